This is an optimization exercise on Yosys and OpenROAD, whose aim is small area, a short achievable clock period and few clock cycles, not a production implementation. Where RTL was checked, it was by simulation tests only, not by an equivalence proof against the original. Order is by start time. A run may have started before the one above it ended, and the first run may already hold edits. The series may have gaps, and a smaller design here may also do less where the tests do not look. Function not checked in runs 5 to 10, 13 to 19, 21 to 23, 26, 27, 31, 34, 35 and 38: the RTL went through the layout flow alone. Power is estimated from default activity; no workload was simulated.

==> flow/constraint.sdc <==
create_clock -name core_clock -period 3.6 [get_ports {clk}]
set_input_delay 0.7200 -clock core_clock [delete_from_list [all_inputs] [get_ports {clk}]]
set_output_delay 0.7200 -clock core_clock [all_outputs]
set_load 0.01 [all_outputs]
==> flow/config.mk <==
export PLATFORM = sky130hd
export DESIGN_NAME = powlib_xbar_top
export DESIGN_NICKNAME = powlib_xbar_top
export VERILOG_FILES = /design/flow/design.v
export SDC_FILE = /design/flow/constraint.sdc
export NUM_CORES = 4
export LEC_CHECK = 0
export CAP_MARGIN = 20
export CORE_MARGIN = 2
export CORE_UTILIZATION = 40
export SLEW_MARGIN = 20
==> flow/design.v <==
function integer powlib_clogb2;
  input reg [32-1:0] value;
  begin
    value = value - 1;
    for (powlib_clogb2=0; value>0; powlib_clogb2=powlib_clogb2+1) begin
      value = value >> 1;
    end
  end
endfunction
function integer powlib_grayencode;
  input reg [32-1:0] value;
  begin
    powlib_grayencode = value^(value>>1);
  end
endfunction
function integer powlib_graydecode;
  input reg     [32-1:0] encoded;
        reg     [32-1:0] value;
        integer                  i;
  begin
    value[32-1] = encoded[32-1];
    for (i=32-2; i>=0; i=i-1) begin
      value[i] = encoded[i]^value[i+1];
    end
    powlib_graydecode = value;
  end 
endfunction
function integer powlib_digits;
  input reg     [32-1:0] value;
  input reg     [32-1:0] base;
        integer                  i;
  begin
    i = 0;
    while (value!=0) begin
      value = value/base;
      i     = i+1;
    end
    if (i==0) begin
      powlib_digits = 1;
    end else begin
      powlib_digits = i;
    end    
  end
endfunction
function integer powlib_itoaw;
  parameter                      BASE = 10;          
  parameter                      CW   = 8;  
  input     reg [32-1:0] value;
  begin
    powlib_itoaw = (powlib_digits(value,BASE)+1)*CW;
  end
endfunction    
function [32*8-1:0] powlib_itoa;
  parameter                      BASE = 10;          
  parameter                      CW   = 8;  
  input     reg [32-1:0] value;  
            reg [CW-1:0]         digit;
            integer              i;
  begin
    powlib_itoa = 0;
    i           = 1;
    while (value!=0) begin
      digit                 = value%BASE;
      value                 = value/BASE;
      powlib_itoa[i*CW+:CW] = digit + "0";
      i                     = i+1;
    end
    if (i==1) begin
      powlib_itoa[1*CW+:CW] = "0";
    end
  end
endfunction
`timescale 1ns / 1ps
module powlib_flipflop(d,q,clk,rst,vld);
  parameter              W    = 1;     
  parameter      [W-1:0] INIT = 0;     
  parameter              EAR  = 0;     
  parameter              EVLD = 0;     
  input     wire [W-1:0] d;            
  input     wire         vld;          
  input     wire         clk;          
  input     wire         rst;          
  output    reg  [W-1:0] q;            
            reg          vld0;
  always @(*) begin
    vld0 <= vld==1 || EVLD==0;
  end            
  if (EAR==0) begin
    always @(posedge clk) begin
      if (rst==1) begin
        q <= INIT;
      end else if (vld0==1) begin
        q <= d;
      end
    end
  end else begin
    always @(posedge clk or posedge rst) begin
      if (rst==1) begin
        q <= INIT;
      end else if (vld0==1) begin
        q <= d;
      end    
    end  
  end
endmodule
module powlib_ffsync(d,q,aclk,bclk,arst,brst,vld);
  parameter                W    = 1;     
  parameter        [W-1:0] INIT = 0;     
  parameter                EAR  = 0;     
  parameter                EVLD = 0;     
  parameter                S    = 2;     
  input     wire   [W-1:0] d;            
  input     wire           vld;          
  input     wire           aclk, bclk;   
  input     wire           arst, brst;   
  output    wire   [W-1:0] q;            
            genvar         i;
            wire   [W-1:0] ds [0:S];
            wire   [W-1:0] aq;
  powlib_flipflop #(.W(W),.INIT(INIT),.EAR(EAR),.EVLD(EVLD))  aff (.d(d),.q(aq),.clk(aclk),.rst(arst),.vld(vld));
  for (i=0; i<S; i=i+1) begin
    powlib_flipflop #(.W(W),.INIT(INIT),.EAR(EAR))  bffs (.d(ds[i]),.q(ds[i+1]),.clk(bclk),.rst(brst));
  end
  if (S<1) begin
    assign q     = aq;
  end else begin
    assign ds[0] = aq;
    assign q     = ds[S];
  end 
endmodule
module powlib_edge(d,q,clk,rst,vld);
  parameter              W    = 1;       
  parameter      [W-1:0] INIT = 0;       
  parameter              EAR  = 0;       
  parameter              EHP  = 1;       
  parameter              EHN  = 0;       
  parameter              EVLD = 0;       
  input     wire [W-1:0] d;              
  output    wire [W-1:0] q;              
  input     wire         vld;            
  input     wire         clk;            
  input     wire         rst;            
            wire [W-1:0] q_0;
  assign                 q = ( (EHP!=0) ? (d & ~q_0) : {W{1'd0}} ) |
                             ( (EHN!=0) ? (~d & q_0) : {W{1'd0}} );             
  powlib_flipflop #(.W(W),.INIT(INIT),.EAR(EAR),.EVLD(EVLD))  ff (.d(d),.q(q_0),.clk(clk),.rst(rst),.vld(vld));
endmodule
module powlib_pipe(d,q,clk,rst,vld);
  parameter              W    = 1;     
  parameter      [W-1:0] INIT = 0;     
  parameter              EAR  = 0;     
  parameter              EVLD = 0;     
  parameter              S    = 4;     
  input     wire [W-1:0] d;            
  output    wire [W-1:0] q;            
  input     wire         clk;          
  input     wire         rst;          
  input     wire         vld;          
  if (S<1) begin
    assign q = d;
  end else begin
    powlib_ffsync #(.W(W),.INIT(INIT),.EAR(EAR),.EVLD(EVLD),.S(S-1)) ffs (.d(d),.q(q),.aclk(clk),.bclk(clk),.arst(rst),.brst(rst),.vld(vld));
  end
endmodule
module powlib_flag(q,set,clr,clk,rst);
  parameter      INIT = 0;     
  parameter      EAR  = 0;     
  output    wire q;            
  input     wire set;          
  input     wire clr;          
  input     wire clk;          
  input     wire rst;          
  powlib_flipflop #(.W(1),.INIT(INIT),.EAR(EAR),.EVLD(1)) flag_inst (
    .d((clr) ? 1'd0 :
       (set) ? 1'd1 : q),
    .q(q),
    .clk(clk),
    .rst(rst),
    .vld(clr||set));
endmodule
module powlib_cntr(cntr,nval,adv,ld,dx,clr,clk,rst);
  parameter              W     = 32;  
  parameter      [W-1:0] X     = 1;   
  parameter      [W-1:0] INIT  = 0;   
  parameter              ELD   = 1;   
  parameter              EDX   = 0;   
  parameter              EAR   = 0;   
  output    wire [W-1:0] cntr;        
  input     wire [W-1:0] nval;        
  input     wire         adv;         
  input     wire         ld;          
  input     wire [W-1:0] dx;          
  input     wire         clr;         
  input     wire         clk;         
  input     wire         rst;         
            wire         ld0   = ld && (ELD!=0);
            wire [W-1:0] x0    = (EDX!=0) ? dx : X;        
  powlib_flipflop #(.W(W),.INIT(INIT),.EAR(EAR),.EVLD(1)) cntr_inst (
    .d((clr) ? INIT    : 
       (ld0) ? nval    :
       (adv) ? cntr+x0 : cntr),
    .q(cntr),
    .clk(clk),
    .rst(rst),
    .vld(clr||ld0||adv));
endmodule
module powlib_grayencodeff(d,q,clk,rst,vld);
function integer powlib_clogb2;
  input reg [32-1:0] value;
  begin
    value = value - 1;
    for (powlib_clogb2=0; value>0; powlib_clogb2=powlib_clogb2+1) begin
      value = value >> 1;
    end
  end
endfunction
function integer powlib_grayencode;
  input reg [32-1:0] value;
  begin
    powlib_grayencode = value^(value>>1);
  end
endfunction
function integer powlib_graydecode;
  input reg     [32-1:0] encoded;
        reg     [32-1:0] value;
        integer                  i;
  begin
    value[32-1] = encoded[32-1];
    for (i=32-2; i>=0; i=i-1) begin
      value[i] = encoded[i]^value[i+1];
    end
    powlib_graydecode = value;
  end 
endfunction
function integer powlib_digits;
  input reg     [32-1:0] value;
  input reg     [32-1:0] base;
        integer                  i;
  begin
    i = 0;
    while (value!=0) begin
      value = value/base;
      i     = i+1;
    end
    if (i==0) begin
      powlib_digits = 1;
    end else begin
      powlib_digits = i;
    end    
  end
endfunction
function integer powlib_itoaw;
  parameter                      BASE = 10;          
  parameter                      CW   = 8;  
  input     reg [32-1:0] value;
  begin
    powlib_itoaw = (powlib_digits(value,BASE)+1)*CW;
  end
endfunction    
function [32*8-1:0] powlib_itoa;
  parameter                      BASE = 10;          
  parameter                      CW   = 8;  
  input     reg [32-1:0] value;  
            reg [CW-1:0]         digit;
            integer              i;
  begin
    powlib_itoa = 0;
    i           = 1;
    while (value!=0) begin
      digit                 = value%BASE;
      value                 = value/BASE;
      powlib_itoa[i*CW+:CW] = digit + "0";
      i                     = i+1;
    end
    if (i==1) begin
      powlib_itoa[1*CW+:CW] = "0";
    end
  end
endfunction
  parameter                       W    = 1;            
  parameter      [W-1:0]          INIT = 0;            
  parameter                       EAR  = 0;            
  parameter                       EVLD = 0;            
  input     wire [W-1:0]          d;                   
  input     wire                  vld;                 
  input     wire                  clk;                 
  input     wire                  rst;                 
  output    wire [W-1:0]          q;                   
            wire [32-1:0] d0 = powlib_grayencode(d); 
            wire [W-1:0]          d1 = d0[W-1:0];
  powlib_flipflop #(.W(W),.INIT(powlib_grayencode(INIT)),.EAR(EAR),.EVLD(EVLD)) ff_inst (
    .d(d1),.q(q),.vld(vld),.clk(clk),.rst(rst));
endmodule
module powlib_graydecodeff(d,q,clk,rst,vld);
function integer powlib_clogb2;
  input reg [32-1:0] value;
  begin
    value = value - 1;
    for (powlib_clogb2=0; value>0; powlib_clogb2=powlib_clogb2+1) begin
      value = value >> 1;
    end
  end
endfunction
function integer powlib_grayencode;
  input reg [32-1:0] value;
  begin
    powlib_grayencode = value^(value>>1);
  end
endfunction
function integer powlib_graydecode;
  input reg     [32-1:0] encoded;
        reg     [32-1:0] value;
        integer                  i;
  begin
    value[32-1] = encoded[32-1];
    for (i=32-2; i>=0; i=i-1) begin
      value[i] = encoded[i]^value[i+1];
    end
    powlib_graydecode = value;
  end 
endfunction
function integer powlib_digits;
  input reg     [32-1:0] value;
  input reg     [32-1:0] base;
        integer                  i;
  begin
    i = 0;
    while (value!=0) begin
      value = value/base;
      i     = i+1;
    end
    if (i==0) begin
      powlib_digits = 1;
    end else begin
      powlib_digits = i;
    end    
  end
endfunction
function integer powlib_itoaw;
  parameter                      BASE = 10;          
  parameter                      CW   = 8;  
  input     reg [32-1:0] value;
  begin
    powlib_itoaw = (powlib_digits(value,BASE)+1)*CW;
  end
endfunction    
function [32*8-1:0] powlib_itoa;
  parameter                      BASE = 10;          
  parameter                      CW   = 8;  
  input     reg [32-1:0] value;  
            reg [CW-1:0]         digit;
            integer              i;
  begin
    powlib_itoa = 0;
    i           = 1;
    while (value!=0) begin
      digit                 = value%BASE;
      value                 = value/BASE;
      powlib_itoa[i*CW+:CW] = digit + "0";
      i                     = i+1;
    end
    if (i==1) begin
      powlib_itoa[1*CW+:CW] = "0";
    end
  end
endfunction
  parameter                       W    = 1;          
  parameter      [W-1:0]          INIT = 0;          
  parameter                       EAR  = 0;          
  parameter                       EVLD = 0;          
  input     wire [W-1:0]          d;                 
  input     wire                  vld;               
  input     wire                  clk;               
  input     wire                  rst;               
  output    wire [W-1:0]          q;                 
            wire [32-1:0] d0 = powlib_graydecode(d); 
            wire [W-1:0]          d1 = d0[W-1:0];
  powlib_flipflop #(.W(W),.INIT(powlib_graydecode(INIT)),.EAR(EAR),.EVLD(EVLD)) ff_inst (
    .d(d1),.q(q),.vld(vld),.clk(clk),.rst(rst));
endmodule
module powlib_dpram(wridx,wrdata,wrvld,wrbe,rdidx,rddata,rdrdy,clk,wrclk,rdclk);
function integer powlib_clogb2;
  input reg [32-1:0] value;
  begin
    value = value - 1;
    for (powlib_clogb2=0; value>0; powlib_clogb2=powlib_clogb2+1) begin
      value = value >> 1;
    end
  end
endfunction
function integer powlib_grayencode;
  input reg [32-1:0] value;
  begin
    powlib_grayencode = value^(value>>1);
  end
endfunction
function integer powlib_graydecode;
  input reg     [32-1:0] encoded;
        reg     [32-1:0] value;
        integer                  i;
  begin
    value[32-1] = encoded[32-1];
    for (i=32-2; i>=0; i=i-1) begin
      value[i] = encoded[i]^value[i+1];
    end
    powlib_graydecode = value;
  end 
endfunction
function integer powlib_digits;
  input reg     [32-1:0] value;
  input reg     [32-1:0] base;
        integer                  i;
  begin
    i = 0;
    while (value!=0) begin
      value = value/base;
      i     = i+1;
    end
    if (i==0) begin
      powlib_digits = 1;
    end else begin
      powlib_digits = i;
    end    
  end
endfunction
function integer powlib_itoaw;
  parameter                      BASE = 10;          
  parameter                      CW   = 8;  
  input     reg [32-1:0] value;
  begin
    powlib_itoaw = (powlib_digits(value,BASE)+1)*CW;
  end
endfunction    
function [32*8-1:0] powlib_itoa;
  parameter                      BASE = 10;          
  parameter                      CW   = 8;  
  input     reg [32-1:0] value;  
            reg [CW-1:0]         digit;
            integer              i;
  begin
    powlib_itoa = 0;
    i           = 1;
    while (value!=0) begin
      digit                 = value%BASE;
      value                 = value/BASE;
      powlib_itoa[i*CW+:CW] = digit + "0";
      i                     = i+1;
    end
    if (i==1) begin
      powlib_itoa[1*CW+:CW] = "0";
    end
  end
endfunction
  parameter                    W      = 32;                
  parameter                    D      = 128;               
  parameter         [W*D-1:0]  INIT   = 0;                 
  parameter                    WIDX   = powlib_clogb2(D);  
  parameter                    EWBE   = 0;                 
  parameter                    ERDRDY = 0;                 
  parameter                    ERRD   = 0;                 
  parameter                    EASYNC = 0;                 
  parameter                    EDBG   = 0;                 
  parameter                    ID     = "DPRAM";           
  input     wire    [WIDX-1:0] wridx;                      
  input     wire    [W-1:0]    wrdata;                     
  input     wire               wrvld;                      
  input     wire    [W-1:0]    wrbe;                       
  input     wire    [WIDX-1:0] rdidx;                      
  output    reg     [W-1:0]    rddata;                     
  input     wire               rdrdy;                      
  input     wire               clk;                        
  input     wire               wrclk;                      
  input     wire               rdclk;                      
            wire               wrclk0, rdclk0;
            reg     [W-1:0]    mem[D-1:0];                 
            reg                rdrdy0;
            integer            i; 
  assign wrclk0 = (EASYNC!=0) ? wrclk : clk; 
  assign rdclk0 = (EASYNC!=0) ? rdclk : clk;
  always @(*) begin
    rdrdy0 <= rdrdy==1 || ERDRDY==0;
  end    
  if (ERRD!=0) begin
    always @(posedge rdclk0) begin
      if (rdrdy0==1) begin
        rddata <= mem[rdidx];
      end
    end
  end else begin
    always @(*) begin
      rddata <= mem[rdidx];
    end
  end
  always @(posedge wrclk0) begin               
    if (EWBE==0) begin
      if (wrvld==1) begin
        mem[wridx] <= wrdata;
      end
    end else begin
      for (i=0; i<W; i=i+1) begin
        if (wrbe[i]==1) begin
          mem[wridx][i] <= wrdata[i];
        end
      end
    end    
  end
  if (EDBG!=0) begin
    always @(posedge wrclk0) begin      
      for (i=0; i<D; i=i+1) begin
        $display("ID: %s, i: %d, mem[i]: %h", ID, i, mem[i]);        
      end     
    end
  end
endmodule
`timescale 1ns / 1ps
module powlib_downfifo(wrdata,wrvld,wrrdy,wrnf,rddata,rdvld,rdrdy,wrclk,wrrst,rdclk,rdrst);
function integer powlib_clogb2;
  input reg [32-1:0] value;
  begin
    value = value - 1;
    for (powlib_clogb2=0; value>0; powlib_clogb2=powlib_clogb2+1) begin
      value = value >> 1;
    end
  end
endfunction
function integer powlib_grayencode;
  input reg [32-1:0] value;
  begin
    powlib_grayencode = value^(value>>1);
  end
endfunction
function integer powlib_graydecode;
  input reg     [32-1:0] encoded;
        reg     [32-1:0] value;
        integer                  i;
  begin
    value[32-1] = encoded[32-1];
    for (i=32-2; i>=0; i=i-1) begin
      value[i] = encoded[i]^value[i+1];
    end
    powlib_graydecode = value;
  end 
endfunction
function integer powlib_digits;
  input reg     [32-1:0] value;
  input reg     [32-1:0] base;
        integer                  i;
  begin
    i = 0;
    while (value!=0) begin
      value = value/base;
      i     = i+1;
    end
    if (i==0) begin
      powlib_digits = 1;
    end else begin
      powlib_digits = i;
    end    
  end
endfunction
function integer powlib_itoaw;
  parameter                      BASE = 10;          
  parameter                      CW   = 8;  
  input     reg [32-1:0] value;
  begin
    powlib_itoaw = (powlib_digits(value,BASE)+1)*CW;
  end
endfunction    
function [32*8-1:0] powlib_itoa;
  parameter                      BASE = 10;          
  parameter                      CW   = 8;  
  input     reg [32-1:0] value;  
            reg [CW-1:0]         digit;
            integer              i;
  begin
    powlib_itoa = 0;
    i           = 1;
    while (value!=0) begin
      digit                 = value%BASE;
      value                 = value/BASE;
      powlib_itoa[i*CW+:CW] = digit + "0";
      i                     = i+1;
    end
    if (i==1) begin
      powlib_itoa[1*CW+:CW] = "0";
    end
  end
endfunction
  parameter                  W      = 16;          
  parameter                  MULT   = 2;           
  parameter                  NFS    = 0;           
  parameter                  D      = 12;          
  parameter                  S      = 0;           
  parameter                  EASYNC = 0;           
  parameter                  DD     = 8;           
  parameter                  EAR    = 0;           
  parameter                  ID     = "DOWNFIFO";  
  parameter                  EDBG   = 0;           
  localparam                 WR_W   = W*MULT;      
  localparam                 PTR_W  = powlib_clogb2(WR_W);
  input      wire             wrclk;                
  input      wire             wrrst;                
  input      wire             rdclk;                
  input      wire             rdrst;                
  input      wire [WR_W-1:0]  wrdata;               
  input      wire             wrvld;                
  output     wire             wrrdy;                
  output     wire             wrnf;                 
  output     wire [W-1:0]     rddata;               
  output     wire             rdvld;                
  input      wire             rdrdy;                
             wire [WR_W-1:0]  data_s0_0, data_s1_0;
             wire [W-1:0]     data_s1_1 [0:MULT-1];
             reg  [W-1:0]     data_s2_0;
             wire [W-1:0]     data_s3_0;
             wire             vld_s0_0, vld_s0_1, vld_s1_0, 
                              vld_s1_1, vld_s2_0, vld_s3_0;
             wire             rdy_s0_0, rdy_s3_0;
             wire             nf_s3_0;             
             wire [PTR_W-1:0] ptr_s1_0;
             wire             adv_s0_0;
             wire             clr_s0_0;
             genvar           i;
  powlib_swissfifo #(.W(WR_W),.NFS(NFS),.D(D),.S(S),
    .EASYNC(EASYNC),.DD(DD),.EAR(EAR),
    .ID({ID,"_WR_FIFO"}),.EDBG(EDBG))
  fifo_wr_s0_inst (
    .wrdata(wrdata),.wrvld(wrvld),.wrrdy(wrrdy),.wrnf(wrnf),.wrclk(wrclk),.wrrst(wrrst),
    .rddata(data_s0_0),.rdvld(vld_s0_0),.rdrdy(rdy_s0_0),.rdclk(rdclk),.rdrst(rdrst));
  assign rdy_s0_0 = !nf_s3_0 && (!adv_s0_0 || clr_s0_0);
  assign vld_s0_1 = vld_s0_0 && rdy_s0_0;
  assign adv_s0_0 = vld_s1_0 || (ptr_s1_0!=0);
  assign clr_s0_0 = ptr_s1_0 == (MULT-1);
  powlib_flipflop #(.W(WR_W), .EAR(EAR),.EVLD(1)) data_s0_s1_0_inst (.d(data_s0_0),.q(data_s1_0),.vld(vld_s0_1),   .clk(rdclk),.rst(1'd0));
  powlib_flipflop #(.W(1),    .EAR(EAR))           vld_s0_s1_0_inst (.d(vld_s0_1), .q(vld_s1_0),                   .clk(rdclk),.rst(rdrst));  
  powlib_cntr     #(.W(PTR_W),.EAR(EAR),.ELD(0))  cntr_s0_s1_0_inst (.cntr(ptr_s1_0),.adv(adv_s0_0),.clr(clr_s0_0),.clk(rdclk),.rst(rdrst));
  for (i=0; i<MULT; i=i+1) assign data_s1_1[i] = data_s1_0[i*W+:W];
  assign vld_s1_1 = adv_s0_0;
  always @(posedge rdclk) data_s2_0 <= data_s1_1[ptr_s1_0];
  powlib_flipflop #(.W(1),    .EAR(EAR))           vld_s1_s2_0_inst (.d(vld_s1_1), .q(vld_s2_0),                   .clk(rdclk),.rst(rdrst));
  powlib_flipflop #(.W(W),    .EAR(EAR))          data_s2_s3_0_inst (.d(data_s2_0),.q(data_s3_0),                  .clk(rdclk),.rst(1'd0));
  powlib_flipflop #(.W(1),    .EAR(EAR))           vld_s2_s3_0_inst (.d(vld_s2_0), .q(vld_s3_0),                   .clk(rdclk),.rst(rdrst));   
  powlib_swissfifo #(.W(W),.NFS(3+(MULT-1)),.D(10+(MULT-1)),
    .EASYNC(0),.EAR(EAR),.ID({ID,"_RD_FIFO"}),.EDBG(EDBG))
  fifo_s3_rd_inst (
    .wrdata(data_s3_0),.wrvld(vld_s3_0),.wrrdy(rdy_s3_0),.wrnf(nf_s3_0),.wrclk(rdclk),.wrrst(rdrst),
    .rddata(rddata),.rdvld(rdvld),.rdrdy(rdrdy),.rdclk(rdclk),.rdrst(rdrst));   
endmodule
module powlib_upfifo(wrdata,wrvld,wrrdy,wrnf,rddata,rdvld,rdrdy,wrclk,wrrst,rdclk,rdrst);
function integer powlib_clogb2;
  input reg [32-1:0] value;
  begin
    value = value - 1;
    for (powlib_clogb2=0; value>0; powlib_clogb2=powlib_clogb2+1) begin
      value = value >> 1;
    end
  end
endfunction
function integer powlib_grayencode;
  input reg [32-1:0] value;
  begin
    powlib_grayencode = value^(value>>1);
  end
endfunction
function integer powlib_graydecode;
  input reg     [32-1:0] encoded;
        reg     [32-1:0] value;
        integer                  i;
  begin
    value[32-1] = encoded[32-1];
    for (i=32-2; i>=0; i=i-1) begin
      value[i] = encoded[i]^value[i+1];
    end
    powlib_graydecode = value;
  end 
endfunction
function integer powlib_digits;
  input reg     [32-1:0] value;
  input reg     [32-1:0] base;
        integer                  i;
  begin
    i = 0;
    while (value!=0) begin
      value = value/base;
      i     = i+1;
    end
    if (i==0) begin
      powlib_digits = 1;
    end else begin
      powlib_digits = i;
    end    
  end
endfunction
function integer powlib_itoaw;
  parameter                      BASE = 10;          
  parameter                      CW   = 8;  
  input     reg [32-1:0] value;
  begin
    powlib_itoaw = (powlib_digits(value,BASE)+1)*CW;
  end
endfunction    
function [32*8-1:0] powlib_itoa;
  parameter                      BASE = 10;          
  parameter                      CW   = 8;  
  input     reg [32-1:0] value;  
            reg [CW-1:0]         digit;
            integer              i;
  begin
    powlib_itoa = 0;
    i           = 1;
    while (value!=0) begin
      digit                 = value%BASE;
      value                 = value/BASE;
      powlib_itoa[i*CW+:CW] = digit + "0";
      i                     = i+1;
    end
    if (i==1) begin
      powlib_itoa[1*CW+:CW] = "0";
    end
  end
endfunction
  parameter                  W      = 16;          
  parameter                  MULT   = 2;           
  parameter                  NFS    = 0;           
  parameter                  D      = 8;           
  parameter                  S      = 0;           
  parameter                  EASYNC = 0;           
  parameter                  DD     = 4;           
  parameter                  EAR    = 0;           
  parameter                  ID     = "UPFIFO";    
  parameter                  EDBG   = 0;           
  localparam                 RD_W   = W*MULT;      
  localparam                 PTR_W  = powlib_clogb2(RD_W);
  input      wire             wrclk;                
  input      wire             wrrst;                
  input      wire             rdclk;                
  input      wire             rdrst;                
  input      wire [W-1:0]     wrdata;               
  input      wire             wrvld;                
  output     wire             wrrdy;                
  output     wire             wrnf;                 
  output     wire [RD_W-1:0]  rddata;               
  output     wire             rdvld;                
  input      wire             rdrdy;                
             wire [W-1:0]     data_s0_0, data_s1_0;
             reg  [W-1:0]     datas_s2_0 [0:MULT-1];
             wire [RD_W-1:0]  datas_s2_1, datas_s3_0;
             wire             vld_s0_0, vld_s0_1, 
                              vld_s1_0, vld_s1_1,
                              vld_s2_0, vld_s3_0;
             wire             rdy_s0_0, rdy_s3_0, nf_s3_0;
             wire [PTR_W-1:0] ptr_s2_0;
             wire             adv_s1_0, clr_s1_0;
             genvar           i;
  powlib_swissfifo #(.W(W),.NFS(NFS),.D(D),.S(S),
    .EASYNC(0),.DD(DD),.EAR(EAR),
    .ID({ID,"_WR_FIFO"}),.EDBG(EDBG))
  fifo_wr_s0_inst (
    .wrdata(wrdata),.wrvld(wrvld),.wrrdy(wrrdy),.wrnf(wrnf),.wrclk(wrclk),.wrrst(wrrst),
    .rddata(data_s0_0),.rdvld(vld_s0_0),.rdrdy(rdy_s0_0),.rdclk(wrclk),.rdrst(wrrst));
  assign rdy_s0_0 = !nf_s3_0;
  assign vld_s0_1 = vld_s0_0 && rdy_s0_0;
  powlib_flipflop #(.W(W),    .EAR(EAR))         data_s0_s1_inst  (.d(data_s0_0), .q(data_s1_0),                .clk(wrclk),.rst(1'd0));
  powlib_flipflop #(.W(1),    .EAR(EAR))          vld_s0_s1_inst  (.d(vld_s0_1),  .q(vld_s1_0),                 .clk(wrclk),.rst(wrrst));
  assign vld_s1_1 = (ptr_s2_0==(MULT-1)) && vld_s1_0;
  assign adv_s1_0 = vld_s1_0;
  assign clr_s1_0 = vld_s1_1;
  always @(posedge wrclk) datas_s2_0[ptr_s2_0] <= data_s1_0;  
  powlib_flipflop #(.W(1),    .EAR(EAR))          vld_s1_s2_inst  (.d(vld_s1_1),  .q(vld_s2_0),                 .clk(wrclk),.rst(wrrst));
  powlib_cntr     #(.W(PTR_W),.EAR(EAR),.ELD(0)) cntr_s1_s2_inst (.cntr(ptr_s2_0),.adv(adv_s1_0),.clr(clr_s1_0),.clk(wrclk),.rst(wrrst));
  for (i=0; i<MULT; i=i+1) assign datas_s2_1[i*W+:W] = datas_s2_0[i];
  powlib_flipflop #(.W(RD_W),.EAR(EAR))          data_s2_s3_inst  (.d(datas_s2_1),.q(datas_s3_0),               .clk(wrclk),.rst(1'd0));
  powlib_flipflop #(.W(1),   .EAR(EAR))          vld_s2_s3_inst   (.d(vld_s2_0),  .q(vld_s3_0),                 .clk(wrclk),.rst(wrrst));
  powlib_swissfifo #(.W(RD_W),.NFS(3),.D(10),
    .EASYNC(EASYNC),.EAR(EAR),
    .ID({ID,"_RD_FIFO"}),.EDBG(EDBG))
  fifo_s3_rd_inst (
    .wrdata(datas_s3_0),.wrvld(vld_s3_0),.wrrdy(rdy_s3_0),.wrnf(nf_s3_0),.wrclk(wrclk),.wrrst(wrrst),
    .rddata(rddata),.rdvld(rdvld),.rdrdy(rdrdy),.rdclk(rdclk),.rdrst(rdrst));  
endmodule
module powlib_swissfifo(wrdata,wrvld,wrrdy,wrnf,rddata,rdvld,rdrdy,wrclk,wrrst,rdclk,rdrst);
  parameter               W      = 16;          
  parameter               NFS    = 0;           
  parameter               D      = 8;           
  parameter               S      = 0;           
  parameter               EASYNC = 0;           
  parameter               DD     = 4;           
  parameter               EAR    = 0;           
  parameter               ID     = "SWISSFIFO"; 
  parameter               EDBG   = 0;           
  input      wire         wrclk;                
  input      wire         wrrst;                
  input      wire         rdclk;                
  input      wire         rdrst;                
  input      wire [W-1:0] wrdata;               
  input      wire         wrvld;                
  output     wire         wrrdy;                
  output     wire         wrnf;                 
  output     wire [W-1:0] rddata;               
  output     wire         rdvld;                
  input      wire         rdrdy;                
             wire [W-1:0] data_s0_0, data_s1_0, 
                          data_s2_0, data_s3_0,
                          data_s4_0;
             wire         vld_s0_0, vld_s1_0, vld_s1_1,
                          vld_s2_0, vld_s3_0, vld_s4_0,
                          rdy_s0_0, rdy_s1_0, rdy_s2_0,
                          rdy_s3_0, rdy_s4_0,
                          nf_s0_0, nf_s2_0;
  if (S!=0 && EASYNC!=0) begin
    localparam LD        = D-( 2*(S+1)+DD );
    assign     data_s0_0 = wrdata;
    assign     vld_s0_0  = wrvld;
    assign     wrrdy     = rdy_s0_0;
    assign     wrnf      = nf_s0_0;
    assign     rdy_s1_0  = ~nf_s2_0;
    assign     vld_s1_1  = vld_s1_0 & rdy_s1_0; 
    assign     rddata    = data_s4_0;
    assign     rdvld     = vld_s4_0;
    assign     rdy_s4_0  = rdrdy;
    powlib_sfifo #(.W(W),.D(S+1),.NFS(NFS),.EAR(EAR),.EDBG(EDBG),.ID({ID,"_SFIFO_0"})) sfifo_0_inst (
      .wrdata(data_s0_0),.wrvld(vld_s0_0),.wrrdy(rdy_s0_0),.wrnf(nf_s0_0),
      .rddata(data_s1_0),.rdvld(vld_s1_0),.rdrdy(rdy_s1_0), 
      .clk(wrclk),.rst(wrrst));
    powlib_pipe #(.W(W),.EAR(EAR),.S(S)) datapipe_inst (
      .d(data_s1_0),.q(data_s2_0),.clk(wrclk),.rst(0));
    powlib_pipe #(.W(1),.EAR(EAR),.S(S)) vldpipe_inst (
      .d(vld_s1_1),.q(vld_s2_0),.clk(wrclk),.rst(wrrst));  
    powlib_sfifo #(.W(W),.D(LD+S+1),.NFS(S),.EAR(EAR),.EDBG(EDBG),.ID({ID,"_SFIFO_1"})) sfifo_1_inst (
      .wrdata(data_s2_0),.wrvld(vld_s2_0),.wrrdy(rdy_s2_0),.wrnf(nf_s2_0),
      .rddata(data_s3_0),.rdvld(vld_s3_0),.rdrdy(rdy_s3_0), 
      .clk(wrclk),.rst(wrrst));  
    powlib_afifo #(.W(W),.D(DD),.EAR(EAR),.EDBG(EDBG),.ID({ID,"_AFIFO"})) afifo_inst (
      .wrdata(data_s3_0),.wrvld(vld_s3_0),.wrrdy(rdy_s3_0),.wrclk(wrclk),.wrrst(wrrst),
      .rddata(data_s4_0),.rdvld(vld_s4_0),.rdrdy(rdy_s4_0),.rdclk(rdclk),.rdrst(rdrst));
    initial begin
      if ( ( 2*(S+1)+DD )>=D ) begin
        $display("ID: %s, D: %d, S: %d, DD: %d, EASYNC: %d, D should be greater than ( 2*(S+1)+DD ).", ID, D, S, DD, EASYNC);
        $finish;
      end
    end
  end
  if (S!=0 && EASYNC==0) begin
    localparam LD        = D-( 2*(S+1) );
    assign     data_s0_0 = wrdata;
    assign     vld_s0_0  = wrvld;
    assign     wrrdy     = rdy_s0_0;
    assign     wrnf      = nf_s0_0;
    assign     rdy_s1_0  = ~nf_s2_0;
    assign     vld_s1_1  = vld_s1_0 & rdy_s1_0; 
    assign     rddata    = data_s3_0;
    assign     rdvld     = vld_s3_0;
    assign     rdy_s3_0  = rdrdy;
    powlib_sfifo #(.W(W),.D(S+1),.NFS(NFS),.EAR(EAR),.EDBG(EDBG),.ID({ID,"_SFIFO_0"})) sfifo_0_inst (
      .wrdata(data_s0_0),.wrvld(vld_s0_0),.wrrdy(rdy_s0_0),.wrnf(nf_s0_0),
      .rddata(data_s1_0),.rdvld(vld_s1_0),.rdrdy(rdy_s1_0), 
      .clk(wrclk),.rst(wrrst));
    powlib_pipe #(.W(W),.EAR(EAR),.S(S)) datapipe_inst (
      .d(data_s1_0),.q(data_s2_0),.clk(wrclk),.rst(0));
    powlib_pipe #(.W(1),.EAR(EAR),.S(S)) vldpipe_inst (
      .d(vld_s1_1),.q(vld_s2_0),.clk(wrclk),.rst(wrrst));  
    powlib_sfifo #(.W(W),.D(LD+S+1),.NFS(S),.EAR(EAR),.EDBG(EDBG),.ID({ID,"_SFIFO_1"})) sfifo_1_inst (
      .wrdata(data_s2_0),.wrvld(vld_s2_0),.wrrdy(rdy_s2_0),.wrnf(nf_s2_0),
      .rddata(data_s3_0),.rdvld(vld_s3_0),.rdrdy(rdy_s3_0), 
      .clk(wrclk),.rst(wrrst));  
    initial begin
      if ( ( 2*(S+1) )>=D ) begin
        $display("ID: %s, D: %d, S: %d, DD: %d, EASYNC: %d, D should be greater than ( 2*(S+1) ).", ID, D, S, DD, EASYNC);
        $finish;
      end    
    end
  end
  if (S==0 && EASYNC!=0) begin
    localparam LD        = D-( DD );
    assign     data_s0_0 = wrdata;
    assign     vld_s0_0  = wrvld;
    assign     wrrdy     = rdy_s0_0;
    assign     wrnf      = nf_s0_0;
    assign     rddata    = data_s2_0;
    assign     rdvld     = vld_s2_0;
    assign     rdy_s2_0  = rdrdy;
    powlib_sfifo #(.W(W),.D(LD),.NFS(NFS),.EAR(EAR),.EDBG(EDBG),.ID({ID,"_SFIFO"})) sfifo_inst (
      .wrdata(data_s0_0),.wrvld(vld_s0_0),.wrrdy(rdy_s0_0),.wrnf(nf_s0_0),
      .rddata(data_s1_0),.rdvld(vld_s1_0),.rdrdy(rdy_s1_0), 
      .clk(wrclk),.rst(wrrst));
    powlib_afifo #(.W(W),.D(DD),.EAR(EAR),.EDBG(EDBG),.ID({ID,"_AFIFO"})) afifo_inst (
      .wrdata(data_s1_0),.wrvld(vld_s1_0),.wrrdy(rdy_s1_0),.wrclk(wrclk),.wrrst(wrrst),
      .rddata(data_s2_0),.rdvld(vld_s2_0),.rdrdy(rdy_s2_0),.rdclk(rdclk),.rdrst(rdrst));
    initial begin
      if ( ( DD )>=D ) begin
        $display("ID: %s, D: %d, S: %d, DD: %d, EASYNC: %d, D should be greater than ( DD ).", ID, D, S, DD, EASYNC);
        $finish;
      end    
    end    
  end
  if (S==0 && EASYNC==0) begin
    assign data_s0_0 = wrdata;
    assign vld_s0_0  = wrvld;
    assign wrrdy     = rdy_s0_0;
    assign wrnf      = nf_s0_0;
    assign rddata    = data_s1_0;
    assign rdvld     = vld_s1_0;
    assign rdy_s1_0  = rdrdy;
    powlib_sfifo #(.W(W),.D(D),.NFS(NFS),.EAR(EAR),.EDBG(EDBG),.ID({ID,"_SFIFO"})) sfifo_inst (
      .wrdata(data_s0_0),.wrvld(vld_s0_0),.wrrdy(rdy_s0_0),.wrnf(nf_s0_0),
      .rddata(data_s1_0),.rdvld(vld_s1_0),.rdrdy(rdy_s1_0), 
      .clk(wrclk),.rst(wrrst));
  end
endmodule
module powlib_sfifo(wrdata,wrvld,wrrdy,wrnf,rddata,rdvld,rdrdy,clk,rst);
function integer powlib_clogb2;
  input reg [32-1:0] value;
  begin
    value = value - 1;
    for (powlib_clogb2=0; value>0; powlib_clogb2=powlib_clogb2+1) begin
      value = value >> 1;
    end
  end
endfunction
function integer powlib_grayencode;
  input reg [32-1:0] value;
  begin
    powlib_grayencode = value^(value>>1);
  end
endfunction
function integer powlib_graydecode;
  input reg     [32-1:0] encoded;
        reg     [32-1:0] value;
        integer                  i;
  begin
    value[32-1] = encoded[32-1];
    for (i=32-2; i>=0; i=i-1) begin
      value[i] = encoded[i]^value[i+1];
    end
    powlib_graydecode = value;
  end 
endfunction
function integer powlib_digits;
  input reg     [32-1:0] value;
  input reg     [32-1:0] base;
        integer                  i;
  begin
    i = 0;
    while (value!=0) begin
      value = value/base;
      i     = i+1;
    end
    if (i==0) begin
      powlib_digits = 1;
    end else begin
      powlib_digits = i;
    end    
  end
endfunction
function integer powlib_itoaw;
  parameter                      BASE = 10;          
  parameter                      CW   = 8;  
  input     reg [32-1:0] value;
  begin
    powlib_itoaw = (powlib_digits(value,BASE)+1)*CW;
  end
endfunction    
function [32*8-1:0] powlib_itoa;
  parameter                      BASE = 10;          
  parameter                      CW   = 8;  
  input     reg [32-1:0] value;  
            reg [CW-1:0]         digit;
            integer              i;
  begin
    powlib_itoa = 0;
    i           = 1;
    while (value!=0) begin
      digit                 = value%BASE;
      value                 = value/BASE;
      powlib_itoa[i*CW+:CW] = digit + "0";
      i                     = i+1;
    end
    if (i==1) begin
      powlib_itoa[1*CW+:CW] = "0";
    end
  end
endfunction
  parameter                     W     = 16;       
  parameter                     D     = 8;        
  parameter                     NFS   = 0;        
  parameter                     EAR   = 0;        
  parameter                     EDBG  = 0;        
  parameter                     ID    = "SFIFO";  
  localparam                    WPTR  = powlib_clogb2(D);
  localparam         [WPTR-1:0] NFT   = D-NFS-1;  
  input      wire               clk;              
  input      wire               rst;              
  input      wire    [W-1:0]    wrdata;           
  input      wire               wrvld;            
  output     wire               wrrdy;            
  output     wire               wrnf;             
  output     wire    [W-1:0]    rddata;           
  output     wire               rdvld;            
  input      wire               rdrdy;            
             wire    [WPTR-1:0] wrptr, rdptr0, rdptrm1;     
  assign                        wrrdy  = (wrptr!=rdptrm1) && !rst;
             wire               wrinc  =  wrvld && wrrdy; 
             wire               wrclr  = (wrptr==(D-1))   && wrinc;    
  assign                        rdvld  = rdvld1;
             wire               rdvld0 = (rdptr0!=wrptr)  && !rst;
             wire               rdinc  = rdvld0 && (rdrdy||!rdvld1);    
             wire               rdrdy0 = rdinc || (rdvld1 && rdrdy);             
             wire               rdclr0 = (rdptr0==(D-1))  && rdinc;   
             wire    [WPTR-1:0] amtcurr;
             wire               amtop  =  wrinc || rdinc;      
             wire    [WPTR-1:0] amtdx  = (wrinc!=0 && rdinc==0) ?  1 : 
                                         (wrinc==0 && rdinc!=0) ? -1 : 0;
  assign                        wrnf   = (amtcurr>=NFT)   || rst;                     
  powlib_cntr     #(.W(WPTR),.ELD(0),            .EAR(EAR))  wrcntr_inst (.cntr(wrptr),  .adv(wrinc),           .clr(wrclr), .clk(clk),.rst(rst));
  powlib_cntr     #(.W(WPTR),.ELD(0),            .EAR(EAR))  rdcntr_inst (.cntr(rdptr0), .adv(rdinc),           .clr(rdclr0),.clk(clk),.rst(rst));
  powlib_cntr     #(.W(WPTR),.ELD(0), .EDX(1),   .EAR(EAR))  nfcntr_inst (.cntr(amtcurr),.adv(amtop),.dx(amtdx),.clr(1'b0),  .clk(clk),.rst(rst));  
  powlib_flipflop #(.W(WPTR),.EVLD(1),.INIT(D-1),.EAR(EAR)) rdptrm1_inst (.d(rdptr0),.q(rdptrm1),.vld(rdinc),                .clk(clk),.rst(rst));  
  powlib_flipflop #(.W(1),   .EVLD(1),           .EAR(EAR))   rdvld_inst (.d(rdvld0),.q(rdvld1), .vld(rdrdy0),               .clk(clk),.rst(rst));
  powlib_dpram    #(.W(W),.D(D),.EDBG(EDBG),.ID({ID,"_DPRAM"}),.ERRD(1),.ERDRDY(1)) ram_inst (.wridx(wrptr),.wrdata(wrdata),.wrvld(wrinc),.rdidx(rdptr0),.rddata(rddata),.rdrdy(rdrdy0),.clk(clk));
  initial begin
    if ((NFS+1)>D) begin
      $display("ID: %s, NFS: %d, D: %d, NFS+1 should not be greater than D.", ID, NFS, D);
      $finish;
    end
    if (D<2) begin
      $display("ID: %s, D: %d, D should be at least 2.", ID, D);
      $finish;
    end
  end
endmodule
module powlib_afifo(wrdata,wrvld,wrrdy,rddata,rdvld,rdrdy,wrclk,wrrst,rdclk,rdrst);
function integer powlib_clogb2;
  input reg [32-1:0] value;
  begin
    value = value - 1;
    for (powlib_clogb2=0; value>0; powlib_clogb2=powlib_clogb2+1) begin
      value = value >> 1;
    end
  end
endfunction
function integer powlib_grayencode;
  input reg [32-1:0] value;
  begin
    powlib_grayencode = value^(value>>1);
  end
endfunction
function integer powlib_graydecode;
  input reg     [32-1:0] encoded;
        reg     [32-1:0] value;
        integer                  i;
  begin
    value[32-1] = encoded[32-1];
    for (i=32-2; i>=0; i=i-1) begin
      value[i] = encoded[i]^value[i+1];
    end
    powlib_graydecode = value;
  end 
endfunction
function integer powlib_digits;
  input reg     [32-1:0] value;
  input reg     [32-1:0] base;
        integer                  i;
  begin
    i = 0;
    while (value!=0) begin
      value = value/base;
      i     = i+1;
    end
    if (i==0) begin
      powlib_digits = 1;
    end else begin
      powlib_digits = i;
    end    
  end
endfunction
function integer powlib_itoaw;
  parameter                      BASE = 10;          
  parameter                      CW   = 8;  
  input     reg [32-1:0] value;
  begin
    powlib_itoaw = (powlib_digits(value,BASE)+1)*CW;
  end
endfunction    
function [32*8-1:0] powlib_itoa;
  parameter                      BASE = 10;          
  parameter                      CW   = 8;  
  input     reg [32-1:0] value;  
            reg [CW-1:0]         digit;
            integer              i;
  begin
    powlib_itoa = 0;
    i           = 1;
    while (value!=0) begin
      digit                 = value%BASE;
      value                 = value/BASE;
      powlib_itoa[i*CW+:CW] = digit + "0";
      i                     = i+1;
    end
    if (i==1) begin
      powlib_itoa[1*CW+:CW] = "0";
    end
  end
endfunction
  parameter                  W    = 16;        
  parameter                  D    = 8;         
  parameter                  EAR  = 0;         
  parameter                  EDBG = 0;         
  parameter                  ID   = "AFIFO";   
  localparam                 WPTR =  powlib_clogb2(D);
  input      wire [W-1:0]    wrdata;           
  input      wire            wrvld;            
  output     wire            wrrdy;            
  output     wire [W-1:0]    rddata;           
  output     wire            rdvld;            
  input      wire            rdrdy;            
  input      wire            wrclk;            
  input      wire            wrrst;            
  input      wire            rdclk;            
  input      wire            rdrst;            
             wire [WPTR-1:0] wrptr, graywrptr,   graywrptr0;
             wire [WPTR-1:0] rdptr, grayrdptrm1, grayrdptrm10;
             wire            rdrdy0 = rdinc || (rdvld1 && rdrdy); 
             assign          rdvld  = rdvld1;
  powlib_afifo_wrcntrl #(.W(WPTR),.EAR(EAR)) wrcntrl_inst (
    .wrptr(wrptr),.graywrptr(graywrptr),.grayrdptrm1(grayrdptrm10),
    .wrvld(wrvld),.wrrdy(wrrdy),.wrinc(wrinc),
    .wrclk(wrclk),.wrrst(wrrst));
  powlib_afifo_rdcntrl #(.W(WPTR),.EAR(EAR)) rdcntrl_inst (
    .rdptr(rdptr), .grayrdptrm1(grayrdptrm1),.graywrptr(graywrptr0),
    .rdvld(rdvld0),.rdvld1(rdvld1),.rdrdy(rdrdy),.rdinc(rdinc),
    .rdclk(rdclk), .rdrst(rdrst));
  powlib_ffsync #(.W(WPTR),.INIT(0),.EAR(EAR)) graywrptr_sync_inst (
    .d(graywrptr),.q(graywrptr0),
    .aclk(wrclk),.bclk(rdclk),.arst(wrrst),.brst(rdrst));
  powlib_ffsync #(.W(WPTR),.INIT(powlib_grayencode({WPTR{1'd1}})),.EAR(EAR)) grayrdptrm1_sync_inst (
    .d(grayrdptrm1),.q(grayrdptrm10),
    .aclk(rdclk),.bclk(wrclk),.arst(rdrst),.brst(wrrst));
  powlib_flipflop #(.W(1),.EVLD(1),.EAR(EAR)) rdvld_inst (.d(rdvld0),.q(rdvld1),.vld(rdrdy0),.clk(rdclk),.rst(rdrst));
  powlib_dpram #(.W(W),.D(D),.EDBG(EDBG),.ERRD(1),.ERDRDY(1),.EASYNC(1),.ID({ID,"_DPRAM"})) ram_inst (
    .wridx(wrptr),.wrdata(wrdata),.wrvld(wrinc), .wrclk(wrclk),
    .rdidx(rdptr),.rddata(rddata),.rdrdy(rdrdy0),.rdclk(rdclk));
  initial begin
    if ((1<<WPTR)!=D) begin
      $display("ID: %s, D: %d, D is not a power of 2.", ID, D);
      $finish;
    end
    if (D<2) begin
      $display("ID: %s, D: %d, D should be at least 2.", ID, D);
      $finish;
    end    
  end
endmodule
module powlib_afifo_wrcntrl(wrptr,graywrptr,grayrdptrm1,wrvld,wrrdy,wrinc,wrclk,wrrst);
function integer powlib_clogb2;
  input reg [32-1:0] value;
  begin
    value = value - 1;
    for (powlib_clogb2=0; value>0; powlib_clogb2=powlib_clogb2+1) begin
      value = value >> 1;
    end
  end
endfunction
function integer powlib_grayencode;
  input reg [32-1:0] value;
  begin
    powlib_grayencode = value^(value>>1);
  end
endfunction
function integer powlib_graydecode;
  input reg     [32-1:0] encoded;
        reg     [32-1:0] value;
        integer                  i;
  begin
    value[32-1] = encoded[32-1];
    for (i=32-2; i>=0; i=i-1) begin
      value[i] = encoded[i]^value[i+1];
    end
    powlib_graydecode = value;
  end 
endfunction
function integer powlib_digits;
  input reg     [32-1:0] value;
  input reg     [32-1:0] base;
        integer                  i;
  begin
    i = 0;
    while (value!=0) begin
      value = value/base;
      i     = i+1;
    end
    if (i==0) begin
      powlib_digits = 1;
    end else begin
      powlib_digits = i;
    end    
  end
endfunction
function integer powlib_itoaw;
  parameter                      BASE = 10;          
  parameter                      CW   = 8;  
  input     reg [32-1:0] value;
  begin
    powlib_itoaw = (powlib_digits(value,BASE)+1)*CW;
  end
endfunction    
function [32*8-1:0] powlib_itoa;
  parameter                      BASE = 10;          
  parameter                      CW   = 8;  
  input     reg [32-1:0] value;  
            reg [CW-1:0]         digit;
            integer              i;
  begin
    powlib_itoa = 0;
    i           = 1;
    while (value!=0) begin
      digit                 = value%BASE;
      value                 = value/BASE;
      powlib_itoa[i*CW+:CW] = digit + "0";
      i                     = i+1;
    end
    if (i==1) begin
      powlib_itoa[1*CW+:CW] = "0";
    end
  end
endfunction
  parameter              W   = 16;        
  parameter              EAR = 0;
  output    wire [W-1:0] wrptr;
  output    wire [W-1:0] graywrptr;
  input     wire [W-1:0] grayrdptrm1;
  input     wire         wrvld;
  output    wire         wrrdy;
  output    wire         wrinc;
  input     wire         wrclk;
  input     wire         wrrst;
            wire [W-1:0] wrptr0;
            wire         wrinc0 = wrvld && wrrdy0;
            wire         wrrdy0 = (graywrptr!=grayrdptrm1) && !wrrst;
  assign                 wrinc  = wrinc0;
  assign                 wrrdy  = wrrdy0;
  powlib_flipflop #(.W(W),.INIT(0),.EAR(EAR),.EVLD(1)) wrptr0_inst (
    .d(wrptr0),.q(wrptr),.vld(wrinc0),.clk(wrclk),.rst(wrrst));
  powlib_grayencodeff #(.W(W),.INIT(0),.EAR(EAR),.EVLD(1)) encode_inst (
    .d(wrptr0),.q(graywrptr),.vld(wrinc0),.clk(wrclk),.rst(wrrst));
  powlib_cntr #(.W(W),.INIT(1),.EAR(EAR),.ELD(0)) cntr_inst (
    .cntr(wrptr0),.adv(wrinc0),.clr(1'd0),.clk(wrclk),.rst(wrrst));
endmodule
module powlib_afifo_rdcntrl(rdptr,grayrdptrm1,graywrptr,rdvld,rdvld1,rdrdy,rdclk,rdrst,rdinc);
function integer powlib_clogb2;
  input reg [32-1:0] value;
  begin
    value = value - 1;
    for (powlib_clogb2=0; value>0; powlib_clogb2=powlib_clogb2+1) begin
      value = value >> 1;
    end
  end
endfunction
function integer powlib_grayencode;
  input reg [32-1:0] value;
  begin
    powlib_grayencode = value^(value>>1);
  end
endfunction
function integer powlib_graydecode;
  input reg     [32-1:0] encoded;
        reg     [32-1:0] value;
        integer                  i;
  begin
    value[32-1] = encoded[32-1];
    for (i=32-2; i>=0; i=i-1) begin
      value[i] = encoded[i]^value[i+1];
    end
    powlib_graydecode = value;
  end 
endfunction
function integer powlib_digits;
  input reg     [32-1:0] value;
  input reg     [32-1:0] base;
        integer                  i;
  begin
    i = 0;
    while (value!=0) begin
      value = value/base;
      i     = i+1;
    end
    if (i==0) begin
      powlib_digits = 1;
    end else begin
      powlib_digits = i;
    end    
  end
endfunction
function integer powlib_itoaw;
  parameter                      BASE = 10;          
  parameter                      CW   = 8;  
  input     reg [32-1:0] value;
  begin
    powlib_itoaw = (powlib_digits(value,BASE)+1)*CW;
  end
endfunction    
function [32*8-1:0] powlib_itoa;
  parameter                      BASE = 10;          
  parameter                      CW   = 8;  
  input     reg [32-1:0] value;  
            reg [CW-1:0]         digit;
            integer              i;
  begin
    powlib_itoa = 0;
    i           = 1;
    while (value!=0) begin
      digit                 = value%BASE;
      value                 = value/BASE;
      powlib_itoa[i*CW+:CW] = digit + "0";
      i                     = i+1;
    end
    if (i==1) begin
      powlib_itoa[1*CW+:CW] = "0";
    end
  end
endfunction
  parameter              W   = 16;        
  parameter              EAR = 0;
  output    wire [W-1:0] rdptr;
  output    wire [W-1:0] grayrdptrm1;
  input     wire [W-1:0] graywrptr;
  output    wire         rdvld;
  input     wire         rdvld1;
  input     wire         rdrdy;
  output    wire         rdinc;
  input     wire         rdclk;
  input     wire         rdrst;
            wire [W-1:0] grayrdptr;
            wire         rdvld0 = (graywrptr!=grayrdptr) && !rdrst;
            wire [W-1:0] rdptr0;
            wire         rdinc0 = rdvld0 && (rdrdy||!rdvld1);
  assign                 rdvld  = rdvld0;
  assign                 rdinc  = rdinc0;
  powlib_flipflop #(.W(W),.INIT(0),.EAR(EAR),.EVLD(1)) rdptr0_inst (
    .d(rdptr0),.q(rdptr),.vld(rdinc0),.clk(rdclk),.rst(rdrst));
  powlib_flipflop #(.W(W),.INIT(powlib_grayencode({W{1'd1}})),.EAR(EAR),.EVLD(1)) encodem1_inst (
    .d(grayrdptr),.q(grayrdptrm1),.vld(rdinc0),.clk(rdclk),.rst(rdrst));
  powlib_grayencodeff #(.W(W),.INIT(0),.EAR(EAR),.EVLD(1)) encode_inst (
    .d(rdptr0),.q(grayrdptr),.vld(rdinc0),.clk(rdclk),.rst(rdrst));
  powlib_cntr #(.W(W),.INIT(1),.EAR(EAR),.ELD(0)) cntr_inst (
    .cntr(rdptr0),.adv(rdinc0),.clr(1'd0),.clk(rdclk),.rst(rdrst));
endmodule
`timescale 1ns / 1ps
module powlib_buscross(wrclks,wrrsts,wrdatas,wraddrs,wrvlds,wrrdys,wrnfs,
                       rdclks,rdrsts,rddatas,rdaddrs,rdvlds,rdrdys);
function integer powlib_clogb2;
  input reg [32-1:0] value;
  begin
    value = value - 1;
    for (powlib_clogb2=0; value>0; powlib_clogb2=powlib_clogb2+1) begin
      value = value >> 1;
    end
  end
endfunction
function integer powlib_grayencode;
  input reg [32-1:0] value;
  begin
    powlib_grayencode = value^(value>>1);
  end
endfunction
function integer powlib_graydecode;
  input reg     [32-1:0] encoded;
        reg     [32-1:0] value;
        integer                  i;
  begin
    value[32-1] = encoded[32-1];
    for (i=32-2; i>=0; i=i-1) begin
      value[i] = encoded[i]^value[i+1];
    end
    powlib_graydecode = value;
  end 
endfunction
function integer powlib_digits;
  input reg     [32-1:0] value;
  input reg     [32-1:0] base;
        integer                  i;
  begin
    i = 0;
    while (value!=0) begin
      value = value/base;
      i     = i+1;
    end
    if (i==0) begin
      powlib_digits = 1;
    end else begin
      powlib_digits = i;
    end    
  end
endfunction
function integer powlib_itoaw;
  parameter                      BASE = 10;          
  parameter                      CW   = 8;  
  input     reg [32-1:0] value;
  begin
    powlib_itoaw = (powlib_digits(value,BASE)+1)*CW;
  end
endfunction    
function [32*8-1:0] powlib_itoa;
  parameter                      BASE = 10;          
  parameter                      CW   = 8;  
  input     reg [32-1:0] value;  
            reg [CW-1:0]         digit;
            integer              i;
  begin
    powlib_itoa = 0;
    i           = 1;
    while (value!=0) begin
      digit                 = value%BASE;
      value                 = value/BASE;
      powlib_itoa[i*CW+:CW] = digit + "0";
      i                     = i+1;
    end
    if (i==1) begin
      powlib_itoa[1*CW+:CW] = "0";
    end
  end
endfunction
  parameter                        NFS       = 0;                      
  parameter                        D         = 8;                      
  parameter                        S         = 0;                      
  parameter                        EAR       = 0;                      
  parameter                        ID        = "BUSCROSS";             
  parameter                        EDBG      = 0;                      
  parameter                        B_WRS     = 4;                      
  parameter                        B_RDS     = 3;                      
  parameter                        B_AW      = 2;                      
  parameter                        B_DW      = 4;                      
  parameter                        B_D       = 8;                      
  parameter                        B_S       = 0;                      
  parameter                        B_DD      = 4;                      
  parameter      [B_WRS*B_RDS-1:0] B_EASYNCS = {1'b0,1'b0,1'b0,1'b0,
                                                1'b0,1'b0,1'b0,1'b0,
                                                1'b0,1'b0,1'b0,1'b0};  
  parameter      [B_AW*B_RDS-1:0]  B_BASES   = {2'b00,2'b10,2'b11};    
  parameter      [B_AW*B_RDS-1:0]  B_SIZES   = {2'b01,2'b00,2'b00};    
  input     wire [B_WRS-1:0]       wrclks;                             
  input     wire [B_WRS-1:0]       wrrsts;                             
  input     wire [B_WRS*B_DW-1:0]  wrdatas;                            
  input     wire [B_WRS*B_AW-1:0]  wraddrs;                            
  input     wire [B_WRS-1:0]       wrvlds;                             
  output    wire [B_WRS-1:0]       wrrdys;                             
  output    wire [B_WRS-1:0]       wrnfs;                              
  input     wire [B_RDS-1:0]       rdclks;                             
  input     wire [B_RDS-1:0]       rdrsts;                             
  output    wire [B_RDS*B_DW-1:0]  rddatas;                            
  output    wire [B_RDS*B_AW-1:0]  rdaddrs;                            
  output    wire [B_RDS-1:0]       rdvlds;                             
  input     wire [B_RDS-1:0]       rdrdys;                             
            wire [B_WRS*B_DW-1:0]  datas_s0_0;
            wire [B_WRS*B_AW-1:0]  addrs_s0_0;
            wire [B_WRS-1:0]       vlds_s0_0;
            wire [B_RDS-1:0]       rdys_s0_0 [0:B_WRS-1];
            wire [B_WRS-1:0]       rdys_s0_1 [0:B_RDS-1];
            wire [B_WRS-1:0]       nfs_s0_0;
            genvar i, j;
  for (i=0; i<B_WRS; i=i+1) begin
    wire                             vld_s0_0;
    wire                             rdy_s0_0;    
    assign                           vlds_s0_0[i] = vld_s0_0 && rdy_s0_0;
    assign                           rdy_s0_0     = &rdys_s0_0[i];    
    powlib_busfifo #(.NFS(NFS),.D(D),.S(S),.EAR(EAR),.ID({ID,"_INPUTFIFO"}),.B_AW(B_AW),.B_DW(B_DW)) fifo_in_s0_inst (
      .wrclk(wrclks[i]),.wrrst(wrrsts[i]),.rdclk(wrclks[i]),.rdrst(wrrsts[i]),
      .wrdata(   wrdatas[i*B_DW+:B_DW]),.wraddr(   wraddrs[i*B_AW+:B_AW]),.wrvld(wrvlds[i]),.wrrdy(wrrdys[i]),.wrnf(wrnfs[i]),
      .rddata(datas_s0_0[i*B_DW+:B_DW]),.rdaddr(addrs_s0_0[i*B_AW+:B_AW]),.rdvld(vld_s0_0), .rdrdy(rdy_s0_0));    
  end
  for (j=0; j<B_RDS; j=j+1) begin    
    for (i=0; i<B_WRS; i=i+1) begin
      assign rdys_s0_0[i][j] = rdys_s0_1[j][i];
    end    
    powlib_buscross_lane #(
      .NFS(0),.D(B_D),.S(B_S),.DD(B_DD),.EAR(EAR),.ID({ID,"_LANE"}),.EDBG(EDBG),
      .B_WRS(B_WRS),.B_AW(B_AW),.B_DW(B_DW),.B_EASYNCS(B_EASYNCS[j*B_WRS+:B_WRS]),
      .B_BASE(B_BASES[j*B_AW+:B_AW]),.B_SIZE(B_SIZES[j*B_AW+:B_AW]))
    lane_s0_out_inst (
      .wrclks(wrclks),.wrrsts(wrrsts),.rdclk(rdclks[j]),.rdrst(rdrsts[j]),
      .wrdatas(datas_s0_0),.wraddrs(addrs_s0_0),.wrvlds(vlds_s0_0),.wrrdys(rdys_s0_1[j]),.wrnfs(nfs_s0_0),
      .rddata(rddatas[j*B_DW+:B_DW]),.rdaddr(rdaddrs[j*B_AW+:B_AW]),.rdvld(rdvlds[j]),.rdrdy(rdrdys[j]));    
  end
endmodule
module powlib_buscross_lane(wrdatas,wraddrs,wrvlds,wrrdys,wrnfs,wrclks,wrrsts,rddata,rdaddr,rdvld,rdrdy,rdclk,rdrst);
function integer powlib_clogb2;
  input reg [32-1:0] value;
  begin
    value = value - 1;
    for (powlib_clogb2=0; value>0; powlib_clogb2=powlib_clogb2+1) begin
      value = value >> 1;
    end
  end
endfunction
function integer powlib_grayencode;
  input reg [32-1:0] value;
  begin
    powlib_grayencode = value^(value>>1);
  end
endfunction
function integer powlib_graydecode;
  input reg     [32-1:0] encoded;
        reg     [32-1:0] value;
        integer                  i;
  begin
    value[32-1] = encoded[32-1];
    for (i=32-2; i>=0; i=i-1) begin
      value[i] = encoded[i]^value[i+1];
    end
    powlib_graydecode = value;
  end 
endfunction
function integer powlib_digits;
  input reg     [32-1:0] value;
  input reg     [32-1:0] base;
        integer                  i;
  begin
    i = 0;
    while (value!=0) begin
      value = value/base;
      i     = i+1;
    end
    if (i==0) begin
      powlib_digits = 1;
    end else begin
      powlib_digits = i;
    end    
  end
endfunction
function integer powlib_itoaw;
  parameter                      BASE = 10;          
  parameter                      CW   = 8;  
  input     reg [32-1:0] value;
  begin
    powlib_itoaw = (powlib_digits(value,BASE)+1)*CW;
  end
endfunction    
function [32*8-1:0] powlib_itoa;
  parameter                      BASE = 10;          
  parameter                      CW   = 8;  
  input     reg [32-1:0] value;  
            reg [CW-1:0]         digit;
            integer              i;
  begin
    powlib_itoa = 0;
    i           = 1;
    while (value!=0) begin
      digit                 = value%BASE;
      value                 = value/BASE;
      powlib_itoa[i*CW+:CW] = digit + "0";
      i                     = i+1;
    end
    if (i==1) begin
      powlib_itoa[1*CW+:CW] = "0";
    end
  end
endfunction
  parameter                        NFS       = 0;        
  parameter                        D         = 8;        
  parameter                        S         = 0;        
  parameter                        DD        = 4;        
  parameter                        EAR       = 0;        
  parameter                        ID        = "LANE";   
  parameter                        EDBG      = 0;        
  parameter                        B_WRS     = 4;
  parameter                        B_AW      = 2;
  parameter                        B_DW      = 4;
  parameter       [B_WRS-1:0]      B_EASYNCS = {1'b0,1'b0,1'b0,1'b0};           
  parameter       [B_AW-1:0]       B_BASE    = 0;        
  parameter       [B_AW-1:0]       B_SIZE    = 2;        
  localparam      [B_AW-1:0]       B_HIGH    = B_BASE+B_SIZE;  
  input      wire [B_WRS-1:0]      wrclks;
  input      wire [B_WRS-1:0]      wrrsts;
  input      wire [B_WRS*B_DW-1:0] wrdatas;
  input      wire [B_WRS*B_AW-1:0] wraddrs;
  input      wire [B_WRS-1:0]      wrvlds;
  output     wire [B_WRS-1:0]      wrrdys; 
  output     wire [B_WRS-1:0]      wrnfs;  
  input      wire                  rdclk;
  input      wire                  rdrst;
  output     wire [B_DW-1:0]       rddata;
  output     wire [B_AW-1:0]       rdaddr;
  output     wire                  rdvld;
  input      wire                  rdrdy;  
             wire [B_WRS-1:0]      conds_s0_0;    
             wire [B_WRS-1:0]      vlds_s1_0; 
             wire                  vld_s1_0;
             wire [B_DW-1:0]       data_s1_0;
             wire [B_AW-1:0]       addr_s1_0; 
             wire [B_DW-1:0]       data_s2_0;
             wire [B_AW-1:0]       addr_s2_0;             
             wire                  vld_s2_0;
             wire                  nf_s2_0;
             wire                  rdy_s2_0;
             wire [B_DW-1:0]       datas_s1_2 [0:B_WRS];
             wire [B_AW-1:0]       addrs_s1_2 [0:B_WRS];
             genvar                i;
             assign                vld_s1_0 = |vlds_s1_0;
             assign                datas_s1_2[0] = {B_DW{1'b0}};
             assign                addrs_s1_2[0] = {B_AW{1'b0}};
             assign                data_s1_0 = datas_s1_2[B_WRS];
             assign                addr_s1_0 = addrs_s1_2[B_WRS];
  for (i=0; i<B_WRS; i=i+1) begin
    wire [B_DW-1:0] data_in_0;
    wire [B_AW-1:0] addr_in_0;
    wire [B_DW-1:0] data_s0_0;
    wire [B_AW-1:0] addr_s0_0;
    wire            vld_s0_0;
    wire            rdy_s0_0;
    wire            cond_s0_0;
    wire            cond_s0_1;   
    wire            cond_in_0;
    wire            vld_in_0;
    wire            rdy_in_0;
    wire            nf_in_0;
    wire [B_DW-1:0] data_s1_1;
    wire [B_AW-1:0] addr_s1_1;     
    assign          addr_in_0     = wraddrs[i*B_AW+:B_AW];
    assign          data_in_0     = wrdatas[i*B_DW+:B_DW];
    assign          cond_in_0     = (addr_in_0>=B_BASE) && (addr_in_0<=B_HIGH);        
    assign          vld_in_0      = cond_in_0 && wrvlds[i];                            
    assign          wrrdys[i]     = rdy_in_0;
    assign          wrnfs[i]      = nf_in_0; 
    assign          conds_s0_0[i] = ((i==0) ? 0 :  conds_s0_0[i-1]) || vld_s0_0;       
    assign          cond_s0_0     = ((i==0) ? 1 : !conds_s0_0[i-1]) && conds_s0_0[i];  
    assign          cond_s0_1     = cond_s0_0 && !nf_s2_0;
    assign          rdy_s0_0      = cond_s0_1;
    assign          addrs_s1_2[i+1] = addrs_s1_2[i] | ((vlds_s1_0[i]) ? addr_s1_1 : {B_AW{1'b0}});  
    assign          datas_s1_2[i+1] = datas_s1_2[i] | ((vlds_s1_0[i]) ? data_s1_1 : {B_DW{1'b0}});  
    powlib_busfifo #(
      .D(D),.S(S),.EASYNC(B_EASYNCS[i]),.DD(DD),.EAR(EAR),
      .ID({ID,"_INFIFO"}),.EDBG(EDBG),
      .B_AW(B_AW),.B_DW(B_DW))
    fifo_in_s0_inst (
      .wrclk(wrclks[i]),.wrrst(wrrsts[i]),
      .rdclk(rdclk),    .rdrst(rdrst),
      .wrdata(data_in_0),.wraddr(addr_in_0),.wrvld(vld_in_0),.wrrdy(rdy_in_0),.wrnf(nf_in_0),
      .rddata(data_s0_0),.rdaddr(addr_s0_0),.rdvld(vld_s0_0),.rdrdy(rdy_s0_0));
    powlib_flipflop #(         .EAR(EAR))  vld_s0_s1_0_inst (.d(cond_s0_1),.q(vlds_s1_0[i]),.clk(rdclk),.rst(rdrst));
    powlib_flipflop #(.W(B_AW),.EAR(EAR)) addr_s0_s1_0_inst (.d(addr_s0_0),.q(addr_s1_1),   .clk(rdclk),.rst(1'b0));
    powlib_flipflop #(.W(B_DW),.EAR(EAR)) data_s0_s1_0_inst (.d(data_s0_0),.q(data_s1_1),   .clk(rdclk),.rst(1'b0));
  end
  powlib_flipflop #(         .EAR(EAR))  vld_s1_s2_0_inst (.d( vld_s1_0),.q( vld_s2_0),.clk(rdclk),.rst(rdrst));
  powlib_flipflop #(.W(B_AW),.EAR(EAR)) addr_s1_s2_0_inst (.d(addr_s1_0),.q(addr_s2_0),.clk(rdclk),.rst(1'b0));
  powlib_flipflop #(.W(B_DW),.EAR(EAR)) data_s1_s2_0_inst (.d(data_s1_0),.q(data_s2_0),.clk(rdclk),.rst(1'b0));  
  powlib_busfifo #(
    .NFS(2),.D(8),.EAR(EAR),.EDBG(EDBG),.ID({ID,"_OUTFIFO"}),
    .B_AW(B_AW),.B_DW(B_DW)) 
  fifo_s2_out_inst (
    .wrclk(rdclk),.wrrst(rdrst),.rdclk(rdclk),.rdrst(rdrst),
    .wrdata(data_s2_0),.wraddr(addr_s2_0),.wrvld(vld_s2_0),.wrrdy(rdy_s2_0),.wrnf(nf_s2_0),
    .rddata(rddata),   .rdaddr(rdaddr),   .rdvld(rdvld),   .rdrdy(rdrdy));
endmodule
module powlib_busfifo(wrdata,wraddr,wrvld,wrrdy,wrnf,wrclk,wrrst,
                      rddata,rdaddr,rdvld,rdrdy,     rdclk,rdrst);
  parameter                   NFS    = 0;           
  parameter                   D      = 8;           
  parameter                   S      = 0;           
  parameter                   EASYNC = 0;           
  parameter                   DD     = 4;           
  parameter                   EAR    = 0;           
  parameter                   ID     = "BUSFIFO";   
  parameter                   EDBG   = 0;           
  parameter                   B_AW   = 2;           
  parameter                   B_DW   = 4;           
  localparam                  OFF_0  = 0;
  localparam                  OFF_1  = OFF_0+B_DW;
  localparam                  OFF_2  = OFF_1+B_AW;
  localparam                  B_WW   = OFF_2;
  input      wire             wrclk;                
  input      wire             wrrst;                
  input      wire             rdclk;                
  input      wire             rdrst;                
  input      wire [B_DW-1:0]  wrdata;               
  input      wire [B_AW-1:0]  wraddr;               
  input      wire             wrvld;                
  output     wire             wrrdy;                
  output     wire             wrnf;                 
  output     wire [B_DW-1:0]  rddata;               
  output     wire [B_AW-1:0]  rdaddr;               
  output     wire             rdvld;                
  input      wire             rdrdy;                
             wire [B_WW-1:0]  wrword;  
             wire [B_WW-1:0]  rdword;
  assign                      wrword[OFF_0 +: B_DW]  = wrdata;
  assign                      wrword[OFF_1 +: B_AW]  = wraddr;                     
  assign                      rddata                 = rdword[OFF_0 +: B_DW];
  assign                      rdaddr                 = rdword[OFF_1 +: B_AW];
  powlib_swissfifo #(
    .W(B_WW),.NFS(NFS),.D(D),.S(S),.EASYNC(EASYNC),.DD(DD),.EAR(EAR),
    .ID({ID,"_SWISS"}),.EDBG(EDBG))
  swissfifo_inst (
    .wrdata(wrword),.wrvld(wrvld),.wrrdy(wrrdy),.wrnf(wrnf),.wrclk(wrclk),.wrrst(wrrst),
    .rddata(rdword),.rdvld(rdvld),.rdrdy(rdrdy),            .rdclk(rdclk),.rdrst(rdrst));
endmodule
`timescale 1ns / 1ps
module powlib_xbar_top(clk,rst,wrdatas,wraddrs,wrvlds,wrrdys,rddatas,rdaddrs,rdvlds,rdrdys);
  localparam                       B_WRS = 4;
  localparam                       B_RDS = 3;
  localparam                       B_AW  = 2;
  localparam                       B_DW  = 8;
  input     wire                   clk;
  input     wire                   rst;
  input     wire [B_WRS*B_DW-1:0]  wrdatas;
  input     wire [B_WRS*B_AW-1:0]  wraddrs;
  input     wire [B_WRS-1:0]       wrvlds;
  output    wire [B_WRS-1:0]       wrrdys;
  output    wire [B_RDS*B_DW-1:0]  rddatas;
  output    wire [B_RDS*B_AW-1:0]  rdaddrs;
  output    wire [B_RDS-1:0]       rdvlds;
  input     wire [B_RDS-1:0]       rdrdys;
            wire [B_WRS-1:0]       wrnfs;
  powlib_buscross #(.B_WRS(B_WRS),.B_RDS(B_RDS),.B_AW(B_AW),.B_DW(B_DW)) crossbar_inst (
    .wrclks({B_WRS{clk}}),.wrrsts({B_WRS{rst}}),
    .wrdatas(wrdatas),.wraddrs(wraddrs),.wrvlds(wrvlds),.wrrdys(wrrdys),.wrnfs(wrnfs),
    .rdclks({B_RDS{clk}}),.rdrsts({B_RDS{rst}}),
    .rddatas(rddatas),.rdaddrs(rdaddrs),.rdvlds(rdvlds),.rdrdys(rdrdys));
endmodule
==> flow/run.sh <==
#!/bin/bash
# synth_recipe.tcl (not shown) runs the flow's synth.tcl, then flattens the netlist and writes it again
# the make line also repeats each setting of config.mk as NAME=value (left out here)
make -C /OpenROAD-flow-scripts/flow DESIGN_CONFIG=/design/flow/config.mk WORK_HOME=/design/flow/orfs CLKGATE_MAP_FILE= SYNTH_SCRIPT=/design/flow/synth_recipe.tcl finish
==> impl_results.md, run 1 <==
* Cell Rows at 162
* H-tree levels at 4
* TritonCTS clock tree: built
* Final period util at about nine tenths
* Area Overhead vs Synth at 15.2%
* FF+latch count, synth at ~2.1k
* Mapped Avg Cell Area at 18.7 um2
* Routed wire length at 161,000 um
* Vias/cell at about 5.1
* CTS Buffer Depth at 3
* Die width at roughly 450 um
* Critical Path RT at ~2.9 ns
* DR DRC count at 0
* Clock sink total at roughly 2.1k
* Full die area at between 0.15 and 0.2 mm2
* Mapped Cells at 4,187
* Leakage at just under 30 nW
* Final Max Tran Viols at 0
* RSZ-0062 raised after global routing: false
* Ys Warns at 19
* Clock latency at the later pin of the worst-skew pair at a little over 0.8 ns
* Global-route wire length before repair at about 240,000 um
* Final ANT Viol Nets at 0
* Post-cts hold buffer count at 0
* CP Capture Type: primary output
* Worst path max stage delay at between 0.6 and 0.7 ns
* Share of layout cells above drive strength 1 at 24.9%
* Slack of the worst reg-to-reg path at 0.77 ns
* Vias at 37.2k
* Largest net degree at the start of global routing at between 50 and 60
* CP cell instances: xnor2_1 -> a31oi_1 -> clkdlybuf4s50_1
* PwrDens at 651 mW/mm2
* Core footprint at around 0.19 mm2
* Starting Density at 40.2%
* CP arrival at 2.51 ns
* Post-synth EDFFs at ~1.7k
* Post-route setup TNS at 0 ns
* Clock skew at 0.0493 ns
* Post-CTS sizing at 0
* DPL Wire Length at 102,000 um
* First DRT Iteration DRCs at about 2.8k
* Most used DFF post-synth: edfxtp_1
* I/O pin count at 86
* DR pass1 iterations at 7
* Final setup viols at 0
* Async set-reset flop share out of synthesis at 0%
* Reg2reg path depth at 10
* Vias in the first global route at approximately 38k
* Port Buf Inserts at 85
* Status: timing/DRC/antenna clean
* CTS clk-pin slew, worst paths at roughly 0.060 ns
* Final non-filler cell total at approximately 7.3k
* CTS root buffer: clkbuf_16
* Remaining Overflow, GRT at 0
* WS Path Type: reg2out
* Setup bufs post-CTS at 0
* Worst vdd ir at 0.000424 V
* Nets at ~4.6k
* Hold WC Path Type: in2reg
* Max-capacitance violation count at 0
* Initial antenna violation count at 3
* Register area share after synthesis at about three quarters
* CP Launch Type: flop
* Final Wtd Congestion at a little under 0.8
* WL per Instance at 22.0 um
* Hold path startpoint: rst
* Mapped Area at roughly 0.078 mm2
* Dpl cells at 6,909
* Cts bufs inserted at roughly 210
* WP buf/inv at 1
* Yosys cell types at a little over 60
* Critical path's slowest cell: clkdlybuf4s50_1
* WHS Path Cells at 2
* Slew @ Worst Pin at between 1 and 1.5 ns
* Final Hold Viols at 0
* Crit path time final at 3.23 ns
* GRT Total Usage at between 15 and 20%
* CP delay by family, top: buffers and inverters
* F_max at ~0.31 GHz
* Worst Path Max Fanout at 9
* Slew HR at a little over 30%
* Chip height at about 450 um
[synthesized netlist by cell type, types with 5 or more instances]
cell | instances | area share (%)
a21oi_1 | 70 | 0.45
or4_1 | 6 | 0.057
a31oi_1 | 10 | 0.080
xnor2_1 | 40 | 0.45
nor3_1 | 69 | 0.44
nor4_1 | 19 | 0.15
or3_1 | 14 | 0.11
nor3b_1 | 33 | 0.32
and3b_1 | 6 | 0.067
nand2b_1 | 45 | 0.36
xor2_2 | 5 | 0.10
clkbuf_1 | 141 | 0.68
and4b_1 | 7 | 0.089
nand2_1 | 287 | 1.4
a31o_2 | 10 | 0.11
buf_1 | 19 | 0.091
a22oi_1 | 60 | 0.57
dfxtp_1 | 364 | 9.3
buf_2 | 61 | 0.39
and2_1 | 10 | 0.080
buf_4 | 16 | 0.15
and3_1 | 13 | 0.10
o31ai_1 | 9 | 0.086
ha_1 | 85 | 1.4
inv_1 | 51 | 0.24
nor4bb_1 | 5 | 0.064
nand3b_1 | 12 | 0.11
nand4_1 | 5 | 0.040
edfxtp_1 | 1710 | 66
or2_2 | 5 | 0.040
xor2_1 | 72 | 0.80
nor4b_1 | 19 | 0.21
o21ai_0 | 45 | 0.29
nor3b_2 | 5 | 0.080
mux2i_1 | 57 | 0.73
mux2_2 | 166 | 2.4
nand3_1 | 24 | 0.15
nor2_1 | 185 | 0.89
mux4_2 | 380 | 11
[where the power goes]
part	switching, mW	internal (mW)
Clock	8.85	12.0
Combinational	3.54	3.12
Sequential	2.21	29.1
Total	14.6	44.2
[cell families (layout without fill, tap and decap cells)]
family | count (synthesis) | in the layout | share of synthesized area (%)
AO/OA/AOI/OAI | 230 | 230 | 1.86
XOR/XNOR | 117 | 117 | 1.36
adder cells (fa/ha/maj) | 88 | 88 | 1.43
buffers and inverters | 290 | 777 | 1.58
flip-flops | 2074 | 2074 | 74.8
multiplexers | 603 | 603 | 14.0
other | 0 | 2 | 0
AND/OR/NAND/NOR | 785 | 785 | 4.93
[worst max path at each step]
stage          startpoint   endpoint  slack [ns]  cells after the start
2_1_floorplan         rst       flop        0.28                      6
3_3_place_gp    rdrdys[1]       flop        0.25                     11
3_5_place_dp    rdrdys[2]       flop        0.28                     10
4_1_cts              flop  wrrdys[1]        0.20                      3
5_1_grt              flop  wrrdys[1]        0.20                      3
6_report             flop  wrrdys[1]        0.37                      3
[cells in the final DEF, fill, tap and decap left out, types with 12 or more instances in the layout]
cell type        synthesis  routed
clkbuf_8                 0      18
dfxtp_1                364     364
ha_1                    85      85
mux2_2                 166     166
buf_4                   16     247
xnor2_1                 40      40
nand2_1                287     287
mux4_2                 380     380
nor4_2                   2      14
a21oi_1                 70      70
clkbuf_16                0     208
bufinv_16                0      13
nor3b_1                 33      33
nor3_1                  69      69
nand3b_1                12      12
nor4b_2                  0      18
a22oi_1                 60      60
edfxtp_1              1710    1710
clkdlybuf4s50_1          0      84
nor2_1                 185     185
xor2_1                  72      72
nand3_1                 24      24
nand2b_1                45      45
or3_1                   14      14
mux2i_1                 57      57
and3_1                  13      13
inv_1                   51      50
clkinv_2                 0      39
clkinv_1                 0      20
clkbuf_1               141      72
o21ai_0                 45      45
[metrics by stage]
| stage | total power, mW | setup WS, ns | area (um2) | util [%] | hold slack, ns |
|---|---|---|---|---|---|
| finish | 58.8 | 0.372 | 90300 | 46.3 | 0.257 |
| global route | 61.2 | 0.197 | 90300 | 46.3 | 0.212 |
| CTS | 59.5 | 0.196 | 90300 | 46.3 | 0.185 |
| detailed placement | 38.7 | 0.280 | 83700 | 42.9 | 0.327 |
| global placement | 38.5 | 0.251 | 83700 | 42.9 | 0.325 |
| floorplan | 35.4 | 0.283 | 78400 | - | 0.323 |
[per-layer routing]
layer / up-vias / global-route usage, % / share of wire (%)
li1: 17000 / - / -
met1: 19300 / 22.4 / 45
met2: 693 / 26.4 / 49
met3: 232 / 2.50 / 3.8
met4: 2 / 4.69 / 2.3
met5: - / 0 / 0.029
[cell type report]
| type | count | area (um2) |
|---|---|---|
| Fill cell | 16400 | 105000 |
| Sequential cell | 2074 | 58600 |
| Multi-Input combinational cell | 1823 | 18700 |
| Clock buffer | 298 | 5720 |
| Tap cell | 2624 | 3280 |
| Timing Repair Buffer | 337 | 2810 |
| Clock inverter | 91 | 887 |
| Inverter | 51 | 194 |
| Antenna cell | 2 | 5.00 |
Testbench counts, summed over its fixed seeds: cycles 5,071.
==> inputs of run 2 (changes only) <==
==> flow/design.v (replaced) <==
`timescale 1ns / 1ps
module powlib_xbar_top(clk,rst,wrdatas,wraddrs,wrvlds,wrrdys,rddatas,rdaddrs,rdvlds,rdrdys);
  localparam                       B_WRS = 4;
  localparam                       B_RDS = 3;
  localparam                       B_AW  = 2;
  localparam                       B_DW  = 8;
  input     wire                   clk;
  input     wire                   rst;
  input     wire [B_WRS*B_DW-1:0]  wrdatas;
  input     wire [B_WRS*B_AW-1:0]  wraddrs;
  input     wire [B_WRS-1:0]       wrvlds;
  output    wire [B_WRS-1:0]       wrrdys;
  output    wire [B_RDS*B_DW-1:0]  rddatas;
  output    wire [B_RDS*B_AW-1:0]  rdaddrs;
  output    wire [B_RDS-1:0]       rdvlds;
  input     wire [B_RDS-1:0]       rdrdys;
  wire [B_WRS-1:0] req [0:B_RDS-1];
  wire [B_WRS-1:0] gnt [0:B_RDS-1];
  wire [B_RDS-1:0] acc;
  wire [B_RDS-1:0] ld;
  reg  [B_RDS-1:0] vld_q;
  reg  [B_RDS*B_DW-1:0] dat_q;
  reg              a0_q;                  
  reg  [2*B_RDS-1:0]   ptr_q;     
  genvar i, j;
  for (i=0; i<B_WRS; i=i+1) begin : g_req
    wire [1:0] a = wraddrs[i*B_AW+:B_AW];
    assign req[0][i] = wrvlds[i] &  a[1] &  a[0];
    assign req[1][i] = wrvlds[i] &  a[1] & ~a[0];
    assign req[2][i] = wrvlds[i] & ~a[1];
    assign wrrdys[i] = (gnt[0][i] & acc[0]) | (gnt[1][i] & acc[1]) | (gnt[2][i] & acc[2]);
  end
  for (j=0; j<B_RDS; j=j+1) begin : g_rd
    wire [2*B_WRS-1:0] rr = {req[j],req[j]} >> ptr_q[2*j+:2];
    wire [B_WRS-1:0]   rg = rr[0] ? 4'b0001 : rr[1] ? 4'b0010 : rr[2] ? 4'b0100 : rr[3] ? 4'b1000 : 4'b0000;
    wire [2*B_WRS-1:0] gg = {rg,rg} << ptr_q[2*j+:2];
    assign gnt[j] = gg[2*B_WRS-1:B_WRS];
    assign acc[j] = ~vld_q[j] | rdrdys[j];
    assign ld[j]  = acc[j] & (|req[j]);
    wire [B_DW-1:0] d = ({B_DW{gnt[j][0]}} & wrdatas[0*B_DW+:B_DW]) |
                        ({B_DW{gnt[j][1]}} & wrdatas[1*B_DW+:B_DW]) |
                        ({B_DW{gnt[j][2]}} & wrdatas[2*B_DW+:B_DW]) |
                        ({B_DW{gnt[j][3]}} & wrdatas[3*B_DW+:B_DW]);
    always @(posedge clk) begin
      if (rst)
        vld_q[j] <= 1'b0;
      else if (acc[j])
        vld_q[j] <= |req[j];
      if (ld[j]) begin
        dat_q[j*B_DW+:B_DW] <= d;
      end
      if (rst)
        ptr_q[2*j+:2] <= 2'd0;
      else if (ld[j])
        ptr_q[2*j+:2] <= gnt[j][0] ? 2'd1 : gnt[j][1] ? 2'd2 : gnt[j][2] ? 2'd3 : 2'd0;
    end
    assign rddatas[j*B_DW+:B_DW] = dat_q[j*B_DW+:B_DW];
    assign rdvlds[j]             = vld_q[j];
  end
  always @(posedge clk) begin
    if (ld[2])
      a0_q <= (gnt[2][0] & wraddrs[0]) | (gnt[2][1] & wraddrs[2]) |
              (gnt[2][2] & wraddrs[4]) | (gnt[2][3] & wraddrs[6]);
  end
  assign rdaddrs = {1'b0, a0_q, 2'b10, 2'b11};
endmodule
==> impl_results.md, run 2 <==
* Global-route wire length before repair at approximately 11,000 um
* Fraction of power consumed by the clock network at between 20% and 30%
* Worst Path Max Fanout at 7
* Async set-reset flop share out of synthesis at 0%
* Worst path max stage delay at between 0.5 and 0.6 ns
* PwrDens at about 360 mW/mm2
* Vias/cell at 5.91
* Fin util at 59.8%
* CTS Buffer Depth at 2
* Chip height at 78.8 um
* Combinational Power Share at between 30% and 40%
* Worst vdd ir at approximately 0.00016 V
* Post-cts hold buffer count at 0
* Synth top area cells: edfxtp_1 (34%), a221o_1 (8.0%), dfxtp_1 (8.0%)
* Layout filler cell count at approximately 480
* CTS root buffer: clkbuf_8
* Post-synth top area cell: edfxtp_1
* Final period util at a little over nine tenths
* Slew @ Worst Pin at just under 0.6 ns
* Leakage at 1.27 nW
* Placed cell areas at 0.00315 mm2
* Die width at around 80 um
* Ys Warns at 1
* Vias in the first global route at 2,174
* Post-CTS sizing at 0
* Most used DFF post-synth: edfxtp_1
* DR DRC count at 0
* Final setup viols at 0
* Critical path's slowest cell: clkdlybuf4s50_1
* Initial antenna violation count at 0
* Largest regs: dat_q x24, ptr_q x6, vld_q x3
* FF+latch count, synth at 34
* Status: timing/DRC/antenna clean
* Mapped Area at roughly 0.0022 mm2
* Mapped Avg Cell Area at between 10 and 15 um2
* Clock latency at the later pin of the worst-skew pair at around 0.30 ns
* Most frequent CP cell: clkdlybuf4s50_1
* H-tree levels at 2
* List of most frequent post-synthesis cells: edfxtp_1 (25), nand2_1 (24), a221o_1 (18)
* CP Capture Type: primary output
* DPL Wire Length at 5220 um
* Core footprint at around 0.0054 mm2
* Internal power at 0.830 mW
* Register share of total power at between 40% and 50%
* Post-route setup TNS at 0 ns
* I/O pin count at between 80 and 90
* CP arrival at roughly 2.8 ns
* Port Buf Inserts at 80
* Hold WC Path Type: reg2reg
* Starting Density at 41.2%
* DR pass1 iterations at 5
* Post-synth EDFFs at 25
* Share of layout cells above drive strength 1 at 11.0%
* F_max at 0.285 GHz
* CP Launch Type: input port
* Full die area at 0.00621 mm2
* Slew HR at 60.8%
* Setup bufs post-CTS at 0
* Cell Rows at 27
* First DRT Iteration DRCs at 130
* Final Wtd Congestion at around 0.85
* Remaining Overflow, GRT at 0
* Most common cell in the netlist: edfxtp_1
* Crit path time final at approximately 3.5 ns
* WL per Instance at between 15 and 20 um
* Register area share after synthesis at between 40% and 50%
* Area Overhead vs Synth at 45.3%
* Vias at about 2.3k
* Mapped Cells at 218
* Sw Ratio at just under 30%
* Net Sw Power at between 0.3 and 0.4 mW
* Clock sink total at 34
* WP buf/inv at 2
* CP delay by family, top: buffers and inverters
* Critical Path RT at about 2.9 ns
* GRT Total Usage at 23.8%
* TritonCTS clock tree: built
* RSZ-0062 raised after global routing: false
* Area of the multi-input gates at between 0.001 and 0.0015 mm2
* CP cell instances: clkdlybuf4s50_1 -> nand3b_1 -> a22oi_2 -> o31ai_4 -> a22o_1 -> a21o_1 -> clkdlybuf4s50_1
* Final ANT Viol Nets at 0
* Clock skew at 0.0118 ns
* Final Hold Viols at 0
* ANT cells at 0
* Max reg flops at 24
* CTS clk-pin slew, worst paths at ~0.080 ns
* Fin area at approximately 0.0033 mm2
* Routed wire length at between 7000 and 8000 um
* WS Path Type: in2out
* Largest net degree at the start of global routing at 12
* Final Max Tran Viols at 0
* Biggest register: dat_q
* Cts bufs inserted at 5
* Top-area cell type share of the netlist area at roughly a third
* Register area at roughly 930 um2
* Nets at between 300 and 400
* Most common cell after layout, fill and taps aside: clkdlybuf4s50_1
* Most frequent cells in the layout: clkdlybuf4s50_1 (79), edfxtp_1 (25), nand2_1 (24)
* Max-capacitance violation count at 0
* Yosys cell types at 51
* Total power at ~1.2 mW
## run 2: cell count changes in the layout (fill, tap and decap cells not counted), sizes merged, moves of 77 or more
cell,delta
dfxtp,-355
mux4,-380
mux2,-166
ha,-85
clkbuf,-292
xor2,-77
nand2,-263
nor2,-179
edfxtp,-1685
buf,-239
## run 2: layer usage
| layer | vias to the layer above | wire length, um | track usage, % |
|---|---|---|---|
| met5 | - | 0 | 0 |
| met4 | 0 | 72 | 8.07 |
| met3 | 8 | 580 | 4.66 |
| met2 | 109 | 3560 | 39.5 |
| met1 | 1091 | 3070 | 31.1 |
| li1 | 1044 | - | - |
## run 2: path summary, 6_finish.rpt
path,start,to,slack (ns),depth (start not counted)
worst max-delay path,wrvlds[2],wrrdys[0],0.09,7
worst min-delay path,ptr_q[1],ptr_q[1],0.54,2
worst max register to register,ptr_q[5],a0_q,1.69,5
worst min register to register,ptr_q[1],ptr_q[1],0.54,2
## run 2: area by class of cell
class	instances	share of cell area, %
Multi-Input combinational cell	157	35.9
Sequential cell	34	28.6
Timing Repair Buffer	94	27.9
Tap cell	72	2.77
Clock buffer	6	2.54
Inverter	16	1.85
Clock inverter	2	0.385
## run 2: power groups by stage
stage / sequential, mW / clock [mW] / combinational (mW)
final: 0.499 / 0.304 / 0.373
after global routing: 0.504 / 0.325 / 0.399
after CTS: 0.499 / 0.309 / 0.371
after detailed placement: 0.507 / 0 / 0.369
after global placement: 0.507 / 0 / 0.369
after floorplan: 0.522 / 0 / 0.155
## run 2: worst register-to-register path, stage by stage, from the launching register on
cell,delay [ns]
dfxtp_1,0.50
nor2b_1,0.08
a21oi_1,0.13
o22ai_1,0.10
and2_1,0.37
a221o_1,0.47
## run 2: stage by stage
step	setup WS, ns	hold WS [ns]	cells
after floorplan	1.05	0.499	221
after global placement	0.0954	0.521	373
after detailed placement	0.0585	0.529	373
after CTS	0.0561	0.542	381
after global routing	0.00174	0.590	381
final	0.0885	0.544	381
## run 2: cells by family (layout without fill, tap and decap cells)
family	Yosys count	after routing	synth area share (%)
flops	34	34	41.6
other cells	2	5	0.336
buf+inv	30	118	6.93
simple gates	68	68	17.9
compound gates	84	84	33.2
Testbench counts for the RTL of run 2, summed over its fixed seeds: cycles 4,900.
==> inputs of run 3 (changes only) <==
--- a/flow/config.mk
+++ b/flow/config.mk
@@ -8,4 +8,5 @@
 export CAP_MARGIN = 20
 export CORE_MARGIN = 2
 export CORE_UTILIZATION = 40
+export SETUP_SLACK_MARGIN = 2.5
 export SLEW_MARGIN = 20
==> impl_results.md, run 3 <==
* Status: timing/DRC/antenna clean
* Final Hold Viols at 0
* Top-area cell type share of the netlist area at between 30% and 40%
* Chip height at approximately 80 um
* TritonCTS clock tree: built
* Remaining Overflow, GRT at 0
* PwrDens at 351 mW/mm2
* Mapped Avg Cell Area at between 10 and 15 um2
* Async set-reset flop share out of synthesis at 0%
* Slack of the worst reg-to-reg path at 1.01 ns
* Initial antenna violation count at 0
* F_max at about 0.36 GHz
* Core footprint at roughly 0.0054 mm2
* Max-capacitance violation count at 0
* H-tree levels at 2
* Area Overhead vs Synth at 82.6%
* First DRT Iteration DRCs at 291
* Largest family of logic cells by synthesized area: compound AO/OA/AOI/OAI gates
* Routed wire length at just over 9000 um
* Simple-Gate Fraction of Synth Area at ~18%
* Crit path time final at 2.74 ns
* I/O pin count at between 80 and 90
* Slew @ Worst Pin at about 0.53 ns
* Post-cts hold buffer count at 0
* Largest net degree at the start of global routing at 13
* Port Buf Inserts at 80
* Final Max Tran Viols at 0
* Fin area at between 0.004 and 0.005 mm2
* Register area share after synthesis at about two fifths
* Clock sink total at 34
* Register share of total power at 35.3%
* Share of layout cells above drive strength 1 at approximately half
* Mux contribution to synthesized area at 0%
* WS Path Type: in2out
* Post-route setup TNS at 0 ns
* Post-synth EDFFs at 25
* Worst Path Max Fanout at 6
* Vias in the first global route at about 2.6k
* Die width at 78.8 um
* Internal power at 1.01 mW
* Most frequent cells in the layout: buf_6 (36), clkdlybuf4s50_1 (33), buf_2 (30)
* Hold WC Path Type: reg2reg
* CP Capture Type: primary output
* Cell Rows at 27
* Clock skew at ~0.0077 ns
* Mapped Cells at between 200 and 250
* CTS root buffer: clkbuf_8
* Total power at 1.44 mW
* Fin Hold WS at 0.553 ns
* Global-route wire length before repair at between 10,000 and 15,000 um
* Vias at approximately 2.6k
* Worst vdd ir at roughly 0.00026 V
* Final period util at ~76%
* RSZ-0062 raised after global routing: true
* Mapped Area at 0.00224 mm2
* Final Wtd Congestion at around 0.93
* Post-synth top area cell: edfxtp_1
* Yosys cell types at 51
* Placed cell areas at roughly 0.0033 mm2
* Fraction of power consumed by the clock network at a little under a third
* Slew HR at 65.0%
* Cts bufs inserted at 5
* Starting Density at roughly two fifths
* Synth Area in Compound Gates at roughly a third
* CP Launch Type: input port
* Most common cell after layout, fill and taps aside: buf_6
* Biggest register: dat_q
* Nets at between 400 and 500
* Final ANT Viol Nets at 0
* Adder-cell share of the synthesized area at 0%
* Combinational Power Share at around 34%
* Sw Ratio at 29.8%
* Max reg flops at 24
* GRT Total Usage at roughly 30%
* Most common cell in the netlist: edfxtp_1
* Net Sw Power at 0.428 mW
* DR DRC count at 0
* Synth top area cells: edfxtp_1 (34%), a221o_1 (8.0%), dfxtp_1 (8.0%)
* CP arrival at 2.02 ns
* CTS Buffer Depth at 2
* Critical Path RT at between 2 and 3 ns
* Ys Warns at 1
* FF+latch count, synth at 34
* Clock latency at the later pin of the worst-skew pair at between 0.2 and 0.3 ns
* DPL Wire Length at between 5000 and 6000 um
* CTS clk-pin slew, worst paths at ~0.080 ns
* Full die area at ~0.0062 mm2
* Most used DFF post-synth: edfxtp_1
* XOR/XNOR Fraction of Synth Area at 0%
* Leakage at about 1.7 nW
* WL per Instance at approximately 22 um
* Fin util at 75.2%
* ANT cells at 0
* Vias/cell at just over 6
* Largest regs: dat_q x24, ptr_q x6, vld_q x3
* List of most frequent post-synthesis cells: edfxtp_1 (25), nand2_1 (24), a221o_1 (18)
* DR pass1 iterations at 6
* Final setup viols at 0
==> run 3: cell count changes in the layout (fill, tap and decap cells not counted), moves of 5 or more <==
| cell | change |
|---|---|
| buf_6 | +36 |
| buf_2 | +30 |
| dfxtp_1 | -5 |
| buf_4 | +15 |
| clkdlybuf4s50_1 | -46 |
| nand2_1 | -5 |
==> run 3: metal layers <==
metal,vias to the layer above,part of all wire [%],wire length [um],track usage [%]
met5,-,0,0,0
met2,177,48,4490,49.3
met1,1245,37,3490,36.6
met4,0,4.9,460,13.3
li1,1152,-,-,-
met3,40,9.4,874,6.48
==> run 3: logic make-up after synthesis <==
group,Yosys count
compound gates,84
buf+inv,30
flops,34
other cells,2
simple gates,68
==> run 3: final timing paths <==
| path | from | endpoint | depth (start not counted) |
|---|---|---|---|
| worst max-delay path | wraddrs[1] | wrrdys[1] | 8 |
| worst max register to register | ptr_q[2] | dat_q[13] | 12 |
| worst min-delay path | vld_q[0] | vld_q[0] | 2 |
| worst min register to register | vld_q[0] | vld_q[0] | 2 |
==> run 3: layout make-up <==
type                       count  area [um2]
clock buffer                   5        68.8
sequential                    34         942
multi-input combinational    158        1550
fill                         361        1350
inverter                      16        77.6
timing repair inverter         2        18.8
timing repair buffer         139        1270
tap                           72        90.1
clock inverter                 3        68.8
==> run 3: critical path, cell delays in order <==
cell and delay [ns]:
buf_6 0.10, nand2b_4 0.15, buf_6 0.14, a21oi_4 0.16
a211oi_4 0.07, a222oi_1 0.40, inv_1 0.11, buf_2 0.16
==> run 3: power by group through the flow <==
stage	Combinational, mW	Sequential [mW]	Clock (mW)
2_1_floorplan	0.172	0.524	0
3_3_place_gp	0.390	0.508	0
3_5_place_dp	0.390	0.510	0
4_1_cts	0.444	0.503	0.437
5_1_grt	0.519	0.510	0.456
6_report	0.493	0.507	0.436
==> run 3: repair_timing <==
action,4_1_cts,5_1_grt
endpoints found under the setup margin,91,91
pin swaps,33,21
setup buffers,31,8
cloned,6,1
gates resized for setup,270,35
==> run 3: metrics by stage <==
step | setup slack (ns) | cells
6_report | 0.857 | 429
5_1_grt | 0.801 | 429
3_3_place_gp | 0.0580 | 375
3_5_place_dp | 0.0280 | 375
4_1_cts | 0.925 | 420
2_1_floorplan | 1.10 | 221
==> inputs of run 4 (changes only) <==
--- a/flow/config.mk
+++ b/flow/config.mk
@@ -8,5 +8,5 @@
 export CAP_MARGIN = 20
 export CORE_MARGIN = 2
 export CORE_UTILIZATION = 40
-export SETUP_SLACK_MARGIN = 2.5
+export SETUP_SLACK_MARGIN = 1.5
 export SLEW_MARGIN = 20
==> impl_results.md, run 4 <==
* Status: timing/DRC/antenna clean
* Max reg flops at 24
* Nets at between 300 and 400
* GRT Total Usage at around a quarter
* TritonCTS clock tree: built
* Adder-cell share of the synthesized area at 0%
* Register area share after synthesis at between 40% and 50%
* Post-synth top area cell: edfxtp_1
* Fraction of power consumed by the clock network at roughly 25%
* DPL Wire Length at roughly 5000 um
* Final Wtd Congestion at about 0.96
* Clock skew at between 0.015 and 0.02 ns
* RSZ-0062 raised after global routing: true
* Yosys cell types at a little over 50
* XOR/XNOR Fraction of Synth Area at 0%
* Mapped Avg Cell Area at about 10 um2
* Most common cell in the netlist: edfxtp_1
* Final Hold Viols at 0
* Slew HR at 49.6%
* Final ANT Viol Nets at 0
* Grt met3 use at approximately 4.5%
* Leakage at ~1.4 nW
* Remaining Overflow, GRT at 0
* FF+latch count, synth at 34
* Largest net degree at the start of global routing at 13
* Mux contribution to synthesized area at 0%
* CP Capture Type: primary output
* Sw Ratio at a little under a third
* Most used DFF post-synth: edfxtp_1
* CTS Buffer Depth at 2
* Max-capacitance violation count at 0
* Most frequent cells in the layout: clkdlybuf4s50_1 (64), buf_4 (27), edfxtp_1 (25)
* Routed wire length at approximately 7600 um
* Starting Density at between 40% and 50%
* Post-synth EDFFs at 25
* Chip height at 78.8 um
* Core footprint at 0.00544 mm2
* First DRT Iteration DRCs at roughly 130
* WS Path Type: in2out
* Worst vdd ir at 0.000190 V
* Final period util at approximately 74%
* Synth Area in Compound Gates at 33.2%
* Met1 GRT Util at around a third
* PwrDens at 339 mW/mm2
* List of most frequent post-synthesis cells: edfxtp_1 (25), nand2_1 (24), a221o_1 (18)
* H-tree levels at 2
* Simple-Gate Fraction of Synth Area at between 15 and 20%
* Top-area cell type share of the netlist area at approximately a third
* CP arrival at slightly below 2 ns
* Clock latency at the later pin of the worst-skew pair at 0.30 ns
* Combinational Power Share at 33.3%
* Biggest register: dat_q
* Final setup viols at 0
* Synth top area cells: edfxtp_1 (34%), a221o_1 (8.0%), dfxtp_1 (8.0%)
* Layout filler cell count at between 400 and 500
* Slew @ Worst Pin at 0.755 ns
* CTS clk-pin slew, worst paths at roughly 0.070 ns
* Vias in the first global route at roughly 2.2k
* F_max at about 0.37 GHz
* DR DRC count at 0
* Fin Hold WS at roughly 0.57 ns
* Internal power at 0.846 mW
* I/O pin count at 86
* Post-route setup TNS at 0 ns
* Async set-reset flop share out of synthesis at 0%
* Full die area at about 0.0062 mm2
* Die width at roughly 79 um
* Initial antenna violation count at 0
* Critical Path RT at about 2.9 ns
* Clock sink total at 34
* ANT cells at 0
* M2 GR Usage at a little over two fifths
* WL per Instance at 19.0 um
* Most common cell after layout, fill and taps aside: clkdlybuf4s50_1
* Final Max Tran Viols at 0
* Cell Rows at 27
* Global-route wire length before repair at ~12,000 um
* Share of layout cells above drive strength 1 at 26.9%
* Crit path time final at 2.67 ns
* CP Launch Type: input port
* Register share of total power at 41.4%
* DR pass1 iterations at 5
* Mapped Cells at ~220
* Largest family of logic cells by synthesized area: compound AO/OA/AOI/OAI gates
* Hold WC Path Type: reg2reg
* GRT Max-Usage Layer: met2
* CTS root buffer: clkbuf_8
* Vias at roughly 2.3k
* Vias/cell at 5.71
* Cts bufs inserted at 5
* Mapped Area at 0.00224 mm2
* Ys Warns at 1
* Worst Path Max Fanout at 6
* Area Overhead vs Synth at 59.5%
* Net Sw Power at roughly 0.36 mW
* Largest regs: dat_q x24, ptr_q x6, vld_q x3
* Port Buf Inserts at 80
==> run 4: area by class of cell <==
cell class / count / area [um2] / area share [%]
clock buffer: 6 / 82.6 / 2.31
tap: 72 / 90.1 / 2.52
timing repair buffer: 112 / 1050 / 29.3
multi-input combinational: 157 / 1350 / 37.7
sequential: 34 / 931 / 26.1
clock inverter: 2 / 12.5 / 0.351
inverter: 16 / 60.1 / 1.68
==> run 4: through the flow <==
stage | power (mW) | cell area [um2] | setup WS [ns] | util, % | std cells
floorplan | 0.681 | 2290 | 1.10 | - | 221
global placement | 0.877 | 3180 | 0.107 | 58.5 | 372
detailed placement | 0.878 | 3180 | 0.0755 | 58.5 | 372
CTS | 1.20 | 3460 | 0.942 | 63.5 | 398
global route | 1.27 | 3570 | 0.864 | 65.6 | 399
finish | 1.21 | 3570 | 0.925 | 65.6 | 399
==> run 4: cells by family after synthesis <==
family | Yosys count
AO/OA/AOI/OAI | 84
buffers and inverters | 30
flip-flops | 34
other | 2
AND/OR/NAND/NOR | 68
==> run 4: per-layer routing <==
layer	up-vias	routed length [um]
li1	1089	-
met1	1075	3120
met2	100	3640
met3	15	666
met4	0	163
met5	-	0
==> run 4: path summary, 6_finish.rpt <==
check / startpoint / endpoint / slack, ns / depth (start not counted)
setup / recovery: rdrdys[1] / wrrdys[1] / 0.93 / 5
hold / removal: ptr_q[1] / ptr_q[1] / 0.57 / 2
setup reg to reg: ptr_q[2] / dat_q[10] / 1.21 / 12
hold reg to reg: ptr_q[1] / ptr_q[1] / 0.57 / 2
==> run 4: power groups by stage <==
stage	Clock [mW]	Combinational [mW]	Sequential (mW)
after global routing	0.330	0.430	0.505
after global placement	0	0.370	0.507
after detailed placement	0	0.370	0.508
after floorplan	0	0.159	0.523
after CTS	0.313	0.386	0.500
final	0.307	0.403	0.501
==> run 4: worst max-delay path: stages <==
cell and delay [ns]:
clkdlybuf4s50_1 0.38, nand2b_2 0.23, a222oi_1 0.36, inv_1 0.10, buf_2 0.15
==> run 4: what timing repair did <==
item                       CTS  global route
gates cloned                 1             0
resized for setup           97            18
pin swaps                   14             4
setup endpoints to repair   60            25
hold buffers                 0             0
buffers inserted            17             1
==> inputs of run 5 (changes only) <==
==> flow/design.v (replaced) <==
`timescale 1ns / 1ps
module powlib_xbar_top(clk,rst,wrdatas,wraddrs,wrvlds,wrrdys,rddatas,rdaddrs,rdvlds,rdrdys);
  localparam                       B_WRS = 4;
  localparam                       B_RDS = 3;
  localparam                       B_AW  = 2;
  localparam                       B_DW  = 8;
  localparam                       B_WW  = B_AW+B_DW;
  input     wire                   clk;
  input     wire                   rst;
  input     wire [B_WRS*B_DW-1:0]  wrdatas;
  input     wire [B_WRS*B_AW-1:0]  wraddrs;
  input     wire [B_WRS-1:0]       wrvlds;
  output    wire [B_WRS-1:0]       wrrdys;
  output    wire [B_RDS*B_DW-1:0]  rddatas;
  output    wire [B_RDS*B_AW-1:0]  rdaddrs;
  output    wire [B_RDS-1:0]       rdvlds;
  input     wire [B_RDS-1:0]       rdrdys;
  reg  [B_WRS-1:0]      sv_q;             
  reg  [B_WRS*B_WW-1:0] sk_q;             
  reg  [B_RDS-1:0]      vld_q;            
  reg  [B_RDS*B_DW-1:0] dat_q;
  reg                   a0_q;             
  reg  [1:0]            ptr_q;            
  wire [B_WRS*B_WW-1:0] ow;               
  wire [B_WRS-1:0]      ov;               
  wire [B_WRS-1:0]      req [0:B_RDS-1];
  wire [B_WRS-1:0]      gnt [0:B_RDS-1];
  wire [B_WRS-1:0]      tkn;              
  wire [B_RDS-1:0]      acc;
  wire [B_RDS-1:0]      ld;
  genvar i, j;
  for (i=0; i<B_WRS; i=i+1) begin : g_wr
    assign ov[i]           = sv_q[i] | wrvlds[i];
    assign ow[i*B_WW+:B_WW] = sv_q[i] ? sk_q[i*B_WW+:B_WW] : {wraddrs[i*B_AW+:B_AW], wrdatas[i*B_DW+:B_DW]};
    wire [1:0] a = ow[i*B_WW+B_DW+:B_AW];
    assign req[0][i] = ov[i] &  a[1] &  a[0];
    assign req[1][i] = ov[i] &  a[1] & ~a[0];
    assign req[2][i] = ov[i] & ~a[1];
    assign tkn[i]    = (gnt[0][i] & acc[0]) | (gnt[1][i] & acc[1]) | (gnt[2][i] & acc[2]);
    assign wrrdys[i] = ~sv_q[i];
    always @(posedge clk) begin
      if (rst)
        sv_q[i] <= 1'b0;
      else
        sv_q[i] <= ov[i] & ~tkn[i];
      if (~sv_q[i])
        sk_q[i*B_WW+:B_WW] <= {wraddrs[i*B_AW+:B_AW], wrdatas[i*B_DW+:B_DW]};
    end
  end
  for (j=0; j<B_RDS; j=j+1) begin : g_rd
    wire [2*B_WRS-1:0] rr = {req[j],req[j]} >> ptr_q;
    wire [B_WRS-1:0]   rg = rr[0] ? 4'b0001 : rr[1] ? 4'b0010 : rr[2] ? 4'b0100 : rr[3] ? 4'b1000 : 4'b0000;
    wire [2*B_WRS-1:0] gg = {rg,rg} << ptr_q;
    assign gnt[j] = gg[2*B_WRS-1:B_WRS];
    assign acc[j] = ~vld_q[j] | rdrdys[j];
    assign ld[j]  = acc[j] & (|req[j]);
    wire [B_DW-1:0] d = ({B_DW{gnt[j][0]}} & ow[0*B_WW+:B_DW]) |
                        ({B_DW{gnt[j][1]}} & ow[1*B_WW+:B_DW]) |
                        ({B_DW{gnt[j][2]}} & ow[2*B_WW+:B_DW]) |
                        ({B_DW{gnt[j][3]}} & ow[3*B_WW+:B_DW]);
    always @(posedge clk) begin
      if (rst)
        vld_q[j] <= 1'b0;
      else if (acc[j])
        vld_q[j] <= |req[j];
      if (ld[j])
        dat_q[j*B_DW+:B_DW] <= d;
    end
    assign rddatas[j*B_DW+:B_DW] = dat_q[j*B_DW+:B_DW];
    assign rdvlds[j]             = vld_q[j];
  end
  always @(posedge clk) begin
    if (ld[2])
      a0_q <= (gnt[2][0] & ow[0*B_WW+B_DW]) | (gnt[2][1] & ow[1*B_WW+B_DW]) |
              (gnt[2][2] & ow[2*B_WW+B_DW]) | (gnt[2][3] & ow[3*B_WW+B_DW]);
    if (rst)
      ptr_q <= 2'd0;
    else
      ptr_q <= ptr_q + 2'd1;
  end
  assign rdaddrs = {1'b0, a0_q, 2'b10, 2'b11};
endmodule
--- a/flow/config.mk
+++ b/flow/config.mk
@@ -8,5 +8,5 @@
 export CAP_MARGIN = 20
 export CORE_MARGIN = 2
 export CORE_UTILIZATION = 40
-export SETUP_SLACK_MARGIN = 1.5
+export SETUP_SLACK_MARGIN = 2.2
 export SLEW_MARGIN = 20
==> impl_results.md, run 5 <==
* Largest net degree at the start of global routing at 25
* RR Startpoint: sv_q[2]
* TritonCTS clock tree: built
* Cell Rows at 35
* M2 GR Usage at between 40% and 50%
* DR pass1 iterations at 8
* Starting Density at 41.0%
* PwrDens at between 500 and 600 mW/mm2
* CTS root buffer: clkbuf_8
* Hold path endpoint: sk_q[38]
* Status: timing/DRC/antenna clean
* GRT Total Usage at about a quarter
* Most used DFF post-synth: dfxtp_1
* Synth top area cells: dfxtp_1 (26%), edfxtp_1 (20%), mux2_2 (9.3%)
* Max-capacitance violation count at 0
* Post-route setup TNS at 0 ns
* Most frequent cells in the layout: buf_4 (49), dfxtp_1 (40), clkdlybuf4s50_1 (36)
* Slew HR at 65.3%
* Max reg flops at 40
* Slew @ Worst Pin at around 0.52 ns
* CTS clk-pin slew, worst paths at roughly 0.07 ns
* FF+latch count, synth at 74
* Largest regs: sk_q x40, dat_q x24, sv_q x4
* Area Overhead vs Synth at 70.0%
* Vias at 3,929
* RSZ-0062 raised after global routing: true
* Share of layout cells above drive strength 1 at between 50% and 60%
* Total power at 3.28 mW
* Async set-reset flop share out of synthesis at 0%
* Final Worst Setup Slack at roughly 1.4 ns
* Largest family of logic cells by synthesized area: compound AO/OA/AOI/OAI gates
* Final setup viols at 0
* Slack of the worst reg-to-reg path at between 1 and 1.5 ns
* Simple-Gate Fraction of Synth Area at 12.2%
* F_max at 0.457 GHz
* Adder-cell share of the synthesized area at 0%
* Ys Warns at 1
* Mux contribution to synthesized area at under 10%
* Hold WC Path Type: reg2reg
* CP cell instances: buf_8 -> or3b_4 -> buf_6 -> a41oi_4 -> o22ai_2 -> nand2_2 -> a21oi_2 -> or3_1
* Core footprint at approximately 0.0092 mm2
* Crit path time final at about 2.2 ns
* WHS Path Cells at 2
* Post-synth EDFFs at 25
* Clock skew at approximately 0.008 ns
* ANT cells at 0
* Critical path's slowest cell: or3b_4
* GRT Max-Usage Layer: met2
* XOR/XNOR Fraction of Synth Area at less than 1%
* Leakage at between 2 and 3 nW
* Die width at approximately 100 um
* Mapped Area at around 0.0037 mm2
* Post-cts hold buffer count at 0
* Critical Path RT at between 3 and 4 ns
* Vias/cell at slightly above 6
* Global-route wire length before repair at ~20,000 um
* First DRT Iteration DRCs at 424
* Nets at ~580
* CTS Buffer Depth at 2
* Mapped Cells at ~380
* CP arrival at around 2.3 ns
* Port Buf Inserts at 80
* Yosys cell types at between 50 and 60
* Vias in the first global route at approximately 3.7k
* Worst reg2reg endpoint: a0_q
* DPL Wire Length at between 8000 and 9000 um
* Post-synth top area cell: dfxtp_1
* WS Path Type: in2reg
* Full die area at ~0.010 mm2
* Biggest register: sk_q
* Clock latency at the later pin of the worst-skew pair at 0.35 ns
* Final Wtd Congestion at 0.941
* Chip height at ~100 um
* WL per Instance at roughly 22 um
* Worst Path Max Fanout at 3
* Dpl ws at ~0.42 ns
* Routed wire length at ~14,000 um
* Mapped Avg Cell Area at between 9 and 10 um2
* DR DRC count at 0
* Grt met3 use at just under 3%
* Most common cell in the netlist: dfxtp_1
* Worst path max stage delay at 0.41 ns
* Met1 GRT Util at a little under two fifths
* List of most frequent post-synthesis cells: dfxtp_1 (49), inv_1 (31), mux2_2 (31)
* Reg2reg path depth at 7
* Most common cell after layout, fill and taps aside: buf_4
* Synth Area in Compound Gates at 24.8%
* Layout filler cell count at between 600 and 700
* Worst vdd ir at 0.000314 V
* Final Hold Viols at 0
* Final Max Tran Viols at 0
* H-tree levels at 3
* Hold path startpoint: sk_q[38]
* Register area share after synthesis at 46.2%
* CP Capture Type: flop
* Cts bufs inserted at 9
* Remaining Overflow, GRT at 0
* Final period util at 60.7%
* I/O pin count at 86
* Top-area cell type share of the netlist area at 26.2%
* Final ANT Viol Nets at 0
* Initial antenna violation count at 0
* Clock sink total at 74
* CP Launch Type: input port
-- run 5: cell count changes after synthesis, sizes merged, moves of 9 or more --
cell   delta
o21ai    +14
a22o      -9
o22ai     +9
a221o    -10
mux2     +31
nor2     +14
inv      +15
a22oi    +24
dfxtp    +40
-- run 5: routing by layer --
| metal | vias to the layer above | part of all wire, % |
|---|---|---|
| li1 | 1757 | - |
| met3 | 66 | 8.6 |
| met2 | 276 | 46 |
| met4 | 0 | 4.7 |
| met1 | 1830 | 41 |
| met5 | - | 0 |
-- run 5: power breakdown --
part	internal, mW	switching [mW]
registers	1.07	0.0934
logic	0.679	0.722
clock network	0.393	0.317
total	2.15	1.13
-- run 5: timing repair --
item / in CTS / in global routing
buffers inserted: 55 / 21
gates resized for setup: 273 / 62
cloned: 5 / 2
setup endpoints to repair: 112 / 89
pin swaps: 52 / 46
-- run 5: cells by family (layout without fill, tap and decap cells) --
family                    Yosys count  count (layout)
other                               2               5
muxes                              32              32
and+or+nand+nor                    90              90
xor gates and xnor gates            1               1
AOI/OAI and AO/OA                 124             129
buffers and inverters              54             207
DFF                                74              74
-- run 5: cell type report --
| type | instances | area (um2) | share of cell area (%) |
|---|---|---|---|
| Clock buffer | 10 | 128 | 2.00 |
| Sequential cell | 74 | 1760 | 27.6 |
| Inverter | 32 | 123 | 1.92 |
| Multi-Input combinational cell | 257 | 2650 | 41.6 |
| Tap cell | 111 | 139 | 2.18 |
| Clock inverter | 6 | 91.3 | 1.43 |
| Timing Repair Buffer | 159 | 1480 | 23.3 |
-- run 5: worst max-delay path by stage --
stage | startpoint | to | slack (ns) | depth (start not counted)
3_3_place_gp | wraddrs[5] | dat_q[15] | 0.50 | 6
3_5_place_dp | wraddrs[5] | dat_q[15] | 0.42 | 6
4_1_cts | wraddrs[1] | a0_q | 1.42 | 7
2_1_floorplan | wraddrs[7] | a0_q | 1.21 | 7
5_1_grt | wraddrs[7] | dat_q[23] | 1.38 | 8
6_report | wraddrs[5] | a0_q | 1.41 | 8
-- run 5: metrics by stage --
step	std cells	area, um2	utilization (%)	hold slack, ns
after floorplan	380	4140	-	0.468
after global placement	550	4900	53.5	0.513
after detailed placement	550	4900	53.5	0.518
after CTS	626	5890	64.3	0.536
after global routing	649	6370	69.6	0.567
final	649	6370	69.6	0.533
-- run 5: critical path: cells and delay by family --
kind,cells,cell delay [ns]
AO/OA/AOI/OAI,3,0.39
buffers and inverters,2,0.25
AND/OR/NAND/NOR,3,0.90
==> inputs of run 6 (changes only) <==
==> flow/design.v (replaced) <==
`timescale 1ns / 1ps
module powlib_xbar_top(clk,rst,wrdatas,wraddrs,wrvlds,wrrdys,rddatas,rdaddrs,rdvlds,rdrdys);
  localparam                       B_WRS = 4;
  localparam                       B_RDS = 3;
  localparam                       B_AW  = 2;
  localparam                       B_DW  = 8;
  input     wire                   clk;
  input     wire                   rst;
  input     wire [B_WRS*B_DW-1:0]  wrdatas;
  input     wire [B_WRS*B_AW-1:0]  wraddrs;
  input     wire [B_WRS-1:0]       wrvlds;
  output    wire [B_WRS-1:0]       wrrdys;
  output    wire [B_RDS*B_DW-1:0]  rddatas;
  output    wire [B_RDS*B_AW-1:0]  rdaddrs;
  output    wire [B_RDS-1:0]       rdvlds;
  input     wire [B_RDS-1:0]       rdrdys;
  wire [B_WRS-1:0] req [0:B_RDS-1];
  wire [B_WRS-1:0] gnt [0:B_RDS-1];
  wire [B_RDS-1:0] acc;
  wire [B_RDS-1:0] ld;
  reg  [B_RDS-1:0] vld_q;
  reg  [B_RDS*B_DW-1:0] dat_q;
  reg              a0_q;                  
  reg  [1:0]       ptr_q;                 
  genvar i, j;
  for (i=0; i<B_WRS; i=i+1) begin : g_req
    wire [1:0] a = wraddrs[i*B_AW+:B_AW];
    assign req[0][i] = wrvlds[i] &  a[1] &  a[0];
    assign req[1][i] = wrvlds[i] &  a[1] & ~a[0];
    assign req[2][i] = wrvlds[i] & ~a[1];
    assign wrrdys[i] = (gnt[0][i] & acc[0]) | (gnt[1][i] & acc[1]) | (gnt[2][i] & acc[2]);
  end
  for (j=0; j<B_RDS; j=j+1) begin : g_rd
    wire [2*B_WRS-1:0] rr = {req[j],req[j]} >> ptr_q;
    wire [B_WRS-1:0]   rg = rr[0] ? 4'b0001 : rr[1] ? 4'b0010 : rr[2] ? 4'b0100 : rr[3] ? 4'b1000 : 4'b0000;
    wire [2*B_WRS-1:0] gg = {rg,rg} << ptr_q;
    assign gnt[j] = gg[2*B_WRS-1:B_WRS];
    assign acc[j] = ~vld_q[j] | rdrdys[j];
    assign ld[j]  = acc[j] & (|req[j]);
    wire [B_DW-1:0] d = ({B_DW{gnt[j][0]}} & wrdatas[0*B_DW+:B_DW]) |
                        ({B_DW{gnt[j][1]}} & wrdatas[1*B_DW+:B_DW]) |
                        ({B_DW{gnt[j][2]}} & wrdatas[2*B_DW+:B_DW]) |
                        ({B_DW{gnt[j][3]}} & wrdatas[3*B_DW+:B_DW]);
    always @(posedge clk) begin
      if (rst)
        vld_q[j] <= 1'b0;
      else if (acc[j])
        vld_q[j] <= |req[j];
      if (ld[j]) begin
        dat_q[j*B_DW+:B_DW] <= d;
      end
    end
    assign rddatas[j*B_DW+:B_DW] = dat_q[j*B_DW+:B_DW];
    assign rdvlds[j]             = vld_q[j];
  end
  always @(posedge clk) begin
    if (rst)
      ptr_q <= 2'd0;
    else
      ptr_q <= ptr_q + 2'd1;
    if (ld[2])
      a0_q <= (gnt[2][0] & wraddrs[0]) | (gnt[2][1] & wraddrs[2]) |
              (gnt[2][2] & wraddrs[4]) | (gnt[2][3] & wraddrs[6]);
  end
  assign rdaddrs = {1'b0, a0_q, 2'b10, 2'b11};
endmodule
--- a/flow/config.mk
+++ b/flow/config.mk
@@ -8,5 +8,5 @@
 export CAP_MARGIN = 20
 export CORE_MARGIN = 2
 export CORE_UTILIZATION = 40
-export SETUP_SLACK_MARGIN = 2.2
+export SETUP_SLACK_MARGIN = 1.5
 export SLEW_MARGIN = 20
==> impl_results.md, run 6 <==
* Internal power at slightly below 0.8 mW
* Sw Ratio at 30.5%
* Dpl ws at ~0.11 ns
* Clock sink total at 30
* Most common cell in the netlist: edfxtp_1
* H-tree levels at 2
* Mapped Avg Cell Area at 10.1 um2
* Mapped Area at 0.00211 mm2
* Most used DFF post-synth: edfxtp_1
* Crit path time final at about 2.7 ns
* Full die area at roughly 0.0059 mm2
* Reg2reg path depth at 5
* Max reg flops at 24
* Critical Path RT at ~2.9 ns
* Vias at between 2k and 2.5k
* First DRT Iteration DRCs at 109
* Post-cts hold buffer count at 0
* Clock skew at between 0.009 and 0.01 ns
* Most frequent cells in the layout: clkdlybuf4s50_1 (64), buf_4 (32), edfxtp_1 (25)
* Core footprint at about 0.0051 mm2
* TritonCTS clock tree: built
* Max-capacitance violation count at 0
* WS Path Type: in2out
* Final period util at approximately 76%
* Synth top area cells: edfxtp_1 (36%), a221o_1 (9.0%), a22oi_1 (6.0%)
* CTS Buffer Depth at 2
* GRT Total Usage at approximately a quarter
* Mapped Cells at 208
* Final setup viols at 0
* Slack of the worst reg-to-reg path at ~1.6 ns
* CTS root buffer: clkbuf_8
* Vias/cell at between 5 and 6
* ANT cells at 0
* Post-synth top area cell: edfxtp_1
* DR pass1 iterations at 4
* List of most frequent post-synthesis cells: edfxtp_1 (25), a221o_1 (19), inv_1 (19)
* Largest regs: dat_q x24, vld_q x3, ptr_q x2
* Crit. Startpoint: wraddrs[5]
* Global-route wire length before repair at around 11,000 um
* Register share of total power at 40.2%
* Final Worst Setup Slack at 0.861 ns
* CP cell instances: buf_8 -> buf_6 -> nor2b_4 -> buf_4 -> a21oi_2 -> o221a_1 -> a221o_2 -> buf_6
* Biggest register: dat_q
* Combinational Power Share at between 30% and 40%
* Largest net degree at the start of global routing at 18
* CTS clk-pin slew, worst paths at roughly 0.07 ns
* Initial antenna violation count at 0
* Share of layout cells above drive strength 1 at a little under 30%
* CP Launch Type: input port
* Vias in the first global route at 2,171
* Die width at 76.6 um
* Most frequent CP cell: buf_6
* Hold WC Path Type: reg2reg
* Clock latency at the later pin of the worst-skew pair at ~0.28 ns
* Port Buf Inserts at 80
* Final ANT Viol Nets at 0
* Top-area cell type share of the netlist area at 35.6%
* Final Hold Viols at 0
* Cts bufs inserted at 5
* RSZ-0062 raised after global routing: true
* CP delay by family, top: compound AO/OA/AOI/OAI gates
* Fin area at around 0.0034 mm2
* Leakage at between 1 and 1.5 nW
* Routed wire length at between 7000 and 8000 um
* Net Sw Power at ~0.34 mW
* Critical path's slowest cell: a221o_2
* Post-route setup TNS at 0 ns
* Worst reg2reg endpoint: dat_q[21]
* PwrDens at ~330 mW/mm2
* Worst setup path endpoint: wrrdys[1]
* Cell Rows at 26
* Final Max Tran Viols at 0
* CP Depth at 8
* Chip height at 76.6 um
* Starting Density at a little over 40%
* Nets at between 300 and 400
* Worst vdd ir at 0.000150 V
* WP buf/inv at 4
* I/O pin count at 86
* Async set-reset flop share out of synthesis at 0%
* FF+latch count, synth at 30
* Ys Warns at 1
* DPL Wire Length at between 4000 and 5000 um
* Status: timing/DRC/antenna clean
* RR Startpoint: ptr_q[1]
* Yosys cell types at 45
* Register area share after synthesis at around two fifths
* Worst path max stage delay at 0.37 ns
* Remaining Overflow, GRT at 0
* Final Wtd Congestion at around 0.93
* Most common cell after layout, fill and taps aside: clkdlybuf4s50_1
* Area Overhead vs Synth at 59.3%
* DR DRC count at 0
* Placed cell areas at roughly 0.0030 mm2
* F_max at around 0.37 GHz
* Fin Hold WS at about 0.57 ns
* Fraction of power consumed by the clock network at between 20% and 30%
* Post-synth EDFFs at 25
* WL per Instance at approximately 19 um
* WHS Path Cells at 1
* CP Capture Type: primary output
* CP arrival at between 2 and 2.5 ns
* Worst Path Max Fanout at 3
## run 6: cell types whose count changed in the layout (fill, tap and decap cells not counted), moves of 8 or more
cell / delta
dfxtp_1: -37
mux2_2: -31
clkdlybuf4s50_1: +28
buf_6: -26
a22oi_2: -22
buf_2: -18
buf_4: -17
a221o_1: +11
a22oi_1: +10
a22o_1: +9
nand3_1: -9
inv_1: -8
## run 6: metrics by stage
stage	utilization (%)	power, mW	std cells
floorplan	-	0.629	211
global placement	59.5	0.828	365
detailed placement	59.5	0.827	365
CTS	64.5	1.11	388
global route	65.8	1.17	392
finish	65.8	1.12	392
## run 6: power groups by stage
| stage | logic [mW] | clock network (mW) | registers, mW |
|---|---|---|---|
| after floorplan | 0.159 | 0 | 0.470 |
| after global placement | 0.372 | 0 | 0.456 |
| after detailed placement | 0.371 | 0 | 0.456 |
| after CTS | 0.390 | 0.275 | 0.450 |
| after global routing | 0.425 | 0.290 | 0.456 |
| final | 0.403 | 0.269 | 0.451 |
## run 6: final cells by class
class,instances,area [um2]
inverters,19,71.3
clock inverters,3,16.3
flip-flops and latches,30,856
repair buffers,116,1050
fillers,417,1750
well taps,70,87.6
clock buffers,5,68.8
multi-input cells,149,1200
## run 6: how the worst min path moves through the flow
stage | slack, ns | endpoint | startpoint
4_1_cts | 0.60 | vld_q[1] | vld_q[1]
5_1_grt | 0.60 | ptr_q[0] | ptr_q[0]
3_5_place_dp | 0.57 | vld_q[1] | vld_q[1]
6_report | 0.57 | ptr_q[0] | ptr_q[0]
3_3_place_gp | 0.56 | vld_q[1] | vld_q[1]
2_1_floorplan | 0.54 | vld_q[1] | vld_q[1]
## run 6: timing repair
action | 4_1_cts | 5_1_grt
resized for setup | 89 | 16
pin swaps | 16 | 12
endpoints found under the setup margin | 46 | 21
cloned | 0 | 0
buffers inserted | 15 | 4
## run 6: cell families after synthesis
kind of cell              Yosys count  synth area share (%)
AOI/OAI and AO/OA                  87                  34.9
other                               2                 0.356
DFF                                30                  40.3
buffers and inverters              32                  8.72
xor gates and xnor gates            1                 0.415
and+or+nand+nor                    56                  15.3
## run 6: metal layers
metal / wire, um / share of wire (%) / track usage (%) / vias up
met4: 160 / 2.2 / 9.82 / 0
met3: 574 / 7.9 / 4.86 / 18
met1: 2900 / 40 / 29.7 / 1054
met2: 3660 / 50 / 42.5 / 131
li1: - / - / - / 1044
met5: 0 / 0 / 0 / -
==> inputs of run 7 (changes only) <==
==> flow/design.v (replaced) <==
`timescale 1ns / 1ps
module powlib_xbar_top(clk,rst,wrdatas,wraddrs,wrvlds,wrrdys,rddatas,rdaddrs,rdvlds,rdrdys);
  localparam                       B_WRS = 4;
  localparam                       B_RDS = 3;
  localparam                       B_AW  = 2;
  localparam                       B_DW  = 8;
  input     wire                   clk;
  input     wire                   rst;
  input     wire [B_WRS*B_DW-1:0]  wrdatas;
  input     wire [B_WRS*B_AW-1:0]  wraddrs;
  input     wire [B_WRS-1:0]       wrvlds;
  output    wire [B_WRS-1:0]       wrrdys;
  output    wire [B_RDS*B_DW-1:0]  rddatas;
  output    wire [B_RDS*B_AW-1:0]  rdaddrs;
  output    wire [B_RDS-1:0]       rdvlds;
  input     wire [B_RDS-1:0]       rdrdys;
  reg  [B_RDS-1:0]      vld_q;            
  reg  [B_RDS*B_DW-1:0] dat_q;            
  reg                   a0_q;             
  reg  [B_WRS-1:0]      top_q;            
  wire [B_WRS-1:0]      dec [0:B_RDS-1];  
  wire [B_WRS-1:0]      req [0:B_RDS-1];  
  wire [B_WRS-1:0]      gnt [0:B_RDS-1];  
  wire [B_WRS-1:0]      blk [0:B_RDS-1];  
  wire [B_RDS-1:0]      acc;              
  wire [B_RDS-1:0]      ld;
  wire [B_WRS*B_WRS-1:0] pri;
  genvar i, j, k;
  for (k=0; k<B_WRS; k=k+1) begin : g_pk
    for (i=0; i<B_WRS; i=i+1) begin : g_pi
      if (k==i) begin : g_same
        assign pri[k*B_WRS+i] = 1'b0;
      end else begin : g_other
        wire [B_WRS-1:0] m;
        for (j=0; j<B_WRS; j=j+1) begin : g_m
          assign m[j] = (((j-i-1+2*B_WRS)%B_WRS) <= ((k-i-1+2*B_WRS)%B_WRS)) ? top_q[j] : 1'b0;
        end
        assign pri[k*B_WRS+i] = |m;
      end
    end
  end
  for (i=0; i<B_WRS; i=i+1) begin : g_wr
    wire [1:0] a = wraddrs[i*B_AW+:B_AW];
    assign dec[0][i] =  a[1] &  a[0];
    assign dec[1][i] =  a[1] & ~a[0];
    assign dec[2][i] = ~a[1];
    assign req[0][i] = wrvlds[i] & dec[0][i];
    assign req[1][i] = wrvlds[i] & dec[1][i];
    assign req[2][i] = wrvlds[i] & dec[2][i];
    assign wrrdys[i] = (dec[0][i] & acc[0] & ~blk[0][i]) |
                       (dec[1][i] & acc[1] & ~blk[1][i]) |
                       (dec[2][i] & acc[2] & ~blk[2][i]);
  end
  for (j=0; j<B_RDS; j=j+1) begin : g_rd
    for (i=0; i<B_WRS; i=i+1) begin : g_blk
      wire [B_WRS-1:0] b;
      for (k=0; k<B_WRS; k=k+1) begin : g_b
        assign b[k] = req[j][k] & pri[k*B_WRS+i];
      end
      assign blk[j][i] = |b;
      assign gnt[j][i] = req[j][i] & ~blk[j][i];
    end
    assign acc[j] = ~vld_q[j] | rdrdys[j];
    assign ld[j]  = acc[j] & (|req[j]);
    wire [B_DW-1:0] d = ({B_DW{gnt[j][0]}} & wrdatas[0*B_DW+:B_DW]) |
                        ({B_DW{gnt[j][1]}} & wrdatas[1*B_DW+:B_DW]) |
                        ({B_DW{gnt[j][2]}} & wrdatas[2*B_DW+:B_DW]) |
                        ({B_DW{gnt[j][3]}} & wrdatas[3*B_DW+:B_DW]);
    always @(posedge clk) begin
      if (rst)
        vld_q[j] <= 1'b0;
      else if (acc[j])
        vld_q[j] <= |req[j];
      if (ld[j])
        dat_q[j*B_DW+:B_DW] <= d;
    end
    assign rddatas[j*B_DW+:B_DW] = dat_q[j*B_DW+:B_DW];
    assign rdvlds[j]             = vld_q[j];
  end
  always @(posedge clk) begin
    if (rst)
      top_q <= 4'b0001;
    else
      top_q <= {top_q[B_WRS-2:0], top_q[B_WRS-1]};
    if (ld[2])
      a0_q <= (gnt[2][0] & wraddrs[0]) | (gnt[2][1] & wraddrs[2]) |
              (gnt[2][2] & wraddrs[4]) | (gnt[2][3] & wraddrs[6]);
  end
  assign rdaddrs = {1'b0, a0_q, 2'b10, 2'b11};
endmodule
--- a/flow/config.mk
+++ b/flow/config.mk
@@ -5,6 +5,7 @@
 export SDC_FILE = /design/flow/constraint.sdc
 export NUM_CORES = 4
 export LEC_CHECK = 0
+export ABC_CLOCK_PERIOD_IN_PS = 1000
 export CAP_MARGIN = 20
 export CORE_MARGIN = 2
 export CORE_UTILIZATION = 40
==> impl_results.md, run 7 <==
* Cts bufs inserted at 5
* Post-synth EDFFs at 25
* GRT Total Usage at between 20% and 30%
* Slew @ Worst Pin at 0.621 ns
* PwrDens at around 330 mW/mm2
* Ys Warns at 1
* Final period util at between 70 and 80%
* Core footprint at around 0.0054 mm2
* Post-synth top area cell: edfxtp_1
* Grt met3 use at between 4 and 5%
* WS Path Type: in2out
* Placed cell areas at around 0.0032 mm2
* Critical Path RT at 2.88 ns
* Final Worst Setup Slack at 1.03 ns
* Nets at 398
* Hold WC Path Type: reg2reg
* Fin area at roughly 0.0036 mm2
* Synth top area cells: edfxtp_1 (34%), a22oi_1 (9.1%), nand2_1 (6.9%)
* Final Wtd Congestion at 0.959
* Full die area at 0.00615 mm2
* DR pass1 iterations at 6
* Post-cts hold buffer count at 0
* Dpl ws at slightly above 0.08 ns
* Leakage at between 1 and 1.5 nW
* CP Capture Type: primary output
* Async set-reset flop share out of synthesis at 0%
* Worst vdd ir at 0.000182 V
* CP arrival at about 1.9 ns
* Largest net degree at the start of global routing at 15
* Top-area cell type share of the netlist area at between 30% and 40%
* Most used DFF post-synth: edfxtp_1
* CP delay by family, top: compound AO/OA/AOI/OAI gates
* CTS clk-pin slew, worst paths at around 0.070 ns
* Clock skew at 0.00289 ns
* List of most frequent post-synthesis cells: nand2_1 (41), a22oi_1 (27), edfxtp_1 (25)
* FF+latch count, synth at 32
* Vias in the first global route at 2,394
* Status: timing/DRC/antenna clean
* TritonCTS clock tree: built
* Final setup viols at 0
* Cell Rows at 27
* Yosys cell types at 50
* Initial antenna violation count at 0
* CTS Buffer Depth at 2
* H-tree levels at 2
* Slew HR at between 50% and 60%
* Critical path's slowest cell: o22ai_1
* WL per Instance at 19.3 um
* Vias at around 2.5k
* Most common cell in the netlist: nand2_1
* M2 GR Usage at between 40% and 50%
* RSZ-0062 raised after global routing: true
* Most common cell after layout, fill and taps aside: clkdlybuf4s50_1
* DR DRC count at 0
* Routed wire length at slightly above 8000 um
* Worst Path Max Fanout at 7
* Global-route wire length before repair at approximately 12,000 um
* Crit path time final at about 2.6 ns
* Starting Density at between 40% and 50%
* Met1 GRT Util at around 33%
* Fin Hold WS at around 0.58 ns
* Clock latency at the later pin of the worst-skew pair at 0.28 ns
* GRT Max-Usage Layer: met2
* Vias/cell at a little under 6
* F_max at 0.390 GHz
* Port Buf Inserts at 80
* Mapped Area at roughly 0.0022 mm2
* CTS root buffer: clkbuf_8
* CP cell instances: clkbuf_4 -> and4b_1 -> o22ai_1 -> a31oi_2 -> o31ai_4 -> buf_2
* Final Max Tran Viols at 0
* Final Hold Viols at 0
* Max reg flops at 24
* Area Overhead vs Synth at 61.8%
* Final ANT Viol Nets at 0
* DPL Wire Length at 5810 um
* Share of layout cells above drive strength 1 at a little under a third
* Layout filler cell count at between 400 and 500
* Worst path max stage delay at about 0.32 ns
* CP Launch Type: input port
* Area of the multi-input gates at 0.00147 mm2
* Register area at around 900 um2
* WP buf/inv at 2
* Biggest register: dat_q
* Chip height at just under 80 um
* Register area share after synthesis at 40.2%
* I/O pin count at 86
* Remaining Overflow, GRT at 0
* Clock sink total at 32
* Die width at ~80 um
* Largest regs: dat_q x24, top_q x4, vld_q x3
* Max-capacitance violation count at 0
* ANT cells at 0
* Post-route setup TNS at 0 ns
* First DRT Iteration DRCs at approximately 250
* Mapped Cells at 245
* Most frequent cells in the layout: clkdlybuf4s50_1 (62), nand2_1 (39), buf_4 (29)
* Mapped Avg Cell Area at approximately 9.0 um2
-- run 7: cell count changes after synthesis, moves of 5 or more --
cell	change
a221o_1	-18
a22o_1	-10
a22oi_1	+10
nor2_1	+8
o22ai_1	-7
nand2_1	+27
nand4b_1	+8
a222oi_1	+8
nor3_1	+10
inv_1	-17
nand3_1	+10
clkbuf_1	+5
-- run 7: metal layers --
layer	up-vias	share of wire [%]	wire length, um
li1	1152	-	-
met1	1160	39	3180
met2	168	50	4070
met3	26	7.6	623
met4	0	3.4	275
met5	-	0	0
-- run 7: worst reg2reg max path, cell delays in order (launching register included) --
cell and delay [ns]:
dfxtp_2 0.42, nor3_1 0.40, o22ai_2 0.16, nor3_1 0.40, buf_4 0.24, a222oi_1 0.09
nand2_1 0.14
-- run 7: logic make-up (layout without fill, tap and decap cells) --
logic type,after synthesis,after routing,synth area share (%)
simple gates,134,134,33.8
other cells,2,5,0.339
flops,32,32,40.2
buf+inv,17,119,4.12
compound gates,60,60,21.6
-- run 7: cell type report --
class                   count  area share [%]
well taps                  72            2.51
clock inverters             2           0.977
clock buffers               6            2.02
multi-input cells         199            40.9
inverters                   2           0.209
flip-flops and latches     32            25.0
repair buffers            109            28.4
-- run 7: timing repair --
| item | CTS | global route |
|---|---|---|
| pin swaps | 22 | 7 |
| hold endpoints to repair | 0 | 0 |
| endpoints found under the setup margin | 54 | 25 |
| resized for setup | 111 | 17 |
| buffers inserted | 12 | 1 |
-- run 7: report_power, final --
part,total (mW),internal [mW],switching (mW)
sequential,0.466,0.447,0.0191
clock,0.340,0.205,0.135
combinational,0.382,0.199,0.183
-- run 7: stage by stage --
| step | power, mW | instances | utilization, % |
|---|---|---|---|
| 2_1_floorplan | 0.630 | 248 | - |
| 3_3_place_gp | 0.826 | 401 | 59.3 |
| 3_5_place_dp | 0.825 | 401 | 59.3 |
| 4_1_cts | 1.18 | 421 | 64.5 |
| 5_1_grt | 1.24 | 422 | 65.9 |
| 6_report | 1.19 | 422 | 65.9 |
-- run 7: path summary, 6_finish.rpt --
kind	slack, ns	from	cells past startpoint	to
worst max-delay path	1.03	wraddrs[0]	6	wrrdys[2]
worst min-delay path	0.58	top_q[0]	1	top_q[1]
worst max register to register	1.61	top_q[1]	6	dat_q[7]
worst min register to register	0.58	top_q[0]	1	top_q[1]
==> inputs of run 8 (changes only) <==
--- a/flow/config.mk
+++ b/flow/config.mk
@@ -5,7 +5,6 @@
 export SDC_FILE = /design/flow/constraint.sdc
 export NUM_CORES = 4
 export LEC_CHECK = 0
-export ABC_CLOCK_PERIOD_IN_PS = 1000
 export CAP_MARGIN = 20
 export CORE_MARGIN = 2
 export CORE_UTILIZATION = 40
==> impl_results.md, run 8 <==
* Cts bufs inserted at 5
* F_max at about 0.39 GHz
* Worst vdd ir at about 0.00018 V
* Post-synth EDFFs at 25
* Most frequent cells in the layout: clkdlybuf4s50_1 (62), nand2_1 (39), buf_4 (29)
* CTS Buffer Depth at 2
* Top layer in use: met4
* WP buf/inv at 2
* Fin Hold WS at about 0.58 ns
* Worst Path Max Fanout at 7
* Final ANT Viol Nets at 0
* CP Launch Type: input port
* CP arrival at approximately 1.9 ns
* Vias at around 2.5k
* PwrDens at ~330 mW/mm2
* I/O pin count at 86
* Most used DFF post-synth: edfxtp_1
* Fin util at between 60% and 70%
* Mapped Avg Cell Area at 9.04 um2
* Vias/cell at roughly 5.9
* Crit path time final at between 2 and 3 ns
* Top-area cell type share of the netlist area at around a third
* CP delay by family, top: compound AO/OA/AOI/OAI gates
* Wire length on met3 at ~620 um
* CP Capture Type: primary output
* TritonCTS clock tree: built
* Biggest register: dat_q
* Critical Path RT at about 2.9 ns
* Max-capacitance violation count at 0
* Mapped Area at around 0.0022 mm2
* Vias in the first global route at ~2.4k
* Post-synth top area cell: edfxtp_1
* Core footprint at between 0.005 and 0.006 mm2
* Max reg flops at 24
* Hold WC Path Type: reg2reg
* GRT Total Usage at about a quarter
* Ys Warns at 1
* Routed wl met2 at ~4000 um
* Most common cell after layout, fill and taps aside: clkdlybuf4s50_1
* Async set-reset flop share out of synthesis at 0%
* Wire length on met1 at 3180 um
* DR pass1 iterations at 6
* Synth top area cells: edfxtp_1 (34%), a22oi_1 (9.1%), nand2_1 (6.9%)
* Mapped Cells at 245
* Final non-filler cell total at around 420
* Routed wire length at 8150 um
* WL per Instance at 19.3 um
* Critical path's slowest cell: o22ai_1
* Clock skew at a little under 0.003 ns
* Largest net degree at the start of global routing at 15
* CP cell instances: clkbuf_4 -> and4b_1 -> o22ai_1 -> a31oi_2 -> o31ai_4 -> buf_2
* Chip height at around 78 um
* Remaining Overflow, GRT at 0
* Full die area at between 0.006 and 0.007 mm2
* DR DRC count at 0
* Register area share after synthesis at roughly two fifths
* Final period util at between 70% and 80%
* ANT cells at 0
* Dpl cells at between 400 and 500
* Final Hold Viols at 0
* Clock latency at the later pin of the worst-skew pair at 0.28 ns
* Most common cell in the netlist: nand2_1
* CTS root buffer: clkbuf_8
* Leakage at 1.40 nW
* Starting Density at 40.7%
* Dpl ws at 0.0813 ns
* Final Worst Setup Slack at between 1 and 1.5 ns
* RSZ-0062 raised after global routing: true
* DPL Wire Length at roughly 5800 um
* Slew @ Worst Pin at a little over 0.6 ns
* First DRT Iteration DRCs at around 250
* Clock sink total at 32
* Die width at 78.4 um
* Status: timing/DRC/antenna clean
* List of most frequent post-synthesis cells: nand2_1 (41), a22oi_1 (27), edfxtp_1 (25)
* CTS clk-pin slew, worst paths at around 0.070 ns
* Nets at 398
* Slew HR at ~59%
* Layout filler cell count at between 400 and 500
* Final Wtd Congestion at around 0.96
* Initial antenna violation count at 0
* Final Max Tran Viols at 0
* Area Overhead vs Synth at 61.8%
* Final setup viols at 0
* WS Path Type: in2out
* Post-route setup TNS at 0 ns
* Largest regs: dat_q x24, top_q x4, vld_q x3
* Port Buf Inserts at 80
* H-tree levels at 2
* Worst path max stage delay at around 0.32 ns
* FF+latch count, synth at 32
* Yosys cell types at 50
* Share of layout cells above drive strength 1 at 30.9%
* Global-route wire length before repair at about 12,000 um
* Cell Rows at 27
-- run 8: cells by family (layout without fill, tap and decap cells) --
group	after synthesis	count (layout)	synth area share (%)
simple gates	134	134	33.8
flops	32	32	40.2
other cells	2	5	0.339
buf+inv	17	119	4.12
compound gates	60	60	21.6
-- run 8: final timing paths --
path | end | cells after the start | slack [ns] | from
worst min register to register | top_q[1] | 1 | 0.58 | top_q[0]
worst max-delay path | wrrdys[2] | 6 | 1.03 | wraddrs[0]
worst min-delay path | top_q[1] | 1 | 0.58 | top_q[0]
worst max register to register | dat_q[7] | 6 | 1.61 | top_q[1]
-- run 8: worst reg2reg max path, cell delays in order, from the launching register on --
cell and delay [ns]:
dfxtp_2 0.42, nor3_1 0.40, o22ai_2 0.16, nor3_1 0.40, buf_4 0.24, a222oi_1 0.09, nand2_1 0.14
-- run 8: repair_timing --
item / 4_1_cts / 5_1_grt
hold buffers: 0 / 0
endpoints found under the setup margin: 54 / 25
pin swaps: 22 / 7
endpoints found under the hold margin: 0 / 0
setup buffers: 12 / 1
gates resized for setup: 111 / 17
-- run 8: where the power goes --
part,total [mW],internal (mW),leakage (nW),switching (mW)
Clock,0.340,0.205,0.0552,0.135
Combinational,0.382,0.199,1.04,0.183
Sequential,0.466,0.447,0.309,0.0191
Total,1.19,0.852,1.40,0.337
-- run 8: final cells by class --
cell class	count	area, um2	share of cell area [%]
well taps	72	90.1	2.51
clock inverters	2	35.0	0.977
clock buffers	6	72.6	2.02
flip-flops and latches	32	896	25.0
multi-input cells	199	1470	40.9
inverters	2	7.51	0.209
repair buffers	109	1020	28.4
-- run 8: per-stage QoR --
stage,total power [mW],cell area (um2)
finish,1.19,3590
global placement,0.826,3230
detailed placement,0.825,3230
global route,1.24,3590
floorplan,0.630,2320
CTS,1.18,3510
-- run 8: per-layer routing --
metal | vias to the layer above | global-route usage, %
met5 | - | 0
met4 | 0 | 11.9
met3 | 26 | 4.94
li1 | 1152 | -
met2 | 168 | 44.7
met1 | 1160 | 32.6
==> inputs of run 9 (changes only) <==
==> flow/flow/run.sh (new file) <==
#!/bin/bash
# Standard layout, except that the port buffers are the smallest plain
# buffer (the resizer upsizes the ones on critical paths) instead of the
# delay buffer buffer_ports picks by default.
set -euo pipefail
export BUFFER_PORTS_ARGS="-buffer_cell sky130_fd_sc_hd__buf_1"
bash standard.sh > standard.log 2>&1
==> flow/standard.sh (new file) <==
#!/bin/bash
# synth_recipe.tcl (not shown) runs the flow's synth.tcl, then flattens the netlist and writes it again
# the make line also repeats each setting of config.mk as NAME=value (left out here)
make -C /OpenROAD-flow-scripts/flow DESIGN_CONFIG=/design/flow/config.mk WORK_HOME=/design/flow/orfs CLKGATE_MAP_FILE= SYNTH_SCRIPT=/design/flow/synth_recipe.tcl "${@:-finish}"
removed: flow/run.sh
==> impl_results.md, run 9 <==
* Largest net degree at the start of global routing at 15
* Final period util at a little over 70%
* Wire length on met3 at 700 um
* Post-route setup TNS at 0 ns
* Biggest register: dat_q
* Combinational Power Share at about 27%
* Cts bufs inserted at 5
* Final Worst Setup Slack at slightly above 1 ns
* Sw Ratio at 30.0%
* Share of layout cells above drive strength 1 at approximately 25%
* PwrDens at between 300 and 400 mW/mm2
* Global-route wire length before repair at roughly 12,000 um
* Max-capacitance violation count at 0
* Most used DFF post-synth: edfxtp_1
* DR DRC count at 0
* Status: timing/DRC/antenna clean
* Most common cell in the netlist: nand2_1
* Final ANT Viol Nets at 0
* Full die area at between 0.006 and 0.007 mm2
* Worst vdd ir at roughly 0.00015 V
* RR Startpoint: top_q[2]
* Largest regs: dat_q x24, top_q x4, vld_q x3
* Slack of the worst reg-to-reg path at 1.56 ns
* Hold path startpoint: top_q[0]
* Mapped Area at roughly 0.0022 mm2
* Register share of total power at between 40% and 50%
* Clock latency at the later pin of the worst-skew pair at approximately 0.28 ns
* Final Hold Viols at 0
* F_max at 0.390 GHz
* Remaining Overflow, GRT at 0
* Mapped Cells at about 250
* Nets at 393
* Final non-filler cell total at between 400 and 500
* ANT cells at 0
* CTS root buffer: clkbuf_8
* Starting Density at approximately two fifths
* First DRT Iteration DRCs at roughly 220
* Initial antenna violation count at 0
* CTS Buffer Depth at 2
* Area Overhead vs Synth at 39.8%
* Die width at a little under 80 um
* Final Wtd Congestion at 0.914
* Top layer in use: met4
* Slew HR at just under 50%
* Dpl ws at between 0.6 and 0.7 ns
* Internal power at just under 0.8 mW
* Chip height at 78.4 um
* Register area share after synthesis at approximately 40%
* Leakage at 1.19 nW
* WS Path Type: in2out
* Routed wire length at around 7800 um
* Crit path time final at ~2.6 ns
* GRT Total Usage at between 20% and 30%
* Top-area cell type share of the netlist area at around a third
* Fin util at between 50% and 60%
* Critical Path RT at approximately 2.9 ns
* Async set-reset flop share out of synthesis at 0%
* Yosys cell types at 50
* Critical path's slowest cell: a221o_1
* Worst path max stage delay at around 0.37 ns
* Slew @ Worst Pin at 0.766 ns
* DR pass1 iterations at 7
* CP cell instances: buf_6 -> and3b_2 -> a221o_1 -> nand4bb_1 -> nand3_2 -> buf_6
* RSZ-0062 raised after global routing: true
* CP Capture Type: primary output
* DPL Wire Length at between 5000 and 6000 um
* Wire length on met1 at about 3200 um
* Net Sw Power at 0.332 mW
* Post-synth top area cell: edfxtp_1
* Hold WC Path Type: reg2reg
* Vias at between 2k and 3k
* Port Buf Inserts at 80
* Post-synth EDFFs at 25
* Final setup viols at 0
* Clock sink total at 32
* FF+latch count, synth at 32
* I/O pin count at 86
* Vias in the first global route at approximately 2.2k
* Max reg flops at 24
* Worst Path Max Fanout at 5
* Most common cell after layout, fill and taps aside: buf_1
* List of most frequent post-synthesis cells: nand2_1 (41), a22oi_1 (27), edfxtp_1 (25)
* TritonCTS clock tree: built
* CTS clk-pin slew, worst paths at approximately 0.07 ns
* Most frequent CP cell: buf_6
* Fraction of power consumed by the clock network at a little over 30%
* Post-cts hold buffer count at 0
* H-tree levels at 2
* Vias/cell at between 5 and 6
* CP arrival at around 1.8 ns
* Ys Warns at 1
* Final Max Tran Viols at 0
* Clock skew at ~0.0034 ns
* Mapped Avg Cell Area at about 9 um2
* Cell Rows at 27
* Dpl cells at ~390
* WL per Instance at approximately 19 um
* Synth top area cells: edfxtp_1 (34%), a22oi_1 (9.1%), nand2_1 (6.9%)
* Routed wl met2 at approximately 3800 um
* CP Launch Type: input port
* Most frequent cells in the layout: buf_1 (64), nand2_1 (39), a22oi_1 (26), buf_4 (26), edfxtp_1 (25)
* Core footprint at around 0.0054 mm2
* Crit. Startpoint: wrvlds[1]
run 9: per-stage QoR:
step                      instance area, um2  hold slack (ns)  power (mW)
after CTS                               3000            0.576        1.09
after global placement                  2640            0.652       0.724
after floorplan                         2320            0.591       0.630
after global routing                    3100            0.599        1.16
after detailed placement                2640            0.655       0.723
final                                   3100            0.593        1.11
run 9: power groups by stage:
stage          registers, mW  clock network, mW  logic (mW)
3_5_place_dp           0.472                  0       0.251
5_1_grt                0.466              0.365       0.324
2_1_floorplan          0.484                  0       0.146
6_report               0.463              0.346       0.300
4_1_cts                0.465              0.345       0.283
3_3_place_gp           0.472                  0       0.252
run 9: per-layer routing:
metal  GRT usage (%)  up-vias
met5               0        -
met4            8.95        0
met3            5.86       15
met2            40.9      153
met1            31.2     1183
li1                -     1149
run 9: path summary, 6_finish.rpt:
path                    end  depth (start not counted)
setup / recovery  wrrdys[3]                          6
hold / removal     top_q[1]                          1
setup reg to reg  dat_q[14]                          6
hold reg to reg    top_q[1]                          1
run 9: cell families (layout without fill, tap and decap cells):
group / count (synthesis) / after routing / share of synthesized area [%]
AND/OR/NAND/NOR: 134 / 134 / 33.8
buffers and inverters: 17 / 114 / 4.12
other: 2 / 5 / 0.339
AO/OA/AOI/OAI: 60 / 60 / 21.6
flip-flops: 32 / 32 / 40.2
run 9: critical path, delay by kind of cell:
kind	cells	cell delay, ns
buf+inv	2	0.20
compound gates	1	0.37
simple gates	3	0.56
run 9: timing repair:
| item | 4_1_cts | 5_1_grt |
|---|---|---|
| endpoints found under the setup margin | 54 | 20 |
| buffers inserted | 14 | 6 |
| resized for setup | 56 | 16 |
| pin swaps | 15 | 9 |
run 9: area by class of cell:
type / count / area, um2
repair buffers: 104 / 607
multi-input cells: 199 / 1380
well taps: 72 / 90.1
clock inverters: 2 / 35.0
clock buffers: 6 / 72.6
flip-flops and latches: 32 / 903
inverters: 2 / 7.51
fillers: 531 / 2340
==> inputs of run 10 (changes only) <==
--- a/flow/flow/run.sh
+++ b/flow/flow/run.sh
@@ -4,4 +4,4 @@
 # delay buffer buffer_ports picks by default.
 set -euo pipefail
 export BUFFER_PORTS_ARGS="-buffer_cell sky130_fd_sc_hd__buf_1"
-bash standard.sh > standard.log 2>&1
+bash standard.sh MATCH_CELL_FOOTPRINT=0 finish > standard.log 2>&1
==> impl_results.md, run 10 <==
* Status: timing/DRC/antenna clean
* CP Capture Type: primary output
* Simple-Gate Fraction of Synth Area at around 34%
* First DRT Iteration DRCs at 321
* FF+latch count, synth at 32
* GRT Total Usage at roughly a quarter
* Total power at roughly 1.1 mW
* Leakage at between 1 and 1.5 nW
* Mapped Cells at approximately 250
* Mux contribution to synthesized area at 0%
* Cell Rows at 27
* M2 GR Usage at about two fifths
* Adder-cell share of the synthesized area at 0%
* Final ANT Viol Nets at 0
* List of most frequent post-synthesis cells: nand2_1 (41), a22oi_1 (27), edfxtp_1 (25)
* Post-synth top area cell: edfxtp_1
* Final Wtd Congestion at 0.962
* Fin area at 0.00332 mm2
* Met1 GRT Util at roughly 33%
* Post-synth EDFFs at 25
* Worst vdd ir at 0.000166 V
* Port Buf Inserts at 80
* Ys Warns at 1
* Slew @ Worst Pin at 0.972 ns
* RSZ-0062 raised after global routing: true
* Hold WC Path Type: reg2reg
* WL per Instance at 19.7 um
* Grt met3 use at between 5 and 6%
* Cts bufs inserted at 5
* Initial antenna violation count at 0
* Worst Path Max Fanout at 5
* Most common cell after layout, fill and taps aside: buf_1
* Post-route setup TNS at 0 ns
* Full die area at slightly above 0.006 mm2
* Die width at 78.4 um
* Dpl ws at around 0.68 ns
* Most used DFF post-synth: edfxtp_1
* Register area at 903 um2
* Vias/cell at slightly above 6
* Largest regs: dat_q x24, top_q x4, vld_q x3
* Top-area cell type share of the netlist area at around a third
* Routed wire length at approximately 8400 um
* CTS clk-pin slew, worst paths at approximately 0.060 ns
* DR DRC count at 0
* Final period util at between 70 and 80%
* Most frequent cells in the layout: buf_1 (64), nand2_1 (32), buf_4 (31)
* PwrDens at roughly 340 mW/mm2
* Mapped Area at 0.00222 mm2
* Max reg flops at 24
* Final Hold Viols at 0
* Global-route wire length before repair at between 10,000 and 15,000 um
* Final non-filler cell total at ~430
* Final setup viols at 0
* Async set-reset flop share out of synthesis at 0%
* Mapped Avg Cell Area at approximately 9.0 um2
* Fin util at between 60 and 70%
* ANT cells at 0
* Area Overhead vs Synth at 49.7%
* Placed cell areas at approximately 0.0026 mm2
* Fin Hold WS at 0.535 ns
* Clock latency at the later pin of the worst-skew pair at between 0.2 and 0.3 ns
* Vias in the first global route at approximately 2.3k
* Synth Area in Compound Gates at between 20% and 30%
* Nets at approximately 400
* H-tree levels at 2
* Starting Density at 40.7%
* DR pass1 iterations at 5
* F_max at between 0.3 and 0.4 GHz
* Largest family of logic cells by synthesized area: simple AND/OR/NAND/NOR gates
* Final Worst Setup Slack at roughly 1.0 ns
* Register area share after synthesis at roughly 40%
* CTS Buffer Depth at 2
* Most common cell in the netlist: nand2_1
* Chip height at slightly below 80 um
* Critical Path RT at roughly 2.9 ns
* Clock skew at ~0.0074 ns
* DPL Wire Length at around 5400 um
* I/O pin count at 86
* Share of layout cells above drive strength 1 at 33.1%
* Area of the multi-input gates at approximately 0.0015 mm2
* Crit path time final at ~2.6 ns
* XOR/XNOR Fraction of Synth Area at 0%
* Synth top area cells: edfxtp_1 (34%), a22oi_1 (9.1%), nand2_1 (6.9%)
* Final Max Tran Viols at 0
* Core footprint at 0.00544 mm2
* Largest net degree at the start of global routing at 15
* Yosys cell types at 50
* CP arrival at around 1.9 ns
* GRT Max-Usage Layer: met2
* Max-capacitance violation count at 0
* Clock sink total at 32
* TritonCTS clock tree: built
* Biggest register: dat_q
* Vias at around 2.6k
* CP Launch Type: input port
* Slew HR at between 30% and 40%
* CTS root buffer: clkbuf_8
* Layout filler cell count at 471
* Dpl cells at 389
* WS Path Type: in2out
* Remaining Overflow, GRT at 0
-- run 10: cell counts after synthesis --
No cell type changed its count.
-- run 10: critical path: stages --
cell     delay, ns
buf_12        0.08
buf_4         0.10
nand3_2       0.16
a21oi_2       0.23
nor3_1        0.09
a31oi_2       0.23
o31ai_4       0.10
buf_2         0.15
-- run 10: layer usage --
layer	share of wire [%]	up-vias	wire length (um)
met1	39	1229	3330
met4	4.0	0	337
met3	9.5	30	802
met2	47	207	3970
met5	0	-	0
li1	-	1174	-
-- run 10: path summary, 6_finish.rpt --
| check | startpoint | end | slack (ns) | cells after the start |
|---|---|---|---|---|
| worst max-delay path | wraddrs[7] | wrrdys[2] | 1.01 | 8 |
| worst min-delay path | top_q[1] | top_q[2] | 0.54 | 1 |
| worst max register to register | top_q[2] | dat_q[11] | 1.62 | 7 |
| worst min register to register | top_q[1] | top_q[2] | 0.54 | 1 |
-- run 10: layout make-up --
type	count	share of cell area [%]
clock buffers	6	2.19
clock inverters	2	1.06
inverters	2	0.226
multi-input cells	199	44.5
flip-flops and latches	32	27.2
well taps	72	2.72
repair buffers	115	22.1
-- run 10: cells by family (layout without fill, tap and decap cells) --
group | Yosys count | after routing
AND/OR/NAND/NOR | 134 | 134
AO/OA/AOI/OAI | 60 | 60
flip-flops | 32 | 32
buffers and inverters | 17 | 125
other | 2 | 5
-- run 10: what timing repair did --
action	4_1_cts	5_1_grt
pin swaps	20	10
hold buffers	0	0
cloned	0	1
setup endpoints to repair	54	25
resized for setup	85	39
buffers inserted	18	12
-- run 10: where the power goes --
part	switching, mW	internal, mW
Clock	0.135	0.205
Sequential	0.0160	0.446
Combinational	0.192	0.142
==> inputs of run 11 (changes only) <==
--- a/flow/design.v
+++ b/flow/design.v
@@ -17,26 +17,18 @@
   reg  [B_RDS-1:0]      vld_q;            
   reg  [B_RDS*B_DW-1:0] dat_q;            
   reg                   a0_q;             
-  reg  [B_WRS-1:0]      top_q;            
+  reg  [1:0]            top_q;            
   wire [B_WRS-1:0]      dec [0:B_RDS-1];  
   wire [B_WRS-1:0]      req [0:B_RDS-1];  
-  wire [B_WRS-1:0]      gnt [0:B_RDS-1];  
+  wire [B_WRS-1:0]      tk  [0:B_RDS-1];  
   wire [B_WRS-1:0]      blk [0:B_RDS-1];  
   wire [B_RDS-1:0]      acc;              
-  wire [B_RDS-1:0]      ld;
+  wire [B_RDS-1:0]      hold;             
   wire [B_WRS*B_WRS-1:0] pri;
   genvar i, j, k;
   for (k=0; k<B_WRS; k=k+1) begin : g_pk
     for (i=0; i<B_WRS; i=i+1) begin : g_pi
-      if (k==i) begin : g_same
-        assign pri[k*B_WRS+i] = 1'b0;
-      end else begin : g_other
-        wire [B_WRS-1:0] m;
-        for (j=0; j<B_WRS; j=j+1) begin : g_m
-          assign m[j] = (((j-i-1+2*B_WRS)%B_WRS) <= ((k-i-1+2*B_WRS)%B_WRS)) ? top_q[j] : 1'b0;
-        end
-        assign pri[k*B_WRS+i] = |m;
-      end
+      assign pri[k*B_WRS+i] = (k!=i) && (((top_q-i-1)&2'd3) <= ((k-i-1)&3));
     end
   end
   for (i=0; i<B_WRS; i=i+1) begin : g_wr
@@ -58,33 +50,32 @@
         assign b[k] = req[j][k] & pri[k*B_WRS+i];
       end
       assign blk[j][i] = |b;
-      assign gnt[j][i] = req[j][i] & ~blk[j][i];
+      assign tk[j][i]  = req[j][i] & ~blk[j][i] & acc[j];
     end
-    assign acc[j] = ~vld_q[j] | rdrdys[j];
-    assign ld[j]  = acc[j] & (|req[j]);
-    wire [B_DW-1:0] d = ({B_DW{gnt[j][0]}} & wrdatas[0*B_DW+:B_DW]) |
-                        ({B_DW{gnt[j][1]}} & wrdatas[1*B_DW+:B_DW]) |
-                        ({B_DW{gnt[j][2]}} & wrdatas[2*B_DW+:B_DW]) |
-                        ({B_DW{gnt[j][3]}} & wrdatas[3*B_DW+:B_DW]);
+    assign acc[j]  = ~vld_q[j] | rdrdys[j];
+    assign hold[j] = ~acc[j];
+    wire [B_DW-1:0] d = ({B_DW{tk[j][0]}} & wrdatas[0*B_DW+:B_DW]) |
+                        ({B_DW{tk[j][1]}} & wrdatas[1*B_DW+:B_DW]) |
+                        ({B_DW{tk[j][2]}} & wrdatas[2*B_DW+:B_DW]) |
+                        ({B_DW{tk[j][3]}} & wrdatas[3*B_DW+:B_DW]) |
+                        ({B_DW{hold[j]}}  & dat_q[j*B_DW+:B_DW]);
     always @(posedge clk) begin
       if (rst)
         vld_q[j] <= 1'b0;
-      else if (acc[j])
-        vld_q[j] <= |req[j];
-      if (ld[j])
-        dat_q[j*B_DW+:B_DW] <= d;
+      else
+        vld_q[j] <= hold[j] | (|req[j]);
+      dat_q[j*B_DW+:B_DW] <= d;
     end
     assign rddatas[j*B_DW+:B_DW] = dat_q[j*B_DW+:B_DW];
     assign rdvlds[j]             = vld_q[j];
   end
   always @(posedge clk) begin
     if (rst)
-      top_q <= 4'b0001;
+      top_q <= 2'd0;
     else
-      top_q <= {top_q[B_WRS-2:0], top_q[B_WRS-1]};
-    if (ld[2])
-      a0_q <= (gnt[2][0] & wraddrs[0]) | (gnt[2][1] & wraddrs[2]) |
-              (gnt[2][2] & wraddrs[4]) | (gnt[2][3] & wraddrs[6]);
+      top_q <= top_q + 2'd1;
+    a0_q <= (tk[2][0] & wraddrs[0]) | (tk[2][1] & wraddrs[2]) |
+            (tk[2][2] & wraddrs[4]) | (tk[2][3] & wraddrs[6]) | (hold[2] & a0_q);
   end
   assign rdaddrs = {1'b0, a0_q, 2'b10, 2'b11};
 endmodule
--- a/flow/flow/run.sh
+++ b/flow/flow/run.sh
@@ -4,4 +4,4 @@
 # delay buffer buffer_ports picks by default.
 set -euo pipefail
 export BUFFER_PORTS_ARGS="-buffer_cell sky130_fd_sc_hd__buf_1"
-bash standard.sh MATCH_CELL_FOOTPRINT=0 finish > standard.log 2>&1
+bash standard.sh > standard.log 2>&1
--- a/flow/config.mk
+++ b/flow/config.mk
@@ -8,5 +8,5 @@
 export CAP_MARGIN = 20
 export CORE_MARGIN = 2
 export CORE_UTILIZATION = 40
-export SETUP_SLACK_MARGIN = 1.5
+export SETUP_SLACK_MARGIN = 2.0
 export SLEW_MARGIN = 20
==> impl_results.md, run 11 <==
* GRT Total Usage at around 30%
* CP Depth at 7
* Largest net degree at the start of global routing at 15
* Critical path's slowest cell: o221ai_2
* Hold WC Path Type: reg2reg
* Post-synth top area cell: dfxtp_1
* Worst vdd ir at 0.000382 V
* Vias in the first global route at roughly 2.6k
* CTS clk-pin slew, worst paths at 0.07 ns
* Routed wl met2 at slightly above 4000 um
* Share of layout cells above drive strength 1 at between 30% and 40%
* Worst path max stage delay at approximately 0.3 ns
* Worst Path Max Fanout at 7
* Synth Area in Compound Gates at about 30%
* Clock skew at approximately 0.007 ns
* WHS Path Cells at 2
* Starting Density at around two fifths
* Ys Warns at 1
* Top layer in use: met4
* CTS root buffer: clkbuf_8
* Cell Rows at 26
* Post-route setup TNS at 0 ns
* Adder-cell share of the synthesized area at between 4 and 5%
* Slew HR at a little over two fifths
* Remaining Overflow, GRT at 0
* Async set-reset flop share out of synthesis at 0%
* TritonCTS clock tree: built
* Crit path time final at between 2 and 3 ns
* Area Overhead vs Synth at 63.8%
* Wire length on met3 at 1010 um
* Wire length on met1 at 3710 um
* Final Hold Viols at 0
* Vias at 2,716
* F_max at 0.382 GHz
* Status: timing/DRC/antenna clean
* Most common cell after layout, fill and taps aside: buf_1
* Post-synth EDFFs at 0
* DR pass1 iterations at 5
* Core footprint at a little over 0.005 mm2
* Chip height at around 77 um
* Nets at roughly 420
* Dpl ws at approximately 0.69 ns
* DPL Wire Length at roughly 5700 um
* Largest regs: dat_q x24, vld_q x3, top_q x2
* CP delay by family, top: compound AO/OA/AOI/OAI gates
* Register area share after synthesis at between 20% and 30%
* Mapped Cells at roughly 250
* Simple-Gate Fraction of Synth Area at 29.6%
* Max-capacitance violation count at 0
* Mapped Area at roughly 0.0021 mm2
* Slew @ Worst Pin at ~0.87 ns
* Mapped Avg Cell Area at 8.73 um2
* Die width at about 77 um
* Clock sink total at 30
* RSZ-0062 raised after global routing: true
* Most frequent cells in the layout: buf_1 (64), nand2_1 (29), buf_4 (29)
* FF+latch count, synth at 30
* Full die area at ~0.006 mm2
* Reg2reg path depth at 18
* Final Max Tran Viols at 0
* Synth top area cells: dfxtp_1 (28%), a222oi_1 (7.5%), nand2_1 (6.5%)
* Final period util at 72.8%
* CP Launch Type: input port
* Most used DFF post-synth: dfxtp_1
* Total power at approximately 1.2 mW
* Largest family of logic cells by synthesized area: compound AO/OA/AOI/OAI gates
* Global-route wire length before repair at ~14,000 um
* ANT cells at 0
* Mux contribution to synthesized area at 0%
* I/O pin count at 86
* Biggest register: dat_q
* DR DRC count at 0
* First DRT Iteration DRCs at around 400
* Final ANT Viol Nets at 0
* Vias/cell at ~6.2
* Final setup viols at 0
* List of most frequent post-synthesis cells: nand2_1 (37), dfxtp_1 (30), a222oi_1 (16)
* WL per Instance at 20.9 um
* Routed wire length at roughly 9100 um
* Critical Path RT at ~2.9 ns
* PwrDens at between 300 and 400 mW/mm2
* Fin util at roughly two thirds
* Final Worst Setup Slack at between 0.9 and 1 ns
* XOR/XNOR Fraction of Synth Area at 0%
* CTS Buffer Depth at 2
* Clock latency at the later pin of the worst-skew pair at 0.29 ns
* CP arrival at approximately 1.9 ns
* WP buf/inv at 2
* Fin Hold WS at about 0.46 ns
* Final Wtd Congestion at roughly 0.98
* Port Buf Inserts at 80
* Initial antenna violation count at 0
* Post-cts hold buffer count at 0
* CP cell instances: buf_4 -> nand3b_1 -> o221ai_2 -> a211oi_2 -> a21oi_1 -> o21ai_2 -> buf_2
* Max reg flops at 24
* H-tree levels at 2
* WS Path Type: in2out
* Yosys cell types at between 50 and 60
* Top-area cell type share of the netlist area at 28.1%
* Cts bufs inserted at 5
* Most common cell in the netlist: nand2_1
* CP Capture Type: primary output
* Leakage at between 1 and 1.5 nW
[run 11: changes by cell type in the layout (fill, tap and decap cells not counted), sizes merged, moves of 7 or more]
cell	delta
ha	+7
a32oi	+15
o211ai	+10
dfxtp	+23
buf	+12
edfxtp	-25
a222oi	+8
a22oi	-18
nand4b	-9
[run 11: cell type report]
type                       instances  area (um2)
tap                               70        87.6
multi-input combinational        194        1820
fill                             435        1640
timing repair buffer             127         846
clock inverter                     3        40.0
clock buffer                       5        68.8
sequential                        30         608
inverter                           7        33.8
[run 11: report_power, final]
group / total [mW] / switching, mW / internal [mW]
logic: 0.469 / 0.254 / 0.214
clock network: 0.339 / 0.136 / 0.203
registers: 0.399 / 0.0257 / 0.373
total: 1.21 / 0.416 / 0.791
[run 11: path summary, 6_finish.rpt]
check             start        end  slack, ns
min                a0_q       a0_q       0.46
max          wraddrs[6]  wrrdys[1]       0.98
max reg2reg    top_q[1]  dat_q[10]       1.11
min reg2reg        a0_q       a0_q       0.46
[run 11: cells by family after synthesis]
kind of cell,Yosys count
AOI/OAI and AO/OA,75
other,2
and+or+nand+nor,107
buffers and inverters,24
DFF,30
adders and majority gates,7
[run 11: repair_timing]
action,4_1_cts,5_1_grt
pin swaps,22,12
buffers inserted,40,3
endpoints found under the setup margin,29,29
gates resized for setup,91,20
cloned,1,0
[run 11: stage by stage]
step,instances,instance area [um2]
4_1_cts,433,3380
6_report,436,3500
5_1_grt,436,3500
2_1_floorplan,248,2350
3_5_place_dp,384,2610
3_3_place_gp,384,2610
[run 11: layer usage]
layer  global-route usage, %  up-vias
met5                       0        -
met1                    40.0     1259
li1                        -     1218
met3                    6.82       27
met2                    44.5      212
met4                    15.9        0
[run 11: worst register-to-register path, cell delays in order (launching register included)]
cell and delay (ns):
dfxtp_4 0.37, inv_6 0.08, ha_4 0.14, and4b_4 0.26, a211oi_4 0.05, buf_4 0.14, buf_6 0.10, buf_6 0.10
buf_6 0.10, buf_6 0.10, buf_6 0.10, buf_6 0.11, buf_6 0.10, buf_6 0.10, buf_6 0.10, nor3b_4 0.14
buf_6 0.14, nand2_2 0.05, o211ai_1 0.08
Testbench counts for the RTL of run 11, summed over its fixed seeds: cycles 4,878.
==> inputs of run 12 (changes only) <==
--- a/flow/config.mk
+++ b/flow/config.mk
@@ -8,5 +8,5 @@
 export CAP_MARGIN = 20
 export CORE_MARGIN = 2
 export CORE_UTILIZATION = 40
-export SETUP_SLACK_MARGIN = 2.0
+export SETUP_SLACK_MARGIN = 1.5
 export SLEW_MARGIN = 20
==> impl_results.md, run 12 <==
* Most common cell after layout, fill and taps aside: buf_1
* GRT Total Usage at 26.8%
* CTS Buffer Depth at 2
* DR pass1 iterations at 8
* Global-route wire length before repair at between 10,000 and 15,000 um
* Core footprint at 0.00514 mm2
* Post-cts hold buffer count at 0
* Combinational Power Share at between 30% and 40%
* Net Sw Power at about 0.39 mW
* Clock skew at around 0.012 ns
* Post-route setup TNS at 0 ns
* Vias in the first global route at ~2.5k
* Vias at 2,565
* Vias/cell at 6.21
* Max reg flops at 24
* Crit path time final at ~2.6 ns
* Async set-reset flop share out of synthesis at 0%
* H-tree levels at 2
* Initial antenna violation count at 0
* Clock sink total at 30
* Register area share after synthesis at about 28%
* Largest net degree at the start of global routing at 16
* CP delay by family, top: simple AND/OR/NAND/NOR gates
* Yosys cell types at 58
* CTS root buffer: clkbuf_8
* Worst Path Max Fanout at 3
* Max-capacitance violation count at 0
* Worst vdd ir at 0.000153 V
* Final Max Tran Viols at 0
* Remaining Overflow, GRT at 0
* Post-synth top area cell: dfxtp_1
* I/O pin count at 86
* WS Path Type: in2out
* Slew @ Worst Pin at 0.950 ns
* Largest regs: dat_q x24, vld_q x3, top_q x2
* Most frequent CP cell: buf_6
* Register share of total power at 37.2%
* Post-synth EDFFs at 0
* ANT cells at 0
* PwrDens at 363 mW/mm2
* Die width at a little under 80 um
* Ys Warns at 1
* Share of layout cells above drive strength 1 at roughly 29%
* Internal power at about 0.68 mW
* Final ANT Viol Nets at 0
* CP Launch Type: input port
* Area Overhead vs Synth at 37.8%
* Fin area at about 0.0029 mm2
* Most common cell in the netlist: nand2_1
* Biggest register: dat_q
* Clock latency at the later pin of the worst-skew pair at 0.29 ns
* TritonCTS clock tree: built
* F_max at around 0.38 GHz
* Final Wtd Congestion at 0.985
* Leakage at around 1.1 nW
* Full die area at 0.00595 mm2
* Sw Ratio at a little over a third
* Cts bufs inserted at 5
* Top-area cell type share of the netlist area at between 20% and 30%
* DR DRC count at 0
* Starting Density at 41.6%
* CTS clk-pin slew, worst paths at around 0.070 ns
* CP Capture Type: primary output
* Port Buf Inserts at 80
* Final Hold Viols at 0
* WP buf/inv at 3
* Status: timing/DRC/antenna clean
* Most used DFF post-synth: dfxtp_1
* RSZ-0062 raised after global routing: true
* Worst path max stage delay at slightly above 0.4 ns
* First DRT Iteration DRCs at between 500 and 600
* Critical path's slowest cell: or3b_4
* Mapped Area at about 0.0021 mm2
* WL per Instance at approximately 20 um
* Slew HR at between 30% and 40%
* Synth top area cells: dfxtp_1 (28%), a222oi_1 (7.5%), nand2_1 (6.5%)
* Chip height at 77.1 um
* Hold WC Path Type: reg2reg
* Critical Path RT at between 2 and 3 ns
* Placed cell areas at approximately 0.0025 mm2
* CP arrival at around 1.9 ns
* Most frequent cells in the layout: buf_1 (65), nand2_1 (36), dfxtp_1 (28)
* DPL Wire Length at 5590 um
* Mapped Cells at about 250
* Routed wire length at a little over 8000 um
* CP cell instances: buf_6 -> buf_6 -> and3b_4 -> a211oi_2 -> or3b_4 -> nand3_2 -> buf_6
* Nets at a little under 400
* Fraction of power consumed by the clock network at 28.4%
* Final period util at 72.9%
* Mapped Avg Cell Area at about 8.7 um2
* Final setup viols at 0
* Cell Rows at 26
* List of most frequent post-synthesis cells: nand2_1 (37), dfxtp_1 (30), a222oi_1 (16)
* FF+latch count, synth at 30
## run 12: cell counts after synthesis
No cell type changed its count.
## run 12: final timing paths
path,end,startpoint,slack [ns],cells after the start
hold reg to reg,dat_q[16],dat_q[16],0.45,2
setup reg to reg,dat_q[6],top_q[1],1.58,8
setup / recovery,wrrdys[0],wrvlds[2],0.98,7
hold / removal,dat_q[16],dat_q[16],0.45,2
## run 12: layer usage
metal  share of wire, %  global-route usage [%]  vias up
li1                   -                       -     1162
met4                3.3                    12.3        0
met2                 48                    44.0      192
met5                  0                       0        -
met3                9.6                    5.88       29
met1                 39                    33.3     1182
## run 12: logic make-up after synthesis
| kind of cell | synth area share (%) |
|---|---|
| AND/OR/NAND/NOR | 29.6 |
| AO/OA/AOI/OAI | 30.8 |
| flip-flops | 28.1 |
| buffers and inverters | 7.08 |
| adder cells (fa/ha/maj) | 4.09 |
| other | 0.351 |
## run 12: power groups by stage
stage / sequential (mW) / clock [mW] / combinational, mW
detailed placement: 0.403 / 0 / 0.298
CTS: 0.397 / 0.308 / 0.346
global placement: 0.403 / 0 / 0.300
floorplan: 0.418 / 0 / 0.179
global route: 0.404 / 0.324 / 0.393
finish: 0.398 / 0.304 / 0.367
## run 12: what timing repair did
action                                 4_1_cts  5_1_grt
endpoints found under the hold margin        0        0
buffers inserted                            14        5
pin swaps                                    6        5
gates resized for setup                     48       13
setup endpoints to repair                   29        9
## run 12: tightest hold or removal path, stage by stage, from the launching register on
cell     delay (ns)
dfxtp_1        0.32
nand2_1        0.05
nand3_1        0.05
## run 12: area by class of cell
| type | instances | area [um2] |
|---|---|---|
| clock buffers | 6 | 82.6 |
| clock inverters | 2 | 12.5 |
| fillers | 517 | 2190 |
| inverters | 7 | 28.8 |
| multi-input cells | 194 | 1600 |
| flip-flops and latches | 30 | 608 |
| well taps | 70 | 87.6 |
| repair buffers | 104 | 524 |
## run 12: stage by stage
step	total power, mW	std cells	hold WS (ns)	util, %	setup slack (ns)
after floorplan	0.597	248	0.427	-	1.20
after global placement	0.703	386	0.437	48.8	0.764
after detailed placement	0.702	386	0.439	48.8	0.736
after CTS	1.05	408	0.457	55.7	0.989
after global routing	1.12	413	0.492	57.4	0.883
final	1.07	413	0.453	57.4	0.976
==> inputs of run 13 (changes only) <==
--- a/flow/design.v
+++ b/flow/design.v
@@ -28,7 +28,11 @@
   genvar i, j, k;
   for (k=0; k<B_WRS; k=k+1) begin : g_pk
     for (i=0; i<B_WRS; i=i+1) begin : g_pi
-      assign pri[k*B_WRS+i] = (k!=i) && (((top_q-i-1)&2'd3) <= ((k-i-1)&3));
+      wire [B_WRS-1:0] m;
+      for (j=0; j<B_WRS; j=j+1) begin : g_pm
+        assign m[j] = (k!=i) && (((j-i-1)&3) <= ((k-i-1)&3));
+      end
+      assign pri[k*B_WRS+i] = m[top_q];
     end
   end
   for (i=0; i<B_WRS; i=i+1) begin : g_wr
@@ -73,7 +77,7 @@
     if (rst)
       top_q <= 2'd0;
     else
-      top_q <= top_q + 2'd1;
+      top_q <= {top_q[1]^top_q[0], ~top_q[0]};
     a0_q <= (tk[2][0] & wraddrs[0]) | (tk[2][1] & wraddrs[2]) |
             (tk[2][2] & wraddrs[4]) | (tk[2][3] & wraddrs[6]) | (hold[2] & a0_q);
   end
--- a/flow/config.mk
+++ b/flow/config.mk
@@ -8,5 +8,5 @@
 export CAP_MARGIN = 20
 export CORE_MARGIN = 2
 export CORE_UTILIZATION = 40
-export SETUP_SLACK_MARGIN = 1.5
+export SETUP_SLACK_MARGIN = 1.0
 export SLEW_MARGIN = 20
==> impl_results.md, run 13 <==
* Status: timing/DRC/antenna clean
* ANT cells at 0
* GRT Total Usage at between 20% and 30%
* Slack of the worst reg-to-reg path at between 1.5 and 2 ns
* Final Max Tran Viols at 0
* Max-capacitance violation count at 0
* Nets at between 400 and 500
* Register area share after synthesis at around 27%
* Clock latency at the later pin of the worst-skew pair at about 0.29 ns
* Most used DFF post-synth: dfxtp_1
* Slew @ Worst Pin at 0.678 ns
* Placed cell areas at 0.00260 mm2
* Fin area at around 0.003 mm2
* Mapped Area at 0.00222 mm2
* Post-synth EDFFs at 0
* Full die area at between 0.006 and 0.007 mm2
* Crit. Startpoint: top_q[1]
* WS Path Type: reg2out
* Mapped Avg Cell Area at roughly 8 um2
* Final setup viols at 0
* RR Startpoint: top_q[1]
* Largest regs: dat_q x24, vld_q x3, top_q x2
* PwrDens at 356 mW/mm2
* Critical path's slowest cell: or4_4
* Yosys cell types at 50
* Chip height at about 78 um
* Dpl cells at ~420
* Async set-reset flop share out of synthesis at 0%
* CTS Buffer Depth at 2
* Largest net degree at the start of global routing at 22
* Mapped Cells at between 200 and 300
* Final period util at between 70% and 80%
* Worst reg2reg endpoint: dat_q[3]
* CP Launch Type: flop
* Hold path endpoint: top_q[0]
* Final Wtd Congestion at between 1 and 1.5
* Routed wire length at between 8000 and 9000 um
* Leakage at 1.18 nW
* DR pass1 iterations at 5
* Vias at between 2k and 3k
* Hold WC Path Type: reg2reg
* Layout filler cell count at about 540
* Vias/cell at ~6.2
* RSZ-0062 raised after global routing: true
* I/O pin count at 86
* Crit path time final at roughly 2.6 ns
* WHS Path Cells at 1
* Initial antenna violation count at 0
* CTS clk-pin slew, worst paths at approximately 0.06 ns
* Critical Path RT at 2.88 ns
* Remaining Overflow, GRT at 0
* CP Capture Type: primary output
* Global-route wire length before repair at 13,500 um
* FF+latch count, synth at 30
* Most frequent cells in the layout: buf_1 (66), nand2_1 (32), dfxtp_1 (28)
* Share of layout cells above drive strength 1 at a little under a quarter
* CP arrival at between 1.5 and 2 ns
* Reg2reg path depth at 9
* Max reg flops at 24
* DPL Wire Length at 5930 um
* Area Overhead vs Synth at 34.9%
* DR DRC count at 0
* Die width at 78.5 um
* Port Buf Inserts at 80
* H-tree levels at 2
* Post-cts hold buffer count at 0
* Ys Warns at 1
* Final ANT Viol Nets at 0
* Core footprint at approximately 0.0054 mm2
* Worst Path Max Fanout at 3
* TritonCTS clock tree: built
* Final non-filler cell total at 440
* Most common cell after layout, fill and taps aside: buf_1
* Cell Rows at 27
* F_max at around 0.38 GHz
* First DRT Iteration DRCs at between 200 and 250
* Most common cell in the netlist: nand2_1
* Worst path max stage delay at about 0.5 ns
* Slew HR at between 50 and 60%
* Top-area cell type share of the netlist area at 27.1%
* Clock sink total at 30
* Hold path startpoint: top_q[0]
* Worst vdd ir at 0.000246 V
* List of most frequent post-synthesis cells: nand2_1 (33), dfxtp_1 (30), nand3_1 (27)
* Final Hold Viols at 0
* Starting Density at between 40% and 50%
* CP cell instances: inv_1 -> ha_2 -> nor3b_2 -> or4_4 -> nor2_4 -> or3_4 -> buf_6
* Biggest register: dat_q
* Clock skew at between 0.009 and 0.01 ns
* Synth top area cells: dfxtp_1 (27%), a22oi_1 (7.1%), nand3_1 (6.1%)
* WL per Instance at 20.2 um
* Post-synth top area cell: dfxtp_1
* Post-route setup TNS at 0 ns
* Area of the multi-input gates at between 0.0015 and 0.002 mm2
* Register area at slightly above 600 um2
* CTS root buffer: clkbuf_8
* Vias in the first global route at approximately 2.6k
* Cts bufs inserted at 5
run 13: what timing repair did:
action                     in CTS  in global routing
setup endpoints to repair       4                  4
buffers inserted               12                  2
gates resized for setup        42                 18
pin swaps                       7                  5
run 13: power breakdown:
group | switching (mW) | internal, mW
Clock | 0.142 | 0.154
Sequential | 0.0247 | 0.373
Combinational | 0.216 | 0.158
run 13: how the worst max path moves through the flow:
| stage | endpoint | slack [ns] |
|---|---|---|
| after floorplan | wrrdys[1] | 1.08 |
| after global placement | wrrdys[1] | 0.63 |
| after detailed placement | wrrdys[1] | 0.62 |
| after CTS | wrrdys[1] | 0.97 |
| after global routing | wrrdys[1] | 0.93 |
| final | wrrdys[1] | 0.98 |
run 13: metrics by stage:
stage	power (mW)	worst slack [ns]	util (%)	hold WS, ns
final	1.07	0.979	55.1	0.458
after global routing	1.12	0.933	55.1	0.471
after CTS	1.04	0.968	53.3	0.469
after detailed placement	0.713	0.619	47.8	0.453
after global placement	0.714	0.632	47.8	0.446
after floorplan	0.594	1.08	-	0.451
run 13: layout make-up:
cell class	instances	area share (%)
Clock buffer	6	2.76
Clock inverter	2	0.418
Inverter	6	0.752
Multi-Input combinational cell	217	53.8
Sequential cell	30	20.3
Tap cell	72	3.01
Timing Repair Buffer	107	19.0
run 13: cell families (layout without fill, tap and decap cells):
kind of cell             Yosys count  in the layout  share of synthesized area, %
buffers and inverters             28            121                          6.37
adder cells (fa/ha/maj)            7              7                          3.95
other                              2              5                         0.338
AND/OR/NAND/NOR                  132            132                          35.7
AO/OA/AOI/OAI                     73             73                          26.6
flip-flops                        30             30                          27.1
run 13: routing by layer:
metal  GRT usage (%)  share of wire [%]
met2            43.0                 46
met4            12.6                2.4
met1            37.6                 42
met5               0                  0
met3            6.09                9.5
run 13: critical path, delay by kind of cell, from the launching register on:
family / cells / cell delay [ns]
flops: 1 / 0.35
simple gates: 4 / 0.80
fa+ha+maj: 1 / 0.25
buf+inv: 2 / 0.22
==> inputs of run 14 (changes only) <==
--- a/flow/config.mk
+++ b/flow/config.mk
@@ -8,5 +8,7 @@
 export CAP_MARGIN = 20
 export CORE_MARGIN = 2
 export CORE_UTILIZATION = 40
+export CTS_BUF_LIST = sky130_fd_sc_hd__clkbuf_4
+export CTS_CLUSTER_SIZE = 30
 export SETUP_SLACK_MARGIN = 1.0
 export SLEW_MARGIN = 20
==> impl_results.md, run 14 <==
* I/O pin count at 86
* List of most frequent post-synthesis cells: nand2_1 (33), dfxtp_1 (30), nand3_1 (27)
* Yosys cell types at 50
* Chip height at between 70 and 80 um
* TritonCTS clock tree: built
* Starting Density at approximately two fifths
* H-tree levels at 2
* Worst reg2reg endpoint: dat_q[13]
* Biggest register: dat_q
* Leakage at 1.17 nW
* Register area share after synthesis at around 27%
* Internal power at between 0.6 and 0.7 mW
* ANT cells at 0
* Top-area cell type share of the netlist area at a little over a quarter
* Slew @ Worst Pin at between 0.6 and 0.7 ns
* Final Wtd Congestion at around 1
* Reg2reg path depth at 7
* Most common cell in the netlist: nand2_1
* Routed wire length at 8650 um
* Port Buf Inserts at 80
* Remaining Overflow, GRT at 0
* Core footprint at around 0.0054 mm2
* Register area at just over 600 um2
* Max-capacitance violation count at 0
* Mapped Cells at 272
* RSZ-0062 raised after global routing: true
* Critical Path RT at 2.88 ns
* Full die area at around 0.0062 mm2
* CP arrival at 1.98 ns
* Net Sw Power at 0.375 mW
* Clock latency at the later pin of the worst-skew pair at between 0.3 and 0.4 ns
* Mapped Area at 0.00222 mm2
* Critical path's slowest cell: or3_4
* Worst vdd ir at between 0.0002 and 0.00025 V
* Vias/cell at roughly 6.2
* Nets at about 430
* Sw Ratio at between 30% and 40%
* DPL Wire Length at between 5000 and 6000 um
* Initial antenna violation count at 0
* CTS root buffer: clkbuf_4
* First DRT Iteration DRCs at 248
* RR Startpoint: top_q[1]
* Max reg flops at 24
* Fraction of power consumed by the clock network at roughly a fifth
* WS Path Type: in2out
* Post-synth EDFFs at 0
* F_max at ~0.37 GHz
* Final setup viols at 0
* Register share of total power at ~41%
* Hold WC Path Type: reg2reg
* Cts bufs inserted at 5
* Status: timing/DRC/antenna clean
* Combinational Power Share at 38.6%
* Ys Warns at 1
* Total power at ~0.98 mW
* Mapped Avg Cell Area at about 8 um2
* Crit. Startpoint: wraddrs[6]
* Final ANT Viol Nets at 0
* CP Launch Type: input port
* Vias in the first global route at around 2.7k
* CP delay by family, top: simple AND/OR/NAND/NOR gates
* Die width at just under 80 um
* Synth top area cells: dfxtp_1 (27%), a22oi_1 (7.1%), nand3_1 (6.1%)
* Worst path max stage delay at ~0.35 ns
* DR DRC count at 0
* Crit path time final at approximately 2.7 ns
* CP Depth at 6
* Most common cell after layout, fill and taps aside: buf_1
* Clock sink total at 30
* Async set-reset flop share out of synthesis at 0%
* GRT Total Usage at approximately 28%
* Fin util at between 50% and 60%
* CTS clk-pin slew, worst paths at about 0.11 ns
* CP Capture Type: primary output
* Vias at around 2.7k
* Final Max Tran Viols at 0
* Largest net degree at the start of global routing at 22
* Clock skew at roughly 0.012 ns
* Slew HR at 55.8%
* Final Hold Viols at 0
* Fin Hold WS at roughly 0.47 ns
* DR pass1 iterations at 5
* CP cell instances: buf_1 -> and3_1 -> a22o_1 -> nor4_4 -> or3_4 -> buf_6
* CTS Buffer Depth at 2
* Area Overhead vs Synth at 34.5%
* Post-route setup TNS at 0 ns
* PwrDens at between 300 and 400 mW/mm2
* Global-route wire length before repair at between 10,000 and 15,000 um
* Layout filler cell count at 553
* Largest regs: dat_q x24, vld_q x3, top_q x2
* Area of the multi-input gates at between 0.0015 and 0.002 mm2
* FF+latch count, synth at 30
* WL per Instance at between 15 and 20 um
* Most used DFF post-synth: dfxtp_1
* WP buf/inv at 2
* Worst setup path endpoint: wrrdys[1]
* Share of layout cells above drive strength 1 at between 20% and 30%
* Slack of the worst reg-to-reg path at 1.66 ns
* Worst Path Max Fanout at 5
* Final period util at 74.9%
* Cell Rows at 27
* Post-synth top area cell: dfxtp_1
* Most frequent cells in the layout: buf_1 (67), nand2_1 (32), dfxtp_1 (28), buf_4 (28), nand3_1 (27)
-- run 14: cell types whose count changed in the layout (fill, tap and decap cells not counted), moves of 2 or more --
cell and change:
nor2_2 -2, nor2_1 +2, buf_4 +2, clkbuf_2 +2, clkbuf_4 +4, clkbuf_8 -6
-- run 14: worst reg2reg max path: stages, from the launching register on --
cell	delay (ns)
dfxtp_4	0.38
buf_6	0.13
buf_4	0.13
nor4bb_1	0.39
nor4_2	0.07
and3_1	0.32
a222oi_1	0.27
o211ai_1	0.14
-- run 14: power groups by stage --
stage               clock, mW  sequential (mW)  combinational, mW
finish                  0.205            0.398              0.379
floorplan                   0            0.420              0.174
global route            0.223            0.403              0.408
detailed placement          0            0.406              0.307
global placement            0            0.406              0.307
CTS                     0.205            0.397              0.351
-- run 14: worst min path at each step --
stage	endpoint	from	cells past startpoint	slack, ns
3_3_place_gp	dat_q[4]	dat_q[4]	1	0.45
4_1_cts	dat_q[1]	dat_q[1]	1	0.48
3_5_place_dp	dat_q[1]	dat_q[1]	1	0.45
5_1_grt	dat_q[1]	dat_q[1]	1	0.50
6_report	dat_q[1]	dat_q[1]	1	0.47
2_1_floorplan	a0_q	a0_q	2	0.45
-- run 14: layout make-up --
| cell class | instances | area share, % |
|---|---|---|
| flip-flops and latches | 30 | 20.4 |
| inverters | 6 | 0.838 |
| well taps | 72 | 3.02 |
| clock buffers | 5 | 1.26 |
| repair buffers | 110 | 19.4 |
| multi-input cells | 217 | 54.5 |
| clock inverters | 3 | 0.545 |
-- run 14: metrics by stage --
step / worst slack (ns) / instances / instance area [um2]
CTS: 0.947 / 440 / 2890
detailed placement: 0.619 / 418 / 2600
global route: 0.868 / 443 / 2990
floorplan: 1.08 / 275 / 2230
global placement: 0.632 / 418 / 2600
finish: 0.905 / 443 / 2990
-- run 14: logic make-up (layout without fill, tap and decap cells) --
group                      after synthesis  in the layout  share of synthesized area [%]
and+or+nand+nor                        132            132                           35.7
adders and majority gates                7              7                           3.95
AOI/OAI and AO/OA                       73             73                           26.6
DFF                                     30             30                           27.1
other                                    2              5                          0.338
buffers and inverters                   28            124                           6.37
-- run 14: per-layer routing --
| layer | routed length (um) | vias up | GRT usage (%) | part of all wire, % |
|---|---|---|---|---|
| met4 | 311 | 0 | 13.7 | 3.6 |
| met2 | 3910 | 201 | 42.6 | 45 |
| met3 | 865 | 34 | 7.01 | 10 |
| met5 | 0 | - | 0 | 0 |
| met1 | 3570 | 1267 | 36.6 | 41 |
| li1 | - | 1233 | - | - |
-- run 14: timing repair --
action / in CTS / in global routing
pin swaps: 10 / 9
cloned: 0 / 0
setup endpoints to repair: 4 / 4
hold buffers: 0 / 0
gates resized for setup: 41 / 18
setup buffers: 14 / 3
==> inputs of run 15 (changes only) <==
--- a/flow/config.mk
+++ b/flow/config.mk
@@ -8,7 +8,6 @@
 export CAP_MARGIN = 20
 export CORE_MARGIN = 2
 export CORE_UTILIZATION = 40
-export CTS_BUF_LIST = sky130_fd_sc_hd__clkbuf_4
-export CTS_CLUSTER_SIZE = 30
 export SETUP_SLACK_MARGIN = 1.0
 export SLEW_MARGIN = 20
+export TNS_END_PERCENT = 0
==> impl_results.md, run 15 <==
* Top-area cell type share of the netlist area at 27.1%
* Remaining Overflow, GRT at 0
* DPL Wire Length at approximately 6000 um
* Yosys cell types at 50
* Critical Path RT at ~2.9 ns
* Critical path's slowest cell: or3_4
* CP Launch Type: input port
* Vias in the first global route at 2,620
* Synth top area cells: dfxtp_1 (27%), a22oi_1 (7.1%), nand3_1 (6.1%)
* Die width at 78.5 um
* Cell Rows at 27
* Vias/cell at ~6.2
* Largest regs: dat_q x24, vld_q x3, top_q x2
* CP cell instances: buf_2 -> and3_1 -> a22o_4 -> nor4_4 -> or3_4 -> buf_6
* Chip height at 78.5 um
* WHS Path Cells at 1
* Final period util at a little over 70%
* Mapped Cells at between 200 and 300
* CTS root buffer: clkbuf_8
* Async set-reset flop share out of synthesis at 0%
* DR DRC count at 0
* Register area at between 600 and 700 um2
* Final Wtd Congestion at between 1 and 1.5
* Most common cell after layout, fill and taps aside: buf_1
* Vias at around 2.7k
* Worst Path Max Fanout at 5
* Full die area at a little over 0.006 mm2
* Crit path time final at about 2.6 ns
* Final Worst Setup Slack at between 0.9 and 1 ns
* DR pass1 iterations at 5
* CTS Buffer Depth at 2
* Post-cts hold buffer count at 0
* Mapped Area at 0.00222 mm2
* Layout filler cell count at approximately 540
* Final setup viols at 0
* Clock sink total at 30
* Mapped Avg Cell Area at a little over 8 um2
* Max-capacitance violation count at 0
* Clock latency at the later pin of the worst-skew pair at 0.28 ns
* List of most frequent post-synthesis cells: nand2_1 (33), dfxtp_1 (30), nand3_1 (27)
* Final ANT Viol Nets at 0
* Final Hold Viols at 0
* Global-route wire length before repair at 13,500 um
* CTS clk-pin slew, worst paths at about 0.06 ns
* Starting Density at 40.8%
* Hold WC Path Type: reg2reg
* Max reg flops at 24
* CP arrival at 1.89 ns
* H-tree levels at 2
* CP Capture Type: primary output
* ANT cells at 0
* RSZ-0062 raised after global routing: true
* First DRT Iteration DRCs at between 200 and 300
* Leakage at approximately 1.2 nW
* Dpl cells at about 420
* WS Path Type: in2out
* Final non-filler cell total at 440
* F_max at 0.383 GHz
* Nets at ~420
* FF+latch count, synth at 30
* Slew @ Worst Pin at ~0.72 ns
* Most frequent cells in the layout: buf_1 (67), nand2_1 (32), dfxtp_1 (28)
* Worst path max stage delay at 0.40 ns
* Most common cell in the netlist: nand2_1
* Slew HR at ~52%
* Post-synth top area cell: dfxtp_1
* Area Overhead vs Synth at 34.3%
* Routed wire length at roughly 8700 um
* Biggest register: dat_q
* TritonCTS clock tree: built
* Cts bufs inserted at 5
* Port Buf Inserts at 80
* Post-synth EDFFs at 0
* Share of layout cells above drive strength 1 at around 22%
* Post-route setup TNS at 0 ns
* WL per Instance at 19.8 um
* Area of the multi-input gates at between 0.0015 and 0.002 mm2
* Worst vdd ir at 0.000231 V
* GRT Total Usage at between 20 and 30%
* Ys Warns at 1
* Reg2reg path depth at 8
* I/O pin count at 86
* Status: timing/DRC/antenna clean
* Final Max Tran Viols at 0
* Initial antenna violation count at 0
* PwrDens at ~360 mW/mm2
* Core footprint at between 0.005 and 0.006 mm2
* Register area share after synthesis at 27.1%
* Largest net degree at the start of global routing at 22
* Clock skew at 0.0114 ns
* Most used DFF post-synth: dfxtp_1
* Dpl ws at 0.619 ns
## run 15: cell count changes in the layout (fill, tap and decap cells not counted), sizes merged
cell	delta
buf	-2
clkinv	-1
## run 15: metal layers
metal / track usage [%] / share of wire (%)
met5: 0 / 0
met4: 13.0 / 2.8
met3: 6.21 / 9.9
met2: 42.3 / 46
met1: 37.8 / 42
## run 15: power breakdown
group | internal (mW) | total, mW | switching [mW] | leakage, nW
clock | 0.154 | 0.293 | 0.139 | 0.0472
combinational | 0.156 | 0.370 | 0.214 | 0.882
sequential | 0.373 | 0.397 | 0.0244 | 0.251
## run 15: per-stage QoR
step,area (um2),hold WS [ns],power [mW],utilization (%)
after global routing,2980,0.470,1.11,54.8
after CTS,2880,0.469,1.04,53.0
after detailed placement,2600,0.453,0.713,47.8
after global placement,2600,0.446,0.714,47.8
final,2980,0.457,1.06,54.8
after floorplan,2230,0.451,0.594,-
## run 15: cell type report
| cell class | instances | area share, % |
|---|---|---|
| Inverter | 6 | 0.755 |
| Clock buffer | 6 | 2.77 |
| Tap cell | 72 | 3.02 |
| Sequential cell | 30 | 20.4 |
| Clock inverter | 2 | 0.420 |
| Timing Repair Buffer | 107 | 18.9 |
| Multi-Input combinational cell | 217 | 53.8 |
## run 15: kinds of logic after synthesis
logic type	count (synthesis)	share of synthesized area, %
other	2	0.338
and+or+nand+nor	132	35.7
adders and majority gates	7	3.95
AOI/OAI and AO/OA	73	26.6
DFF	30	27.1
buffers and inverters	28	6.37
## run 15: worst paths after layout
kind	start	to	slack (ns)
worst max-delay path	wraddrs[6]	wrrdys[1]	0.99
worst min-delay path	top_q[0]	top_q[0]	0.46
worst max register to register	top_q[1]	dat_q[13]	1.67
worst min register to register	top_q[0]	top_q[0]	0.46
## run 15: worst max-delay path, delay by kind of cell
kind            cells  cell delay, ns
simple gates        3            0.70
buf+inv             2            0.27
compound gates      1            0.19
## run 15: timing repair
action                                  CTS  global route
setup buffers                            10             4
endpoints found under the setup margin    4             4
gates cloned                              0             0
pin swaps                                 7             4
resized for setup                        40            15
==> inputs of run 16 (changes only) <==
--- a/flow/config.mk
+++ b/flow/config.mk
@@ -10,4 +10,4 @@
 export CORE_UTILIZATION = 40
 export SETUP_SLACK_MARGIN = 1.0
 export SLEW_MARGIN = 20
-export TNS_END_PERCENT = 0
+export TNS_END_PERCENT = 10
==> impl_results.md, run 16 <==
* H-tree levels at 2
* WS Path Type: in2out
* CP arrival at around 1.9 ns
* Vias in the first global route at 2,620
* Yosys cell types at 50
* Mapped Area at around 0.0022 mm2
* Max reg flops at 24
* Critical Path RT at between 2 and 3 ns
* WL per Instance at 19.8 um
* Final period util at between 70% and 80%
* Biggest register: dat_q
* DR pass1 iterations at 5
* Largest regs: dat_q x24, vld_q x3, top_q x2
* Initial antenna violation count at 0
* Post-route setup TNS at 0 ns
* Status: timing/DRC/antenna clean
* CP Capture Type: primary output
* Most used DFF post-synth: dfxtp_1
* Critical path's slowest cell: or3_4
* F_max at approximately 0.38 GHz
* Final Max Tran Viols at 0
* Global-route wire length before repair at 13,500 um
* Worst Path Max Fanout at 5
* FF+latch count, synth at 30
* Area Overhead vs Synth at 34.3%
* Routed wire length at between 8000 and 9000 um
* Leakage at 1.18 nW
* Async set-reset flop share out of synthesis at 0%
* Worst path max stage delay at roughly 0.40 ns
* Vias at between 2k and 3k
* Synth top area cells: dfxtp_1 (27%), a22oi_1 (7.1%), nand3_1 (6.1%)
* CTS root buffer: clkbuf_8
* Top-area cell type share of the netlist area at approximately 27%
* Vias/cell at roughly 6.2
* Clock skew at around 0.011 ns
* Slew @ Worst Pin at between 0.7 and 0.8 ns
* Remaining Overflow, GRT at 0
* Starting Density at between 40% and 50%
* Placed cell areas at approximately 0.0026 mm2
* Sw Ratio at roughly 36%
* TritonCTS clock tree: built
* GRT Total Usage at between 20 and 30%
* Crit path time final at approximately 2.6 ns
* Port Buf Inserts at 80
* Final ANT Viol Nets at 0
* CP Launch Type: input port
* CP cell instances: buf_2 -> and3_1 -> a22o_4 -> nor4_4 -> or3_4 -> buf_6
* PwrDens at between 300 and 400 mW/mm2
* Share of layout cells above drive strength 1 at roughly 22%
* Mapped Cells at 272
* Register share of total power at between 30% and 40%
* ANT cells at 0
* Largest net degree at the start of global routing at 22
* WP buf/inv at 2
* Most common cell in the netlist: nand2_1
* Clock sink total at 30
* Post-synth EDFFs at 0
* Most frequent cells in the layout: buf_1 (67), nand2_1 (32), dfxtp_1 (28)
* Final Hold Viols at 0
* RSZ-0062 raised after global routing: true
* I/O pin count at 86
* Full die area at roughly 0.0062 mm2
* Net Sw Power at between 0.3 and 0.4 mW
* CTS Buffer Depth at 2
* Slew HR at a little over half
* Internal power at 0.683 mW
* Cts bufs inserted at 5
* Final Wtd Congestion at between 1 and 1.5
* Nets at about 420
* Fraction of power consumed by the clock network at 27.6%
* Hold WC Path Type: reg2reg
* Combinational Power Share at 34.9%
* Register area share after synthesis at between 20% and 30%
* Most common cell after layout, fill and taps aside: buf_1
* Die width at around 78 um
* CP delay by family, top: simple AND/OR/NAND/NOR gates
* CTS clk-pin slew, worst paths at approximately 0.06 ns
* DR DRC count at 0
* Final setup viols at 0
* Chip height at 78.5 um
* Layout filler cell count at roughly 540
* Cell Rows at 27
* Worst vdd ir at 0.000231 V
* Clock latency at the later pin of the worst-skew pair at roughly 0.28 ns
* Ys Warns at 1
* Fin area at 0.00298 mm2
* Post-synth top area cell: dfxtp_1
* List of most frequent post-synthesis cells: nand2_1 (33), dfxtp_1 (30), nand3_1 (27)
* Max-capacitance violation count at 0
* DPL Wire Length at around 5900 um
* Mapped Avg Cell Area at about 8 um2
* Core footprint at approximately 0.0054 mm2
* First DRT Iteration DRCs at ~280
-- run 16: cell counts after synthesis --
No cell type changed its count.
-- run 16: cells by family (layout without fill, tap and decap cells) --
logic type / after synthesis / after routing / share of synthesized area (%)
other cells: 2 / 5 / 0.338
buf+inv: 28 / 121 / 6.37
simple gates: 132 / 132 / 35.7
flops: 30 / 30 / 27.1
compound gates: 73 / 73 / 26.6
fa+ha+maj: 7 / 7 / 3.95
-- run 16: final cells by class --
| type | instances | area [um2] | area share [%] |
|---|---|---|---|
| Multi-Input combinational cell | 217 | 1600 | 53.8 |
| Sequential cell | 30 | 608 | 20.4 |
| Timing Repair Buffer | 107 | 563 | 18.9 |
| Tap cell | 72 | 90.1 | 3.02 |
| Clock buffer | 6 | 82.6 | 2.77 |
| Inverter | 6 | 22.5 | 0.755 |
| Clock inverter | 2 | 12.5 | 0.420 |
-- run 16: timing repair --
action / CTS / global route
endpoints found under the hold margin: 0 / 0
hold buffers: 0 / 0
resized for setup: 40 / 15
setup endpoints to repair: 4 / 4
buffers inserted: 10 / 4
pin swaps: 7 / 4
-- run 16: power groups by stage --
stage | combinational (mW) | clock [mW] | sequential, mW
2_1_floorplan | 0.174 | 0 | 0.420
3_3_place_gp | 0.307 | 0 | 0.406
3_5_place_dp | 0.307 | 0 | 0.406
4_1_cts | 0.343 | 0.295 | 0.397
5_1_grt | 0.396 | 0.314 | 0.402
6_report | 0.370 | 0.293 | 0.397
-- run 16: per-layer routing --
| metal | vias to the layer above | part of all wire [%] | track usage (%) |
|---|---|---|---|
| met5 | - | 0 | 0 |
| met3 | 27 | 9.9 | 6.21 |
| li1 | 1232 | - | - |
| met1 | 1273 | 42 | 37.8 |
| met2 | 213 | 46 | 42.3 |
| met4 | 0 | 2.8 | 13.0 |
-- run 16: worst reg2reg max path, delay by kind of cell (launching register included) --
family,cells,cell delay (ns)
flip-flops,1,0.35
adder cells (fa/ha/maj),1,0.24
AO/OA/AOI/OAI,4,0.76
AND/OR/NAND/NOR,1,0.15
buffers and inverters,2,0.33
-- run 16: worst paths after layout --
kind	from	endpoint	slack, ns	depth (start not counted)
worst max register to register	top_q[1]	dat_q[13]	1.67	8
worst min register to register	top_q[0]	top_q[0]	0.46	1
worst min-delay path	top_q[0]	top_q[0]	0.46	1
worst max-delay path	wraddrs[6]	wrrdys[1]	0.99	6
-- run 16: per-stage QoR --
step                      hold WS, ns  util, %  power [mW]  std cells  setup WS, ns
final                           0.457     54.8        1.06        440         0.990
after global placement          0.446     47.8       0.714        418         0.632
after floorplan                 0.451        -       0.594        275          1.08
after detailed placement        0.453     47.8       0.713        418         0.619
after global routing            0.470     54.8        1.11        440         0.940
after CTS                       0.469     53.0        1.04        436         0.968
==> inputs of run 17 (changes only) <==
--- a/flow/design.v
+++ b/flow/design.v
@@ -17,7 +17,8 @@
   reg  [B_RDS-1:0]      vld_q;            
   reg  [B_RDS*B_DW-1:0] dat_q;            
   reg                   a0_q;             
-  reg  [1:0]            top_q;            
+  localparam            B_NP = B_WRS*(B_WRS-1)/2;
+  reg  [B_NP-1:0]       pri_q;            
   wire [B_WRS-1:0]      dec [0:B_RDS-1];  
   wire [B_WRS-1:0]      req [0:B_RDS-1];  
   wire [B_WRS-1:0]      tk  [0:B_RDS-1];  
@@ -28,12 +29,23 @@
   genvar i, j, k;
   for (k=0; k<B_WRS; k=k+1) begin : g_pk
     for (i=0; i<B_WRS; i=i+1) begin : g_pi
-      wire [B_WRS-1:0] m;
-      for (j=0; j<B_WRS; j=j+1) begin : g_pm
-        assign m[j] = (k!=i) && (((j-i-1)&3) <= ((k-i-1)&3));
+      if (k==i) begin : g_eq
+        assign pri[k*B_WRS+i] = 1'b0;
+      end else if (k<i) begin : g_lt
+        assign pri[k*B_WRS+i] = pri_q[(k*(2*B_WRS-1-k))/2+i-k-1];
+      end else begin : g_gt
+        assign pri[k*B_WRS+i] = ~pri_q[(i*(2*B_WRS-1-i))/2+k-i-1];
       end
-      assign pri[k*B_WRS+i] = m[top_q];
     end
+  end
+  always @(posedge clk) begin : p_pri
+    integer pk, pi;
+    for (pk=0; pk<B_WRS; pk=pk+1)
+      for (pi=pk+1; pi<B_WRS; pi=pi+1)
+        if (rst)
+          pri_q[(pk*(2*B_WRS-1-pk))/2+pi-pk-1] <= 1'b1;
+        else
+          pri_q[(pk*(2*B_WRS-1-pk))/2+pi-pk-1] <= pri[((pk+B_WRS-1)%B_WRS)*B_WRS+((pi+B_WRS-1)%B_WRS)];
   end
   for (i=0; i<B_WRS; i=i+1) begin : g_wr
     wire [1:0] a = wraddrs[i*B_AW+:B_AW];
@@ -74,10 +86,6 @@
     assign rdvlds[j]             = vld_q[j];
   end
   always @(posedge clk) begin
-    if (rst)
-      top_q <= 2'd0;
-    else
-      top_q <= {top_q[1]^top_q[0], ~top_q[0]};
     a0_q <= (tk[2][0] & wraddrs[0]) | (tk[2][1] & wraddrs[2]) |
             (tk[2][2] & wraddrs[4]) | (tk[2][3] & wraddrs[6]) | (hold[2] & a0_q);
   end
--- a/flow/config.mk
+++ b/flow/config.mk
@@ -10,4 +10,3 @@
 export CORE_UTILIZATION = 40
 export SETUP_SLACK_MARGIN = 1.0
 export SLEW_MARGIN = 20
-export TNS_END_PERCENT = 10
==> impl_results.md, run 17 <==
* Initial antenna violation count at 0
* DR pass1 iterations at 6
* CTS root buffer: clkbuf_8
* Starting Density at between 40% and 50%
* Max-capacitance violation count at 0
* Hold WC Path Type: reg2reg
* F_max at approximately 0.38 GHz
* Combinational Power Share at 31.9%
* Remaining Overflow, GRT at 0
* Leakage at 1.25 nW
* Post-route setup TNS at 0 ns
* Net Sw Power at slightly below 0.4 mW
* Post-synth EDFFs at 0
* FF+latch count, synth at 34
* Register area share after synthesis at around 28%
* Largest regs: dat_q x24, pri_q x6, vld_q x3
* Mapped Avg Cell Area at slightly above 8 um2
* Die width at between 80 and 90 um
* Top-area cell type share of the netlist area at 27.5%
* Critical Path RT at around 2.9 ns
* Async set-reset flop share out of synthesis at 0%
* Area Overhead vs Synth at 31.8%
* Mapped Area at 0.00247 mm2
* DPL Wire Length at between 6000 and 7000 um
* Post-synth top area cell: dfxtp_1
* Worst Path Max Fanout at 12
* Clock sink total at 34
* Fraction of power consumed by the clock network at roughly 28%
* Routed wire length at just over 10,000 um
* Final setup viols at 0
* Nets at about 450
* Final period util at between 70% and 80%
* Status: timing/DRC/antenna clean
* Layout filler cell count at 600
* PwrDens at about 340 mW/mm2
* Max reg flops at 24
* Biggest register: dat_q
* Cell Rows at 28
* Vias in the first global route at roughly 3.0k
* DR DRC count at 0
* Most frequent cells in the layout: nand3_1 (65), buf_1 (64), buf_4 (41)
* Sw Ratio at a little over a third
* CP Launch Type: input port
* TritonCTS clock tree: built
* Final ANT Viol Nets at 0
* Synth top area cells: dfxtp_1 (28%), nand3_1 (13%), a32oi_1 (8.5%)
* CTS Buffer Depth at 2
* GRT Total Usage at around 30%
* Mapped Cells at 301
* First DRT Iteration DRCs at 510
* Ys Warns at 1
* Fin util at between 50 and 60%
* Core footprint at 0.00596 mm2
* List of most frequent post-synthesis cells: nand3_1 (65), dfxtp_1 (34), nand4_1 (25)
* Full die area at approximately 0.0068 mm2
* Most used DFF post-synth: dfxtp_1
* Slew HR at 44.7%
* Cts bufs inserted at 5
* CP arrival at about 1.9 ns
* Yosys cell types at 42
* I/O pin count at 86
* CTS clk-pin slew, worst paths at roughly 0.07 ns
* Final Max Tran Viols at 0
* RSZ-0062 raised after global routing: true
* Final Hold Viols at 0
* Most common cell in the netlist: nand3_1
* Share of layout cells above drive strength 1 at approximately 22%
* ANT cells at 0
* Port Buf Inserts at 80
* Largest net degree at the start of global routing at 15
* Chip height at 82.6 um
* Vias/cell at about 6.5
* Vias at 3,132
* Internal power at approximately 0.71 mW
* Register share of total power at 40.3%
* Slew @ Worst Pin at 0.827 ns
* Clock latency at the later pin of the worst-skew pair at roughly 0.3 ns
* WL per Instance at 21.2 um
* CP Capture Type: primary output
* Post-cts hold buffer count at 0
* WS Path Type: in2out
* Final Worst Setup Slack at 0.971 ns
* H-tree levels at 2
* Worst vdd ir at 0.000163 V
* Crit path time final at 2.63 ns
* Global-route wire length before repair at around 15,000 um
* Final Wtd Congestion at around 1
* Clock skew at 0.0135 ns
* Dpl ws at 0.440 ns
* Most common cell after layout, fill and taps aside: nand3_1
-- run 17: changes by cell type in the layout (fill, tap and decap cells not counted), sizes merged, moves of 6 or more --
| cell | before | now |
|---|---|---|
| o2111ai | 1 | 7 |
| o211ai | 10 | 0 |
| nor2 | 15 | 5 |
| a32oi | 6 | 24 |
| buf | 105 | 118 |
| ha | 7 | 0 |
| nand4 | 9 | 25 |
| nand2 | 33 | 13 |
| a22oi | 21 | 2 |
| nand3 | 27 | 65 |
| and2 | 8 | 17 |
-- run 17: cell families (layout without fill, tap and decap cells) --
kind of cell           after synthesis  count (layout)  share of synthesized area, %
buffers and inverters               39             139                          7.75
and+or+nand+nor                    175             175                          43.3
other                                2               5                         0.304
DFF                                 34              34                          27.5
AOI/OAI and AO/OA                   51              51                          21.1
-- run 17: worst max-delay path, stage by stage --
cell      delay, ns
buf_2          0.21
nor2b_1        0.26
buf_4          0.19
a211oi_2       0.08
a22oi_1        0.19
nand2_1        0.10
buf_2          0.15
-- run 17: area by class of cell --
cell class	instances	area, um2	area share (%)
Clock buffer	6	82.6	2.53
Clock inverter	2	12.5	0.384
Inverter	11	41.3	1.27
Multi-Input combinational cell	231	1690	52.0
Sequential cell	34	681	20.9
Tap cell	75	93.8	2.88
Timing Repair Buffer	120	654	20.1
-- run 17: power groups by stage --
stage	Sequential (mW)	Combinational [mW]	Clock [mW]
2_1_floorplan	0.463	0.172	0
3_3_place_gp	0.454	0.312	0
3_5_place_dp	0.454	0.313	0
4_1_cts	0.446	0.334	0.314
5_1_grt	0.451	0.379	0.330
6_report	0.447	0.354	0.309
-- run 17: what timing repair did --
item,CTS,global route
pin swaps,9,9
resized for setup,35,9
setup buffers,7,9
endpoints found under the setup margin,4,4
-- run 17: worst paths after layout --
| path | from | end | slack [ns] | cells after the start |
|---|---|---|---|---|
| max | wrvlds[3] | wrrdys[1] | 0.97 | 7 |
| min | dat_q[7] | dat_q[7] | 0.50 | 2 |
| max reg2reg | vld_q[1] | dat_q[9] | 1.61 | 6 |
| min reg2reg | dat_q[7] | dat_q[7] | 0.50 | 2 |
-- run 17: per-layer routing --
metal	wire (um)	global-route usage (%)	up-vias
li1	-	-	1374
met1	4010	39.0	1443
met2	4490	47.8	265
met3	1240	7.17	50
met4	402	14.9	0
met5	0	0	-
-- run 17: stage by stage --
stage	instances	cell area [um2]	hold WS, ns	total power, mW
finish	479	3260	0.500	1.11
global route	479	3260	0.523	1.16
CTS	470	3170	0.503	1.09
detailed placement	455	2910	0.481	0.766
global placement	455	2910	0.477	0.766
floorplan	304	2490	0.420	0.635
==> inputs of run 18 (changes only) <==
--- a/flow/config.mk
+++ b/flow/config.mk
@@ -8,5 +8,5 @@
 export CAP_MARGIN = 20
 export CORE_MARGIN = 2
 export CORE_UTILIZATION = 40
-export SETUP_SLACK_MARGIN = 1.0
+export SETUP_SLACK_MARGIN = 1.4
 export SLEW_MARGIN = 20
==> impl_results.md, run 18 <==
* Worst vdd ir at 0.000188 V
* I/O pin count at 86
* Final Max Tran Viols at 0
* Worst path max stage delay at a little under 0.4 ns
* Total power at 1.29 mW
* RR Startpoint: pri_q[2]
* Cell Rows at 28
* Worst reg2reg endpoint: dat_q[10]
* CP Launch Type: input port
* CP Capture Type: primary output
* GRT Total Usage at 32.7%
* Largest regs: dat_q x24, pri_q x6, vld_q x3
* Critical path's slowest cell: a2111oi_4
* Clock skew at just under 0.008 ns
* Remaining Overflow, GRT at 0
* Vias at 3,210
* Hold path startpoint: pri_q[4]
* Final Worst Setup Slack at between 0.9 and 1 ns
* Slew HR at between 30% and 40%
* Most common cell in the netlist: nand3_1
* Internal power at approximately 0.86 mW
* Fin area at around 0.0035 mm2
* Net Sw Power at roughly 0.42 mW
* Mapped Cells at around 300
* Vias/cell at 6.58
* WHS Path Cells at 1
* DR DRC count at 0
* Slew @ Worst Pin at about 0.9 ns
* Worst Path Max Fanout at 5
* ANT cells at 0
* DPL Wire Length at approximately 7000 um
* Full die area at about 0.0068 mm2
* Mapped Avg Cell Area at roughly 8 um2
* Crit. Startpoint: wraddrs[3]
* List of most frequent post-synthesis cells: nand3_1 (65), dfxtp_1 (34), nand4_1 (25)
* Final Hold Viols at 0
* Port Buf Inserts at 80
* Initial antenna violation count at 0
* RSZ-0062 raised after global routing: true
* Routed wire length at ~11,000 um
* Register area share after synthesis at between 20% and 30%
* Crit path time final at 2.64 ns
* Starting Density at 41.5%
* Share of layout cells above drive strength 1 at between 20% and 30%
* CTS clk-pin slew, worst paths at approximately 0.080 ns
* Global-route wire length before repair at about 16,000 um
* Most frequent cells in the layout: nand3_1 (65), buf_1 (65), buf_4 (40)
* Clock latency at the later pin of the worst-skew pair at ~0.30 ns
* Biggest register: dat_q
* FF+latch count, synth at 34
* CTS root buffer: clkbuf_8
* Yosys cell types at 42
* Fraction of power consumed by the clock network at 34.4%
* Max reg flops at 24
* Cts bufs inserted at 5
* Final period util at 73.4%
* Largest net degree at the start of global routing at 15
* Layout filler cell count at ~550
* Sw Ratio at 32.9%
* CP arrival at about 1.9 ns
* First DRT Iteration DRCs at 589
* CP cell instances: buf_8 -> and3b_2 -> a2111oi_4 -> nand2b_1 -> a31oi_2 -> buf_2
* Reg2reg path depth at 6
* Most used DFF post-synth: dfxtp_1
* Post-synth top area cell: dfxtp_1
* Status: timing/DRC/antenna clean
* DR pass1 iterations at 6
* F_max at between 0.3 and 0.4 GHz
* WS Path Type: in2out
* Mapped Area at ~0.0025 mm2
* Synth top area cells: dfxtp_1 (28%), nand3_1 (13%), a32oi_1 (8.5%)
* TritonCTS clock tree: built
* Post-synth EDFFs at 0
* Chip height at a little over 80 um
* Final Wtd Congestion at between 0.9 and 1
* H-tree levels at 2
* WL per Instance at ~23 um
* Ys Warns at 1
* Leakage at 1.37 nW
* Top-area cell type share of the netlist area at between 20 and 30%
* Clock sink total at 34
* Max-capacitance violation count at 0
* PwrDens at ~360 mW/mm2
* Vias in the first global route at roughly 3.0k
* Async set-reset flop share out of synthesis at 0%
* Nets at 461
* Core footprint at between 0.005 and 0.006 mm2
* Hold path endpoint: pri_q[1]
* Final setup viols at 0
* CTS Buffer Depth at 2
* Post-route setup TNS at 0 ns
* Slack of the worst reg-to-reg path at around 1.5 ns
* Dpl ws at between 0.6 and 0.7 ns
* Final ANT Viol Nets at 0
* Die width at ~83 um
* Hold WC Path Type: reg2reg
* Area Overhead vs Synth at 43.5%
* Register share of total power at between 30% and 40%
* Combinational Power Share at 30.8%
* Critical Path RT at around 2.9 ns
* Placed cell areas at around 0.0029 mm2
-- run 18: worst max path at each step --
stage | end | slack [ns]
3_5_place_dp | wrrdys[2] | 0.61
3_3_place_gp | wrrdys[2] | 0.65
5_1_grt | wrrdys[0] | 0.90
2_1_floorplan | wrrdys[0] | 1.01
6_report | wrrdys[0] | 0.96
4_1_cts | wrrdys[0] | 0.99
-- run 18: power by group through the flow --
stage / registers (mW) / clock network [mW] / logic, mW
2_1_floorplan: 0.463 / 0 / 0.176
3_3_place_gp: 0.453 / 0 / 0.314
3_5_place_dp: 0.453 / 0 / 0.315
4_1_cts: 0.446 / 0.445 / 0.364
5_1_grt: 0.452 / 0.460 / 0.420
6_report: 0.449 / 0.444 / 0.396
-- run 18: kinds of logic (layout without fill, tap and decap cells) --
kind of cell	after synthesis	count (layout)	share of synthesized area (%)
AND/OR/NAND/NOR	175	175	43.3
AO/OA/AOI/OAI	51	51	21.1
buffers and inverters	39	148	7.75
flip-flops	34	34	27.5
other	2	5	0.304
-- run 18: layer usage --
layer / part of all wire [%] / global-route usage [%] / vias to the layer above / wire length [um]
met5: 0 / 0 / - / 0
met3: 11 / 6.20 / 70 / 1260
met4: 4.7 / 16.4 / 0 / 520
met1: 39 / 42.8 / 1459 / 4250
li1: - / - / 1387 / -
met2: 45 / 51.1 / 294 / 4990
-- run 18: critical path, delay by kind of cell --
kind | cells | cell delay [ns]
compound gates | 2 | 0.57
simple gates | 2 | 0.36
buf+inv | 2 | 0.26
-- run 18: stage by stage --
| stage | cells | util, % | hold WS (ns) |
|---|---|---|---|
| final | 488 | 59.6 | 0.490 |
| after global routing | 488 | 59.6 | 0.510 |
| after CTS | 478 | 57.1 | 0.469 |
| after detailed placement | 451 | 48.9 | 0.476 |
| after global placement | 451 | 48.9 | 0.472 |
| after floorplan | 304 | - | 0.420 |
-- run 18: area by class of cell --
type                       count  area [um2]  share of cell area, %
inverter                      11        41.3                   1.16
tap                           75        93.8                   2.65
sequential                    34         682                   19.2
multi-input combinational    231        1740                   49.0
timing repair buffer         129         855                   24.1
clock buffer                   5        68.8                   1.94
clock inverter                 3        68.8                   1.94
-- run 18: what timing repair did --
item	4_1_cts	5_1_grt
buffers inserted	19	9
endpoints found under the setup margin	11	4
pin swaps	16	14
gates cloned	0	1
hold buffers	0	0
resized for setup	58	17
==> inputs of run 19 (changes only) <==
--- a/flow/design.v
+++ b/flow/design.v
@@ -70,11 +70,11 @@
     end
     assign acc[j]  = ~vld_q[j] | rdrdys[j];
     assign hold[j] = ~acc[j];
-    wire [B_DW-1:0] d = ({B_DW{tk[j][0]}} & wrdatas[0*B_DW+:B_DW]) |
-                        ({B_DW{tk[j][1]}} & wrdatas[1*B_DW+:B_DW]) |
-                        ({B_DW{tk[j][2]}} & wrdatas[2*B_DW+:B_DW]) |
-                        ({B_DW{tk[j][3]}} & wrdatas[3*B_DW+:B_DW]) |
-                        ({B_DW{hold[j]}}  & dat_q[j*B_DW+:B_DW]);
+    wire [B_DW-1:0] d;
+    powlib_xbar_dmux #(.W(B_DW)) dmux_inst (
+      .sel({hold[j], tk[j]}),
+      .din({dat_q[j*B_DW+:B_DW], wrdatas}),
+      .dout(d));
     always @(posedge clk) begin
       if (rst)
         vld_q[j] <= 1'b0;
@@ -91,3 +91,18 @@
   end
   assign rdaddrs = {1'b0, a0_q, 2'b10, 2'b11};
 endmodule
+module powlib_xbar_dmux(sel,din,dout);
+  parameter                W = 8;
+  parameter                N = 5;
+  input  wire [N-1:0]      sel;
+  input  wire [N*W-1:0]    din;
+  output wire [W-1:0]      dout;
+  genvar b, n;
+  for (b=0; b<W; b=b+1) begin : g_bit
+    wire [N-1:0] t;
+    for (n=0; n<N; n=n+1) begin : g_word
+      assign t[n] = sel[n] & din[n*W+b];
+    end
+    assign dout[b] = |t;
+  end
+endmodule
--- a/flow/config.mk
+++ b/flow/config.mk
@@ -8,5 +8,7 @@
 export CAP_MARGIN = 20
 export CORE_MARGIN = 2
 export CORE_UTILIZATION = 40
-export SETUP_SLACK_MARGIN = 1.4
+export SETUP_SLACK_MARGIN = 1.0
 export SLEW_MARGIN = 20
+export SYNTH_HIERARCHICAL = 1
+export SYNTH_MINIMUM_KEEP_SIZE = 0
==> impl_results.md, run 19 <==
* Status: timing/DRC/antenna clean
* GRT Total Usage at 27.7%
* Clock skew at roughly 0.005 ns
* Global-route wire length before repair at between 10,000 and 15,000 um
* Clock latency at the later pin of the worst-skew pair at 0.28 ns
* H-tree levels at 2
* TritonCTS clock tree: built
* Worst Path Max Fanout at 11
* Max-capacitance violation count at 0
* List of most frequent post-synthesis cells: dfxtp_1 (34), nand2_1 (32), a222oi_1 (24), a22oi_1 (24)
* Most common cell after layout, fill and taps aside: buf_1
* Initial antenna violation count at 0
* Max reg flops at 24
* I/O pin count at between 80 and 90
* CP cell instances: buf_8 -> or3b_1 -> nand4_1 -> nor2_1 -> or3_1 -> buf_1
* CP Launch Type: input port
* Post-route setup TNS at 0 ns
* Starting Density at a little over two fifths
* Cell Rows at 25
* F_max at 0.380 GHz
* Crit path time final at approximately 2.6 ns
* Largest net degree at the start of global routing at 13
* Critical Path RT at roughly 2.9 ns
* CP Capture Type: primary output
* Top-area cell type share of the netlist area at between 30% and 40%
* Total power at about 1.0 mW
* Post-synth EDFFs at 0
* Area of the multi-input gates at 0.00129 mm2
* Full die area at 0.00559 mm2
* Most frequent cells in the layout: buf_1 (65), dfxtp_1 (34), nand2_1 (32)
* Critical path's slowest cell: or3b_1
* Worst vdd ir at about 0.00017 V
* Post-synth top area cell: dfxtp_1
* Synth top area cells: dfxtp_1 (34%), a222oi_1 (12%), a22oi_1 (9.0%)
* PwrDens at between 300 and 400 mW/mm2
* Mapped Avg Cell Area at about 8.5 um2
* Biggest register: dat_q
* Vias in the first global route at between 2k and 2.5k
* Port Buf Inserts at 80
* Mapped Cells at around 240
* DPL Wire Length at between 4000 and 5000 um
* Post-cts hold buffer count at 0
* Slew @ Worst Pin at 0.884 ns
* Slew HR at 40.8%
* Vias/cell at 6.23
* Final period util at 73.2%
* CTS root buffer: clkbuf_8
* ANT cells at 0
* Final Max Tran Viols at 0
* Cts bufs inserted at 5
* RSZ-0062 raised after global routing: true
* Clock sink total at 34
* Hold WC Path Type: reg2reg
* Share of layout cells above drive strength 1 at 21.3%
* First DRT Iteration DRCs at around 500
* Die width at ~75 um
* Final setup viols at 0
* Final ANT Viol Nets at 0
* FF+latch count, synth at 34
* Register area share after synthesis at 34.0%
* Yosys cell types at between 40 and 50
* Leakage at 1.09 nW
* Mapped Area at roughly 0.002 mm2
* Largest regs: dat_q x24, pri_q x6, vld_q x3
* Core footprint at roughly 0.0048 mm2
* DR pass1 iterations at 7
* Fin Hold WS at around 0.47 ns
* Most used DFF post-synth: dfxtp_1
* Ys Warns at 7
* Final Wtd Congestion at 0.929
* CP arrival at between 1.5 and 2 ns
* Fin util at between 50% and 60%
* DR DRC count at 0
* Remaining Overflow, GRT at 0
* Layout filler cell count at ~470
* Area Overhead vs Synth at 36.4%
* WL per Instance at roughly 20 um
* Nets at between 300 and 400
* CTS clk-pin slew, worst paths at about 0.060 ns
* Most common cell in the netlist: dfxtp_1
* Vias at ~2.4k
* CTS Buffer Depth at 2
* Routed wire length at 7640 um
* Register area at around 680 um2
* Chip height at between 70 and 80 um
* Worst path max stage delay at between 0.3 and 0.4 ns
* WS Path Type: in2out
* Final Hold Viols at 0
* Async set-reset flop share out of synthesis at 0%
[run 19: cell types whose count changed after synthesis, sizes merged, moves of 5 or more]
cell / previous run / this run
nand3: 65 / 3
inv: 11 / 6
nand4: 25 / 3
a22oi: 2 / 24
nor4: 5 / 0
nand2: 13 / 32
nand3b: 1 / 8
a32oi: 24 / 0
and2: 17 / 7
and4b: 7 / 0
nor2: 5 / 11
a222oi: 0 / 24
o2111ai: 7 / 2
[run 19: timing repair]
item / in CTS / in global routing
buffers inserted: 18 / 2
endpoints found under the setup margin: 4 / 7
gates resized for setup: 48 / 19
pin swaps: 7 / 7
[run 19: layer usage]
layer,up-vias,share of wire (%),GRT usage (%),routed length [um]
met1,1117,38,37.6,2900
met4,0,3.6,9.72,277
li1,1094,-,-,-
met2,192,46,43.4,3510
met3,34,12,6.43,946
met5,-,0,0,0
[run 19: cell families (layout without fill, tap and decap cells)]
family | after synthesis | after routing | synth area share [%]
DFF | 34 | 34 | 34.0
other | 2 | 5 | 0.375
and+or+nand+nor | 98 | 98 | 27.3
AOI/OAI and AO/OA | 72 | 72 | 30.3
buffers and inverters | 29 | 115 | 7.99
[run 19: final cells by class]
type / instances / share of cell area, %
Inverter: 6 / 1.37
Timing Repair Buffer: 103 / 20.6
Multi-Input combinational cell: 175 / 47.0
Sequential cell: 34 / 24.9
Clock buffer: 6 / 3.02
Tap cell: 67 / 3.07
[run 19: power by group]
group | switching (mW) | internal, mW | leakage (nW)
clock network | 0.134 | 0.148 | 0.0431
registers | 0.0321 | 0.418 | 0.283
logic | 0.158 | 0.121 | 0.761
[run 19: metrics by stage]
step	std cells	cell area, um2	setup WS, ns
after global placement	365	2280	0.633
after floorplan	238	2020	1.14
after CTS	389	2650	0.995
after global routing	391	2730	0.913
after detailed placement	365	2280	0.715
final	391	2730	0.966
[run 19: path summary, 6_finish.rpt]
check,start,end,slack [ns],depth (start not counted)
setup / recovery,wraddrs[7],wrrdys[2],0.97,6
hold / removal,dat_q[20],dat_q[20],0.47,2
hold reg to reg,dat_q[20],dat_q[20],0.47,2
setup reg to reg,vld_q[1],dat_q[13],1.28,15
[run 19: worst max-delay path: cells and delay by family]
kind,cells,cell delay (ns)
buf+inv,2,0.26
simple gates,4,0.93
==> inputs of run 20 (changes only) <==
==> flow/design.v: back to that of run 11 <==
--- a/flow/config.mk
+++ b/flow/config.mk
@@ -10,5 +10,3 @@
 export CORE_UTILIZATION = 40
 export SETUP_SLACK_MARGIN = 1.0
 export SLEW_MARGIN = 20
-export SYNTH_HIERARCHICAL = 1
-export SYNTH_MINIMUM_KEEP_SIZE = 0
==> impl_results.md, run 20 <==
* Post-synth top area cell: dfxtp_1
* Synth top area cells: dfxtp_1 (28%), a222oi_1 (7.5%), nand2_1 (6.5%)
* Async set-reset flop share out of synthesis at 0%
* TritonCTS clock tree: built
* Most common cell in the netlist: nand2_1
* Dpl ws at approximately 0.75 ns
* Die width at roughly 77 um
* RSZ-0062 raised after global routing: true
* Vias at approximately 2.5k
* Status: timing/DRC/antenna clean
* Nets at ~390
* Final Wtd Congestion at between 1 and 1.5
* Clock latency at the later pin of the worst-skew pair at just under 0.3 ns
* Post-synth EDFFs at 0
* Slew HR at 43.5%
* Worst reg2reg endpoint: dat_q[22]
* Final Worst Setup Slack at roughly 1 ns
* Reg2reg path depth at 7
* Port Buf Inserts at 80
* Cell Rows at 26
* ANT cells at 0
* Vias in the first global route at 2,512
* CP Launch Type: flop
* Most frequent cells in the layout: buf_1 (66), nand2_1 (37), dfxtp_1 (28)
* DR DRC count at 0
* Met1 GRT Util at between 30% and 40%
* Slew @ Worst Pin at around 0.84 ns
* Clock sink total at 30
* DPL Wire Length at 5560 um
* F_max at 0.381 GHz
* Critical Path RT at 2.88 ns
* Clock skew at about 0.011 ns
* Ys Warns at 1
* Mapped Cells at ~250
* Crit. Startpoint: top_q[0]
* Mapped Area at approximately 0.0021 mm2
* Most common cell after layout, fill and taps aside: buf_1
* Largest net degree at the start of global routing at 21
* Register area share after synthesis at 28.1%
* Max-capacitance violation count at 0
* Remaining Overflow, GRT at 0
* RR Startpoint: top_q[0]
* Grt met3 use at approximately 4.9%
* Fin Hold WS at roughly 0.46 ns
* Final setup viols at 0
* DR pass1 iterations at 10
* Crit path time final at about 2.6 ns
* Leakage at ~1.1 nW
* Final Max Tran Viols at 0
* WL per Instance at just over 20 um
* Routed wire length at between 8000 and 9000 um
* Chip height at roughly 77 um
* Biggest register: dat_q
* H-tree levels at 2
* Slack of the worst reg-to-reg path at about 1.5 ns
* First DRT Iteration DRCs at just over 400
* Worst Path Max Fanout at 5
* Final ANT Viol Nets at 0
* Cts bufs inserted at 5
* Placed cell areas at approximately 0.0025 mm2
* PwrDens at about 380 mW/mm2
* Most used DFF post-synth: dfxtp_1
* List of most frequent post-synthesis cells: nand2_1 (37), dfxtp_1 (30), a222oi_1 (16)
* M2 GR Usage at 43.5%
* Yosys cell types at 58
* Vias/cell at 6.25
* GRT Max-Usage Layer: met2
* GRT Total Usage at about a quarter
* Worst setup path endpoint: wrrdys[0]
* Fin area at about 0.003 mm2
* Worst vdd ir at roughly 0.00019 V
* Largest regs: dat_q x24, vld_q x3, top_q x2
* Initial antenna violation count at 0
* I/O pin count at 86
* CTS root buffer: clkbuf_8
* Post-route setup TNS at 0 ns
* CTS clk-pin slew, worst paths at 0.08 ns
* Starting Density at about two fifths
* CP arrival at ~1.9 ns
* Mapped Avg Cell Area at a little under 9 um2
* Max reg flops at 24
* Area Overhead vs Synth at 36.8%
* Core footprint at roughly 0.005 mm2
* Full die area at around 0.0059 mm2
* Hold WC Path Type: reg2reg
* Top-area cell type share of the netlist area at ~28%
* FF+latch count, synth at 30
* Final period util at roughly 73%
* WS Path Type: reg2out
* CTS Buffer Depth at 2
* CP Capture Type: primary output
* Global-route wire length before repair at 12,700 um
* Final Hold Viols at 0
* Share of layout cells above drive strength 1 at 25.7%
run 20: changes by cell type after synthesis, moves of 4 or more:
cell	previous run	this run
dfxtp_1	34	30
nand3_1	3	14
clkbuf_1	11	3
o211ai_1	2	11
a22oi_1	24	9
nor3b_1	4	0
a222oi_1	24	16
nand2_1	32	37
a32oi_1	0	15
and2_1	7	1
nand3b_1	8	3
ha_1	0	7
run 20: how the worst min path moves through the flow:
stage | to | slack [ns] | from | depth (start not counted)
6_report | dat_q[19] | 0.46 | dat_q[19] | 2
5_1_grt | dat_q[19] | 0.49 | dat_q[19] | 2
4_1_cts | dat_q[20] | 0.46 | dat_q[20] | 2
3_5_place_dp | dat_q[20] | 0.45 | dat_q[20] | 2
3_3_place_gp | dat_q[19] | 0.44 | dat_q[19] | 2
2_1_floorplan | a0_q | 0.43 | a0_q | 2
run 20: kinds of logic (layout without fill, tap and decap cells):
group	Yosys count	after routing	synth area share [%]
flip-flops	30	30	28.1
other	2	5	0.351
buffers and inverters	24	111	7.08
AO/OA/AOI/OAI	75	75	30.8
adder cells (fa/ha/maj)	7	7	4.09
AND/OR/NAND/NOR	107	107	29.6
run 20: cell type report:
cell class | instances | area (um2)
fillers | 491 | 2210
multi-input cells | 194 | 1600
flip-flops and latches | 30 | 608
repair buffers | 97 | 485
well taps | 70 | 87.6
clock buffers | 6 | 82.6
inverters | 7 | 31.3
clock inverters | 1 | 30.0
run 20: worst max-delay path: stages, from the launching register on:
cell and delay (ns):
dfxtp_4 0.36, buf_8 0.13, ha_4 0.17, and4b_4 0.19
a211oi_2 0.17, or3b_4 0.42, nand3_2 0.07, buf_6 0.10
run 20: where the power goes:
part	internal, mW	switching, mW
logic	0.151	0.217
registers	0.373	0.0238
clock network	0.221	0.140
run 20: timing repair:
action | 4_1_cts | 5_1_grt
hold buffers | 0 | 0
endpoints found under the setup margin | 4 | 4
setup buffers | 8 | 4
resized for setup | 51 | 23
pin swaps | 6 | 11
gates cloned | 0 | 0
run 20: per-layer routing:
| metal | share of wire, % | routed length [um] | vias up |
|---|---|---|---|
| li1 | - | - | 1148 |
| met1 | 42 | 3420 | 1174 |
| met2 | 46 | 3820 | 184 |
| met3 | 9.5 | 780 | 27 |
| met4 | 2.6 | 214 | 0 |
| met5 | 0 | 0 | - |
run 20: through the flow:
stage	power (mW)	cells	utilization, %
final	1.13	405	57.0
after floorplan	0.586	248	-
after CTS	1.09	401	54.2
after global placement	0.691	386	47.7
after global routing	1.17	405	57.0
after detailed placement	0.691	386	47.7
Testbench counts for the RTL of run 20, summed over its fixed seeds: cycles 4,878.
==> inputs of run 21 (changes only) <==
==> flow/design.v (replaced) <==
`timescale 1ns / 1ps
module powlib_xbar_top(clk,rst,wrdatas,wraddrs,wrvlds,wrrdys,rddatas,rdaddrs,rdvlds,rdrdys);
  localparam                       B_WRS = 4;
  localparam                       B_RDS = 3;
  localparam                       B_AW  = 2;
  localparam                       B_DW  = 8;
  localparam                       B_NP  = B_WRS*(B_WRS-1)/2;
  input     wire                   clk;
  input     wire                   rst;
  input     wire [B_WRS*B_DW-1:0]  wrdatas;
  input     wire [B_WRS*B_AW-1:0]  wraddrs;
  input     wire [B_WRS-1:0]       wrvlds;
  output    wire [B_WRS-1:0]       wrrdys;
  output    wire [B_RDS*B_DW-1:0]  rddatas;
  output    wire [B_RDS*B_AW-1:0]  rdaddrs;
  output    wire [B_RDS-1:0]       rdvlds;
  input     wire [B_RDS-1:0]       rdrdys;
  reg  [B_RDS-1:0]      vld_q;            
  reg  [B_RDS*B_DW-1:0] dat_q;            
  reg                   a0_q;             
  reg  [B_NP-1:0]       pri_q;            
  wire [B_RDS-1:0]      dec [0:B_WRS-1];  
  wire [B_RDS-1:0]      req [0:B_WRS-1];  
  wire [B_RDS-1:0]      nbk [0:B_WRS-1];  
  wire [B_RDS-1:0]      tk  [0:B_WRS-1];  
  wire [B_WRS-1:0]      tkr [0:B_RDS-1];  
  wire [B_RDS-1:0]      acc;              
  wire [B_RDS-1:0]      hold;             
  wire [B_WRS*B_WRS-1:0] pri;
  genvar i, j, k;
  for (k=0; k<B_WRS; k=k+1) begin : g_pk
    for (i=0; i<B_WRS; i=i+1) begin : g_pi
      if (k==i) begin : g_eq
        assign pri[k*B_WRS+i] = 1'b0;
      end else if (k<i) begin : g_lt
        assign pri[k*B_WRS+i] = pri_q[(k*(2*B_WRS-1-k))/2+i-k-1];
      end else begin : g_gt
        assign pri[k*B_WRS+i] = ~pri_q[(i*(2*B_WRS-1-i))/2+k-i-1];
      end
    end
  end
  always @(posedge clk) begin : p_pri
    integer pk, pi;
    for (pk=0; pk<B_WRS; pk=pk+1)
      for (pi=pk+1; pi<B_WRS; pi=pi+1)
        if (rst)
          pri_q[(pk*(2*B_WRS-1-pk))/2+pi-pk-1] <= 1'b1;
        else
          pri_q[(pk*(2*B_WRS-1-pk))/2+pi-pk-1] <= pri[((pk+B_WRS-1)%B_WRS)*B_WRS+((pi+B_WRS-1)%B_WRS)];
  end
  for (j=0; j<B_RDS; j=j+1) begin : g_acc
    assign acc[j]  = ~vld_q[j] | rdrdys[j];
    assign hold[j] = ~acc[j];
  end
  for (i=0; i<B_WRS; i=i+1) begin : g_wr
    powlib_xbar_dec dec_inst (
      .vld(wrvlds[i]),.addr(wraddrs[i*B_AW+:B_AW]),.dec(dec[i]),.req(req[i]));
    for (j=0; j<B_RDS; j=j+1) begin : g_rd
      wire [B_WRS-2:0] oreq;
      wire [B_WRS-2:0] opri;
      for (k=0; k<B_WRS-1; k=k+1) begin : g_o
        assign oreq[k] = req[(i+1+k)%B_WRS][j];
        assign opri[k] = pri[((i+1+k)%B_WRS)*B_WRS+i];
      end
      powlib_xbar_nblk nblk_inst (.req(oreq),.pri(opri),.nblk(nbk[i][j]));
      assign tk[i][j]  = req[i][j] & nbk[i][j] & acc[j];
      assign tkr[j][i] = tk[i][j];
    end
    powlib_xbar_rdy rdy_inst (.dec(dec[i]),.acc(acc),.nblk(nbk[i]),.rdy(wrrdys[i]));
  end
  for (j=0; j<B_RDS; j=j+1) begin : g_rd
    wire [B_DW-1:0] d;
    powlib_xbar_dmux #(.W(B_DW)) dmux_inst (
      .sel({hold[j], tkr[j]}),
      .din({dat_q[j*B_DW+:B_DW], wrdatas}),
      .dout(d));
    always @(posedge clk) begin
      if (rst)
        vld_q[j] <= 1'b0;
      else
        vld_q[j] <= hold[j] | req[0][j] | req[1][j] | req[2][j] | req[3][j];
      dat_q[j*B_DW+:B_DW] <= d;
    end
    assign rddatas[j*B_DW+:B_DW] = dat_q[j*B_DW+:B_DW];
    assign rdvlds[j]             = vld_q[j];
  end
  always @(posedge clk) begin
    a0_q <= (tk[0][2] & wraddrs[0]) | (tk[1][2] & wraddrs[2]) |
            (tk[2][2] & wraddrs[4]) | (tk[3][2] & wraddrs[6]) | (hold[2] & a0_q);
  end
  assign rdaddrs = {1'b0, a0_q, 2'b10, 2'b11};
endmodule
module powlib_xbar_dec(vld,addr,dec,req);
  input  wire       vld;
  input  wire [1:0] addr;
  output wire [2:0] dec;
  output wire [2:0] req;
  assign dec[0] =  addr[1] &  addr[0];
  assign dec[1] =  addr[1] & ~addr[0];
  assign dec[2] = ~addr[1];
  assign req    = {3{vld}} & dec;
endmodule
module powlib_xbar_nblk(req,pri,nblk);
  input  wire [2:0] req;
  input  wire [2:0] pri;
  output wire       nblk;
  assign nblk = ~|(req & pri);
endmodule
module powlib_xbar_rdy(dec,acc,nblk,rdy);
  input  wire [2:0] dec;
  input  wire [2:0] acc;
  input  wire [2:0] nblk;
  output wire       rdy;
  assign rdy = |(dec & acc & nblk);
endmodule
module powlib_xbar_dmux(sel,din,dout);
  parameter                W = 8;
  parameter                N = 5;
  input  wire [N-1:0]      sel;
  input  wire [N*W-1:0]    din;
  output wire [W-1:0]      dout;
  genvar b, n;
  for (b=0; b<W; b=b+1) begin : g_bit
    wire [N-1:0] t;
    for (n=0; n<N; n=n+1) begin : g_word
      assign t[n] = sel[n] & din[n*W+b];
    end
    assign dout[b] = |t;
  end
endmodule
--- a/flow/config.mk
+++ b/flow/config.mk
@@ -10,3 +10,5 @@
 export CORE_UTILIZATION = 40
 export SETUP_SLACK_MARGIN = 1.0
 export SLEW_MARGIN = 20
+export SYNTH_HIERARCHICAL = 1
+export SYNTH_MINIMUM_KEEP_SIZE = 0
==> impl_results.md, run 21 <==
* Dpl ws at between 0.9 and 1 ns
* Final setup viols at 0
* Yosys cell types at 21
* Sw Ratio at 29.1%
* Chip height at 73.3 um
* Most common cell after layout, fill and taps aside: buf_1
* WS Path Type: in2out
* Cell Rows at 25
* Adder-cell share of the synthesized area at 0%
* Worst reg2reg endpoint: dat_q[21]
* CTS root buffer: clkbuf_8
* CP Launch Type: input port
* DPL Wire Length at around 4500 um
* Global-route wire length before repair at around 9700 um
* Core footprint at 0.00466 mm2
* Reg2reg path depth at 6
* Critical Path RT at between 2 and 3 ns
* First DRT Iteration DRCs at ~420
* FF+latch count, synth at 34
* Most frequent CP cell: nand3_1
* Ys Warns at 7
* Final Hold Viols at 0
* Mapped Avg Cell Area at 8.69 um2
* DR DRC count at 0
* Post-synth EDFFs at 0
* Max reg flops at 24
* Biggest register: dat_q
* Die width at ~73 um
* Net Sw Power at about 0.3 mW
* Full die area at 0.00537 mm2
* Most frequent cells in the layout: buf_1 (65), a222oi_1 (36), dfxtp_1 (34)
* Final Wtd Congestion at about 0.95
* RR Startpoint: pri_q[0]
* WHS Path Cells at 1
* List of most frequent post-synthesis cells: a222oi_1 (36), dfxtp_1 (34), a22oi_1 (24), nand2_1 (24), and3_1 (17)
* Vias in the first global route at ~1.9k
* Fraction of power consumed by the clock network at between 30% and 40%
* Clock sink total at 34
* CP arrival at 1.90 ns
* DR pass1 iterations at 10
* Register share of total power at a little over two fifths
* Routed wire length at roughly 6700 um
* RSZ-0062 raised after global routing: true
* WL per Instance at approximately 19 um
* Final Max Tran Viols at 0
* Post-cts hold buffer count at 0
* Total power at ~1.0 mW
* F_max at between 0.3 and 0.4 GHz
* XOR/XNOR Fraction of Synth Area at 0%
* Mapped Area at 0.00192 mm2
* Top-area cell type share of the netlist area at a little over a third
* Mux contribution to synthesized area at less than 1%
* I/O pin count at 86
* Remaining Overflow, GRT at 0
* Register area share after synthesis at 35.4%
* CP cell instances: buf_1 -> nor2b_1 -> a222oi_1 -> buf_4 -> nand3_1 -> nand3_1 -> buf_2
* CP Capture Type: primary output
* Clock latency at the later pin of the worst-skew pair at between 0.2 and 0.3 ns
* Vias at approximately 2.3k
* Share of layout cells above drive strength 1 at around 14%
* Largest net degree at the start of global routing at 15
* Vias/cell at 6.42
* CTS Buffer Depth at 2
* Clock skew at around 0.009 ns
* Nets at around 350
* Synth top area cells: dfxtp_1 (35%), a222oi_1 (19%), a22oi_1 (9.4%)
* Status: timing/DRC/antenna clean
* Hold path endpoint: pri_q[2]
* PwrDens at ~430 mW/mm2
* Final ANT Viol Nets at 0
* Hold WC Path Type: reg2reg
* Area Overhead vs Synth at 27.0%
* Largest regs: dat_q x24, pri_q x6, vld_q x3
* Largest family of logic cells by synthesized area: compound AO/OA/AOI/OAI gates
* TritonCTS clock tree: built
* Starting Density at roughly two fifths
* H-tree levels at 2
* Final period util at roughly 73%
* Slack of the worst reg-to-reg path at 1.76 ns
* Most common cell in the netlist: a222oi_1
* Post-synth top area cell: dfxtp_1
* Most used DFF post-synth: dfxtp_1
* Internal power at roughly 0.74 mW
* Synth Area in Compound Gates at 28.9%
* ANT cells at 0
* Async set-reset flop share out of synthesis at 0%
* Max-capacitance violation count at 0
* Worst path max stage delay at 0.44 ns
* Cts bufs inserted at 5
* Combinational Power Share at 23.2%
* Critical path's slowest cell: nor2b_1
* Final Worst Setup Slack at ~0.98 ns
* Initial antenna violation count at 0
* CTS clk-pin slew, worst paths at roughly 0.070 ns
* Worst vdd ir at approximately 0.00036 V
* Hold path startpoint: pri_q[5]
* Simple-Gate Fraction of Synth Area at between 20 and 30%
* GRT Total Usage at a little under a quarter
* Crit path time final at approximately 2.6 ns
* Worst Path Max Fanout at 6
* Post-route setup TNS at 0 ns
* Port Buf Inserts at 80
* Leakage at approximately 1.1 nW
* Mapped Cells at ~220
==> run 21: cell types whose count changed after synthesis, sizes merged, moves of 7 or more <==
cell and change:
ha -7, nor2 -14, a222oi +20, a32oi -15
and3 +16, o211ai -11, a22oi +15, nand2 -13
==> run 21: power groups by stage <==
stage               sequential, mW  clock [mW]  combinational [mW]
global route                 0.447       0.377               0.264
finish                       0.443       0.357               0.242
detailed placement           0.451           0               0.217
floorplan                    0.464           0               0.120
global placement             0.452           0               0.217
CTS                          0.442       0.361               0.219
==> run 21: worst max-delay path by stage <==
stage / start / end / cells after the start
after floorplan: wraddrs[1] / wrrdys[3] / 4
after global placement: wraddrs[6] / wrrdys[2] / 6
after detailed placement: wraddrs[2] / wrrdys[0] / 6
after CTS: wraddrs[1] / wrrdys[3] / 6
after global routing: wrvlds[1] / wrrdys[3] / 7
final: wrvlds[1] / wrrdys[3] / 7
==> run 21: what timing repair did <==
| action | CTS | global route |
|---|---|---|
| setup endpoints to repair | 4 | 4 |
| pin swaps | 3 | 21 |
| gates resized for setup | 7 | 46 |
| setup buffers | 0 | 6 |
==> run 21: logic make-up after synthesis <==
| logic type | count (synthesis) |
|---|---|
| flops | 34 |
| simple gates | 89 |
| compound gates | 63 |
| mux | 1 |
| other cells | 2 |
| buf+inv | 32 |
==> run 21: per-module statistics from Yosys (local to each module, per instance), a selection <==
| module | times used | flops+latches | area, um2 |
|---|---|---|---|
| powlib_xbar_dec | 4 | 0 | 37.5 |
| powlib_xbar_nblk | 12 | 0 | 10.0 |
| powlib_xbar_rdy | 4 | 0 | 20.0 |
| powlib_xbar_top | 1 | 34 | 992 |
==> run 21: metrics by stage <==
| step | util (%) | instance area (um2) | hold WS [ns] | std cells |
|---|---|---|---|---|
| final | 52.3 | 2440 | 0.463 | 352 |
| after global routing | 52.3 | 2440 | 0.489 | 352 |
| after detailed placement | 46.7 | 2180 | 0.441 | 339 |
| after CTS | 49.3 | 2300 | 0.460 | 346 |
| after floorplan | - | 1930 | 0.406 | 224 |
| after global placement | 46.7 | 2180 | 0.451 | 339 |
==> run 21: layer usage <==
metal	global-route usage [%]	share of wire (%)	vias up
li1	-	-	1033
met1	34.1	41	1050
met2	36.5	47	163
met3	4.94	11	15
met4	6.46	1.3	0
met5	0	0	-
==> run 21: critical path, delay by kind of cell <==
family / cells / cell delay [ns]
AND/OR/NAND/NOR: 3 / 0.58
buffers and inverters: 3 / 0.45
AO/OA/AOI/OAI: 1 / 0.14
==> run 21: area by class of cell <==
cell class	count	area, um2
Timing Repair Buffer	86	425
Multi-Input combinational cell	158	1100
Inverter	13	48.8
Fill cell	492	2220
Sequential cell	34	681
Tap cell	54	67.6
Clock inverter	1	30.0
Clock buffer	6	82.6
==> inputs of run 22 (changes only) <==
--- a/flow/config.mk
+++ b/flow/config.mk
@@ -8,7 +8,7 @@
 export CAP_MARGIN = 20
 export CORE_MARGIN = 2
 export CORE_UTILIZATION = 40
-export SETUP_SLACK_MARGIN = 1.0
+export SETUP_SLACK_MARGIN = 1.4
 export SLEW_MARGIN = 20
 export SYNTH_HIERARCHICAL = 1
 export SYNTH_MINIMUM_KEEP_SIZE = 0
==> impl_results.md, run 22 <==
* Adder-cell share of the synthesized area at 0%
* CP Launch Type: input port
* Vias in the first global route at 1,969
* CP cell instances: buf_2 -> and3_4 -> a222oi_1 -> nand3_1 -> nand3_2 -> buf_6
* Status: timing/DRC/antenna clean
* Post-synth top area cell: dfxtp_1
* First DRT Iteration DRCs at about 370
* Port Buf Inserts at 80
* Share of layout cells above drive strength 1 at ~20%
* DPL Wire Length at ~4600 um
* Most common cell in the netlist: a222oi_1
* Max reg flops at 24
* Final setup viols at 0
* Die width at 73.3 um
* Async set-reset flop share out of synthesis at 0%
* Vias at roughly 2.3k
* Mux contribution to synthesized area at less than 1%
* Initial antenna violation count at 0
* Top-area cell type share of the netlist area at roughly 35%
* Most frequent cells in the layout: buf_1 (64), a222oi_1 (36), dfxtp_1 (34)
* Mapped Area at 0.00192 mm2
* Final Wtd Congestion at roughly 0.95
* Most used DFF post-synth: dfxtp_1
* Register area share after synthesis at a little over a third
* Cts bufs inserted at 5
* CP Capture Type: primary output
* Fraction of power consumed by the clock network at 29.4%
* Simple-Gate Fraction of Synth Area at around a quarter
* F_max at slightly below 0.4 GHz
* List of most frequent post-synthesis cells: a222oi_1 (36), dfxtp_1 (34), a22oi_1 (24), nand2_1 (24), and3_1 (17)
* DR pass1 iterations at 9
* ANT cells at 0
* Post-synth EDFFs at 0
* Global-route wire length before repair at roughly 10,000 um
* Vias/cell at ~6.2
* Post-route setup TNS at 0 ns
* Final Hold Viols at 0
* GRT Total Usage at around a quarter
* TritonCTS clock tree: built
* Clock latency at the later pin of the worst-skew pair at slightly below 0.3 ns
* RSZ-0062 raised after global routing: true
* Synth Area in Compound Gates at between 20% and 30%
* DR DRC count at 0
* Ys Warns at 7
* Worst Path Max Fanout at 5
* Total power at approximately 1 mW
* CTS root buffer: clkbuf_8
* Core footprint at between 0.004 and 0.005 mm2
* Area of the multi-input gates at approximately 0.0012 mm2
* Clock sink total at 34
* Full die area at between 0.005 and 0.006 mm2
* Starting Density at 41.2%
* CTS clk-pin slew, worst paths at 0.08 ns
* Crit path time final at 2.60 ns
* Critical Path RT at between 2 and 3 ns
* Worst path max stage delay at 0.50 ns
* Cell Rows at 25
* Yosys cell types at 21
* XOR/XNOR Fraction of Synth Area at 0%
* Nets at 360
* Combinational Power Share at roughly 27%
* Mapped Avg Cell Area at 8.69 um2
* Register area at 681 um2
* Post-cts hold buffer count at 0
* Net Sw Power at ~0.33 mW
* Hold WC Path Type: reg2reg
* Leakage at ~1.2 nW
* Most common cell after layout, fill and taps aside: buf_1
* H-tree levels at 2
* Remaining Overflow, GRT at 0
* WS Path Type: in2out
* FF+latch count, synth at 34
* Internal power at 0.700 mW
* Mapped Cells at 221
* CTS Buffer Depth at 2
* I/O pin count at 86
* Final period util at 72.2%
* Clock skew at just over 0.009 ns
* WL per Instance at 19.2 um
* Register share of total power at approximately 43%
* Sw Ratio at 31.7%
* Critical path's slowest cell: a222oi_1
* Area Overhead vs Synth at 37.3%
* Final ANT Viol Nets at 0
* PwrDens at 389 mW/mm2
* Largest regs: dat_q x24, pri_q x6, vld_q x3
* Biggest register: dat_q
* Largest net degree at the start of global routing at 15
* CP arrival at 1.88 ns
* Layout filler cell count at ~460
* Worst vdd ir at 0.000324 V
* Synth top area cells: dfxtp_1 (35%), a222oi_1 (19%), a22oi_1 (9.4%)
* Routed wire length at 7010 um
* Final Max Tran Viols at 0
* Largest family of logic cells by synthesized area: compound AO/OA/AOI/OAI gates
* Max-capacitance violation count at 0
* Chip height at approximately 73 um
[run 22: per-stage QoR]
step	cell area [um2]	util, %	setup slack [ns]	instances	hold WS [ns]
2_1_floorplan	1990	-	1.40	224	0.406
3_5_place_dp	2240	48.0	0.890	339	0.437
4_1_cts	2510	53.9	1.07	356	0.449
6_report	2640	56.6	1.00	366	0.452
3_3_place_gp	2240	48.0	0.857	339	0.438
5_1_grt	2640	56.6	0.948	366	0.461
[run 22: final cells by class]
cell class / count / area share, %
multi-input cells: 158 / 43.8
clock buffers: 6 / 3.13
repair buffers: 99 / 22.4
clock inverters: 2 / 0.475
well taps: 54 / 2.56
flip-flops and latches: 34 / 25.8
inverters: 13 / 1.85
[run 22: per-module statistics from Yosys, one instance, submodules excluded, a selection]
module	cells inside	flip-flops and latches	times used	area, um2
powlib_xbar_top	85	34	1	992
powlib_xbar_rdy	4	0	4	20.0
powlib_xbar_dec	6	0	4	37.5
powlib_xbar_nblk	1	0	12	10.0
[run 22: final timing paths]
check	slack (ns)	depth (start not counted)	start	to
worst min-delay path	0.45	1	pri_q[2]	pri_q[0]
worst max register to register	1.59	11	pri_q[2]	dat_q[22]
worst min register to register	0.45	1	pri_q[2]	pri_q[0]
worst max-delay path	1.00	6	wrvlds[1]	wrrdys[0]
[run 22: power by group through the flow]
stage | Clock (mW) | Combinational, mW | Sequential, mW
after floorplan | 0 | 0.126 | 0.464
after global placement | 0 | 0.226 | 0.451
after detailed placement | 0 | 0.226 | 0.451
after CTS | 0.302 | 0.256 | 0.443
after global routing | 0.318 | 0.305 | 0.447
final | 0.301 | 0.281 | 0.443
[run 22: cells by family (layout without fill, tap and decap cells)]
group | after synthesis | after routing
AND/OR/NAND/NOR | 89 | 89
other | 2 | 5
buffers and inverters | 32 | 120
flip-flops | 34 | 34
multiplexers | 1 | 1
AO/OA/AOI/OAI | 63 | 63
[run 22: worst max-delay path: cells and delay by family]
family                 cells  cell delay (ns)
buffers and inverters      2             0.21
AO/OA/AOI/OAI              1             0.50
AND/OR/NAND/NOR            3             0.45
[run 22: metal layers]
metal / up-vias / GRT usage, % / part of all wire [%]
li1: 1057 / - / -
met1: 1039 / 34.9 / 40
met2: 160 / 38.0 / 47
met3: 21 / 7.00 / 11
met4: 0 / 10.1 / 2.2
met5: - / 0 / 0
[run 22: timing repair]
action	4_1_cts	5_1_grt
buffers inserted	9	10
resized for setup	38	16
gates cloned	0	0
endpoints found under the hold margin	0	0
pin swaps	18	24
endpoints found under the setup margin	4	12
==> inputs of run 23 (changes only) <==
--- a/flow/config.mk
+++ b/flow/config.mk
@@ -8,7 +8,7 @@
 export CAP_MARGIN = 20
 export CORE_MARGIN = 2
 export CORE_UTILIZATION = 40
-export SETUP_SLACK_MARGIN = 1.4
+export SETUP_SLACK_MARGIN = 1.8
 export SLEW_MARGIN = 20
 export SYNTH_HIERARCHICAL = 1
 export SYNTH_MINIMUM_KEEP_SIZE = 0
==> impl_results.md, run 23 <==
* Top-area cell type share of the netlist area at 35.4%
* Post-synth top area cell: dfxtp_1
* Starting Density at 41.2%
* Fin Hold WS at 0.448 ns
* CP Capture Type: primary output
* Port Buf Inserts at 80
* Max reg flops at 24
* WL per Instance at about 19 um
* Vias in the first global route at approximately 2.1k
* Ys Warns at 7
* ANT cells at 0
* CP arrival at 1.90 ns
* Clock sink total at 34
* Yosys cell types at 21
* Hold WC Path Type: reg2reg
* Cell Rows at 25
* Initial antenna violation count at 0
* Area Overhead vs Synth at 32.9%
* RSZ-0062 raised after global routing: true
* Async set-reset flop share out of synthesis at 0%
* Crit path time final at ~2.6 ns
* Cts bufs inserted at 5
* GRT Total Usage at around a quarter
* PwrDens at slightly below 400 mW/mm2
* H-tree levels at 2
* Worst Path Max Fanout at 6
* DR pass1 iterations at 7
* Vias/cell at about 6.3
* FF+latch count, synth at 34
* Register area share after synthesis at between 30% and 40%
* Full die area at ~0.0054 mm2
* Routed wire length at ~6900 um
* Worst vdd ir at between 0.0002 and 0.00025 V
* Most common cell in the netlist: a222oi_1
* F_max at 0.382 GHz
* Status: timing/DRC/antenna clean
* Final setup viols at 0
* Mapped Area at roughly 0.0019 mm2
* Final Max Tran Viols at 0
* Slew HR at between 60% and 70%
* Final Hold Viols at 0
* First DRT Iteration DRCs at between 200 and 300
* Share of layout cells above drive strength 1 at between 20% and 30%
* Core footprint at 0.00466 mm2
* Fin util at a little over half
* Most used DFF post-synth: dfxtp_1
* Nets at between 300 and 400
* Synth top area cells: dfxtp_1 (35%), a222oi_1 (19%), a22oi_1 (9.4%)
* DPL Wire Length at about 4600 um
* CTS root buffer: clkbuf_8
* Post-route setup TNS at 0 ns
* Remaining Overflow, GRT at 0
* WS Path Type: in2out
* Biggest register: dat_q
* Critical Path RT at ~2.9 ns
* DR DRC count at 0
* Total power at ~1.0 mW
* Largest net degree at the start of global routing at 15
* Fin area at 0.00255 mm2
* Final non-filler cell total at 353
* Most frequent cells in the layout: buf_1 (65), a222oi_1 (36), dfxtp_1 (34)
* Clock skew at roughly 0.007 ns
* Mapped Cells at around 220
* CP Launch Type: input port
* List of most frequent post-synthesis cells: a222oi_1 (36), dfxtp_1 (34), a22oi_1 (24), nand2_1 (24), and3_1 (17)
* Placed cell areas at between 0.002 and 0.0025 mm2
* Largest regs: dat_q x24, pri_q x6, vld_q x3
* Final Wtd Congestion at between 0.8 and 0.9
* Final period util at slightly above 70%
* Layout filler cell count at 465
* Mapped Avg Cell Area at 8.69 um2
* TritonCTS clock tree: built
* Most common cell after layout, fill and taps aside: buf_1
* Die width at between 70 and 80 um
* I/O pin count at between 80 and 90
* Max-capacitance violation count at 0
* Leakage at approximately 1.1 nW
* Chip height at 73.3 um
* Post-cts hold buffer count at 0
* Dpl ws at slightly below 0.9 ns
* CTS clk-pin slew, worst paths at 0.06 ns
* Final ANT Viol Nets at 0
* Clock latency at the later pin of the worst-skew pair at ~0.29 ns
* CTS Buffer Depth at 2
* Global-route wire length before repair at ~10,000 um
* Dpl cells at 339
* Vias at about 2.2k
* Slew @ Worst Pin at 0.542 ns
* Post-synth EDFFs at 0
* Final Worst Setup Slack at 0.985 ns
==> run 23: cell counts after synthesis <==
No cell type changed its count.
==> run 23: kinds of logic after synthesis <==
kind of cell,synth area share (%)
compound gates,28.9
simple gates,25.7
mux,0.521
flops,35.4
buf+inv,8.99
other cells,0.391
==> run 23: area by class of cell <==
| class | instances | area (um2) | area share (%) |
|---|---|---|---|
| Multi-Input combinational cell | 158 | 1190 | 46.7 |
| Sequential cell | 34 | 681 | 26.7 |
| Timing Repair Buffer | 86 | 472 | 18.5 |
| Clock buffer | 7 | 86.3 | 3.38 |
| Tap cell | 54 | 67.6 | 2.65 |
| Inverter | 13 | 48.8 | 1.91 |
| Clock inverter | 1 | 5.00 | 0.196 |
==> run 23: worst max-delay path, cell delays in order <==
cell and delay [ns]:
buf_8 0.11, and3b_2 0.25, a222oi_1 0.47, nand3_1 0.15
nand3_2 0.10, buf_6 0.10
==> run 23: worst paths after layout <==
check             startpoint   endpoint  slack (ns)  cells after the start
setup reg to reg    pri_q[0]  dat_q[23]        1.88                      5
hold / removal      pri_q[5]   pri_q[2]        0.45                      1
hold reg to reg     pri_q[5]   pri_q[2]        0.45                      1
setup / recovery  wraddrs[7]  wrrdys[2]        0.98                      6
==> run 23: report_power, final <==
group / internal, mW / leakage, nW / switching [mW]
clock network: 0.154 / 0.0482 / 0.142
registers: 0.417 / 0.283 / 0.0246
logic: 0.115 / 0.795 / 0.149
total: 0.687 / 1.13 / 0.315
==> run 23: layer usage <==
layer	GRT usage, %	vias up	part of all wire, %
met5	0	-	0
met4	9.70	0	1.6
met3	5.49	12	11
met2	41.2	154	46
met1	33.4	1041	41
li1	-	1030	-
==> run 23: per-module statistics from Yosys, one instance, submodules excluded, excerpt <==
| module | cells inside | area, um2 |
|---|---|---|
| powlib_xbar_rdy | 4 | 20.0 |
| powlib_xbar_nblk | 1 | 10.0 |
| powlib_xbar_top | 85 | 992 |
| powlib_xbar_dec | 6 | 37.5 |
==> run 23: repair_timing <==
item | in CTS | in global routing
buffers inserted | 4 | 2
setup endpoints to repair | 28 | 28
gates resized for setup | 60 | 5
pin swaps | 21 | 16
==> inputs of run 24 (changes only) <==
--- a/flow/design.v
+++ b/flow/design.v
@@ -19,9 +19,7 @@
   reg  [B_RDS*B_DW-1:0] dat_q;            
   reg                   a0_q;             
   reg  [B_NP-1:0]       pri_q;            
-  wire [B_RDS-1:0]      dec [0:B_WRS-1];  
   wire [B_RDS-1:0]      req [0:B_WRS-1];  
-  wire [B_RDS-1:0]      nbk [0:B_WRS-1];  
   wire [B_RDS-1:0]      tk  [0:B_WRS-1];  
   wire [B_WRS-1:0]      tkr [0:B_RDS-1];  
   wire [B_RDS-1:0]      acc;              
@@ -52,21 +50,24 @@
     assign acc[j]  = ~vld_q[j] | rdrdys[j];
     assign hold[j] = ~acc[j];
   end
+  wire [B_RDS-1:0]      t   [0:B_WRS-1];
   for (i=0; i<B_WRS; i=i+1) begin : g_wr
-    powlib_xbar_dec dec_inst (
-      .vld(wrvlds[i]),.addr(wraddrs[i*B_AW+:B_AW]),.dec(dec[i]),.req(req[i]));
     for (j=0; j<B_RDS; j=j+1) begin : g_rd
-      wire [B_WRS-2:0] oreq;
-      wire [B_WRS-2:0] opri;
+      wire             x;
+      wire [B_WRS-2:0] m;
+      powlib_xbar_xterm #(.J(j)) xterm_inst (
+        .addr(wraddrs[i*B_AW+:B_AW]),.acc(acc[j]),.x(x));
       for (k=0; k<B_WRS-1; k=k+1) begin : g_o
-        assign oreq[k] = req[(i+1+k)%B_WRS][j];
-        assign opri[k] = pri[((i+1+k)%B_WRS)*B_WRS+i];
+        powlib_xbar_bterm #(.J(j)) bterm_inst (
+          .vld(wrvlds[(i+1+k)%B_WRS]),.addr(wraddrs[((i+1+k)%B_WRS)*B_AW+:B_AW]),
+          .pri(pri[((i+1+k)%B_WRS)*B_WRS+i]),.m(m[k]));
       end
-      powlib_xbar_nblk nblk_inst (.req(oreq),.pri(opri),.nblk(nbk[i][j]));
-      assign tk[i][j]  = req[i][j] & nbk[i][j] & acc[j];
+      powlib_xbar_rterm rterm_inst (.x(x),.m(m),.t(t[i][j]));
+      assign req[i][j] = wrvlds[i] & x;
+      assign tk[i][j]  = wrvlds[i] & ~t[i][j];
       assign tkr[j][i] = tk[i][j];
     end
-    powlib_xbar_rdy rdy_inst (.dec(dec[i]),.acc(acc),.nblk(nbk[i]),.rdy(wrrdys[i]));
+    assign wrrdys[i] = ~&t[i];
   end
   for (j=0; j<B_RDS; j=j+1) begin : g_rd
     wire [B_DW-1:0] d;
@@ -90,28 +91,32 @@
   end
   assign rdaddrs = {1'b0, a0_q, 2'b10, 2'b11};
 endmodule
-module powlib_xbar_dec(vld,addr,dec,req);
+module powlib_xbar_xterm(addr,acc,x);
+  parameter         J = 0;
+  input  wire [1:0] addr;
+  input  wire       acc;
+  output wire       x;
+  wire              dec = (J==0) ? ( addr[1] &  addr[0]) :
+                          (J==1) ? ( addr[1] & ~addr[0]) :
+                                   (~addr[1]);
+  assign x = dec & acc;
+endmodule
+module powlib_xbar_bterm(vld,addr,pri,m);
+  parameter         J = 0;
   input  wire       vld;
   input  wire [1:0] addr;
-  output wire [2:0] dec;
-  output wire [2:0] req;
-  assign dec[0] =  addr[1] &  addr[0];
-  assign dec[1] =  addr[1] & ~addr[0];
-  assign dec[2] = ~addr[1];
-  assign req    = {3{vld}} & dec;
+  input  wire       pri;
+  output wire       m;
+  wire              dec = (J==0) ? ( addr[1] &  addr[0]) :
+                          (J==1) ? ( addr[1] & ~addr[0]) :
+                                   (~addr[1]);
+  assign m = ~(vld & dec & pri);
 endmodule
-module powlib_xbar_nblk(req,pri,nblk);
-  input  wire [2:0] req;
-  input  wire [2:0] pri;
-  output wire       nblk;
-  assign nblk = ~|(req & pri);
-endmodule
-module powlib_xbar_rdy(dec,acc,nblk,rdy);
-  input  wire [2:0] dec;
-  input  wire [2:0] acc;
-  input  wire [2:0] nblk;
-  output wire       rdy;
-  assign rdy = |(dec & acc & nblk);
+module powlib_xbar_rterm(x,m,t);
+  input  wire       x;
+  input  wire [2:0] m;
+  output wire       t;
+  assign t = ~(x & (&m));
 endmodule
 module powlib_xbar_dmux(sel,din,dout);
   parameter                W = 8;
--- a/flow/config.mk
+++ b/flow/config.mk
@@ -8,7 +8,7 @@
 export CAP_MARGIN = 20
 export CORE_MARGIN = 2
 export CORE_UTILIZATION = 40
-export SETUP_SLACK_MARGIN = 1.8
+export SETUP_SLACK_MARGIN = 1.7
 export SLEW_MARGIN = 20
 export SYNTH_HIERARCHICAL = 1
 export SYNTH_MINIMUM_KEEP_SIZE = 0
==> impl_results.md, run 24 <==
* Slew @ Worst Pin at around 0.49 ns
* Top-area cell type share of the netlist area at 33.2%
* RSZ-0062 raised after global routing: true
* Crit. Startpoint: rdrdys[1]
* CTS Buffer Depth at 2
* Port Buf Inserts at 80
* Vias in the first global route at 2,174
* Sw Ratio at between 30% and 40%
* WL per Instance at 18.8 um
* Vias/cell at about 6.0
* Final period util at between 60% and 70%
* Max-capacitance violation count at 0
* Slew HR at 66.9%
* List of most frequent post-synthesis cells: dfxtp_1 (34), a22oi_1 (30), a222oi_1 (25), nand2_1 (25), nand4_1 (24)
* Largest regs: dat_q x24, pri_q x6, vld_q x3
* CTS clk-pin slew, worst paths at around 0.07 ns
* CP Capture Type: primary output
* TritonCTS clock tree: built
* First DRT Iteration DRCs at 263
* Cell Rows at 26
* Final Wtd Congestion at ~0.87
* GRT Total Usage at 25.3%
* WS Path Type: in2out
* Ys Warns at 7
* Max reg flops at 24
* Combinational Power Share at ~29%
* Biggest register: dat_q
* Final Worst Setup Slack at 1.34 ns
* F_max at ~0.44 GHz
* Nets at approximately 380
* Final Max Tran Viols at 0
* Final ANT Viol Nets at 0
* DR pass1 iterations at 5
* Share of layout cells above drive strength 1 at around 25%
* Die width at roughly 76 um
* Clock skew at 0.0104 ns
* Largest net degree at the start of global routing at 16
* Crit path time final at roughly 2.3 ns
* Final Hold Viols at 0
* Async set-reset flop share out of synthesis at 0%
* Dpl cells at between 300 and 400
* Synth top area cells: dfxtp_1 (33%), a222oi_1 (12%), a22oi_1 (11%)
* Post-synth top area cell: dfxtp_1
* PwrDens at 369 mW/mm2
* DR DRC count at 0
* Core footprint at about 0.005 mm2
* Critical Path RT at ~2.9 ns
* Chip height at approximately 76 um
* Vias at between 2k and 2.5k
* Clock latency at the later pin of the worst-skew pair at 0.29 ns
* Full die area at ~0.0057 mm2
* I/O pin count at 86
* CTS root buffer: clkbuf_8
* Register share of total power at between 40% and 50%
* H-tree levels at 2
* Fraction of power consumed by the clock network at approximately 29%
* Post-synth EDFFs at 0
* Mapped Area at 0.00205 mm2
* Fin util at 56.9%
* Most used DFF post-synth: dfxtp_1
* Worst Path Max Fanout at 5
* Routed wire length at 7550 um
* Status: timing/DRC/antenna clean
* Yosys cell types at 22
* Total power at 1.05 mW
* Starting Density at 40.9%
* CP arrival at around 1.5 ns
* Mapped Cells at around 230
* RR Startpoint: pri_q[3]
* Leakage at ~1.2 nW
* Most frequent cells in the layout: buf_1 (63), dfxtp_1 (34), buf_4 (30)
* Hold path startpoint: pri_q[5]
* Worst vdd ir at around 0.00018 V
* Final setup viols at 0
* Cts bufs inserted at 5
* ANT cells at 0
* Final non-filler cell total at roughly 400
* Post-cts hold buffer count at 0
* Mapped Avg Cell Area at slightly below 9 um2
* Initial antenna violation count at 0
* Dpl ws at 0.998 ns
* DPL Wire Length at ~4900 um
* Hold WC Path Type: reg2reg
* Register area share after synthesis at 33.2%
* Most common cell in the netlist: dfxtp_1
* Clock sink total at 34
* Net Sw Power at approximately 0.34 mW
* Internal power at 0.707 mW
* Post-route setup TNS at 0 ns
* FF+latch count, synth at 34
* Global-route wire length before repair at roughly 11,000 um
* Remaining Overflow, GRT at 0
* Layout filler cell count at 481
* Most common cell after layout, fill and taps aside: buf_1
* Area Overhead vs Synth at 39.1%
* CP Launch Type: input port
-- run 24: changes by cell type after synthesis, moves of 5 or more --
cell / previous run / this run
and3_1: 17 / 4
a222oi_1: 36 / 25
nor2b_4: 0 / 5
nand3_1: 16 / 4
nand4b_1: 0 / 12
a22oi_1: 24 / 30
nand3b_1: 0 / 12
nand4_1: 4 / 24
-- run 24: worst max-delay path: stages --
cell,delay [ns]
buf_1,0.07
nand2b_4,0.15
and3b_2,0.21
nand4_1,0.13
nand3_2,0.12
buf_6,0.14
-- run 24: modules after synthesis (local to each module, per instance), a selection --
| module | copies in the design | flops+latches | cell area (um2) | cells inside |
|---|---|---|---|---|
| powlib_xbar_rterm | 12 | 0 | 6.26 | 1 |
| powlib_xbar_top | 1 | 34 | 1010 | 88 |
-- run 24: power by group through the flow --
stage / registers (mW) / clock network [mW] / logic [mW]
2_1_floorplan: 0.465 / 0 / 0.126
3_3_place_gp: 0.454 / 0 / 0.240
3_5_place_dp: 0.453 / 0 / 0.241
4_1_cts: 0.445 / 0.305 / 0.274
5_1_grt: 0.450 / 0.326 / 0.329
6_report: 0.445 / 0.303 / 0.303
-- run 24: kinds of logic (layout without fill, tap and decap cells) --
kind of cell	count (synthesis)	in the layout	synth area share [%]
flip-flops	34	34	33.2
AO/OA/AOI/OAI	59	59	24.5
buffers and inverters	27	123	7.14
AND/OR/NAND/NOR	110	110	34.8
other	2	5	0.366
-- run 24: final timing paths --
path	slack (ns)	cells after the start	to
min reg2reg	0.46	1	pri_q[2]
min	0.46	1	pri_q[2]
max	1.34	6	wrrdys[2]
max reg2reg	1.87	9	dat_q[9]
-- run 24: final cells by class --
cell class	count	area, um2	share of cell area, %
timing repair buffer	106	588	20.6
tap	70	87.6	3.07
clock buffer	6	82.6	2.90
sequential	34	681	23.9
multi-input combinational	174	1370	47.9
inverter	9	33.8	1.18
clock inverter	2	12.5	0.439
-- run 24: per-layer routing --
layer / track usage (%) / vias up / part of all wire, %
li1: - / 1130 / -
met1: 36.2 / 1141 / 44
met2: 38.8 / 120 / 47
met3: 4.10 / 15 / 7.3
met4: 7.99 / 0 / 1.7
met5: 0 / - / 0
-- run 24: what timing repair did --
action	CTS	global route
gates resized for setup	41	21
pin swaps	4	13
buffers inserted	13	13
gates cloned	0	0
setup endpoints to repair	29	22
-- run 24: stage by stage --
stage	cell area (um2)	hold slack, ns
floorplan	2100	0.408
global placement	2380	0.431
detailed placement	2380	0.440
CTS	2680	0.464
global route	2850	0.493
finish	2850	0.457
Testbench counts for the RTL of run 24, summed over its fixed seeds: cycles 4,878.
==> inputs of run 25 (changes only) <==
--- a/flow/config.mk
+++ b/flow/config.mk
@@ -8,7 +8,7 @@
 export CAP_MARGIN = 20
 export CORE_MARGIN = 2
 export CORE_UTILIZATION = 40
-export SETUP_SLACK_MARGIN = 1.7
+export SETUP_SLACK_MARGIN = 2.0
 export SLEW_MARGIN = 20
 export SYNTH_HIERARCHICAL = 1
 export SYNTH_MINIMUM_KEEP_SIZE = 0
==> impl_results.md, run 25 <==
* Cts bufs inserted at 5
* Register area at just under 700 um2
* Vias at 2,528
* GRT Total Usage at between 20% and 30%
* Slew HR at ~40%
* RSZ-0062 raised after global routing: true
* Top-area cell type share of the netlist area at between 30 and 40%
* Final ANT Viol Nets at 0
* I/O pin count at 86
* CP delay by family, top: simple AND/OR/NAND/NOR gates
* Final period util at roughly 62%
* Status: timing/DRC/antenna clean
* Final setup viols at 0
* Share of layout cells above drive strength 1 at around a quarter
* Routed wire length at around 7700 um
* Largest net degree at the start of global routing at 17
* Fin Hold WS at around 0.46 ns
* Crit path time final at approximately 2.2 ns
* CTS root buffer: clkbuf_8
* Most common cell after layout, fill and taps aside: buf_1
* Post-synth EDFFs at 0
* Critical path's slowest cell: and3_1
* Async set-reset flop share out of synthesis at 0%
* Leakage at between 1 and 1.5 nW
* Fin util at 57.2%
* Post-cts hold buffer count at 0
* Core footprint at 0.00501 mm2
* Worst path max stage delay at 0.22 ns
* Biggest register: dat_q
* Critical Path RT at between 2 and 3 ns
* FF+latch count, synth at 34
* Mapped Cells at 232
* Vias/cell at approximately 6.4
* ANT cells at 0
* CP Launch Type: input port
* Full die area at approximately 0.0057 mm2
* Mapped Avg Cell Area at around 9 um2
* Cell Rows at 26
* Fin area at 0.00287 mm2
* CP cell instances: buf_2 -> and3_1 -> nand4_1 -> nand3_2 -> buf_6
* CP arrival at approximately 1.5 ns
* Dpl ws at between 1 and 1.5 ns
* Synth top area cells: dfxtp_1 (33%), a222oi_1 (12%), a22oi_1 (11%)
* Ys Warns at 7
* Vias in the first global route at 2,211
* Worst Path Max Fanout at 9
* Final Max Tran Viols at 0
* H-tree levels at 2
* Post-synth top area cell: dfxtp_1
* Placed cell areas at about 0.0024 mm2
* WP buf/inv at 2
* F_max at approximately 0.45 GHz
* Total power at ~1.0 mW
* Die width at approximately 76 um
* Dpl cells at approximately 370
* First DRT Iteration DRCs at 327
* Largest regs: dat_q x24, pri_q x6, vld_q x3
* Area of the multi-input gates at 0.00138 mm2
* WS Path Type: in2out
* CTS Buffer Depth at 2
* Worst vdd ir at 0.000184 V
* Layout filler cell count at about 500
* Final Wtd Congestion at 0.886
* TritonCTS clock tree: built
* Post-route setup TNS at 0 ns
* Port Buf Inserts at 80
* Nets at between 300 and 400
* List of most frequent post-synthesis cells: dfxtp_1 (34), a22oi_1 (30), a222oi_1 (25), nand2_1 (25), nand4_1 (24)
* Most used DFF post-synth: dfxtp_1
* Final non-filler cell total at 398
* Clock skew at 0.00694 ns
* DPL Wire Length at a little under 5000 um
* Clock latency at the later pin of the worst-skew pair at just under 0.3 ns
* Max reg flops at 24
* PwrDens at 359 mW/mm2
* Remaining Overflow, GRT at 0
* Most frequent cells in the layout: buf_1 (63), dfxtp_1 (34), a222oi_1 (25), nand2_1 (25)
* Max-capacitance violation count at 0
* CTS clk-pin slew, worst paths at 0.07 ns
* Hold WC Path Type: reg2reg
* Most common cell in the netlist: dfxtp_1
* Final Hold Viols at 0
* WL per Instance at ~19 um
* Yosys cell types at 22
* Final Worst Setup Slack at around 1.4 ns
* Register area share after synthesis at 33.2%
* Slew @ Worst Pin at a little under 0.9 ns
* Mapped Area at 0.00205 mm2
* CP Capture Type: primary output
* DR DRC count at 0
* DR pass1 iterations at 8
* Clock sink total at 34
* Area Overhead vs Synth at 39.8%
* Starting Density at about two fifths
* Global-route wire length before repair at roughly 11,000 um
* Initial antenna violation count at 0
* Chip height at 75.6 um
-- run 25: cell counts after synthesis --
Identical to the previous run, type by type.
-- run 25: repair_timing --
action	4_1_cts	5_1_grt
resized for setup	43	17
setup buffers	17	6
pin swaps	5	9
cloned	1	0
setup endpoints to repair	30	30
-- run 25: final cells by class --
type                            count  area share, %
Multi-Input combinational cell    175           48.3
Sequential cell                    34           23.8
Timing Repair Buffer              103           21.0
Tap cell                           70           3.06
Clock buffer                        5           2.40
Inverter                            9           1.18
Clock inverter                      2          0.349
-- run 25: worst register-to-register path: stages, from the launching register on --
cell and delay, ns:
dfxtp_1 0.43, inv_1 0.11, nand3b_1 0.12, nand4_1 0.16, buf_4 0.17, buf_4 0.12, buf_4 0.12, nor2b_2 0.42
a22oi_1 0.17, nand2_1 0.12
-- run 25: metal layers --
| metal | track usage, % | share of wire [%] | vias up |
|---|---|---|---|
| met2 | 41.2 | 47 | 161 |
| met4 | 9.75 | 2.2 | 0 |
| li1 | - | - | 1124 |
| met1 | 35.4 | 40 | 1217 |
| met3 | 5.82 | 10 | 26 |
| met5 | 0 | 0 | - |
-- run 25: final timing paths --
path,cells after the start,endpoint,start,slack (ns)
worst max-delay path,5,wrrdys[0],wraddrs[0],1.37
worst min-delay path,1,pri_q[0],pri_q[2],0.46
worst max register to register,9,dat_q[17],pri_q[5],1.60
worst min register to register,1,pri_q[0],pri_q[2],0.46
-- run 25: cells by family (layout without fill, tap and decap cells) --
kind of cell	count (synthesis)	in the layout	share of synthesized area (%)
buffers and inverters	27	119	7.14
and+or+nand+nor	110	111	34.8
other	2	5	0.366
DFF	34	34	33.2
AOI/OAI and AO/OA	59	59	24.5
-- run 25: report_power, final --
group	total, mW	internal, mW	switching (mW)
logic	0.313	0.140	0.173
clock network	0.271	0.130	0.141
registers	0.446	0.418	0.0279
-- run 25: Yosys stat by module (local to each module, per instance), a selection --
module,flops+latches,cell area (um2)
powlib_xbar_rterm,0,6.26
powlib_xbar_top,34,1010
==> inputs of run 26 (changes only) <==
--- a/flow/design.v
+++ b/flow/design.v
@@ -22,7 +22,6 @@
   wire [B_RDS-1:0]      req [0:B_WRS-1];  
   wire [B_RDS-1:0]      tk  [0:B_WRS-1];  
   wire [B_WRS-1:0]      tkr [0:B_RDS-1];  
-  wire [B_RDS-1:0]      acc;              
   wire [B_RDS-1:0]      hold;             
   wire [B_WRS*B_WRS-1:0] pri;
   genvar i, j, k;
@@ -46,9 +45,8 @@
         else
           pri_q[(pk*(2*B_WRS-1-pk))/2+pi-pk-1] <= pri[((pk+B_WRS-1)%B_WRS)*B_WRS+((pi+B_WRS-1)%B_WRS)];
   end
-  for (j=0; j<B_RDS; j=j+1) begin : g_acc
-    assign acc[j]  = ~vld_q[j] | rdrdys[j];
-    assign hold[j] = ~acc[j];
+  for (j=0; j<B_RDS; j=j+1) begin : g_hold
+    assign hold[j] = vld_q[j] & ~rdrdys[j];
   end
   wire [B_RDS-1:0]      t   [0:B_WRS-1];
   for (i=0; i<B_WRS; i=i+1) begin : g_wr
@@ -56,7 +54,7 @@
       wire             x;
       wire [B_WRS-2:0] m;
       powlib_xbar_xterm #(.J(j)) xterm_inst (
-        .addr(wraddrs[i*B_AW+:B_AW]),.acc(acc[j]),.x(x));
+        .addr(wraddrs[i*B_AW+:B_AW]),.vld(vld_q[j]),.rdy(rdrdys[j]),.x(x));
       for (k=0; k<B_WRS-1; k=k+1) begin : g_o
         powlib_xbar_bterm #(.J(j)) bterm_inst (
           .vld(wrvlds[(i+1+k)%B_WRS]),.addr(wraddrs[((i+1+k)%B_WRS)*B_AW+:B_AW]),
@@ -91,15 +89,16 @@
   end
   assign rdaddrs = {1'b0, a0_q, 2'b10, 2'b11};
 endmodule
-module powlib_xbar_xterm(addr,acc,x);
+module powlib_xbar_xterm(addr,vld,rdy,x);
   parameter         J = 0;
   input  wire [1:0] addr;
-  input  wire       acc;
+  input  wire       vld;    
+  input  wire       rdy;    
   output wire       x;
   wire              dec = (J==0) ? ( addr[1] &  addr[0]) :
                           (J==1) ? ( addr[1] & ~addr[0]) :
                                    (~addr[1]);
-  assign x = dec & acc;
+  assign x = dec & (~vld | rdy);
 endmodule
 module powlib_xbar_bterm(vld,addr,pri,m);
   parameter         J = 0;
--- a/flow/config.mk
+++ b/flow/config.mk
@@ -8,7 +8,7 @@
 export CAP_MARGIN = 20
 export CORE_MARGIN = 2
 export CORE_UTILIZATION = 40
-export SETUP_SLACK_MARGIN = 2.0
+export SETUP_SLACK_MARGIN = 1.4
 export SLEW_MARGIN = 20
 export SYNTH_HIERARCHICAL = 1
 export SYNTH_MINIMUM_KEEP_SIZE = 0
==> impl_results.md, run 26 <==
* Final ANT Viol Nets at 0
* Synth Area in Compound Gates at about a quarter
* Combinational Power Share at between 20% and 30%
* Mux contribution to synthesized area at 0%
* Global-route wire length before repair at between 10,000 and 15,000 um
* Critical path's slowest cell: nor3b_4
* Max reg flops at 24
* Share of layout cells above drive strength 1 at about 15%
* GRT Total Usage at 24.7%
* CTS clk-pin slew, worst paths at about 0.06 ns
* TritonCTS clock tree: built
* Cts bufs inserted at 5
* Net Sw Power at between 0.3 and 0.4 mW
* Yosys cell types at 21
* Simple-Gate Fraction of Synth Area at around a third
* Final period util at 61.3%
* CP Launch Type: input port
* F_max at 0.453 GHz
* XOR/XNOR Fraction of Synth Area at 0%
* Remaining Overflow, GRT at 0
* Post-synth top area cell: dfxtp_1
* Status: timing/DRC/antenna clean
* Most common cell after layout, fill and taps aside: buf_1
* Most used DFF post-synth: dfxtp_1
* Largest family of logic cells by synthesized area: simple AND/OR/NAND/NOR gates
* I/O pin count at 86
* Mapped Cells at between 200 and 250
* Synth top area cells: dfxtp_1 (32%), a222oi_1 (12%), a22oi_1 (9.8%)
* Ys Warns at 7
* Vias at about 2.4k
* Full die area at around 0.006 mm2
* Worst vdd ir at around 0.00017 V
* Routed wire length at ~7500 um
* Cell Rows at 26
* Biggest register: dat_q
* Final Max Tran Viols at 0
* PwrDens at roughly 400 mW/mm2
* Clock sink total at 34
* Chip height at 77.2 um
* Most common cell in the netlist: dfxtp_1
* Die width at between 70 and 80 um
* Max-capacitance violation count at 0
* DR pass1 iterations at 5
* CP cell instances: buf_4 -> nor3b_4 -> nand4_1 -> nand3_1 -> buf_2
* DPL Wire Length at just over 5000 um
* Internal power at between 0.7 and 0.8 mW
* Starting Density at between 40% and 50%
* Mapped Avg Cell Area at between 8 and 9 um2
* Post-synth EDFFs at 0
* WS Path Type: in2out
* Port Buf Inserts at 80
* DR DRC count at 0
* Leakage at 1.05 nW
* Post-route setup TNS at 0 ns
* Most frequent cells in the layout: buf_1 (61), dfxtp_1 (34), nand2_1 (29)
* Final Hold Viols at 0
* Slew @ Worst Pin at around 0.92 ns
* FF+latch count, synth at 34
* H-tree levels at 2
* Crit path time final at 2.21 ns
* First DRT Iteration DRCs at between 200 and 300
* Register share of total power at between 40% and 50%
* Adder-cell share of the synthesized area at 0%
* Mapped Area at between 0.002 and 0.0025 mm2
* Final Wtd Congestion at around 0.92
* Nets at 370
* CTS Buffer Depth at 2
* RSZ-0062 raised after global routing: true
* WL per Instance at 19.1 um
* Final setup viols at 0
* CP Capture Type: primary output
* Hold WC Path Type: reg2reg
* Vias in the first global route at 2,285
* Register area share after synthesis at between 30% and 40%
* Post-cts hold buffer count at 0
* Clock skew at between 0.007 and 0.008 ns
* Worst Path Max Fanout at 12
* Vias/cell at a little over 6
* Clock latency at the later pin of the worst-skew pair at approximately 0.29 ns
* Fin Hold WS at roughly 0.45 ns
* Core footprint at between 0.005 and 0.006 mm2
* Initial antenna violation count at 0
* Sw Ratio at about 31%
* ANT cells at 0
* Area Overhead vs Synth at 26.2%
* Async set-reset flop share out of synthesis at 0%
* Fraction of power consumed by the clock network at 33.5%
* Largest regs: dat_q x24, pri_q x6, vld_q x3
* Largest net degree at the start of global routing at 16
* CTS root buffer: clkbuf_8
* List of most frequent post-synthesis cells: dfxtp_1 (34), nand2_1 (29), a22oi_1 (28)
* Worst path max stage delay at about 0.22 ns
* CP arrival at ~1.5 ns
* Critical Path RT at approximately 2.9 ns
* Slew HR at around 39%
* Top-area cell type share of the netlist area at approximately a third
run 26: power by group through the flow:
stage | sequential, mW | clock, mW | combinational (mW)
finish | 0.450 | 0.364 | 0.273
global placement | 0.457 | 0 | 0.245
CTS | 0.449 | 0.370 | 0.258
detailed placement | 0.457 | 0 | 0.245
global route | 0.455 | 0.386 | 0.297
floorplan | 0.468 | 0 | 0.128
run 26: worst paths after layout:
check                                 from        end  slack [ns]  cells after the start
worst max-delay path            wraddrs[7]  wrrdys[3]        1.39                      5
worst min-delay path              pri_q[5]   pri_q[2]        0.45                      1
worst max register to register    vld_q[2]       a0_q        1.71                      6
worst min register to register    pri_q[5]   pri_q[2]        0.45                      1
run 26: through the flow:
stage	power (mW)	cells	setup WS (ns)	instance area, um2	util, %
floorplan	0.596	248	1.69	2150	-
global placement	0.701	380	0.941	2430	47.3
detailed placement	0.702	380	1.01	2430	47.3
CTS	1.08	389	1.39	2630	51.2
global route	1.14	391	1.32	2710	52.6
finish	1.09	391	1.39	2710	52.6
run 26: worst max-delay path, delay by kind of cell:
kind | cells | cell delay [ns]
simple gates | 3 | 0.47
buf+inv | 2 | 0.29
run 26: Yosys stat by module (local to each module, per instance), a selection:
| module | times used | area [um2] | flip-flops and latches |
|---|---|---|---|
| powlib_xbar_top | 1 | 1000 | 34 |
| powlib_xbar_rterm | 12 | 6.26 | 0 |
run 26: cells by family after synthesis:
group                  after synthesis
and+or+nand+nor                    110
buffers and inverters               32
AOI/OAI and AO/OA                   67
DFF                                 34
other                                2
run 26: final cells by class:
type | instances | area (um2)
Fill cell | 533 | 2430
Sequential cell | 34 | 681
Clock inverter | 1 | 30.0
Multi-Input combinational cell | 182 | 1340
Inverter | 14 | 52.6
Timing Repair Buffer | 84 | 430
Clock buffer | 6 | 82.6
Tap cell | 70 | 87.6
run 26: metal layers:
layer / global-route usage [%] / part of all wire, %
met2: 38.7 / 46
met3: 5.06 / 10
met4: 9.64 / 1.8
met1: 33.1 / 42
met5: 0 / 0
run 26: repair_timing:
item,in CTS,in global routing
pin swaps,7,10
endpoints found under the setup margin,12,12
setup buffers,2,2
gates resized for setup,35,14
==> inputs of run 27 (changes only) <==
--- a/flow/config.mk
+++ b/flow/config.mk
@@ -8,7 +8,7 @@
 export CAP_MARGIN = 20
 export CORE_MARGIN = 2
 export CORE_UTILIZATION = 40
-export SETUP_SLACK_MARGIN = 1.4
+export SETUP_SLACK_MARGIN = 1.2
 export SLEW_MARGIN = 20
 export SYNTH_HIERARCHICAL = 1
 export SYNTH_MINIMUM_KEEP_SIZE = 0
==> impl_results.md, run 27 <==
* CP delay by family, top: simple AND/OR/NAND/NOR gates
* Max-capacitance violation count at 0
* DPL Wire Length at between 5000 and 6000 um
* Die width at between 70 and 80 um
* Routed wire length at 7330 um
* Biggest register: dat_q
* Final Max Tran Viols at 0
* CP Capture Type: primary output
* Total power at 1.06 mW
* Area Overhead vs Synth at 20.5%
* Register area share after synthesis at about a third
* FF+latch count, synth at 34
* Mapped Avg Cell Area at 8.75 um2
* Crit path time final at approximately 2.3 ns
* Most frequent cells in the layout: buf_1 (66), dfxtp_1 (34), nand2_1 (29)
* Full die area at ~0.006 mm2
* WP buf/inv at 2
* Port Buf Inserts at 80
* H-tree levels at 2
* Post-cts hold buffer count at 0
* Hold WC Path Type: reg2reg
* Fin util at between 50% and 60%
* CP cell instances: clkbuf_4 -> nor2b_4 -> nor3b_4 -> nand4_1 -> nand3_1 -> buf_1
* Status: timing/DRC/antenna clean
* ANT cells at 0
* I/O pin count at 86
* Sw Ratio at between 30 and 40%
* Critical path's slowest cell: nor3b_4
* Cts bufs inserted at 5
* Slew @ Worst Pin at approximately 0.94 ns
* Post-route setup TNS at 0 ns
* RSZ-0062 raised after global routing: true
* Post-synth top area cell: dfxtp_1
* Top-area cell type share of the netlist area at 31.8%
* DR DRC count at 0
* Most common cell in the netlist: dfxtp_1
* Post-synth EDFFs at 0
* Final period util at 64.9%
* Worst vdd ir at about 0.00017 V
* Fin area at approximately 0.0026 mm2
* Nets at approximately 370
* Placed cell areas at 0.00243 mm2
* Clock latency at the later pin of the worst-skew pair at about 0.29 ns
* Remaining Overflow, GRT at 0
* Leakage at between 0.9 and 1 nW
* Register share of total power at ~42%
* Largest regs: dat_q x24, pri_q x6, vld_q x3
* Clock sink total at 34
* Critical Path RT at ~2.9 ns
* Yosys cell types at 21
* Final Hold Viols at 0
* Vias in the first global route at 2,249
* Share of layout cells above drive strength 1 at a little under an eighth
* GRT Total Usage at ~24%
* TritonCTS clock tree: built
* Global-route wire length before repair at ~12,000 um
* Initial antenna violation count at 0
* Ys Warns at 7
* Dpl ws at slightly above 1 ns
* Final ANT Viol Nets at 0
* Fin Hold WS at around 0.45 ns
* Worst Path Max Fanout at 5
* PwrDens at approximately 400 mW/mm2
* DR pass1 iterations at 7
* Combinational Power Share at a little under a quarter
* Final Wtd Congestion at between 0.9 and 1
* Internal power at 0.735 mW
* Worst path max stage delay at ~0.20 ns
* List of most frequent post-synthesis cells: dfxtp_1 (34), nand2_1 (29), a22oi_1 (28)
* CP arrival at between 1.5 and 2 ns
* Cell Rows at 26
* Setup bufs post-CTS at 0
* Synth top area cells: dfxtp_1 (32%), a222oi_1 (12%), a22oi_1 (9.8%)
* Core footprint at just over 0.005 mm2
* Async set-reset flop share out of synthesis at 0%
* Starting Density at 41.7%
* Mapped Cells at between 200 and 250
* CTS clk-pin slew, worst paths at 0.06 ns
* Final Worst Setup Slack at ~1.3 ns
* Largest net degree at the start of global routing at 16
* Most common cell after layout, fill and taps aside: buf_1
* WS Path Type: in2out
* WL per Instance at approximately 19 um
* Fraction of power consumed by the clock network at between 30% and 40%
* Final non-filler cell total at around 390
* Mapped Area at ~0.0021 mm2
* CTS root buffer: clkbuf_8
* CTS Buffer Depth at 2
* Slew HR at 37.1%
* F_max at 0.428 GHz
* Clock skew at roughly 0.0077 ns
* First DRT Iteration DRCs at slightly below 300
* Net Sw Power at between 0.3 and 0.4 mW
* Chip height at between 70 and 80 um
* Vias at about 2.4k
* Vias/cell at between 6 and 7
* Most used DFF post-synth: dfxtp_1
* Final setup viols at 0
* Dpl cells at 380
* CP Launch Type: input port
* Max reg flops at 24
-- run 27: cells by family (layout without fill, tap and decap cells) --
group                  count (synthesis)  in the layout  synth area share, %
AND/OR/NAND/NOR                      110            110                 33.5
other                                  2              5                0.350
flip-flops                            34             34                 31.8
AO/OA/AOI/OAI                         67             67                 26.7
buffers and inverters                 32            101                 7.71
-- run 27: path summary, 6_finish.rpt --
path | slack, ns | cells after the start | to | startpoint
worst max register to register | 1.68 | 6 | dat_q[11] | vld_q[1]
worst min-delay path | 0.45 | 1 | pri_q[2] | pri_q[5]
worst max-delay path | 1.26 | 6 | wrrdys[1] | rdrdys[1]
worst min register to register | 0.45 | 1 | pri_q[2] | pri_q[5]
-- run 27: power by group through the flow --
stage	Clock [mW]	Sequential (mW)	Combinational, mW
after floorplan	0	0.468	0.128
final	0.362	0.450	0.253
after CTS	0.370	0.449	0.247
after global placement	0	0.457	0.245
after global routing	0.386	0.454	0.278
after detailed placement	0	0.457	0.245
-- run 27: cell type report --
type                       instances  area, um2
clock buffer                       6       82.6
clock inverter                     1       30.0
tap                               70       87.6
timing repair buffer              80        328
sequential                        34        681
multi-input combinational        182       1320
fill                             545       2560
inverter                          14       52.6
-- run 27: routing by layer --
layer | part of all wire [%] | global-route usage, % | up-vias | wire [um]
li1 | - | - | 1111 | -
met1 | 43 | 33.1 | 1070 | 3140
met2 | 45 | 37.8 | 160 | 3290
met3 | 10 | 5.29 | 18 | 744
met4 | 2.0 | 9.46 | 0 | 150
met5 | 0 | 0 | - | 0
-- run 27: repair_timing --
action | 4_1_cts | 5_1_grt
endpoints found under the setup margin | 4 | 3
pin swaps | 0 | 1
gates resized for setup | 12 | 8
-- run 27: per-module statistics from Yosys, one instance, submodules excluded, excerpt --
module / cell area (um2) / cells
powlib_xbar_top: 1000 / 85
powlib_xbar_rterm: 6.26 / 1
==> inputs of run 28 (changes only) <==
--- a/flow/design.v
+++ b/flow/design.v
@@ -22,6 +22,7 @@
   wire [B_RDS-1:0]      req [0:B_WRS-1];  
   wire [B_RDS-1:0]      tk  [0:B_WRS-1];  
   wire [B_WRS-1:0]      tkr [0:B_RDS-1];  
+  wire [B_RDS-1:0]      acc;              
   wire [B_RDS-1:0]      hold;             
   wire [B_WRS*B_WRS-1:0] pri;
   genvar i, j, k;
@@ -45,8 +46,9 @@
         else
           pri_q[(pk*(2*B_WRS-1-pk))/2+pi-pk-1] <= pri[((pk+B_WRS-1)%B_WRS)*B_WRS+((pi+B_WRS-1)%B_WRS)];
   end
-  for (j=0; j<B_RDS; j=j+1) begin : g_hold
-    assign hold[j] = vld_q[j] & ~rdrdys[j];
+  for (j=0; j<B_RDS; j=j+1) begin : g_acc
+    assign acc[j]  = ~vld_q[j] | rdrdys[j];
+    assign hold[j] = ~acc[j];
   end
   wire [B_RDS-1:0]      t   [0:B_WRS-1];
   for (i=0; i<B_WRS; i=i+1) begin : g_wr
@@ -54,7 +56,7 @@
       wire             x;
       wire [B_WRS-2:0] m;
       powlib_xbar_xterm #(.J(j)) xterm_inst (
-        .addr(wraddrs[i*B_AW+:B_AW]),.vld(vld_q[j]),.rdy(rdrdys[j]),.x(x));
+        .addr(wraddrs[i*B_AW+:B_AW]),.acc(acc[j]),.x(x));
       for (k=0; k<B_WRS-1; k=k+1) begin : g_o
         powlib_xbar_bterm #(.J(j)) bterm_inst (
           .vld(wrvlds[(i+1+k)%B_WRS]),.addr(wraddrs[((i+1+k)%B_WRS)*B_AW+:B_AW]),
@@ -89,16 +91,15 @@
   end
   assign rdaddrs = {1'b0, a0_q, 2'b10, 2'b11};
 endmodule
-module powlib_xbar_xterm(addr,vld,rdy,x);
+module powlib_xbar_xterm(addr,acc,x);
   parameter         J = 0;
   input  wire [1:0] addr;
-  input  wire       vld;    
-  input  wire       rdy;    
+  input  wire       acc;
   output wire       x;
   wire              dec = (J==0) ? ( addr[1] &  addr[0]) :
                           (J==1) ? ( addr[1] & ~addr[0]) :
                                    (~addr[1]);
-  assign x = dec & (~vld | rdy);
+  assign x = dec & acc;
 endmodule
 module powlib_xbar_bterm(vld,addr,pri,m);
   parameter         J = 0;
--- a/flow/config.mk
+++ b/flow/config.mk
@@ -8,7 +8,7 @@
 export CAP_MARGIN = 20
 export CORE_MARGIN = 2
 export CORE_UTILIZATION = 40
-export SETUP_SLACK_MARGIN = 1.2
+export SETUP_SLACK_MARGIN = 1.4
 export SLEW_MARGIN = 20
 export SYNTH_HIERARCHICAL = 1
 export SYNTH_MINIMUM_KEEP_SIZE = 0
==> impl_results.md, run 28 <==
* Area Overhead vs Synth at 25.2%
* Worst vdd ir at about 0.00014 V
* Largest net degree at the start of global routing at 16
* Final period util at about 63%
* Ys Warns at 7
* FF+latch count, synth at 34
* WP buf/inv at 4
* CP cell instances: buf_1 -> nor2b_1 -> buf_4 -> inv_4 -> nor2b_4 -> nand4_1 -> nand3_1 -> buf_2
* Max-capacitance violation count at 0
* Post-route setup TNS at 0 ns
* Routed wire length at a little over 7000 um
* Worst path max stage delay at around 0.15 ns
* CP Launch Type: input port
* Top-area cell type share of the netlist area at about 33%
* PwrDens at just under 400 mW/mm2
* ANT cells at 0
* CTS Buffer Depth at 2
* Worst Path Max Fanout at 4
* Chip height at about 76 um
* Mapped Area at between 0.002 and 0.0025 mm2
* Post-synth EDFFs at 0
* Post-synth top area cell: dfxtp_1
* Clock sink total at 34
* Crit path time final at 2.26 ns
* DR pass1 iterations at 6
* Critical Path RT at roughly 2.9 ns
* Reg2reg path depth at 9
* Most common cell after layout, fill and taps aside: buf_1
* Final Max Tran Viols at 0
* Clock skew at about 0.0040 ns
* CTS clk-pin slew, worst paths at 0.07 ns
* Core footprint at roughly 0.005 mm2
* RSZ-0062 raised after global routing: true
* Full die area at ~0.0057 mm2
* Hold WC Path Type: reg2reg
* TritonCTS clock tree: built
* Final Hold Viols at 0
* Most common cell in the netlist: dfxtp_1
* Synth top area cells: dfxtp_1 (33%), a222oi_1 (12%), a22oi_1 (11%)
* Mapped Avg Cell Area at between 8 and 9 um2
* Total power at approximately 1.0 mW
* List of most frequent post-synthesis cells: dfxtp_1 (34), a22oi_1 (30), a222oi_1 (25), nand2_1 (25), nand4_1 (24)
* CP Depth at 8
* Post-cts hold buffer count at 0
* Max reg flops at 24
* I/O pin count at 86
* Largest regs: dat_q x24, pri_q x6, vld_q x3
* CP arrival at 1.54 ns
* F_max at 0.443 GHz
* H-tree levels at 2
* Final setup viols at 0
* Status: timing/DRC/antenna clean
* Mapped Cells at 232
* Share of layout cells above drive strength 1 at 14.3%
* Critical path's slowest cell: nor2b_4
* Async set-reset flop share out of synthesis at 0%
* DPL Wire Length at about 4900 um
* GRT Total Usage at about a quarter
* Final ANT Viol Nets at 0
* DR DRC count at 0
* Die width at roughly 76 um
* Yosys cell types at 22
* Most used DFF post-synth: dfxtp_1
* Final Wtd Congestion at a little under 0.9
* WS Path Type: in2out
* WL per Instance at roughly 18 um
* Register area share after synthesis at ~33%
* WHS Path Cells at 1
* Biggest register: dat_q
* CP Capture Type: primary output
* Vias at approximately 2.4k
* Vias in the first global route at between 2k and 2.5k
* Slew @ Worst Pin at between 0.8 and 0.9 ns
* Slew HR at between 40% and 50%
* Nets at around 360
* Global-route wire length before repair at between 10,000 and 15,000 um
* Initial antenna violation count at 0
* Cts bufs inserted at 5
* Clock latency at the later pin of the worst-skew pair at 0.28 ns
* Remaining Overflow, GRT at 0
* Dpl ws at 1.03 ns
* Vias/cell at a little over 6
* Leakage at about 1.0 nW
* Starting Density at between 40% and 50%
* CP delay by family, top: simple AND/OR/NAND/NOR gates
* Cell Rows at 26
* Final Worst Setup Slack at roughly 1.3 ns
* Most frequent cells in the layout: buf_1 (64), dfxtp_1 (34), a22oi_1 (30)
* CTS root buffer: clkbuf_8
* First DRT Iteration DRCs at about 330
* Port Buf Inserts at 80
run 28: cell count changes after synthesis, sizes merged:
cell	before	now
a21oi	11	1
and3b	0	4
nor2b	19	17
and3	0	4
nand2b	3	5
a22oi	28	30
a31oi	0	2
nand2	29	25
inv	14	9
a221oi	3	1
nor3b	4	0
run 28: where the power goes:
part | switching, mW | total [mW] | internal [mW]
registers | 0.0265 | 0.444 | 0.418
logic | 0.153 | 0.257 | 0.105
clock network | 0.145 | 0.298 | 0.154
run 28: what timing repair did:
action                     in CTS  in global routing
setup endpoints to repair      25                  4
pin swaps                       8                  4
setup buffers                   4                  4
gates resized for setup        25                  9
run 28: layer usage:
layer  up-vias  track usage, %  wire (um)
met4         0            7.99         51
met2       146            38.3       3350
li1       1092               -          -
met1      1119            33.6       2980
met3         4            4.63        722
met5         -               0          0
run 28: cell families (layout without fill, tap and decap cells):
kind of cell	Yosys count	count (layout)	synth area share, %
simple gates	110	110	34.8
other cells	2	5	0.366
compound gates	59	59	24.5
buf+inv	27	106	7.14
flops	34	34	33.2
run 28: cell type report:
type	instances	area, um2
fillers	496	2440
multi-input cells	174	1260
flip-flops and latches	34	681
repair buffers	89	403
well taps	70	87.6
clock buffers	6	82.6
inverters	9	36.3
clock inverters	2	12.5
run 28: Yosys stat by module (local to each module, per instance), excerpt:
module,cells,flip-flops and latches
powlib_xbar_rterm,1,0
powlib_xbar_top,88,34
run 28: worst register-to-register path, stage by stage, from the launching register on:
cell	delay (ns)
dfxtp_1	0.32
nor2b_1	0.13
buf_4	0.14
inv_4	0.06
nor2b_4	0.14
nand4_1	0.11
buf_4	0.15
nor2b_1	0.57
a22oi_1	0.19
nand2_1	0.11
run 28: path summary, 6_finish.rpt:
kind	start	endpoint	slack, ns
max reg2reg	vld_q[2]	dat_q[16]	1.63
min	pri_q[4]	pri_q[1]	0.45
min reg2reg	pri_q[4]	pri_q[1]	0.45
max	rdrdys[2]	wrrdys[3]	1.34
run 28: per-stage QoR:
| stage | std cells | hold slack [ns] | area, um2 | util [%] |
|---|---|---|---|---|
| 2_1_floorplan | 235 | 0.408 | 2060 | - |
| 3_3_place_gp | 368 | 0.432 | 2340 | 46.8 |
| 5_1_grt | 384 | 0.467 | 2560 | 51.2 |
| 6_report | 384 | 0.447 | 2560 | 51.2 |
| 4_1_cts | 380 | 0.451 | 2520 | 50.2 |
| 3_5_place_dp | 368 | 0.432 | 2340 | 46.8 |
Testbench counts for the RTL of run 28, summed over its fixed seeds: cycles 4,878.
==> inputs of run 29 (changes only) <==
--- a/flow/config.mk
+++ b/flow/config.mk
@@ -8,6 +8,9 @@
 export CAP_MARGIN = 20
 export CORE_MARGIN = 2
 export CORE_UTILIZATION = 40
+export CTS_BUF_LIST = sky130_fd_sc_hd__clkbuf_4
+export CTS_CLUSTER_DIAMETER = 100
+export CTS_CLUSTER_SIZE = 40
 export SETUP_SLACK_MARGIN = 1.4
 export SLEW_MARGIN = 20
 export SYNTH_HIERARCHICAL = 1
==> impl_results.md, run 29 <==
* Starting Density at between 40 and 50%
* CTS clk-pin slew, worst paths at 0.11 ns
* Register area share after synthesis at approximately 33%
* Mapped Cells at about 230
* CP arrival at roughly 1.5 ns
* Clock skew at around 0.0059 ns
* CTS root buffer: clkbuf_4
* Critical path's slowest cell: nor2b_4
* Layout filler cell count at 505
* F_max at 0.448 GHz
* Max reg flops at 24
* Ys Warns at 7
* Die width at ~76 um
* Slew HR at around two fifths
* TritonCTS clock tree: built
* Yosys cell types at 22
* Full die area at approximately 0.0057 mm2
* DR DRC count at 0
* WS Path Type: in2out
* Final non-filler cell total at around 380
* Most common cell after layout, fill and taps aside: buf_1
* Final setup viols at 0
* Placed cell areas at around 0.0023 mm2
* Core footprint at ~0.0050 mm2
* Synth top area cells: dfxtp_1 (33%), a222oi_1 (12%), a22oi_1 (11%)
* WHS Path Cells at 1
* Cts bufs inserted at 5
* DR pass1 iterations at 8
* Critical Path RT at 2.88 ns
* Most common cell in the netlist: dfxtp_1
* I/O pin count at 86
* Status: timing/DRC/antenna clean
* Share of layout cells above drive strength 1 at 14.6%
* Slew @ Worst Pin at around 0.89 ns
* Reg2reg path depth at 9
* Post-cts hold buffer count at 0
* Initial antenna violation count at 0
* Crit path time final at 2.23 ns
* CP cell instances: buf_6 -> nor2b_4 -> buf_6 -> inv_4 -> nor2b_4 -> nand4_1 -> nand3_1 -> buf_2
* Final Wtd Congestion at between 0.8 and 0.9
* Dpl cells at roughly 370
* Total power at slightly above 0.9 mW
* Post-synth top area cell: dfxtp_1
* Leakage at a little over 1 nW
* Remaining Overflow, GRT at 0
* Clock sink total at 34
* CP Launch Type: input port
* Final Max Tran Viols at 0
* WL per Instance at 18.5 um
* Area of the multi-input gates at 0.00127 mm2
* Biggest register: dat_q
* Routed wire length at just over 7000 um
* Clock latency at the later pin of the worst-skew pair at ~0.34 ns
* RSZ-0062 raised after global routing: true
* Final ANT Viol Nets at 0
* Post-route setup TNS at 0 ns
* Final Hold Viols at 0
* PwrDens at about 360 mW/mm2
* Port Buf Inserts at 80
* Max-capacitance violation count at 0
* First DRT Iteration DRCs at 337
* Mapped Avg Cell Area at roughly 8.8 um2
* H-tree levels at 2
* Global-route wire length before repair at between 10,000 and 15,000 um
* Largest regs: dat_q x24, pri_q x6, vld_q x3
* Hold WC Path Type: reg2reg
* CTS Buffer Depth at 2
* CP Capture Type: primary output
* ANT cells at 0
* Cell Rows at 26
* Final period util at 62.0%
* Worst Path Max Fanout at 4
* Fin util at around 50%
* FF+latch count, synth at 34
* Worst vdd ir at 0.000140 V
* Async set-reset flop share out of synthesis at 0%
* Nets at 362
* Register area at 682 um2
* Most used DFF post-synth: dfxtp_1
* List of most frequent post-synthesis cells: dfxtp_1 (34), a22oi_1 (30), a222oi_1 (25), nand2_1 (25), nand4_1 (24)
* GRT Total Usage at between 20% and 30%
* DPL Wire Length at between 4000 and 5000 um
* Vias at ~2.4k
* Vias in the first global route at roughly 2k
* Post-synth EDFFs at 0
* Largest net degree at the start of global routing at 16
* Area Overhead vs Synth at 24.2%
* Fin area at ~0.0025 mm2
* Most frequent cells in the layout: buf_1 (63), dfxtp_1 (33), a22oi_1 (30)
* Chip height at ~76 um
* Vias/cell at between 6 and 7
* Top-area cell type share of the netlist area at between 30% and 40%
* Worst path max stage delay at ~0.16 ns
* Mapped Area at around 0.0020 mm2
-- run 29: report_power, final --
group / switching, mW / total (mW) / internal (mW) / leakage [nW]
clock network: 0.139 / 0.212 / 0.0726 / 0.0286
registers: 0.0265 / 0.444 / 0.418 / 0.283
logic: 0.153 / 0.260 / 0.107 / 0.722
total: 0.319 / 0.917 / 0.598 / 1.03
-- run 29: modules after synthesis, one instance, submodules excluded, excerpt --
module	area, um2	cells
powlib_xbar_top	1010	88
powlib_xbar_rterm	6.26	1
-- run 29: final cells by class --
class                      instances  share of cell area [%]
multi-input combinational        174                    49.8
sequential                        34                    26.8
timing repair buffer              89                    16.5
tap                               70                    3.44
clock buffer                       5                    1.47
inverter                           9                    1.43
clock inverter                     3                   0.639
-- run 29: critical path, delay by kind of cell --
| family | cells | cell delay (ns) |
|---|---|---|
| buffers and inverters | 4 | 0.36 |
| AND/OR/NAND/NOR | 4 | 0.42 |
-- run 29: routing by layer --
metal,up-vias,part of all wire (%),track usage (%)
met4,0,1.0,8.97
li1,1096,-,-
met5,-,0,0
met1,1155,43,33.6
met2,153,47,38.0
met3,9,9.3,4.23
-- run 29: timing repair --
item / CTS / global route
endpoints found under the setup margin: 5 / 8
gates cloned: 0 / 0
setup buffers: 4 / 4
gates resized for setup: 24 / 17
pin swaps: 8 / 8
-- run 29: worst paths after layout --
check / slack [ns] / startpoint / to
setup / recovery: 1.37 / rdrdys[2] / wrrdys[3]
hold reg to reg: 0.46 / pri_q[4] / pri_q[1]
setup reg to reg: 1.50 / vld_q[2] / dat_q[22]
hold / removal: 0.46 / pri_q[4] / pri_q[1]
-- run 29: logic make-up (layout without fill, tap and decap cells) --
group	count (synthesis)	after routing	share of synthesized area, %
simple gates	110	110	34.8
compound gates	59	59	24.5
buf+inv	27	106	7.14
flops	34	34	33.2
other cells	2	5	0.366
-- run 29: metrics by stage --
stage,hold slack [ns],setup slack (ns)
final,0.460,1.37
after global routing,0.476,1.32
after CTS,0.460,1.29
after detailed placement,0.432,1.03
after global placement,0.432,1.02
after floorplan,0.408,1.46
==> inputs of run 30 (changes only) <==
--- a/flow/config.mk
+++ b/flow/config.mk
@@ -7,7 +7,7 @@
 export LEC_CHECK = 0
 export CAP_MARGIN = 20
 export CORE_MARGIN = 2
-export CORE_UTILIZATION = 40
+export CORE_UTILIZATION = 55
 export CTS_BUF_LIST = sky130_fd_sc_hd__clkbuf_4
 export CTS_CLUSTER_DIAMETER = 100
 export CTS_CLUSTER_SIZE = 40
==> impl_results.md, run 30 <==
* CP Launch Type: input port
* Worst vdd ir at 0.000209 V
* CP Capture Type: primary output
* CTS Buffer Depth at 2
* Register area at 681 um2
* Yosys cell types at 22
* Cts bufs inserted at 5
* Routed wire length at between 6000 and 7000 um
* Remaining Overflow, GRT at 0
* CP Depth at 8
* Max reg flops at 24
* Total power at 0.912 mW
* Critical path's slowest cell: nand4_1
* Slack of the worst reg-to-reg path at ~1.5 ns
* Combinational Power Share at 28.4%
* H-tree levels at 2
* FF+latch count, synth at 34
* Register area share after synthesis at between 30% and 40%
* Ys Warns at 7
* Worst path max stage delay at approximately 0.16 ns
* Most common cell after layout, fill and taps aside: buf_1
* CP cell instances: buf_1 -> nor2b_1 -> buf_6 -> inv_4 -> nor2b_4 -> nand4_1 -> nand3_1 -> buf_2
* Crit path time final at ~2.3 ns
* RR Startpoint: vld_q[2]
* Global-route wire length before repair at around 11,000 um
* Biggest register: dat_q
* Hold WC Path Type: reg2reg
* DR DRC count at 0
* Top-area cell type share of the netlist area at about a third
* Post-synth EDFFs at 0
* Mapped Cells at between 200 and 250
* Vias at 2,479
* Nets at about 370
* DR pass1 iterations at 6
* Routed wl met2 at about 3000 um
* Cell Rows at 22
* Worst Path Max Fanout at 4
* List of most frequent post-synthesis cells: dfxtp_1 (34), a22oi_1 (30), a222oi_1 (25), nand2_1 (25), nand4_1 (24)
* Die width at roughly 65 um
* WP buf/inv at 4
* Worst reg2reg endpoint: dat_q[16]
* Final Worst Setup Slack at 1.29 ns
* CTS root buffer: clkbuf_4
* Post-route setup TNS at 0 ns
* Area of the multi-input gates at ~0.0013 mm2
* PwrDens at around 360 mW/mm2
* Full die area at around 0.0042 mm2
* Max-capacitance violation count at 0
* Register share of total power at about half
* Mapped Avg Cell Area at about 9 um2
* Fin Hold WS at 0.475 ns
* Layout filler cell count at between 300 and 400
* Mapped Area at slightly above 0.002 mm2
* Most common cell in the netlist: dfxtp_1
* Synth top area cells: dfxtp_1 (33%), a222oi_1 (12%), a22oi_1 (11%)
* Sw Ratio at around a third
* TritonCTS clock tree: built
* Chip height at between 60 and 70 um
* DPL Wire Length at approximately 4500 um
* Final Hold Viols at 0
* Top layer in use: met4
* WS Path Type: in2out
* Largest net degree at the start of global routing at 16
* Wire length on met1 at about 2700 um
* Share of layout cells above drive strength 1 at around 14%
* Most frequent cells in the layout: buf_1 (64), dfxtp_1 (34), a22oi_1 (30)
* Clock sink total at 34
* Leakage at slightly above 1 nW
* RSZ-0062 raised after global routing: true
* Critical Path RT at 2.88 ns
* Clock latency at the later pin of the worst-skew pair at 0.34 ns
* Crit. Startpoint: rdrdys[2]
* Final Max Tran Viols at 0
* Core footprint at between 0.003 and 0.004 mm2
* Slew HR at a little under half
* Status: timing/DRC/antenna clean
* CTS clk-pin slew, worst paths at ~0.11 ns
* ANT cells at 0
* Vias/cell at 6.79
* Port Buf Inserts at 80
* Reg2reg path depth at 10
* Dpl ws at approximately 1.1 ns
* Net Sw Power at around 0.32 mW
* Vias in the first global route at 2,180
* Fraction of power consumed by the clock network at 22.7%
* Starting Density at 56.4%
* Area Overhead vs Synth at 22.1%
* Wire length on met3 at 853 um
* Final ANT Viol Nets at 0
* Internal power at ~0.60 mW
* Final Wtd Congestion at just over 0.9
* CP delay by family, top: simple AND/OR/NAND/NOR gates
* Final period util at ~64%
* Slew @ Worst Pin at just over 0.8 ns
* Clock skew at around 0.019 ns
* Worst setup path endpoint: wrrdys[0]
* Post-synth top area cell: dfxtp_1
* WL per Instance at approximately 19 um
* Final setup viols at 0
* Largest regs: dat_q x24, pri_q x6, vld_q x3
* CP arrival at ~1.6 ns
* First DRT Iteration DRCs at ~440
* I/O pin count at between 80 and 90
* Most used DFF post-synth: dfxtp_1
* F_max at around 0.43 GHz
* Async set-reset flop share out of synthesis at 0%
* Initial antenna violation count at 0
* GRT Total Usage at 32.8%
[run 30: cell count changes in the layout (fill, tap and decap cells not counted), sizes merged]
cell / delta
clkbuf: -4
buf: +7
[run 30: worst register-to-register path: cells and delay by family, from the launching register on]
kind | cells | cell delay, ns
AOI/OAI and AO/OA | 1 | 0.21
DFF | 1 | 0.32
and+or+nand+nor | 5 | 1.08
buffers and inverters | 4 | 0.46
[run 30: kinds of logic after synthesis]
group / count (synthesis) / synth area share [%]
buffers and inverters: 27 / 7.14
and+or+nand+nor: 110 / 34.8
AOI/OAI and AO/OA: 59 / 24.5
DFF: 34 / 33.2
other: 2 / 0.366
[run 30: area by class of cell]
class                   instances  area share (%)
clock buffers                   5            1.50
well taps                      48            2.40
flip-flops and latches         34            27.2
multi-input cells             174            50.0
clock inverters                 3           0.650
inverters                       9            1.45
repair buffers                 92            16.8
[run 30: modules after synthesis, one instance, submodules excluded, excerpt]
module,cells,cell area [um2],copies in the design,flip-flops and latches
powlib_xbar_top,88,1010,1,34
powlib_xbar_rterm,1,6.26,12,0
[run 30: metal layers]
metal,GRT usage [%],vias to the layer above
met5,0,-
met4,13.8,0
met3,5.73,38
met2,50.8,216
met1,45.0,1116
li1,-,1109
[run 30: how the worst min path moves through the flow]
| stage | endpoint | start | depth (start not counted) | slack [ns] |
|---|---|---|---|---|
| after floorplan | pri_q[0] | pri_q[2] | 1 | 0.41 |
| after global placement | dat_q[20] | dat_q[20] | 2 | 0.45 |
| final | dat_q[15] | dat_q[15] | 2 | 0.48 |
| after detailed placement | dat_q[15] | dat_q[15] | 2 | 0.45 |
| after CTS | dat_q[15] | dat_q[15] | 2 | 0.48 |
| after global routing | pri_q[0] | pri_q[2] | 1 | 0.51 |
[run 30: power groups by stage]
stage / clock, mW / sequential, mW / combinational, mW
2_1_floorplan: 0 / 0.464 / 0.122
3_3_place_gp: 0 / 0.451 / 0.233
3_5_place_dp: 0 / 0.451 / 0.232
4_1_cts: 0.211 / 0.444 / 0.248
5_1_grt: 0.227 / 0.450 / 0.282
6_report: 0.207 / 0.445 / 0.259
[run 30: per-stage QoR]
stage	util (%)	instances	area, um2
after floorplan	-	235	2060
after global placement	63.7	346	2320
after detailed placement	63.7	346	2320
after CTS	67.9	361	2470
after global routing	68.9	365	2500
final	68.9	365	2500
[run 30: timing repair]
item	CTS	global route
setup buffers	7	4
gates cloned	0	0
pin swaps	9	6
endpoints found under the setup margin	4	14
hold buffers	0	0
resized for setup	25	2
==> inputs of run 31 (changes only) <==
--- a/flow/design.v
+++ b/flow/design.v
@@ -4,7 +4,6 @@
   localparam                       B_RDS = 3;
   localparam                       B_AW  = 2;
   localparam                       B_DW  = 8;
-  localparam                       B_NP  = B_WRS*(B_WRS-1)/2;
   input     wire                   clk;
   input     wire                   rst;
   input     wire [B_WRS*B_DW-1:0]  wrdatas;
@@ -18,7 +17,7 @@
   reg  [B_RDS-1:0]      vld_q;            
   reg  [B_RDS*B_DW-1:0] dat_q;            
   reg                   a0_q;             
-  reg  [B_NP-1:0]       pri_q;            
+  reg  [1:0]            top_q;            
   wire [B_RDS-1:0]      req [0:B_WRS-1];  
   wire [B_RDS-1:0]      tk  [0:B_WRS-1];  
   wire [B_WRS-1:0]      tkr [0:B_RDS-1];  
@@ -28,23 +27,18 @@
   genvar i, j, k;
   for (k=0; k<B_WRS; k=k+1) begin : g_pk
     for (i=0; i<B_WRS; i=i+1) begin : g_pi
-      if (k==i) begin : g_eq
-        assign pri[k*B_WRS+i] = 1'b0;
-      end else if (k<i) begin : g_lt
-        assign pri[k*B_WRS+i] = pri_q[(k*(2*B_WRS-1-k))/2+i-k-1];
-      end else begin : g_gt
-        assign pri[k*B_WRS+i] = ~pri_q[(i*(2*B_WRS-1-i))/2+k-i-1];
+      wire [B_WRS-1:0] pm;
+      for (j=0; j<B_WRS; j=j+1) begin : g_pm
+        assign pm[j] = (k!=i) && (((j-i-1)&3) <= ((k-i-1)&3));
       end
+      assign pri[k*B_WRS+i] = pm[top_q];
     end
   end
-  always @(posedge clk) begin : p_pri
-    integer pk, pi;
-    for (pk=0; pk<B_WRS; pk=pk+1)
-      for (pi=pk+1; pi<B_WRS; pi=pi+1)
-        if (rst)
-          pri_q[(pk*(2*B_WRS-1-pk))/2+pi-pk-1] <= 1'b1;
-        else
-          pri_q[(pk*(2*B_WRS-1-pk))/2+pi-pk-1] <= pri[((pk+B_WRS-1)%B_WRS)*B_WRS+((pi+B_WRS-1)%B_WRS)];
+  always @(posedge clk) begin
+    if (rst)
+      top_q <= 2'd0;
+    else
+      top_q <= {top_q[1]^top_q[0], ~top_q[0]};
   end
   for (j=0; j<B_RDS; j=j+1) begin : g_acc
     assign acc[j]  = ~vld_q[j] | rdrdys[j];
--- a/flow/config.mk
+++ b/flow/config.mk
@@ -7,7 +7,7 @@
 export LEC_CHECK = 0
 export CAP_MARGIN = 20
 export CORE_MARGIN = 2
-export CORE_UTILIZATION = 55
+export CORE_UTILIZATION = 40
 export CTS_BUF_LIST = sky130_fd_sc_hd__clkbuf_4
 export CTS_CLUSTER_DIAMETER = 100
 export CTS_CLUSTER_SIZE = 40
==> impl_results.md, run 31 <==
* CP Depth at 6
* List of most frequent post-synthesis cells: a22oi_1 (30), dfxtp_1 (30), a222oi_1 (25), nand2_1 (25), nand4_1 (24)
* Most used DFF post-synth: dfxtp_1
* Initial antenna violation count at 0
* CTS clk-pin slew, worst paths at 0.10 ns
* CP cell instances: buf_6 -> ha_1 -> nand4b_1 -> nand4_1 -> nand3_1 -> buf_2
* WP buf/inv at 2
* Leakage at 1.05 nW
* Post-synth top area cell: dfxtp_1
* Status: timing/DRC/antenna clean
* Hold path startpoint: top_q[0]
* Worst setup path endpoint: wrrdys[1]
* CP Launch Type: flop
* Worst path max stage delay at 0.40 ns
* Remaining Overflow, GRT at 0
* Critical path's slowest cell: dfxtp_4
* Post-synth EDFFs at 0
* Full die area at 0.00570 mm2
* DPL Wire Length at around 5000 um
* Worst vdd ir at 0.000142 V
* Largest net degree at the start of global routing at 16
* Final Max Tran Viols at 0
* Final ANT Viol Nets at 0
* Yosys cell types at 23
* Chip height at about 75 um
* First DRT Iteration DRCs at between 300 and 400
* Crit. Startpoint: top_q[1]
* Biggest register: dat_q
* WS Path Type: reg2out
* Hold WC Path Type: reg2reg
* Share of layout cells above drive strength 1 at 19.9%
* DR DRC count at 0
* Final Hold Viols at 0
* H-tree levels at 2
* Cell Rows at 26
* Top-area cell type share of the netlist area at 29.4%
* Final setup viols at 0
* Mapped Area at 0.00204 mm2
* I/O pin count at 86
* Die width at around 75 um
* Vias/cell at roughly 6
* RR Startpoint: top_q[0]
* Vias at 2,403
* Most frequent cells in the layout: buf_1 (64), a22oi_1 (30), dfxtp_1 (28)
* Final period util at between 60% and 70%
* Worst reg2reg endpoint: dat_q[5]
* Worst Path Max Fanout at 5
* Ys Warns at 7
* Cts bufs inserted at 5
* Reg2reg path depth at 8
* Slew @ Worst Pin at between 0.8 and 0.9 ns
* CTS Buffer Depth at 2
* Nets at approximately 380
* DR pass1 iterations at 5
* Post-route setup TNS at 0 ns
* CP arrival at 1.58 ns
* Synth top area cells: dfxtp_1 (29%), a222oi_1 (12%), a22oi_1 (11%)
* Mapped Cells at between 200 and 250
* Fin util at a little over half
* CTS root buffer: clkbuf_4
* Clock sink total at 30
* Crit path time final at approximately 2.3 ns
* GRT Total Usage at 25.1%
* Largest regs: dat_q x24, vld_q x3, top_q x2
* Max reg flops at 24
* Slack of the worst reg-to-reg path at approximately 1.5 ns
* Routed wire length at between 7000 and 8000 um
* Slew HR at about 44%
* Max-capacitance violation count at 0
* PwrDens at between 300 and 400 mW/mm2
* RSZ-0062 raised after global routing: true
* Global-route wire length before repair at between 10,000 and 15,000 um
* Clock latency at the later pin of the worst-skew pair at approximately 0.33 ns
* CP Capture Type: primary output
* CP delay by family, top: flip-flops
* Async set-reset flop share out of synthesis at 0%
* Vias in the first global route at 2,091
* Mapped Avg Cell Area at around 8.8 um2
* Critical Path RT at between 2 and 3 ns
* Most common cell after layout, fill and taps aside: buf_1
* Final Wtd Congestion at slightly below 0.9
* Starting Density at between 40% and 50%
* Layout filler cell count at ~510
* Area Overhead vs Synth at 28.8%
* FF+latch count, synth at 30
* Clock skew at around 0.0073 ns
* Core footprint at between 0.005 and 0.006 mm2
* F_max at 0.434 GHz
* Register area share after synthesis at 29.4%
* WL per Instance at around 19 um
* Total power at around 0.9 mW
* Port Buf Inserts at 80
* TritonCTS clock tree: built
* ANT cells at 0
[run 31: changes by cell type after synthesis]
cell      delta
inv_1        +1
or2_1        -3
nor2_1       +2
dfxtp_1      -4
nand2b_1     -3
ha_1         +8
[run 31: modules after synthesis (local to each module, per instance), excerpt]
module	cells inside	flip-flops and latches
powlib_xbar_rterm	1	0
powlib_xbar_top	89	30
[run 31: worst min path at each step]
stage / to / slack (ns) / depth (start not counted)
2_1_floorplan: a0_q / 0.45 / 2
3_3_place_gp: dat_q[6] / 0.45 / 2
3_5_place_dp: dat_q[6] / 0.46 / 2
4_1_cts: top_q[0] / 0.43 / 1
5_1_grt: top_q[0] / 0.48 / 1
6_report: top_q[0] / 0.46 / 1
[run 31: worst register-to-register path, stage by stage, from the launching register on]
cell and delay (ns):
dfxtp_4 0.38, buf_6 0.13, ha_2 0.19, nand4_1 0.10
nand4_1 0.13, buf_4 0.16, nor2b_1 0.59, a222oi_1 0.24
nand2_1 0.10
[run 31: timing repair]
item / 4_1_cts / 5_1_grt
resized for setup: 43 / 11
endpoints found under the hold margin: 0 / 0
pin swaps: 9 / 7
setup buffers: 12 / 3
endpoints found under the setup margin: 29 / 12
hold buffers: 0 / 0
[run 31: report_power, final]
part,switching (mW),internal (mW)
Sequential,0.0263,0.373
Combinational,0.182,0.129
Clock,0.125,0.0725
Total,0.333,0.575
[run 31: cell families after synthesis]
logic type	after synthesis	synth area share, %
other	2	0.368
adder cells (fa/ha/maj)	8	4.90
flip-flops	30	29.4
AND/OR/NAND/NOR	106	33.4
buffers and inverters	28	7.35
AO/OA/AOI/OAI	59	24.6
[run 31: cell type report]
cell class	count	area, um2	share of cell area [%]
Clock buffer	5	37.5	1.43
Clock inverter	3	16.3	0.618
Inverter	10	47.5	1.81
Multi-Input combinational cell	178	1380	52.4
Sequential cell	30	608	23.1
Tap cell	70	87.6	3.33
Timing Repair Buffer	95	454	17.3
[run 31: metal layers]
metal	up-vias	share of wire (%)	global-route usage, %
met3	14	10	5.03
met1	1112	42	34.2
li1	1114	-	-
met2	163	46	40.2
met5	-	0	0
met4	0	1.7	7.99
[run 31: metrics by stage]
| step | hold slack [ns] | setup WS [ns] | std cells | area (um2) |
|---|---|---|---|---|
| final | 0.465 | 1.30 | 391 | 2630 |
| after global routing | 0.476 | 1.20 | 391 | 2630 |
| after CTS | 0.432 | 1.30 | 388 | 2570 |
| after detailed placement | 0.455 | 0.619 | 368 | 2330 |
| after global placement | 0.451 | 0.622 | 368 | 2330 |
| after floorplan | 0.450 | 1.46 | 236 | 2050 |
==> inputs of run 32 (changes only) <==
--- a/flow/design.v
+++ b/flow/design.v
@@ -4,6 +4,7 @@
   localparam                       B_RDS = 3;
   localparam                       B_AW  = 2;
   localparam                       B_DW  = 8;
+  localparam                       B_NP  = B_WRS*(B_WRS-1)/2;
   input     wire                   clk;
   input     wire                   rst;
   input     wire [B_WRS*B_DW-1:0]  wrdatas;
@@ -17,7 +18,7 @@
   reg  [B_RDS-1:0]      vld_q;            
   reg  [B_RDS*B_DW-1:0] dat_q;            
   reg                   a0_q;             
-  reg  [1:0]            top_q;            
+  reg  [B_NP-1:0]       pri_q;            
   wire [B_RDS-1:0]      req [0:B_WRS-1];  
   wire [B_RDS-1:0]      tk  [0:B_WRS-1];  
   wire [B_WRS-1:0]      tkr [0:B_RDS-1];  
@@ -27,18 +28,23 @@
   genvar i, j, k;
   for (k=0; k<B_WRS; k=k+1) begin : g_pk
     for (i=0; i<B_WRS; i=i+1) begin : g_pi
-      wire [B_WRS-1:0] pm;
-      for (j=0; j<B_WRS; j=j+1) begin : g_pm
-        assign pm[j] = (k!=i) && (((j-i-1)&3) <= ((k-i-1)&3));
+      if (k==i) begin : g_eq
+        assign pri[k*B_WRS+i] = 1'b0;
+      end else if (k<i) begin : g_lt
+        assign pri[k*B_WRS+i] = pri_q[(k*(2*B_WRS-1-k))/2+i-k-1];
+      end else begin : g_gt
+        assign pri[k*B_WRS+i] = ~pri_q[(i*(2*B_WRS-1-i))/2+k-i-1];
       end
-      assign pri[k*B_WRS+i] = pm[top_q];
     end
   end
-  always @(posedge clk) begin
-    if (rst)
-      top_q <= 2'd0;
-    else
-      top_q <= {top_q[1]^top_q[0], ~top_q[0]};
+  always @(posedge clk) begin : p_pri
+    integer pk, pi;
+    for (pk=0; pk<B_WRS; pk=pk+1)
+      for (pi=pk+1; pi<B_WRS; pi=pi+1)
+        if (rst)
+          pri_q[(pk*(2*B_WRS-1-pk))/2+pi-pk-1] <= 1'b1;
+        else
+          pri_q[(pk*(2*B_WRS-1-pk))/2+pi-pk-1] <= pri[((pk+B_WRS-1)%B_WRS)*B_WRS+((pi+B_WRS-1)%B_WRS)];
   end
   for (j=0; j<B_RDS; j=j+1) begin : g_acc
     assign acc[j]  = ~vld_q[j] | rdrdys[j];
--- a/flow/config.mk
+++ b/flow/config.mk
@@ -11,7 +11,7 @@
 export CTS_BUF_LIST = sky130_fd_sc_hd__clkbuf_4
 export CTS_CLUSTER_DIAMETER = 100
 export CTS_CLUSTER_SIZE = 40
-export SETUP_SLACK_MARGIN = 1.4
+export SETUP_SLACK_MARGIN = 1.5
 export SLEW_MARGIN = 20
 export SYNTH_HIERARCHICAL = 1
 export SYNTH_MINIMUM_KEEP_SIZE = 0
==> impl_results.md, run 32 <==
* Status: timing/DRC/antenna clean
* Hold path endpoint: pri_q[2]
* DPL Wire Length at about 4800 um
* Placed cell areas at ~0.0023 mm2
* Leakage at ~1.1 nW
* Combinational Power Share at between 20 and 30%
* Port Buf Inserts at 80
* Remaining Overflow, GRT at 0
* Post-synth EDFFs at 0
* Routed wire length at 7490 um
* Most frequent cells in the layout: buf_1 (63), dfxtp_1 (34), a22oi_1 (30)
* TritonCTS clock tree: built
* Slew HR at approximately two fifths
* CP Launch Type: input port
* Ys Warns at 7
* Synth top area cells: dfxtp_1 (33%), a222oi_1 (12%), a22oi_1 (11%)
* Nets at between 300 and 400
* Share of layout cells above drive strength 1 at 17.9%
* WHS Path Cells at 1
* FF+latch count, synth at 34
* Worst path max stage delay at about 0.22 ns
* Fin util at a little over half
* Top-area cell type share of the netlist area at 33.2%
* Reg2reg path depth at 7
* First DRT Iteration DRCs at roughly 460
* CTS Buffer Depth at 2
* Largest regs: dat_q x24, pri_q x6, vld_q x3
* Hold WC Path Type: reg2reg
* CP Capture Type: primary output
* Largest net degree at the start of global routing at 16
* Post-cts hold buffer count at 0
* Most common cell after layout, fill and taps aside: buf_1
* Max reg flops at 24
* Async set-reset flop share out of synthesis at 0%
* Final non-filler cell total at around 390
* Vias at about 2.4k
* WS Path Type: in2out
* H-tree levels at 2
* Fin Hold WS at roughly 0.46 ns
* Max-capacitance violation count at 0
* Clock latency at the later pin of the worst-skew pair at about 0.35 ns
* Yosys cell types at 22
* Mapped Cells at 232
* Full die area at between 0.005 and 0.006 mm2
* Slew @ Worst Pin at between 0.9 and 1 ns
* Die width at around 76 um
* RR Startpoint: pri_q[5]
* Core footprint at around 0.0050 mm2
* Final Worst Setup Slack at 1.34 ns
* CP cell instances: buf_1 -> nand2b_4 -> and3b_2 -> nand4_1 -> nand3_1 -> buf_2
* Chip height at between 70 and 80 um
* Register area at about 700 um2
* Fin area at 0.00264 mm2
* Most common cell in the netlist: dfxtp_1
* F_max at around 0.44 GHz
* Final setup viols at 0
* Crit. Startpoint: rdrdys[1]
* Fraction of power consumed by the clock network at around 28%
* Starting Density at around two fifths
* Vias/cell at roughly 6.3
* Register share of total power at roughly 45%
* Internal power at between 0.6 and 0.7 mW
* RSZ-0062 raised after global routing: true
* Critical path's slowest cell: and3b_2
* Cts bufs inserted at 5
* Critical Path RT at 2.88 ns
* Post-synth top area cell: dfxtp_1
* Vias in the first global route at 2,183
* WL per Instance at roughly 19 um
* Initial antenna violation count at 0
* Clock sink total at 34
* Final ANT Viol Nets at 0
* Layout filler cell count at between 500 and 600
* Dpl ws at about 0.83 ns
* Final period util at 62.7%
* Most used DFF post-synth: dfxtp_1
* Total power at 0.995 mW
* I/O pin count at between 80 and 90
* List of most frequent post-synthesis cells: dfxtp_1 (34), a22oi_1 (30), a222oi_1 (25), nand2_1 (25), nand4_1 (24)
* Sw Ratio at approximately a third
* GRT Total Usage at about a quarter
* Global-route wire length before repair at ~11,000 um
* Dpl cells at ~370
* Net Sw Power at roughly 0.32 mW
* Final Wtd Congestion at ~0.85
* Final Hold Viols at 0
* Register area share after synthesis at about a third
* Crit path time final at roughly 2.3 ns
* Biggest register: dat_q
* Cell Rows at 26
* CTS root buffer: clkbuf_4
* Worst Path Max Fanout at 6
* PwrDens at 377 mW/mm2
* Mapped Area at roughly 0.0020 mm2
* ANT cells at 0
* Mapped Avg Cell Area at approximately 8.8 um2
* Area of the multi-input gates at approximately 0.0013 mm2
* CP arrival at 1.54 ns
* Post-route setup TNS at 0 ns
* Hold path startpoint: pri_q[5]
* DR pass1 iterations at 6
* Slack of the worst reg-to-reg path at approximately 1.7 ns
* CTS clk-pin slew, worst paths at 0.10 ns
* DR DRC count at 0
* Clock skew at between 0.007 and 0.008 ns
* Worst reg2reg endpoint: dat_q[8]
* Final Max Tran Viols at 0
* Area Overhead vs Synth at 28.7%
* Worst vdd ir at between 0.00015 and 0.0002 V
[run 32: worst max-delay path by stage]
stage / end / slack [ns] / depth (start not counted)
CTS: wrrdys[0] / 1.38 / 6
detailed placement: wrrdys[0] / 0.83 / 7
global placement: wrrdys[0] / 0.85 / 7
global route: wrrdys[0] / 1.31 / 6
finish: wrrdys[0] / 1.34 / 6
floorplan: wrrdys[0] / 1.52 / 5
[run 32: worst max-delay path, delay by kind of cell]
| kind | cells | cell delay [ns] |
|---|---|---|
| buf+inv | 2 | 0.22 |
| simple gates | 4 | 0.59 |
[run 32: kinds of logic after synthesis]
logic type | Yosys count | synth area share, %
compound gates | 59 | 24.5
buf+inv | 27 | 7.14
flops | 34 | 33.2
other cells | 2 | 0.366
simple gates | 110 | 34.8
[run 32: per-module statistics from Yosys (local to each module, per instance), a selection]
module,cells inside,cell area [um2],times used
powlib_xbar_rterm,1,6.26,12
powlib_xbar_top,88,1010,1
[run 32: layer usage]
| metal | vias to the layer above | routed length [um] | global-route usage, % | share of wire, % |
|---|---|---|---|---|
| met5 | - | 0 | 0 | 0 |
| met4 | 0 | 138 | 8.38 | 1.8 |
| met3 | 15 | 757 | 7.67 | 10 |
| met2 | 165 | 3480 | 38.3 | 47 |
| met1 | 1159 | 3100 | 36.9 | 41 |
| li1 | 1108 | - | - | - |
[run 32: repair_timing]
item                       CTS  global route
setup endpoints to repair   29            20
buffers inserted            14             1
gates cloned                 0             0
resized for setup           37             9
pin swaps                   15             7
[run 32: layout make-up]
| class | count | share of cell area [%] |
|---|---|---|
| clock buffers | 5 | 1.42 |
| clock inverters | 2 | 1.28 |
| flip-flops and latches | 34 | 25.8 |
| multi-input cells | 174 | 48.9 |
| well taps | 70 | 3.32 |
| inverters | 9 | 1.28 |
| repair buffers | 95 | 18.0 |
[run 32: power groups by stage]
stage	clock network, mW	registers, mW	logic (mW)
floorplan	0	0.464	0.122
global placement	0	0.451	0.237
detailed placement	0	0.451	0.238
CTS	0.279	0.443	0.264
global route	0.296	0.448	0.299
finish	0.276	0.444	0.275
Testbench counts for the RTL of run 32, summed over its fixed seeds: cycles 4,878.
==> inputs of run 33 (changes only) <==
==> flow/flow/run.sh (replaced) <==
#!/bin/bash
# Standard layout, except that the port buffers are the smallest plain
# buffer (the resizer upsizes the ones on critical paths) instead of the
# delay buffer buffer_ports picks by default, and that after timing repair
# at global routing the resizer downsizes gates on paths with slack to spare.
set -euo pipefail
export BUFFER_PORTS_ARGS="-buffer_cell sky130_fd_sc_hd__buf_1"
export RECOVER_POWER=100
bash standard.sh > standard.log 2>&1
--- a/flow/config.mk
+++ b/flow/config.mk
@@ -11,7 +11,7 @@
 export CTS_BUF_LIST = sky130_fd_sc_hd__clkbuf_4
 export CTS_CLUSTER_DIAMETER = 100
 export CTS_CLUSTER_SIZE = 40
-export SETUP_SLACK_MARGIN = 1.5
+export SETUP_SLACK_MARGIN = 1.4
 export SLEW_MARGIN = 20
 export SYNTH_HIERARCHICAL = 1
 export SYNTH_MINIMUM_KEEP_SIZE = 0
==> impl_results.md, run 33 <==
* Status: timing/DRC/antenna clean
* Worst vdd ir at around 0.00013 V
* Worst path max stage delay at about 0.19 ns
* Final Max Tran Viols at 0
* Crit path time final at roughly 2.5 ns
* H-tree levels at 2
* Layout filler cell count at 513
* Register area share after synthesis at between 30% and 40%
* Vias/cell at approximately 6.2
* Yosys cell types at 22
* Final Worst Setup Slack at 1.12 ns
* Worst Path Max Fanout at 4
* Most frequent CP cell: clkbuf_1
* Hold WC Path Type: reg2reg
* F_max at roughly 0.4 GHz
* Max reg flops at 24
* I/O pin count at 86
* Starting Density at between 40% and 50%
* Biggest register: dat_q
* Most used DFF post-synth: dfxtp_1
* Most common cell after layout, fill and taps aside: buf_1
* First DRT Iteration DRCs at approximately 370
* Mapped Area at 0.00205 mm2
* TritonCTS clock tree: built
* Final setup viols at 0
* Chip height at between 70 and 80 um
* CP cell instances: buf_6 -> nor2b_2 -> clkbuf_1 -> clkinvlp_2 -> nor2b_1 -> nand4_1 -> nand3_1 -> clkbuf_1
* Dpl cells at between 300 and 400
* Async set-reset flop share out of synthesis at 0%
* Synth top area cells: dfxtp_1 (33%), a222oi_1 (12%), a22oi_1 (11%)
* Post-synth EDFFs at 0
* Ys Warns at 7
* Register area at slightly below 700 um2
* Final ANT Viol Nets at 0
* WS Path Type: in2out
* Clock latency at the later pin of the worst-skew pair at 0.34 ns
* Core footprint at ~0.0050 mm2
* Clock sink total at 34
* CTS clk-pin slew, worst paths at roughly 0.11 ns
* Final Hold Viols at 0
* Nets at 362
* Post-route setup TNS at 0 ns
* M2 GR Usage at a little under two fifths
* FF+latch count, synth at 34
* GRT Total Usage at 24.3%
* Max-capacitance violation count at 0
* GRT Max-Usage Layer: met2
* Final Wtd Congestion at around 0.88
* Largest net degree at the start of global routing at 16
* DR pass1 iterations at 6
* Die width at 75.6 um
* Clock skew at ~0.0065 ns
* Full die area at 0.00571 mm2
* Total power at 0.905 mW
* Cts bufs inserted at 5
* Area of the multi-input gates at between 0.001 and 0.0015 mm2
* Fin area at ~0.0025 mm2
* Met1 GRT Util at 33.6%
* CP Capture Type: primary output
* RSZ-0062 raised after global routing: true
* Cell Rows at 26
* Post-cts hold buffer count at 0
* DPL Wire Length at approximately 4900 um
* Leakage at between 0.9 and 1 nW
* List of most frequent post-synthesis cells: dfxtp_1 (34), a22oi_1 (30), a222oi_1 (25), nand2_1 (25), nand4_1 (24)
* Mapped Cells at ~230
* Slew HR at between 40% and 50%
* Critical Path RT at between 2 and 3 ns
* Vias in the first global route at between 2k and 2.5k
* Share of layout cells above drive strength 1 at a little under an eighth
* ANT cells at 0
* Area Overhead vs Synth at 21.0%
* Top-area cell type share of the netlist area at between 30 and 40%
* Global-route wire length before repair at roughly 10,000 um
* Dpl ws at 1.03 ns
* PwrDens at between 300 and 400 mW/mm2
* Post-synth top area cell: dfxtp_1
* Largest regs: dat_q x24, pri_q x6, vld_q x3
* DR DRC count at 0
* WP buf/inv at 4
* Vias at 2,375
* Fin util at 49.5%
* CTS root buffer: clkbuf_4
* Mapped Avg Cell Area at a little under 9 um2
* CTS Buffer Depth at 2
* Critical path's slowest cell: nor2b_1
* Placed cell areas at around 0.0023 mm2
* Slew @ Worst Pin at about 0.86 ns
* WL per Instance at 18.5 um
* Fin Hold WS at 0.458 ns
* Final period util at between 60% and 70%
* Routed wire length at just over 7000 um
* Most common cell in the netlist: dfxtp_1
* Most frequent cells in the layout: buf_1 (62), dfxtp_1 (34), a22oi_1 (30)
* Port Buf Inserts at 80
* CP delay by family, top: buffers and inverters
* CP Launch Type: input port
* CP arrival at roughly 1.8 ns
* Grt met3 use at 4.23%
* Remaining Overflow, GRT at 0
* Final non-filler cell total at between 300 and 400
* Initial antenna violation count at 0
[run 33: cells by family after synthesis]
logic type | Yosys count | share of synthesized area, %
AO/OA/AOI/OAI | 59 | 24.5
other | 2 | 0.366
buffers and inverters | 27 | 7.14
flip-flops | 34 | 33.2
AND/OR/NAND/NOR | 110 | 34.8
[run 33: modules after synthesis, one instance, submodules excluded, excerpt]
module             cells  copies in the design  flip-flops and latches
powlib_xbar_top       88                     1                      34
powlib_xbar_rterm      1                    12                       0
[run 33: cell type report]
type | instances | area share, %
Clock buffer | 5 | 1.51
Clock inverter | 3 | 0.656
Multi-Input combinational cell | 174 | 48.9
Tap cell | 70 | 3.53
Timing Repair Buffer | 89 | 16.5
Sequential cell | 34 | 27.4
Inverter | 9 | 1.41
[run 33: power by group]
part           internal, mW  leakage [nW]  switching, mW
Combinational        0.0994         0.665          0.151
Clock                0.0726        0.0286          0.139
Sequential            0.418         0.283         0.0256
[run 33: worst paths after layout]
check	start	end	slack [ns]	cells after the start
worst max-delay path	rdrdys[2]	wrrdys[3]	1.12	8
worst min-delay path	pri_q[4]	pri_q[1]	0.46	1
worst max register to register	vld_q[2]	a0_q	1.30	9
worst min register to register	pri_q[4]	pri_q[1]	0.46	1
[run 33: worst reg2reg max path, cell delays in order, from the launching register on]
cell	delay [ns]
dfxtp_1	0.33
nor2b_2	0.14
clkbuf_1	0.12
clkinvlp_2	0.12
nor2b_1	0.24
nand4_1	0.15
clkbuf_4	0.16
nor2b_1	0.66
a222oi_1	0.21
nand2_1	0.11
[run 33: what timing repair did]
| action | CTS | global route |
|---|---|---|
| buffers inserted | 4 | 4 |
| pin swaps | 8 | 8 |
| hold endpoints to repair | 0 | 0 |
| setup endpoints to repair | 5 | 8 |
| gates resized for setup | 24 | 17 |
[run 33: metal layers]
metal  up-vias  wire length (um)
met2       137              3370
met4         0                55
li1       1096                 -
met3         6               675
met5         -                 0
met1      1136              2990
==> inputs of run 34 (changes only) <==
--- a/flow/design.v
+++ b/flow/design.v
@@ -22,7 +22,6 @@
   wire [B_RDS-1:0]      req [0:B_WRS-1];  
   wire [B_RDS-1:0]      tk  [0:B_WRS-1];  
   wire [B_WRS-1:0]      tkr [0:B_RDS-1];  
-  wire [B_RDS-1:0]      acc;              
   wire [B_RDS-1:0]      hold;             
   wire [B_WRS*B_WRS-1:0] pri;
   genvar i, j, k;
@@ -46,9 +45,8 @@
         else
           pri_q[(pk*(2*B_WRS-1-pk))/2+pi-pk-1] <= pri[((pk+B_WRS-1)%B_WRS)*B_WRS+((pi+B_WRS-1)%B_WRS)];
   end
-  for (j=0; j<B_RDS; j=j+1) begin : g_acc
-    assign acc[j]  = ~vld_q[j] | rdrdys[j];
-    assign hold[j] = ~acc[j];
+  for (j=0; j<B_RDS; j=j+1) begin : g_hold
+    assign hold[j] = vld_q[j] & ~rdrdys[j];
   end
   wire [B_RDS-1:0]      t   [0:B_WRS-1];
   for (i=0; i<B_WRS; i=i+1) begin : g_wr
@@ -56,7 +54,7 @@
       wire             x;
       wire [B_WRS-2:0] m;
       powlib_xbar_xterm #(.J(j)) xterm_inst (
-        .addr(wraddrs[i*B_AW+:B_AW]),.acc(acc[j]),.x(x));
+        .addr(wraddrs[i*B_AW+:B_AW]),.vld(vld_q[j]),.rdy(rdrdys[j]),.x(x));
       for (k=0; k<B_WRS-1; k=k+1) begin : g_o
         powlib_xbar_bterm #(.J(j)) bterm_inst (
           .vld(wrvlds[(i+1+k)%B_WRS]),.addr(wraddrs[((i+1+k)%B_WRS)*B_AW+:B_AW]),
@@ -91,15 +89,16 @@
   end
   assign rdaddrs = {1'b0, a0_q, 2'b10, 2'b11};
 endmodule
-module powlib_xbar_xterm(addr,acc,x);
+module powlib_xbar_xterm(addr,vld,rdy,x);
   parameter         J = 0;
   input  wire [1:0] addr;
-  input  wire       acc;
+  input  wire       vld;    
+  input  wire       rdy;    
   output wire       x;
   wire              dec = (J==0) ? ( addr[1] &  addr[0]) :
                           (J==1) ? ( addr[1] & ~addr[0]) :
                                    (~addr[1]);
-  assign x = dec & acc;
+  assign x = dec & (~vld | rdy);
 endmodule
 module powlib_xbar_bterm(vld,addr,pri,m);
   parameter         J = 0;
==> flow/flow/run.sh (replaced) <==
#!/bin/bash
# Standard layout, except that the port buffers are the smallest plain
# buffer (the resizer upsizes the ones on critical paths) instead of the
# delay buffer buffer_ports picks by default.
set -euo pipefail
export BUFFER_PORTS_ARGS="-buffer_cell sky130_fd_sc_hd__buf_1"
bash standard.sh > standard.log 2>&1
--- a/flow/config.mk
+++ b/flow/config.mk
@@ -11,7 +11,7 @@
 export CTS_BUF_LIST = sky130_fd_sc_hd__clkbuf_4
 export CTS_CLUSTER_DIAMETER = 100
 export CTS_CLUSTER_SIZE = 40
-export SETUP_SLACK_MARGIN = 1.4
+export SETUP_SLACK_MARGIN = 1.45
 export SLEW_MARGIN = 20
 export SYNTH_HIERARCHICAL = 1
 export SYNTH_MINIMUM_KEEP_SIZE = 0
==> impl_results.md, run 34 <==
* Status: timing/DRC/antenna clean
* ANT cells at 0
* Nets at 383
* CP Capture Type: primary output
* Most common cell after layout, fill and taps aside: buf_1
* Initial antenna violation count at 0
* PwrDens at 363 mW/mm2
* Starting Density at a little over two fifths
* CTS Buffer Depth at 2
* Post-synth EDFFs at 0
* Worst vdd ir at 0.000170 V
* Top-area cell type share of the netlist area at between 30% and 40%
* Post-synth top area cell: dfxtp_1
* Worst Path Max Fanout at 5
* Remaining Overflow, GRT at 0
* Slew @ Worst Pin at about 0.95 ns
* FF+latch count, synth at 34
* Combinational Power Share at approximately 29%
* Max-capacitance violation count at 0
* Dpl ws at approximately 1.0 ns
* Async set-reset flop share out of synthesis at 0%
* Final period util at between 60 and 70%
* Ys Warns at 7
* Biggest register: dat_q
* Register area at ~680 um2
* Die width at about 77 um
* CP arrival at 1.52 ns
* Most common cell in the netlist: dfxtp_1
* Post-cts hold buffer count at 0
* Share of layout cells above drive strength 1 at 20.1%
* Mapped Area at 0.00214 mm2
* Clock latency at the later pin of the worst-skew pair at about 0.35 ns
* Mapped Cells at 245
* RR Startpoint: vld_q[0]
* WHS Path Cells at 1
* Hold path endpoint: pri_q[2]
* Clock skew at 0.0143 ns
* First DRT Iteration DRCs at 395
* Final ANT Viol Nets at 0
* Sw Ratio at between 30% and 40%
* Most frequent cells in the layout: buf_1 (61), dfxtp_1 (32), nand2_1 (29)
* DR pass1 iterations at 6
* Hold path startpoint: pri_q[5]
* Final Worst Setup Slack at 1.36 ns
* H-tree levels at 2
* Register share of total power at between 40% and 50%
* Final Wtd Congestion at between 0.9 and 1
* Net Sw Power at roughly 0.33 mW
* Placed cell areas at 0.00243 mm2
* Area Overhead vs Synth at 30.8%
* Full die area at 0.00596 mm2
* Layout filler cell count at approximately 520
* Vias in the first global route at between 2k and 2.5k
* CP cell instances: buf_6 -> inv_1 -> a21oi_2 -> nand4_1 -> nand3_1 -> buf_2
* Vias at about 2.5k
* Max reg flops at 24
* WL per Instance at 19.5 um
* RSZ-0062 raised after global routing: true
* Routed wire length at a little under 8000 um
* CTS clk-pin slew, worst paths at around 0.090 ns
* Port Buf Inserts at 80
* Global-route wire length before repair at 12,000 um
* Fin area at 0.00280 mm2
* Slew HR at a little under two fifths
* WS Path Type: in2out
* Post-route setup TNS at 0 ns
* Leakage at between 1 and 1.5 nW
* GRT Total Usage at 25.3%
* Synth top area cells: dfxtp_1 (32%), a222oi_1 (12%), a22oi_1 (9.8%)
* Critical path's slowest cell: a21oi_2
* Dpl cells at 380
* DR DRC count at 0
* Reg2reg path depth at 9
* Cts bufs inserted at 5
* DPL Wire Length at between 5000 and 6000 um
* Vias/cell at between 6 and 7
* Worst reg2reg endpoint: dat_q[4]
* F_max at 0.447 GHz
* Chip height at approximately 77 um
* Fraction of power consumed by the clock network at 26.9%
* Final non-filler cell total at ~400
* Worst path max stage delay at about 0.22 ns
* Register area share after synthesis at 31.8%
* Fin Hold WS at 0.463 ns
* Core footprint at ~0.005 mm2
* Cell Rows at 26
* Final Max Tran Viols at 0
* Final setup viols at 0
* Clock sink total at 34
* Most used DFF post-synth: dfxtp_1
* Crit path time final at between 2 and 2.5 ns
* I/O pin count at between 80 and 90
* Final Hold Viols at 0
* Internal power at between 0.6 and 0.7 mW
* CP Launch Type: input port
* Largest net degree at the start of global routing at 16
* TritonCTS clock tree: built
* Area of the multi-input gates at roughly 0.0013 mm2
* Slack of the worst reg-to-reg path at between 1.5 and 2 ns
* Critical Path RT at 2.88 ns
* Yosys cell types at 21
* Largest regs: dat_q x24, pri_q x6, vld_q x3
* CTS root buffer: clkbuf_4
* Hold WC Path Type: reg2reg
* List of most frequent post-synthesis cells: dfxtp_1 (34), nand2_1 (29), a22oi_1 (28)
* Mapped Avg Cell Area at about 9 um2
run 34: how the worst max path moves through the flow:
stage | startpoint | endpoint | slack, ns | cells past startpoint
finish | rdrdys[2] | wrrdys[3] | 1.36 | 6
global route | rdrdys[1] | wrrdys[1] | 1.32 | 6
CTS | rdrdys[1] | wrrdys[1] | 1.41 | 6
detailed placement | wraddrs[3] | wrrdys[1] | 1.01 | 5
global placement | wraddrs[3] | wrrdys[1] | 0.94 | 5
floorplan | rdrdys[2] | wrrdys[1] | 1.69 | 4
run 34: logic make-up (layout without fill, tap and decap cells):
logic type	count (synthesis)	count (layout)	synth area share, %
AND/OR/NAND/NOR	110	110	33.5
other	2	5	0.350
flip-flops	34	34	31.8
AO/OA/AOI/OAI	67	67	26.7
buffers and inverters	32	118	7.71
run 34: layer usage:
| layer | wire length, um | GRT usage (%) |
|---|---|---|
| met1 | 3200 | 33.7 |
| met4 | 267 | 10.4 |
| met2 | 3600 | 39.4 |
| met3 | 825 | 5.76 |
| met5 | 0 | 0 |
run 34: Yosys stat by module, one instance, submodules excluded, excerpt:
module / area (um2) / cells inside / flip-flops and latches
powlib_xbar_rterm: 6.26 / 1 / 0
powlib_xbar_top: 1000 / 85 / 34
run 34: worst max-delay path, delay by kind of cell:
family                 cells  cell delay [ns]
buffers and inverters      3             0.28
AO/OA/AOI/OAI              1             0.22
AND/OR/NAND/NOR            2             0.29
run 34: layout make-up:
class	count	area share [%]
flip-flops and latches	34	24.4
clock inverters	2	1.20
repair buffers	97	20.0
multi-input cells	182	48.1
inverters	14	1.87
clock buffers	5	1.34
well taps	70	3.12
run 34: per-stage QoR:
stage | total power, mW | utilization (%)
floorplan | 0.596 | -
global placement | 0.701 | 47.3
detailed placement | 0.702 | 47.3
CTS | 1.01 | 53.0
global route | 1.07 | 54.6
finish | 1.02 | 54.6
run 34: power groups by stage:
stage                     Combinational [mW]  Sequential (mW)  Clock, mW
after floorplan                        0.128            0.468          0
after global placement                 0.245            0.457          0
after detailed placement               0.245            0.457          0
after CTS                              0.276            0.449      0.281
after global routing                   0.319            0.455      0.298
final                                  0.295            0.450      0.274
run 34: repair_timing:
action,in CTS,in global routing
pin swaps,20,13
buffers inserted,13,4
setup endpoints to repair,12,21
resized for setup,49,15
==> inputs of run 35 (changes only) <==
--- a/flow/config.mk
+++ b/flow/config.mk
@@ -11,7 +11,7 @@
 export CTS_BUF_LIST = sky130_fd_sc_hd__clkbuf_4
 export CTS_CLUSTER_DIAMETER = 100
 export CTS_CLUSTER_SIZE = 40
-export SETUP_SLACK_MARGIN = 1.45
+export SETUP_SLACK_MARGIN = 1.3
 export SLEW_MARGIN = 20
 export SYNTH_HIERARCHICAL = 1
 export SYNTH_MINIMUM_KEEP_SIZE = 0
==> impl_results.md, run 35 <==
* H-tree levels at 2
* Reg2reg path depth at 6
* Post-synth EDFFs at 0
* Most common cell after layout, fill and taps aside: buf_1
* Yosys cell types at 21
* Clock skew at between 0.01 and 0.015 ns
* List of most frequent post-synthesis cells: dfxtp_1 (34), nand2_1 (29), a22oi_1 (28)
* CTS Buffer Depth at 2
* Most used DFF post-synth: dfxtp_1
* Clock latency at the later pin of the worst-skew pair at approximately 0.35 ns
* Nets at between 300 and 400
* Most common cell in the netlist: dfxtp_1
* Most frequent cells in the layout: buf_1 (62), dfxtp_1 (34), nand2_1 (29)
* Leakage at between 0.9 and 1 nW
* Mapped Area at between 0.002 and 0.0025 mm2
* WHS Path Cells at 1
* Starting Density at between 40% and 50%
* Fraction of power consumed by the clock network at 27.8%
* Post-route setup TNS at 0 ns
* Largest net degree at the start of global routing at 16
* Worst reg2reg endpoint: dat_q[15]
* Chip height at 77.2 um
* Sw Ratio at 32.9%
* Max reg flops at 24
* Final ANT Viol Nets at 0
* Setup bufs post-CTS at 0
* Hold path endpoint: pri_q[2]
* Area Overhead vs Synth at 20.8%
* Vias in the first global route at about 2.3k
* Slew HR at between 30% and 40%
* WL per Instance at 19.0 um
* Hold WC Path Type: reg2reg
* Top-area cell type share of the netlist area at between 30% and 40%
* Vias at 2,371
* Cts bufs inserted at 5
* PwrDens at 380 mW/mm2
* CP Capture Type: primary output
* TritonCTS clock tree: built
* Ys Warns at 7
* Mapped Cells at 245
* Total power at roughly 0.98 mW
* Register area at 681 um2
* CP Launch Type: input port
* Port Buf Inserts at 80
* Post-synth top area cell: dfxtp_1
* ANT cells at 0
* First DRT Iteration DRCs at roughly 300
* DR pass1 iterations at 6
* Mapped Avg Cell Area at around 8.7 um2
* Initial antenna violation count at 0
* RR Startpoint: vld_q[1]
* CTS clk-pin slew, worst paths at approximately 0.090 ns
* Layout filler cell count at 540
* Combinational Power Share at a little over a quarter
* Hold path startpoint: pri_q[5]
* Final Hold Viols at 0
* Clock sink total at 34
* F_max at 0.444 GHz
* WS Path Type: in2out
* Register share of total power at between 40% and 50%
* Slew @ Worst Pin at just over 0.9 ns
* GRT Total Usage at about a quarter
* Final setup viols at 0
* Dpl ws at a little over 1 ns
* Net Sw Power at approximately 0.32 mW
* Async set-reset flop share out of synthesis at 0%
* I/O pin count at 86
* Status: timing/DRC/antenna clean
* Core footprint at between 0.005 and 0.006 mm2
* Final Worst Setup Slack at about 1.3 ns
* Remaining Overflow, GRT at 0
* CP arrival at 1.53 ns
* Final period util at about 63%
* Biggest register: dat_q
* Cell Rows at 26
* Register area share after synthesis at 31.8%
* Vias/cell at a little over 6
* DPL Wire Length at just over 5000 um
* Crit path time final at around 2.3 ns
* Global-route wire length before repair at 11,700 um
* Internal power at between 0.6 and 0.7 mW
* Routed wire length at roughly 7400 um
* Worst vdd ir at roughly 0.00017 V
* FF+latch count, synth at 34
* CTS root buffer: clkbuf_4
* DR DRC count at 0
* Final Max Tran Viols at 0
* Slack of the worst reg-to-reg path at 1.70 ns
* Max-capacitance violation count at 0
* Full die area at 0.00596 mm2
* Critical Path RT at about 2.9 ns
* Synth top area cells: dfxtp_1 (32%), a222oi_1 (12%), a22oi_1 (9.8%)
* Worst Path Max Fanout at 9
* Die width at about 77 um
* Area of the multi-input gates at ~0.0013 mm2
* Share of layout cells above drive strength 1 at between 10% and 20%
* RSZ-0062 raised after global routing: true
* Largest regs: dat_q x24, pri_q x6, vld_q x3
* Final Wtd Congestion at 0.922
==> run 35: modules after synthesis, one instance, submodules excluded, excerpt <==
module,flops+latches,times used,cells
powlib_xbar_rterm,0,12,1
powlib_xbar_top,34,1,85
==> run 35: per-layer routing <==
layer | global-route usage, % | vias up | part of all wire, %
met3 | 5.41 | 11 | 11
li1 | - | 1110 | -
met5 | 0 | - | 0
met2 | 38.6 | 165 | 46
met1 | 33.4 | 1085 | 41
met4 | 8.93 | 0 | 1.5
==> run 35: how the worst max path moves through the flow <==
stage | to | slack [ns] | depth (start not counted) | from
final | wrrdys[2] | 1.35 | 6 | wraddrs[4]
after global routing | wrrdys[0] | 1.29 | 5 | wraddrs[0]
after CTS | wrrdys[1] | 1.30 | 6 | rdrdys[1]
after detailed placement | wrrdys[1] | 1.01 | 5 | wraddrs[3]
after global placement | wrrdys[1] | 0.94 | 5 | wraddrs[3]
after floorplan | wrrdys[1] | 1.69 | 4 | rdrdys[2]
==> run 35: repair_timing <==
| action | 4_1_cts | 5_1_grt |
|---|---|---|
| gates resized for setup | 22 | 16 |
| hold buffers | 0 | 0 |
| setup endpoints to repair | 4 | 4 |
| pin swaps | 1 | 5 |
==> run 35: area by class of cell <==
type                            count  share of cell area, %
Tap cell                           70                   3.38
Multi-Input combinational cell    182                   51.5
Inverter                           14                   2.03
Sequential cell                    34                   26.3
Timing Repair Buffer               80                   14.1
Clock inverter                      2                   1.30
Clock buffer                        5                   1.45
==> run 35: power by group through the flow <==
stage	Combinational, mW	Sequential, mW	Clock (mW)
2_1_floorplan	0.128	0.468	0
3_3_place_gp	0.245	0.457	0
3_5_place_dp	0.245	0.457	0
4_1_cts	0.252	0.449	0.281
5_1_grt	0.284	0.455	0.298
6_report	0.260	0.449	0.274
==> run 35: worst max-delay path, stage by stage <==
cell and delay (ns):
clkbuf_4 0.18, nand2_1 0.08, a21oi_2 0.15, nand4_1 0.15, nand3_1 0.11, buf_1 0.15
==> run 35: cells by family (layout without fill, tap and decap cells) <==
group,after synthesis,count (layout),synth area share [%]
AND/OR/NAND/NOR,110,110,33.5
AO/OA/AOI/OAI,67,67,26.7
flip-flops,34,34,31.8
buffers and inverters,32,101,7.71
other,2,5,0.350
==> run 35: stage by stage <==
stage	instance area, um2	hold slack (ns)	util, %	instances
floorplan	2150	0.408	-	248
global placement	2430	0.429	47.3	380
detailed placement	2430	0.437	47.3	380
CTS	2540	0.462	49.5	387
global route	2590	0.484	50.4	387
finish	2590	0.455	50.4	387
==> inputs of run 36 (changes only) <==
--- a/flow/design.v
+++ b/flow/design.v
@@ -22,6 +22,7 @@
   wire [B_RDS-1:0]      req [0:B_WRS-1];  
   wire [B_RDS-1:0]      tk  [0:B_WRS-1];  
   wire [B_WRS-1:0]      tkr [0:B_RDS-1];  
+  wire [B_RDS-1:0]      acc;              
   wire [B_RDS-1:0]      hold;             
   wire [B_WRS*B_WRS-1:0] pri;
   genvar i, j, k;
@@ -45,8 +46,9 @@
         else
           pri_q[(pk*(2*B_WRS-1-pk))/2+pi-pk-1] <= pri[((pk+B_WRS-1)%B_WRS)*B_WRS+((pi+B_WRS-1)%B_WRS)];
   end
-  for (j=0; j<B_RDS; j=j+1) begin : g_hold
-    assign hold[j] = vld_q[j] & ~rdrdys[j];
+  for (j=0; j<B_RDS; j=j+1) begin : g_acc
+    assign acc[j]  = ~vld_q[j] | rdrdys[j];
+    assign hold[j] = ~acc[j];
   end
   wire [B_RDS-1:0]      t   [0:B_WRS-1];
   for (i=0; i<B_WRS; i=i+1) begin : g_wr
@@ -54,7 +56,7 @@
       wire             x;
       wire [B_WRS-2:0] m;
       powlib_xbar_xterm #(.J(j)) xterm_inst (
-        .addr(wraddrs[i*B_AW+:B_AW]),.vld(vld_q[j]),.rdy(rdrdys[j]),.x(x));
+        .addr(wraddrs[i*B_AW+:B_AW]),.acc(acc[j]),.x(x));
       for (k=0; k<B_WRS-1; k=k+1) begin : g_o
         powlib_xbar_bterm #(.J(j)) bterm_inst (
           .vld(wrvlds[(i+1+k)%B_WRS]),.addr(wraddrs[((i+1+k)%B_WRS)*B_AW+:B_AW]),
@@ -89,16 +91,15 @@
   end
   assign rdaddrs = {1'b0, a0_q, 2'b10, 2'b11};
 endmodule
-module powlib_xbar_xterm(addr,vld,rdy,x);
+module powlib_xbar_xterm(addr,acc,x);
   parameter         J = 0;
   input  wire [1:0] addr;
-  input  wire       vld;    
-  input  wire       rdy;    
+  input  wire       acc;
   output wire       x;
   wire              dec = (J==0) ? ( addr[1] &  addr[0]) :
                           (J==1) ? ( addr[1] & ~addr[0]) :
                                    (~addr[1]);
-  assign x = dec & (~vld | rdy);
+  assign x = dec & acc;
 endmodule
 module powlib_xbar_bterm(vld,addr,pri,m);
   parameter         J = 0;
==> impl_results.md, run 36 <==
* Status: timing/DRC/antenna clean
* Register area at slightly below 700 um2
* Wire length on met3 at approximately 640 um
* Synth top area cells: dfxtp_1 (33%), a222oi_1 (12%), a22oi_1 (11%)
* Async set-reset flop share out of synthesis at 0%
* Final Wtd Congestion at 0.882
* CP Capture Type: primary output
* Most common cell in the netlist: dfxtp_1
* First DRT Iteration DRCs at approximately 310
* CP Launch Type: input port
* Post-synth EDFFs at 0
* Final Hold Viols at 0
* Leakage at around 1 nW
* Initial antenna violation count at 0
* Most common cell after layout, fill and taps aside: buf_1
* Hold WC Path Type: reg2reg
* Share of layout cells above drive strength 1 at a little over an eighth
* Routed wire length at slightly above 7000 um
* Crit path time final at ~2.3 ns
* RR Startpoint: vld_q[2]
* WL per Instance at around 19 um
* Max reg flops at 24
* Yosys cell types at 22
* RSZ-0062 raised after global routing: true
* TritonCTS clock tree: built
* Register area share after synthesis at around a third
* Core footprint at ~0.0050 mm2
* Reg2reg path depth at 8
* Chip height at between 70 and 80 um
* Final period util at around 63%
* Post-synth top area cell: dfxtp_1
* Post-cts hold buffer count at 0
* Final setup viols at 0
* H-tree levels at 2
* Critical Path RT at 2.88 ns
* Clock skew at 0.00651 ns
* Vias at 2,368
* Remaining Overflow, GRT at 0
* Largest net degree at the start of global routing at 16
* Layout filler cell count at about 510
* Wire length on met1 at a little over 3000 um
* Worst vdd ir at between 0.0001 and 0.00015 V
* CTS Buffer Depth at 2
* Clock sink total at 34
* Top layer in use: met4
* Mapped Avg Cell Area at about 8.8 um2
* Slew @ Worst Pin at ~0.9 ns
* Slew HR at between 40% and 50%
* Top-area cell type share of the netlist area at 33.2%
* Ys Warns at 7
* Full die area at roughly 0.0057 mm2
* Port Buf Inserts at 80
* F_max at ~0.44 GHz
* Most frequent cells in the layout: buf_1 (64), dfxtp_1 (33), a22oi_1 (30)
* GRT Total Usage at 24.3%
* Total power at about 0.9 mW
* Clock latency at the later pin of the worst-skew pair at approximately 0.34 ns
* Mapped Area at between 0.002 and 0.0025 mm2
* Vias in the first global route at around 2.0k
* Largest regs: dat_q x24, pri_q x6, vld_q x3
* WS Path Type: in2out
* Worst Path Max Fanout at 4
* DR pass1 iterations at 7
* DR DRC count at 0
* Routed wl met2 at 3320 um
* WHS Path Cells at 1
* Starting Density at 40.9%
* Post-route setup TNS at 0 ns
* Final Max Tran Viols at 0
* Hold path endpoint: pri_q[1]
* Die width at 75.6 um
* CTS root buffer: clkbuf_4
* Slack of the worst reg-to-reg path at approximately 1.6 ns
* Biggest register: dat_q
* Cts bufs inserted at 5
* CTS clk-pin slew, worst paths at 0.11 ns
* CP arrival at approximately 1.6 ns
* ANT cells at 0
* Most used DFF post-synth: dfxtp_1
* Max-capacitance violation count at 0
* Mapped Cells at approximately 230
* Hold path startpoint: pri_q[4]
* FF+latch count, synth at 34
* I/O pin count at 86
* Area Overhead vs Synth at 21.9%
* Vias/cell at 6.22
* Worst reg2reg endpoint: dat_q[22]
* Global-route wire length before repair at between 10,000 and 15,000 um
* Nets at around 360
* List of most frequent post-synthesis cells: dfxtp_1 (34), a22oi_1 (30), a222oi_1 (25), nand2_1 (25), nand4_1 (24)
* Area of the multi-input gates at 0.00126 mm2
* PwrDens at roughly 360 mW/mm2
* Final ANT Viol Nets at 0
* DPL Wire Length at between 4000 and 5000 um
* Cell Rows at 26
run 36: layer usage:
metal	vias to the layer above	GRT usage, %
li1	1093	-
met1	1118	33.6
met2	147	37.8
met3	10	4.23
met4	0	8.97
met5	-	0
run 36: what timing repair did:
action / in CTS / in global routing
pin swaps: 2 / 6
setup buffers: 2 / 3
cloned: 0 / 0
resized for setup: 19 / 11
endpoints found under the setup margin: 4 / 4
run 36: worst max-delay path by stage:
stage / start / to / slack, ns / depth (start not counted)
finish: rdrdys[2] / wrrdys[3] / 1.33 / 8
floorplan: rdrdys[2] / wrrdys[0] / 1.46 / 5
global placement: wraddrs[5] / wrrdys[2] / 1.02 / 5
CTS: rdrdys[2] / wrrdys[0] / 1.29 / 8
global route: vld_q[2] / wrrdys[2] / 1.28 / 7
detailed placement: wraddrs[7] / dat_q[6] / 1.03 / 6
run 36: worst max-delay path, cell delays in order:
cell,delay [ns]
buf_1,0.07
nor2b_1,0.04
buf_4,0.14
inv_4,0.06
nor2b_4,0.15
nand4_1,0.13
nand3_1,0.11
buf_2,0.13
run 36: kinds of logic (layout without fill, tap and decap cells):
family | count (synthesis) | in the layout | synth area share, %
DFF | 34 | 34 | 33.2
other | 2 | 5 | 0.366
AOI/OAI and AO/OA | 59 | 59 | 24.5
buffers and inverters | 27 | 103 | 7.14
and+or+nand+nor | 110 | 110 | 34.8
run 36: stage by stage:
step                std cells  utilization (%)  setup WS [ns]  area, um2  hold WS, ns
finish                    381             49.9           1.33       2500        0.459
global route              381             49.9           1.28       2500        0.476
CTS                       378             48.7           1.29       2440        0.460
detailed placement        368             46.8           1.03       2340        0.432
global placement          368             46.8           1.02       2340        0.432
floorplan                 235                -           1.46       2060        0.408
run 36: area by class of cell:
type,count,area share [%]
Clock buffer,5,1.50
Clock inverter,3,0.651
Inverter,9,1.45
Multi-Input combinational cell,174,50.7
Sequential cell,34,27.3
Tap cell,70,3.51
Timing Repair Buffer,86,14.9
run 36: power breakdown:
group	internal [mW]	switching (mW)
logic	0.101	0.152
registers	0.418	0.0264
clock network	0.0727	0.138
total	0.592	0.316
run 36: per-module statistics from Yosys, one instance, submodules excluded, excerpt:
module / cells / cell area [um2]
powlib_xbar_rterm: 1 / 6.26
powlib_xbar_top: 88 / 1010
Testbench counts for the RTL of run 36, summed over its fixed seeds: cycles 4,878.
==> inputs of run 37 (changes only) <==
--- a/flow/config.mk
+++ b/flow/config.mk
@@ -7,11 +7,11 @@
 export LEC_CHECK = 0
 export CAP_MARGIN = 20
 export CORE_MARGIN = 2
-export CORE_UTILIZATION = 40
+export CORE_UTILIZATION = 48
 export CTS_BUF_LIST = sky130_fd_sc_hd__clkbuf_4
 export CTS_CLUSTER_DIAMETER = 100
 export CTS_CLUSTER_SIZE = 40
-export SETUP_SLACK_MARGIN = 1.3
+export SETUP_SLACK_MARGIN = 1.35
 export SLEW_MARGIN = 20
 export SYNTH_HIERARCHICAL = 1
 export SYNTH_MINIMUM_KEEP_SIZE = 0
==> impl_results.md, run 37 <==
* Status: timing/DRC/antenna clean
* Largest regs: dat_q x24, pri_q x6, vld_q x3
* Largest net degree at the start of global routing at 16
* CTS Buffer Depth at 2
* Net Sw Power at between 0.3 and 0.4 mW
* Synth top area cells: dfxtp_1 (33%), a222oi_1 (12%), a22oi_1 (11%)
* Worst Path Max Fanout at 4
* Vias at 2,382
* Clock sink total at 34
* Most common cell after layout, fill and taps aside: buf_1
* Worst path max stage delay at 0.15 ns
* Full die area at around 0.0048 mm2
* DPL Wire Length at between 4000 and 5000 um
* I/O pin count at 86
* Slew HR at 42.9%
* Fin util at roughly three fifths
* CP Capture Type: primary output
* Most common cell in the netlist: dfxtp_1
* Port Buf Inserts at 80
* Combinational Power Share at between 20% and 30%
* DR DRC count at 0
* Clock skew at 0.00821 ns
* Vias/cell at 6.54
* Post-synth top area cell: dfxtp_1
* Internal power at approximately 0.6 mW
* Worst vdd ir at about 0.00018 V
* Global-route wire length before repair at between 10,000 and 15,000 um
* WL per Instance at roughly 19 um
* Clock latency at the later pin of the worst-skew pair at roughly 0.33 ns
* PwrDens at ~370 mW/mm2
* F_max at ~0.44 GHz
* Register area share after synthesis at 33.2%
* WS Path Type: in2out
* Mapped Cells at 232
* Reg2reg path depth at 8
* Core footprint at around 0.004 mm2
* Nets at about 360
* Area Overhead vs Synth at 21.9%
* Layout filler cell count at ~380
* Post-route setup TNS at 0 ns
* H-tree levels at 2
* Routed wire length at roughly 7100 um
* Yosys cell types at 22
* Most frequent cells in the layout: buf_1 (64), dfxtp_1 (34), a22oi_1 (30)
* Leakage at 1.03 nW
* Register share of total power at a little under 50%
* Post-synth EDFFs at 0
* Crit path time final at ~2.3 ns
* CP delay by family, top: simple AND/OR/NAND/NOR gates
* Critical Path RT at 2.88 ns
* Fraction of power consumed by the clock network at around 23%
* WP buf/inv at 4
* Share of layout cells above drive strength 1 at 14.0%
* Async set-reset flop share out of synthesis at 0%
* Final Wtd Congestion at between 0.8 and 0.9
* Slack of the worst reg-to-reg path at roughly 1.6 ns
* Final period util at between 60% and 70%
* Critical path's slowest cell: buf_2
* RR Startpoint: pri_q[5]
* GRT Total Usage at between 20% and 30%
* Ys Warns at 7
* CTS root buffer: clkbuf_4
* Biggest register: dat_q
* Mapped Avg Cell Area at slightly below 9 um2
* Post-cts hold buffer count at 0
* Hold path endpoint: pri_q[1]
* Vias in the first global route at roughly 2.3k
* RSZ-0062 raised after global routing: true
* Slew @ Worst Pin at 0.855 ns
* Max-capacitance violation count at 0
* CP arrival at roughly 1.6 ns
* CTS clk-pin slew, worst paths at about 0.10 ns
* Final Hold Viols at 0
* Remaining Overflow, GRT at 0
* Final ANT Viol Nets at 0
* Die width at approximately 70 um
* Chip height at 69.3 um
* Hold path startpoint: pri_q[4]
* FF+latch count, synth at 34
* CP Launch Type: input port
* TritonCTS clock tree: built
* WHS Path Cells at 1
* Mapped Area at about 0.0020 mm2
* Max reg flops at 24
* ANT cells at 0
* Final Max Tran Viols at 0
* Worst reg2reg endpoint: dat_q[0]
* Initial antenna violation count at 0
* First DRT Iteration DRCs at around 320
* Top-area cell type share of the netlist area at 33.2%
* CP cell instances: buf_1 -> nor2b_1 -> buf_6 -> inv_4 -> nor2b_4 -> nand4_1 -> nand3_1 -> buf_2
* Cell Rows at 23
* Cts bufs inserted at 5
* Sw Ratio at approximately a third
* Fin Hold WS at ~0.47 ns
* Hold WC Path Type: reg2reg
* List of most frequent post-synthesis cells: dfxtp_1 (34), a22oi_1 (30), a222oi_1 (25), nand2_1 (25), nand4_1 (24)
* Final setup viols at 0
* DR pass1 iterations at 8
* Most used DFF post-synth: dfxtp_1
* Starting Density at a little over 50%
## run 37: through the flow
| step | setup slack, ns | cells | total power, mW | cell area, um2 |
|---|---|---|---|---|
| global placement | 1.04 | 348 | 0.686 | 2320 |
| CTS | 1.34 | 361 | 0.911 | 2460 |
| global route | 1.27 | 364 | 0.962 | 2500 |
| finish | 1.33 | 364 | 0.916 | 2500 |
| floorplan | 1.46 | 235 | 0.586 | 2060 |
| detailed placement | 1.01 | 348 | 0.687 | 2320 |
## run 37: cell families after synthesis
group | count (synthesis) | synth area share [%]
simple gates | 110 | 34.8
buf+inv | 27 | 7.14
other cells | 2 | 0.366
compound gates | 59 | 24.5
flops | 34 | 33.2
## run 37: modules after synthesis, one instance, submodules excluded, a selection
module,flops+latches,area [um2]
powlib_xbar_rterm,0,6.26
powlib_xbar_top,34,1010
## run 37: how the worst max path moves through the flow
stage,from,endpoint,depth (start not counted)
global route,rdrdys[2],wrrdys[3],8
global placement,wraddrs[5],wrrdys[2],5
detailed placement,wraddrs[1],dat_q[15],6
CTS,rdrdys[2],wrrdys[3],8
floorplan,rdrdys[2],wrrdys[0],5
finish,rdrdys[2],wrrdys[3],8
## run 37: power by group through the flow
stage / registers [mW] / logic, mW / clock network (mW)
6_report: 0.445 / 0.259 / 0.212
5_1_grt: 0.450 / 0.280 / 0.233
4_1_cts: 0.444 / 0.250 / 0.217
3_5_place_dp: 0.451 / 0.236 / 0
3_3_place_gp: 0.452 / 0.234 / 0
2_1_floorplan: 0.464 / 0.122 / 0
## run 37: area by class of cell
type | count | area, um2 | share of cell area, %
multi-input cells | 174 | 1260 | 50.3
inverters | 9 | 36.3 | 1.45
flip-flops and latches | 34 | 681 | 27.2
clock buffers | 6 | 45.0 | 1.80
clock inverters | 1 | 7.51 | 0.300
well taps | 50 | 62.6 | 2.50
repair buffers | 90 | 409 | 16.4
## run 37: repair_timing
action                                  CTS  global route
gates resized for setup                  25             5
setup buffers                             6             3
endpoints found under the setup margin    4            13
pin swaps                                 7             4
## run 37: layer usage
layer | share of wire [%] | track usage (%) | vias up
met3 | 12 | 7.27 | 15
met4 | 1.2 | 9.15 | 0
met1 | 40 | 38.9 | 1093
met2 | 47 | 44.6 | 177
li1 | - | - | 1097
met5 | 0 | 0 | -
==> inputs of run 38 (changes only) <==
--- a/flow/design.v
+++ b/flow/design.v
@@ -51,6 +51,13 @@
     assign hold[j] = ~acc[j];
   end
   wire [B_RDS-1:0]      t   [0:B_WRS-1];
+  wire [B_RDS-1:0]      ofr [0:B_WRS-1];
+  for (k=0; k<B_WRS; k=k+1) begin : g_ofr
+    for (j=0; j<B_RDS; j=j+1) begin : g_rd
+      powlib_xbar_bterm #(.J(j)) bterm_inst (
+        .vld(wrvlds[k]),.addr(wraddrs[k*B_AW+:B_AW]),.ofr(ofr[k][j]));
+    end
+  end
   for (i=0; i<B_WRS; i=i+1) begin : g_wr
     for (j=0; j<B_RDS; j=j+1) begin : g_rd
       wire             x;
@@ -58,9 +65,7 @@
       powlib_xbar_xterm #(.J(j)) xterm_inst (
         .addr(wraddrs[i*B_AW+:B_AW]),.acc(acc[j]),.x(x));
       for (k=0; k<B_WRS-1; k=k+1) begin : g_o
-        powlib_xbar_bterm #(.J(j)) bterm_inst (
-          .vld(wrvlds[(i+1+k)%B_WRS]),.addr(wraddrs[((i+1+k)%B_WRS)*B_AW+:B_AW]),
-          .pri(pri[((i+1+k)%B_WRS)*B_WRS+i]),.m(m[k]));
+        assign m[k] = ~(ofr[(i+1+k)%B_WRS][j] & pri[((i+1+k)%B_WRS)*B_WRS+i]);
       end
       powlib_xbar_rterm rterm_inst (.x(x),.m(m),.t(t[i][j]));
       assign req[i][j] = wrvlds[i] & x;
@@ -101,16 +106,15 @@
                                    (~addr[1]);
   assign x = dec & acc;
 endmodule
-module powlib_xbar_bterm(vld,addr,pri,m);
+module powlib_xbar_bterm(vld,addr,ofr);
   parameter         J = 0;
   input  wire       vld;
   input  wire [1:0] addr;
-  input  wire       pri;
-  output wire       m;
+  output wire       ofr;
   wire              dec = (J==0) ? ( addr[1] &  addr[0]) :
                           (J==1) ? ( addr[1] & ~addr[0]) :
                                    (~addr[1]);
-  assign m = ~(vld & dec & pri);
+  assign ofr = vld & dec;
 endmodule
 module powlib_xbar_rterm(x,m,t);
   input  wire       x;
--- a/flow/config.mk
+++ b/flow/config.mk
@@ -7,11 +7,11 @@
 export LEC_CHECK = 0
 export CAP_MARGIN = 20
 export CORE_MARGIN = 2
-export CORE_UTILIZATION = 48
+export CORE_UTILIZATION = 40
 export CTS_BUF_LIST = sky130_fd_sc_hd__clkbuf_4
 export CTS_CLUSTER_DIAMETER = 100
 export CTS_CLUSTER_SIZE = 40
-export SETUP_SLACK_MARGIN = 1.35
+export SETUP_SLACK_MARGIN = 1.3
 export SLEW_MARGIN = 20
 export SYNTH_HIERARCHICAL = 1
 export SYNTH_MINIMUM_KEEP_SIZE = 0
==> impl_results.md, run 38 <==
* Final period util at 62.8%
* Max reg flops at 24
* Final Wtd Congestion at about 0.93
* Sw Ratio at roughly 34%
* Vias/cell at 5.89
* Final ANT Viol Nets at 0
* PwrDens at between 300 and 400 mW/mm2
* F_max at between 0.4 and 0.5 GHz
* Die width at 75.6 um
* Largest net degree at the start of global routing at 12
* Hold WC Path Type: reg2reg
* Area Overhead vs Synth at 25.1%
* Largest regs: dat_q x24, pri_q x6, vld_q x3
* Worst Path Max Fanout at 5
* Vias at approximately 2.3k
* Final Max Tran Viols at 0
* Placed cell areas at 0.00234 mm2
* Worst path max stage delay at between 0.2 and 0.3 ns
* Critical path's slowest cell: and3b_2
* Net Sw Power at 0.315 mW
* List of most frequent post-synthesis cells: nand2_1 (43), dfxtp_1 (34), a22oi_1 (30)
* Chip height at ~76 um
* Cell Rows at 26
* Remaining Overflow, GRT at 0
* TritonCTS clock tree: built
* Mapped Avg Cell Area at approximately 8.6 um2
* Post-route setup TNS at 0 ns
* Crit path time final at about 2.3 ns
* CTS root buffer: clkbuf_4
* Vias in the first global route at between 1.5k and 2k
* GRT Total Usage at 22.8%
* ANT cells at 0
* Critical Path RT at approximately 2.9 ns
* Core footprint at 0.00504 mm2
* Slew HR at 47.9%
* CTS Buffer Depth at 2
* Status: timing/DRC/antenna clean
* CP Capture Type: primary output
* Internal power at between 0.6 and 0.7 mW
* Clock sink total at 34
* Most used DFF post-synth: dfxtp_1
* Starting Density at 40.7%
* Register area share after synthesis at 33.2%
* Most common cell in the netlist: nand2_1
* Mapped Area at between 0.002 and 0.0025 mm2
* Total power at 0.917 mW
* Fin area at roughly 0.0026 mm2
* Routed wire length at 6860 um
* Combinational Power Share at approximately 28%
* Post-synth EDFFs at 0
* DR DRC count at 0
* Ys Warns at 7
* First DRT Iteration DRCs at between 200 and 250
* Synth top area cells: dfxtp_1 (33%), a222oi_1 (12%), a22oi_1 (11%)
* CP cell instances: buf_4 -> and3b_2 -> nand2b_1 -> nand4_1 -> nand3_1 -> buf_2
* I/O pin count at 86
* CP Launch Type: input port
* Clock latency at the later pin of the worst-skew pair at ~0.35 ns
* Most frequent cells in the layout: buf_1 (63), nand2_1 (42), dfxtp_1 (34)
* CP arrival at approximately 1.5 ns
* Final setup viols at 0
* Most common cell after layout, fill and taps aside: buf_1
* Register share of total power at around half
* Mapped Cells at between 200 and 250
* Worst vdd ir at roughly 0.00014 V
* Post-synth top area cell: dfxtp_1
* Initial antenna violation count at 0
* Nets at 362
* Async set-reset flop share out of synthesis at 0%
* Biggest register: dat_q
* Clock skew at approximately 0.011 ns
* Top-area cell type share of the netlist area at around a third
* Final Hold Viols at 0
* FF+latch count, synth at 34
* DR pass1 iterations at 6
* H-tree levels at 2
* Share of layout cells above drive strength 1 at 16.9%
* Full die area at approximately 0.0057 mm2
* Slew @ Worst Pin at about 0.78 ns
* Leakage at 1.06 nW
* RSZ-0062 raised after global routing: true
* Cts bufs inserted at 5
* Max-capacitance violation count at 0
* Fraction of power consumed by the clock network at roughly a quarter
* WL per Instance at between 15 and 20 um
* CTS clk-pin slew, worst paths at roughly 0.12 ns
* DPL Wire Length at slightly below 5000 um
* Port Buf Inserts at 80
* Layout filler cell count at 513
* Global-route wire length before repair at 9510 um
* WS Path Type: in2out
* Yosys cell types at 20
## run 38: cell count changes after synthesis, sizes merged, moves of 6 or more
cell,before,now
nand2,25,43
nand4,24,12
inv,9,3
nand4b,12,0
nand3b,12,0
nand2b,5,23
## run 38: what timing repair did
item	in CTS	in global routing
endpoints found under the setup margin	13	4
resized for setup	24	42
pin swaps	1	12
hold buffers	0	0
buffers inserted	2	1
## run 38: worst paths after layout
| check | slack [ns] | end | start | depth (start not counted) |
|---|---|---|---|---|
| max reg2reg | 1.77 | dat_q[16] | vld_q[2] | 7 |
| min reg2reg | 0.48 | dat_q[3] | dat_q[3] | 2 |
| min | 0.48 | dat_q[3] | dat_q[3] | 2 |
| max | 1.34 | wrrdys[2] | wraddrs[6] | 6 |
## run 38: per-module statistics from Yosys, one instance, submodules excluded, a selection
| module | cells inside | area (um2) |
|---|---|---|
| powlib_xbar_top | 118 | 1170 |
| powlib_xbar_rterm | 1 | 6.26 |
## run 38: through the flow
stage | worst slack [ns] | util [%] | hold WS [ns] | std cells
final | 1.34 | 50.9 | 0.483 | 384
after global routing | 1.29 | 50.9 | 0.500 | 384
after CTS | 1.29 | 48.6 | 0.484 | 383
after detailed placement | 0.527 | 46.4 | 0.454 | 373
after global placement | 0.587 | 46.4 | 0.451 | 373
after floorplan | 1.46 | - | 0.417 | 241
## run 38: kinds of logic after synthesis
| group | share of synthesized area [%] |
|---|---|
| compound gates | 24.5 |
| simple gates | 36.0 |
| buf+inv | 6.04 |
| other cells | 0.366 |
| flops | 33.2 |
## run 38: worst max-delay path: cells and delay by family
kind / cells / cell delay, ns
and+or+nand+nor: 4 / 0.55
buffers and inverters: 2 / 0.28
## run 38: per-layer routing
layer | global-route usage [%] | vias to the layer above | part of all wire, %
met1 | 31.4 | 1065 | 43
met3 | 4.89 | 11 | 9.3
met4 | 9.75 | 0 | 1.5
li1 | - | 1056 | -
met5 | 0 | - | 0
met2 | 34.5 | 130 | 46
## run 38: power by group through the flow
stage                     logic, mW  clock network, mW  registers, mW
after global placement        0.230                  0          0.453
after CTS                     0.241              0.217          0.446
after floorplan               0.126                  0          0.465
after detailed placement      0.232                  0          0.453
after global routing          0.281              0.235          0.450
final                         0.257              0.214          0.446
## run 38: final cells by class
| cell class | instances | area [um2] | share of cell area (%) |
|---|---|---|---|
| Clock buffer | 5 | 37.5 | 1.46 |
| Clock inverter | 3 | 16.3 | 0.634 |
| Inverter | 3 | 11.3 | 0.439 |
| Multi-Input combinational cell | 186 | 1310 | 51.2 |
| Sequential cell | 34 | 681 | 26.5 |
| Tap cell | 70 | 87.6 | 3.41 |
| Timing Repair Buffer | 83 | 419 | 16.3 |

==> port drivers added, routing unchanged <==
In the flow no input, the clock included, has a driving cell. The finished layouts below were timed again as built, in two steps. Step 1 sets driving cells, clkbuf_16 on the clock port and buf_2 on the other inputs (assumed; they add their load-dependent delay and slew). Step 2 adds t to the input delays and takes it off the output delays; t is the mean of the earliest and latest rising clock arrival at the registers after step 1. Input paths then give back, and output paths get back, about the clock's delay inside the block. Slacks: ideal ports / drivers / drivers and shift; pairs: ideal ports / drivers.
run	t (ns)	slack for setup (ns)	worst setup path at the end	worst register clock-pin slew, ns
run 1	0.885	0.372 / 0.285 / 0.263	input to register	0.07 / 0.07
run 2	0.318	0.088 / 0.057 / 0.057	input to output	0.08 / 0.08
run 3	0.320	0.857 / 0.825 / 0.671	input to register	0.08 / 0.08
run 4	0.318	0.925 / 0.886 / 0.764	input to register	0.09 / 0.09
run 5	0.377	1.414 / 1.407 / 1.030	input to register	0.08 / 0.08
run 6	0.308	0.861 / 0.814 / 0.814	input to output	0.07 / 0.07
run 7	0.306	1.033 / 0.992 / 0.992	input to output	0.07 / 0.07
run 8	0.306	1.033 / 0.992 / 0.992	input to output	0.07 / 0.07
run 9	0.311	1.035 / 0.996 / 0.996	input to output	0.07 / 0.07
run 10	0.305	1.006 / 0.945 / 0.945	input to output	0.07 / 0.07
run 11	0.314	0.979 / 0.951 / 0.743	input to register	0.07 / 0.07
run 12	0.318	0.976 / 0.940 / 0.940	input to output	0.08 / 0.08
run 13	0.311	0.979 / 0.950 / 0.960	input to output	0.07 / 0.07
run 14	0.352	0.905 / 0.883 / 0.883	input to output	0.12 / 0.12
run 15	0.307	0.990 / 0.961 / 0.961	input to output	0.08 / 0.08
run 16	0.307	0.990 / 0.961 / 0.961	input to output	0.08 / 0.08
run 17	0.322	0.971 / 0.947 / 0.947	input to output	0.08 / 0.08
run 18	0.323	0.956 / 0.915 / 0.915	input to output	0.08 / 0.08
run 19	0.306	0.966 / 0.928 / 0.768	input to register	0.07 / 0.07
run 20	0.309	0.976 / 0.948 / 0.969	input to output	0.08 / 0.08
run 21	0.303	0.985 / 0.961 / 0.961	input to output	0.07 / 0.07
run 22	0.314	1.002 / 0.974 / 0.945	input to register	0.08 / 0.08
run 23	0.311	0.985 / 0.944 / 0.944	input to output	0.07 / 0.07
run 24	0.315	1.341 / 1.320 / 1.320	input to output	0.08 / 0.08
run 25	0.311	1.369 / 1.345 / 1.173	input to register	0.07 / 0.07
run 26	0.313	1.393 / 1.343 / 1.241	input to register	0.07 / 0.07
run 27	0.314	1.264 / 1.238 / 1.186	input to register	0.07 / 0.07
run 28	0.307	1.344 / 1.317 / 1.222	input to register	0.07 / 0.07
run 29	0.361	1.369 / 1.326 / 1.087	input to register	0.12 / 0.12
run 30	0.355	1.286 / 1.262 / 1.079	input to register	0.12 / 0.12
run 31	0.351	1.298 / 1.272 / 1.143	input to register	0.11 / 0.11
run 32	0.371	1.345 / 1.323 / 1.168	input to register	0.11 / 0.11
run 33	0.363	1.115 / 1.081 / 0.920	input to register	0.11 / 0.11
run 34	0.367	1.362 / 1.316 / 1.100	input to register	0.11 / 0.11
run 35	0.369	1.349 / 1.327 / 1.255	input to register	0.11 / 0.11
run 36	0.358	1.328 / 1.302 / 1.186	input to register	0.12 / 0.12
run 37	0.354	1.328 / 1.307 / 1.085	input to register	0.11 / 0.11
run 38	0.374	1.339 / 1.304 / 1.281	input to register	0.12 / 0.12
After both steps setup and hold are still met in every run listed. The setup slack of run 5, which loses most, moves by -0.007 ns with the drivers and by -0.384 ns with both steps.
